Source: an optimization exercise on an open RTL-to-GDS flow (aim: small area and a short achievable clock period). Production flows keep margins and buffers that such runs may drop. RTL that was checked went through simulation tests only; none was proved equivalent to the original. Runs are listed by start time; runs that overlapped did not see each other's results, and the first one shown may already differ from the original design. Not every run is shown, and edits may drop behaviour that the tests do not exercise. For runs 2 to 9, 12, 14 to 17, 26, 34 and 35, only the layout was checked, not whether the RTL still works. No activity file was given, so power comes from the tool's default toggle rates.

File: design/flow/config.mk
export PLATFORM = sky130hd
export DESIGN_NAME = fp_adder
export DESIGN_NICKNAME = fp_adder
export VERILOG_FILES = /design/flow/design.v
export SDC_FILE = /design/flow/constraint.sdc
export NUM_CORES = 4
export LEC_CHECK = 0
export CAP_MARGIN = 20
export CORE_MARGIN = 2
export CORE_UTILIZATION = 40
export SLEW_MARGIN = 20
File: design/flow/constraint.sdc
create_clock -name core_clock -period 5.0 [get_ports {clk}]
set_input_delay 1.0000 -clock core_clock [delete_from_list [all_inputs] [get_ports {clk}]]
set_output_delay 1.0000 -clock core_clock [all_outputs]
set_load 0.01 [all_outputs]
File: design/flow/design.v
module decode #(parameter E_WIDTH=8, M_WIDTH=23) (clk, rst, A, B, sign_A, sign_B, exp_A, exp_B, mnt_A, mnt_B, exp_diff, gt_lt);
    input clk;
    input rst;
    input [E_WIDTH+M_WIDTH:0] A;
    input [E_WIDTH+M_WIDTH:0] B;
    output reg sign_A;
    output reg sign_B;
    output reg [E_WIDTH-1:0] exp_A;
    output reg [E_WIDTH-1:0] exp_B;
    output reg [M_WIDTH-1:0] mnt_A; 
    output reg [M_WIDTH-1:0] mnt_B; 
    output reg [E_WIDTH-1:0] exp_diff;
    output reg gt_lt;
    parameter BIAS = (1 << (E_WIDTH-1)) - 1;
    always @(posedge clk or negedge rst) begin
        if(rst == 1'b0) begin
            sign_A <= 0;
            sign_B <= 0;
            exp_A <= 0;
            exp_B <= 0;
            mnt_A <= 0;
            mnt_B <= 0;
            exp_diff <= 0;
            gt_lt <= 0;
        end
        else begin
            sign_A <= A[E_WIDTH+M_WIDTH];
            sign_B <= B[E_WIDTH+M_WIDTH];
          exp_A <= $signed(A[E_WIDTH+M_WIDTH-1:M_WIDTH]) - BIAS;
          exp_B <= $signed(B[E_WIDTH+M_WIDTH-1:M_WIDTH]) - BIAS;
            mnt_A <= A[M_WIDTH-1:0];
            mnt_B <= B[M_WIDTH-1:0];
            if (A[E_WIDTH+M_WIDTH-1:M_WIDTH] > B[E_WIDTH+M_WIDTH-1:M_WIDTH]) begin
                gt_lt <= 1'b1;        
              	exp_diff <= A[E_WIDTH+M_WIDTH-1:M_WIDTH] - B[E_WIDTH+M_WIDTH-1:M_WIDTH];
            end
            else begin
                gt_lt <= 1'b0;        
                exp_diff <= B[E_WIDTH+M_WIDTH-1:M_WIDTH] - A[E_WIDTH+M_WIDTH-1:M_WIDTH];
            end 
        end
    end
endmodule 
module spc_case #(parameter E_WIDTH=8, M_WIDTH=23) (clk, rst, sign_A, sign_B, exp_A, exp_B, exp_A_org, exp_B_org, mnt_A, mnt_B, res, s_case);
    input clk;
    input rst;
    input sign_A;
    input sign_B;
    input [E_WIDTH-1:0] exp_A;
    input [E_WIDTH-1:0] exp_B;
    input [E_WIDTH-1:0] exp_A_org;
    input [E_WIDTH-1:0] exp_B_org;
    input [M_WIDTH-1:0] mnt_A; 
    input [M_WIDTH-1:0] mnt_B; 
    output reg [E_WIDTH+M_WIDTH:0] res;
    output reg s_case;
    parameter BIAS = 1 << (E_WIDTH-1);
    parameter nBIAS = BIAS + 1'b1;
    always @(posedge clk or negedge rst) begin 
        if(rst == 1'b0) begin 
            res <= 0;
            s_case <= 0;
        end
        else begin
            if (((exp_A==BIAS) && (mnt_A!=0)) || ((exp_B==BIAS) && (mnt_B!=0))) begin
                res[E_WIDTH+M_WIDTH] <= 1'b0;
                res[E_WIDTH+M_WIDTH-1:M_WIDTH] <= (BIAS<<1) - 1;
                res[M_WIDTH-1:0] <= 1;
                s_case <= 1'b1;
            end
            else if (exp_A==BIAS) begin
                res <= {sign_A,exp_A_org,mnt_A};
                s_case <= 1'b1;
                if ((exp_B==BIAS) && (sign_A!=sign_B)) begin
                    res[E_WIDTH+M_WIDTH:M_WIDTH] <= {sign_A,exp_A_org};
                    res[M_WIDTH-1:0] <= 1;
                    s_case <= 1'b1;
                end
            end
            else if (exp_B==BIAS) begin
                res <= {sign_B,exp_B_org,mnt_B};
                s_case <= 1'b1;
            end
            else if (($signed(exp_A)==nBIAS) && (mnt_A==0)) begin
                res <= {sign_B,exp_B_org,mnt_B};
                s_case <= 1'b1;
            end
            else if (($signed(exp_B)==nBIAS) && (mnt_B==0)) begin
                res <= {sign_A,exp_A_org,mnt_A};
                s_case <= 1'b1;
            end
            else begin
                res <= 0;
                s_case <= 1'b0;
            end
        end
    end
endmodule
module align #(parameter E_WIDTH=8, M_WIDTH=23) (clk, rst, sign_A, sign_B, A, B, exp_A, exp_B, exp_diff, gt_lt, align_A, align_B, sign_res, exp_res, add_sub);
    input clk;
    input rst;
    input sign_A;
    input sign_B;
    input [M_WIDTH-1:0] A;
    input [M_WIDTH-1:0] B;
    input [E_WIDTH-1:0] exp_A;
    input [E_WIDTH-1:0] exp_B;
    input [E_WIDTH-1:0] exp_diff;
    input gt_lt;
    output reg [M_WIDTH-1:0] align_A;
    output reg [M_WIDTH-1:0] align_B;
    output reg sign_res;
    output reg [E_WIDTH-1:0] exp_res;
    output reg add_sub;
    wire [M_WIDTH-1:0] small_no;
    wire [M_WIDTH-1:0] align_A_wire;
    wire [M_WIDTH-1:0] align_B_wire;
    wire add_sub_wire;
    assign small_no = gt_lt?B:A;
    assign align_A_wire = gt_lt?A:B;
  	assign align_B_wire = small_no>>exp_diff;
    assign add_sub_wire = rst?(sign_A^sign_B):1'b0;
    always @(posedge clk or negedge rst) begin
        if (rst == 1'b0) begin
          	align_A <= 0;
          	align_B <= 0;
          	add_sub <= 0;
            sign_res <= 1'b0;
            exp_res <= 0;
        end
        else begin
          align_A <= align_A_wire;
          align_B <= align_B_wire;
          add_sub <= add_sub_wire;
          if (gt_lt == 1'b0) begin
            sign_res <= sign_B;
            exp_res <= $signed(exp_B)+127; 
          end
          else begin
            sign_res <= sign_A;
            exp_res <= $signed(exp_A)+127;
          end
        end
    end
endmodule    
module adder #(parameter E_WIDTH=8, M_WIDTH=23) (clk, rst, add_sub, A, B, sign_res, exp_res, sum_spc_case, s_case, sum);   
    input clk;
    input rst;
    input add_sub;
    input [M_WIDTH-1:0] A;
    input [M_WIDTH-1:0] B;
    input sign_res;
    input [E_WIDTH-1:0] exp_res;
    input [E_WIDTH+M_WIDTH:0] sum_spc_case;
    input s_case;
    output reg [E_WIDTH+M_WIDTH+1:0] sum;
    always @(posedge clk or negedge rst) begin
        if (rst == 1'b0) begin
            sum <= 0;
        end
        else if (s_case == 1'b1) begin
            sum <= {sum_spc_case[E_WIDTH+M_WIDTH:M_WIDTH],1'b0,sum_spc_case[M_WIDTH-1:0]};
        end
        else begin
          if (add_sub == 1'b0) begin
                sum[E_WIDTH+M_WIDTH+1:M_WIDTH+1] <= {sign_res,exp_res};
                sum[M_WIDTH:0] <= A + B;
            end
            else begin
                sum[E_WIDTH+M_WIDTH+1:M_WIDTH+1] <= {sign_res,exp_res};
                sum[M_WIDTH:0] <= A - B;
            end 
        end
    end
endmodule    
module normalize #(parameter E_WIDTH=8, M_WIDTH=23) (clk, rst, sum, res);
    input clk;
    input rst;
    input [E_WIDTH+M_WIDTH+1:0] sum;
    output reg [E_WIDTH+M_WIDTH:0] res;
    wire [E_WIDTH-1:0] exp;
    wire [M_WIDTH-1:0] val;
    parameter BIAS = 1 << (E_WIDTH-1);
    assign exp = sum[M_WIDTH]?sum[E_WIDTH+M_WIDTH:M_WIDTH+1]+1:sum[E_WIDTH+M_WIDTH:M_WIDTH+1];
    assign val = sum[M_WIDTH]?sum[M_WIDTH:1]:sum[M_WIDTH-1:0];
    always @(posedge clk or negedge rst) begin
        if (rst == 1'b0) begin
            res <= 0;
        end
        else begin
            if (exp == BIAS) begin
                res[E_WIDTH+M_WIDTH:M_WIDTH] <= {sum[E_WIDTH+M_WIDTH+1],exp};
                res[M_WIDTH-1:0] <= 0; 
            end
            else begin
                res[E_WIDTH+M_WIDTH:M_WIDTH] <= {sum[E_WIDTH+M_WIDTH+1],exp};
                res[M_WIDTH-1:0] <= val;
            end
        end
    end
endmodule
module fp_adder #(parameter E_WIDTH=8, M_WIDTH=23) (clk, rst, A, B, res);
  input clk;
  input rst;
  input [E_WIDTH+M_WIDTH:0] A;
  input [E_WIDTH+M_WIDTH:0] B;
  output [E_WIDTH+M_WIDTH:0] res;
  wire sign_A;
  wire sign_B;
  wire [E_WIDTH-1:0] exp_A;
  wire [E_WIDTH-1:0] exp_B;
  wire [M_WIDTH-1:0] mnt_A; 
  wire [M_WIDTH-1:0] mnt_B; 
  wire [E_WIDTH-1:0] exp_diff;
  wire gt_lt;
  wire [E_WIDTH+M_WIDTH:0] res_spc_case;
  wire s_case;
  wire [M_WIDTH-1:0] align_A; 
  wire [M_WIDTH-1:0] align_B; 
  wire sign_res;
  wire [E_WIDTH-1:0] exp_res;
  wire add_sub;
  wire [E_WIDTH+M_WIDTH+1:0] res_adder;
  wire [E_WIDTH-1:0] exp_A_org = exp_A + ((1 << (E_WIDTH-1)) - 1);
  wire [E_WIDTH-1:0] exp_B_org = exp_B + ((1 << (E_WIDTH-1)) - 1);
  decode #(E_WIDTH,M_WIDTH) unit1
                (
                .clk(clk),
                .rst(rst),
                .A(A),
                .B(B),
                .sign_A(sign_A),
                .sign_B(sign_B),
                .exp_A(exp_A),
                .exp_B(exp_B),
                .mnt_A(mnt_A),
                .mnt_B(mnt_B),
                .exp_diff(exp_diff),
                .gt_lt(gt_lt)
                );
  spc_case #(E_WIDTH,M_WIDTH) unit21
               (
                .clk(clk),
                .rst(rst),
                .sign_A(sign_A),
                .sign_B(sign_B),
                .exp_A(exp_A),
                .exp_B(exp_B),
                .exp_A_org(exp_A_org),
                .exp_B_org(exp_B_org),
                .mnt_A(mnt_A),
                .mnt_B(mnt_B),
                .res(res_spc_case),
                .s_case(s_case)
                );
  align #(E_WIDTH,M_WIDTH) unit22
                (
                .clk(clk), 
                .rst(rst),
                .sign_A(sign_A),
                .sign_B(sign_B),
                .A(mnt_A),
                .B(mnt_B),
                .exp_A(exp_A),
                .exp_B(exp_B),
                .exp_diff(exp_diff),
                .gt_lt(gt_lt),
                .align_A(align_A),
                .align_B(align_B),
                .sign_res(sign_res),
                .exp_res(exp_res),
                .add_sub(add_sub)
                );   
  adder #(E_WIDTH,M_WIDTH) unit3
                (
                .clk(clk), 
                .rst(rst),
                .add_sub(add_sub),
                .A(align_A),
                .B(align_B),
                .sign_res(sign_res),
                .exp_res(exp_res),
                .sum_spc_case(res_spc_case),
                .s_case(s_case),
                .sum(res_adder)
                );   
  normalize #(E_WIDTH,M_WIDTH) unit4
                (
                .clk(clk),
                .rst(rst),
                .sum(res_adder),
                .res(res)
                );
endmodule
File: design/flow/run.sh
#!/bin/bash
# synth_recipe.tcl (not shown) runs the flow's synth.tcl, then flattens the netlist and writes it again
# the make line also repeats each setting of config.mk as NAME=value (left out here)
make -C /OpenROAD-flow-scripts/flow DESIGN_CONFIG=/design/flow/config.mk WORK_HOME=/design/flow/orfs CLKGATE_MAP_FILE= SYNTH_SCRIPT=/design/flow/synth_recipe.tcl finish
==> impl_results.md, run 1 <==
- WP data arrival: ~4.3 ns
- Worst R2R Setup Slack: between 1 and 1.5 ns
- Critical path required time: ~5.4 ns
- Unrepaired setup endpoints after global routing: no
- EDFF count, synth: 0
- PortBufs: between 90 and 100
- Yosys cell types: 81
- Tightest Hold Check Type: reg -> reg
- Mapped Avg Cell Area: 10.7 um2
- Die X-Extent: ~180 um
- CTS resizes: 0
- GP Congestion: around 0.92
- Buf/Inv on CP: 0
- Slew Viols, Final: 0
- Slew HR: 0.293
- Ratio of cells with drive above 1 in the final layout: 0.116
- Cell taking the most area after synthesis: dfrtp_1
- Ant. Diodes: 0
- Worst slew pin tran: around 1.0 ns
- Maximum vdd drop: 0.216 mV
- Yosys synthesis warning count: 5
- CORE AREA: roughly 30000 um2
- Area occupied by multi-input gates: 6050 um2
- Die area: between 30000 and 40000 um2
- Die Ht: 178 um
- Sequential cell area fraction in the yosys report: 0.467
- Reg2reg start: unit22.align_B[4]$_DFF_PN0_
- Crit path capture: unit3.sum[12]$_DFF_PN0_
- Slowest-stage cell, CP: or4_1
- Mapped Nets: 1252
- Fill count: about 2800
- CTS buffer count: 25
- Worst r2r dst: unit3.sum[12]$_DFF_PN0_
- Routed len/inst: ~19 um
- Clk sinks: around 230
- TritonCTS clock tree: built
- CTS Root Cell: clkbuf_16
- Mapped Cells: around 1100
- CP top delay family: simple AND/OR/NAND/NOR gates
- Initial drt markers: between 600 and 700
- Initial antenna violation count: 0
- Leak pwr: ~6 nW
- Post-DP HPWL: about 23000 um
- FF/Latch Area: about 5700 um2
- Final setup vio count: 0
- Commonest non-fill, non-tap cells in the layout: dfrtp_1 (226), nor2_1 (100), clkdlybuf4s50_1 (96), nand2_1 (91), mux2i_1 (51)
- Drt drc: 0
- Vias in the first global route: a little under 9000
- Max Cap Viol: 0
- Drt first pass iters: 5
- Post-layout min period: 3.96 ns
- FF+latch count, synth: 227
- Syn-to-layout area delta: 17.6%
- Slowest stage delay, CP: around 0.55 ns
- Post-CTS Hold Buffers: 0
- Setup tns final: 0 ns
- Cells along the critical path: or4_1 > or3_1 > nor3_1 > a21oi_1 > xnor2_1 > ha_1 > and3_1 > a221oi_1 > o21ai_0 > a21boi_1 > xor2_1 > o21ai_0
- Overall power consumption: 7.74 mW
- CP Launch Type: flip-flop
- Status: complete, no violations
- Row cnt: 63
- Io pins: 98
- Total track usage: 0.194
- Final ANT Viol Nets: 0
- Worst setup startpoint: unit22.align_B[4]$_DFF_PN0_
- Post-CTS Setup Inserts: 0
- Grt ovf: 0
- Vias per inst: between 5 and 6
- Hold Fails Final Rpt: 0
- Mapped cell area: between 10000 and 15000 um2
- Worst setup EP type: flip-flop
- Most common cell after layout, fill and taps aside: dfrtp_1
- Crit-path most repeated cell: o21ai_0
- Initial core utilization: 0.409
- Primary FF master, synth: dfrtp_1
- H-Tree Depth: 1
- Synth area leaders: dfrtp_1 (47%), ha_1 (5.0%), mux4_2 (4.4%), mux2i_1 (4.2%), mux2_2 (3.9%)
- Clock Latency Late Sink: ~0.53 ns
- Global-route wire length before repair: a little under 50000 um
- Clk buf depth: 3
- Ys async rst share: 1.00
- Setup CP Type: reg -> reg
- Largest net degree at the start of global routing: between 100 and 150
- Final Skew: approximately 0.014 ns
- Power Density: between 500 and 600 nW/um2
- Via count: 9045
- Fmax: between 200 and 300 MHz
- Final Routed Wirelength: about 30000 um
- Post-synth top area share: 0.467
- Worst path depth: 12
- Crit share post-route: 0.792
- Clock transition at path regs: ~0.060 ns
- Final nets: roughly 1300
- Number of cells on the worst reg-to-reg path: 12
- CP max FO: 7
-- cells in the mapped netlist (4+ instances only) --
cell type and count:
a211oi_1 8, a21o_1 13, a21oi_1 44, a221oi_1 24
a31oi_1 8, a32oi_1 4, and2_1 4, and3_1 13
buf_1 8, buf_2 16, buf_6 5, clkbuf_1 25
dfrtp_1 227, ha_1 49, inv_1 40, mux2_2 42
mux2i_1 51, mux4_2 24, nand2_1 91, nand2b_1 4
nand3_1 28, nand4_1 12, nor2_1 100, nor2b_1 7
nor3_1 37, nor4_1 20, o211ai_1 8, o21a_1 5
o21ai_0 40, o221ai_1 11, o22ai_1 7, o31ai_1 6
or2_2 6, or3_1 6, xnor2_1 49, xor2_1 24
-- flip-flops by register name (all words and copies together) (netlist names), 23 cells and up --
signal	cells
unit3.sum	33
unit21.res	32
unit4.res	32
unit1.mnt_A	23
unit1.mnt_B	23
unit22.align_A	23
unit22.align_B	23
-- logic make-up after synthesis --
kind of cell             Yosys count  share of synthesized area
AO/OA/AOI/OAI                    219                      0.127
XOR/XNOR                          73                     0.0525
adder cells (fa/ha/maj)           52                     0.0553
buffers and inverters             99                     0.0364
flip-flops                       227                      0.467
multiplexers                     117                      0.125
AND/OR/NAND/NOR                  347                      0.137
-- routing by layer --
metal  vias up  part of all wire  GRT usage
met5         -                 0          0
met4         0             0.024     0.0471
met2       352              0.43      0.290
li1       4264                 -          -
met1      4384              0.49      0.299
met3        45             0.063     0.0228
-- metrics by stage --
stage | utilization | worst slack (ns) | instances | hold slack (ns) | cell area [um2]
finish | 0.481 | 1.04 | 1618 | 0.370 | 14300
global route | 0.481 | 0.837 | 1618 | 0.379 | 14300
CTS | 0.481 | 1.14 | 1618 | 0.379 | 14300
detailed placement | 0.450 | 1.15 | 1572 | 0.365 | 13400
global placement | 0.450 | 1.23 | 1572 | 0.332 | 13400
floorplan | - | 1.62 | 1134 | 0.331 | 12200
-- where the power goes --
group	switching [mW]	internal, mW
sequential	0.285	2.20
combinational	1.77	1.52
clock	0.745	1.22
total	2.80	4.94
-- worst min path at each step --
stage,start,endpoint,slack [ns],depth (start not counted)
after floorplan,unit3.sum[32]$_DFF_PN0_,unit4.res[31]$_DFF_PN0_,0.33,0
after global placement,unit3.sum[32]$_DFF_PN0_,unit4.res[31]$_DFF_PN0_,0.33,0
after detailed placement,unit3.sum[32]$_DFF_PN0_,unit4.res[31]$_DFF_PN0_,0.37,0
after CTS,unit3.sum[32]$_DFF_PN0_,unit4.res[31]$_DFF_PN0_,0.38,0
after global routing,unit3.sum[32]$_DFF_PN0_,unit4.res[31]$_DFF_PN0_,0.38,0
final,unit3.sum[32]$_DFF_PN0_,unit4.res[31]$_DFF_PN0_,0.37,0
-- worst reg2reg max path, cell delays in order (launching register included) --
cell      delay [ns]
dfrtp_1         0.41
or4_1           0.55
or3_1           0.45
nor3_1          0.24
a21oi_1         0.12
xnor2_1         0.16
ha_1            0.35
and3_1          0.21
a221oi_1        0.25
o21ai_0         0.23
a21boi_1        0.54
xor2_1          0.20
o21ai_0         0.10
-- layout make-up --
type	count	area share
Clock buffer	35	0.0505
Clock inverter	11	0.0125
Inverter	42	0.0112
Multi-Input combinational cell	808	0.423
Sequential cell	227	0.397
Tap cell	390	0.0341
Timing Repair Buffer	105	0.0724
==> run 2, diff against run 1 <==
==> design/flow/design.v (replaced) <==
module fp_adder (clk, rst, A, B, res);
  input clk;
  input rst;
  input [31:0] A;
  input [31:0] B;
  output reg [31:0] res;
  wire [7:0]  eA = A[30:23];
  wire [7:0]  eB = B[30:23];
  wire        gt = eA > eB;
  wire [7:0]  d  = gt ? eA - eB : eB - eA;
  reg  [22:0] l1;      
  reg  [22:0] m1;      
  reg  [4:0]  d1;      
  reg         big1;    
  reg  [7:0]  e1;      
  reg         s1;      
  reg         sub1;    
  always @(posedge clk) begin
    l1   <= gt ? A[22:0] : B[22:0];
    m1   <= gt ? B[22:0] : A[22:0];
    d1   <= d[4:0];
    big1 <= |d[7:5];
    e1   <= gt ? eA : eB;
    s1   <= gt ? A[31] : B[31];
    sub1 <= A[31] ^ B[31];
  end
  wire [22:0] sh   = big1 ? 23'd0 : (m1 >> d1);
  wire        d0   = (d1 == 5'd0) & ~big1;
  wire        lnz  = |l1;
  wire        mnz  = |m1;
  wire        e255 = &e1;
  wire        nan  = e255 & (lnz | (d0 & mnz));
  wire        z    = (e1 == 8'd0) & ~lnz;
  reg  [22:0] l2;
  reg  [22:0] m2;
  reg  [7:0]  e2;
  reg         s2;
  reg         sub2;
  always @(posedge clk) begin
    l2   <= e255 ? 23'd0 : l1;
    m2   <= e255 ? {22'd0, nan | (d0 & sub1)} : sh;
    e2   <= e1;
    s2   <= nan ? 1'b0 : s1 ^ (d0 & sub1 & (e255 | (z & mnz)));
    sub2 <= sub1 & ~e255 & ~z;
  end
  wire [23:0] sum = sub2 ? {1'b0, l2} - {1'b0, m2} : {1'b0, l2} + {1'b0, m2};
  reg  [23:0] S3;
  reg  [7:0]  e3;
  reg         s3;
  always @(posedge clk) begin
    S3 <= sum;
    e3 <= e2;
    s3 <= s2;
  end
  wire [7:0]  eo = S3[23] ? e3 + 8'd1 : e3;
  wire [22:0] fo = S3[23] ? S3[23:1] : S3[22:0];
  always @(posedge clk or negedge rst) begin
    if (!rst)
      res <= 32'd0;
    else
      res <= {s3, eo, (eo == 8'd128) ? 23'd0 : fo};
  end
endmodule
--- a/design/flow/config.mk
+++ b/design/flow/config.mk
@@ -5,7 +5,9 @@
 export SDC_FILE = /design/flow/constraint.sdc
 export NUM_CORES = 4
 export LEC_CHECK = 0
+export ABC_CLOCK_PERIOD_IN_PS = 1800
 export CAP_MARGIN = 20
 export CORE_MARGIN = 2
-export CORE_UTILIZATION = 40
+export CORE_UTILIZATION = 60
+export SETUP_SLACK_MARGIN = 3.1
 export SLEW_MARGIN = 20
==> impl_results.md, run 2 <==
- Routed len/inst: approximately 24 um
- Yosys synthesis warning count: 1
- Ratio of cells with drive above 1 in the final layout: 0.386
- Commonest non-fill, non-tap cells in the layout: dfxtp_1 (138), buf_4 (65), nor2_1 (60), mux2i_1 (53), clkdlybuf4s50_1 (49)
- Post-synth top area share: 0.343
- Crit share post-route: 0.665
- Critical path required time: 5.36 ns
- Largest regs: res (32), S3 (24)
- Worst path depth: 13
- Initial antenna violation count: 0
- Final Skew: roughly 0.012 ns
- CP top delay family: simple AND/OR/NAND/NOR gates
- Die X-Extent: ~130 um
- Total track usage: 0.324
- EDFF count, synth: 0
- Power Density: around 590 nW/um2
- Slowest stage delay, CP: approximately 0.51 ns
- Cell taking the most area after synthesis: dfxtp_1
- CP max FO: 5
- Clk sinks: 183
- Io pins: around 100
- Final Routed Wirelength: 30100 um
- Area occupied by multi-input gates: 5680 um2
- FF+latch count, synth: between 150 and 200
- Die Ht: approximately 130 um
- Die area: ~16000 um2
- Setup CP Type: reg -> reg
- Status: complete, no violations
- Most flops, register: res
- Final setup vio count: 0
- Final Core Density: 0.877
- Syn-to-layout area delta: 43.5%
- Hold Crit Depth: 0
- Initial core utilization: 0.611
- Unrepaired setup endpoints after global routing: yes
- Sequential cell area fraction in the yosys report: 0.434
- Largest net degree at the start of global routing: 36
- Cells along the critical path: or3_4 > buf_4 > buf_6 > nor3_4 > nor2_1 > xnor2_1 > ha_2 > a2111o_1 > o21ai_4 > o21ai_4 > or4_4 > o21ai_2 > xnor2_1
- Fmax: around 300 MHz
- Vias in the first global route: 7727
- Primary FF master, synth: dfxtp_1
- Initial drt markers: roughly 750
- Maximum vdd drop: between 0.2 and 0.3 mV
- Most common cell in the synthesized netlist: dfxtp_1
- Worst slew pin tran: approximately 0.54 ns
- Slew Viols, Final: 0
- CTS Root Cell: clkbuf_16
- Most common cell after layout, fill and taps aside: dfxtp_1
- Global-route wire length before repair: about 40000 um
- Mapped cell area: a little under 9000 um2
- Row cnt: 44
- Max Cap Viol: 0
- Slew HR: 0.638
- CTS buffer count: 17
- H-Tree Depth: 4
- Tightest Hold Check Type: reg -> reg
- Clock Latency Late Sink: 0.45 ns
- Clock transition at path regs: around 0.080 ns
- Drt drc: 0
- Post-DP HPWL: ~15000 um
- Vias per inst: approximately 6.3
- CP Launch Type: flip-flop
- Worst setup EP type: flip-flop
- Commonest cells in the netlist: dfxtp_1 (151), nor2_1 (83), mux2i_1 (60), mux2_2 (52), nand2_1 (46)
- Post-layout min period: around 3.3 ns
- Mapped Nets: around 1000
- Hold Fails Final Rpt: 0
- Final ANT Viol Nets: 0
- Via count: 8026
- WP data arrival: 3.69 ns
- Synth area leaders: dfxtp_1 (34%), dfrtp_1 (9.1%), mux2i_1 (6.8%), mux2_2 (6.6%), ha_1 (5.8%)
- GP Congestion: 0.897
- Number of cells on the worst reg-to-reg path: 13
- Leak pwr: roughly 5.3 nW
- Ys async rst share: 0.175
- PortBufs: 97
- Mapped Avg Cell Area: slightly below 10 um2
- Yosys cell types: 73
- Setup tns final: 0 ns
- Slowest-stage cell, CP: a2111o_1
- CORE AREA: 14400 um2
- Drt first pass iters: 5
- Buf/Inv on CP: 2
- Final nets: ~1200
- Fill count: between 600 and 700
- Ant. Diodes: 0
- Mapped Cells: just under 900
- FF/Latch Area: 3860 um2
- Clk buf depth: 2
- Max reg flops: 32
- TritonCTS clock tree: built
- Grt ovf: 0
-- run 2: worst reg2reg max path, stage by stage, from the launching register on --
cell	delay [ns]
dfxtp_2	0.33
or3_4	0.40
buf_4	0.15
buf_6	0.12
nor3_4	0.21
nor2_1	0.09
xnor2_1	0.13
ha_2	0.20
a2111o_1	0.51
o21ai_4	0.34
o21ai_4	0.12
or4_4	0.43
o21ai_2	0.08
xnor2_1	0.14
-- run 2: power by group --
part           switching [mW]  leakage, nW  total (mW)  internal [mW]
registers               0.269         1.64        2.11           1.84
clock network           0.676        0.298        1.38          0.707
logic                    2.03         3.38        3.95           1.92
-- run 2: per-stage QoR --
step | setup WS, ns | hold slack [ns] | instances | cell area [um2] | total power, mW
3_3_place_gp | 1.23 | 0.316 | 1136 | 10200 | 4.69
6_report | 1.68 | 0.330 | 1279 | 12700 | 7.45
2_1_floorplan | 1.99 | 0.310 | 893 | 9200 | 4.08
3_5_place_dp | 1.11 | 0.314 | 1136 | 10200 | 4.76
4_1_cts | 1.91 | 0.332 | 1244 | 11900 | 6.60
5_1_grt | 1.62 | 0.341 | 1279 | 12700 | 7.70
-- run 2: final timing paths --
path,startpoint,slack [ns],endpoint
min reg2reg,e2[1]$_DFF_P_,0.33,e3[1]$_DFF_P_
max,m2[4]$_SDFF_PP0_,1.68,S3[19]$_DFF_P_
min,e2[1]$_DFF_P_,0.33,e3[1]$_DFF_P_
max in group asynchronous,rst,3.75,res[21]$_DFF_PN0_
min in group asynchronous,rst,0.96,res[8]$_DFF_PN0_
max reg2reg,m2[4]$_SDFF_PP0_,1.68,S3[19]$_DFF_P_
-- run 2: layout make-up --
| class | count | share of cell area |
|---|---|---|
| Tap cell | 184 | 0.0182 |
| Sequential cell | 183 | 0.305 |
| Clock inverter | 14 | 0.0128 |
| Timing Repair Buffer | 211 | 0.165 |
| Clock buffer | 18 | 0.0356 |
| Inverter | 41 | 0.0140 |
| Multi-Input combinational cell | 628 | 0.449 |
-- run 2: routing by layer --
metal | share of wire | global-route usage
met4 | 0.052 | 0.151
met3 | 0.059 | 0.0706
met5 | 0 | 0
met2 | 0.52 | 0.592
met1 | 0.37 | 0.357
-- run 2: logic make-up (layout without fill, tap and decap cells) --
family                     Yosys count  after routing  share of synthesized area
adders and majority gates           44             44                     0.0650
muxes                              116            116                      0.144
buffers and inverters               85            284                     0.0414
AOI/OAI and AO/OA                  158            158                      0.120
xor gates and xnor gates            55             55                     0.0546
and+or+nand+nor                    252            255                      0.142
DFF                                183            183                      0.434
-- run 2: what timing repair did --
item / 4_1_cts / 5_1_grt
endpoints found under the hold margin: 0 / 0
setup buffers: 64 / 34
pin swaps: 56 / 100
cloned: 12 / 1
gates resized for setup: 287 / 121
setup endpoints to repair: 159 / 147
hold buffers: 0 / 0
==> run 3, diff against run 2 <==
==> design/flow/config.mk (replaced) <==
export PLATFORM = sky130hd
export DESIGN_NAME = fp_adder
export DESIGN_NICKNAME = fp_adder
export VERILOG_FILES = /design/flow/design.v
export SDC_FILE = /design/flow/constraint.sdc
export NUM_CORES = 4
export LEC_CHECK = 0
export CAP_MARGIN = 20
export CORE_MARGIN = 2
export CORE_UTILIZATION = 40
export SLEW_MARGIN = 20
==> impl_results.md, run 3 <==
- Post-layout min period: approximately 3.7 ns
- Mapped Cells: 893
- Post-Place Cells: roughly 1200
- CTS resizes: 0
- Ant. Diodes: 0
- Hold Fails Final Rpt: 0
- Mapped cell area: slightly below 9000 um2
- H-Tree Depth: 4
- Crit share post-route: 0.732
- Worst R2R Setup Slack: 1.44 ns
- CP Launch Type: input port
- Slowest stage delay, CP: a little under 0.7 ns
- Sequential cell area fraction in the yosys report: 0.434
- PortBufs: 97
- Post-synth top area share: 0.343
- Yosys cell types: 73
- Highest Signal Layer: met4
- Initial core utilization: 0.405
- CTS buffer count: 17
- Grt ovf: 0
- Die area: 23200 um2
- Largest regs: res (32), S3 (24)
- CP max FO: 42
- Leak pwr: 4.32 nW
- Commonest cells in the netlist: dfxtp_1 (151), nor2_1 (83), mux2i_1 (60), mux2_2 (52), nand2_1 (46)
- Post-DP HPWL: 14300 um
- Clk buf depth: 2
- Cells along the critical path: clkdlybuf4s50_1 > inv_1 > ha_1 > fa_1 > and2b_1 > o2111ai_1 > a41oi_4 > buf_12 > mux2_2
- Final Routed Wirelength: 18400 um
- Syn-to-layout area delta: 20.3%
- Vias per inst: slightly above 5
- Commonest non-fill, non-tap cells in the layout: dfxtp_1 (151), clkdlybuf4s50_1 (97), nor2_1 (82), mux2i_1 (60), mux2_2 (52)
- Routed len/inst: 14.5 um
- Most common cell in the synthesized netlist: dfxtp_1
- Ratio of cells with drive above 1 in the final layout: 0.115
- Die X-Extent: between 150 and 200 um
- Worst setup EP type: flip-flop
- Largest net degree at the start of global routing: 43
- TritonCTS clock tree: built
- Clock transition at path regs: roughly 0.070 ns
- Post-CTS Setup Inserts: 0
- Initial antenna violation count: 0
- Global-route wire length before repair: roughly 31000 um
- Maximum vdd drop: 0.243 mV
- Vias in the first global route: 6231
- Ys async rst share: 0.175
- Final setup vio count: 0
- Row cnt: 54
- Clk sinks: about 180
- Fmax: approximately 270 MHz
- Slew HR: 0.284
- Worst slew pin tran: about 1.1 ns
- Yosys synthesis warning count: 1
- Via count: between 6000 and 7000
- Slowest-stage cell, CP: a41oi_4
- Final nets: around 1100
- Setup CP Type: in -> reg
- Mapped Avg Cell Area: about 9.9 um2
- Critical path required time: 5.31 ns
- Clock Latency Late Sink: 0.43 ns
- Unrepaired setup endpoints after global routing: no
- Max reg flops: 32
- CP top delay family: compound AO/OA/AOI/OAI gates
- EDFF count, synth: 0
- Setup tns final: 0 ns
- Met2 WL: 8340 um
- CTS Root Cell: clkbuf_16
- GP Congestion: around 0.89
- Fill count: roughly 2100
- Power Density: 558 nW/um2
- Mapped Nets: approximately 1000
- Cell taking the most area after synthesis: dfxtp_1
- WL met3: 703 um
- CORE AREA: roughly 22000 um2
- Synth area leaders: dfxtp_1 (34%), dfrtp_1 (9.1%), mux2i_1 (6.8%), mux2_2 (6.6%), ha_1 (5.8%)
- Status: complete, no violations
- FF+latch count, synth: around 180
- WP data arrival: about 4.0 ns
- Tightest Hold Check Type: reg -> reg
- Buf/Inv on CP: 3
- Wl on met1: 9080 um
- Final Skew: about 0.011 ns
- Most common cell after layout, fill and taps aside: dfxtp_1
- Max Cap Viol: 0
- Initial drt markers: 371
- Finished Layout Cells: ~1300
- Drt first pass iters: 5
- Final ANT Viol Nets: 0
- Total track usage: 0.163
- Io pins: 98
- Primary FF master, synth: dfxtp_1
- Die Ht: ~150 um
- Post-CTS Hold Buffers: 0
- Slew Viols, Final: 0
- Most flops, register: res
- Drt drc: 0
[run 3: cell counts after synthesis]
No cell type changed its count.
[run 3: logic make-up after synthesis]
family / share of synthesized area
buffers and inverters: 0.0414
AND/OR/NAND/NOR: 0.142
flip-flops: 0.434
multiplexers: 0.144
adder cells (fa/ha/maj): 0.0650
XOR/XNOR: 0.0546
AO/OA/AOI/OAI: 0.120
[run 3: metal layers]
metal,vias to the layer above,track usage
li1,3299,-
met1,2958,0.225
met2,147,0.261
met3,22,0.0313
met4,0,0.0472
met5,-,0
[run 3: final timing paths]
| kind | from | endpoint | cells past startpoint |
|---|---|---|---|
| setup / recovery | A[23] | l1[13]$_DFF_P_ | 9 |
| hold / removal | e2[2]$_DFF_P_ | e3[2]$_DFF_P_ | 0 |
| setup reg to reg | m2[4]$_SDFF_PP0_ | S3[22]$_DFF_P_ | 14 |
| hold reg to reg | e2[2]$_DFF_P_ | e3[2]$_DFF_P_ | 0 |
| max in group asynchronous | rst | res[15]$_DFF_PN0_ | 2 |
| min in group asynchronous | rst | res[21]$_DFF_PN0_ | 2 |
[run 3: through the flow]
| step | total power, mW | setup slack (ns) | hold slack (ns) | cell area, um2 | utilization |
|---|---|---|---|---|---|
| after floorplan | 3.91 | 1.84 | 0.310 | 8810 | - |
| after global placement | 4.59 | 0.974 | 0.311 | 10000 | 0.460 |
| after detailed placement | 4.61 | 0.920 | 0.312 | 10000 | 0.460 |
| after CTS | 5.97 | 1.37 | 0.328 | 10600 | 0.487 |
| after global routing | 6.35 | 1.14 | 0.331 | 10600 | 0.487 |
| final | 5.92 | 1.34 | 0.328 | 10600 | 0.487 |
[run 3: where the power goes]
| group | switching, mW | internal, mW | leakage [nW] |
|---|---|---|---|
| clock | 0.592 | 0.746 | 0.292 |
| sequential | 0.244 | 1.83 | 1.64 |
| combinational | 1.29 | 1.21 | 2.39 |
| total | 2.12 | 3.79 | 4.32 |
[run 3: final cells by class]
| class | instances | area (um2) | share of cell area |
|---|---|---|---|
| Clock buffer | 20 | 468 | 0.0441 |
| Clock inverter | 12 | 131 | 0.0124 |
| Inverter | 41 | 154 | 0.0145 |
| Multi-Input combinational cell | 625 | 4640 | 0.438 |
| Sequential cell | 183 | 3820 | 0.361 |
| Tap cell | 280 | 350 | 0.0330 |
| Timing Repair Buffer | 104 | 1040 | 0.0977 |
==> run 4, diff against run 3 <==
--- a/design/flow/design.v
+++ b/design/flow/design.v
@@ -1,13 +1,65 @@
+module pfx_add #(parameter N = 23) (a, b, cin, s, cout);
+  input  [N-1:0] a;
+  input  [N-1:0] b;
+  input          cin;
+  output [N-1:0] s;
+  output         cout;
+  localparam L = $clog2(N);
+  wire [N-1:0] p = a ^ b;
+  wire [N-1:0] g [0:L];
+  wire [N-1:0] t [0:L];
+  assign g[0] = (a & b) | {{(N-1){1'b0}}, p[0] & cin};
+  assign t[0] = p;
+  genvar l, i;
+  generate
+    for (l = 0; l < L; l = l + 1) begin : lev
+      for (i = 0; i < N; i = i + 1) begin : bt
+        if ((i >> l) & 1) begin : cmb
+          localparam integer J = ((i >> l) << l) - 1;
+          assign g[l+1][i] = g[l][i] | (t[l][i] & g[l][J]);
+          assign t[l+1][i] = t[l][i] & t[l][J];
+        end else begin : pas
+          assign g[l+1][i] = g[l][i];
+          assign t[l+1][i] = t[l][i];
+        end
+      end
+    end
+  endgenerate
+  assign s    = p ^ {g[L][N-2:0], cin};
+  assign cout = g[L][N-1];
+endmodule
 module fp_adder (clk, rst, A, B, res);
   input clk;
   input rst;
   input [31:0] A;
   input [31:0] B;
   output reg [31:0] res;
-  wire [7:0]  eA = A[30:23];
-  wire [7:0]  eB = B[30:23];
-  wire        gt = eA > eB;
-  wire [7:0]  d  = gt ? eA - eB : eB - eA;
+  wire [7:0] eA = A[30:23];
+  wire [7:0] eB = B[30:23];
+  wire [7:0] ep = eA ^ ~eB;
+  wire [7:0] eg [0:3];
+  wire [7:0] et [0:3];
+  assign eg[0] = eA & ~eB;
+  assign et[0] = ep;
+  genvar l, i;
+  generate
+    for (l = 0; l < 3; l = l + 1) begin : elev
+      for (i = 0; i < 8; i = i + 1) begin : ebit
+        if ((i >> l) & 1) begin : cmb
+          localparam integer J = ((i >> l) << l) - 1;
+          assign eg[l+1][i] = eg[l][i] | (et[l][i] & eg[l][J]);
+          assign et[l+1][i] = et[l][i] & et[l][J];
+        end else begin : pas
+          assign eg[l+1][i] = eg[l][i];
+          assign et[l+1][i] = et[l][i];
+        end
+      end
+    end
+  endgenerate
+  wire       gt   = eg[3][7];
+  wire [7:0] d_ab = ep ^ {eg[3][6:0] | et[3][6:0], 1'b1};
+  wire [7:0] d_ba = ~(ep ^ {eg[3][6:0], 1'b0});
+  wire [7:0] d    = gt ? d_ab : d_ba;
   reg  [22:0] l1;      
   reg  [22:0] m1;      
   reg  [4:0]  d1;      
@@ -43,21 +95,35 @@
     s2   <= nan ? 1'b0 : s1 ^ (d0 & sub1 & (e255 | (z & mnz)));
     sub2 <= sub1 & ~e255 & ~z;
   end
-  wire [23:0] sum = sub2 ? {1'b0, l2} - {1'b0, m2} : {1'b0, l2} + {1'b0, m2};
+  wire [22:0] sum;
+  wire        cout;
+  pfx_add #(23) add (.a(l2), .b(m2 ^ {23{sub2}}), .cin(sub2), .s(sum), .cout(cout));
   reg  [23:0] S3;
   reg  [7:0]  e3;
   reg         s3;
   always @(posedge clk) begin
-    S3 <= sum;
+    S3 <= {cout ^ sub2, sum};
     e3 <= e2;
     s3 <= s2;
   end
-  wire [7:0]  eo = S3[23] ? e3 + 8'd1 : e3;
-  wire [22:0] fo = S3[23] ? S3[23:1] : S3[22:0];
+  wire [7:0]  einc;
+  genvar k;
+  generate
+    for (k = 0; k < 8; k = k + 1) begin : inc
+      if (k == 0) begin : b0
+        assign einc[0] = ~e3[0];
+      end else begin : bk
+        assign einc[k] = e3[k] ^ (&e3[k-1:0]);
+      end
+    end
+  endgenerate
+  wire [7:0]  eo  = S3[23] ? einc : e3;
+  wire [22:0] fo  = S3[23] ? S3[23:1] : S3[22:0];
+  wire        clr = S3[23] ? (e3 == 8'd127) : (e3 == 8'd128);
   always @(posedge clk or negedge rst) begin
     if (!rst)
       res <= 32'd0;
     else
-      res <= {s3, eo, (eo == 8'd128) ? 23'd0 : fo};
+      res <= {s3, eo, clr ? 23'd0 : fo};
   end
 endmodule
==> design/flow/flow/run.sh (new file) <==
#!/bin/bash
# Standard layout, but adders left to ABC instead of the full/half adder cells.
export ADDER_MAP_FILE=
bash standard.sh > standard.log 2>&1
==> design/flow/standard.sh (new file) <==
#!/bin/bash
# synth_recipe.tcl (not shown) runs the flow's synth.tcl, then flattens the netlist and writes it again
# the make line also repeats each setting of config.mk as NAME=value (left out here)
make -C /OpenROAD-flow-scripts/flow DESIGN_CONFIG=/design/flow/config.mk WORK_HOME=/design/flow/orfs CLKGATE_MAP_FILE= SYNTH_SCRIPT=/design/flow/synth_recipe.tcl "${@:-finish}"
--- a/design/flow/config.mk
+++ b/design/flow/config.mk
@@ -5,6 +5,7 @@
 export SDC_FILE = /design/flow/constraint.sdc
 export NUM_CORES = 4
 export LEC_CHECK = 0
+export ABC_AREA = 1
 export CAP_MARGIN = 20
 export CORE_MARGIN = 2
 export CORE_UTILIZATION = 40
removed: design/flow/run.sh
==> impl_results.md, run 4 <==
- Clk sinks: between 150 and 200
- Setup CP Type: in -> reg
- Initial drt markers: between 500 and 600
- Total track usage: 0.166
- CORE AREA: 20400 um2
- Final setup vio count: 0
- Vias per inst: between 4 and 5
- Yosys synthesis warning count: 2
- Worst Setup Slack, final: just over 2 ns
- Post-synthesis xor/xnor area fraction: 0.0395
- Most common cell in the synthesized netlist: nand2_1
- Mapped Avg Cell Area: 7.04 um2
- Setup tns final: 0 ns
- Clk buf depth: 2
- Ant. Diodes: 0
- CTS buffer count: 17
- Worst slew pin tran: slightly below 1 ns
- Final Routed Wirelength: roughly 17000 um
- Switching share of power: 0.327
- Sequential Power Share: 0.432
- Leak pwr: between 4 and 5 nW
- CTS Root Cell: clkbuf_16
- Yosys cell types: 43
- Overall power consumption: about 4.5 mW
- Main combinational cell family by area after synthesis: simple AND/OR/NAND/NOR gates
- Critical path required time: roughly 5.3 ns
- TritonCTS clock tree: built
- Tightest Hold Check Type: reg -> reg
- Grt ovf: 0
- Crit share post-route: 0.595
- Crit-path most repeated cell: nand2_1
- CP max FO: 68
- Cell taking the most area after synthesis: dfxtp_1
- Largest regs: res (32), S3 (24)
- Post-DP HPWL: around 14000 um
- Ys async rst share: 0.175
- Hold Fails Final Rpt: 0
- PortBufs: between 90 and 100
- Post-Place Cells: between 1500 and 2000
- Slowest-stage cell, CP: clkdlybuf4s50_1
- Maximum vdd drop: roughly 0.23 mV
- Commonest cells in the netlist: nand2_1 (365), inv_1 (165), dfxtp_1 (151), o21ai_0 (113), nor2_1 (104)
- Fmax: ~340 MHz
- Clk pwr share: 0.283
- Slew HR: 0.359
- Via count: between 6000 and 7000
- Vias in the first global route: approximately 6300
- Drt first pass iters: 6
- Worst setup EP type: flip-flop
- Post-synthesis mux area share: 0.00477
- Die Ht: 149 um
- Post-layout min period: ~3.0 ns
- Largest net degree at the start of global routing: 69
- H-Tree Depth: 4
- Buf/Inv on CP: 3
- Die X-Extent: 149 um
- Cells along the critical path: clkdlybuf4s50_1 > inv_1 > nand2_1 > nand2_1 > o21ai_1 > nand2_1 > nand2_2 > nand3_1 > nand2_2 > buf_4 > nand2_1 > nand2_1 > nand2_1 > nand2_1 > nand3_1
- WP data arrival: roughly 3.3 ns
- Sequential cell area fraction in the yosys report: 0.455
- CP Launch Type: input port
- Mapped cell area: about 8400 um2
- Final ANT Viol Nets: 0
- Syn-to-layout area delta: 20.5%
- Finished Layout Cells: roughly 1600
- Synth Area in Simple Gates: 0.277
- Synth Area in Adders: 0
- Sw Pwr: 1.48 mW
- Max reg flops: 32
- Primary FF master, synth: dfxtp_1
- Final Skew: around 0.012 ns
- Io pins: 98
- DP Worst Slack: between 1.5 and 2 ns
- Unrepaired setup endpoints after global routing: no
- Synth area leaders: dfxtp_1 (36%), nand2_1 (16%), dfrtp_1 (9.5%), inv_1 (7.4%), o21ai_0 (6.7%)
- Mapped Cells: about 1200
- Max Cap Viol: 0
- GP Congestion: 0.901
- Routed len/inst: 11.1 um
- EDFF count, synth: 0
- Pint: ~3.1 mW
- Post-CTS Setup Inserts: 0
- Drt drc: 0
- Initial core utilization: 0.411
- Final nets: roughly 1300
- Initial antenna violation count: 0
- Global-route wire length before repair: between 20000 and 30000 um
- Die area: 22200 um2
- FF+latch count, synth: 183
- Status: complete, no violations
- Most flops, register: res
- CTS resizes: 0
- Post-CTS Hold Buffers: 0
- Commonest non-fill, non-tap cells in the layout: nand2_1 (364), inv_1 (165), dfxtp_1 (151), o21ai_0 (113), nor2_1 (104)
- Hold slack final: ~0.33 ns
- Clock Latency Late Sink: between 0.4 and 0.5 ns
- CP top delay family: simple AND/OR/NAND/NOR gates
- Row cnt: 52
- Most common cell after layout, fill and taps aside: nand2_1
- Combinational Power Share: 0.285
- Post-synth top area share: 0.360
- Slew Viols, Final: 0
- Power Density: 449 nW/um2
- Slowest stage delay, CP: about 0.48 ns
- Mapped Nets: 1258
- Ratio of cells with drive above 1 in the final layout: 0.0559
- Compound-Gate Fraction of Synth Area: 0.124
- Clock transition at path regs: ~0.07 ns
[run 4: cell count changes in the layout (fill, tap and decap cells not counted), sizes merged, moves of 41 or more]
cell / change
ha: -41
inv: +132
mux2: -53
mux2i: -56
nand2: +326
o21ai: +83
[run 4: power by group through the flow]
stage	clock [mW]	combinational [mW]	sequential (mW)
floorplan	0	0.839	1.99
global placement	0	1.29	1.99
detailed placement	0	1.30	2.00
CTS	1.32	1.30	1.96
global route	1.40	1.49	2.00
finish	1.29	1.29	1.96
[run 4: per-layer routing]
| metal | share of wire | track usage |
|---|---|---|
| met3 | 0.040 | 0.0324 |
| met5 | 0 | 0 |
| met4 | 0.0075 | 0.0410 |
| met1 | 0.51 | 0.232 |
| met2 | 0.45 | 0.264 |
[run 4: final cells by class]
type	instances	area, um2
fill	2040	10300
sequential	183	3820
multi-input combinational	799	3740
timing repair buffer	103	1020
inverter	170	638
clock buffer	17	425
tap	270	338
clock inverter	15	140
[run 4: path summary, 6_finish.rpt]
check | cells after the start | end | startpoint | slack [ns]
hold reg to reg | 0 | e3[5]$_DFF_P_ | e2[5]$_DFF_P_ | 0.33
max in group asynchronous | 2 | res[11]$_DFF_PN0_ | rst | 3.73
min in group asynchronous | 2 | res[23]$_DFF_PN0_ | rst | 0.98
setup reg to reg | 11 | m2[13]$_SDFF_PP0_ | e1[0]$_DFF_P_ | 2.24
setup / recovery | 15 | big1$_DFF_P_ | B[24] | 2.03
hold / removal | 0 | e3[5]$_DFF_P_ | e2[5]$_DFF_P_ | 0.33
[run 4: per-stage QoR]
step / utilization / cell area (um2)
floorplan: - / 8400
global placement: 0.468 / 9550
detailed placement: 0.468 / 9550
CTS: 0.495 / 10100
global route: 0.495 / 10100
finish: 0.495 / 10100
[run 4: cell families (layout without fill, tap and decap cells)]
family	after synthesis	count (layout)
flip-flops	183	183
AND/OR/NAND/NOR	565	565
multiplexers	4	4
buffers and inverters	210	305
AO/OA/AOI/OAI	193	193
XOR/XNOR	37	37
==> run 5, diff against run 4 <==
==> design/flow/run.sh (new file) <==
#!/bin/bash
# synth_recipe.tcl (not shown) runs the flow's synth.tcl, then flattens the netlist and writes it again
# the make line also repeats each setting of config.mk as NAME=value (left out here)
make -C /OpenROAD-flow-scripts/flow DESIGN_CONFIG=/design/flow/config.mk WORK_HOME=/design/flow/orfs CLKGATE_MAP_FILE= SYNTH_SCRIPT=/design/flow/synth_recipe.tcl finish
removed: design/flow/flow/run.sh
removed: design/flow/standard.sh
==> impl_results.md, run 5 <==
- Ratio of cells with drive above 1 in the final layout: 0.0475
- Primary FF master, synth: dfxtp_1
- Hold Crit Depth: 0
- Post-synth top area share: 0.361
- GP Congestion: around 0.90
- Initial core utilization: 0.411
- Setup tns final: 0 ns
- Mapped Nets: around 1200
- Post-layout min period: around 3.3 ns
- CP Launch Type: input port
- Max Cap Viol: 0
- Area occupied by multi-input gates: 3840 um2
- CP max FO: 73
- Slew Viols, Final: 0
- CTS resizes: 0
- Sequential Power Share: 0.415
- Final ANT Viol Nets: 0
- FF/Latch Area: approximately 3800 um2
- Tightest Hold Check Type: reg -> reg
- DP Worst Slack: between 1 and 1.5 ns
- Reg2reg start: sub2$_DFF_P_
- CORE AREA: 20400 um2
- Die Ht: roughly 150 um
- Ant. Diodes: 0
- CTS Root Cell: clkbuf_16
- Largest regs: res (32), S3 (24)
- Most common cell after layout, fill and taps aside: nand2_1
- Number of cells on the worst reg-to-reg path: 10
- Initial antenna violation count: 0
- Crit share post-route: 0.658
- Post-CTS Setup Inserts: 0
- Critical path required time: 5.30 ns
- Fill count: approximately 2000
- Die X-Extent: around 150 um
- Status: complete, no violations
- Mapped cell area: around 8400 um2
- Io pins: slightly below 100
- Global-route wire length before repair: ~29000 um
- Synth area leaders: dfxtp_1 (36%), nand2_1 (15%), dfrtp_1 (9.6%), inv_1 (5.8%), ha_1 (4.9%)
- Pint: approximately 3.3 mW
- Ys async rst share: 0.175
- Total track usage: 0.162
- Sequential cell area fraction in the yosys report: 0.456
- Clock Latency Late Sink: around 0.43 ns
- Final Routed Wirelength: between 15000 and 20000 um
- Power Density: 473 nW/um2
- CTS buffer count: 17
- WP data arrival: about 3.6 ns
- Drt drc: 0
- Vias in the first global route: approximately 6000
- EDFF count, synth: 0
- Clock transition at path regs: roughly 0.06 ns
- Most common cell in the synthesized netlist: nand2_1
- Syn-to-layout area delta: 21.3%
- H-Tree Depth: 4
- Leak pwr: between 4 and 5 nW
- Die area: approximately 22000 um2
- Mapped Avg Cell Area: about 7.6 um2
- Yosys cell types: 46
- Initial drt markers: ~360
- Hold Fails Final Rpt: 0
- Slew HR: 0.408
- Combinational Power Share: 0.288
- Sw Pwr: 1.50 mW
- Largest net degree at the start of global routing: 74
- Final nets: between 1000 and 1500
- Worst slew pin tran: 0.886 ns
- Switching share of power: 0.312
- FF+latch count, synth: between 150 and 200
- Final setup vio count: 0
- Mapped Cells: about 1100
- Clk buf depth: 2
- Via count: around 6600
- Post-CTS Hold Buffers: 0
- Clk pwr share: 0.297
- Worst hold path endpoint: e3[6]$_DFF_P_
- Vias per inst: ~4.5
- Max reg flops: 32
- Yosys synthesis warning count: 2
- Unrepaired setup endpoints after global routing: no
- PortBufs: slightly below 100
- Commonest non-fill, non-tap cells in the layout: nand2_1 (336), dfxtp_1 (151), inv_1 (130), clkdlybuf4s50_1 (97), nor2_1 (94)
- Most flops, register: res
- Setup CP Type: in -> reg
- Worst r2r dst: S3[16]$_DFF_P_
- Row cnt: 52
- Post-DP HPWL: 13300 um
- Worst R2R Setup Slack: approximately 2.1 ns
- Worst Setup Slack, final: roughly 1.7 ns
- TritonCTS clock tree: built
- Drt first pass iters: 4
- Maximum vdd drop: ~0.24 mV
- Routed len/inst: between 10 and 15 um
- Fmax: 304 MHz
- Commonest cells in the netlist: nand2_1 (336), dfxtp_1 (151), inv_1 (130), nor2_1 (94), o21ai_0 (80)
- Cell taking the most area after synthesis: dfxtp_1
- Hold Crit Start: e2[6]$_DFF_P_
- Grt ovf: 0
- Final Skew: roughly 0.0070 ns
- Worst setup EP type: flip-flop
- Clk sinks: roughly 180
[run 5: cell count changes after synthesis, moves of 11 or more]
cell / before / now
o21ai_1: 4 / 15
inv_1: 165 / 130
o21ai_0: 113 / 80
nand2_1: 365 / 336
clkbuf_1: 26 / 13
ha_1: 0 / 33
[run 5: power by group through the flow]
| stage | Sequential, mW | Combinational (mW) | Clock (mW) |
|---|---|---|---|
| 4_1_cts | 2.00 | 1.40 | 1.46 |
| 3_3_place_gp | 2.03 | 1.37 | 0 |
| 3_5_place_dp | 2.03 | 1.39 | 0 |
| 5_1_grt | 2.04 | 1.59 | 1.52 |
| 2_1_floorplan | 2.02 | 0.887 | 0 |
| 6_report | 2.00 | 1.38 | 1.43 |
[run 5: metal layers]
| layer | GRT usage | vias up | routed length [um] |
|---|---|---|---|
| met5 | 0 | - | 0 |
| met4 | 0.0538 | 0 | 278 |
| met3 | 0.0288 | 18 | 657 |
| met2 | 0.247 | 129 | 7290 |
| met1 | 0.231 | 2821 | 8750 |
| li1 | - | 3610 | - |
[run 5: worst max-delay path by stage]
stage                     startpoint             end  slack (ns)  depth (start not counted)
final                          B[23]  m1[10]$_DFF_P_        1.71                         11
after detailed placement       B[23]  m1[10]$_DFF_P_        1.24                         11
after floorplan                B[23]    big1$_DFF_P_        2.16                         14
after global placement         B[23]  m1[11]$_DFF_P_        1.34                         11
after CTS                      B[23]  m1[10]$_DFF_P_        1.71                         11
after global routing           B[23]  m1[10]$_DFF_P_        1.46                         12
[run 5: cell families (layout without fill, tap and decap cells)]
family                   Yosys count  after routing  share of synthesized area
AND/OR/NAND/NOR                  501            501                      0.240
flip-flops                       183            183                      0.456
AO/OA/AOI/OAI                    163            163                      0.105
adder cells (fa/ha/maj)           41             41                     0.0684
XOR/XNOR                          41             41                     0.0429
multiplexers                       2              2                    0.00239
buffers and inverters            172            269                     0.0851
[run 5: critical path, stage by stage]
cell and delay [ns]:
clkdlybuf4s50_1 0.48, inv_1 0.05, ha_1 0.19, fa_1 0.42, inv_1 0.13, o21ai_4 0.10, nand2_2 0.09, nand2_4 0.33
inv_2 0.24, buf_4 0.38, o21ai_0 0.14
[run 5: area by class of cell]
cell class                 instances  share of cell area
multi-input combinational        748               0.378
sequential                       183               0.376
timing repair buffer             102              0.0993
inverter                         135              0.0501
clock buffer                      22              0.0467
tap                              270              0.0333
clock inverter                    10              0.0164
[run 5: through the flow]
stage / area (um2) / power [mW] / cells / utilization / hold WS (ns)
after floorplan: 8380 / 2.91 / 1103 / - / 0.310
after global routing: 10200 / 5.15 / 1470 / 0.499 / 0.331
final: 10200 / 4.81 / 1470 / 0.499 / 0.326
after detailed placement: 9520 / 3.42 / 1438 / 0.467 / 0.313
after global placement: 9520 / 3.40 / 1438 / 0.467 / 0.311
after CTS: 10200 / 4.86 / 1470 / 0.499 / 0.324
==> run 6, diff against run 5 <==
==> design/flow/flow/run.sh (new file) <==
#!/bin/bash
# Standard layout, but adders left to ABC instead of the full/half adder cells.
export ADDER_MAP_FILE=
bash standard.sh > standard.log 2>&1
==> design/flow/standard.sh (new file) <==
#!/bin/bash
# synth_recipe.tcl (not shown) runs the flow's synth.tcl, then flattens the netlist and writes it again
# the make line also repeats each setting of config.mk as NAME=value (left out here)
make -C /OpenROAD-flow-scripts/flow DESIGN_CONFIG=/design/flow/config.mk WORK_HOME=/design/flow/orfs CLKGATE_MAP_FILE= SYNTH_SCRIPT=/design/flow/synth_recipe.tcl "${@:-finish}"
--- a/design/flow/config.mk
+++ b/design/flow/config.mk
@@ -8,5 +8,6 @@
 export ABC_AREA = 1
 export CAP_MARGIN = 20
 export CORE_MARGIN = 2
-export CORE_UTILIZATION = 40
+export CORE_UTILIZATION = 55
+export SETUP_SLACK_MARGIN = 2.8
 export SLEW_MARGIN = 20
removed: design/flow/run.sh
==> impl_results.md, run 6 <==
- Hold slack final: around 0.33 ns
- Yosys synthesis warning count: 2
- Status: complete, no violations
- Ys async rst share: 0.175
- Post-DP HPWL: 12900 um
- Final Skew: 0.00880 ns
- CORE AREA: roughly 15000 um2
- Via count: approximately 7300
- Slew HR: 0.556
- Grt ovf: 0
- Post-synth top area share: 0.360
- Power Density: roughly 430 nW/um2
- Max reg flops: 32
- Mapped Nets: approximately 1300
- Post-synthesis mux area share: 0.00477
- Max Cap Viol: 0
- Total track usage: 0.230
- WP data arrival: ~2.5 ns
- Worst setup EP type: flip-flop
- Mapped Avg Cell Area: about 7 um2
- Worst slew pin tran: between 0.6 and 0.7 ns
- Final Core Density: 0.703
- Tightest Hold Check Type: reg -> reg
- Mapped cell area: 8400 um2
- Final setup vio count: 0
- Die X-Extent: between 100 and 150 um
- Synth area leaders: dfxtp_1 (36%), nand2_1 (16%), dfrtp_1 (9.5%), inv_1 (7.4%), o21ai_0 (6.7%)
- Most common cell after layout, fill and taps aside: nand2_1
- Leak pwr: just over 5 nW
- TritonCTS clock tree: built
- Row cnt: 45
- Largest regs: res (32), S3 (24)
- Slew Viols, Final: 0
- Initial drt markers: slightly below 500
- Fmax: about 450 MHz
- Die Ht: between 100 and 150 um
- PortBufs: a little under 100
- Largest net degree at the start of global routing: 44
- Sequential cell area fraction in the yosys report: 0.455
- Routed len/inst: around 12 um
- Clock Latency Late Sink: about 0.43 ns
- Io pins: 98
- Maximum vdd drop: about 0.26 mV
- Setup CP Type: in -> reg
- Compound-Gate Fraction of Synth Area: 0.124
- Drt drc: 0
- Post-synthesis xor/xnor area fraction: 0.0395
- Mapped Cells: ~1200
- Slowest stage delay, CP: around 0.25 ns
- Commonest non-fill, non-tap cells in the layout: nand2_1 (348), inv_1 (155), dfxtp_1 (148), o21ai_0 (103), nor2_1 (94)
- Main combinational cell family by area after synthesis: simple AND/OR/NAND/NOR gates
- Overall power consumption: ~4.6 mW
- Primary FF master, synth: dfxtp_1
- Final nets: roughly 1400
- Synth Area in Simple Gates: 0.277
- EDFF count, synth: 0
- Initial core utilization: 0.558
- Yosys cell types: between 40 and 50
- Commonest cells in the netlist: nand2_1 (365), inv_1 (165), dfxtp_1 (151), o21ai_0 (113), nor2_1 (104)
- H-Tree Depth: 4
- CP max FO: 4
- CTS Root Cell: clkbuf_16
- Cells along the critical path: dlygate4sd2_1 > inv_2 > nor2_1 > inv_1 > nand2_1 > nor2_1 > nand2_1 > nor2_4 > nand2_1 > nand2_1 > nand2_2 > nand2_1 > nand2_1 > nand2_1 > nand3_2
- Post-layout min period: 2.22 ns
- Crit-path most repeated cell: nand2_1
- Setup tns final: 0 ns
- Syn-to-layout area delta: 25.9%
- Clock transition at path regs: roughly 0.07 ns
- Synth Area in Adders: 0
- Vias per inst: 4.85
- CTS buffer count: 17
- Final Routed Wirelength: 18300 um
- Ant. Diodes: 0
- Crit share post-route: 0.445
- Ratio of cells with drive above 1 in the final layout: 0.119
- Most common cell in the synthesized netlist: nand2_1
- GP Congestion: ~0.95
- Hold Fails Final Rpt: 0
- Initial antenna violation count: 1
- Slowest-stage cell, CP: dlygate4sd2_1
- Clk sinks: roughly 180
- Critical path required time: about 5.3 ns
- Vias in the first global route: about 6600
- Unrepaired setup endpoints after global routing: yes
- Final ANT Viol Nets: 0
- Fill count: ~1300
- CP Launch Type: input port
- Global-route wire length before repair: about 30000 um
- Drt first pass iters: 6
- Most flops, register: res
- Cell taking the most area after synthesis: dfxtp_1
- Clk buf depth: 2
- Die area: between 15000 and 20000 um2
- FF+latch count, synth: between 150 and 200
-- run 6: area by class of cell --
type / count / area (um2) / share of cell area
Clock buffer: 22 / 495 / 0.0469
Clock inverter: 10 / 81.3 / 0.00770
Inverter: 170 / 656 / 0.0620
Multi-Input combinational cell: 799 / 3980 / 0.376
Sequential cell: 183 / 3830 / 0.362
Tap cell: 188 / 235 / 0.0223
Timing Repair Buffer: 128 / 1290 / 0.123
-- run 6: per-layer routing --
metal / GRT usage / share of wire / routed length, um
met1: 0.308 / 0.47 / 8660
met2: 0.374 / 0.46 / 8460
met3: 0.0494 / 0.046 / 848
met4: 0.0711 / 0.017 / 319
met5: 0 / 0.00071 / 13
-- run 6: final timing paths --
check                                   start                end  cells past startpoint  slack [ns]
worst max-delay path                    B[23]       big1$_DFF_P_                     15        2.78
worst min-delay path               s3$_DFF_P_  res[31]$_DFF_PN0_                      0        0.33
max in group asynchronous                 rst   res[9]$_DFF_PN0_                      2        3.77
min in group asynchronous                 rst  res[31]$_DFF_PN0_                      2        0.95
worst min register to register     s3$_DFF_P_  res[31]$_DFF_PN0_                      0        0.33
worst max register to register  d1[3]$_DFF_P_      s2$_SDFF_PP0_                     10        2.93
-- run 6: kinds of logic after synthesis --
| group | count (synthesis) |
|---|---|
| DFF | 183 |
| buffers and inverters | 210 |
| and+or+nand+nor | 565 |
| muxes | 4 |
| AOI/OAI and AO/OA | 193 |
| xor gates and xnor gates | 37 |
-- run 6: metrics by stage --
stage	cell area (um2)	instances	worst slack (ns)
5_1_grt	10600	1500	2.70
2_1_floorplan	8490	1192	2.80
3_5_place_dp	9530	1443	1.65
3_3_place_gp	9530	1443	1.69
6_report	10600	1500	2.78
4_1_cts	10400	1493	2.81
-- run 6: where the power goes --
group | internal (mW) | switching (mW)
clock network | 0.714 | 0.565
registers | 1.79 | 0.174
logic | 0.563 | 0.774
-- run 6: timing repair --
action | in CTS | in global routing
gates resized for setup | 89 | 58
hold buffers | 0 | 0
pin swaps | 16 | 19
endpoints found under the setup margin | 144 | 87
buffers inserted | 15 | 5
cloned | 3 | 2
-- run 6: worst max-delay path: cells and delay by family --
family	cells	cell delay, ns
AND/OR/NAND/NOR	12	1.15
buffers and inverters	3	0.38
==> run 7, diff against run 6 <==
--- a/design/flow/config.mk
+++ b/design/flow/config.mk
@@ -9,5 +9,5 @@
 export CAP_MARGIN = 20
 export CORE_MARGIN = 2
 export CORE_UTILIZATION = 55
-export SETUP_SLACK_MARGIN = 2.8
+export SETUP_SLACK_MARGIN = 3.0
 export SLEW_MARGIN = 20
==> impl_results.md, run 7 <==
- Status: complete, no violations
- CP max FO: 4
- Fmax: 460 MHz
- Largest net degree at the start of global routing: 44
- FF+latch count, synth: ~180
- Ys async rst share: 0.175
- Mapped cell area: roughly 8400 um2
- Slowest-stage cell, CP: xor2_4
- Final Core Density: 0.762
- Post-DP HPWL: ~13000 um
- Setup tns final: 0 ns
- Post-synth top area share: 0.360
- Die Ht: roughly 130 um
- Ant. Diodes: 0
- Cells along the critical path: buf_6 > xor2_4 > nor2_2 > nor2_2 > nand2_4 > buf_6 > a21oi_4 > nand2_2 > nand2_4 > nand3b_1 > nand2_2 > nand3_2
- Drt drc: 0
- Critical path required time: around 5.3 ns
- Worst slew pin tran: between 0.4 and 0.5 ns
- Unrepaired setup endpoints after global routing: yes
- Worst R2R Setup Slack: slightly above 3 ns
- Yosys synthesis warning count: 2
- Final nets: 1413
- Post-CTS Hold Buffers: 0
- Post-Place Cells: between 1000 and 1500
- Most common cell after layout, fill and taps aside: nand2_1
- H-Tree Depth: 4
- PortBufs: a little under 100
- Cell taking the most area after synthesis: dfxtp_1
- Max reg flops: 32
- Mapped Nets: about 1300
- Power Density: around 430 nW/um2
- DP Worst Slack: 1.45 ns
- Ratio of cells with drive above 1 in the final layout: 0.245
- Leak pwr: 5.51 nW
- Via count: ~8000
- Worst setup startpoint: B[26]
- Vias per inst: slightly above 5
- Clk sinks: roughly 180
- Maximum vdd drop: around 0.26 mV
- Routed len/inst: ~15 um
- Vias in the first global route: roughly 7000
- Setup CP Type: in -> reg
- Hold slack final: approximately 0.33 ns
- Commonest cells in the netlist: nand2_1 (365), inv_1 (165), dfxtp_1 (151), o21ai_0 (113), nor2_1 (104)
- Most common cell in the synthesized netlist: nand2_1
- Slowest stage delay, CP: between 0.2 and 0.25 ns
- Worst hold path endpoint: res[31]$_DFF_PN0_
- Number of cells on the worst reg-to-reg path: 14
- Placed cell areas: 9550 um2
- Row cnt: between 40 and 50
- Initial drt markers: roughly 590
- Grt ovf: 0
- Mapped Cells: roughly 1200
- Initial core utilization: 0.558
- WP data arrival: around 2.5 ns
- Die X-Extent: 128 um
- CTS buffer count: 17
- Primary FF master, synth: dfxtp_1
- Largest regs: res (32), S3 (24)
- Cell area after layout: between 10000 and 15000 um2
- Die area: around 16000 um2
- Clk buf depth: 2
- Most flops, register: res
- Post-layout min period: between 2 and 2.5 ns
- Final setup vio count: 0
- Final ANT Viol Nets: 0
- Slew HR: 0.674
- Hold Crit Start: s3$_DFF_P_
- CTS Root Cell: clkbuf_16
- Tightest Hold Check Type: reg -> reg
- Worst r2r dst: S3[19]$_DFF_P_
- GP Congestion: between 0.9 and 1
- Total track usage: 0.250
- Hold Crit Depth: 0
- Io pins: 98
- Final Skew: between 0.01 and 0.015 ns
- Finished Layout Cells: about 1500
- Clock Latency Late Sink: approximately 0.43 ns
- Yosys cell types: 43
- Worst setup EP type: flip-flop
- Mapped Avg Cell Area: ~7.0 um2
- Syn-to-layout area delta: 36.4%
- Synth area leaders: dfxtp_1 (36%), nand2_1 (16%), dfrtp_1 (9.5%), inv_1 (7.4%), o21ai_0 (6.7%)
- Hold Fails Final Rpt: 0
- Clock transition at path regs: roughly 0.08 ns
- TritonCTS clock tree: built
- Crit share post-route: 0.435
- Reg2reg start: sub2$_DFF_P_
- Slew Viols, Final: 0
- Overall power consumption: 4.89 mW
- Final Routed Wirelength: 23000 um
- CP Launch Type: input port
- Worst Setup Slack, final: 2.82 ns
- Sequential cell area fraction in the yosys report: 0.455
- Commonest non-fill, non-tap cells in the layout: nand2_1 (303), dfxtp_1 (146), inv_1 (143), nor2_1 (84), o21ai_0 (75)
- Drt first pass iters: 5
- Max Cap Viol: 0
- EDFF count, synth: 0
- CORE AREA: around 15000 um2
- Initial antenna violation count: 0
- Global-route wire length before repair: 32800 um
-- run 7: how the worst max path moves through the flow --
stage / to / slack, ns
floorplan: d1[4]$_DFF_P_ / 2.82
global placement: d1[3]$_DFF_P_ / 1.54
detailed placement: d1[3]$_DFF_P_ / 1.45
CTS: l1[11]$_DFF_P_ / 2.98
global route: big1$_DFF_P_ / 2.79
finish: big1$_DFF_P_ / 2.82
-- run 7: layout make-up --
class	instances	area (um2)
timing repair buffer	174	1690
fill	1060	3580
clock inverter	13	170
sequential	183	3840
clock buffer	19	433
multi-input combinational	799	4360
inverter	170	709
tap	188	235
timing repair inverter	2	10.0
-- run 7: kinds of logic (layout without fill, tap and decap cells) --
group | Yosys count | in the layout | synth area share
AND/OR/NAND/NOR | 565 | 565 | 0.277
buffers and inverters | 210 | 378 | 0.100
AO/OA/AOI/OAI | 193 | 193 | 0.124
flip-flops | 183 | 183 | 0.455
XOR/XNOR | 37 | 37 | 0.0395
multiplexers | 4 | 4 | 0.00477
-- run 7: worst max-delay path: cells and delay by family --
kind	cells	cell delay [ns]
XOR/XNOR	1	0.22
buffers and inverters	2	0.25
AO/OA/AOI/OAI	1	0.19
AND/OR/NAND/NOR	8	0.83
-- run 7: where the power goes --
part,internal (mW),switching (mW)
registers,1.79,0.194
clock network,0.794,0.573
logic,0.640,0.900
total,3.23,1.67
-- run 7: layer usage --
metal  share of wire  wire, um  global-route usage
met1            0.43      9870               0.325
met2            0.49     11200               0.417
met3           0.047      1070              0.0473
met4           0.036       831              0.0905
met5               0         0                   0
-- run 7: what timing repair did --
item                                    4_1_cts  5_1_grt
cloned                                        6        7
pin swaps                                    32       42
endpoints found under the setup margin      158      121
setup buffers                                40       21
gates resized for setup                     278      172
==> run 8, diff against run 7 <==
==> design/flow/flow/run.sh (replaced) <==
#!/bin/bash
# Standard layout with two changes: adders are left to ABC instead of the
# full/half adder cells, and the port buffers are buf_2 instead of delay cells.
export ADDER_MAP_FILE=
export BUFFER_PORTS_ARGS="-buffer_cell sky130_fd_sc_hd__buf_2"
bash standard.sh > standard.log 2>&1
--- a/design/flow/config.mk
+++ b/design/flow/config.mk
@@ -9,5 +9,5 @@
 export CAP_MARGIN = 20
 export CORE_MARGIN = 2
 export CORE_UTILIZATION = 55
-export SETUP_SLACK_MARGIN = 3.0
+export SETUP_SLACK_MARGIN = 3.3
 export SLEW_MARGIN = 20
==> impl_results.md, run 8 <==
- Status: complete, no violations
- Grt ovf: 0
- Fill count: approximately 1000
- Mapped Avg Cell Area: roughly 7 um2
- Final Routed Wirelength: about 24000 um
- CP max FO: 5
- Commonest cells in the netlist: nand2_1 (365), inv_1 (165), dfxtp_1 (151), o21ai_0 (113), nor2_1 (104)
- Ys async rst share: 0.175
- Most common cell after layout, fill and taps aside: nand2_1
- CTS Root Cell: clkbuf_16
- Synth area leaders: dfxtp_1 (36%), nand2_1 (16%), dfrtp_1 (9.5%), inv_1 (7.4%), o21ai_0 (6.7%)
- Die area: 16300 um2
- DP Worst Slack: between 2 and 2.5 ns
- Worst Setup Slack, final: about 2.9 ns
- Largest net degree at the start of global routing: 33
- CTS buffer count: 17
- Clk sinks: approximately 180
- Setup tns final: 0 ns
- CP Launch Type: input port
- Mapped cell area: 8400 um2
- Clock transition at path regs: about 0.06 ns
- Vias per inst: roughly 5.2
- Post-synthesis xor/xnor area fraction: 0.0395
- Final ANT Viol Nets: 0
- Clk buf depth: 2
- Most crowded layer after global routing: met2
- Cell taking the most area after synthesis: dfxtp_1
- Most flops, register: res
- Worst setup EP type: flip-flop
- Drt first pass iters: 8
- Total track usage: 0.258
- Initial core utilization: 0.558
- PortBufs: 97
- Drt drc: 0
- Crit share post-route: 0.429
- FF+latch count, synth: between 150 and 200
- Post-CTS Hold Buffers: 0
- Unrepaired setup endpoints after global routing: yes
- Worst R2R Setup Slack: around 3.0 ns
- Final Core Density: 0.783
- Worst r2r dst: S3[19]$_DFF_P_
- Die X-Extent: between 100 and 150 um
- Initial antenna violation count: 0
- Max Cap Viol: 0
- Post-DP HPWL: roughly 13000 um
- Met3 usage: 0.0452
- Final setup vio count: 0
- Max reg flops: 32
- Ant. Diodes: 0
- Final Skew: 0.0126 ns
- Syn-to-layout area delta: 40.1%
- Slew HR: 0.561
- H-Tree Depth: 4
- Critical path required time: approximately 5.3 ns
- Io pins: just under 100
- Post-layout min period: ~2.1 ns
- Row cnt: 45
- Synth Area in Simple Gates: 0.277
- Main combinational cell family by area after synthesis: simple AND/OR/NAND/NOR gates
- Worst setup startpoint: B[28]
- Area occupied by multi-input gates: roughly 4700 um2
- Clock Latency Late Sink: between 0.4 and 0.5 ns
- Grt met2 use: 0.428
- GP Congestion: approximately 0.90
- Final nets: between 1000 and 1500
- Reg2reg start: sub2$_DFF_P_
- Yosys synthesis warning count: 2
- Post-synthesis mux area share: 0.00477
- Setup CP Type: in -> reg
- Synth Area in Adders: 0
- Via count: 8104
- Slew Viols, Final: 0
- EDFF count, synth: 0
- Post-Place Cells: ~1400
- Power Density: about 430 nW/um2
- WP data arrival: approximately 2.5 ns
- CORE AREA: roughly 15000 um2
- Leak pwr: around 5.7 nW
- Sequential cell area fraction in the yosys report: 0.455
- Post-synth top area share: 0.360
- Crit path capture: d1[4]$_DFF_P_
- Largest regs: res (32), S3 (24)
- Global Route met1 Usage: 0.328
- Compound-Gate Fraction of Synth Area: 0.124
- Fmax: approximately 470 MHz
- Mapped Cells: between 1000 and 1500
- Finished Layout Cells: 1557
- Global-route wire length before repair: approximately 33000 um
- Routed len/inst: approximately 15 um
- Maximum vdd drop: approximately 0.27 mV
- Yosys cell types: 43
- Commonest non-fill, non-tap cells in the layout: nand2_1 (265), dfxtp_1 (145), inv_1 (143), buf_2 (90), nor2_1 (80)
- FF/Latch Area: just under 4000 um2
- Initial drt markers: between 500 and 600
- Most common cell in the synthesized netlist: nand2_1
- Ratio of cells with drive above 1 in the final layout: 0.337
- Overall power consumption: slightly above 5 mW
- Tightest Hold Check Type: reg -> reg
- Vias in the first global route: 6960
- Worst slew pin tran: around 0.66 ns
- Mapped Nets: 1258
- Die Ht: approximately 130 um
- Hold Fails Final Rpt: 0
- TritonCTS clock tree: built
- Primary FF master, synth: dfxtp_1
- Number of cells on the worst reg-to-reg path: 13
## run 8: cell counts after synthesis
No cell type changed its count.
## run 8: report_power, final
group	leakage [nW]	internal, mW	switching [mW]	total, mW
sequential	1.65	1.79	0.189	1.98
combinational	3.81	0.763	1.02	1.79
clock	0.278	0.756	0.560	1.32
## run 8: critical path, cell delays in order
cell,delay [ns]
buf_8,0.08
inv_2,0.06
nor2_4,0.13
nor2_4,0.07
a21oi_4,0.14
inv_2,0.07
a21oi_4,0.24
nand2_8,0.13
buf_12,0.16
o21ai_1,0.11
o21ai_1,0.11
xor2_1,0.15
## run 8: layout make-up
cell class,instances,share of cell area
Sequential cell,183,0.326
Tap cell,188,0.0200
Clock inverter,10,0.00787
Multi-Input combinational cell,799,0.401
Timing Repair Buffer,184,0.142
Clock buffer,21,0.0419
Inverter,170,0.0602
Timing Repair inverter,2,0.000851
## run 8: logic make-up after synthesis
kind of cell | count (synthesis)
multiplexers | 4
AND/OR/NAND/NOR | 565
AO/OA/AOI/OAI | 193
buffers and inverters | 210
XOR/XNOR | 37
flip-flops | 183
## run 8: how the worst min path moves through the flow
| stage | startpoint | cells after the start | endpoint |
|---|---|---|---|
| after global routing | e2[0]$_DFF_P_ | 0 | e3[0]$_DFF_P_ |
| after global placement | e2[6]$_DFF_P_ | 0 | e3[6]$_DFF_P_ |
| after detailed placement | e2[0]$_DFF_P_ | 0 | e3[0]$_DFF_P_ |
| after floorplan | e2[0]$_DFF_P_ | 0 | e3[0]$_DFF_P_ |
| after CTS | e2[0]$_DFF_P_ | 0 | e3[0]$_DFF_P_ |
| final | e2[7]$_DFF_P_ | 0 | e3[7]$_DFF_P_ |
## run 8: metrics by stage
step	hold WS, ns	area [um2]
final	0.326	11800
after global routing	0.330	11800
after CTS	0.328	10800
after detailed placement	0.313	9050
after global placement	0.312	9050
after floorplan	0.310	8520
## run 8: layer usage
| metal | routed length (um) | part of all wire | vias to the layer above |
|---|---|---|---|
| met1 | 9900 | 0.42 | 3633 |
| met4 | 1200 | 0.050 | 0 |
| met3 | 1150 | 0.048 | 89 |
| met2 | 11500 | 0.48 | 320 |
| li1 | - | - | 4062 |
| met5 | 0 | 0 | - |
## run 8: what timing repair did
item	4_1_cts	5_1_grt
pin swaps	53	61
setup buffers	40	29
setup endpoints to repair	165	159
gates cloned	12	4
resized for setup	186	208
==> run 9, diff against run 8 <==
--- a/design/flow/config.mk
+++ b/design/flow/config.mk
@@ -9,5 +9,5 @@
 export CAP_MARGIN = 20
 export CORE_MARGIN = 2
 export CORE_UTILIZATION = 55
-export SETUP_SLACK_MARGIN = 3.3
+export SETUP_SLACK_MARGIN = 3.0
 export SLEW_MARGIN = 20
==> impl_results.md, run 9 <==
- Status: complete, no violations
- EDFF count, synth: 0
- Syn-to-layout area delta: 29.2%
- Sequential cell area fraction in the yosys report: 0.455
- Commonest non-fill, non-tap cells in the layout: nand2_1 (311), dfxtp_1 (147), inv_1 (147), buf_2 (91), nor2_1 (87)
- Reg2reg start: sub2$_DFF_P_
- Largest regs: res (32), S3 (24)
- WP data arrival: ~2.4 ns
- Critical path required time: between 5 and 6 ns
- Mapped Cells: approximately 1200
- Commonest cells in the netlist: nand2_1 (365), inv_1 (165), dfxtp_1 (151), o21ai_0 (113), nor2_1 (104)
- Hold Crit Start: e2[4]$_DFF_P_
- Post-synthesis xor/xnor area fraction: 0.0395
- CTS buffer count: 17
- Worst hold path endpoint: e3[4]$_DFF_P_
- Power Density: roughly 440 nW/um2
- Final Routed Wirelength: about 20000 um
- Initial core utilization: 0.558
- FF+latch count, synth: 183
- Post-DP HPWL: around 13000 um
- Buf/Inv on CP: 6
- Ant. Diodes: 0
- Mapped cell area: ~8400 um2
- Hold Fails Final Rpt: 0
- Post-synth top area share: 0.360
- Row cnt: between 40 and 50
- Fmax: 478 MHz
- Post-synthesis mux area share: 0.00477
- H-Tree Depth: 4
- Compound-Gate Fraction of Synth Area: 0.124
- Yosys synthesis warning count: 2
- DP Worst Slack: 2.09 ns
- Crit share post-route: 0.419
- Yosys cell types: 43
- Total track usage: 0.228
- PortBufs: a little under 100
- Worst r2r dst: S3[23]$_DFF_P_
- Die Ht: between 100 and 150 um
- Initial drt markers: between 400 and 500
- Overall power consumption: about 4.8 mW
- Number of cells on the worst reg-to-reg path: 14
- Worst setup EP type: flip-flop
- Die area: around 16000 um2
- Global-route wire length before repair: between 20000 and 30000 um
- Cell taking the most area after synthesis: dfxtp_1
- Worst R2R Setup Slack: roughly 3.1 ns
- Leak pwr: about 5.3 nW
- Final nets: around 1400
- Final ANT Viol Nets: 0
- Primary FF master, synth: dfxtp_1
- Post-layout min period: between 2 and 2.5 ns
- CORE AREA: 15000 um2
- Drt drc: 0
- Slew HR: 0.560
- Most flops, register: res
- Largest net degree at the start of global routing: 44
- Synth area leaders: dfxtp_1 (36%), nand2_1 (16%), dfrtp_1 (9.5%), inv_1 (7.4%), o21ai_0 (6.7%)
- Ys async rst share: 0.175
- Tightest Hold Check Type: reg -> reg
- Io pins: between 90 and 100
- Max Cap Viol: 0
- Slowest stage delay, CP: about 0.16 ns
- Post-CTS Hold Buffers: 0
- Crit-path most repeated cell: inv_2
- Setup tns final: 0 ns
- Die X-Extent: 128 um
- Clock Latency Late Sink: between 0.4 and 0.5 ns
- Grt ovf: 0
- Mapped Nets: between 1000 and 1500
- Routed len/inst: 13.4 um
- Drt first pass iters: 5
- CTS Root Cell: clkbuf_16
- Clk sinks: around 180
- Placed cell areas: ~9100 um2
- TritonCTS clock tree: built
- Vias per inst: 4.99
- Maximum vdd drop: 0.259 mV
- Most common cell after layout, fill and taps aside: nand2_1
- Most common cell in the synthesized netlist: nand2_1
- Final Skew: approximately 0.011 ns
- Vias in the first global route: ~6400
- Setup CP Type: in -> reg
- Main combinational cell family by area after synthesis: simple AND/OR/NAND/NOR gates
- Clock transition at path regs: about 0.070 ns
- Final setup vio count: 0
- Hold Crit Depth: 0
- CP top delay family: buffers and inverters
- Synth Area in Simple Gates: 0.277
- CP max FO: 7
- Ratio of cells with drive above 1 in the final layout: 0.246
- Cells along the critical path: buf_2 > inv_2 > nand2_1 > inv_2 > nor2_4 > nand2_2 > inv_4 > nand3_4 > nand2_8 > clkinv_8 > buf_12 > o21ai_2 > xor2_1
- GP Congestion: 0.909
- Worst Setup Slack, final: about 2.9 ns
- Mapped Avg Cell Area: roughly 7 um2
- Initial antenna violation count: 0
- Slew Viols, Final: 0
- Slowest-stage cell, CP: buf_12
- Worst slew pin tran: ~0.66 ns
- Synth Area in Adders: 0
- Via count: about 7600
- Cell area after layout: roughly 11000 um2
- Max reg flops: 32
- CP Launch Type: input port
- Unrepaired setup endpoints after global routing: yes
- Clk buf depth: 2
[run 9: cell counts after synthesis]
No cell type changed its count.
[run 9: metal layers]
metal | GRT usage | routed length [um]
met4 | 0.0730 | 527
met5 | 0 | 0
met1 | 0.308 | 9220
met2 | 0.366 | 9660
met3 | 0.0515 | 1010
[run 9: power by group]
group          internal [mW]  total (mW)  switching, mW
combinational          0.600        1.45          0.851
sequential              1.79        1.98          0.183
clock                  0.793        1.33          0.540
total                   3.19        4.76           1.57
[run 9: worst register-to-register path, stage by stage, from the launching register on]
cell and delay, ns:
dfxtp_4 0.39, clkbuf_16 0.17, or2_2 0.31, nand2_1 0.06
nand2_1 0.07, nand2_2 0.08, inv_2 0.04, nand2_2 0.07
nor2_1 0.08, a21oi_4 0.19, nand2_8 0.10, nand2_2 0.08
nand2_1 0.05, nand2_1 0.06, nand2_1 0.05
[run 9: through the flow]
| step | instances | util | hold WS [ns] |
|---|---|---|---|
| after detailed placement | 1442 | 0.603 | 0.313 |
| after global routing | 1523 | 0.722 | 0.335 |
| final | 1523 | 0.722 | 0.326 |
| after CTS | 1489 | 0.668 | 0.326 |
| after floorplan | 1192 | - | 0.310 |
| after global placement | 1442 | 0.603 | 0.312 |
[run 9: logic make-up after synthesis]
| group | count (synthesis) |
|---|---|
| AND/OR/NAND/NOR | 565 |
| buffers and inverters | 210 |
| AO/OA/AOI/OAI | 193 |
| flip-flops | 183 |
| XOR/XNOR | 37 |
| multiplexers | 4 |
[run 9: worst max-delay path by stage]
stage | cells after the start | end | start
global placement | 15 | big1$_DFF_P_ | B[24]
finish | 13 | d1[2]$_DFF_P_ | B[27]
floorplan | 11 | d1[4]$_DFF_P_ | A[28]
CTS | 13 | m1[19]$_DFF_P_ | A[24]
detailed placement | 13 | d1[4]$_DFF_P_ | B[24]
global route | 15 | big1$_DFF_P_ | A[24]
[run 9: area by class of cell]
type                       instances  area (um2)
timing repair buffer             151        1280
clock inverter                     9         114
multi-input combinational        799        4200
sequential                       183        3830
clock buffer                      22         485
timing repair inverter             1        5.00
fill                            1218        4180
inverter                         170         699
tap                              188         235
[run 9: what timing repair did]
action                     CTS  global route
setup endpoints to repair  126           105
cloned                       7             9
gates resized for setup     44           153
setup buffers                9            25
pin swaps                    9            33
==> run 10, diff against run 9 <==
--- a/design/flow/design.v
+++ b/design/flow/design.v
@@ -4,7 +4,7 @@
   input          cin;
   output [N-1:0] s;
   output         cout;
-  localparam L = $clog2(N);
+  localparam L = (N > 16) ? 5 : (N > 8) ? 4 : (N > 4) ? 3 : (N > 2) ? 2 : 1;
   wire [N-1:0] p = a ^ b;
   wire [N-1:0] g [0:L];
   wire [N-1:0] t [0:L];
==> impl_results.md, run 10 <==
- CP Launch Type: input port
- Commonest non-fill, non-tap cells in the layout: nand2_1 (311), dfxtp_1 (147), inv_1 (147), buf_2 (91), nor2_1 (87)
- Setup CP Type: in -> reg
- Leak pwr: about 5.3 nW
- Unrepaired setup endpoints after global routing: yes
- Ratio of cells with drive above 1 in the final layout: 0.246
- Worst slew pin tran: roughly 0.66 ns
- Worst R2R Setup Slack: a little over 3 ns
- Routed len/inst: ~13 um
- Initial core utilization: 0.558
- Largest regs: res (32), S3 (24)
- Most common cell after layout, fill and taps aside: nand2_1
- Primary FF master, synth: dfxtp_1
- Post-Place Cells: between 1000 and 1500
- Cell taking the most area after synthesis: dfxtp_1
- Row cnt: 45
- Worst setup EP type: flip-flop
- Fmax: 478 MHz
- Most common cell in the synthesized netlist: nand2_1
- Status: complete, no violations
- Drt drc: 0
- Wl on met1: 9220 um
- Io pins: 98
- Clock transition at path regs: ~0.070 ns
- Mapped Cells: ~1200
- Vias in the first global route: 6381
- WL met3: 1010 um
- Setup tns final: 0 ns
- Worst Setup Slack, final: approximately 2.9 ns
- Final Core Density: 0.722
- Clock Latency Late Sink: 0.42 ns
- Slew Viols, Final: 0
- Die Ht: between 100 and 150 um
- CP max FO: 7
- Syn-to-layout area delta: 29.2%
- Post-layout min period: 2.09 ns
- Drt first pass iters: 5
- Initial drt markers: about 470
- Via count: between 7000 and 8000
- Initial antenna violation count: 0
- Crit path capture: d1[2]$_DFF_P_
- Crit share post-route: 0.419
- Commonest cells in the netlist: nand2_1 (365), inv_1 (165), dfxtp_1 (151), o21ai_0 (113), nor2_1 (104)
- Max Cap Viol: 0
- Maximum vdd drop: around 0.26 mV
- Hold slack final: 0.326 ns
- Die area: around 16000 um2
- TritonCTS clock tree: built
- FF+latch count, synth: about 180
- Synth area leaders: dfxtp_1 (36%), nand2_1 (16%), dfrtp_1 (9.5%), inv_1 (7.4%), o21ai_0 (6.7%)
- WP data arrival: between 2 and 2.5 ns
- Clk buf depth: 2
- Final ANT Viol Nets: 0
- Post-CTS Hold Buffers: 0
- Tightest Hold Check Type: reg -> reg
- Worst setup startpoint: B[27]
- Vias per inst: roughly 5.0
- H-Tree Depth: 4
- Mapped Nets: 1258
- Post-synth top area share: 0.360
- Max reg flops: 32
- Ys async rst share: 0.175
- Yosys synthesis warning count: 2
- Fill count: 1218
- Die X-Extent: approximately 130 um
- EDFF count, synth: 0
- CTS Root Cell: clkbuf_16
- CTS buffer count: 17
- Sequential cell area fraction in the yosys report: 0.455
- Critical path required time: approximately 5.4 ns
- Grt ovf: 0
- PortBufs: just under 100
- Final Skew: 0.0107 ns
- Slew HR: 0.560
- Post-DP HPWL: about 13000 um
- Mapped cell area: roughly 8400 um2
- Yosys cell types: 43
- Final nets: 1389
- Reg2reg start: sub2$_DFF_P_
- Worst r2r dst: S3[23]$_DFF_P_
- CORE AREA: around 15000 um2
- Largest net degree at the start of global routing: between 40 and 50
- Hold Fails Final Rpt: 0
- Final setup vio count: 0
- Power Density: about 440 nW/um2
- Most flops, register: res
- Met2 WL: approximately 9700 um
- Highest Signal Layer: met4
- Global-route wire length before repair: 29800 um
- GP Congestion: about 0.91
- Finished Layout Cells: roughly 1500
- Final Routed Wirelength: 20400 um
- Number of cells on the worst reg-to-reg path: 14
- Clk sinks: 183
- Mapped Avg Cell Area: 7.04 um2
- DP Worst Slack: 2.09 ns
- Ant. Diodes: 0
- Total track usage: 0.228
[run 10: how the worst min path moves through the flow]
stage               cells after the start           from  slack (ns)       endpoint
floorplan                               0  e2[0]$_DFF_P_        0.31  e3[0]$_DFF_P_
global placement                        0  e2[7]$_DFF_P_        0.31  e3[7]$_DFF_P_
detailed placement                      0  e2[4]$_DFF_P_        0.31  e3[4]$_DFF_P_
CTS                                     0  e2[4]$_DFF_P_        0.33  e3[4]$_DFF_P_
global route                            0  e2[0]$_DFF_P_        0.34  e3[0]$_DFF_P_
finish                                  0  e2[4]$_DFF_P_        0.33  e3[4]$_DFF_P_
[run 10: worst max-delay path: stages]
cell and delay (ns):
buf_2 0.09, inv_2 0.04, nand2_1 0.07, inv_2 0.07
nor2_4 0.15, nand2_2 0.10, inv_4 0.10, nand3_4 0.11
nand2_8 0.14, clkinv_8 0.11, buf_12 0.16, o21ai_2 0.13
xor2_1 0.16
[run 10: layout make-up]
cell class / instances / area [um2] / share of cell area
clock buffers: 22 / 485 / 0.0447
clock inverters: 9 / 114 / 0.0105
inverters: 170 / 699 / 0.0645
multi-input cells: 799 / 4200 / 0.387
flip-flops and latches: 183 / 3830 / 0.353
well taps: 188 / 235 / 0.0217
repair buffers: 151 / 1280 / 0.118
repair inverters: 1 / 5.00 / 0.000461
[run 10: repair_timing]
item / in CTS / in global routing
gates cloned: 7 / 9
hold endpoints to repair: 0 / 0
pin swaps: 9 / 33
resized for setup: 44 / 153
setup endpoints to repair: 126 / 105
setup buffers: 9 / 25
[run 10: per-layer routing]
metal  up-vias  GRT usage
met5         -          0
met4         0     0.0730
met3        40     0.0515
met2       214      0.366
met1      3369      0.308
li1       3980          -
[run 10: logic make-up (layout without fill, tap and decap cells)]
kind of cell	after synthesis	after routing	synth area share
xor+xnor	37	37	0.0395
buf+inv	210	353	0.100
mux	4	4	0.00477
simple gates	565	565	0.277
compound gates	193	193	0.124
flops	183	183	0.455
[run 10: power by group]
group | internal [mW] | total (mW) | leakage, nW | switching (mW)
registers | 1.79 | 1.98 | 1.65 | 0.183
logic | 0.600 | 1.45 | 3.39 | 0.851
clock network | 0.793 | 1.33 | 0.284 | 0.540
[run 10: stage by stage]
stage          area (um2)  power (mW)
3_5_place_dp         9060        3.16
6_report            10900        4.76
4_1_cts             10000        4.58
5_1_grt             10900        5.04
3_3_place_gp         9060        3.14
2_1_floorplan        8520        2.84
==> run 11, diff against run 10 <==
--- a/design/flow/config.mk
+++ b/design/flow/config.mk
@@ -9,5 +9,7 @@
 export CAP_MARGIN = 20
 export CORE_MARGIN = 2
 export CORE_UTILIZATION = 55
+export CTS_BUF_LIST = sky130_fd_sc_hd__clkbuf_8
+export CTS_CLUSTER_SIZE = 40
 export SETUP_SLACK_MARGIN = 3.0
 export SLEW_MARGIN = 20
==> impl_results.md, run 11 <==
- Setup tns final: 0 ns
- Die area: approximately 16000 um2
- FF+latch count, synth: about 180
- Most flops, register: res
- PortBufs: 97
- Overall power consumption: between 4 and 5 mW
- Post-layout min period: approximately 2.1 ns
- Worst slew pin tran: 0.661 ns
- Commonest non-fill, non-tap cells in the layout: nand2_1 (315), dfxtp_1 (147), inv_1 (147), o21ai_0 (100), buf_2 (93)
- Yosys cell types: 43
- GP Congestion: between 0.9 and 1
- Clk sinks: about 180
- Io pins: 98
- WP data arrival: ~2.4 ns
- Yosys synthesis warning count: 2
- Row cnt: 45
- Drt first pass iters: 6
- CTS Root Cell: clkbuf_8
- CTS buffer count: 17
- Status: complete, no violations
- Ys async rst share: 0.175
- Slew Viols, Final: 0
- Maximum vdd drop: roughly 0.18 mV
- CORE AREA: 15000 um2
- Fmax: around 480 MHz
- Post-Place Cells: ~1400
- Post-synth top area share: 0.360
- Final setup vio count: 0
- CP max FO: 5
- Mapped Avg Cell Area: roughly 7.0 um2
- Largest regs: res (32), S3 (24)
- Ratio of cells with drive above 1 in the final layout: 0.248
- Die X-Extent: around 130 um
- Ant. Diodes: 0
- Final nets: 1382
- Die Ht: approximately 130 um
- Crit share post-route: 0.420
- Clock Latency Late Sink: between 0.4 and 0.5 ns
- Leak pwr: ~5.2 nW
- Sequential cell area fraction in the yosys report: 0.455
- Cell taking the most area after synthesis: dfxtp_1
- Max Cap Viol: 0
- Cells along the critical path: buf_6 > inv_4 > nor2_4 > nor2_4 > a21oi_2 > inv_2 > a21oi_4 > nand2_4 > buf_6 > buf_16 > buf_4 > nand2_1 > o21ai_0
- Placed cell areas: roughly 9000 um2
- Clock transition at path regs: 0.08 ns
- Grt ovf: 0
- Worst setup EP type: flip-flop
- Initial drt markers: between 300 and 400
- Mapped Cells: ~1200
- Vias per inst: just under 5
- CP Launch Type: input port
- H-Tree Depth: 4
- Initial antenna violation count: 0
- Drt drc: 0
- Mapped cell area: between 8000 and 9000 um2
- Finished Layout Cells: approximately 1500
- CP top delay family: buffers and inverters
- Final Skew: roughly 0.013 ns
- Initial core utilization: 0.558
- Synth area leaders: dfxtp_1 (36%), nand2_1 (16%), dfrtp_1 (9.5%), inv_1 (7.4%), o21ai_0 (6.7%)
- Vias in the first global route: around 6200
- EDFF count, synth: 0
- Final Routed Wirelength: around 19000 um
- Mapped Nets: roughly 1300
- Final ANT Viol Nets: 0
- Most common cell in the synthesized netlist: nand2_1
- Total track usage: 0.222
- Tightest Hold Check Type: reg -> reg
- Global-route wire length before repair: ~29000 um
- Hold Fails Final Rpt: 0
- Cell area after layout: 10500 um2
- Clk buf depth: 2
- Max reg flops: 32
- Routed len/inst: 12.6 um
- Syn-to-layout area delta: 25.6%
- Unrepaired setup endpoints after global routing: yes
- Slowest stage delay, CP: around 0.19 ns
- Post-DP HPWL: about 13000 um
- Power Density: 420 nW/um2
- Critical path required time: roughly 5.3 ns
- Setup CP Type: in -> reg
- Via count: between 7000 and 8000
- Buf/Inv on CP: 6
- Largest net degree at the start of global routing: 44
- TritonCTS clock tree: built
- Slowest-stage cell, CP: a21oi_4
- Most common cell after layout, fill and taps aside: nand2_1
- Primary FF master, synth: dfxtp_1
- Slew HR: 0.559
- Commonest cells in the netlist: nand2_1 (365), inv_1 (165), dfxtp_1 (151), o21ai_0 (113), nor2_1 (104)
## run 11: timing repair
action                     4_1_cts  5_1_grt
cloned                           6        2
hold buffers                     0        0
setup buffers                    7       28
setup endpoints to repair      127      102
resized for setup               36      148
pin swaps                        5       39
## run 11: cell type report
class,count,area [um2]
Inverter,170,696
Clock buffer,19,262
Sequential cell,183,3830
Multi-Input combinational cell,799,4250
Timing Repair Buffer,144,1110
Clock inverter,12,151
Timing Repair inverter,1,5.00
Tap cell,188,235
Fill cell,1241,4490
## run 11: final timing paths
check | from | end | slack, ns | depth (start not counted)
max | B[28] | e1[1]$_DFF_P_ | 2.90 | 13
min | e2[4]$_DFF_P_ | e3[4]$_DFF_P_ | 0.33 | 0
max reg2reg | sub2$_DFF_P_ | S3[23]$_DFF_P_ | 3.04 | 12
min reg2reg | e2[4]$_DFF_P_ | e3[4]$_DFF_P_ | 0.33 | 0
max in group asynchronous | rst | res[12]$_DFF_PN0_ | 4.00 | 1
min in group asynchronous | rst | res[25]$_DFF_PN0_ | 0.56 | 1
## run 11: power by group
group	total [mW]	internal, mW	switching, mW	leakage, nW
Sequential	1.97	1.79	0.184	1.65
Combinational	1.43	0.588	0.846	3.33
Clock	1.02	0.517	0.502	0.207
## run 11: cells by family (layout without fill, tap and decap cells)
logic type | after synthesis | count (layout) | synth area share
AO/OA/AOI/OAI | 193 | 193 | 0.124
XOR/XNOR | 37 | 37 | 0.0395
buffers and inverters | 210 | 346 | 0.100
flip-flops | 183 | 183 | 0.455
multiplexers | 4 | 4 | 0.00477
AND/OR/NAND/NOR | 565 | 565 | 0.277
## run 11: stage by stage
stage | utilization | hold slack, ns | worst slack, ns
2_1_floorplan | - | 0.310 | 2.82
3_3_place_gp | 0.603 | 0.312 | 2.16
3_5_place_dp | 0.603 | 0.313 | 2.09
6_report | 0.702 | 0.330 | 2.90
5_1_grt | 0.702 | 0.340 | 2.87
4_1_cts | 0.653 | 0.330 | 3.00
## run 11: metal layers
layer,wire (um),track usage,share of wire,vias to the layer above
li1,-,-,-,3958
met1,8820,0.305,0.46,3244
met2,9080,0.358,0.48,214
met3,858,0.0356,0.045,24
met4,308,0.0750,0.016,0
met5,0,0,0,-
==> run 12, diff against run 11 <==
--- a/design/flow/design.v
+++ b/design/flow/design.v
@@ -60,7 +60,7 @@
   wire [7:0] d_ab = ep ^ {eg[3][6:0] | et[3][6:0], 1'b1};
   wire [7:0] d_ba = ~(ep ^ {eg[3][6:0], 1'b0});
   wire [7:0] d    = gt ? d_ab : d_ba;
-  reg  [22:0] l1;      
+  reg  [22:0] x1;      
   reg  [22:0] m1;      
   reg  [4:0]  d1;      
   reg         big1;    
@@ -68,7 +68,7 @@
   reg         s1;      
   reg         sub1;    
   always @(posedge clk) begin
-    l1   <= gt ? A[22:0] : B[22:0];
+    x1   <= A[22:0] ^ B[22:0];
     m1   <= gt ? B[22:0] : A[22:0];
     d1   <= d[4:0];
     big1 <= |d[7:5];
@@ -76,6 +76,7 @@
     s1   <= gt ? A[31] : B[31];
     sub1 <= A[31] ^ B[31];
   end
+  wire [22:0] l1   = m1 ^ x1;
   wire [22:0] sh   = big1 ? 23'd0 : (m1 >> d1);
   wire        d0   = (d1 == 5'd0) & ~big1;
   wire        lnz  = |l1;
--- a/design/flow/config.mk
+++ b/design/flow/config.mk
@@ -9,7 +9,5 @@
 export CAP_MARGIN = 20
 export CORE_MARGIN = 2
 export CORE_UTILIZATION = 55
-export CTS_BUF_LIST = sky130_fd_sc_hd__clkbuf_8
-export CTS_CLUSTER_SIZE = 40
 export SETUP_SLACK_MARGIN = 3.0
 export SLEW_MARGIN = 20
==> impl_results.md, run 12 <==
- Status: complete, no violations
- Global-route wire length before repair: 28600 um
- Fmax: 500 MHz
- Hold slack final: ~0.33 ns
- Worst path depth: 16
- Clock transition at path regs: ~0.070 ns
- CORE AREA: around 15000 um2
- Cell taking the most area after synthesis: dfxtp_1
- CP Launch Type: input port
- Primary FF master, synth: dfxtp_1
- Vias in the first global route: around 6200
- Max Cap Viol: 0
- Via count: 7216
- Clock Latency Late Sink: ~0.43 ns
- Syn-to-layout area delta: 21.8%
- CTS Root Cell: clkbuf_16
- Setup CP Type: in -> reg
- Leak pwr: a little over 5 nW
- Final Skew: around 0.010 ns
- Mapped Cells: 1196
- Most flops, register: res
- Die X-Extent: about 130 um
- Initial antenna violation count: 0
- Vias per inst: 4.71
- Hold Crit Depth: 0
- Hold Fails Final Rpt: 0
- Sequential cell area fraction in the yosys report: 0.445
- Final Routed Wirelength: 18400 um
- Post-layout min period: about 2.0 ns
- Cells along the critical path: buf_2 > inv_2 > nand2_2 > inv_2 > nor2_4 > nand3_4 > nor2_4 > nand2_8 > nand2_8 > clkinv_16 > nand2_4 > nand2_1 > nand2_1 > nand2_1 > inv_1 > nand3_1
- Row cnt: 45
- Number of cells on the worst reg-to-reg path: 13
- Commonest non-fill, non-tap cells in the layout: nand2_1 (369), dfxtp_1 (145), inv_1 (128), buf_2 (93), nor2_1 (92)
- Mapped Nets: around 1300
- Initial core utilization: 0.563
- WP data arrival: 2.31 ns
- Initial drt markers: about 370
- Slew HR: 0.566
- Grt ovf: 0
- Crit share post-route: 0.400
- Worst slew pin tran: about 0.65 ns
- Die Ht: ~130 um
- Setup tns final: 0 ns
- Mapped Avg Cell Area: 7.18 um2
- Crit-path most repeated cell: nand2_1
- Clk buf depth: 2
- Post-DP HPWL: 12900 um
- Final setup vio count: 0
- Max reg flops: 32
- Power Density: roughly 470 nW/um2
- Slowest stage delay, CP: around 0.17 ns
- Worst setup EP type: flip-flop
- Ant. Diodes: 0
- Most common cell in the synthesized netlist: nand2_1
- Synth area leaders: dfxtp_1 (35%), nand2_1 (17%), dfrtp_1 (9.3%), inv_1 (6.2%), xor2_1 (5.2%)
- Commonest cells in the netlist: nand2_1 (397), dfxtp_1 (151), inv_1 (142), nor2_1 (113), o21ai_0 (55)
- Drt first pass iters: 5
- Buf/Inv on CP: 5
- CTS buffer count: 17
- Final ANT Viol Nets: 0
- Drt drc: 0
- Routed len/inst: approximately 12 um
- CP top delay family: simple AND/OR/NAND/NOR gates
- Most common cell after layout, fill and taps aside: nand2_1
- PortBufs: 97
- Mapped cell area: roughly 8600 um2
- Unrepaired setup endpoints after global routing: yes
- Yosys synthesis warning count: 2
- EDFF count, synth: 0
- Slew Viols, Final: 0
- Post-synth top area share: 0.352
- H-Tree Depth: 4
- Clk sinks: between 150 and 200
- Total track usage: 0.214
- TritonCTS clock tree: built
- FF+latch count, synth: 183
- Largest net degree at the start of global routing: 42
- Ratio of cells with drive above 1 in the final layout: 0.202
- CP max FO: 8
- Critical path required time: 5.31 ns
- Ys async rst share: 0.175
- Slowest-stage cell, CP: nor2_4
- Io pins: 98
- Largest regs: res (32), S3 (24)
- Tightest Hold Check Type: reg -> reg
- Yosys cell types: between 40 and 50
- Die area: approximately 17000 um2
- Maximum vdd drop: 0.259 mV
- GP Congestion: ~0.98
- Final nets: about 1400
[run 12: kinds of logic after synthesis]
logic type	count (synthesis)	share of synthesized area
mux	6	0.00699
buf+inv	181	0.0873
simple gates	611	0.291
xor+xnor	80	0.0825
flops	183	0.445
compound gates	135	0.0867
[run 12: cell type report]
| class | count | area [um2] |
|---|---|---|
| clock buffers | 18 | 439 |
| clock inverters | 14 | 123 |
| fillers | 1301 | 4800 |
| inverters | 148 | 624 |
| multi-input cells | 835 | 4390 |
| flip-flops and latches | 183 | 3840 |
| well taps | 211 | 264 |
| repair buffers | 121 | 762 |
| repair inverters | 3 | 21.3 |
[run 12: metrics by stage]
stage,worst slack (ns),util,cell area (um2),instances,power [mW]
global route,2.90,0.685,10500,1533,5.21
floorplan,2.77,-,8680,1196,3.09
finish,3.00,0.685,10500,1533,4.87
CTS,2.96,0.654,9980,1512,4.75
detailed placement,1.50,0.605,9240,1473,3.45
global placement,1.55,0.605,9240,1473,3.43
[run 12: routing by layer]
layer	track usage	share of wire	vias to the layer above
met3	0.0453	0.040	20
met4	0.0627	0.015	0
li1	-	-	3929
met1	0.303	0.49	3105
met2	0.331	0.46	162
met5	0	0	-
[run 12: worst paths after layout]
| kind | endpoint | slack (ns) | from |
|---|---|---|---|
| min in group asynchronous | res[31]$_DFF_PN0_ | 0.59 | rst |
| min | e3[0]$_DFF_P_ | 0.33 | e2[0]$_DFF_P_ |
| max in group asynchronous | res[10]$_DFF_PN0_ | 3.98 | rst |
| max | big1$_DFF_P_ | 3.00 | B[29] |
| min reg2reg | e3[0]$_DFF_P_ | 0.33 | e2[0]$_DFF_P_ |
| max reg2reg | S3[16]$_DFF_P_ | 3.06 | sub2$_DFF_P_ |
[run 12: power breakdown]
group,internal (mW),switching (mW)
clock network,0.672,0.607
registers,1.83,0.212
logic,0.617,0.938
total,3.12,1.76
[run 12: timing repair]
| action | CTS | global route |
|---|---|---|
| pin swaps | 3 | 35 |
| gates cloned | 4 | 4 |
| resized for setup | 38 | 93 |
| buffers inserted | 3 | 17 |
| endpoints found under the setup margin | 69 | 55 |
| hold buffers | 0 | 0 |
==> run 13, diff against run 12 <==
--- a/design/flow/design.v
+++ b/design/flow/design.v
@@ -60,7 +60,7 @@
   wire [7:0] d_ab = ep ^ {eg[3][6:0] | et[3][6:0], 1'b1};
   wire [7:0] d_ba = ~(ep ^ {eg[3][6:0], 1'b0});
   wire [7:0] d    = gt ? d_ab : d_ba;
-  reg  [22:0] x1;      
+  reg  [22:0] l1;      
   reg  [22:0] m1;      
   reg  [4:0]  d1;      
   reg         big1;    
@@ -68,7 +68,7 @@
   reg         s1;      
   reg         sub1;    
   always @(posedge clk) begin
-    x1   <= A[22:0] ^ B[22:0];
+    l1   <= gt ? A[22:0] : B[22:0];
     m1   <= gt ? B[22:0] : A[22:0];
     d1   <= d[4:0];
     big1 <= |d[7:5];
@@ -76,7 +76,6 @@
     s1   <= gt ? A[31] : B[31];
     sub1 <= A[31] ^ B[31];
   end
-  wire [22:0] l1   = m1 ^ x1;
   wire [22:0] sh   = big1 ? 23'd0 : (m1 >> d1);
   wire        d0   = (d1 == 5'd0) & ~big1;
   wire        lnz  = |l1;
--- a/design/flow/config.mk
+++ b/design/flow/config.mk
@@ -9,5 +9,7 @@
 export CAP_MARGIN = 20
 export CORE_MARGIN = 2
 export CORE_UTILIZATION = 55
-export SETUP_SLACK_MARGIN = 3.0
+export CTS_BUF_LIST = sky130_fd_sc_hd__clkbuf_8
+export CTS_CLUSTER_SIZE = 40
+export SETUP_SLACK_MARGIN = 2.9
 export SLEW_MARGIN = 20
==> impl_results.md, run 13 <==
- FF+latch count, synth: approximately 180
- Final Routed Wirelength: approximately 18000 um
- Largest regs: res (32), S3 (24)
- Most flops, register: res
- Initial antenna violation count: 0
- GP Congestion: between 0.9 and 1
- Initial core utilization: 0.558
- Mapped Cells: around 1200
- Most common cell in the synthesized netlist: nand2_1
- Sequential cell area fraction in the yosys report: 0.455
- PortBufs: 97
- TritonCTS clock tree: built
- Clk sinks: ~180
- Synth area leaders: dfxtp_1 (36%), nand2_1 (16%), dfrtp_1 (9.5%), inv_1 (7.4%), o21ai_0 (6.7%)
- Vias per inst: 4.83
- Combinational Power Share: 0.297
- Pint: approximately 2.8 mW
- Worst R2R Setup Slack: just over 3 ns
- Io pins: 98
- Cell taking the most area after synthesis: dfxtp_1
- Hold Fails Final Rpt: 0
- Switching share of power: 0.342
- Drt first pass iters: 5
- Slowest stage delay, CP: 0.25 ns
- Status: complete, no violations
- CP Launch Type: input port
- Worst Setup Slack, final: roughly 2.9 ns
- Fmax: 478 MHz
- Sw Pwr: 1.48 mW
- Worst setup startpoint: B[28]
- Ys async rst share: 0.175
- Most common cell after layout, fill and taps aside: nand2_1
- Cells along the critical path: buf_2 > nor2_4 > nor2_2 > a21oi_2 > inv_2 > a21oi_4 > nand2_8 > buf_12 > buf_4 > o21ai_0
- Final Core Density: 0.663
- CP max FO: 6
- Post-synth top area share: 0.360
- Post-CTS Hold Buffers: 0
- Commonest cells in the netlist: nand2_1 (365), inv_1 (165), dfxtp_1 (151), o21ai_0 (113), nor2_1 (104)
- Clock transition at path regs: roughly 0.090 ns
- Primary FF master, synth: dfxtp_1
- Yosys cell types: 43
- FF/Latch Area: around 3800 um2
- CTS Root Cell: clkbuf_8
- Slowest-stage cell, CP: o21ai_0
- Reg2reg start: sub2$_DFF_P_
- Clk buf depth: 2
- Setup tns final: 0 ns
- Max reg flops: 32
- H-Tree Depth: 4
- Post-DP HPWL: approximately 13000 um
- Mapped Nets: 1258
- CP top delay family: compound AO/OA/AOI/OAI gates
- Grt ovf: 0
- EDFF count, synth: 0
- Setup CP Type: in -> reg
- Worst setup EP type: flip-flop
- Die Ht: about 130 um
- Final Skew: 0.0127 ns
- Commonest non-fill, non-tap cells in the layout: nand2_1 (353), inv_1 (154), dfxtp_1 (147), o21ai_0 (105)
- Unrepaired setup endpoints after global routing: yes
- Power Density: between 400 and 500 nW/um2
- Tightest Hold Check Type: reg -> reg
- Leak pwr: about 5 nW
- Worst slew pin tran: around 0.66 ns
- Area occupied by multi-input gates: about 4000 um2
- Final nets: 1364
- Row cnt: 45
- Sequential Power Share: 0.455
- Global-route wire length before repair: roughly 29000 um
- CORE AREA: around 15000 um2
- Crit share post-route: 0.419
- Initial drt markers: roughly 410
- Die X-Extent: around 130 um
- Die area: 16300 um2
- Hold slack final: around 0.32 ns
- Slew HR: 0.558
- Largest net degree at the start of global routing: 53
- Ant. Diodes: 0
- Critical path required time: roughly 5.4 ns
- Final setup vio count: 0
- Clock Latency Late Sink: between 0.4 and 0.5 ns
- Ratio of cells with drive above 1 in the final layout: 0.182
- Hold Crit Start: s2$_SDFF_PP0_
- CTS buffer count: 17
- WP data arrival: approximately 2.5 ns
- Vias in the first global route: roughly 6000
- Routed len/inst: between 10 and 15 um
- Clk pwr share: 0.248
- Drt drc: 0
- Total track usage: 0.219
- Buf/Inv on CP: 4
- Mapped cell area: ~8400 um2
- Final ANT Viol Nets: 0
- Maximum vdd drop: approximately 0.19 mV
- Yosys synthesis warning count: 2
- DP Worst Slack: between 1.5 and 2 ns
- Via count: about 7200
- Syn-to-layout area delta: 18.6%
- Max Cap Viol: 0
- Fill count: 1324
- Mapped Avg Cell Area: around 7.0 um2
- Post-layout min period: between 2 and 2.5 ns
- Slew Viols, Final: 0
## run 13: changes by cell type after synthesis, sizes merged, moves of 2 or more
cell | before | now
nor3 | 7 | 5
clkbuf | 19 | 26
mux2i | 6 | 4
a21oi | 45 | 48
xor2 | 52 | 27
nor2 | 118 | 111
a22oi | 2 | 0
nand3 | 50 | 45
nand2 | 408 | 372
o21ai | 63 | 117
inv | 146 | 169
or2 | 6 | 10
o211ai | 2 | 4
xnor2 | 28 | 10
## run 13: final cells by class
class,instances,share of cell area
multi-input cells,799,0.395
flip-flops and latches,183,0.385
repair buffers,125,0.0820
inverters,170,0.0693
well taps,188,0.0236
clock buffers,17,0.0235
clock inverters,14,0.0200
repair inverters,2,0.00138
## run 13: metal layers
metal  GRT usage  share of wire  vias to the layer above
met2       0.332           0.44                      170
met1       0.305           0.50                     3111
li1            -              -                     3922
met4      0.0866          0.021                        0
met3      0.0482          0.037                       25
met5           0              0                        -
## run 13: stage by stage
step	instance area, um2	instances	power, mW
floorplan	8530	1192	2.84
global placement	9060	1441	3.14
detailed placement	9060	1441	3.16
CTS	9650	1475	4.27
global route	9960	1498	4.62
finish	9960	1498	4.32
## run 13: power by group through the flow
stage                     Combinational, mW  Clock, mW  Sequential [mW]
after global placement                 1.16          0             1.99
after global routing                   1.46       1.16             2.01
after floorplan                       0.856          0             1.99
final                                  1.28       1.07             1.97
after detailed placement               1.17          0             1.99
after CTS                              1.21       1.10             1.96
## run 13: kinds of logic after synthesis
family | count (synthesis) | synth area share
xor gates and xnor gates | 37 | 0.0395
muxes | 4 | 0.00477
DFF | 183 | 0.455
AOI/OAI and AO/OA | 193 | 0.124
and+or+nand+nor | 565 | 0.277
buffers and inverters | 210 | 0.100
## run 13: final timing paths
kind,cells past startpoint,end
worst max-delay path,10,l1[19]$_DFF_P_
worst min-delay path,0,s3$_DFF_P_
worst max register to register,14,S3[23]$_DFF_P_
worst min register to register,0,s3$_DFF_P_
max in group asynchronous,1,res[11]$_DFF_PN0_
min in group asynchronous,1,res[31]$_DFF_PN0_
## run 13: what timing repair did
| action | 4_1_cts | 5_1_grt |
|---|---|---|
| resized for setup | 25 | 32 |
| setup endpoints to repair | 124 | 78 |
| cloned | 2 | 4 |
| buffers inserted | 1 | 19 |
| pin swaps | 1 | 12 |
## run 13: worst reg2reg max path, stage by stage, from the launching register on
cell	delay, ns
dfxtp_4	0.39
buf_12	0.16
or2_2	0.31
nand3_1	0.11
nand2_1	0.09
inv_1	0.08
nand2_1	0.10
inv_2	0.09
nand2_1	0.06
nor2_2	0.09
nand2_2	0.07
nand2_4	0.11
nand2_1	0.08
nand3_1	0.07
nand2_1	0.06
==> run 14, diff against run 13 <==
--- a/design/flow/design.v
+++ b/design/flow/design.v
@@ -60,7 +60,7 @@
   wire [7:0] d_ab = ep ^ {eg[3][6:0] | et[3][6:0], 1'b1};
   wire [7:0] d_ba = ~(ep ^ {eg[3][6:0], 1'b0});
   wire [7:0] d    = gt ? d_ab : d_ba;
-  reg  [22:0] l1;      
+  reg  [22:0] x1;      
   reg  [22:0] m1;      
   reg  [4:0]  d1;      
   reg         big1;    
@@ -68,7 +68,7 @@
   reg         s1;      
   reg         sub1;    
   always @(posedge clk) begin
-    l1   <= gt ? A[22:0] : B[22:0];
+    x1   <= A[22:0] ^ B[22:0];
     m1   <= gt ? B[22:0] : A[22:0];
     d1   <= d[4:0];
     big1 <= |d[7:5];
@@ -76,6 +76,7 @@
     s1   <= gt ? A[31] : B[31];
     sub1 <= A[31] ^ B[31];
   end
+  wire [22:0] l1   = m1 ^ x1;
   wire [22:0] sh   = big1 ? 23'd0 : (m1 >> d1);
   wire        d0   = (d1 == 5'd0) & ~big1;
   wire        lnz  = |l1;
--- a/design/flow/config.mk
+++ b/design/flow/config.mk
@@ -11,5 +11,5 @@
 export CORE_UTILIZATION = 55
 export CTS_BUF_LIST = sky130_fd_sc_hd__clkbuf_8
 export CTS_CLUSTER_SIZE = 40
-export SETUP_SLACK_MARGIN = 2.9
+export SETUP_SLACK_MARGIN = 3.0
 export SLEW_MARGIN = 20
==> impl_results.md, run 14 <==
- Power Density: between 400 and 500 nW/um2
- Final Skew: approximately 0.018 ns
- Final nets: 1371
- Cell taking the most area after synthesis: dfxtp_1
- Initial core utilization: 0.563
- Commonest cells in the netlist: nand2_1 (397), dfxtp_1 (151), inv_1 (142), nor2_1 (113), o21ai_0 (55)
- Unrepaired setup endpoints after global routing: yes
- Number of cells on the worst reg-to-reg path: 13
- H-Tree Depth: 4
- Buf/Inv on CP: 1
- Post-DP HPWL: ~13000 um
- Cells along the critical path: buf_2
- Global-route wire length before repair: between 20000 and 30000 um
- Most common cell in the synthesized netlist: nand2_1
- Critical path required time: around 4.0 ns
- CP max FO: 1
- Synth area leaders: dfxtp_1 (35%), nand2_1 (17%), dfrtp_1 (9.3%), inv_1 (6.2%), xor2_1 (5.2%)
- Hold Crit Start: s3$_DFF_P_
- Max Cap Viol: 0
- Setup CP Type: reg -> out
- Worst slew pin tran: 0.651 ns
- Post-CTS Hold Buffers: 0
- Post-layout min period: 1.98 ns
- Hold Fails Final Rpt: 0
- Largest net degree at the start of global routing: 42
- Post-synth top area share: 0.352
- Row cnt: 45
- Primary FF master, synth: dfxtp_1
- Hold Crit Depth: 0
- Worst setup EP type: output port
- CP Launch Type: flip-flop
- Syn-to-layout area delta: 18.0%
- Hold slack final: ~0.33 ns
- CTS buffer count: 17
- Most flops, register: res
- Routed len/inst: roughly 12 um
- PortBufs: 97
- Ys async rst share: 0.175
- Worst hold path endpoint: res[31]$_DFF_PN0_
- Reg2reg start: sub2$_DFF_P_
- Clk buf depth: 2
- TritonCTS clock tree: built
- Leak pwr: between 5 and 6 nW
- Slew Viols, Final: 0
- GP Congestion: around 1
- Die X-Extent: between 100 and 150 um
- Yosys cell types: 49
- Slowest stage delay, CP: around 0.37 ns
- Placed cell areas: slightly above 9000 um2
- Area occupied by multi-input gates: approximately 4300 um2
- FF+latch count, synth: ~180
- Status: complete, no violations
- CORE AREA: 15300 um2
- EDFF count, synth: 0
- Total track usage: 0.210
- Die Ht: roughly 130 um
- Worst r2r dst: S3[16]$_DFF_P_
- CTS Root Cell: clkbuf_8
- Mapped Nets: ~1300
- Via count: 7173
- Slowest-stage cell, CP: dfrtp_1
- Initial drt markers: around 370
- Drt drc: 0
- Clk sinks: around 180
- Worst R2R Setup Slack: about 3.1 ns
- Cell area after layout: approximately 10000 um2
- Drt first pass iters: 5
- Clock Latency Late Sink: 0.48 ns
- Overall power consumption: approximately 4.5 mW
- Slew HR: 0.566
- Sequential cell area fraction in the yosys report: 0.445
- Ratio of cells with drive above 1 in the final layout: 0.197
- DP Worst Slack: 1.50 ns
- Mapped Avg Cell Area: around 7.2 um2
- Fmax: roughly 500 MHz
- CP top delay family: flip-flops
- Initial antenna violation count: 0
- Clock transition at path regs: 0.10 ns
- Ant. Diodes: 0
- Mapped cell area: 8590 um2
- Final setup vio count: 0
- Commonest non-fill, non-tap cells in the layout: nand2_1 (370), dfxtp_1 (145), inv_1 (129), nor2_1 (92), buf_2 (90)
- Vias in the first global route: 6063
- Tightest Hold Check Type: reg -> reg
- Mapped Cells: 1196
- WP data arrival: between 0.9 and 1 ns
- Max reg flops: 32
- Crit share post-route: 0.397
- Setup tns final: 0 ns
- Yosys synthesis warning count: 2
- Worst Setup Slack, final: around 3.0 ns
- FF/Latch Area: just under 4000 um2
- Final ANT Viol Nets: 0
- Die area: ~17000 um2
- Io pins: between 90 and 100
- Maximum vdd drop: approximately 0.18 mV
- Final Routed Wirelength: ~18000 um
- Grt ovf: 0
- Most common cell after layout, fill and taps aside: nand2_1
- Vias per inst: between 4 and 5
- Largest regs: res (32), S3 (24)
- Fill count: between 1000 and 1500
## run 14: changes by cell type in the layout (fill, tap and decap cells not counted), moves of 6 or more
cell,delta
xnor2_1,+18
buf_6,+7
nor2_2,+11
o21ai_0,-53
or2_2,-6
nand2_2,+17
xor2_1,+25
buf_4,-6
nand2_1,+17
inv_1,-25
## run 14: repair_timing
item | in CTS | in global routing
cloned | 3 | 2
setup endpoints to repair | 82 | 85
buffers inserted | 2 | 17
pin swaps | 3 | 24
gates resized for setup | 23 | 98
## run 14: how the worst max path moves through the flow
stage / startpoint / to / slack, ns / depth (start not counted)
3_5_place_dp: B[24] / big1$_DFF_P_ / 1.50 / 16
4_1_cts: B[26] / big1$_DFF_P_ / 2.96 / 13
2_1_floorplan: B[24] / d1[4]$_DFF_P_ / 2.77 / 13
6_report: res[17]$_DFF_PN0_ / res[17] / 3.02 / 1
3_3_place_gp: B[24] / big1$_DFF_P_ / 1.55 / 16
5_1_grt: B[25] / big1$_DFF_P_ / 2.95 / 15
## run 14: kinds of logic (layout without fill, tap and decap cells)
| kind of cell | after synthesis | in the layout | synth area share |
|---|---|---|---|
| mux | 6 | 6 | 0.00699 |
| xor+xnor | 80 | 80 | 0.0825 |
| simple gates | 611 | 613 | 0.291 |
| buf+inv | 181 | 301 | 0.0873 |
| flops | 183 | 183 | 0.445 |
| compound gates | 135 | 135 | 0.0867 |
## run 14: final cells by class
type | count | area share
timing repair buffer | 119 | 0.0726
sequential | 183 | 0.379
clock buffer | 18 | 0.0244
inverter | 148 | 0.0606
tap | 211 | 0.0260
clock inverter | 14 | 0.0121
multi-input combinational | 834 | 0.424
timing repair inverter | 2 | 0.000988
## run 14: where the power goes
group | internal, mW | switching [mW]
Sequential | 1.83 | 0.212
Combinational | 0.609 | 0.914
Clock | 0.379 | 0.569
## run 14: metal layers
layer,routed length [um],global-route usage,share of wire,vias up
li1,-,-,-,3919
met3,613,0.0403,0.034,30
met4,376,0.0780,0.021,0
met2,7900,0.319,0.44,158
met5,0,0,0,-
met1,8890,0.299,0.50,3066
## run 14: stage by stage
step | utilization | instances
6_report | 0.664 | 1529
3_5_place_dp | 0.605 | 1473
2_1_floorplan | - | 1196
4_1_cts | 0.637 | 1510
5_1_grt | 0.664 | 1529
3_3_place_gp | 0.605 | 1473
==> run 15, diff against run 14 <==
--- a/design/flow/design.v
+++ b/design/flow/design.v
@@ -121,7 +121,7 @@
   wire [7:0]  eo  = S3[23] ? einc : e3;
   wire [22:0] fo  = S3[23] ? S3[23:1] : S3[22:0];
   wire        clr = S3[23] ? (e3 == 8'd127) : (e3 == 8'd128);
-  always @(posedge clk or negedge rst) begin
+  always @(posedge clk) begin
     if (!rst)
       res <= 32'd0;
     else
==> impl_results.md, run 15 <==
- Mapped Nets: approximately 1300
- Status: complete, no violations
- Crit share post-route: 0.402
- GP Congestion: about 0.95
- Slew Viols, Final: 0
- Unrepaired setup endpoints after global routing: yes
- Initial antenna violation count: 0
- Setup CP Type: in -> reg
- Clock Latency Late Sink: roughly 0.48 ns
- TritonCTS clock tree: built
- CTS buffer count: 17
- Cell taking the most area after synthesis: dfxtp_1
- Final setup vio count: 0
- Critical path required time: ~5.4 ns
- Final nets: between 1000 and 1500
- Post-layout min period: roughly 2.0 ns
- Mapped Cells: ~1200
- Final Skew: about 0.013 ns
- Final ANT Viol Nets: 0
- Hold Fails Final Rpt: 0
- Overall power consumption: ~4.5 mW
- Most flops, register: res
- FF+latch count, synth: around 180
- CORE AREA: ~15000 um2
- Most common cell in the synthesized netlist: nand2_1
- Leak pwr: between 5 and 6 nW
- Post-DP HPWL: between 10000 and 15000 um
- Max reg flops: 32
- CP max FO: 5
- Sequential Power Share: 0.448
- Pint: about 2.8 mW
- CP Launch Type: input port
- Clk sinks: 183
- Yosys synthesis warning count: 2
- Primary FF master, synth: dfxtp_1
- Switching share of power: 0.382
- WP data arrival: 2.38 ns
- Maximum vdd drop: around 0.20 mV
- Global-route wire length before repair: ~30000 um
- Initial drt markers: about 350
- Commonest non-fill, non-tap cells in the layout: nand2_1 (365), dfxtp_1 (178), inv_1 (123), buf_2 (95), nor2_1 (86)
- Fmax: roughly 500 MHz
- Synth area leaders: dfxtp_1 (43%), nand2_1 (17%), inv_1 (5.9%), xor2_1 (4.6%), nor2_1 (4.3%)
- Vias in the first global route: between 6000 and 7000
- Ys async rst share: 0
- Placed cell areas: between 9000 and 10000 um2
- Final Routed Wirelength: ~19000 um
- Largest net degree at the start of global routing: 42
- Initial core utilization: 0.562
- Clock transition at path regs: approximately 0.11 ns
- Sequential cell area fraction in the yosys report: 0.429
- Row cnt: between 40 and 50
- Die Ht: roughly 130 um
- Ratio of cells with drive above 1 in the final layout: 0.215
- Via count: between 7000 and 8000
- Largest regs: res (32), S3 (24)
- Worst setup EP type: flip-flop
- Max Cap Viol: 0
- Mapped Avg Cell Area: around 7.1 um2
- Mapped cell area: 8550 um2
- Cell area after layout: approximately 10000 um2
- Yosys cell types: 52
- PortBufs: 97
- Routed len/inst: 12.4 um
- Tightest Hold Check Type: reg -> reg
- Commonest cells in the netlist: nand2_1 (387), dfxtp_1 (183), inv_1 (134), nor2_1 (97), o21ai_0 (67)
- H-Tree Depth: 4
- Drt first pass iters: 5
- Post-synth top area share: 0.429
- Most common cell after layout, fill and taps aside: nand2_1
- Setup tns final: 0 ns
- Vias per inst: between 4 and 5
- Syn-to-layout area delta: 19.7%
- Hold slack final: around 0.33 ns
- Die area: ~17000 um2
- Die X-Extent: approximately 130 um
- Worst slew pin tran: 0.635 ns
- Clk pwr share: 0.220
- Power Density: roughly 440 nW/um2
- CTS Root Cell: clkbuf_8
- EDFF count, synth: 0
- Sw Pwr: around 1.7 mW
- Combinational Power Share: 0.333
- Clk buf depth: 2
- Drt drc: 0
- Final Core Density: 0.673
- Grt ovf: 0
- Io pins: 98
- Total track usage: 0.228
- Slew HR: 0.577
- Ant. Diodes: 0
## run 15: cell types whose count changed after synthesis, sizes merged, moves of 5 or more
cell | previous run | this run
dfxtp | 151 | 183
nor2 | 118 | 107
o21ai | 63 | 70
o22ai | 1 | 6
a21oi | 45 | 51
inv | 146 | 140
xor2 | 52 | 47
dfrtp | 32 | 0
## run 15: timing repair
| item | in CTS | in global routing |
|---|---|---|
| gates resized for setup | 30 | 67 |
| setup endpoints to repair | 106 | 92 |
| hold buffers | 0 | 0 |
| gates cloned | 5 | 2 |
| endpoints found under the hold margin | 0 | 0 |
| buffers inserted | 13 | 15 |
| pin swaps | 7 | 19 |
## run 15: cells by family (layout without fill, tap and decap cells)
family          count (synthesis)  after routing  synth area share
buf+inv                       178            306            0.0866
xor+xnor                       76             76            0.0809
compound gates                147            148            0.0959
mux                             8              8           0.00937
flops                         183            183             0.429
simple gates                  605            607             0.299
## run 15: stage by stage
stage / setup slack, ns / std cells
after global placement: 2.10 / 1449
after floorplan: 2.84 / 1197
final: 2.99 / 1516
after global routing: 2.93 / 1516
after CTS: 2.92 / 1499
after detailed placement: 2.05 / 1449
## run 15: critical path: stages
cell,delay [ns]
buf_2,0.11
inv_2,0.05
nor2_2,0.04
nor2_2,0.17
nand2_2,0.11
nor3_4,0.18
nand2_4,0.11
nand2_8,0.13
buf_6,0.12
nand2_2,0.06
nand2_1,0.07
nand2_1,0.05
nand2_1,0.09
nand3_2,0.07
## run 15: routing by layer
metal  part of all wire  wire, um  vias up  GRT usage
met2               0.46      8760      180      0.362
met1               0.48      9020     3235      0.311
met3              0.037       706       27     0.0403
met5                  0         0        -          0
li1                   -         -     3962          -
met4              0.020       381        0     0.0876
## run 15: power groups by stage
stage	sequential, mW	clock [mW]	combinational (mW)
final	2.00	0.980	1.48
after global routing	2.04	1.06	1.69
after detailed placement	2.03	0	1.33
after floorplan	1.98	0	1.05
after CTS	1.99	0.995	1.39
after global placement	2.02	0	1.32
## run 15: path summary, 6_finish.rpt
| path | start | endpoint | slack (ns) | cells past startpoint |
|---|---|---|---|---|
| max | B[27] | big1$_DFF_P_ | 2.99 | 14 |
| min | s2$_SDFF_PP0_ | s3$_DFF_P_ | 0.33 | 0 |
| max reg2reg | d1[0]$_DFF_P_ | m2[7]$_SDFF_PP0_ | 3.09 | 7 |
| min reg2reg | s2$_SDFF_PP0_ | s3$_DFF_P_ | 0.33 | 0 |
## run 15: cell type report
type / count / area (um2)
fillers: 1347 / 4970
multi-input cells: 839 / 4480
well taps: 188 / 235
flip-flops and latches: 183 / 3680
clock buffers: 17 / 234
repair buffers: 128 / 807
clock inverters: 15 / 173
inverters: 143 / 597
repair inverters: 3 / 23.8
==> run 16, diff against run 15 <==
--- a/design/flow/config.mk
+++ b/design/flow/config.mk
@@ -11,5 +11,5 @@
 export CORE_UTILIZATION = 55
 export CTS_BUF_LIST = sky130_fd_sc_hd__clkbuf_8
 export CTS_CLUSTER_SIZE = 40
-export SETUP_SLACK_MARGIN = 3.0
+export SETUP_SLACK_MARGIN = 3.1
 export SLEW_MARGIN = 20
==> impl_results.md, run 16 <==
- Status: complete, no violations
- Slowest-stage cell, CP: nor2_1
- Drt drc: 0
- Critical path required time: 5.35 ns
- WP data arrival: around 2.4 ns
- Worst R2R Setup Slack: just over 3 ns
- Clock Latency Late Sink: 0.47 ns
- Cell taking the most area after synthesis: dfxtp_1
- Reg2reg start: sub2$_DFF_P_
- Vias per inst: 5.02
- Die Ht: ~130 um
- Crit-path most repeated cell: nand2_1
- Cell area after layout: between 10000 and 15000 um2
- Cells along the critical path: buf_2 > inv_1 > nor2_1 > inv_1 > nand2_1 > nor2_4 > nand2_1 > nand3_1 > nand2_1 > nand2_1 > nand2_4 > nand3_1 > nand2_1 > nand3_1
- Slew HR: 0.576
- Most common cell after layout, fill and taps aside: nand2_1
- Mapped cell area: ~8500 um2
- Initial drt markers: 390
- Io pins: 98
- Worst setup startpoint: B[23]
- Worst slew pin tran: roughly 0.64 ns
- Slowest stage delay, CP: roughly 0.19 ns
- Tightest Hold Check Type: reg -> reg
- Slew Viols, Final: 0
- H-Tree Depth: 4
- Post-DP HPWL: approximately 13000 um
- Final setup vio count: 0
- Post-synth top area share: 0.429
- Power Density: around 440 nW/um2
- Post-synthesis xor/xnor area fraction: 0.0809
- Post-synthesis mux area share: 0.00937
- Ratio of cells with drive above 1 in the final layout: 0.283
- Clock transition at path regs: 0.11 ns
- Buf/Inv on CP: 3
- Hold slack final: around 0.33 ns
- Grt ovf: 0
- Routed len/inst: between 10 and 15 um
- Post-layout min period: between 2 and 2.5 ns
- Total track usage: 0.231
- GP Congestion: around 0.95
- Primary FF master, synth: dfxtp_1
- Compound-Gate Fraction of Synth Area: 0.0959
- Mapped Avg Cell Area: roughly 7 um2
- Crit path capture: big1$_DFF_P_
- WL met3: around 810 um
- Met2 WL: around 10000 um
- Most flops, register: res
- Post-CTS Hold Buffers: 0
- Worst r2r dst: S3[23]$_DFF_P_
- Clk sinks: ~180
- Mapped Cells: approximately 1200
- Final Routed Wirelength: between 20000 and 25000 um
- Largest regs: res (32), S3 (24)
- Synth Area in Simple Gates: 0.299
- Ant. Diodes: 0
- Sequential cell area fraction in the yosys report: 0.429
- Via count: about 7700
- Setup CP Type: in -> reg
- EDFF count, synth: 0
- Worst path depth: 14
- Synth area leaders: dfxtp_1 (43%), nand2_1 (17%), inv_1 (5.9%), xor2_1 (4.6%), nor2_1 (4.3%)
- Ys async rst share: 0
- Yosys synthesis warning count: 2
- Fmax: a little under 500 MHz
- Die area: roughly 17000 um2
- Highest Signal Layer: met4
- Synth Area in Adders: 0
- Wl on met1: roughly 9400 um
- Final nets: 1408
- Clk buf depth: 2
- CORE AREA: ~15000 um2
- Die X-Extent: roughly 130 um
- Unrepaired setup endpoints after global routing: yes
- Crit share post-route: 0.409
- Syn-to-layout area delta: 28.5%
- Vias in the first global route: around 6500
- Largest net degree at the start of global routing: 42
- Final Skew: 0.0123 ns
- Max reg flops: 32
- CP Launch Type: input port
- Drt first pass iters: 5
- Initial antenna violation count: 0
- Max Cap Viol: 0
- Placed cell areas: between 9000 and 10000 um2
- CP top delay family: simple AND/OR/NAND/NOR gates
- Initial core utilization: 0.562
- Most common cell in the synthesized netlist: nand2_1
- Final ANT Viol Nets: 0
- Main combinational cell family by area after synthesis: simple AND/OR/NAND/NOR gates
- TritonCTS clock tree: built
- Worst setup EP type: flip-flop
- CTS buffer count: 17
- CTS Root Cell: clkbuf_8
- Mapped Nets: 1263
- Commonest non-fill, non-tap cells in the layout: nand2_1 (337), dfxtp_1 (174), inv_1 (117), buf_2 (83), nor2_1 (75)
- FF+latch count, synth: approximately 180
- CP max FO: 4
- Finished Layout Cells: about 1500
- Leak pwr: between 5 and 6 nW
- Final Core Density: 0.722
- Number of cells on the worst reg-to-reg path: 11
- Maximum vdd drop: about 0.19 mV
- Hold Fails Final Rpt: 0
- Commonest cells in the netlist: nand2_1 (387), dfxtp_1 (183), inv_1 (134), nor2_1 (97), o21ai_0 (67)
- Yosys cell types: 52
- Post-Place Cells: ~1500
- Row cnt: 45
- PortBufs: 97
- Setup tns final: 0 ns
- Global-route wire length before repair: a little over 30000 um
==> run 16: area by class of cell <==
class	instances	area, um2
multi-input cells	838	4830
fillers	1213	4220
flip-flops and latches	183	3680
repair buffers	154	1140
inverters	143	623
well taps	188	235
clock buffers	17	234
clock inverters	15	204
repair inverters	5	37.5
==> run 16: how the worst min path moves through the flow <==
stage | start | endpoint | cells past startpoint | slack (ns)
final | s2$_SDFF_PP0_ | s3$_DFF_P_ | 0 | 0.33
after global routing | e1[3]$_DFF_P_ | e2[3]$_DFF_P_ | 0 | 0.34
after CTS | s2$_SDFF_PP0_ | s3$_DFF_P_ | 0 | 0.34
after detailed placement | e2[6]$_DFF_P_ | e3[6]$_DFF_P_ | 0 | 0.31
after global placement | e2[2]$_DFF_P_ | e3[2]$_DFF_P_ | 0 | 0.31
after floorplan | e2[0]$_DFF_P_ | e3[0]$_DFF_P_ | 0 | 0.31
==> run 16: per-layer routing <==
metal | vias to the layer above | track usage
met5 | - | 0
met4 | 0 | 0.0806
met3 | 34 | 0.0445
met2 | 217 | 0.373
met1 | 3464 | 0.311
li1 | 4026 | -
==> run 16: repair_timing <==
action / 4_1_cts / 5_1_grt
buffers inserted: 23 / 29
cloned: 4 / 5
resized for setup: 77 / 155
pin swaps: 22 / 68
endpoints found under the setup margin: 139 / 126
==> run 16: power breakdown <==
part	leakage, nW	internal, mW	total, mW	switching (mW)
registers	1.53	1.79	2.00	0.203
clock network	0.223	0.479	1.07	0.592
logic	3.63	0.701	1.74	1.04
total	5.39	2.97	4.80	1.83
==> run 16: cells by family after synthesis <==
kind of cell    Yosys count
xor+xnor                 76
flops                   183
simple gates            605
buf+inv                 178
compound gates          147
mux                       8
==> run 16: metrics by stage <==
| stage | setup WS (ns) | total power [mW] |
|---|---|---|
| 6_report | 2.95 | 4.80 |
| 5_1_grt | 2.92 | 5.12 |
| 4_1_cts | 3.06 | 4.51 |
| 3_5_place_dp | 2.05 | 3.36 |
| 3_3_place_gp | 2.10 | 3.34 |
| 2_1_floorplan | 2.84 | 3.03 |
==> run 16: worst reg2reg max path: stages (launching register included) <==
cell,delay [ns]
dfxtp_4,0.40
clkbuf_16,0.18
xnor2_1,0.14
or2_1,0.24
nand2_1,0.17
nor2_2,0.07
inv_1,0.13
nor2_1,0.09
a21oi_2,0.22
nand2_1,0.10
nand2_1,0.08
nand2_1,0.05
==> run 17, diff against run 16 <==
--- a/design/flow/design.v
+++ b/design/flow/design.v
@@ -121,7 +121,7 @@
   wire [7:0]  eo  = S3[23] ? einc : e3;
   wire [22:0] fo  = S3[23] ? S3[23:1] : S3[22:0];
   wire        clr = S3[23] ? (e3 == 8'd127) : (e3 == 8'd128);
-  always @(posedge clk) begin
+  always @(posedge clk or negedge rst) begin
     if (!rst)
       res <= 32'd0;
     else
--- a/design/flow/config.mk
+++ b/design/flow/config.mk
@@ -8,8 +8,8 @@
 export ABC_AREA = 1
 export CAP_MARGIN = 20
 export CORE_MARGIN = 2
-export CORE_UTILIZATION = 55
+export CORE_UTILIZATION = 50
 export CTS_BUF_LIST = sky130_fd_sc_hd__clkbuf_8
 export CTS_CLUSTER_SIZE = 40
-export SETUP_SLACK_MARGIN = 3.1
+export SETUP_SLACK_MARGIN = 3.05
 export SLEW_MARGIN = 20
==> impl_results.md, run 17 <==
- PortBufs: 97
- Drt drc: 0
- Total track usage: 0.203
- Hold Crit Start: e2[1]$_DFF_P_
- Slew HR: 0.559
- Clock transition at path regs: 0.10 ns
- Max Cap Viol: 0
- Met3 usage: 0.0375
- Final Skew: ~0.017 ns
- Cells along the critical path: buf_2 > inv_1 > nor2_4 > nor2_2 > nand2_2 > nor2_4 > nand2_8 > nand2_8 > inv_16 > nand2_4 > nand2_2 > nand2_1 > nand2_1 > inv_1 > nand3_1
- Post-layout min period: approximately 2.0 ns
- Post-DP HPWL: ~13000 um
- Setup tns final: 0 ns
- H-Tree Depth: 4
- Number of cells on the worst reg-to-reg path: 14
- Largest net degree at the start of global routing: 42
- Maximum vdd drop: between 0.15 and 0.2 mV
- Hold Fails Final Rpt: 0
- Vias in the first global route: around 6300
- CP max FO: 8
- Die X-Extent: between 100 and 150 um
- Sequential cell area fraction in the yosys report: 0.445
- Worst r2r dst: S3[20]$_DFF_P_
- Ratio of cells with drive above 1 in the final layout: 0.223
- Routed len/inst: about 12 um
- Mapped cell area: ~8600 um2
- Io pins: between 90 and 100
- Slew Viols, Final: 0
- Crit share post-route: 0.403
- Slowest stage delay, CP: roughly 0.17 ns
- DP Worst Slack: 1.97 ns
- Status: complete, no violations
- Crit path capture: big1$_DFF_P_
- Primary FF master, synth: dfxtp_1
- Tightest Hold Check Type: reg -> reg
- Commonest cells in the netlist: nand2_1 (397), dfxtp_1 (151), inv_1 (142), nor2_1 (113), o21ai_0 (55)
- Clock Latency Late Sink: 0.45 ns
- Global-route wire length before repair: around 30000 um
- Power Density: around 430 nW/um2
- Worst Setup Slack, final: 2.98 ns
- Ys async rst share: 0.175
- Global Route met1 Usage: 0.290
- Reg2reg start: sub2$_DFF_P_
- Vias per inst: between 4 and 5
- Clk sinks: around 180
- Most flops, register: res
- Worst setup EP type: flip-flop
- Grt met2 use: 0.315
- Initial antenna violation count: 0
- Initial drt markers: between 400 and 500
- CP top delay family: simple AND/OR/NAND/NOR gates
- Critical path required time: around 5.3 ns
- Largest regs: res (32), S3 (24)
- Final ANT Viol Nets: 0
- Most crowded layer after global routing: met2
- Slowest-stage cell, CP: nand2_8
- Yosys cell types: slightly below 50
- CORE AREA: ~17000 um2
- Syn-to-layout area delta: 22.8%
- Drt first pass iters: 5
- Unrepaired setup endpoints after global routing: yes
- FF+latch count, synth: 183
- Max reg flops: 32
- Worst slew pin tran: between 0.6 and 0.7 ns
- Worst R2R Setup Slack: roughly 3.1 ns
- Worst setup startpoint: B[28]
- Yosys synthesis warning count: 2
- Grt ovf: 0
- Mapped Cells: roughly 1200
- Die Ht: approximately 140 um
- Mapped Avg Cell Area: about 7.2 um2
- Cell taking the most area after synthesis: dfxtp_1
- Die area: around 18000 um2
- Row cnt: 47
- Final nets: between 1000 and 1500
- CP Launch Type: input port
- CTS Root Cell: clkbuf_8
- Fmax: around 500 MHz
- Worst path depth: 15
- Final setup vio count: 0
- Most common cell after layout, fill and taps aside: nand2_1
- CTS buffer count: 17
- WP data arrival: 2.35 ns
- Most common cell in the synthesized netlist: nand2_1
- Initial core utilization: 0.514
- Commonest non-fill, non-tap cells in the layout: nand2_1 (362), dfxtp_1 (146), inv_1 (131), nor2_1 (91), buf_2 (89)
- GP Congestion: roughly 0.94
- TritonCTS clock tree: built
- Final Routed Wirelength: roughly 19000 um
- Cell area after layout: between 10000 and 15000 um2
- EDFF count, synth: 0
- Placed cell areas: approximately 9300 um2
- Ant. Diodes: 0
- Post-synth top area share: 0.352
- Leak pwr: between 5 and 6 nW
- Buf/Inv on CP: 4
- Fill count: 1532
- Synth area leaders: dfxtp_1 (35%), nand2_1 (17%), dfrtp_1 (9.3%), inv_1 (6.2%), xor2_1 (5.2%)
- Mapped Nets: between 1000 and 1500
- Clk buf depth: 2
- Setup CP Type: in -> reg
- Post-CTS Hold Buffers: 0
- Via count: ~7300
run 17: worst register-to-register path: cells and delay by family (launching register included):
kind                   cells  cell delay [ns]
AOI/OAI and AO/OA          1             0.22
buffers and inverters      1             0.15
DFF                        1             0.41
and+or+nand+nor           12             1.04
run 17: metrics by stage:
stage	power, mW	hold WS (ns)	std cells	util
finish	4.58	0.329	1564	0.631
global route	4.92	0.340	1564	0.631
CTS	4.42	0.326	1536	0.595
detailed placement	3.45	0.313	1484	0.555
global placement	3.44	0.310	1484	0.555
floorplan	3.09	0.310	1196	-
run 17: timing repair:
item | 4_1_cts | 5_1_grt
buffers inserted | 15 | 26
gates resized for setup | 41 | 122
setup endpoints to repair | 130 | 88
cloned | 5 | 2
pin swaps | 13 | 45
run 17: cells by family (layout without fill, tap and decap cells):
| logic type | Yosys count | in the layout | share of synthesized area |
|---|---|---|---|
| compound gates | 135 | 135 | 0.0867 |
| xor+xnor | 80 | 80 | 0.0825 |
| mux | 6 | 6 | 0.00699 |
| buf+inv | 181 | 327 | 0.0873 |
| simple gates | 611 | 613 | 0.291 |
| flops | 183 | 183 | 0.445 |
run 17: how the worst min path moves through the flow:
stage,endpoint,cells past startpoint
after floorplan,e3[0]$_DFF_P_,0
after global placement,e3[6]$_DFF_P_,0
after detailed placement,e3[3]$_DFF_P_,0
after CTS,e3[1]$_DFF_P_,0
after global routing,e3[3]$_DFF_P_,0
final,e3[1]$_DFF_P_,0
run 17: per-layer routing:
layer | wire length, um | share of wire
met1 | 9260 | 0.48
met2 | 8590 | 0.45
met3 | 846 | 0.044
met4 | 399 | 0.021
met5 | 0 | 0
run 17: report_power, final:
group	leakage [nW]	total (mW)	switching (mW)	internal [mW]
logic	3.43	1.63	0.967	0.659
clock network	0.193	0.912	0.510	0.402
registers	1.65	2.04	0.209	1.83
run 17: layout make-up:
cell class	count	area (um2)	area share
Timing Repair Buffer	144	995	0.0943
Tap cell	220	275	0.0261
Multi-Input combinational cell	834	4440	0.421
Sequential cell	183	3840	0.364
Clock inverter	14	111	0.0106
Timing Repair inverter	3	18.8	0.00178
Clock buffer	18	248	0.0235
Inverter	148	617	0.0585
==> run 18, diff against run 17 <==
--- a/design/flow/design.v
+++ b/design/flow/design.v
@@ -62,23 +62,22 @@
   wire [7:0] d    = gt ? d_ab : d_ba;
   reg  [22:0] x1;      
   reg  [22:0] m1;      
-  reg  [4:0]  d1;      
-  reg         big1;    
+  reg  [7:0]  d1;      
   reg  [7:0]  e1;      
   reg         s1;      
   reg         sub1;    
   always @(posedge clk) begin
     x1   <= A[22:0] ^ B[22:0];
     m1   <= gt ? B[22:0] : A[22:0];
-    d1   <= d[4:0];
-    big1 <= |d[7:5];
+    d1   <= d;
     e1   <= gt ? eA : eB;
     s1   <= gt ? A[31] : B[31];
     sub1 <= A[31] ^ B[31];
   end
   wire [22:0] l1   = m1 ^ x1;
-  wire [22:0] sh   = big1 ? 23'd0 : (m1 >> d1);
-  wire        d0   = (d1 == 5'd0) & ~big1;
+  wire        big1 = |d1[7:5];
+  wire [22:0] sh   = big1 ? 23'd0 : (m1 >> d1[4:0]);
+  wire        d0   = (d1 == 8'd0);
   wire        lnz  = |l1;
   wire        mnz  = |m1;
   wire        e255 = &e1;
@@ -121,7 +120,7 @@
   wire [7:0]  eo  = S3[23] ? einc : e3;
   wire [22:0] fo  = S3[23] ? S3[23:1] : S3[22:0];
   wire        clr = S3[23] ? (e3 == 8'd127) : (e3 == 8'd128);
-  always @(posedge clk or negedge rst) begin
+  always @(posedge clk) begin
     if (!rst)
       res <= 32'd0;
     else
--- a/design/flow/config.mk
+++ b/design/flow/config.mk
@@ -8,8 +8,8 @@
 export ABC_AREA = 1
 export CAP_MARGIN = 20
 export CORE_MARGIN = 2
-export CORE_UTILIZATION = 50
+export CORE_UTILIZATION = 55
 export CTS_BUF_LIST = sky130_fd_sc_hd__clkbuf_8
 export CTS_CLUSTER_SIZE = 40
-export SETUP_SLACK_MARGIN = 3.05
+export SETUP_SLACK_MARGIN = 3.0
 export SLEW_MARGIN = 20
==> impl_results.md, run 18 <==
- Post-synth top area share: 0.441
- WP data arrival: 2.31 ns
- Hold Crit Depth: 0
- Fill count: between 1000 and 1500
- PortBufs: 97
- CP max FO: 11
- Slew Viols, Final: 0
- Unrepaired setup endpoints after global routing: yes
- Hold Crit Start: s2$_SDFF_PP0_
- Sw Pwr: about 1.6 mW
- Final Routed Wirelength: about 17000 um
- Sequential Power Share: 0.448
- Sequential cell area fraction in the yosys report: 0.441
- Drt first pass iters: 4
- Vias in the first global route: 6244
- Die Ht: about 130 um
- Crit share post-route: 0.389
- Io pins: 98
- Status: complete, no violations
- Fmax: 514 MHz
- Primary FF master, synth: dfxtp_1
- Syn-to-layout area delta: 16.7%
- Via count: 7134
- FF+latch count, synth: around 190
- FF/Latch Area: 3720 um2
- GP Congestion: roughly 0.9
- Most common cell in the synthesized netlist: nand2_1
- Mapped Avg Cell Area: roughly 7 um2
- Setup CP Type: in -> reg
- Synth area leaders: dfxtp_1 (44%), nand2_1 (17%), inv_1 (6.4%), xor2_1 (4.8%), nor2_1 (4.8%)
- Global-route wire length before repair: between 20000 and 30000 um
- Final setup vio count: 0
- Setup tns final: 0 ns
- CP Launch Type: input port
- Clk sinks: between 150 and 200
- Slew HR: 0.506
- Switching share of power: 0.367
- Commonest cells in the netlist: nand2_1 (387), dfxtp_1 (185), inv_1 (144), nor2_1 (107), o21ai_0 (70)
- Finished Layout Cells: between 1000 and 1500
- Mapped Nets: approximately 1300
- Max reg flops: 32
- Die X-Extent: roughly 130 um
- Largest regs: res (32), S3 (24)
- Clock Latency Late Sink: approximately 0.47 ns
- Initial core utilization: 0.557
- Worst setup EP type: flip-flop
- EDFF count, synth: 0
- Drt drc: 0
- Power Density: 454 nW/um2
- Overall power consumption: around 4.5 mW
- Grt ovf: 0
- Post-layout min period: between 1.5 and 2 ns
- Final ANT Viol Nets: 0
- Vias per inst: between 4 and 5
- Area occupied by multi-input gates: 4180 um2
- Routed len/inst: approximately 12 um
- Yosys synthesis warning count: 2
- Cell taking the most area after synthesis: dfxtp_1
- Initial antenna violation count: 0
- Number of cells on the worst reg-to-reg path: 10
- Final Skew: around 0.014 ns
- Max Cap Viol: 0
- Ratio of cells with drive above 1 in the final layout: 0.171
- Maximum vdd drop: ~0.24 mV
- CORE AREA: around 15000 um2
- TritonCTS clock tree: built
- Worst slew pin tran: 0.740 ns
- Combinational Power Share: 0.314
- Yosys cell types: 42
- Leak pwr: between 4 and 5 nW
- Final nets: about 1400
- H-Tree Depth: 4
- Post-CTS Hold Buffers: 0
- Mapped Cells: 1190
- Tightest Hold Check Type: reg -> reg
- Most flops, register: res
- Hold Fails Final Rpt: 0
- Total track usage: 0.221
- Reg2reg start: sub2$_DFF_P_
- Ys async rst share: 0
- Clk pwr share: 0.239
- Largest net degree at the start of global routing: between 40 and 50
- Die area: around 16000 um2
- Critical path required time: 5.37 ns
- Row cnt: 45
- CTS Root Cell: clkbuf_8
- Clk buf depth: 2
- Commonest non-fill, non-tap cells in the layout: nand2_1 (369), dfxtp_1 (180), inv_1 (127), nor2_1 (98), buf_2 (95)
- Mapped cell area: 8410 um2
- Clock transition at path regs: approximately 0.11 ns
- Worst setup startpoint: B[24]
- Initial drt markers: 371
- Ant. Diodes: 0
- Most common cell after layout, fill and taps aside: nand2_1
- Post-Place Cells: 1444
- Post-DP HPWL: around 13000 um
- Pint: 2.82 mW
- CTS buffer count: 17
## run 18: layout make-up
type / instances / share of cell area
inverters: 147 / 0.0638
multi-input cells: 827 / 0.426
repair inverters: 1 / 0.000510
repair buffers: 109 / 0.0615
clock inverters: 15 / 0.0210
flip-flops and latches: 185 / 0.379
well taps: 188 / 0.0240
clock buffers: 17 / 0.0238
## run 18: through the flow
| step | area [um2] | worst slack, ns | utilization | hold slack, ns |
|---|---|---|---|---|
| 6_report | 9810 | 3.06 | 0.650 | 0.329 |
| 5_1_grt | 9810 | 2.96 | 0.650 | 0.335 |
| 2_1_floorplan | 8620 | 2.91 | - | 0.310 |
| 3_3_place_gp | 9150 | 2.05 | 0.606 | 0.313 |
| 4_1_cts | 9700 | 3.00 | 0.643 | 0.325 |
| 3_5_place_dp | 9150 | 2.02 | 0.606 | 0.318 |
## run 18: cells by family after synthesis
logic type | synth area share
AND/OR/NAND/NOR | 0.284
flip-flops | 0.441
buffers and inverters | 0.0859
AO/OA/AOI/OAI | 0.100
XOR/XNOR | 0.0822
multiplexers | 0.00715
## run 18: routing by layer
metal,global-route usage,vias to the layer above,share of wire
li1,-,3901,-
met1,0.306,3074,0.50
met2,0.348,140,0.44
met3,0.0461,19,0.035
met4,0.0705,0,0.019
met5,0,-,0
## run 18: critical path: stages
cell	delay [ns]
buf_2	0.16
inv_12	0.06
nand2_4	0.06
a21oi_4	0.17
nand2_1	0.08
nand2_2	0.12
nand3_4	0.11
buf_4	0.19
nand2_4	0.15
nand2_1	0.07
o21ai_1	0.15
## run 18: final timing paths
| check | end | slack [ns] |
|---|---|---|
| worst max-delay path | e1[2]$_DFF_P_ | 3.06 |
| worst min-delay path | s3$_DFF_P_ | 0.33 |
| worst max register to register | S3[22]$_DFF_P_ | 3.15 |
| worst min register to register | s3$_DFF_P_ | 0.33 |
## run 18: power groups by stage
stage / logic (mW) / clock network [mW] / registers [mW]
6_report: 1.40 / 1.06 / 2.00
5_1_grt: 1.61 / 1.14 / 2.04
4_1_cts: 1.37 / 1.08 / 2.00
3_5_place_dp: 1.33 / 0 / 2.03
3_3_place_gp: 1.32 / 0 / 2.03
2_1_floorplan: 1.02 / 0 / 2.01
## run 18: timing repair
| item | CTS | global route |
|---|---|---|
| gates cloned | 3 | 0 |
| setup endpoints to repair | 75 | 59 |
| gates resized for setup | 10 | 35 |
| pin swaps | 2 | 5 |
| setup buffers | 7 | 3 |
==> run 19, diff against run 18 <==
--- a/design/flow/config.mk
+++ b/design/flow/config.mk
@@ -10,6 +10,6 @@
 export CORE_MARGIN = 2
 export CORE_UTILIZATION = 55
 export CTS_BUF_LIST = sky130_fd_sc_hd__clkbuf_8
-export CTS_CLUSTER_SIZE = 40
+export CTS_CLUSTER_SIZE = 60
 export SETUP_SLACK_MARGIN = 3.0
 export SLEW_MARGIN = 20
==> impl_results.md, run 19 <==
- Primary FF master, synth: dfxtp_1
- Final setup vio count: 0
- Vias in the first global route: ~6200
- Slowest stage delay, CP: between 0.15 and 0.2 ns
- WP data arrival: 2.31 ns
- Initial drt markers: ~370
- Finished Layout Cells: 1489
- Clock Latency Late Sink: 0.47 ns
- Commonest non-fill, non-tap cells in the layout: nand2_1 (369), dfxtp_1 (180), inv_1 (127), nor2_1 (98), buf_2 (95)
- Most crowded layer after global routing: met2
- EDFF count, synth: 0
- CP top delay family: simple AND/OR/NAND/NOR gates
- Worst setup EP type: flip-flop
- Main combinational cell family by area after synthesis: simple AND/OR/NAND/NOR gates
- Slowest-stage cell, CP: buf_4
- Leak pwr: ~4.9 nW
- CP Launch Type: input port
- Placed cell areas: approximately 9000 um2
- Overall power consumption: ~4.5 mW
- Fmax: 514 MHz
- Cell taking the most area after synthesis: dfxtp_1
- Met3 usage: 0.0461
- Slew Viols, Final: 0
- Initial antenna violation count: 0
- Worst Setup Slack, final: 3.06 ns
- Mapped Nets: around 1300
- Post-synthesis mux area share: 0.00714
- Fill count: approximately 1400
- Grt ovf: 0
- Post-layout min period: 1.94 ns
- PortBufs: just under 100
- Global Route met1 Usage: 0.306
- Largest net degree at the start of global routing: 42
- Drt first pass iters: 4
- Total track usage: 0.221
- Tightest Hold Check Type: reg -> reg
- Mapped Cells: 1190
- Post-Place Cells: around 1400
- Post-synthesis xor/xnor area fraction: 0.0822
- Ys async rst share: 0
- Mapped cell area: 8410 um2
- Crit share post-route: 0.389
- Clock transition at path regs: roughly 0.11 ns
- Synth area leaders: dfxtp_1 (44%), nand2_1 (17%), inv_1 (6.4%), xor2_1 (4.8%), nor2_1 (4.8%)
- Die Ht: roughly 130 um
- Commonest cells in the netlist: nand2_1 (387), dfxtp_1 (185), inv_1 (144), nor2_1 (107), o21ai_0 (70)
- FF+latch count, synth: approximately 190
- Hold Crit Depth: 0
- Buf/Inv on CP: 3
- Max reg flops: 32
- Max Cap Viol: 0
- Critical path required time: roughly 5.4 ns
- Io pins: 98
- Largest regs: res (32), S3 (24)
- Final nets: between 1000 and 1500
- TritonCTS clock tree: built
- Hold Crit Start: s2$_SDFF_PP0_
- Post-synth top area share: 0.441
- Final ANT Viol Nets: 0
- Ant. Diodes: 0
- Setup tns final: 0 ns
- Most common cell after layout, fill and taps aside: nand2_1
- Die X-Extent: about 130 um
- CP max FO: 11
- Cells along the critical path: buf_2 > inv_12 > nand2_4 > a21oi_4 > nand2_1 > nand2_2 > nand3_4 > buf_4 > nand2_4 > nand2_1 > o21ai_1
- Number of cells on the worst reg-to-reg path: 10
- Slew HR: 0.506
- Final Routed Wirelength: between 15000 and 20000 um
- Mapped Avg Cell Area: just over 7 um2
- DP Worst Slack: 2.02 ns
- Maximum vdd drop: between 0.2 and 0.25 mV
- Yosys cell types: 42
- Drt drc: 0
- Sequential cell area fraction in the yosys report: 0.441
- Clk sinks: around 190
- Setup CP Type: in -> reg
- Most flops, register: res
- Vias per inst: approximately 4.8
- Synth Area in Adders: 0
- Post-DP HPWL: ~13000 um
- Compound-Gate Fraction of Synth Area: 0.100
- Reg2reg start: sub2$_DFF_P_
- Hold Fails Final Rpt: 0
- CTS Root Cell: clkbuf_8
- CORE AREA: between 15000 and 20000 um2
- Cell area after layout: around 9800 um2
- Post-CTS Hold Buffers: 0
- Global-route wire length before repair: around 29000 um
- CTS buffer count: 17
- Worst slew pin tran: between 0.7 and 0.8 ns
- Ratio of cells with drive above 1 in the final layout: 0.171
- Hold slack final: ~0.33 ns
- Power Density: between 400 and 500 nW/um2
- H-Tree Depth: 4
- Initial core utilization: 0.557
- Final Core Density: 0.650
- Worst setup startpoint: B[24]
- GP Congestion: around 0.91
- Status: complete, no violations
- Yosys synthesis warning count: 2
- Worst path depth: 11
- Via count: 7134
- Synth Area in Simple Gates: 0.284
- Unrepaired setup endpoints after global routing: yes
- Row cnt: 45
- Most common cell in the synthesized netlist: nand2_1
- Die area: roughly 16000 um2
- Syn-to-layout area delta: 16.7%
- Final Skew: 0.0137 ns
- Grt met2 use: 0.348
- Routed len/inst: between 10 and 15 um
- Clk buf depth: 2
==> run 19: logic make-up after synthesis <==
family / Yosys count
buffers and inverters: 180
AO/OA/AOI/OAI: 155
multiplexers: 6
XOR/XNOR: 78
AND/OR/NAND/NOR: 586
flip-flops: 185
==> run 19: final timing paths <==
path	end	slack [ns]
setup / recovery	e1[2]$_DFF_P_	3.06
hold / removal	s3$_DFF_P_	0.33
setup reg to reg	S3[22]$_DFF_P_	3.15
hold reg to reg	s3$_DFF_P_	0.33
==> run 19: layout make-up <==
cell class	instances	area (um2)	area share
sequential	185	3720	0.379
multi-input combinational	827	4180	0.426
inverter	147	626	0.0638
clock buffer	17	234	0.0238
timing repair inverter	1	5.00	0.000510
timing repair buffer	109	603	0.0615
clock inverter	15	206	0.0210
tap	188	235	0.0240
==> run 19: worst register-to-register path, cell delays in order, from the launching register on <==
cell and delay [ns]:
dfxtp_4 0.40, buf_8 0.17, or2_1 0.25, a21oi_1 0.18
nor2_2 0.09, a21oi_1 0.17, o21ai_2 0.11, a21boi_1 0.21
nand2_1 0.08, nand2_1 0.06, nand2_1 0.04
==> run 19: report_power, final <==
part / internal (mW) / switching, mW
sequential: 1.81 / 0.184
combinational: 0.530 / 0.867
clock: 0.477 / 0.586
==> run 19: layer usage <==
layer	routed length, um	vias up
met4	321	0
li1	-	3901
met2	7670	140
met5	0	-
met3	607	19
met1	8710	3074
==> run 19: what timing repair did <==
item | 4_1_cts | 5_1_grt
pin swaps | 2 | 5
setup buffers | 7 | 3
gates cloned | 3 | 0
gates resized for setup | 10 | 35
setup endpoints to repair | 75 | 59
==> run 20, diff against run 19 <==
--- a/design/flow/config.mk
+++ b/design/flow/config.mk
@@ -8,8 +8,8 @@
 export ABC_AREA = 1
 export CAP_MARGIN = 20
 export CORE_MARGIN = 2
-export CORE_UTILIZATION = 55
+export CORE_UTILIZATION = 62
 export CTS_BUF_LIST = sky130_fd_sc_hd__clkbuf_8
-export CTS_CLUSTER_SIZE = 60
+export CTS_CLUSTER_SIZE = 40
 export SETUP_SLACK_MARGIN = 3.0
 export SLEW_MARGIN = 20
==> impl_results.md, run 20 <==
- PortBufs: just under 100
- Max Cap Viol: 0
- CTS buffer count: 17
- Die area: roughly 15000 um2
- Final setup vio count: 0
- Mapped Nets: 1256
- Mapped cell area: between 8000 and 9000 um2
- Largest regs: res (32), S3 (24)
- Slew Viols, Final: 0
- Ratio of cells with drive above 1 in the final layout: 0.198
- Final nets: about 1400
- Final ANT Viol Nets: 0
- Clock Latency Late Sink: 0.47 ns
- Ant. Diodes: 0
- H-Tree Depth: 4
- Yosys cell types: 42
- Fmax: ~500 MHz
- Worst setup EP type: flip-flop
- Via count: between 7000 and 8000
- CTS Root Cell: clkbuf_8
- Vias in the first global route: 6427
- Grt ovf: 0
- Global-route wire length before repair: 28800 um
- Initial drt markers: between 300 and 400
- Mapped Avg Cell Area: between 7 and 8 um2
- Syn-to-layout area delta: 19.6%
- EDFF count, synth: 0
- CP max FO: 3
- Maximum vdd drop: ~0.20 mV
- Slowest stage delay, CP: ~0.29 ns
- Worst slew pin tran: a little over 0.7 ns
- Largest net degree at the start of global routing: between 40 and 50
- WP data arrival: 2.36 ns
- Most common cell after layout, fill and taps aside: nand2_1
- Number of cells on the worst reg-to-reg path: 14
- Setup tns final: 0 ns
- Setup CP Type: in -> reg
- Cells along the critical path: buf_2 > inv_6 > nand2_4 > inv_1 > or2_2 > nor3b_2 > nand2_1 > nand2_1 > o211ai_1 > a21boi_0
- Most flops, register: res
- Slowest-stage cell, CP: or2_2
- Io pins: 98
- Status: complete, no violations
- Commonest cells in the netlist: nand2_1 (387), dfxtp_1 (185), inv_1 (144), nor2_1 (107), o21ai_0 (70)
- Die X-Extent: 120 um
- Commonest non-fill, non-tap cells in the layout: nand2_1 (359), dfxtp_1 (180), inv_1 (125), nor2_1 (97), buf_2 (94)
- Crit share post-route: 0.399
- Unrepaired setup endpoints after global routing: yes
- Post-synth top area share: 0.441
- Routed len/inst: between 10 and 15 um
- Final Routed Wirelength: ~18000 um
- Cell taking the most area after synthesis: dfxtp_1
- GP Congestion: between 0.9 and 1
- Row cnt: 42
- Clock transition at path regs: approximately 0.10 ns
- CORE AREA: 13200 um2
- Post-DP HPWL: about 13000 um
- Max reg flops: 32
- Die Ht: roughly 120 um
- Synth area leaders: dfxtp_1 (44%), nand2_1 (17%), inv_1 (6.4%), xor2_1 (4.8%), nor2_1 (4.8%)
- Clk sinks: 185
- Power Density: approximately 450 nW/um2
- Crit-path most repeated cell: nand2_1
- Drt first pass iters: 5
- Mapped Cells: between 1000 and 1500
- Slew HR: 0.528
- Vias per inst: between 4 and 5
- Tightest Hold Check Type: reg -> reg
- Yosys synthesis warning count: 2
- Primary FF master, synth: dfxtp_1
- Final Skew: between 0.009 and 0.01 ns
- Leak pwr: roughly 5 nW
- Hold Crit Depth: 0
- Post-layout min period: approximately 2 ns
- FF+latch count, synth: 185
- TritonCTS clock tree: built
- Clk buf depth: 2
- Hold Fails Final Rpt: 0
- Total track usage: 0.248
- Initial antenna violation count: 0
- CP Launch Type: input port
- Sequential cell area fraction in the yosys report: 0.441
- Most common cell in the synthesized netlist: nand2_1
- Critical path required time: roughly 5.4 ns
- Hold slack final: 0.325 ns
- Ys async rst share: 0
- Drt drc: 0
- Initial core utilization: 0.635
## run 20: cell counts after synthesis
Identical to the previous run, type by type.
## run 20: stage by stage
stage,instance area (um2),power [mW],util,cells,worst slack (ns)
5_1_grt,10100,4.82,0.759,1496,2.94
3_3_place_gp,9130,3.33,0.690,1432,2.09
4_1_cts,9710,4.41,0.733,1476,3.02
3_5_place_dp,9130,3.36,0.690,1432,2.05
6_report,10100,4.52,0.759,1496,3.01
2_1_floorplan,8620,3.03,-,1190,2.91
## run 20: per-layer routing
metal | vias to the layer above | routed length [um] | track usage
met1 | 3155 | 8410 | 0.323
met4 | 0 | 307 | 0.0828
met2 | 164 | 8690 | 0.417
li1 | 3930 | - | -
met5 | - | 0 | 0
met3 | 24 | 699 | 0.0458
## run 20: final timing paths
check / start / slack [ns] / to
worst max register to register: sub2$_DFF_P_ / 3.06 / S3[22]$_DFF_P_
worst min-delay path: s2$_SDFF_PP0_ / 0.32 / s3$_DFF_P_
worst max-delay path: B[23] / 3.01 / d1[7]$_DFF_P_
worst min register to register: s2$_SDFF_PP0_ / 0.32 / s3$_DFF_P_
## run 20: repair_timing
action,in CTS,in global routing
gates cloned,4,2
gates resized for setup,13,62
setup endpoints to repair,73,66
pin swaps,3,16
hold buffers,0,0
buffers inserted,8,18
## run 20: layout make-up
type	count	area (um2)
multi-input cells	828	4270
flip-flops and latches	185	3720
fillers	1037	3190
repair buffers	126	758
inverters	147	643
clock buffers	17	234
well taps	176	220
clock inverters	15	189
repair inverters	2	16.3
## run 20: kinds of logic (layout without fill, tap and decap cells)
logic type | after synthesis | count (layout) | synth area share
flops | 185 | 185 | 0.441
simple gates | 586 | 589 | 0.284
mux | 6 | 6 | 0.00715
compound gates | 155 | 155 | 0.100
buf+inv | 180 | 307 | 0.0859
xor+xnor | 78 | 78 | 0.0822
## run 20: critical path, delay by kind of cell
family | cells | cell delay, ns
buffers and inverters | 3 | 0.19
AO/OA/AOI/OAI | 2 | 0.33
AND/OR/NAND/NOR | 5 | 0.83
## run 20: report_power, final
group	internal [mW]	total [mW]	leakage, nW	switching [mW]
Clock	0.505	1.05	0.207	0.541
Sequential	1.81	2.00	1.55	0.186
Combinational	0.575	1.48	3.26	0.901
Total	2.89	4.52	5.01	1.63
==> run 21, diff against run 20 <==
--- a/design/flow/config.mk
+++ b/design/flow/config.mk
@@ -8,8 +8,9 @@
 export ABC_AREA = 1
 export CAP_MARGIN = 20
 export CORE_MARGIN = 2
-export CORE_UTILIZATION = 62
+export CORE_UTILIZATION = 55
 export CTS_BUF_LIST = sky130_fd_sc_hd__clkbuf_8
-export CTS_CLUSTER_SIZE = 40
+export CTS_CLUSTER_DIAMETER = 150
+export CTS_CLUSTER_SIZE = 60
 export SETUP_SLACK_MARGIN = 3.0
 export SLEW_MARGIN = 20
==> impl_results.md, run 21 <==
- TritonCTS clock tree: built
- Ant. Diodes: 0
- Unrepaired setup endpoints after global routing: yes
- Final ANT Viol Nets: 0
- Hold Fails Final Rpt: 0
- CTS Root Cell: clkbuf_8
- Die X-Extent: between 100 and 150 um
- Post-layout min period: roughly 1.9 ns
- Total track usage: 0.221
- Sequential Power Share: 0.448
- CORE AREA: 15100 um2
- Most common cell after layout, fill and taps aside: nand2_1
- H-Tree Depth: 4
- Routed len/inst: 11.6 um
- Sequential cell area fraction in the yosys report: 0.441
- Slowest stage delay, CP: 0.19 ns
- Max reg flops: 32
- Final nets: roughly 1400
- Crit share post-route: 0.389
- CP max FO: 11
- Initial drt markers: between 300 and 400
- Vias per inst: 4.79
- Combinational Power Share: 0.314
- Max Cap Viol: 0
- Cell taking the most area after synthesis: dfxtp_1
- Initial antenna violation count: 0
- Cells along the critical path: buf_2 > inv_12 > nand2_4 > a21oi_4 > nand2_1 > nand2_2 > nand3_4 > buf_4 > nand2_4 > nand2_1 > o21ai_1
- Commonest cells in the netlist: nand2_1 (387), dfxtp_1 (185), inv_1 (144), nor2_1 (107), o21ai_0 (70)
- Worst setup EP type: flip-flop
- Buf/Inv on CP: 3
- Via count: slightly above 7000
- Slew Viols, Final: 0
- WP data arrival: approximately 2.3 ns
- FF+latch count, synth: 185
- CP top delay family: simple AND/OR/NAND/NOR gates
- Setup CP Type: in -> reg
- Sw Pwr: about 1.6 mW
- Yosys synthesis warning count: 2
- Synth area leaders: dfxtp_1 (44%), nand2_1 (17%), inv_1 (6.4%), xor2_1 (4.8%), nor2_1 (4.8%)
- Mapped Nets: approximately 1300
- Io pins: 98
- Final Routed Wirelength: 17300 um
- Commonest non-fill, non-tap cells in the layout: nand2_1 (369), dfxtp_1 (180), inv_1 (127), nor2_1 (98), buf_2 (95)
- PortBufs: between 90 and 100
- Grt ovf: 0
- GP Congestion: 0.909
- Mapped Avg Cell Area: a little over 7 um2
- Tightest Hold Check Type: reg -> reg
- Power Density: ~450 nW/um2
- Largest regs: res (32), S3 (24)
- CP Launch Type: input port
- CTS buffer count: 17
- Drt first pass iters: 4
- Largest net degree at the start of global routing: 42
- Clk buf depth: 2
- Yosys cell types: 42
- Slew HR: 0.506
- Row cnt: 45
- Clk sinks: about 190
- Maximum vdd drop: around 0.24 mV
- Primary FF master, synth: dfxtp_1
- Drt drc: 0
- Setup tns final: 0 ns
- Most flops, register: res
- Post-CTS Hold Buffers: 0
- Final Skew: 0.0137 ns
- Critical path required time: 5.37 ns
- Final setup vio count: 0
- Post-synth top area share: 0.441
- Post-DP HPWL: 12600 um
- Global-route wire length before repair: 29000 um
- Die Ht: 128 um
- Pint: 2.82 mW
- Syn-to-layout area delta: 16.7%
- Switching share of power: 0.367
- EDFF count, synth: 0
- Initial core utilization: 0.557
- Leak pwr: 4.90 nW
- Overall power consumption: between 4 and 5 mW
- Hold slack final: 0.329 ns
- Ys async rst share: 0
- Ratio of cells with drive above 1 in the final layout: 0.171
- Clock transition at path regs: between 0.1 and 0.15 ns
- Worst slew pin tran: between 0.7 and 0.8 ns
- Clock Latency Late Sink: 0.47 ns
- Slowest-stage cell, CP: buf_4
- Fmax: between 500 and 600 MHz
- Die area: ~16000 um2
- Clk pwr share: 0.239
- Most common cell in the synthesized netlist: nand2_1
- Mapped Cells: 1190
- Status: complete, no violations
- Vias in the first global route: between 6000 and 7000
- Mapped cell area: 8410 um2
run 21: changes by cell type in the layout (fill, tap and decap cells not counted), sizes merged:
cell / previous run / this run
inv: 151 / 154
clkbuf: 20 / 19
clkinvlp: 5 / 2
nand2: 398 / 397
bufinv: 3 / 2
buf: 123 / 107
run 21: cell families (layout without fill, tap and decap cells):
logic type	Yosys count	count (layout)	share of synthesized area
xor gates and xnor gates	78	78	0.0822
muxes	6	6	0.00715
buffers and inverters	180	289	0.0859
and+or+nand+nor	586	588	0.284
DFF	185	185	0.441
AOI/OAI and AO/OA	155	155	0.100
run 21: layer usage:
metal,vias to the layer above,track usage,part of all wire
li1,3901,-,-
met1,3074,0.306,0.50
met2,140,0.348,0.44
met3,19,0.0461,0.035
met4,0,0.0705,0.019
met5,-,0,0
run 21: power by group through the flow:
stage	clock, mW	sequential [mW]	combinational [mW]
6_report	1.06	2.00	1.40
5_1_grt	1.14	2.04	1.61
4_1_cts	1.08	2.00	1.37
3_3_place_gp	0	2.03	1.32
3_5_place_dp	0	2.03	1.33
2_1_floorplan	0	2.01	1.02
run 21: what timing repair did:
| item | 4_1_cts | 5_1_grt |
|---|---|---|
| setup endpoints to repair | 75 | 59 |
| pin swaps | 2 | 5 |
| resized for setup | 10 | 35 |
| gates cloned | 3 | 0 |
| buffers inserted | 7 | 3 |
run 21: per-stage QoR:
| stage | cells | area [um2] | worst slack (ns) | utilization |
|---|---|---|---|---|
| 2_1_floorplan | 1190 | 8620 | 2.91 | - |
| 3_3_place_gp | 1444 | 9150 | 2.05 | 0.606 |
| 3_5_place_dp | 1444 | 9150 | 2.02 | 0.606 |
| 4_1_cts | 1486 | 9700 | 3.00 | 0.643 |
| 5_1_grt | 1489 | 9810 | 2.96 | 0.650 |
| 6_report | 1489 | 9810 | 3.06 | 0.650 |
run 21: path summary, 6_finish.rpt:
kind	from	endpoint	slack (ns)	cells after the start
max	B[24]	e1[2]$_DFF_P_	3.06	11
min reg2reg	s2$_SDFF_PP0_	s3$_DFF_P_	0.33	0
min	s2$_SDFF_PP0_	s3$_DFF_P_	0.33	0
max reg2reg	sub2$_DFF_P_	S3[22]$_DFF_P_	3.15	10
run 21: layout make-up:
class / instances / area (um2)
fillers: 1396 / 5280
multi-input cells: 827 / 4180
flip-flops and latches: 185 / 3720
inverters: 147 / 626
repair buffers: 109 / 603
well taps: 188 / 235
clock buffers: 17 / 234
clock inverters: 15 / 206
repair inverters: 1 / 5.00
==> run 22, diff against run 21 <==
--- a/design/flow/config.mk
+++ b/design/flow/config.mk
@@ -9,8 +9,7 @@
 export CAP_MARGIN = 20
 export CORE_MARGIN = 2
 export CORE_UTILIZATION = 55
-export CTS_BUF_LIST = sky130_fd_sc_hd__clkbuf_8
-export CTS_CLUSTER_DIAMETER = 150
-export CTS_CLUSTER_SIZE = 60
+export CTS_BUF_LIST = sky130_fd_sc_hd__clkbuf_4 sky130_fd_sc_hd__clkbuf_8
+export CTS_CLUSTER_SIZE = 40
 export SETUP_SLACK_MARGIN = 3.0
 export SLEW_MARGIN = 20
==> impl_results.md, run 22 <==
- Worst slew pin tran: ~0.74 ns
- Mapped Avg Cell Area: around 7 um2
- Fill count: about 1400
- Hold Fails Final Rpt: 0
- Vias in the first global route: 6244
- Largest regs: res (32), S3 (24)
- Post-DP HPWL: around 13000 um
- Sequential cell area fraction in the yosys report: 0.441
- Die area: between 15000 and 20000 um2
- Die X-Extent: 128 um
- Worst setup EP type: flip-flop
- Vias per inst: ~4.8
- Hold Crit Start: s2$_SDFF_PP0_
- Fmax: a little over 500 MHz
- GP Congestion: a little over 0.9
- CP Launch Type: input port
- Slew Viols, Final: 0
- CP max FO: 11
- Slew HR: 0.506
- Main combinational cell family by area after synthesis: simple AND/OR/NAND/NOR gates
- CORE AREA: 15100 um2
- Clk sinks: approximately 190
- Setup tns final: 0 ns
- Io pins: 98
- Final ANT Viol Nets: 0
- Routed len/inst: ~12 um
- H-Tree Depth: 4
- Post-synth top area share: 0.441
- PortBufs: 97
- Post-synthesis mux area share: 0.00714
- Reg2reg start: sub2$_DFF_P_
- Initial core utilization: 0.557
- Most flops, register: res
- Global-route wire length before repair: around 29000 um
- Compound-Gate Fraction of Synth Area: 0.100
- Clock Latency Late Sink: around 0.47 ns
- Max Cap Viol: 0
- Ys async rst share: 0
- Leak pwr: 4.90 nW
- Synth Area in Simple Gates: 0.284
- TritonCTS clock tree: built
- Total track usage: 0.221
- Final setup vio count: 0
- Placed cell areas: just over 9000 um2
- Number of cells on the worst reg-to-reg path: 10
- Clk buf depth: 2
- Mapped Nets: 1256
- Final Routed Wirelength: roughly 17000 um
- Synth area leaders: dfxtp_1 (44%), nand2_1 (17%), inv_1 (6.4%), xor2_1 (4.8%), nor2_1 (4.8%)
- FF+latch count, synth: between 150 and 200
- Die Ht: roughly 130 um
- Mapped Cells: around 1200
- Max reg flops: 32
- Maximum vdd drop: 0.236 mV
- Yosys synthesis warning count: 2
- Status: complete, no violations
- Syn-to-layout area delta: 16.7%
- Most common cell in the synthesized netlist: nand2_1
- WP data arrival: between 2 and 2.5 ns
- Clock transition at path regs: 0.11 ns
- Post-synthesis xor/xnor area fraction: 0.0822
- Drt first pass iters: 4
- Cell area after layout: approximately 10000 um2
- Power Density: around 450 nW/um2
- Most common cell after layout, fill and taps aside: nand2_1
- CTS Root Cell: clkbuf_8
- Final Skew: approximately 0.014 ns
- Synth Area in Adders: 0
- Initial antenna violation count: 0
- Via count: 7134
- Ratio of cells with drive above 1 in the final layout: 0.171
- Critical path required time: between 5 and 6 ns
- Overall power consumption: ~4.5 mW
- Ant. Diodes: 0
- Final nets: between 1000 and 1500
- Crit share post-route: 0.389
- Hold Crit Depth: 0
- Mapped cell area: about 8400 um2
- CTS buffer count: 17
- Post-layout min period: 1.94 ns
- Drt drc: 0
- Unrepaired setup endpoints after global routing: yes
- Initial drt markers: ~370
- Commonest cells in the netlist: nand2_1 (387), dfxtp_1 (185), inv_1 (144), nor2_1 (107), o21ai_0 (70)
- Row cnt: 45
- Largest net degree at the start of global routing: 42
- Primary FF master, synth: dfxtp_1
- Yosys cell types: 42
- Worst setup startpoint: B[24]
- Final Core Density: 0.650
- EDFF count, synth: 0
- Setup CP Type: in -> reg
- Grt ovf: 0
- Commonest non-fill, non-tap cells in the layout: nand2_1 (369), dfxtp_1 (180), inv_1 (127), nor2_1 (98), buf_2 (95)
- Tightest Hold Check Type: reg -> reg
- Cell taking the most area after synthesis: dfxtp_1
-- run 22: cell counts in the layout (fill, tap and decap cells not counted) --
No cell type changed its count.
-- run 22: per-stage QoR --
| step | hold WS, ns | worst slack, ns | cells |
|---|---|---|---|
| 6_report | 0.329 | 3.06 | 1489 |
| 3_5_place_dp | 0.318 | 2.02 | 1444 |
| 2_1_floorplan | 0.310 | 2.91 | 1190 |
| 5_1_grt | 0.335 | 2.96 | 1489 |
| 3_3_place_gp | 0.313 | 2.05 | 1444 |
| 4_1_cts | 0.325 | 3.00 | 1486 |
-- run 22: worst max-delay path, stage by stage --
cell     delay [ns]
buf_2          0.16
inv_12         0.06
nand2_4        0.06
a21oi_4        0.17
nand2_1        0.08
nand2_2        0.12
nand3_4        0.11
buf_4          0.19
nand2_4        0.15
nand2_1        0.07
o21ai_1        0.15
-- run 22: cell type report --
type                       count  area (um2)  share of cell area
timing repair buffer         109         603              0.0615
timing repair inverter         1        5.00            0.000510
sequential                   185        3720               0.379
tap                          188         235              0.0240
multi-input combinational    827        4180               0.426
clock buffer                  17         234              0.0238
inverter                     147         626              0.0638
clock inverter                15         206              0.0210
-- run 22: kinds of logic after synthesis --
kind of cell | after synthesis
and+or+nand+nor | 586
AOI/OAI and AO/OA | 155
buffers and inverters | 180
DFF | 185
muxes | 6
xor gates and xnor gates | 78
-- run 22: final timing paths --
| path | end | slack, ns |
|---|---|---|
| max | e1[2]$_DFF_P_ | 3.06 |
| min | s3$_DFF_P_ | 0.33 |
| max reg2reg | S3[22]$_DFF_P_ | 3.15 |
| min reg2reg | s3$_DFF_P_ | 0.33 |
-- run 22: timing repair --
item                                    in CTS  in global routing
setup buffers                                7                  3
hold endpoints to repair                     0                  0
gates resized for setup                     10                 35
endpoints found under the setup margin      75                 59
gates cloned                                 3                  0
pin swaps                                    2                  5
hold buffers                                 0                  0
-- run 22: per-layer routing --
metal,wire length (um),track usage,vias to the layer above
li1,-,-,3901
met1,8710,0.306,3074
met2,7670,0.348,140
met3,607,0.0461,19
met4,321,0.0705,0
met5,0,0,-
-- run 22: power breakdown --
part | internal (mW) | leakage, nW | switching, mW
combinational | 0.530 | 3.13 | 0.867
sequential | 1.81 | 1.55 | 0.184
clock | 0.477 | 0.222 | 0.586
total | 2.82 | 4.90 | 1.64
==> run 23, diff against run 22 <==
--- a/design/flow/config.mk
+++ b/design/flow/config.mk
@@ -9,7 +9,8 @@
 export CAP_MARGIN = 20
 export CORE_MARGIN = 2
 export CORE_UTILIZATION = 55
-export CTS_BUF_LIST = sky130_fd_sc_hd__clkbuf_4 sky130_fd_sc_hd__clkbuf_8
+export CTS_BUF_LIST = sky130_fd_sc_hd__clkbuf_8
 export CTS_CLUSTER_SIZE = 40
+export PLACE_DENSITY = 0.7
 export SETUP_SLACK_MARGIN = 3.0
 export SLEW_MARGIN = 20
==> impl_results.md, run 23 <==
- Routed len/inst: between 10 and 15 um
- Setup CP Type: in -> reg
- Yosys synthesis warning count: 2
- Mapped Cells: around 1200
- Ys async rst share: 0
- CTS Root Cell: clkbuf_8
- CTS buffer count: 17
- WL met3: 561 um
- Syn-to-layout area delta: 19.4%
- Post-synthesis xor/xnor area fraction: 0.0822
- Cell taking the most area after synthesis: dfxtp_1
- Reg2reg start: sub2$_DFF_P_
- Via count: 7226
- Worst slew pin tran: between 0.5 and 0.6 ns
- Die Ht: about 130 um
- Cells along the critical path: buf_2 > inv_1 > nand2_1 > nand2_2 > o21ai_1 > a21oi_4 > nand2_8 > buf_4 > o21ai_1 > xor2_1
- Initial core utilization: 0.557
- Grt ovf: 0
- Worst setup EP type: flip-flop
- EDFF count, synth: 0
- Drt drc: 0
- Compound-Gate Fraction of Synth Area: 0.100
- Tightest Hold Check Type: reg -> reg
- TritonCTS clock tree: built
- Sequential cell area fraction in the yosys report: 0.441
- Number of cells on the worst reg-to-reg path: 14
- Max reg flops: 32
- Placed cell areas: between 9000 and 10000 um2
- Total track usage: 0.218
- Hold Fails Final Rpt: 0
- Hold Crit Start: s2$_SDFF_PP0_
- Vias per inst: 4.81
- Final setup vio count: 0
- Critical path required time: roughly 5.4 ns
- Crit-path most repeated cell: o21ai_1
- Main combinational cell family by area after synthesis: simple AND/OR/NAND/NOR gates
- Slew HR: 0.615
- Post-DP HPWL: around 13000 um
- Power Density: between 400 and 500 nW/um2
- Initial antenna violation count: 0
- Commonest cells in the netlist: nand2_1 (387), dfxtp_1 (185), inv_1 (144), nor2_1 (107), o21ai_0 (70)
- Wl on met1: 8660 um
- Slowest-stage cell, CP: a21oi_4
- Die X-Extent: approximately 130 um
- Clock transition at path regs: about 0.090 ns
- Unrepaired setup endpoints after global routing: yes
- Synth Area in Simple Gates: 0.284
- Slowest stage delay, CP: around 0.2 ns
- Clk sinks: around 190
- Synth area leaders: dfxtp_1 (44%), nand2_1 (17%), inv_1 (6.4%), xor2_1 (4.8%), nor2_1 (4.8%)
- Commonest non-fill, non-tap cells in the layout: nand2_1 (357), dfxtp_1 (180), inv_1 (127), nor2_1 (95), buf_2 (95)
- Ant. Diodes: 0
- Post-synth top area share: 0.441
- FF/Latch Area: 3710 um2
- Finished Layout Cells: 1502
- GP Congestion: a little under 0.9
- Largest net degree at the start of global routing: 42
- Fill count: around 1400
- CP max FO: 8
- Max Cap Viol: 0
- Leak pwr: between 4 and 5 nW
- Worst R2R Setup Slack: about 3.1 ns
- FF+latch count, synth: 185
- Crit share post-route: 0.391
- CP Launch Type: input port
- Most common cell after layout, fill and taps aside: nand2_1
- Setup tns final: 0 ns
- WP data arrival: between 2 and 2.5 ns
- Synth Area in Adders: 0
- Ratio of cells with drive above 1 in the final layout: 0.193
- Initial drt markers: around 450
- Area occupied by multi-input gates: about 4300 um2
- Worst hold path endpoint: s3$_DFF_P_
- Mapped Avg Cell Area: 7.06 um2
- Die area: 16300 um2
- Post-layout min period: around 2.0 ns
- Vias in the first global route: approximately 6200
- Met2 WL: ~8200 um
- Hold slack final: between 0.3 and 0.4 ns
- Hold Crit Depth: 0
- Most flops, register: res
- Drt first pass iters: 6
- Mapped Nets: ~1300
- Maximum vdd drop: just under 0.2 mV
- CORE AREA: 15100 um2
- Mapped cell area: between 8000 and 9000 um2
- Yosys cell types: between 40 and 50
- Primary FF master, synth: dfxtp_1
- Io pins: 98
- Highest Signal Layer: met4
- Largest regs: res (32), S3 (24)
- Clock Latency Late Sink: between 0.4 and 0.5 ns
- Fmax: between 500 and 600 MHz
- Cell area after layout: ~10000 um2
- H-Tree Depth: 4
- Final ANT Viol Nets: 0
- Post-Place Cells: about 1400
- Final Routed Wirelength: about 18000 um
- Slew Viols, Final: 0
- PortBufs: between 90 and 100
- Status: complete, no violations
- Final Skew: between 0.01 and 0.015 ns
- Final nets: ~1400
- Global-route wire length before repair: between 20000 and 30000 um
- Clk buf depth: 2
- Post-synthesis mux area share: 0.00714
- Most common cell in the synthesized netlist: nand2_1
- Worst r2r dst: S3[21]$_DFF_P_
- Row cnt: 45
[run 23: cell count changes in the layout (fill, tap and decap cells not counted), moves of 3 or more]
cell        previous run  this run
buf_4                  7        19
buf_6                  4         1
clkinv_8               3         0
clkinvlp_4             1         4
nand2_1              369       357
nand2_2               15        24
nor2_1                98        95
nor2_2                 9        12
[run 23: cell type report]
cell class,instances,area share
flip-flops and latches,185,0.370
repair inverters,2,0.00162
repair buffers,121,0.0732
inverters,147,0.0646
multi-input cells,827,0.427
clock inverters,15,0.0166
well taps,188,0.0234
clock buffers,17,0.0233
[run 23: cell families (layout without fill, tap and decap cells)]
group	count (synthesis)	after routing
compound gates	155	155
xor+xnor	78	78
buf+inv	180	302
flops	185	185
mux	6	6
simple gates	586	588
[run 23: stage by stage]
| step | setup slack [ns] | power (mW) | utilization |
|---|---|---|---|
| 6_report | 3.04 | 4.48 | 0.665 |
| 5_1_grt | 2.93 | 4.81 | 0.665 |
| 4_1_cts | 2.97 | 4.38 | 0.641 |
| 3_5_place_dp | 2.05 | 3.36 | 0.606 |
| 3_3_place_gp | 2.08 | 3.34 | 0.606 |
| 2_1_floorplan | 2.91 | 3.03 | - |
[run 23: power breakdown]
part	switching, mW	internal [mW]
Combinational	0.887	0.578
Sequential	0.202	1.81
Clock	0.547	0.456
Total	1.64	2.85
[run 23: critical path, delay by kind of cell]
kind / cells / cell delay (ns)
AOI/OAI and AO/OA: 3 / 0.49
and+or+nand+nor: 3 / 0.36
buffers and inverters: 3 / 0.33
xor gates and xnor gates: 1 / 0.17
[run 23: per-layer routing]
layer	vias to the layer above	global-route usage
met2	153	0.348
met1	3129	0.298
met4	0	0.0750
li1	3912	-
met5	-	0
met3	32	0.0415
[run 23: worst max-delay path by stage]
stage                  from             end  slack (ns)  cells past startpoint
2_1_floorplan         B[24]   d1[6]$_DFF_P_        2.91                     12
3_3_place_gp          B[24]   d1[4]$_DFF_P_        2.08                     12
3_5_place_dp          B[24]   d1[4]$_DFF_P_        2.05                     12
4_1_cts               B[30]   d1[4]$_DFF_P_        2.97                     11
5_1_grt        sub2$_DFF_P_  S3[22]$_DFF_P_        2.93                     16
6_report              B[30]   d1[3]$_DFF_P_        3.04                     10
[run 23: timing repair]
item,4_1_cts,5_1_grt
gates cloned,3,3
pin swaps,2,12
gates resized for setup,11,66
endpoints found under the setup margin,80,86
setup buffers,6,14
hold buffers,0,0
==> run 24, diff against run 23 <==
--- a/design/flow/config.mk
+++ b/design/flow/config.mk
@@ -11,6 +11,5 @@
 export CORE_UTILIZATION = 55
 export CTS_BUF_LIST = sky130_fd_sc_hd__clkbuf_8
 export CTS_CLUSTER_SIZE = 40
-export PLACE_DENSITY = 0.7
-export SETUP_SLACK_MARGIN = 3.0
+export SETUP_SLACK_MARGIN = 3.05
 export SLEW_MARGIN = 20
==> impl_results.md, run 24 <==
- Setup tns final: 0 ns
- Clock transition at path regs: roughly 0.09 ns
- Io pins: 98
- Maximum vdd drop: approximately 0.18 mV
- Slowest-stage cell, CP: clkbuf_4
- Die Ht: 128 um
- Sequential cell area fraction in the yosys report: 0.441
- Total track usage: 0.217
- Worst slew pin tran: between 0.7 and 0.8 ns
- Largest net degree at the start of global routing: 42
- CORE AREA: 15100 um2
- Mapped Cells: between 1000 and 1500
- Final Routed Wirelength: 18400 um
- GP Congestion: 0.926
- TritonCTS clock tree: built
- Most common cell in the synthesized netlist: nand2_1
- Commonest non-fill, non-tap cells in the layout: nand2_1 (331), dfxtp_1 (173), inv_1 (122), buf_2 (87), nor2_1 (85)
- Critical path required time: between 5 and 6 ns
- Primary FF master, synth: dfxtp_1
- Yosys synthesis warning count: 2
- Setup CP Type: in -> reg
- Post-DP HPWL: about 13000 um
- Ys async rst share: 0
- CP max FO: 6
- Hold Fails Final Rpt: 0
- Final setup vio count: 0
- Row cnt: 45
- Initial antenna violation count: 0
- Drt drc: 0
- Power Density: 445 nW/um2
- Leak pwr: 5.13 nW
- Cells along the critical path: clkbuf_4 > inv_8 > nand2_4 > nand2_2 > nor2_2 > nand2_2 > nand2_4 > nand3_4 > nand2_8 > buf_6 > nor2_1 > nor2_1 > xor2_1
- Crit share post-route: 0.394
- Initial drt markers: 437
- Commonest cells in the netlist: nand2_1 (387), dfxtp_1 (185), inv_1 (144), nor2_1 (107), o21ai_0 (70)
- Most common cell after layout, fill and taps aside: nand2_1
- Cell taking the most area after synthesis: dfxtp_1
- Status: complete, no violations
- Ratio of cells with drive above 1 in the final layout: 0.248
- CTS buffer count: 17
- Clk sinks: between 150 and 200
- DP Worst Slack: just over 2 ns
- Via count: 7302
- Max Cap Viol: 0
- Initial core utilization: 0.557
- Drt first pass iters: 5
- Tightest Hold Check Type: reg -> reg
- CTS Root Cell: clkbuf_8
- PortBufs: 97
- Post-CTS Hold Buffers: 0
- Fill count: about 1300
- Yosys cell types: 42
- Synth area leaders: dfxtp_1 (44%), nand2_1 (17%), inv_1 (6.4%), xor2_1 (4.8%), nor2_1 (4.8%)
- Slew Viols, Final: 0
- Hold slack final: 0.334 ns
- Largest regs: res (32), S3 (24)
- Post-synth top area share: 0.441
- Unrepaired setup endpoints after global routing: yes
- Vias per inst: 4.83
- Buf/Inv on CP: 3
- Worst Setup Slack, final: 3.03 ns
- Most flops, register: res
- Fmax: 507 MHz
- Grt ovf: 0
- FF+latch count, synth: around 190
- Final nets: approximately 1400
- H-Tree Depth: 4
- Mapped cell area: 8410 um2
- Slowest stage delay, CP: roughly 0.16 ns
- Vias in the first global route: about 6100
- Syn-to-layout area delta: 24.2%
- Worst setup EP type: flip-flop
- Ant. Diodes: 0
- Final ANT Viol Nets: 0
- Clk buf depth: 2
- Die area: between 15000 and 20000 um2
- Global-route wire length before repair: roughly 29000 um
- WP data arrival: 2.37 ns
- Die X-Extent: approximately 130 um
- Clock Latency Late Sink: between 0.4 and 0.5 ns
- Routed len/inst: 12.2 um
- Slew HR: 0.510
- Post-layout min period: 1.97 ns
- CP top delay family: simple AND/OR/NAND/NOR gates
- Final Skew: between 0.01 and 0.015 ns
- Max reg flops: 32
- Mapped Avg Cell Area: about 7 um2
- Mapped Nets: about 1300
- CP Launch Type: input port
- EDFF count, synth: 0
==> run 24: cell counts after synthesis <==
Identical to the previous run, type by type.
==> run 24: per-stage QoR <==
step                 util  cells  power, mW  area, um2
floorplan               -   1190       3.03       8620
global placement    0.606   1444       3.35       9150
detailed placement  0.606   1444       3.36       9150
CTS                 0.642   1489       4.36       9680
global route        0.692   1512       4.98      10400
finish              0.692   1512       4.65      10400
==> run 24: routing by layer <==
metal	vias to the layer above	wire, um	GRT usage
li1	3935	-	-
met1	3155	8830	0.305
met2	181	8480	0.338
met3	31	686	0.0431
met4	0	412	0.0646
met5	-	0	0
==> run 24: repair_timing <==
item | 4_1_cts | 5_1_grt
pin swaps | 2 | 43
setup buffers | 10 | 21
endpoints found under the setup margin | 79 | 72
gates cloned | 3 | 2
resized for setup | 13 | 170
==> run 24: kinds of logic after synthesis <==
| family | synth area share |
|---|---|
| AOI/OAI and AO/OA | 0.100 |
| buffers and inverters | 0.0859 |
| muxes | 0.00715 |
| DFF | 0.441 |
| xor gates and xnor gates | 0.0822 |
| and+or+nand+nor | 0.284 |
==> run 24: area by class of cell <==
cell class | count | area [um2] | area share
multi-input cells | 827 | 4580 | 0.438
flip-flops and latches | 185 | 3730 | 0.357
repair buffers | 132 | 881 | 0.0844
inverters | 147 | 631 | 0.0604
well taps | 188 | 235 | 0.0225
clock buffers | 17 | 234 | 0.0224
clock inverters | 15 | 154 | 0.0147
repair inverters | 1 | 5.00 | 0.000479
==> run 24: path summary, 6_finish.rpt <==
path	slack (ns)	depth (start not counted)	to	startpoint
setup / recovery	3.03	13	d1[4]$_DFF_P_	B[26]
hold / removal	0.33	0	s3$_DFF_P_	s2$_SDFF_PP0_
setup reg to reg	3.04	12	S3[21]$_DFF_P_	sub2$_DFF_P_
hold reg to reg	0.33	0	s3$_DFF_P_	s2$_SDFF_PP0_
==> run 24: power breakdown <==
| part | switching (mW) | total, mW | leakage (nW) | internal [mW] |
|---|---|---|---|---|
| combinational | 0.997 | 1.67 | 3.39 | 0.672 |
| sequential | 0.188 | 2.00 | 1.55 | 1.82 |
| clock | 0.564 | 0.977 | 0.194 | 0.413 |
| total | 1.75 | 4.65 | 5.13 | 2.90 |
==> run 25, diff against run 24 <==
==> design/flow/flow/run.sh (replaced) <==
#!/bin/bash
# Standard layout with three changes: adders are left to ABC instead of the
# full/half adder cells, the port buffers are buf_2 instead of delay cells,
# and non-critical gates are downsized after global routing.
export ADDER_MAP_FILE=
export BUFFER_PORTS_ARGS="-buffer_cell sky130_fd_sc_hd__buf_2"
export RECOVER_POWER=100
bash standard.sh > standard.log 2>&1
--- a/design/flow/config.mk
+++ b/design/flow/config.mk
@@ -11,5 +11,5 @@
 export CORE_UTILIZATION = 55
 export CTS_BUF_LIST = sky130_fd_sc_hd__clkbuf_8
 export CTS_CLUSTER_SIZE = 40
-export SETUP_SLACK_MARGIN = 3.05
+export SETUP_SLACK_MARGIN = 3.0
 export SLEW_MARGIN = 20
==> impl_results.md, run 25 <==
- Status: complete, no violations
- Commonest cells in the netlist: nand2_1 (387), dfxtp_1 (185), inv_1 (144), nor2_1 (107), o21ai_0 (70)
- Clk buf depth: 2
- Mapped Nets: ~1300
- Tightest Hold Check Type: reg -> reg
- Post-DP HPWL: approximately 13000 um
- Max Cap Viol: 0
- Vias per inst: 4.80
- Clk pwr share: 0.241
- Initial drt markers: between 300 and 400
- Final ANT Viol Nets: 0
- Final setup vio count: 0
- Post-layout min period: 3.16 ns
- Mapped Avg Cell Area: between 7 and 8 um2
- Commonest non-fill, non-tap cells in the layout: nand2_1 (381), dfxtp_1 (182), inv_1 (128), nor2_1 (98), o21ai_0 (67)
- Ant. Diodes: 0
- Yosys cell types: 42
- Primary FF master, synth: dfxtp_1
- Setup tns final: 0 ns
- Io pins: slightly below 100
- Largest net degree at the start of global routing: 42
- Hold Fails Final Rpt: 0
- Most flops, register: res
- Ratio of cells with drive above 1 in the final layout: 0.111
- Setup CP Type: in -> reg
- Crit-path most repeated cell: nand2_1
- WP data arrival: approximately 3.5 ns
- Post-CTS Hold Buffers: 0
- Worst slew pin tran: 1.05 ns
- DP Worst Slack: 2.02 ns
- Largest regs: res (32), S3 (24)
- EDFF count, synth: 0
- Power Density: 458 nW/um2
- CTS buffer count: 17
- Combinational Power Share: 0.306
- Worst Setup Slack, final: roughly 1.8 ns
- Mapped Cells: around 1200
- Via count: between 7000 and 8000
- PortBufs: 97
- Cell taking the most area after synthesis: dfxtp_1
- Ys async rst share: 0
- Final Skew: ~0.014 ns
- Synth area leaders: dfxtp_1 (44%), nand2_1 (17%), inv_1 (6.4%), xor2_1 (4.8%), nor2_1 (4.8%)
- Post-synth top area share: 0.441
- Sw Pwr: 1.63 mW
- Buf/Inv on CP: 3
- Drt drc: 0
- Clk sinks: approximately 190
- CP top delay family: simple AND/OR/NAND/NOR gates
- Die Ht: 128 um
- Hold slack final: 0.328 ns
- Switching share of power: 0.369
- Overall power consumption: ~4.4 mW
- Mapped cell area: approximately 8400 um2
- Most common cell after layout, fill and taps aside: nand2_1
- Vias in the first global route: 6244
- Max reg flops: 32
- Crit share post-route: 0.632
- Fmax: approximately 320 MHz
- CP Launch Type: input port
- GP Congestion: about 0.91
- Total track usage: 0.221
- Initial antenna violation count: 0
- Grt ovf: 0
- Critical path required time: roughly 5.4 ns
- Initial core utilization: 0.557
- FF+latch count, synth: ~190
- Maximum vdd drop: about 0.24 mV
- CTS Root Cell: clkbuf_8
- Clock transition at path regs: about 0.11 ns
- Final Routed Wirelength: approximately 17000 um
- Drt first pass iters: 5
- Sequential cell area fraction in the yosys report: 0.441
- Sequential Power Share: 0.453
- H-Tree Depth: 4
- Slew HR: 0.297
- Row cnt: 45
- Pint: roughly 2.8 mW
- Die X-Extent: 128 um
- Slew Viols, Final: 0
- Fill count: ~1500
- Slowest-stage cell, CP: clkinvlp_2
- Leak pwr: 4.67 nW
- TritonCTS clock tree: built
- Slowest stage delay, CP: ~0.9 ns
- Routed len/inst: ~12 um
- Global-route wire length before repair: ~29000 um
- Worst setup EP type: flip-flop
- Die area: approximately 16000 um2
- Syn-to-layout area delta: 14.4%
- Unrepaired setup endpoints after global routing: yes
- CORE AREA: between 15000 and 20000 um2
- Cells along the critical path: buf_2 > inv_8 > nand2_1 > nand2_1 > nor2_1 > nand2_1 > nand2_1 > nand3_4 > nand2_1 > clkinvlp_2 > nor2_1 > nor2_1 > xor2_1
- Yosys synthesis warning count: 2
- CP max FO: 29
- Most common cell in the synthesized netlist: nand2_1
- Final nets: 1354
- Clock Latency Late Sink: 0.48 ns
## run 25: cell counts after synthesis
Identical to the previous run, type by type.
## run 25: metal layers
layer / track usage / vias up / share of wire
met3: 0.0461 / 17 / 0.042
met1: 0.306 / 3074 / 0.50
met5: 0 / - / 0
met2: 0.348 / 156 / 0.44
li1: - / 3895 / -
met4: 0.0705 / 0 / 0.019
## run 25: worst paths after layout
check	start	endpoint	slack [ns]	depth (start not counted)
max reg2reg	sub2$_DFF_P_	S3[19]$_DFF_P_	2.09	15
max	A[26]	d1[4]$_DFF_P_	1.84	13
min	s2$_SDFF_PP0_	s3$_DFF_P_	0.33	0
min reg2reg	s2$_SDFF_PP0_	s3$_DFF_P_	0.33	0
## run 25: what timing repair did
item	in CTS	in global routing
resized for setup	10	35
pin swaps	2	5
setup buffers	7	3
setup endpoints to repair	75	59
cloned	3	0
## run 25: layout make-up
cell class | instances | area [um2] | area share
timing repair inverter | 1 | 5.00 | 0.000520
clock buffer | 17 | 234 | 0.0243
tap | 188 | 235 | 0.0245
sequential | 185 | 3710 | 0.386
clock inverter | 15 | 206 | 0.0215
multi-input combinational | 827 | 4110 | 0.427
inverter | 147 | 609 | 0.0633
timing repair buffer | 109 | 513 | 0.0533
## run 25: power by group through the flow
stage | logic, mW | registers (mW) | clock network (mW)
2_1_floorplan | 1.02 | 2.01 | 0
3_3_place_gp | 1.32 | 2.03 | 0
3_5_place_dp | 1.33 | 2.03 | 0
4_1_cts | 1.37 | 2.00 | 1.08
5_1_grt | 1.56 | 2.04 | 1.14
6_report | 1.35 | 2.00 | 1.06
## run 25: metrics by stage
step	std cells	util	cell area, um2
floorplan	1190	-	8620
global placement	1444	0.606	9150
detailed placement	1444	0.606	9150
CTS	1486	0.643	9700
global route	1489	0.637	9620
finish	1489	0.637	9620
## run 25: kinds of logic (layout without fill, tap and decap cells)
| family | Yosys count | in the layout | synth area share |
|---|---|---|---|
| compound gates | 155 | 155 | 0.100 |
| buf+inv | 180 | 289 | 0.0859 |
| xor+xnor | 78 | 78 | 0.0822 |
| flops | 185 | 185 | 0.441 |
| simple gates | 586 | 588 | 0.284 |
| mux | 6 | 6 | 0.00715 |
==> run 26, diff against run 25 <==
--- a/design/flow/design.v
+++ b/design/flow/design.v
@@ -6,27 +6,37 @@
   output         cout;
   localparam L = (N > 16) ? 5 : (N > 8) ? 4 : (N > 4) ? 3 : (N > 2) ? 2 : 1;
   wire [N-1:0] p = a ^ b;
-  wire [N-1:0] g [0:L];
-  wire [N-1:0] t [0:L];
+  wire [N-1:0] g [0:2*L];
+  wire [N-1:0] t [0:2*L];
   assign g[0] = (a & b) | {{(N-1){1'b0}}, p[0] & cin};
   assign t[0] = p;
   genvar l, i;
   generate
-    for (l = 0; l < L; l = l + 1) begin : lev
+    for (l = 0; l < L; l = l + 1) begin : up
       for (i = 0; i < N; i = i + 1) begin : bt
-        if ((i >> l) & 1) begin : cmb
-          localparam integer J = ((i >> l) << l) - 1;
-          assign g[l+1][i] = g[l][i] | (t[l][i] & g[l][J]);
-          assign t[l+1][i] = t[l][i] & t[l][J];
+        if (((i + 1) % (1 << (l + 1))) == 0) begin : cmb
+          assign g[l+1][i] = g[l][i] | (t[l][i] & g[l][i - (1 << l)]);
+          assign t[l+1][i] = t[l][i] & t[l][i - (1 << l)];
         end else begin : pas
           assign g[l+1][i] = g[l][i];
           assign t[l+1][i] = t[l][i];
         end
       end
     end
+    for (l = L - 2; l >= 0; l = l - 1) begin : dn
+      for (i = 0; i < N; i = i + 1) begin : bt
+        if (((i + 1) % (1 << (l + 1))) == (1 << l) && i >= (1 << (l + 1))) begin : cmb
+          assign g[2*L-1-l][i] = g[2*L-2-l][i] | (t[2*L-2-l][i] & g[2*L-2-l][i - (1 << l)]);
+          assign t[2*L-1-l][i] = t[2*L-2-l][i] & t[2*L-2-l][i - (1 << l)];
+        end else begin : pas
+          assign g[2*L-1-l][i] = g[2*L-2-l][i];
+          assign t[2*L-1-l][i] = t[2*L-2-l][i];
+        end
+      end
+    end
   endgenerate
-  assign s    = p ^ {g[L][N-2:0], cin};
-  assign cout = g[L][N-1];
+  assign s    = p ^ {g[2*L-1][N-2:0], cin};
+  assign cout = g[2*L-1][N-1];
 endmodule
 module fp_adder (clk, rst, A, B, res);
   input clk;
==> design/flow/flow/run.sh (replaced) <==
#!/bin/bash
# Standard layout with two changes: adders are left to ABC instead of the
# full/half adder cells, and the port buffers are buf_2 instead of delay cells.
export ADDER_MAP_FILE=
export BUFFER_PORTS_ARGS="-buffer_cell sky130_fd_sc_hd__buf_2"
bash standard.sh > standard.log 2>&1
==> impl_results.md, run 26 <==
- Final nets: about 1300
- Post-DP HPWL: ~13000 um
- Maximum vdd drop: ~0.21 mV
- GP Congestion: 0.899
- Syn-to-layout area delta: 30.2%
- Unrepaired setup endpoints after global routing: yes
- Mapped cell area: between 8000 and 9000 um2
- Io pins: 98
- CP max FO: 7
- Drt drc: 0
- Post-layout min period: 2.12 ns
- Setup CP Type: in -> reg
- Main combinational cell family by area after synthesis: simple AND/OR/NAND/NOR gates
- Clock transition at path regs: 0.10 ns
- Initial drt markers: 420
- Synth area leaders: dfxtp_1 (44%), nand2_1 (12%), xor2_1 (6.4%), inv_1 (6.0%), nor2_1 (5.7%)
- Final Skew: 0.0137 ns
- Max Cap Viol: 0
- Cells along the critical path: buf_6 > inv_4 > nor2_4 > nor2_2 > inv_2 > nor3_4 > nand3_4 > nand2_8 > buf_12 > clkinv_16 > nand2_2 > o21ai_2 > xor2_1
- Initial core utilization: 0.555
- Total track usage: 0.233
- Global-route wire length before repair: about 30000 um
- Slowest stage delay, CP: ~0.32 ns
- TritonCTS clock tree: built
- Mapped Nets: 1175
- Critical path required time: between 5 and 6 ns
- Most common cell in the synthesized netlist: nand2_1
- PortBufs: 97
- Fmax: roughly 470 MHz
- Synth Area in Simple Gates: 0.264
- Ys async rst share: 0
- Fill count: 1192
- Final setup vio count: 0
- FF+latch count, synth: 185
- CORE AREA: 15000 um2
- Tightest Hold Check Type: reg -> reg
- Yosys synthesis warning count: 2
- Worst slew pin tran: between 0.5 and 0.6 ns
- Crit share post-route: 0.424
- Die Ht: roughly 130 um
- Primary FF master, synth: dfxtp_1
- Initial antenna violation count: 0
- WP data arrival: around 2.5 ns
- Via count: about 7400
- Commonest cells in the netlist: nand2_1 (271), dfxtp_1 (185), inv_1 (133), nor2_1 (127), xor2_1 (61)
- Hold Fails Final Rpt: 0
- Synth Area in Adders: 0
- Row cnt: 45
- Worst R2R Setup Slack: 2.88 ns
- Clk sinks: around 190
- Worst r2r dst: S3[21]$_DFF_P_
- Vias per inst: roughly 5
- CTS buffer count: 17
- Max reg flops: 32
- Cell taking the most area after synthesis: dfxtp_1
- Compound-Gate Fraction of Synth Area: 0.0984
- Largest regs: res (32), S3 (24)
- Post-synthesis mux area share: 0.00360
- Mapped Avg Cell Area: 7.52 um2
- Status: complete, no violations
- Final ANT Viol Nets: 0
- Power Density: 453 nW/um2
- Post-CTS Hold Buffers: 0
- Drt first pass iters: 5
- Most flops, register: res
- Die area: 16200 um2
- Clk buf depth: 2
- EDFF count, synth: 0
- Worst setup startpoint: A[29]
- Die X-Extent: ~130 um
- Reg2reg start: sub2$_DFF_P_
- Clock Latency Late Sink: 0.48 ns
- Crit path capture: d1[6]$_DFF_P_
- Final Routed Wirelength: 20700 um
- Commonest non-fill, non-tap cells in the layout: nand2_1 (222), dfxtp_1 (180), inv_1 (118), nor2_1 (100), buf_2 (89)
- Mapped Cells: around 1100
- Grt ovf: 0
- Largest net degree at the start of global routing: 34
- Yosys cell types: 51
- Sequential cell area fraction in the yosys report: 0.444
- Slew Viols, Final: 0
- H-Tree Depth: 4
- Most common cell after layout, fill and taps aside: nand2_1
- Vias in the first global route: 6344
- Setup tns final: 0 ns
- Hold slack final: about 0.33 ns
- Number of cells on the worst reg-to-reg path: 16
- Routed len/inst: ~14 um
- Overall power consumption: approximately 4.9 mW
- Ratio of cells with drive above 1 in the final layout: 0.311
- Slowest-stage cell, CP: nor3_4
- Worst setup EP type: flip-flop
- Ant. Diodes: 0
- Leak pwr: between 5 and 6 nW
- Post-synth top area share: 0.444
- Slew HR: 0.619
- Post-synthesis xor/xnor area fraction: 0.0975
- CP Launch Type: input port
- CTS Root Cell: clkbuf_8
run 26: stage by stage:
step	area (um2)	util	setup WS, ns	std cells
2_1_floorplan	8420	-	2.70	1109
5_1_grt	10900	0.722	2.78	1463
4_1_cts	10100	0.669	2.94	1434
6_report	10900	0.722	2.88	1463
3_3_place_gp	8930	0.594	1.33	1364
3_5_place_dp	8930	0.594	1.27	1364
run 26: worst max-delay path, delay by kind of cell:
kind,cells,cell delay (ns)
simple gates,6,0.85
xor+xnor,1,0.15
buf+inv,5,0.44
compound gates,1,0.06
run 26: what timing repair did:
action / CTS / global route
gates resized for setup: 78 / 165
endpoints found under the setup margin: 99 / 95
cloned: 12 / 3
buffers inserted: 26 / 26
pin swaps: 13 / 47
run 26: how the worst min path moves through the flow:
stage | from | endpoint | slack, ns | depth (start not counted)
final | e2[0]$_DFF_P_ | e3[0]$_DFF_P_ | 0.33 | 0
after global routing | e2[6]$_DFF_P_ | e3[6]$_DFF_P_ | 0.34 | 0
after CTS | e2[7]$_DFF_P_ | e3[7]$_DFF_P_ | 0.34 | 0
after detailed placement | e2[7]$_DFF_P_ | e3[7]$_DFF_P_ | 0.31 | 0
after global placement | e2[4]$_DFF_P_ | e3[4]$_DFF_P_ | 0.31 | 0
after floorplan | e2[0]$_DFF_P_ | e3[0]$_DFF_P_ | 0.31 | 0
run 26: area by class of cell:
| type | count | area [um2] | area share |
|---|---|---|---|
| multi-input cells | 747 | 4550 | 0.419 |
| flip-flops and latches | 185 | 3720 | 0.343 |
| repair buffers | 163 | 1290 | 0.119 |
| inverters | 145 | 626 | 0.0576 |
| well taps | 188 | 235 | 0.0217 |
| clock buffers | 17 | 234 | 0.0216 |
| clock inverters | 15 | 180 | 0.0166 |
| repair inverters | 3 | 23.8 | 0.00219 |
run 26: logic make-up after synthesis:
kind of cell,after synthesis
compound gates,139
xor+xnor,89
buf+inv,180
flops,185
mux,3
simple gates,513
run 26: report_power, final:
part           switching, mW  internal (mW)  total, mW
Sequential             0.192           1.82       2.01
Combinational           1.07          0.805       1.88
Clock                  0.599          0.424       1.02
Total                   1.87           3.05       4.91
run 26: routing by layer:
layer / track usage / vias to the layer above / routed length, um
met3: 0.0343 / 58 / 807
met5: 0 / - / 0
met4: 0.125 / 0 / 893
met2: 0.384 / 254 / 9920
li1: - / 3773 / -
met1: 0.297 / 3293 / 9090
==> run 27, diff against run 26 <==
--- a/design/flow/design.v
+++ b/design/flow/design.v
@@ -6,37 +6,27 @@
   output         cout;
   localparam L = (N > 16) ? 5 : (N > 8) ? 4 : (N > 4) ? 3 : (N > 2) ? 2 : 1;
   wire [N-1:0] p = a ^ b;
-  wire [N-1:0] g [0:2*L];
-  wire [N-1:0] t [0:2*L];
+  wire [N-1:0] g [0:L];
+  wire [N-1:0] t [0:L];
   assign g[0] = (a & b) | {{(N-1){1'b0}}, p[0] & cin};
   assign t[0] = p;
   genvar l, i;
   generate
-    for (l = 0; l < L; l = l + 1) begin : up
+    for (l = 0; l < L; l = l + 1) begin : lev
       for (i = 0; i < N; i = i + 1) begin : bt
-        if (((i + 1) % (1 << (l + 1))) == 0) begin : cmb
-          assign g[l+1][i] = g[l][i] | (t[l][i] & g[l][i - (1 << l)]);
-          assign t[l+1][i] = t[l][i] & t[l][i - (1 << l)];
+        if ((i >> l) & 1) begin : cmb
+          localparam integer J = ((i >> l) << l) - 1;
+          assign g[l+1][i] = g[l][i] | (t[l][i] & g[l][J]);
+          assign t[l+1][i] = t[l][i] & t[l][J];
         end else begin : pas
           assign g[l+1][i] = g[l][i];
           assign t[l+1][i] = t[l][i];
         end
       end
     end
-    for (l = L - 2; l >= 0; l = l - 1) begin : dn
-      for (i = 0; i < N; i = i + 1) begin : bt
-        if (((i + 1) % (1 << (l + 1))) == (1 << l) && i >= (1 << (l + 1))) begin : cmb
-          assign g[2*L-1-l][i] = g[2*L-2-l][i] | (t[2*L-2-l][i] & g[2*L-2-l][i - (1 << l)]);
-          assign t[2*L-1-l][i] = t[2*L-2-l][i] & t[2*L-2-l][i - (1 << l)];
-        end else begin : pas
-          assign g[2*L-1-l][i] = g[2*L-2-l][i];
-          assign t[2*L-1-l][i] = t[2*L-2-l][i];
-        end
-      end
-    end
   endgenerate
-  assign s    = p ^ {g[2*L-1][N-2:0], cin};
-  assign cout = g[2*L-1][N-1];
+  assign s    = p ^ {g[L][N-2:0], cin};
+  assign cout = g[L][N-1];
 endmodule
 module fp_adder (clk, rst, A, B, res);
   input clk;
==> design/flow/flow/run.sh (replaced) <==
#!/bin/bash
# Standard layout with three changes:
#  - adders are left to ABC instead of the full/half adder cells;
#  - ABC maps for least area under a 1200 ps delay target (map -D 1200) instead of
#    its own shortest delay, leaving the critical paths to timing repair;
#  - the port buffers are buf_2 instead of delay cells.
set -e
rm -rf scripts && cp -r "$FLOW_HOME/scripts" scripts
printf '%s\n' strash dch "map -D 1200" topo "stime -c" "buffer -c" "upsize -c" "dnsize -c" > scripts/abc_area.script
export ADDER_MAP_FILE=
export BUFFER_PORTS_ARGS="-buffer_cell sky130_fd_sc_hd__buf_2"
bash standard.sh SCRIPTS_DIR="$PWD/scripts" finish > standard.log 2>&1
==> impl_results.md, run 27 <==
- Worst setup EP type: flip-flop
- Die Ht: 125 um
- Wl on met1: between 8000 and 9000 um
- Fmax: approximately 470 MHz
- Most common cell in the synthesized netlist: nand2_1
- Ratio of cells with drive above 1 in the final layout: 0.314
- GP Congestion: ~0.9
- CTS buffer count: 17
- Global-route wire length before repair: 29200 um
- Final nets: roughly 1300
- Setup CP Type: reg -> reg
- Hold Fails Final Rpt: 0
- Sw Pwr: ~1.8 mW
- Post-DP HPWL: 12200 um
- Yosys synthesis warning count: 2
- Slew HR: 0.580
- Die X-Extent: ~130 um
- Row cnt: 44
- Mapped cell area: 8100 um2
- Sequential Power Share: 0.412
- Final Routed Wirelength: between 15000 and 20000 um
- Largest regs: res (32), S3 (24)
- Highest Signal Layer: met4
- CTS Root Cell: clkbuf_8
- Routed len/inst: 14.1 um
- Initial antenna violation count: 0
- Unrepaired setup endpoints after global routing: yes
- Die area: about 16000 um2
- H-Tree Depth: 4
- Final ANT Viol Nets: 0
- Vias per inst: around 5.1
- Max reg flops: 32
- Tightest Hold Check Type: reg -> reg
- Commonest cells in the netlist: nand2_1 (290), dfxtp_1 (185), nor2_1 (108), inv_1 (81), o21ai_0 (66)
- Worst slew pin tran: approximately 0.63 ns
- Clk pwr share: 0.213
- Crit-path most repeated cell: nor2_1
- Post-CTS Hold Buffers: 0
- Most flops, register: res
- Mapped Cells: about 1000
- CP Launch Type: flip-flop
- TritonCTS clock tree: built
- Pint: slightly above 3 mW
- Combinational Power Share: 0.375
- Syn-to-layout area delta: 32.6%
- Commonest non-fill, non-tap cells in the layout: nand2_1 (241), dfxtp_1 (167), buf_2 (93), nor2_1 (90), inv_1 (69)
- Clock transition at path regs: around 0.090 ns
- Cell taking the most area after synthesis: dfxtp_1
- Grt ovf: 0
- Status: complete, no violations
- Slew Viols, Final: 0
- Post-layout min period: around 2.1 ns
- Slowest-stage cell, CP: dfxtp_4
- FF+latch count, synth: 185
- Yosys cell types: between 50 and 60
- Met2 WL: ~9400 um
- Maximum vdd drop: 0.218 mV
- Via count: around 7100
- Ys async rst share: 0
- CORE AREA: ~14000 um2
- Clock Latency Late Sink: between 0.4 and 0.5 ns
- EDFF count, synth: 0
- Mapped Avg Cell Area: about 7.7 um2
- Drt drc: 0
- Cells along the critical path: buf_12 > xor2_1 > nor2_1 > nor2_1 > nand2_1 > o21ai_2 > a21oi_2 > o21ai_4 > nand2_2 > a221oi_2
- Sequential cell area fraction in the yosys report: 0.457
- Final setup vio count: 0
- PortBufs: 97
- Initial drt markers: slightly below 400
- Io pins: 98
- Placed cell areas: approximately 9000 um2
- Max Cap Viol: 0
- Primary FF master, synth: dfxtp_1
- Mapped Nets: 1115
- Clk sinks: 185
- Cell area after layout: roughly 11000 um2
- Switching share of power: 0.372
- Slowest stage delay, CP: about 0.44 ns
- Post-synth top area share: 0.457
- Crit share post-route: 0.429
- Vias in the first global route: 6233
- Final Skew: 0.0143 ns
- WP data arrival: 2.53 ns
- Drt first pass iters: 9
- Power Density: between 400 and 500 nW/um2
- Most common cell after layout, fill and taps aside: nand2_1
- Synth area leaders: dfxtp_1 (46%), nand2_1 (13%), xor2_1 (5.5%), nor2_1 (5.0%), xnor2_1 (4.3%)
- Largest net degree at the start of global routing: 29
- Total track usage: 0.230
- CP max FO: 8
- Leak pwr: between 5 and 6 nW
- Clk buf depth: 2
- WL met3: ~770 um
- Ant. Diodes: 0
- Initial core utilization: 0.560
- Setup tns final: 0 ns
- Critical path required time: 5.38 ns
## run 27: changes by cell type in the layout (fill, tap and decap cells not counted), moves of 11 or more
cell	delta
dfxtp_2	+14
nand3_1	-18
dfxtp_1	-13
xnor2_2	+14
inv_1	-49
nand2_2	-17
xor2_1	-17
buf_4	-12
a211oi_2	-11
a21oi_1	+16
nand2_1	+19
## run 27: area by class of cell
| class | instances | area (um2) |
|---|---|---|
| Tap cell | 184 | 230 |
| Clock buffer | 17 | 234 |
| Multi-Input combinational cell | 751 | 4820 |
| Timing Repair Buffer | 154 | 1180 |
| Sequential cell | 185 | 3730 |
| Clock inverter | 15 | 179 |
| Timing Repair inverter | 2 | 13.8 |
| Fill cell | 1114 | 3730 |
| Inverter | 85 | 353 |
## run 27: what timing repair did
action,4_1_cts,5_1_grt
setup buffers,24,21
gates cloned,9,3
gates resized for setup,77,168
setup endpoints to repair,103,99
endpoints found under the hold margin,0,0
pin swaps,29,54
## run 27: metal layers
layer	GRT usage	vias to the layer above
met5	0	-
met4	0.0941	0
met3	0.0424	42
met2	0.370	195
met1	0.308	3174
li1	-	3697
## run 27: kinds of logic (layout without fill, tap and decap cells)
kind of cell	Yosys count	after routing	synth area share
and+or+nand+nor	473	473	0.241
DFF	185	185	0.457
AOI/OAI and AO/OA	172	175	0.128
buffers and inverters	116	273	0.0588
xor gates and xnor gates	94	94	0.104
muxes	9	9	0.0113
## run 27: path summary, 6_finish.rpt
kind	depth (start not counted)	to	from	slack (ns)
worst min-delay path	0	e3[1]$_DFF_P_	e2[1]$_DFF_P_	0.33
worst min register to register	0	e3[1]$_DFF_P_	e2[1]$_DFF_P_	0.33
worst max-delay path	10	S3[18]$_DFF_P_	sub2$_DFF_P_	2.85
worst max register to register	10	S3[18]$_DFF_P_	sub2$_DFF_P_	2.85
## run 27: critical path: cells and delay by family (launching register included)
family                 cells  cell delay, ns
AO/OA/AOI/OAI              4            0.78
buffers and inverters      1            0.17
AND/OR/NAND/NOR            4            0.48
XOR/XNOR                   1            0.18
flip-flops                 1            0.44
## run 27: per-stage QoR
step	util	hold WS [ns]	power, mW	setup WS [ns]	instances
after CTS	0.686	0.336	4.68	2.85	1369
final	0.742	0.334	4.91	2.85	1393
after global placement	0.608	0.311	3.41	1.86	1304
after floorplan	-	0.310	3.08	2.71	1049
after global routing	0.742	0.349	5.20	2.67	1393
after detailed placement	0.608	0.312	3.42	1.81	1304
## run 27: power groups by stage
stage / Sequential, mW / Clock [mW] / Combinational [mW]
final: 2.03 / 1.04 / 1.84
after floorplan: 2.02 / 0 / 1.06
after global placement: 2.02 / 0 / 1.39
after CTS: 2.00 / 1.05 / 1.62
after global routing: 2.07 / 1.11 / 2.03
after detailed placement: 2.03 / 0 / 1.39
==> run 28, diff against run 27 <==
==> design/flow/flow/run.sh (replaced) <==
#!/bin/bash
# Standard layout with three changes:
#  - adders are left to ABC instead of the full/half adder cells;
#  - ABC maps for least area under a 1400 ps delay target (map -D 1400) instead of
#    its own shortest delay, leaving the critical paths to timing repair;
#  - the port buffers are buf_2 instead of delay cells.
set -e
rm -rf scripts && cp -r "$FLOW_HOME/scripts" scripts
printf '%s\n' strash dch "map -D 1400" topo "stime -c" "buffer -c" "upsize -c" "dnsize -c" > scripts/abc_area.script
export ADDER_MAP_FILE=
export BUFFER_PORTS_ARGS="-buffer_cell sky130_fd_sc_hd__buf_2"
bash standard.sh SCRIPTS_DIR="$PWD/scripts" finish > standard.log 2>&1
==> impl_results.md, run 28 <==
- Sw Pwr: 1.83 mW
- Post-Place Cells: 1253
- Power Density: ~470 nW/um2
- CTS buffer count: 17
- Io pins: just under 100
- Hold slack final: ~0.33 ns
- Most common cell in the synthesized netlist: nand2_1
- EDFF count, synth: 0
- Total track usage: 0.222
- Vias in the first global route: roughly 5900
- Clock Latency Late Sink: 0.47 ns
- Mapped Nets: about 1100
- Leak pwr: a little under 5 nW
- GP Congestion: a little over 0.9
- Primary FF master, synth: dfxtp_1
- PortBufs: between 90 and 100
- Slew HR: 0.583
- Sequential cell area fraction in the yosys report: 0.465
- Clk pwr share: 0.201
- TritonCTS clock tree: built
- Critical path required time: about 5.4 ns
- Cell taking the most area after synthesis: dfxtp_1
- Final Core Density: 0.754
- Status: complete, no violations
- Worst slew pin tran: 0.626 ns
- Post-layout min period: roughly 2.2 ns
- Post-DP HPWL: 11400 um
- Max Cap Viol: 0
- Clk buf depth: 2
- Mapped Avg Cell Area: 7.94 um2
- Yosys synthesis warning count: 2
- Yosys cell types: 52
- Synth area leaders: dfxtp_1 (47%), nand2_1 (11%), xor2_1 (6.7%), nor2_1 (5.3%), xnor2_1 (5.2%)
- Fmax: approximately 450 MHz
- Die area: between 15000 and 20000 um2
- Combinational Power Share: 0.386
- CORE AREA: about 14000 um2
- Grt ovf: 0
- H-Tree Depth: 4
- Initial core utilization: 0.569
- Maximum vdd drop: 0.223 mV
- Final Routed Wirelength: about 19000 um
- Final nets: 1217
- Worst setup EP type: flip-flop
- Hold Fails Final Rpt: 0
- Setup tns final: 0 ns
- Crit share post-route: 0.442
- Drt first pass iters: 6
- WP data arrival: about 2.6 ns
- Sequential Power Share: 0.413
- FF+latch count, synth: around 190
- Initial drt markers: 517
- Die X-Extent: ~120 um
- Largest regs: res (32), S3 (24)
- Most common cell after layout, fill and taps aside: nand2_1
- Vias per inst: just over 5
- Drt drc: 0
- Die Ht: 124 um
- Syn-to-layout area delta: 32.6%
- Most flops, register: res
- Commonest non-fill, non-tap cells in the layout: nand2_1 (203), dfxtp_1 (180), buf_2 (93), nor2_1 (91), inv_1 (84)
- Slew Viols, Final: 0
- Cell area after layout: between 10000 and 15000 um2
- Setup CP Type: reg -> reg
- Pint: between 3 and 4 mW
- Global-route wire length before repair: 27800 um
- Post-CTS Hold Buffers: 0
- Post-synth top area share: 0.465
- Finished Layout Cells: 1344
- Initial antenna violation count: 0
- Unrepaired setup endpoints after global routing: yes
- CP max FO: 6
- Placed cell areas: between 8000 and 9000 um2
- Clock transition at path regs: about 0.10 ns
- CTS Root Cell: clkbuf_8
- Ys async rst share: 0
- Commonest cells in the netlist: nand2_1 (242), dfxtp_1 (185), nor2_1 (112), inv_1 (91), o21ai_0 (66)
- Ant. Diodes: 0
- Max reg flops: 32
- Final Skew: roughly 0.013 ns
- Tightest Hold Check Type: reg -> reg
- Mapped Cells: ~1000
- Routed len/inst: between 10 and 15 um
- Final ANT Viol Nets: 0
- Mapped cell area: approximately 8000 um2
- CP Launch Type: flip-flop
- Ratio of cells with drive above 1 in the final layout: 0.302
- Final setup vio count: 0
- Row cnt: 43
- Via count: 6822
- Clk sinks: about 190
- Switching share of power: 0.371
- Largest net degree at the start of global routing: 35
## run 28: cells by family (layout without fill, tap and decap cells)
logic type,count (synthesis),after routing,share of synthesized area
muxes,14,14,0.0178
buffers and inverters,122,283,0.0616
xor gates and xnor gates,109,109,0.121
and+or+nand+nor,413,413,0.214
AOI/OAI and AO/OA,159,160,0.120
DFF,185,185,0.465
## run 28: power groups by stage
stage                     Sequential (mW)  Clock (mW)  Combinational, mW
after floorplan                      2.04           0               1.06
after global placement               2.04           0               1.38
after detailed placement             2.05           0               1.39
after CTS                            2.02        1.01               1.58
after global routing                 2.08        1.07               2.09
final                                2.04       0.994               1.91
## run 28: per-stage QoR
| stage | power (mW) | worst slack, ns |
|---|---|---|
| floorplan | 3.10 | 2.74 |
| global placement | 3.43 | 2.20 |
| detailed placement | 3.44 | 2.13 |
| CTS | 4.61 | 2.84 |
| global route | 5.25 | 2.67 |
| finish | 4.94 | 2.79 |
## run 28: metal layers
layer  global-route usage  wire length, um  up-vias
met3               0.0421              897       36
met4               0.0945              488        0
met5                    0                0        -
met1                0.294             8280     3059
met2                0.357             8940      211
li1                     -                -     3516
## run 28: worst max-delay path, cell delays in order (launching register included)
cell	delay (ns)
dfxtp_4	0.40
buf_12	0.16
xnor2_1	0.21
xor2_1	0.30
nand2_1	0.19
o221ai_2	0.26
a21oi_2	0.13
nand2_2	0.10
a31oi_4	0.05
nor2_2	0.15
nor2_1	0.06
nand2_1	0.05
nand2_1	0.04
## run 28: final cells by class
type / instances / area (um2)
timing repair inverter: 4 / 27.5
tap: 180 / 225
clock buffer: 19 / 262
inverter: 91 / 365
clock inverter: 13 / 136
timing repair buffer: 156 / 1280
multi-input combinational: 696 / 4540
sequential: 185 / 3710
fill: 1033 / 3440
## run 28: repair_timing
item                                    in CTS  in global routing
hold endpoints to repair                     0                  0
gates cloned                                10                  4
buffers inserted                            21                 24
pin swaps                                   22                 43
resized for setup                           77                139
endpoints found under the setup margin     104                 98
## run 28: final timing paths
path	depth (start not counted)	startpoint	end	slack (ns)
worst max-delay path	12	sub2$_DFF_P_	S3[19]$_DFF_P_	2.79
worst min-delay path	0	e2[0]$_DFF_P_	e3[0]$_DFF_P_	0.33
worst max register to register	12	sub2$_DFF_P_	S3[19]$_DFF_P_	2.79
worst min register to register	0	e2[0]$_DFF_P_	e3[0]$_DFF_P_	0.33
==> run 29, diff against run 28 <==
==> design/flow/flow/run.sh (replaced) <==
#!/bin/bash
# Standard layout with two changes: adders are left to ABC instead of the
# full/half adder cells, and the port buffers are buf_1 instead of delay cells.
export ADDER_MAP_FILE=
export BUFFER_PORTS_ARGS="-buffer_cell sky130_fd_sc_hd__buf_1"
bash standard.sh > standard.log 2>&1
==> impl_results.md, run 29 <==
- Hold slack final: 0.338 ns
- Vias per inst: ~4.7
- EDFF count, synth: 0
- WP data arrival: roughly 2.4 ns
- Clk buf depth: 2
- Unrepaired setup endpoints after global routing: yes
- Final ANT Viol Nets: 0
- Routed len/inst: around 12 um
- Post-CTS Hold Buffers: 0
- Row cnt: 45
- DP Worst Slack: around 1.9 ns
- Die X-Extent: approximately 130 um
- TritonCTS clock tree: built
- Setup CP Type: in -> reg
- Worst setup EP type: flip-flop
- Post-DP HPWL: 12700 um
- Slew HR: 0.514
- Tightest Hold Check Type: reg -> reg
- Sw Pwr: approximately 1.7 mW
- Clock Latency Late Sink: 0.48 ns
- Initial drt markers: slightly below 400
- Met3 usage: 0.0398
- CTS Root Cell: clkbuf_8
- Final nets: 1366
- Die area: between 15000 and 20000 um2
- Cell area after layout: between 9000 and 10000 um2
- Fmax: between 500 and 600 MHz
- Yosys cell types: 42
- Syn-to-layout area delta: 17.1%
- Crit share post-route: 0.398
- Mapped Cells: 1190
- Commonest cells in the netlist: nand2_1 (387), dfxtp_1 (185), inv_1 (144), nor2_1 (107), o21ai_0 (70)
- Cell taking the most area after synthesis: dfxtp_1
- Setup tns final: 0 ns
- FF+latch count, synth: between 150 and 200
- PortBufs: just under 100
- CORE AREA: between 15000 and 20000 um2
- Drt drc: 0
- Most common cell in the synthesized netlist: nand2_1
- Pint: around 2.8 mW
- Hold Fails Final Rpt: 0
- Final setup vio count: 0
- Most crowded layer after global routing: met2
- Initial antenna violation count: 0
- Ratio of cells with drive above 1 in the final layout: 0.116
- Most flops, register: res
- Commonest non-fill, non-tap cells in the layout: nand2_1 (371), dfxtp_1 (181), inv_1 (126), nor2_1 (97), buf_1 (83)
- Global-route wire length before repair: roughly 29000 um
- Worst Setup Slack, final: around 3.0 ns
- Global Route met1 Usage: 0.299
- Power Density: 455 nW/um2
- Maximum vdd drop: 0.195 mV
- Yosys synthesis warning count: 2
- Via count: 7070
- Worst R2R Setup Slack: 3.11 ns
- Post-layout min period: 1.99 ns
- Worst r2r dst: S3[22]$_DFF_P_
- Clk pwr share: 0.238
- Grt ovf: 0
- Placed cell areas: 9020 um2
- Sequential cell area fraction in the yosys report: 0.441
- Number of cells on the worst reg-to-reg path: 10
- Ant. Diodes: 0
- Synth area leaders: dfxtp_1 (44%), nand2_1 (17%), inv_1 (6.4%), xor2_1 (4.8%), nor2_1 (4.8%)
- Switching share of power: 0.370
- Status: complete, no violations
- Post-synth top area share: 0.441
- Ys async rst share: 0
- Final Routed Wirelength: 17500 um
- Worst slew pin tran: around 0.73 ns
- Grt met2 use: 0.343
- GP Congestion: between 0.9 and 1
- Mapped Nets: about 1300
- Worst setup startpoint: B[26]
- H-Tree Depth: 4
- Mapped cell area: approximately 8400 um2
- Final Skew: approximately 0.014 ns
- Io pins: about 100
- Max reg flops: 32
- Combinational Power Share: 0.317
- Critical path required time: roughly 5.4 ns
- Sequential Power Share: 0.445
- Die Ht: between 100 and 150 um
- Largest regs: res (32), S3 (24)
- Primary FF master, synth: dfxtp_1
- Total track usage: 0.218
- Clk sinks: roughly 190
- Clock transition at path regs: 0.10 ns
- Initial core utilization: 0.557
- CP max FO: 5
- Mapped Avg Cell Area: a little over 7 um2
- Most common cell after layout, fill and taps aside: nand2_1
- Leak pwr: approximately 4.7 nW
- Reg2reg start: sub2$_DFF_P_
- Slew Viols, Final: 0
- Crit path capture: e1[0]$_DFF_P_
- Max Cap Viol: 0
- CP Launch Type: input port
- Largest net degree at the start of global routing: between 40 and 50
- Vias in the first global route: slightly above 6000
- CTS buffer count: 17
- Drt first pass iters: 5
-- run 29: changes by cell type in the layout (fill, tap and decap cells not counted), sizes merged, moves of 6 or more --
cell	before	now
a21oi	46	57
buf	152	107
clkbuf	23	29
clkinvlp	12	4
inv	94	154
mux2i	13	6
nand2	243	398
nand3	12	46
nand3b	0	6
nor3	13	6
nor4	9	2
o22ai	14	5
xnor2	48	31
xor2	61	47
-- run 29: power groups by stage --
stage / sequential (mW) / combinational (mW) / clock, mW
2_1_floorplan: 2.01 / 1.02 / 0
3_3_place_gp: 2.03 / 1.29 / 0
3_5_place_dp: 2.03 / 1.30 / 0
4_1_cts: 2.00 / 1.33 / 1.09
5_1_grt: 2.03 / 1.63 / 1.14
6_report: 1.99 / 1.42 / 1.06
-- run 29: repair_timing --
action,CTS,global route
pin swaps,2,10
resized for setup,18,55
setup buffers,4,16
setup endpoints to repair,79,65
cloned,3,2
-- run 29: per-stage QoR --
step / power, mW / utilization / cells
finish: 4.48 / 0.652 / 1501
global route: 4.81 / 0.652 / 1501
CTS: 4.42 / 0.634 / 1483
detailed placement: 3.34 / 0.598 / 1444
global placement: 3.32 / 0.598 / 1444
floorplan: 3.03 / - / 1190
-- run 29: critical path, stage by stage --
cell	delay [ns]
clkbuf_4	0.16
inv_8	0.03
nand2_4	0.06
nand2_2	0.06
nor2_2	0.12
nand2_1	0.08
nand2_2	0.12
nand3_4	0.14
buf_4	0.19
nand2_4	0.09
buf_4	0.11
nand2_1	0.04
o21ai_0	0.15
-- run 29: cells by family (layout without fill, tap and decap cells) --
family | Yosys count | in the layout | share of synthesized area
AND/OR/NAND/NOR | 586 | 589 | 0.284
AO/OA/AOI/OAI | 155 | 155 | 0.100
flip-flops | 185 | 185 | 0.441
XOR/XNOR | 78 | 78 | 0.0822
buffers and inverters | 180 | 300 | 0.0859
multiplexers | 6 | 6 | 0.00715
-- run 29: how the worst min path moves through the flow --
stage / start / to / slack [ns] / cells after the start
after detailed placement: e2[6]$_DFF_P_ / e3[6]$_DFF_P_ / 0.31 / 0
after global routing: s2$_SDFF_PP0_ / s3$_DFF_P_ / 0.34 / 0
after global placement: e2[3]$_DFF_P_ / e3[3]$_DFF_P_ / 0.31 / 0
after CTS: e2[6]$_DFF_P_ / e3[6]$_DFF_P_ / 0.34 / 0
after floorplan: e2[0]$_DFF_P_ / e3[0]$_DFF_P_ / 0.31 / 0
final: e2[3]$_DFF_P_ / e3[3]$_DFF_P_ / 0.34 / 0
-- run 29: area by class of cell --
type / instances / area [um2]
repair buffers: 119 / 574
repair inverters: 2 / 16.3
clock buffers: 17 / 234
fillers: 1380 / 5250
flip-flops and latches: 185 / 3720
multi-input cells: 828 / 4230
well taps: 188 / 235
clock inverters: 15 / 201
inverters: 147 / 639
-- run 29: layer usage --
metal / share of wire / up-vias
met1: 0.51 / 2994
li1: - / 3914
met4: 0.019 / 0
met5: 0 / -
met2: 0.44 / 136
met3: 0.034 / 26
==> run 30, diff against run 29 <==
==> design/flow/flow/run.sh (replaced) <==
#!/bin/bash
# Standard layout with two changes: adders are left to ABC instead of the
# full/half adder cells, and the port buffers are buf_2 instead of delay cells.
export ADDER_MAP_FILE=
export BUFFER_PORTS_ARGS="-buffer_cell sky130_fd_sc_hd__buf_2"
bash standard.sh > standard.log 2>&1
--- a/design/flow/config.mk
+++ b/design/flow/config.mk
@@ -11,5 +11,6 @@
 export CORE_UTILIZATION = 55
 export CTS_BUF_LIST = sky130_fd_sc_hd__clkbuf_8
 export CTS_CLUSTER_SIZE = 40
+export PLACE_DENSITY = 0.5
 export SETUP_SLACK_MARGIN = 3.0
 export SLEW_MARGIN = 20
==> impl_results.md, run 30 <==
- Fmax: roughly 510 MHz
- Mapped Nets: approximately 1300
- Pint: 2.82 mW
- Final ANT Viol Nets: 0
- Global-route wire length before repair: 29000 um
- Post-layout min period: 1.94 ns
- Vias in the first global route: around 6200
- FF+latch count, synth: 185
- Final Routed Wirelength: 17300 um
- Setup CP Type: in -> reg
- Synth area leaders: dfxtp_1 (44%), nand2_1 (17%), inv_1 (6.4%), xor2_1 (4.8%), nor2_1 (4.8%)
- Drt drc: 0
- Worst setup EP type: flip-flop
- Io pins: 98
- Leak pwr: around 4.9 nW
- H-Tree Depth: 4
- Met2 WL: between 7000 and 8000 um
- Clock Latency Late Sink: roughly 0.47 ns
- Clk pwr share: 0.239
- Setup tns final: 0 ns
- Primary FF master, synth: dfxtp_1
- Sequential Power Share: 0.448
- CTS Root Cell: clkbuf_8
- Hold Fails Final Rpt: 0
- Final setup vio count: 0
- Final Skew: ~0.014 ns
- WL met3: roughly 600 um
- Most flops, register: res
- Slew HR: 0.506
- Clock transition at path regs: 0.11 ns
- Ratio of cells with drive above 1 in the final layout: 0.171
- Grt ovf: 0
- CTS buffer count: 17
- Mapped Cells: around 1200
- Final nets: 1354
- Post-synth top area share: 0.441
- Die area: ~16000 um2
- Largest net degree at the start of global routing: 42
- Cell taking the most area after synthesis: dfxtp_1
- WP data arrival: 2.31 ns
- Max Cap Viol: 0
- Syn-to-layout area delta: 16.7%
- Largest regs: res (32), S3 (24)
- Routed len/inst: between 10 and 15 um
- Crit share post-route: 0.389
- CP max FO: 11
- Via count: 7134
- Post-DP HPWL: 12600 um
- GP Congestion: about 0.91
- Wl on met1: roughly 8700 um
- Most common cell after layout, fill and taps aside: nand2_1
- Row cnt: 45
- Ant. Diodes: 0
- Mapped Avg Cell Area: just over 7 um2
- Initial antenna violation count: 0
- Sequential cell area fraction in the yosys report: 0.441
- Drt first pass iters: 4
- Unrepaired setup endpoints after global routing: yes
- Final Core Density: 0.650
- Ys async rst share: 0
- Slew Viols, Final: 0
- CORE AREA: approximately 15000 um2
- CP Launch Type: input port
- Initial core utilization: 0.557
- Initial drt markers: approximately 370
- Tightest Hold Check Type: reg -> reg
- TritonCTS clock tree: built
- Worst slew pin tran: between 0.7 and 0.8 ns
- Mapped cell area: roughly 8400 um2
- Die Ht: approximately 130 um
- Commonest non-fill, non-tap cells in the layout: nand2_1 (369), dfxtp_1 (180), inv_1 (127), nor2_1 (98), buf_2 (95)
- Commonest cells in the netlist: nand2_1 (387), dfxtp_1 (185), inv_1 (144), nor2_1 (107), o21ai_0 (70)
- Yosys synthesis warning count: 2
- Power Density: ~450 nW/um2
- Status: complete, no violations
- Sw Pwr: around 1.6 mW
- Vias per inst: approximately 4.8
- Die X-Extent: between 100 and 150 um
- EDFF count, synth: 0
- Critical path required time: 5.37 ns
- Yosys cell types: 42
- Max reg flops: 32
- Clk buf depth: 2
- Switching share of power: 0.367
- Most common cell in the synthesized netlist: nand2_1
- Maximum vdd drop: ~0.24 mV
- Highest Signal Layer: met4
- PortBufs: 97
- Clk sinks: between 150 and 200
- Total track usage: 0.221
- Combinational Power Share: 0.314
[run 30: cell count changes in the layout (fill, tap and decap cells not counted), sizes merged]
cell / change
clkbuf: -10
clkinv: +1
clkinvlp: -2
nand2: -1
[run 30: area by class of cell]
| cell class | count | area (um2) |
|---|---|---|
| Inverter | 147 | 626 |
| Timing Repair inverter | 1 | 5.00 |
| Clock inverter | 15 | 206 |
| Sequential cell | 185 | 3720 |
| Timing Repair Buffer | 109 | 603 |
| Multi-Input combinational cell | 827 | 4180 |
| Tap cell | 188 | 235 |
| Clock buffer | 17 | 234 |
| Fill cell | 1396 | 5280 |
[run 30: cell families after synthesis]
logic type | synth area share
flip-flops | 0.441
multiplexers | 0.00715
XOR/XNOR | 0.0822
AO/OA/AOI/OAI | 0.100
buffers and inverters | 0.0859
AND/OR/NAND/NOR | 0.284
[run 30: final timing paths]
check / from / to / slack (ns) / depth (start not counted)
worst max-delay path: B[24] / e1[2]$_DFF_P_ / 3.06 / 11
worst min-delay path: s2$_SDFF_PP0_ / s3$_DFF_P_ / 0.33 / 0
worst max register to register: sub2$_DFF_P_ / S3[22]$_DFF_P_ / 3.15 / 10
worst min register to register: s2$_SDFF_PP0_ / s3$_DFF_P_ / 0.33 / 0
[run 30: critical path, cell delays in order]
cell	delay [ns]
buf_2	0.16
inv_12	0.06
nand2_4	0.06
a21oi_4	0.17
nand2_1	0.08
nand2_2	0.12
nand3_4	0.11
buf_4	0.19
nand2_4	0.15
nand2_1	0.07
o21ai_1	0.15
[run 30: stage by stage]
step	hold WS [ns]	total power [mW]	cell area (um2)	std cells	worst slack, ns
after CTS	0.325	4.44	9700	1486	3.00
final	0.329	4.46	9810	1489	3.06
after floorplan	0.310	3.03	8620	1190	2.91
after detailed placement	0.318	3.36	9150	1444	2.02
after global routing	0.335	4.79	9810	1489	2.96
after global placement	0.313	3.35	9150	1444	2.05
[run 30: power by group through the flow]
stage               logic [mW]  clock network, mW  registers (mW)
CTS                       1.37               1.08            2.00
global placement          1.32                  0            2.03
global route              1.61               1.14            2.04
finish                    1.40               1.06            2.00
floorplan                 1.02                  0            2.01
detailed placement        1.33                  0            2.03
[run 30: per-layer routing]
layer | GRT usage | up-vias
li1 | - | 3901
met1 | 0.306 | 3074
met2 | 0.348 | 140
met3 | 0.0461 | 19
met4 | 0.0705 | 0
met5 | 0 | -
[run 30: repair_timing]
action | 4_1_cts | 5_1_grt
gates resized for setup | 10 | 35
cloned | 3 | 0
setup endpoints to repair | 75 | 59
buffers inserted | 7 | 3
hold buffers | 0 | 0
pin swaps | 2 | 5
==> run 31, diff against run 30 <==
--- a/design/flow/config.mk
+++ b/design/flow/config.mk
@@ -8,9 +8,8 @@
 export ABC_AREA = 1
 export CAP_MARGIN = 20
 export CORE_MARGIN = 2
-export CORE_UTILIZATION = 55
+export CORE_UTILIZATION = 58
 export CTS_BUF_LIST = sky130_fd_sc_hd__clkbuf_8
 export CTS_CLUSTER_SIZE = 40
-export PLACE_DENSITY = 0.5
 export SETUP_SLACK_MARGIN = 3.0
 export SLEW_MARGIN = 20
==> impl_results.md, run 31 <==
- Status: complete, no violations
- Hold Fails Final Rpt: 0
- Final Core Density: 0.708
- Post-DP HPWL: about 13000 um
- Global-route wire length before repair: approximately 29000 um
- Vias per inst: slightly below 5
- Worst setup EP type: flip-flop
- Primary FF master, synth: dfxtp_1
- Worst Setup Slack, final: around 3 ns
- Most flops, register: res
- CTS Root Cell: clkbuf_8
- EDFF count, synth: 0
- Post-synthesis mux area share: 0.00714
- Crit share post-route: 0.392
- Critical path required time: around 5.4 ns
- Max Cap Viol: 0
- Yosys cell types: 42
- Final Routed Wirelength: roughly 18000 um
- Final setup vio count: 0
- DP Worst Slack: 2.03 ns
- Mapped cell area: ~8400 um2
- Mapped Avg Cell Area: 7.06 um2
- Worst slew pin tran: 0.699 ns
- CORE AREA: roughly 14000 um2
- Clock Latency Late Sink: roughly 0.47 ns
- Slew Viols, Final: 0
- CP Launch Type: input port
- Die Ht: 124 um
- Max reg flops: 32
- Ratio of cells with drive above 1 in the final layout: 0.183
- Io pins: slightly below 100
- Routed len/inst: 11.8 um
- Fmax: 511 MHz
- Drt first pass iters: 6
- H-Tree Depth: 4
- Via count: between 7000 and 8000
- Largest net degree at the start of global routing: 42
- Initial core utilization: 0.599
- Setup CP Type: in -> reg
- Most common cell after layout, fill and taps aside: nand2_1
- Final ANT Viol Nets: 0
- Commonest cells in the netlist: nand2_1 (387), dfxtp_1 (185), inv_1 (144), nor2_1 (107), o21ai_0 (70)
- Post-layout min period: about 2.0 ns
- Slew HR: 0.533
- CP max FO: 14
- Cell taking the most area after synthesis: dfxtp_1
- Compound-Gate Fraction of Synth Area: 0.100
- Cell area after layout: between 9000 and 10000 um2
- Synth area leaders: dfxtp_1 (44%), nand2_1 (17%), inv_1 (6.4%), xor2_1 (4.8%), nor2_1 (4.8%)
- Grt ovf: 0
- TritonCTS clock tree: built
- GP Congestion: 0.895
- Drt drc: 0
- Syn-to-layout area delta: 18.2%
- Die area: approximately 15000 um2
- Final Skew: approximately 0.018 ns
- Power Density: about 450 nW/um2
- Sequential cell area fraction in the yosys report: 0.441
- FF+latch count, synth: roughly 190
- Die X-Extent: 124 um
- Mapped Cells: 1190
- Yosys synthesis warning count: 2
- Clock transition at path regs: 0.10 ns
- Ant. Diodes: 0
- Synth Area in Adders: 0
- CTS buffer count: 17
- Main combinational cell family by area after synthesis: simple AND/OR/NAND/NOR gates
- Total track usage: 0.226
- WP data arrival: 2.32 ns
- Most common cell in the synthesized netlist: nand2_1
- Ys async rst share: 0
- Synth Area in Simple Gates: 0.284
- Vias in the first global route: around 6400
- Mapped Nets: ~1300
- Row cnt: 43
- Leak pwr: between 4 and 5 nW
- Initial drt markers: 370
- PortBufs: 97
- Maximum vdd drop: about 0.23 mV
- Unrepaired setup endpoints after global routing: yes
- Clk buf depth: 2
- Tightest Hold Check Type: reg -> reg
- Initial antenna violation count: 0
- Largest regs: res (32), S3 (24)
- Placed cell areas: 9140 um2
- Final nets: between 1000 and 1500
- Commonest non-fill, non-tap cells in the layout: nand2_1 (364), dfxtp_1 (181), inv_1 (128), nor2_1 (96), buf_2 (93)
- Post-synthesis xor/xnor area fraction: 0.0822
- Setup tns final: 0 ns
- Post-synth top area share: 0.441
- Clk sinks: 185
run 31: cell counts after synthesis:
Identical to the previous run, type by type.
run 31: metal layers:
metal	share of wire	vias up	GRT usage
li1	-	3904	-
met1	0.49	3124	0.308
met2	0.46	149	0.362
met3	0.036	22	0.0442
met4	0.014	0	0.0707
met5	0	-	0
run 31: final cells by class:
type	count	area, um2
Multi-Input combinational cell	828	4260
Tap cell	180	225
Timing Repair inverter	2	16.3
Sequential cell	185	3720
Clock buffer	17	234
Timing Repair Buffer	114	647
Inverter	147	639
Clock inverter	15	201
Fill cell	1184	4100
run 31: where the power goes:
part | leakage, nW | switching (mW) | internal, mW | total, mW
registers | 1.55 | 0.187 | 1.81 | 2.00
clock network | 0.218 | 0.555 | 0.513 | 1.07
logic | 3.18 | 0.886 | 0.547 | 1.43
run 31: cell families (layout without fill, tap and decap cells):
kind of cell / Yosys count / count (layout)
DFF: 185 / 185
xor gates and xnor gates: 78 / 78
and+or+nand+nor: 586 / 589
AOI/OAI and AO/OA: 155 / 155
buffers and inverters: 180 / 295
muxes: 6 / 6
run 31: path summary, 6_finish.rpt:
| kind | start | slack (ns) | endpoint | cells after the start |
|---|---|---|---|---|
| max | B[24] | 3.04 | d1[4]$_DFF_P_ | 12 |
| min | e2[2]$_DFF_P_ | 0.33 | e3[2]$_DFF_P_ | 0 |
| min reg2reg | e2[2]$_DFF_P_ | 0.33 | e3[2]$_DFF_P_ | 0 |
| max reg2reg | sub2$_DFF_P_ | 3.08 | S3[16]$_DFF_P_ | 12 |
run 31: what timing repair did:
| item | in CTS | in global routing |
|---|---|---|
| hold buffers | 0 | 0 |
| pin swaps | 2 | 7 |
| setup endpoints to repair | 74 | 58 |
| buffers inserted | 7 | 8 |
| cloned | 4 | 1 |
| gates resized for setup | 11 | 51 |
run 31: metrics by stage:
step | hold WS, ns | instances | power [mW]
final | 0.335 | 1488 | 4.50
after global routing | 0.345 | 1488 | 4.81
after detailed placement | 0.312 | 1436 | 3.36
after floorplan | 0.310 | 1190 | 3.03
after CTS | 0.336 | 1479 | 4.45
after global placement | 0.313 | 1436 | 3.34
run 31: worst max-delay path, stage by stage:
cell	delay [ns]
clkbuf_4	0.16
inv_12	0.06
nand2_4	0.06
a21oi_4	0.13
nand2_1	0.08
nand2_2	0.14
nand3_4	0.14
nand2_8	0.17
clkinv_16	0.09
nor2_2	0.08
nor2_1	0.05
xor2_1	0.13
==> run 32, diff against run 31 <==
--- a/design/flow/config.mk
+++ b/design/flow/config.mk
@@ -8,8 +8,8 @@
 export ABC_AREA = 1
 export CAP_MARGIN = 20
 export CORE_MARGIN = 2
-export CORE_UTILIZATION = 58
+export CORE_UTILIZATION = 55
 export CTS_BUF_LIST = sky130_fd_sc_hd__clkbuf_8
 export CTS_CLUSTER_SIZE = 40
-export SETUP_SLACK_MARGIN = 3.0
+export SETUP_SLACK_MARGIN = 2.95
 export SLEW_MARGIN = 20
==> impl_results.md, run 32 <==
- Status: complete, no violations
- Final nets: roughly 1400
- Placed cell areas: 9140 um2
- Slew Viols, Final: 0
- Vias in the first global route: a little over 6000
- Sequential cell area fraction in the yosys report: 0.441
- Row cnt: 45
- Initial drt markers: roughly 430
- Number of cells on the worst reg-to-reg path: 12
- Highest Signal Layer: met4
- Cell taking the most area after synthesis: dfxtp_1
- Worst Setup Slack, final: 2.99 ns
- Met2 WL: about 7800 um
- Final setup vio count: 0
- CP Launch Type: input port
- Via count: between 7000 and 8000
- Mapped Avg Cell Area: between 7 and 8 um2
- Power Density: between 400 and 500 nW/um2
- Io pins: 98
- Max reg flops: 32
- Drt drc: 0
- Fill count: between 1000 and 1500
- TritonCTS clock tree: built
- Post-DP HPWL: 12800 um
- Vias per inst: 4.73
- Clk buf depth: 2
- Crit share post-route: 0.402
- Post-layout min period: 2.01 ns
- EDFF count, synth: 0
- Slew HR: 0.513
- Clock Latency Late Sink: roughly 0.47 ns
- Ratio of cells with drive above 1 in the final layout: 0.174
- Post-synth top area share: 0.441
- Wl on met1: between 8000 and 9000 um
- Most common cell in the synthesized netlist: nand2_1
- FF/Latch Area: between 3000 and 4000 um2
- CTS buffer count: 17
- Post-CTS Hold Buffers: 0
- Grt ovf: 0
- Die X-Extent: roughly 130 um
- Largest regs: res (32), S3 (24)
- Global-route wire length before repair: around 29000 um
- Reg2reg start: sub2$_DFF_P_
- Commonest cells in the netlist: nand2_1 (387), dfxtp_1 (185), inv_1 (144), nor2_1 (107), o21ai_0 (70)
- PortBufs: 97
- Clk sinks: between 150 and 200
- CTS Root Cell: clkbuf_8
- Largest net degree at the start of global routing: 42
- Post-Place Cells: about 1400
- Total track usage: 0.218
- WP data arrival: 2.36 ns
- Fmax: around 500 MHz
- Most flops, register: res
- Drt first pass iters: 5
- CORE AREA: between 15000 and 20000 um2
- Final ANT Viol Nets: 0
- Routed len/inst: approximately 12 um
- Clock transition at path regs: roughly 0.1 ns
- Most common cell after layout, fill and taps aside: nand2_1
- Tightest Hold Check Type: reg -> reg
- Yosys cell types: 42
- Max Cap Viol: 0
- Setup tns final: 0 ns
- Unrepaired setup endpoints after global routing: no
- Worst r2r dst: S3[20]$_DFF_P_
- Final Skew: 0.0147 ns
- Worst setup startpoint: B[25]
- Leak pwr: slightly below 5 nW
- Die area: approximately 16000 um2
- WL met3: between 600 and 700 um
- Commonest non-fill, non-tap cells in the layout: nand2_1 (366), dfxtp_1 (181), inv_1 (128), nor2_1 (98), buf_2 (97)
- GP Congestion: between 0.8 and 0.9
- CP max FO: 3
- Setup CP Type: in -> reg
- Mapped Cells: roughly 1200
- Yosys synthesis warning count: 2
- Area occupied by multi-input gates: 4200 um2
- Worst R2R Setup Slack: about 3.1 ns
- Critical path required time: around 5.4 ns
- Initial core utilization: 0.557
- Finished Layout Cells: between 1000 and 1500
- Worst slew pin tran: approximately 0.73 ns
- Syn-to-layout area delta: 17.1%
- FF+latch count, synth: about 190
- DP Worst Slack: 2.02 ns
- Mapped Nets: about 1300
- Crit path capture: d1[7]$_DFF_P_
- Maximum vdd drop: around 0.21 mV
- Primary FF master, synth: dfxtp_1
- Mapped cell area: 8410 um2
- Die Ht: between 100 and 150 um
- Cell area after layout: just under 10000 um2
- Hold Fails Final Rpt: 0
- H-Tree Depth: 4
- Ant. Diodes: 0
- Final Routed Wirelength: ~17000 um
- Initial antenna violation count: 0
- Hold slack final: ~0.33 ns
- Worst setup EP type: flip-flop
- Ys async rst share: 0
- Synth area leaders: dfxtp_1 (44%), nand2_1 (17%), inv_1 (6.4%), xor2_1 (4.8%), nor2_1 (4.8%)
-- run 32: kinds of logic after synthesis --
group | Yosys count | synth area share
AO/OA/AOI/OAI | 155 | 0.100
buffers and inverters | 180 | 0.0859
multiplexers | 6 | 0.00715
AND/OR/NAND/NOR | 586 | 0.284
XOR/XNOR | 78 | 0.0822
flip-flops | 185 | 0.441
-- run 32: routing by layer --
| metal | vias to the layer above | GRT usage |
|---|---|---|
| met1 | 2996 | 0.307 |
| met5 | - | 0 |
| met2 | 153 | 0.345 |
| met4 | 0 | 0.0608 |
| met3 | 20 | 0.0389 |
| li1 | 3896 | - |
-- run 32: report_power, final --
part           switching (mW)  internal [mW]  total, mW
logic                   0.867          0.536       1.40
clock network           0.561          0.515       1.08
registers               0.183           1.81       1.99
-- run 32: layout make-up --
| cell class | instances | share of cell area |
|---|---|---|
| multi-input combinational | 827 | 0.427 |
| clock inverter | 15 | 0.0208 |
| timing repair inverter | 1 | 0.000508 |
| timing repair buffer | 113 | 0.0630 |
| sequential | 185 | 0.377 |
| clock buffer | 17 | 0.0238 |
| tap | 188 | 0.0239 |
| inverter | 147 | 0.0635 |
-- run 32: how the worst min path moves through the flow --
stage	cells after the start	start	slack, ns	end
3_5_place_dp	0	e2[6]$_DFF_P_	0.32	e3[6]$_DFF_P_
5_1_grt	0	s2$_SDFF_PP0_	0.33	s3$_DFF_P_
4_1_cts	0	s2$_SDFF_PP0_	0.33	s3$_DFF_P_
3_3_place_gp	0	e2[7]$_DFF_P_	0.31	e3[7]$_DFF_P_
2_1_floorplan	0	e2[0]$_DFF_P_	0.31	e3[0]$_DFF_P_
6_report	0	s2$_SDFF_PP0_	0.33	s3$_DFF_P_
-- run 32: worst max-delay path, cell delays in order --
cell	delay [ns]
buf_2	0.14
inv_4	0.04
nand2_2	0.07
inv_1	0.06
a21boi_1	0.17
nand2_2	0.12
buf_4	0.16
a21oi_1	0.22
nand2_1	0.12
o211ai_1	0.16
a21boi_0	0.11
-- run 32: timing repair --
action,in CTS,in global routing
resized for setup,11,37
pin swaps,2,9
endpoints found under the setup margin,73,50
gates cloned,3,0
setup buffers,4,10
-- run 32: through the flow --
stage | util | total power [mW]
2_1_floorplan | - | 3.03
3_3_place_gp | 0.606 | 3.35
3_5_place_dp | 0.606 | 3.37
4_1_cts | 0.641 | 4.46
5_1_grt | 0.652 | 4.80
6_report | 0.652 | 4.47
==> run 33, diff against run 32 <==
==> design/flow/flow/run.sh (replaced) <==
#!/bin/bash
# Standard layout with three changes:
#  - adders are left to ABC instead of the full/half adder cells;
#  - ABC runs its choice computation and mapping twice (dch; map) in the
#    area script;
#  - the port buffers are buf_2 instead of delay cells.
set -e
rm -rf scripts && cp -r "$FLOW_HOME/scripts" scripts
printf '%s\n' strash dch "map -B 0.9" strash dch "map -B 0.9" topo "stime -c" "buffer -c" "upsize -c" "dnsize -c" > scripts/abc_area.script
export ADDER_MAP_FILE=
export BUFFER_PORTS_ARGS="-buffer_cell sky130_fd_sc_hd__buf_2"
bash standard.sh SCRIPTS_DIR="$PWD/scripts" finish > standard.log 2>&1
--- a/design/flow/config.mk
+++ b/design/flow/config.mk
@@ -11,5 +11,5 @@
 export CORE_UTILIZATION = 55
 export CTS_BUF_LIST = sky130_fd_sc_hd__clkbuf_8
 export CTS_CLUSTER_SIZE = 40
-export SETUP_SLACK_MARGIN = 2.95
+export SETUP_SLACK_MARGIN = 3.0
 export SLEW_MARGIN = 20
==> impl_results.md, run 33 <==
- Status: complete, no violations
- Mapped cell area: ~8400 um2
- Commonest cells in the netlist: nand2_1 (377), dfxtp_1 (185), inv_1 (122), nor2_1 (87), o21ai_0 (76)
- CP Launch Type: input port
- Slew HR: 0.475
- Drt drc: 0
- Vias per inst: 4.76
- Final setup vio count: 0
- Compound-Gate Fraction of Synth Area: 0.103
- Initial antenna violation count: 0
- Unrepaired setup endpoints after global routing: yes
- Power Density: around 450 nW/um2
- Synth area leaders: dfxtp_1 (44%), nand2_1 (17%), inv_1 (5.4%), xor2_1 (4.7%), o21ai_0 (4.5%)
- Clk buf depth: 2
- Max reg flops: 32
- Drt first pass iters: 6
- CORE AREA: about 15000 um2
- Maximum vdd drop: 0.212 mV
- Clk sinks: between 150 and 200
- Post-synth top area share: 0.439
- Mapped Nets: between 1000 and 1500
- Global-route wire length before repair: approximately 29000 um
- Main combinational cell family by area after synthesis: simple AND/OR/NAND/NOR gates
- Tightest Hold Check Type: reg -> reg
- Syn-to-layout area delta: 22.2%
- Most common cell in the synthesized netlist: nand2_1
- Mapped Avg Cell Area: 7.28 um2
- Largest regs: res (32), S3 (24)
- Ratio of cells with drive above 1 in the final layout: 0.237
- Mapped Cells: 1160
- Post-synthesis xor/xnor area fraction: 0.0859
- FF+latch count, synth: ~190
- Post-layout min period: around 2 ns
- GP Congestion: 0.934
- Hold Fails Final Rpt: 0
- Most common cell after layout, fill and taps aside: nand2_1
- Clock Latency Late Sink: between 0.4 and 0.5 ns
- Most flops, register: res
- Hold slack final: 0.333 ns
- PortBufs: 97
- Worst R2R Setup Slack: 3.10 ns
- Synth Area in Simple Gates: 0.287
- Clock transition at path regs: roughly 0.10 ns
- Grt ovf: 0
- Post-DP HPWL: about 13000 um
- Overall power consumption: 4.69 mW
- Worst r2r dst: S3[19]$_DFF_P_
- Fmax: just under 500 MHz
- Critical path required time: 5.38 ns
- Ant. Diodes: 0
- Hold Crit Start: e2[2]$_DFF_P_
- Reg2reg start: sub2$_DFF_P_
- Total track usage: 0.220
- Die Ht: between 100 and 150 um
- Ys async rst share: 0
- Slew Viols, Final: 0
- Final Skew: between 0.01 and 0.015 ns
- Largest net degree at the start of global routing: 36
- Final ANT Viol Nets: 0
- Final Routed Wirelength: 18800 um
- Post-CTS Hold Buffers: 0
- Worst setup EP type: flip-flop
- Die X-Extent: about 130 um
- H-Tree Depth: 4
- Die area: 16400 um2
- Final nets: 1354
- Worst slew pin tran: 0.779 ns
- Primary FF master, synth: dfxtp_1
- WP data arrival: between 2 and 2.5 ns
- Leak pwr: around 5.1 nW
- CP max FO: 6
- TritonCTS clock tree: built
- EDFF count, synth: 0
- Number of cells on the worst reg-to-reg path: 15
- Yosys synthesis warning count: 2
- Cell taking the most area after synthesis: dfxtp_1
- Via count: between 7000 and 8000
- Sequential cell area fraction in the yosys report: 0.439
- Worst hold path endpoint: e3[2]$_DFF_P_
- CTS Root Cell: clkbuf_8
- Post-synthesis mux area share: 0.00711
- Initial drt markers: between 300 and 400
- Io pins: 98
- Max Cap Viol: 0
- Routed len/inst: between 10 and 15 um
- Yosys cell types: 48
- Vias in the first global route: just over 6000
- Setup tns final: 0 ns
- Hold Crit Depth: 0
- Initial core utilization: 0.560
- Setup CP Type: in -> reg
- Commonest non-fill, non-tap cells in the layout: nand2_1 (339), dfxtp_1 (182), inv_1 (114), buf_2 (95), nor2_1 (76)
- CTS buffer count: 17
- Crit share post-route: 0.403
- Synth Area in Adders: 0
- Row cnt: between 40 and 50
==> run 33: cell count changes in the layout (fill, tap and decap cells not counted), moves of 4 or more <==
cell	before	now
nand2_2	18	47
nand2_1	366	339
nor2_1	98	76
buf_4	13	28
inv_1	128	114
a21oi_1	53	42
nand3_1	43	35
or2_4	0	7
o21ai_1	6	12
buf_12	0	5
nor2_2	9	14
inv_6	6	2
nand4_1	11	7
==> run 33: routing by layer <==
| layer | track usage | up-vias | share of wire |
|---|---|---|---|
| li1 | - | 3864 | - |
| met1 | 0.302 | 3040 | 0.48 |
| met2 | 0.349 | 164 | 0.47 |
| met3 | 0.0405 | 23 | 0.034 |
| met4 | 0.0795 | 0 | 0.020 |
| met5 | 0 | - | 0 |
==> run 33: cells by family after synthesis <==
| kind of cell | count (synthesis) |
|---|---|
| AOI/OAI and AO/OA | 155 |
| buffers and inverters | 162 |
| and+or+nand+nor | 573 |
| xor gates and xnor gates | 79 |
| DFF | 185 |
| muxes | 6 |
==> run 33: area by class of cell <==
cell class / count / area, um2
fill: 1287 / 4770
multi-input combinational: 817 / 4470
sequential: 185 / 3710
timing repair buffer: 135 / 912
inverter: 129 / 543
clock buffer: 19 / 262
tap: 188 / 235
clock inverter: 13 / 168
timing repair inverter: 3 / 23.8
==> run 33: repair_timing <==
item | CTS | global route
pin swaps | 5 | 35
setup endpoints to repair | 100 | 77
buffers inserted | 7 | 25
gates resized for setup | 23 | 90
cloned | 6 | 4
==> run 33: worst max path at each step <==
stage	start	to	slack, ns	depth (start not counted)
2_1_floorplan	B[29]	d1[6]$_DFF_P_	2.85	10
3_3_place_gp	B[29]	d1[5]$_DFF_P_	2.11	10
3_5_place_dp	B[29]	d1[5]$_DFF_P_	2.05	10
4_1_cts	B[29]	d1[5]$_DFF_P_	2.98	12
5_1_grt	B[25]	d1[6]$_DFF_P_	2.92	13
6_report	B[25]	d1[3]$_DFF_P_	2.98	12
==> run 33: through the flow <==
step	cells	instance area, um2	setup slack [ns]	util
detailed placement	1415	9090	2.05	0.602
CTS	1460	9790	2.98	0.649
global route	1489	10300	2.92	0.684
finish	1489	10300	2.98	0.684
global placement	1415	9090	2.11	0.602
floorplan	1160	8540	2.85	-
==> run 33: report_power, final <==
part / internal (mW) / switching [mW] / leakage (nW)
clock network: 0.528 / 0.533 / 0.223
registers: 1.82 / 0.175 / 1.55
logic: 0.648 / 0.987 / 3.31
total: 2.99 / 1.70 / 5.08
==> run 33: critical path, stage by stage <==
cell      delay (ns)
buf_2           0.12
inv_2           0.04
nand2_2         0.08
nand2_4         0.06
nor2_2          0.12
nand2_1         0.09
nand2_2         0.13
nand3_4         0.15
nand2_8         0.18
o211ai_1        0.11
o21ai_1         0.15
xnor2_2         0.17
==> run 34, diff against run 33 <==
--- a/design/flow/design.v
+++ b/design/flow/design.v
@@ -1,39 +1,10 @@
-module pfx_add #(parameter N = 23) (a, b, cin, s, cout);
-  input  [N-1:0] a;
-  input  [N-1:0] b;
-  input          cin;
-  output [N-1:0] s;
-  output         cout;
-  localparam L = (N > 16) ? 5 : (N > 8) ? 4 : (N > 4) ? 3 : (N > 2) ? 2 : 1;
-  wire [N-1:0] p = a ^ b;
-  wire [N-1:0] g [0:L];
-  wire [N-1:0] t [0:L];
-  assign g[0] = (a & b) | {{(N-1){1'b0}}, p[0] & cin};
-  assign t[0] = p;
-  genvar l, i;
-  generate
-    for (l = 0; l < L; l = l + 1) begin : lev
-      for (i = 0; i < N; i = i + 1) begin : bt
-        if ((i >> l) & 1) begin : cmb
-          localparam integer J = ((i >> l) << l) - 1;
-          assign g[l+1][i] = g[l][i] | (t[l][i] & g[l][J]);
-          assign t[l+1][i] = t[l][i] & t[l][J];
-        end else begin : pas
-          assign g[l+1][i] = g[l][i];
-          assign t[l+1][i] = t[l][i];
-        end
-      end
-    end
-  endgenerate
-  assign s    = p ^ {g[L][N-2:0], cin};
-  assign cout = g[L][N-1];
-endmodule
-module fp_adder (clk, rst, A, B, res);
-  input clk;
-  input rst;
-  input [31:0] A;
-  input [31:0] B;
-  output reg [31:0] res;
+module swap_sel (A, B, m, d, e, s);
+  input  [31:0] A;
+  input  [31:0] B;
+  output [22:0] m;
+  output [7:0]  d;
+  output [7:0]  e;
+  output        s;
   wire [7:0] eA = A[30:23];
   wire [7:0] eB = B[30:23];
   wire [7:0] ep = eA ^ ~eB;
@@ -59,7 +30,22 @@
   wire       gt   = eg[3][7];
   wire [7:0] d_ab = ep ^ {eg[3][6:0] | et[3][6:0], 1'b1};
   wire [7:0] d_ba = ~(ep ^ {eg[3][6:0], 1'b0});
-  wire [7:0] d    = gt ? d_ab : d_ba;
+  assign d = gt ? d_ab : d_ba;
+  assign m = gt ? B[22:0] : A[22:0];
+  assign e = gt ? A[30:23] : B[30:23];
+  assign s = gt ? A[31] : B[31];
+endmodule
+module fp_adder (clk, rst, A, B, res);
+  input clk;
+  input rst;
+  input [31:0] A;
+  input [31:0] B;
+  output reg [31:0] res;
+  wire [22:0] m0;
+  wire [7:0]  d0w;
+  wire [7:0]  e0;
+  wire        s0;
+  swap_sel sel (.A(A), .B(B), .m(m0), .d(d0w), .e(e0), .s(s0));
   reg  [22:0] x1;      
   reg  [22:0] m1;      
   reg  [7:0]  d1;      
@@ -68,10 +54,10 @@
   reg         sub1;    
   always @(posedge clk) begin
     x1   <= A[22:0] ^ B[22:0];
-    m1   <= gt ? B[22:0] : A[22:0];
-    d1   <= d;
-    e1   <= gt ? eA : eB;
-    s1   <= gt ? A[31] : B[31];
+    m1   <= m0;
+    d1   <= d0w;
+    e1   <= e0;
+    s1   <= s0;
     sub1 <= A[31] ^ B[31];
   end
   wire [22:0] l1   = m1 ^ x1;
@@ -95,9 +81,29 @@
     s2   <= nan ? 1'b0 : s1 ^ (d0 & sub1 & (e255 | (z & mnz)));
     sub2 <= sub1 & ~e255 & ~z;
   end
-  wire [22:0] sum;
-  wire        cout;
-  pfx_add #(23) add (.a(l2), .b(m2 ^ {23{sub2}}), .cin(sub2), .s(sum), .cout(cout));
+  genvar l, i;
+  wire [22:0] ab = m2 ^ {23{sub2}};
+  wire [22:0] ap = l2 ^ ab;
+  wire [22:0] ag [0:5];
+  wire [22:0] at [0:5];
+  assign ag[0] = (l2 & ab) | {22'd0, ap[0] & sub2};
+  assign at[0] = ap;
+  generate
+    for (l = 0; l < 5; l = l + 1) begin : alev
+      for (i = 0; i < 23; i = i + 1) begin : abit
+        if ((i >> l) & 1) begin : cmb
+          localparam integer J = ((i >> l) << l) - 1;
+          assign ag[l+1][i] = ag[l][i] | (at[l][i] & ag[l][J]);
+          assign at[l+1][i] = at[l][i] & at[l][J];
+        end else begin : pas
+          assign ag[l+1][i] = ag[l][i];
+          assign at[l+1][i] = at[l][i];
+        end
+      end
+    end
+  endgenerate
+  wire [22:0] sum  = ap ^ {ag[5][21:0], sub2};
+  wire        cout = ag[5][22];
   reg  [23:0] S3;
   reg  [7:0]  e3;
   reg         s3;
==> design/flow/flow/run.sh (replaced) <==
#!/bin/bash
# Standard layout with two changes: adders are left to ABC instead of the
# full/half adder cells, and the port buffers are buf_2 instead of delay cells.
export ADDER_MAP_FILE=
export BUFFER_PORTS_ARGS="-buffer_cell sky130_fd_sc_hd__buf_2"
bash standard.sh > standard.log 2>&1
--- a/design/flow/config.mk
+++ b/design/flow/config.mk
@@ -11,5 +11,6 @@
 export CORE_UTILIZATION = 55
 export CTS_BUF_LIST = sky130_fd_sc_hd__clkbuf_8
 export CTS_CLUSTER_SIZE = 40
-export SETUP_SLACK_MARGIN = 3.0
+export SETUP_SLACK_MARGIN = 3.1
 export SLEW_MARGIN = 20
+export SYNTH_HIERARCHICAL = 1
==> impl_results.md, run 34 <==
- Commonest non-fill, non-tap cells in the layout: nand2_1 (308), dfxtp_1 (162), inv_1 (120), nor2_1 (112), buf_2 (79)
- Tightest Hold Check Type: reg -> reg
- Clock Latency Late Sink: ~0.47 ns
- Slew Viols, Final: 0
- CTS buffer count: 17
- Die X-Extent: around 130 um
- Die area: 17000 um2
- Slew HR: 0.680
- Grt ovf: 0
- Hold Fails Final Rpt: 0
- H-Tree Depth: 4
- Post-layout min period: 1.95 ns
- CP Launch Type: flip-flop
- Sequential cell area fraction in the yosys report: 0.422
- Clock transition at path regs: roughly 0.090 ns
- EDFF count, synth: 0
- Max reg flops: 32
- Io pins: around 100
- Crit share post-route: 0.391
- Routed len/inst: roughly 13 um
- Setup CP Type: reg -> reg
- Global-route wire length before repair: between 30000 and 40000 um
- Cell area after layout: between 10000 and 15000 um2
- Post-DP HPWL: roughly 14000 um
- Unrepaired setup endpoints after global routing: yes
- GP Congestion: 0.925
- Slowest stage delay, CP: roughly 0.4 ns
- Most common cell in the synthesized netlist: nand2_1
- Ratio of cells with drive above 1 in the final layout: 0.258
- Post-synth top area share: 0.422
- Initial drt markers: between 400 and 500
- Largest regs: res (32), S3 (24)
- Fmax: roughly 500 MHz
- Drt drc: 0
- Total track usage: 0.227
- Ys async rst share: 0
- Most flops, register: res
- Vias in the first global route: between 6000 and 7000
- Status: complete, no violations
- Yosys cell types: 52
- Mapped Cells: around 1200
- Cells along the critical path: buf_12 > buf_8 > xor2_4 > nand2_1 > nand2_2 > nand2_2 > nor2_2 > nor2_2 > nand2_4 > nand2_4 > nand2_8 > buf_4 > xor2_1
- TritonCTS clock tree: built
- Final Skew: about 0.013 ns
- CP max FO: 8
- Setup tns final: 0 ns
- Critical path required time: between 5 and 6 ns
- Most common cell after layout, fill and taps aside: nand2_1
- Leak pwr: roughly 5.2 nW
- Vias per inst: 4.83
- Cell taking the most area after synthesis: dfxtp_1
- Commonest cells in the netlist: nand2_1 (336), dfxtp_1 (185), inv_1 (138), nor2_1 (134), nand3_1 (60)
- Ant. Diodes: 0
- Row cnt: 46
- Maximum vdd drop: about 0.20 mV
- Initial antenna violation count: 0
- Final ANT Viol Nets: 0
- Initial core utilization: 0.557
- Die Ht: ~130 um
- Synth area leaders: dfxtp_1 (42%), nand2_1 (14%), inv_1 (5.9%), nor2_1 (5.7%), xor2_1 (4.6%)
- Worst setup EP type: flip-flop
- Placed cell areas: between 9000 and 10000 um2
- Mapped Nets: 1273
- Yosys synthesis warning count: 8
- Largest net degree at the start of global routing: 47
- Final nets: 1392
- Drt first pass iters: 5
- Max Cap Viol: 0
- WP data arrival: ~2.3 ns
- CTS Root Cell: clkbuf_8
- FF+latch count, synth: between 150 and 200
- Final setup vio count: 0
- Worst slew pin tran: approximately 0.47 ns
- Clk sinks: roughly 190
- Mapped cell area: around 8800 um2
- Primary FF master, synth: dfxtp_1
- Slowest-stage cell, CP: dfxtp_4
- CORE AREA: approximately 16000 um2
- Via count: ~7500
- Final Routed Wirelength: just under 20000 um
- Clk buf depth: 2
- Power Density: around 440 nW/um2
- PortBufs: a little under 100
- Syn-to-layout area delta: 21.5%
- Mapped Avg Cell Area: just over 7 um2
[run 34: modules after synthesis, one instance, submodules excluded]
| module | cell area [um2] | times used | flip-flops and latches | cells inside |
|---|---|---|---|---|
| fp_adder | 7720 | 1 | 185 | 989 |
| swap_sel | 1060 | 1 | 0 | 218 |
[run 34: layout make-up]
| cell class | instances | area [um2] |
|---|---|---|
| Clock buffer | 17 | 234 |
| Clock inverter | 15 | 164 |
| Fill cell | 1414 | 5100 |
| Inverter | 154 | 646 |
| Multi-Input combinational cell | 839 | 4670 |
| Sequential cell | 185 | 3740 |
| Tap cell | 216 | 270 |
| Timing Repair Buffer | 129 | 945 |
[run 34: logic make-up after synthesis]
group	share of synthesized area
AND/OR/NAND/NOR	0.305
buffers and inverters	0.0929
flip-flops	0.422
AO/OA/AOI/OAI	0.0922
XOR/XNOR	0.0803
multiplexers	0.00798
[run 34: critical path: cells and delay by family, from the launching register on]
family / cells / cell delay [ns]
xor gates and xnor gates: 2 / 0.30
buffers and inverters: 3 / 0.43
and+or+nand+nor: 8 / 0.71
DFF: 1 / 0.40
[run 34: stage by stage]
stage | utilization | hold WS (ns) | cells | setup slack, ns | total power, mW
finish | 0.677 | 0.334 | 1555 | 3.05 | 4.74
global placement | 0.601 | 0.313 | 1489 | 2.54 | 3.45
global route | 0.677 | 0.341 | 1555 | 2.99 | 5.10
CTS | 0.641 | 0.336 | 1529 | 3.06 | 4.51
floorplan | - | 0.310 | 1207 | 3.02 | 3.12
detailed placement | 0.601 | 0.313 | 1489 | 2.48 | 3.46
[run 34: final timing paths]
path                                  endpoint          start  slack, ns  cells after the start
worst max register to register  S3[16]$_DFF_P_   sub2$_DFF_P_       3.05                     13
worst min-delay path             e3[5]$_DFF_P_  e2[5]$_DFF_P_       0.33                      0
worst min register to register   e3[5]$_DFF_P_  e2[5]$_DFF_P_       0.33                      0
worst max-delay path            S3[16]$_DFF_P_   sub2$_DFF_P_       3.05                     13
[run 34: power by group]
part	internal, mW	switching [mW]
sequential	1.82	0.185
clock	0.415	0.573
combinational	0.730	1.02
total	2.97	1.78
[run 34: metal layers]
metal	track usage	wire length [um]	vias to the layer above
met2	0.360	9380	175
met4	0.0807	361	0
li1	-	-	4012
met5	0	0	-
met1	0.305	9190	3291
met3	0.0546	789	25
[run 34: what timing repair did]
action | CTS | global route
endpoints found under the setup margin | 119 | 119
setup buffers | 5 | 22
pin swaps | 10 | 26
gates resized for setup | 36 | 96
gates cloned | 3 | 4
hold buffers | 0 | 0
==> run 35, diff against run 34 <==
--- a/design/flow/config.mk
+++ b/design/flow/config.mk
@@ -11,6 +11,6 @@
 export CORE_UTILIZATION = 55
 export CTS_BUF_LIST = sky130_fd_sc_hd__clkbuf_8
 export CTS_CLUSTER_SIZE = 40
-export SETUP_SLACK_MARGIN = 3.1
+export SETUP_SLACK_MARGIN = 3.0
 export SLEW_MARGIN = 20
 export SYNTH_HIERARCHICAL = 1
==> impl_results.md, run 35 <==
- Post-synth top area share: 0.422
- Drt first pass iters: 5
- Most common cell in the synthesized netlist: nand2_1
- CORE AREA: between 15000 and 20000 um2
- Post-Place Cells: between 1000 and 1500
- Final setup vio count: 0
- Critical path required time: ~5.4 ns
- Post-CTS Hold Buffers: 0
- Clock Latency Late Sink: between 0.4 and 0.5 ns
- Primary FF master, synth: dfxtp_1
- Setup CP Type: reg -> reg
- Final Skew: 0.0141 ns
- Io pins: between 90 and 100
- FF+latch count, synth: ~190
- Final nets: ~1400
- Leak pwr: 5.19 nW
- Area occupied by multi-input gates: 4600 um2
- EDFF count, synth: 0
- Row cnt: 46
- Mapped Cells: 1207
- Vias per inst: around 4.8
- Initial drt markers: 438
- Ratio of cells with drive above 1 in the final layout: 0.234
- Final Core Density: 0.659
- Hold Crit Depth: 0
- TritonCTS clock tree: built
- DP Worst Slack: 2.50 ns
- Yosys synthesis warning count: 8
- H-Tree Depth: 4
- Grt ovf: 0
- Total track usage: 0.215
- Final Routed Wirelength: around 19000 um
- Ant. Diodes: 0
- Number of cells on the worst reg-to-reg path: 14
- Routed len/inst: around 12 um
- Die Ht: roughly 130 um
- Final ANT Viol Nets: 0
- Hold slack final: 0.337 ns
- Maximum vdd drop: about 0.22 mV
- Largest net degree at the start of global routing: 47
- Status: complete, no violations
- Sequential cell area fraction in the yosys report: 0.422
- WP data arrival: roughly 2.4 ns
- Finished Layout Cells: about 1500
- Largest regs: res (32), S3 (24)
- Most flops, register: res
- CTS buffer count: 17
- Setup tns final: 0 ns
- Clk buf depth: 2
- Via count: roughly 7400
- Initial antenna violation count: 0
- Mapped cell area: 8780 um2
- Worst Setup Slack, final: roughly 3.0 ns
- Post-DP HPWL: 13700 um
- Worst setup EP type: flip-flop
- Initial core utilization: 0.557
- Ys async rst share: 0
- Post-layout min period: around 2.0 ns
- Synth area leaders: dfxtp_1 (42%), nand2_1 (14%), inv_1 (5.9%), nor2_1 (5.7%), xor2_1 (4.6%)
- CTS Root Cell: clkbuf_8
- Commonest non-fill, non-tap cells in the layout: nand2_1 (296), dfxtp_1 (180), inv_1 (128), nor2_1 (120), buf_2 (97)
- CP max FO: 8
- Die area: between 15000 and 20000 um2
- Most common cell after layout, fill and taps aside: nand2_1
- CP Launch Type: flip-flop
- Die X-Extent: approximately 130 um
- Clock transition at path regs: ~0.10 ns
- FF/Latch Area: between 3000 and 4000 um2
- Commonest cells in the netlist: nand2_1 (336), dfxtp_1 (185), inv_1 (138), nor2_1 (134), nand3_1 (60)
- Max reg flops: 32
- Unrepaired setup endpoints after global routing: yes
- Drt drc: 0
- Power Density: 446 nW/um2
- Global-route wire length before repair: between 20000 and 30000 um
- Yosys cell types: 52
- Vias in the first global route: 6221
- Crit share post-route: 0.398
- Cell taking the most area after synthesis: dfxtp_1
- Worst R2R Setup Slack: approximately 3 ns
- Syn-to-layout area delta: 18.3%
- Fill count: 1458
- Hold Fails Final Rpt: 0
- Mapped Avg Cell Area: about 7.3 um2
- GP Congestion: between 0.9 and 1
- Clk sinks: ~190
- Mapped Nets: about 1300
- Fmax: ~500 MHz
- Worst slew pin tran: slightly below 0.7 ns
- Slew Viols, Final: 0
- Max Cap Viol: 0
- Tightest Hold Check Type: reg -> reg
- Slew HR: 0.537
- PortBufs: 97
[run 35: cell types whose count changed in the layout (fill, tap and decap cells not counted), sizes merged]
cell / before / now
buf: 127 / 118
nand3: 65 / 63
nand2: 368 / 367
clkinv: 11 / 9
clkbuf: 19 / 20
clkinvlp: 1 / 3
inv: 156 / 157
[run 35: timing repair]
item | 4_1_cts | 5_1_grt
setup buffers | 0 | 17
pin swaps | 0 | 19
gates resized for setup | 10 | 93
setup endpoints to repair | 35 | 86
cloned | 0 | 7
[run 35: worst max-delay path: stages, from the launching register on]
cell and delay [ns]:
dfxtp_4 0.40, buf_12 0.16, or2_4 0.25, nand2_1 0.06, nand2_1 0.09, nand2_2 0.09
inv_1 0.07, nand2_2 0.09, nor2_1 0.07, a21oi_4 0.19, nand2_8 0.13, nand2_4 0.10
nand2_2 0.05, nand2_1 0.06, nand2_1 0.06
[run 35: where the power goes]
group          internal, mW  switching [mW]
registers              1.81           0.174
clock network         0.423           0.579
logic                 0.648           0.996
total                  2.88            1.75
[run 35: routing by layer]
metal / GRT usage / routed length, um / vias to the layer above
li1: - / - / 3985
met1: 0.299 / 8840 / 3203
met2: 0.332 / 8760 / 174
met3: 0.0383 / 766 / 28
met4: 0.0889 / 403 / 0
met5: 0 / 0 / -
[run 35: logic make-up after synthesis]
logic type	share of synthesized area
multiplexers	0.00798
flip-flops	0.422
AND/OR/NAND/NOR	0.305
AO/OA/AOI/OAI	0.0922
XOR/XNOR	0.0803
buffers and inverters	0.0929
[run 35: per-stage QoR]
| stage | cell area (um2) | total power [mW] |
|---|---|---|
| 3_3_place_gp | 9400 | 3.43 |
| 5_1_grt | 10400 | 4.99 |
| 6_report | 10400 | 4.63 |
| 4_1_cts | 9840 | 4.45 |
| 2_1_floorplan | 8860 | 3.11 |
| 3_5_place_dp | 9400 | 3.45 |
[run 35: per-module statistics from Yosys, one instance, submodules excluded]
module	flip-flops and latches	times used	cell area, um2
fp_adder	185	1	7720
swap_sel	0	1	1060
[run 35: worst paths after layout]
kind                                       end     startpoint
worst min-delay path             e3[6]$_DFF_P_  e2[6]$_DFF_P_
worst max register to register  S3[21]$_DFF_P_   sub2$_DFF_P_
worst max-delay path            S3[21]$_DFF_P_   sub2$_DFF_P_
worst min register to register   e3[6]$_DFF_P_  e2[6]$_DFF_P_
[run 35: cell type report]
| class | instances | area share |
|---|---|---|
| sequential | 185 | 0.358 |
| inverter | 154 | 0.0603 |
| timing repair inverter | 1 | 0.00157 |
| timing repair buffer | 121 | 0.0711 |
| clock inverter | 15 | 0.0176 |
| tap | 216 | 0.0260 |
| multi-input combinational | 836 | 0.443 |
| clock buffer | 17 | 0.0225 |

[what the ideal ports hide]
No port has a modelled driver above. Below, the same layouts with a new extraction and two added sets of constraints.
Step 1, drivers: a clkbuf_16 drives clk and a buf_2 each remaining input, both assumed.
Step 2 also shifts input and output timing later by t, the mid clock arrival at the registers, as if the neighbouring blocks saw the same clock.
Slacks: ideal / step 1 / step 2; pairs: ideal / step 1.
run | shift t [ns] | setup WS [ns] | hold WS [ns] | worst register clock-pin slew, ns
run 1 | 0.571 | 1.039 / 1.039 / 1.039 | 0.370 / 0.370 / 0.370 | 0.07 / 0.07
run 2 | 0.485 | 1.676 / 1.676 / 1.676 | 0.330 / 0.330 / 0.330 | 0.08 / 0.08
run 3 | 0.466 | 1.341 / 1.360 / 0.894 | 0.328 / 0.328 / 0.328 | 0.07 / 0.07
run 4 | 0.460 | 2.027 / 2.040 / 1.580 | 0.328 / 0.328 / 0.328 | 0.07 / 0.07
run 5 | 0.470 | 1.711 / 1.732 / 1.263 | 0.326 / 0.326 / 0.326 | 0.07 / 0.07
run 6 | 0.469 | 2.776 / 2.801 / 2.332 | 0.325 / 0.325 / 0.325 | 0.07 / 0.07
run 7 | 0.467 | 2.824 / 2.834 / 2.368 | 0.326 / 0.326 / 0.326 | 0.08 / 0.08
run 8 | 0.473 | 2.854 / 2.847 / 2.375 | 0.326 / 0.326 / 0.326 | 0.07 / 0.07
run 9 | 0.465 | 2.907 / 2.885 / 2.421 | 0.326 / 0.326 / 0.326 | 0.07 / 0.07
run 10 | 0.465 | 2.907 / 2.885 / 2.421 | 0.326 / 0.326 / 0.326 | 0.07 / 0.07
run 11 | 0.500 | 2.901 / 2.882 / 2.382 | 0.330 / 0.330 / 0.330 | 0.09 / 0.09
run 12 | 0.471 | 2.999 / 3.022 / 2.551 | 0.330 / 0.330 / 0.330 | 0.07 / 0.07
run 13 | 0.502 | 2.907 / 2.926 / 2.424 | 0.321 / 0.321 / 0.321 | 0.10 / 0.10
run 14 | 0.511 | 3.015 / 2.975 / 2.509 | 0.333 / 0.333 / 0.333 | 0.10 / 0.10
run 15 | 0.512 | 2.990 / 3.008 / 2.497 | 0.330 / 0.330 / 0.330 | 0.11 / 0.11
run 16 | 0.504 | 2.954 / 2.969 / 2.465 | 0.333 / 0.333 / 0.333 | 0.11 / 0.11
run 17 | 0.488 | 2.985 / 2.997 / 2.510 | 0.329 / 0.329 / 0.329 | 0.10 / 0.10
run 18 | 0.505 | 3.056 / 3.053 / 2.572 | 0.329 / 0.329 / 0.329 | 0.11 / 0.11
run 19 | 0.505 | 3.056 / 3.053 / 2.572 | 0.329 / 0.329 / 0.329 | 0.11 / 0.11
run 20 | 0.496 | 3.006 / 3.023 / 2.526 | 0.325 / 0.325 / 0.325 | 0.10 / 0.10
run 21 | 0.505 | 3.056 / 3.053 / 2.572 | 0.329 / 0.329 / 0.329 | 0.11 / 0.11
run 22 | 0.505 | 3.056 / 3.053 / 2.572 | 0.329 / 0.329 / 0.329 | 0.11 / 0.11
run 23 | 0.506 | 3.045 / 3.051 / 2.555 | 0.328 / 0.328 / 0.328 | 0.10 / 0.10
run 24 | 0.496 | 3.028 / 3.040 / 2.544 | 0.334 / 0.334 / 0.334 | 0.10 / 0.10
run 25 | 0.508 | 1.842 / 1.862 / 1.353 | 0.328 / 0.328 / 0.328 | 0.11 / 0.11
run 26 | 0.514 | 2.879 / 2.880 / 2.366 | 0.335 / 0.335 / 0.335 | 0.11 / 0.11
run 27 | 0.511 | 2.853 / 2.853 / 2.360 | 0.334 / 0.334 / 0.334 | 0.11 / 0.11
run 28 | 0.508 | 2.790 / 2.790 / 2.307 | 0.334 / 0.334 / 0.334 | 0.10 / 0.10
run 29 | 0.508 | 3.010 / 3.023 / 2.517 | 0.338 / 0.338 / 0.338 | 0.11 / 0.11
run 30 | 0.505 | 3.056 / 3.053 / 2.572 | 0.329 / 0.329 / 0.329 | 0.11 / 0.11
run 31 | 0.496 | 3.042 / 3.052 / 2.562 | 0.335 / 0.335 / 0.335 | 0.10 / 0.10
run 32 | 0.500 | 2.990 / 3.007 / 2.507 | 0.330 / 0.330 / 0.330 | 0.10 / 0.10
run 33 | 0.499 | 2.985 / 2.996 / 2.497 | 0.333 / 0.333 / 0.333 | 0.10 / 0.10
run 34 | 0.508 | 3.047 / 3.043 / 2.643 | 0.334 / 0.334 / 0.334 | 0.10 / 0.10
run 35 | 0.514 | 3.009 / 3.009 / 2.614 | 0.337 / 0.337 / 0.337 | 0.10 / 0.10
After both steps every run listed still meets setup and hold. The setup slack of run 11, which loses most, moves by -0.019 ns with the drivers and by -0.519 ns with both steps.
